This is an optimization exercise on Yosys and OpenROAD, whose aim is small area, not a production implementation. Only simulation tests tie the RTL to the original design; equivalence was not proved. Order is by start time. A run may have started before the one above it ended, and the first run may already hold edits. Some runs may be left out. An edit can pass the tests and still lose a function that they never use. Power figures rest on the tool's default switching activity, not on a simulated workload.

--- config.mk ---
export PLATFORM = sky130hd
export DESIGN_NAME = can2
export DESIGN_NICKNAME = can2
export VERILOG_FILES = /design/flow/design.v
export SDC_FILE = /design/flow/constraint.sdc
export NUM_CORES = 4
export LEC_CHECK = 0
export CAP_MARGIN = 20
export CORE_MARGIN = 2
export CORE_UTILIZATION = 40
export SLEW_MARGIN = 20
--- constraint.sdc ---
create_clock -name core_clock -period 20.0 [get_ports {clock}]
set_input_delay 4.0000 -clock core_clock [delete_from_list [all_inputs] [get_ports {clock}]]
set_output_delay 4.0000 -clock core_clock [all_outputs]
set_load 0.01 [all_outputs]
--- design.v ---
module accmaskreg2(
  input wire clk,
  input wire rst,
  input wire cpu,             
  input wire [15:0] reginp,   
  output reg [15:0] regout    
);
always@(posedge clk)   
begin
  if (rst == 1'b0) begin   
    regout <= 16'd0;
  end
  else if (cpu == 1'b1) begin   
    regout <= reginp;
  end
end
endmodule
module biterrordetect2 (
  input  wire clock,        
  input  wire bitin,       
  input  wire bitout,      
  input  wire activ,       
  input  wire reset,       
  output reg  biterror     
  );
always@(posedge clock)     
begin
  if (reset ==1'b0)
    biterror <= 1'b0;
  else if (activ == 1'b1)
   begin
    if (bitin != bitout)
      biterror <= 1'b1;
    else
      biterror <= 1'b0;
   end
end
endmodule
module bittime2 (
 input wire clock,
 input wire Prescale_EN,                 
 input wire reset,                      
 input wire hardsync,                    
 input wire notnull,                     
 input wire gtsjwp1,                     
 input wire gttseg1p1,                   
 input wire cpsgetseg1ptseg2p2,          
 input wire cetseg1ptseg2p1,             
 input wire countesmpltime,              
 input wire puffer,                      
 input wire rx,                          
 output reg increment,                   
 output reg setctzero,                   
 output reg setctotwo,                   
 output reg sendpoint,                   
 output reg smplpoint,                   
 output reg [1:0] smpldbit_reg_ctrl,     
 output reg [1:0] tseg_reg_ctrl,         
 output reg [3:0] bitst	                 
 );	
 parameter [3:0] normal = 4'd0, hardset = 4'd1, stretchok = 4'd2, stretchnok = 4'd3,
                 slimok  = 4'd4, slimnok  = 4'd5, sndprescnt = 4'd6, samplepoint = 4'd7,				 
				         resetstate = 4'd8;
 reg [3:0] current_state, next_state;
 always @(posedge clock, negedge reset)   
 begin
  if (reset == 1'b0)
    current_state <= resetstate;
  else 
    if (Prescale_EN == 1'b1)
    current_state <= next_state;  
 end
 always @*   
 begin
  case (current_state)
    normal      : bitst <= 4'h0;
	  hardset     : bitst <= 4'h1;
	  stretchok   : bitst <= 4'h2;
	  stretchnok  : bitst <= 4'h3;
	  slimok      : bitst <= 4'h4;
	  slimnok     : bitst <= 4'h5;
	  sndprescnt  : bitst <= 4'h6;
	  samplepoint : bitst <= 4'h7;
	  resetstate  : bitst <= 4'h8;
    default     : bitst <= 4'ha;
  endcase
 end
 always @*                      
 begin
   case (current_state)
    resetstate : begin
   	  increment  <= 1'b0; setctzero <= 1'b0; setctotwo <= 1'b0; sendpoint <= 1'b0;
      smplpoint  <= 1'b0; smpldbit_reg_ctrl <= 2'b01; tseg_reg_ctrl <= 2'b01;
      next_state <= hardset;
	  end
  	 normal: begin
  	   increment <= 1'b1; setctzero <= 1'b0; setctotwo <= 1'b0; sendpoint <= 1'b0;
      smplpoint <= 1'b0; smpldbit_reg_ctrl <= 2'b00; tseg_reg_ctrl <= 2'b00;
	    if (rx == 1'b0 && puffer == 1'b1)
  	     if (hardsync == 1)
  		     next_state <= hardset;
  	 	   else
  		     if (notnull == 1'b1 && gtsjwp1 == 1'b0)
  		      next_state <= stretchok;
  	 	    else if (gtsjwp1 == 1'b1 && gttseg1p1 == 1'b0)
   		     next_state <= stretchnok;
 	       else if (gttseg1p1 == 1'b1 && cpsgetseg1ptseg2p2 == 1'b0)
  		      next_state <= slimnok;
  		     else if (cpsgetseg1ptseg2p2 == 1'b1)
  		      next_state <= slimok;
  		     else
  		      next_state <= normal;
  	   else 
  	     if (cetseg1ptseg2p1 == 1'b1)
  		     next_state <= sndprescnt;
  		    else if (countesmpltime == 1'b1)
  	      next_state <= samplepoint;
  		    else
  		     next_state <= normal;
   	end
  	 hardset : begin
  	    increment <= 1'b0; setctzero <= 1'b0; setctotwo <= 1'b1; sendpoint <= 1'b1;
       smplpoint <= 1'b0; smpldbit_reg_ctrl <= 2'b00; tseg_reg_ctrl <= 2'b01;
       next_state <= normal;
  	 end
  	 sndprescnt : begin
        increment <= 1'b0; setctzero <= 1'b1; setctotwo <= 1'b0; sendpoint <= 1'b1;
        smplpoint <= 1'b0; smpldbit_reg_ctrl <= 2'b00; tseg_reg_ctrl <= 2'b01;	
  	     if (rx == 1'b0 && puffer == 1'b1)
  	       if (hardsync == 1)
  		       next_state <= hardset;
  		      else
  	        next_state <= slimok;
  	     else
  	      next_state <= normal;
 	  end
  	 stretchok : begin
  	   increment  <= 1'b1; setctzero <= 1'b0; setctotwo <= 1'b0; sendpoint <= 1'b0;
      smplpoint  <= 1'b0; smpldbit_reg_ctrl <= 2'b00; tseg_reg_ctrl <= 2'b10;
      next_state <= normal;  
  	 end
  	 stretchnok : begin
  	   increment  <= 1'b1; setctzero <= 1'b0; setctotwo <= 1'b0; sendpoint <= 1'b0;
      smplpoint  <= 1'b0; smpldbit_reg_ctrl <= 2'b00; tseg_reg_ctrl <= 2'b11;
      next_state <= normal;
  	 end
  	 slimok : begin
  	   increment  <= 1'b0; setctzero <= 1'b0; setctotwo <= 1'b1; sendpoint <= 1'b1;
      smplpoint  <= 1'b0; smpldbit_reg_ctrl <= 2'b00; tseg_reg_ctrl <= 2'b01;
      next_state <= normal;
  	 end
  	 slimnok : begin
      increment <= 1'b1; setctzero <= 1'b0; setctotwo <= 1'b0; sendpoint <= 1'b0;
      smplpoint <= 1'b0; smpldbit_reg_ctrl <= 2'b00; tseg_reg_ctrl <= 2'b00;
  	   if (cpsgetseg1ptseg2p2 == 1'b1)
  	     next_state <= slimok;
  	   else
  	     next_state <= slimnok;  
  	 end	
  	 samplepoint : begin
      increment <= 1'b1; setctzero <= 1'b0; setctotwo <= 1'b0; sendpoint <= 1'b0;
      smplpoint <= 1'b1; smpldbit_reg_ctrl <= 2'b10; tseg_reg_ctrl <= 2'b00;
  	   if (rx == 1'b0 && puffer == 1'b1)
  	     if (hardsync == 1)
  		     next_state <= hardset;
  		    else
  		     if (cpsgetseg1ptseg2p2 == 1'b1)
  		      next_state <= slimok;
  		     else
  		      next_state <= slimnok;
  	   else
  	    next_state <= normal; 
  	 end
  	 default : begin 
     	 increment <= 1'b0; setctzero <= 1'b0; setctotwo <= 1'b0; sendpoint <= 1'b0;
      	smplpoint <= 1'b0; smpldbit_reg_ctrl <= 2'b00; tseg_reg_ctrl <= 2'b00;  	   
  	   next_state <= current_state; 
  	 end
   endcase
 end
endmodule
module bittiming2 (
 input wire clock,          
 input wire Prescale_EN,    
 input wire reset,
 input wire hardsync,       
 input wire rx,             
 input wire [2:0] tseg1,    
 input wire [2:0] tseg2,    
 input wire [2:0] sjw,      
 output wire sendpoint,      
 output wire smplpoint,      
 output wire smpledbit,      
 output wire [6:0] bitst    
 );	
 wire [4:0] tseg1pcount; 
 wire [4:0] tseg1p1psjw;        
 wire       notnull;            
 wire       gtsjwp1;            
 wire       gttseg1p1;          
 wire       cpsgetseg1ptseg2p2; 
 wire       cetseg1ptseg2p1;    
 wire       countesmpltime;     
 wire       puffer;             
 wire [4:0] tseg1mpl;           
 wire       increment;          
 wire       setctzero;          
 wire       setctotwo;          
 wire [3:0] count;              
 wire [1:0] smpldbit_reg_ctrl;  
 wire [1:0] tseg_reg_ctrl;  
 wire [2:0] deblatch; 
 reg        rxf;
 always @(posedge clock, negedge reset)     
 begin
  if (reset == 1'b0)                        
    rxf <= 1'b1;
  else 
    rxf <= rx;
 end
 assign deblatch [0]   = Prescale_EN;
 assign deblatch [2:1] = tseg_reg_ctrl;
 assign bitst    [6:4] = deblatch;
 bittime2 bittiming (
  .clock              ( clock              ),  
  .Prescale_EN        ( Prescale_EN        ),  
  .reset              ( reset              ),  
  .hardsync           ( hardsync           ),  
  .notnull            ( notnull            ),  
  .gtsjwp1            ( gtsjwp1            ),  
  .gttseg1p1          ( gttseg1p1          ),  
  .cpsgetseg1ptseg2p2 ( cpsgetseg1ptseg2p2 ),  
  .cetseg1ptseg2p1    ( cetseg1ptseg2p1    ),  
  .countesmpltime     ( countesmpltime     ),  
  .puffer             ( puffer             ),  
  .rx                 ( rxf                ),  
  .increment          ( increment          ),  
  .setctzero          ( setctzero          ),  
  .setctotwo          ( setctotwo          ),  
  .sendpoint          ( sendpoint          ),  
  .smplpoint          ( smplpoint          ),  
  .smpldbit_reg_ctrl  ( smpldbit_reg_ctrl  ),  
  .tseg_reg_ctrl      ( tseg_reg_ctrl      ),  
  .bitst              ( bitst[3:0]         )   
  );            
 sum2 aritmetic (
  .count              ( count              ),  
  .tseg1org           ( tseg1              ),  
  .tseg1mpl           ( tseg1mpl           ),  
  .tseg2              ( tseg2              ),  
  .sjw                ( sjw                ),  
  .notnull            ( notnull            ),  
  .gtsjwp1            ( gtsjwp1            ),  
  .gttseg1p1          ( gttseg1p1          ),  
  .cpsgetseg1ptseg2p2 ( cpsgetseg1ptseg2p2 ),  
  .cetseg1ptseg2p1    ( cetseg1ptseg2p1    ),  
  .countesmpltime     ( countesmpltime     ),  
  .tseg1p1psjw        ( tseg1p1psjw        ),  
  .tseg1pcount        ( tseg1pcount        )   
  );
 timecount2 counter (
  .clock       ( clock       ),  
  .Prescale_EN ( Prescale_EN ),  
  .reset       ( reset       ),  
  .increment   ( increment   ),  
  .setctzero   ( setctzero   ),  
  .setctotwo   ( setctotwo   ),  
  .counto      ( count       )   
  );
 edgepuffer2 flipflop (
  .clock       ( clock       ),  
  .Prescale_EN ( Prescale_EN ),  
  .reset       ( reset       ),  
  .rx          ( rxf         ),  
  .puffer      ( puffer      )   
  );
 smpldbit_reg2 smpldbit_reg_i (
  .clock    ( clock             ),  
  .reset    ( reset             ),  
  .ctrl     ( smpldbit_reg_ctrl ),  
  .smpldbit ( smpledbit         ),  
  .puffer   ( puffer            )   
  );
 tseg_reg2 tseg_reg_i (
  .clock       ( clock         ),  
  .reset       ( reset         ),  
  .ctrl        ( tseg_reg_ctrl ),  
  .tseg1       ( tseg1         ),  
  .tseg1pcount ( tseg1pcount   ),  
  .tseg1p1psjw ( tseg1p1psjw   ),  
  .tseg1mpl    ( tseg1mpl      )   
 );
endmodule
module counter2 (
  input  wire clock,
  input  wire Prescale_EN,
  input  wire inc,            
  input  wire reset,
  output reg  lt3,            
  output reg  gt3,
  output reg  eq3,
  output reg  lt11,           
  output reg  eq11,
  output wire [6:0]counto
);
reg       inc_rise_merker;   
reg [6:0] count;
assign counto = count;       
always@(posedge clock)       
begin
  if (Prescale_EN == 1'b1)   
   begin
    if (reset == 1'b0)
      begin
       count           <= 7'd0;
       inc_rise_merker <= 1'b0;       
      end
    else if (inc == 1'b1)
      begin
       if (inc_rise_merker == 1'b0)    
        begin                          
         inc_rise_merker <= 1'b1;
         if (count == 7'd127)          
           count <= 7'd0;
         else
           count <= count + 1;
        end
      end
    else
      inc_rise_merker <= 1'b0;         
   end 
end
always @*
begin
  if (count < 3) 
    begin
     lt3 = 1'b1; 
     gt3 = 1'b0; 
     eq3 = 1'b0;
    end
  else if (count == 3) 
    begin
     lt3 = 1'b0; 
     gt3 = 1'b0; 
     eq3 = 1'b1;
    end
  else 
    begin
     lt3 = 1'b0; 
     gt3 = 1'b1; 
     eq3 = 1'b0;
    end
end    
always @*
begin
  if (count < 11) 
    begin
     lt11 = 1'b1; 
     eq11 = 1'b0;
    end
  else if (count == 11) 
    begin
     lt11 = 1'b0; 
     eq11 = 1'b1;
    end
  else 
    begin
     lt11 = 1'b0; 
     eq11 = 1'b0;
    end     
end
endmodule
module decapsulation2 (
  input  wire [17:0] message_b,
  input  wire [10:0] message_c,
  input  wire        extended,
  output reg  [28:0] identifier
  );
always @*
begin
  if(extended == 1'b0)   
   begin
    identifier [28:18] = message_b[10:0];
    identifier [17: 0] = 18'd0;
   end
  else                 
   begin    
    identifier [28:18] = message_c;
    identifier [17: 0] = message_b;
   end
end
endmodule
module destuffing2(
  input  wire clock,
  input  wire bitin,     
  input  wire activ,     
  input  wire reset,     
  input  wire direct,    
  output reg  stfer,     
  output reg  stuff,     
  output reg  bitout     
  );
reg [2:0] count;
reg [3:0] state;
reg buff;          
reg edged;         
always@(posedge clock)     
begin
 if (reset == 1'b0)
  begin
    count = 3'b0;
    state = 4'b0000;
    stuff <= 1'b0;
    stfer <= 1'b0;
    edged = 1'b0;
  end  
 else
  begin
    if (activ == 1'b1)
      if (edged == 1'b0)
       begin
        edged <= 1'b1;
        bitout <= bitin;        
        if (bitin == buff)      
          state[3] = 1'b1; 
        else
          state[3] = 1'b0;
        if (count == 3'd0)      
          state[2] = 1'b1;
        else
          state[2] = 1'b0;
        if (count == 3'd5)      
          state[1] = 1'b1;
        else
          state[1] = 1'b0;
        if (direct == 1'b1)     
          state[0] = 1'b1;
        else
          state[0] = 1'b0;
        case (state)
         4'b0100, 4'b1100, 4'b0000  : begin
                                      buff  = bitin;     
                                      count = 3'b1;      
                                      stuff <= 1'b0;      
                                      stfer <= 1'b0;
                                      end
         4'b0010                    : begin
                                      count = 3'b1;      
                                      stuff <= 1'b1;
                                      buff  = bitin;
                                      end
         4'b1010                    : begin
                                      stfer <= 1'b1;      
                                      stuff <= 1'b0;
                                      count = 3'd0;
                                      end
         4'b1000                    : begin 
                                      count = count +4'd1;  
                                      stuff <= 1'b0;         
                                      end
         default                    : begin                
                                      buff   = buff;
                                      count  = count;
                                      stuff <= stuff;
                                      stfer <= stfer;
                                      end                  
        endcase
       end
      else
        edged <= 1'b1;
    else
      edged <= 1'b0;
  end
end
endmodule
module edgepuffer2 (
 input  wire  clock, 			
 input  wire  Prescale_EN, 	  
 input  wire  reset,     
 input  wire  rx,             
 output wire  puffer	         
 );	
 reg buff;	 
 assign puffer = buff;
 always @(posedge clock, negedge reset)
 begin
 if (reset == 1'b0)
  begin
	  buff   <= 1'b0;
	end
 else
	 if (Prescale_EN == 1'b1)    
	  begin                
	   buff   <= rx;             
	  end
 end
endmodule
module encapsulation2 (
  input  wire        clock,          
  input  wire [28:0] identifier,     
  input  wire        extended,       
  input  wire        remote,         
  input  wire        activ,          
  input  wire        reset,
  input  wire [ 3:0] datalen,        
  output wire [ 3:0] tmlen,          
  output reg  [38:0] message         
  );
reg [3:0] datalen_buf;
reg rem;
assign tmlen = datalen_buf;
always@(posedge clock)             
begin                              
  if(reset == 1'b0) begin               
    datalen_buf <= 4'b0000;
    rem <= 1'b0;
  end
  else begin           
    if(activ == 1'b1 ) begin
      if(rem == 1'b0) begin
        rem <= 1'b1;    
        if (remote == 1'b1)
          datalen_buf <= 4'b0000;      
        else
          datalen_buf <= datalen;      
      end    
    end
    else
     rem <= 1'b0;
  end 
end
always @*
begin
  message[38]  = 1'b0;                     
  message[6]   = remote;                   
  message[5:4] = 2'b00;                    
  message[3:0] = datalen;                  
  if (extended == 1'b1)                     
   begin
    message[37:27] = identifier [28:18];   
    message[26:25] = 2'b11;                
    message[24:7]  = identifier[17:0];     
   end
  else
   begin
    message[37:18] = 20'd0;                
    message[17:7]  = identifier[28:18];    
 end
end
endmodule
module equal_id2 (
  input wire        extended,      
  input wire [28:0] idregister,    
  input wire [28:0] idreceived,    
  input wire [28:0] accmask,       
  output reg        equal          
);
always @*
 begin
   if (  ((extended == 1'b1) & (( (idregister        ^ idreceived)        & accmask)        == 29'd0)) | 
         ((extended == 1'b0) & ((((idregister[28:18] ^ idreceived[28:18]) & accmask[28:18]) == 11'd0)))  )
    equal = 1'b1;
   else
    equal = 1'b0;
 end
endmodule
module erbcount2(
   input  wire clock,     
   input  wire reset,
   input  wire elevrecb,        
   output reg  erb_eq128        
  );
reg [7:0] counter;              
reg       edged;                
always @(posedge clock)         
begin
  if (reset == 1'b0)            
    begin
     counter <= 8'd0;
     edged   <= 1'b0;
    end
  else if (elevrecb == 1'b1)
    begin
    if (edged == 1'b0)          
      begin
       edged <= 1'b1;
       if (counter < 8'd128)
         counter <= counter+1;  
      end 
    end                      
  else
    edged <= 1'b0;              
end                             
always @*               
begin
  if (counter == 8'd128)
    erb_eq128 = 1'b1;
  else
    erb_eq128 = 1'b0;
end
endmodule
module fastshift2 (
  input  wire       reset,
  input  wire       clock,       
  input  wire       activate,    
  input  wire [3:0] rmlb,        
  output wire       setzero,     
  output wire       directshift  
  );
wire      reset_i;
reg       directshift_i;
reg       working;
reg [7:0] count;                     
reg [3:0] upper4count, lower4count;  
reg [3:0] rmlb_us;                   
reg [7:0] count_us;                  
assign reset_i     = reset;
assign setzero     = ~working;        
assign directshift = directshift_i;
always@(posedge clock)   
begin
  if (reset_i == 1'b0)   
    begin
      working <= 1'b0;
      count <= 8'd128;           
      directshift_i <= 1'b0;
    end
  else if (activate == 1'b1)   
    begin
      working <= 1'b1;
    end
  else if (working == 1'b1)    
    begin                      
      if (!((rmlb_us == upper4count) && (lower4count == 4'd0)))  
        begin
          directshift_i <= ~directshift_i;   
          count         <= count - 1;         
        end
      else
        working <= 1'b0;   
    end
end
always @*  
begin
  count_us    = count;
  upper4count = count_us[7:4];
  lower4count = count_us[3:0];
  rmlb_us     = rmlb;
end
endmodule
module faultfsm2(
   input  wire  clock,
   input  wire  reset,        
   input  wire  rec_lt96,     
   input  wire  rec_ge96,     
   input  wire  rec_ge128,    
   input  wire  tec_lt96,     
   input  wire  tec_ge96,     
   input  wire  tec_ge128,    
   input  wire  tec_ge256,    
   input  wire  erb_eq128,    
   output reg   resetcount,   
   output reg   erroractive,  
   output reg   errorpassive, 
   output reg   busoff,       
   output reg   warnsig,      
   output wire  irqsig      
);
localparam  [2:0] erroractiv  = 3'b000, 
                  errorpassiv = 3'b001, 
                  busof       = 3'b010, 
                  resetstate  = 3'b011, 
                  warning     = 3'b100;
reg [2:0] CURRENT_STATE, NEXT_STATE;
always @(posedge clock) 
begin
  if (reset == 1'b0)               
    CURRENT_STATE <= erroractiv;   
  else
    CURRENT_STATE <= NEXT_STATE;
end                 
assign irqsig = (CURRENT_STATE == NEXT_STATE) ? 1'b0 : 1'b1;
always @*
begin
  case (CURRENT_STATE)
    erroractiv: begin
      erroractive  = 1'b1; 
      errorpassive = 1'b0;
      busoff       = 1'b0;
      warnsig      = 1'b0;
      resetcount   = 1'b1;
      if (rec_ge96 == 1'b1 || tec_ge96 == 1'b1)
        NEXT_STATE = warning;
      else
        NEXT_STATE = erroractiv;
    end 
    warning: begin
      erroractive  = 1'b1;
      errorpassive = 1'b0;
      busoff       = 1'b0;
      warnsig      = 1'b1;
      resetcount   = 1'b1;
      if (rec_ge128 == 1'b1 || tec_ge128 == 1'b1)  
        NEXT_STATE = errorpassiv;
      else if (rec_lt96 == 1'b1 && tec_lt96 == 1'b1)  
        NEXT_STATE = erroractiv;
      else
        NEXT_STATE = warning;
    end
    errorpassiv: begin
      erroractive  = 1'b0;
      errorpassive = 1'b1;
      busoff       = 1'b0;
      warnsig      = 1'b0;
      resetcount   = 1'b1;
      if (tec_ge256 == 1'b1)  
        NEXT_STATE = busof;
      else if (tec_ge128 == 1'b0 && rec_ge128 == 1'b0)  
        NEXT_STATE = erroractiv;
      else
        NEXT_STATE = errorpassiv;  
    end
    busof: begin
      erroractive  = 1'b0;
      errorpassive = 1'b0;
      busoff       = 1'b1;
      warnsig      = 1'b0;
      resetcount   = 1'b1;
      if (erb_eq128 == 1'b1)  
        NEXT_STATE = resetstate;
      else
        NEXT_STATE = busof;
    end
    resetstate: begin
      erroractive  = 1'b1;
      errorpassive = 1'b0;
      busoff       = 1'b0;
      warnsig      = 1'b0;
      resetcount   = 1'b0;
      NEXT_STATE   = erroractiv;
    end
    default: begin
      erroractive  = 1'b0;
      errorpassive = 1'b0;
      busoff       = 1'b0;
      warnsig      = 1'b0;
      resetcount   = 1'b0;
      NEXT_STATE   = CURRENT_STATE;
    end
  endcase  
end
endmodule
module fce2(
   input  wire clock,
   input  wire reset,
   input  wire inconerec,          
   input  wire incegtrec,          
   input  wire incegttra,          
   input  wire decrec,             
   input  wire dectra,             
   input  wire elevrecb,           
   output wire erroractive,        
   output wire errorpassive,       
   output wire busoff,             
   output wire warnsig,            
   output wire irqsig,
   output wire [7:0] tecfce,   
   output wire [7:0] recfce
); 
  wire rec_ge96_i;
  wire rec_ge128_i;
  wire rec_lt96_i;       
  wire tec_lt96_i; 
  wire tec_ge96_i;
  wire tec_ge128_i;
  wire tec_ge256_i;
  wire erb_eq128_i;
  wire resetcount_i;    
  wire resetsig;
  assign resetsig = reset & resetcount_i;   
  faultfsm2 fsm (
      .clock        ( clock        ),
      .reset        ( reset        ),
      .rec_lt96     ( rec_lt96_i   ),    
      .rec_ge96     ( rec_ge96_i   ),    
      .rec_ge128    ( rec_ge128_i  ),    
      .tec_lt96     ( tec_lt96_i   ),    
      .tec_ge96     ( tec_ge96_i   ),    
      .tec_ge128    ( tec_ge128_i  ),    
      .tec_ge256    ( tec_ge256_i  ),    
      .erb_eq128    ( erb_eq128_i  ),    
      .resetcount   ( resetcount_i ),    
      .erroractive  ( erroractive  ),    
      .errorpassive ( errorpassive ),    
      .busoff       ( busoff       ),    
      .warnsig      ( warnsig      ),
      .irqsig       ( irqsig       )     
  );
  rec2 rec_count ( 
      .reset     ( resetsig     ),
      .clock     ( clock        ),
      .inconerec ( inconerec    ),
      .incegtrec ( incegtrec    ),
      .decrec    ( decrec       ),
      .rec_lt96  ( rec_lt96_i   ),
      .rec_ge96  ( rec_ge96_i   ),
      .rec_ge128 ( rec_ge128_i  ),
      .reccount  ( recfce       )
  );
  tec2 tec_count (
      .reset     ( resetsig     ),
      .clock     ( clock        ),
      .incegttra ( incegttra    ),
      .dectra    ( dectra       ),
      .tec_lt96  ( tec_lt96_i   ),
      .tec_ge96  ( tec_ge96_i   ),
      .tec_ge128 ( tec_ge128_i  ),
      .tec_ge256 ( tec_ge256_i  ),
      .teccount  ( tecfce       )
  );
  erbcount2 erb_count (
      .clock     ( clock        ),
      .reset     ( resetsig     ),
      .elevrecb  ( elevrecb     ),
      .erb_eq128 ( erb_eq128_i  )
  );
endmodule
module fsm_register2(
    input  wire       clock,
    input  wire       reset,
    input  wire [1:0] ackerror_set,      
    input  wire [1:0] onarbit_set,
    input  wire [1:0] transmitter_set,
    input  wire [1:0] receiver_set,
    input  wire [1:0] error_set,
    input  wire [1:0] first_set,
    input  wire [1:0] puffer_set,
    input  wire [1:0] rext_set,
    input  wire [1:0] rrtr_set,
    output reg        ackerror,          
    output reg        onarbit,
    output reg        transmitter,
    output reg        receiver,
    output reg        error,
    output reg        first,
    output reg        puffer,
    output reg        rext,
    output reg        rrtr
  );
always@(posedge clock)   
  begin   
      if (reset == 1'b0)                  
        ackerror <= 1'b0;
      else
        case (ackerror_set)
          2'b11   : ackerror <= 1'b1;     
          2'b10   : ackerror <= 1'b0;     
          default : ackerror <= ackerror;   
        endcase
end
always@(posedge clock)   
  begin   
      if (reset == 1'b0) 
        case (onarbit_set) 
          2'b11   : onarbit <= 1'b1;
          2'b10   : onarbit <= 1'b0;
          default : onarbit <= 1'b0;   
        endcase
end 
always@(posedge clock)   
  begin   
      if (reset == 1'b0) 
        transmitter <= 1'b0;
      else
        case (transmitter_set) 
          2'b11   : transmitter <= 1'b1;
          2'b10   : transmitter <= 1'b0;
          default : transmitter <= transmitter;   
        endcase
end
always@(posedge clock)   
  begin   
      if (reset == 1'b0) 
        receiver <= 1'b0;
      else
        case (receiver_set) 
          2'b11   : receiver <= 1'b1;
          2'b10   : receiver <= 1'b0;
          default : receiver <= receiver;   
        endcase
end
always@(posedge clock)   
  begin   
      if (reset == 1'b0) 
        error <= 1'b0;
      else
        case (error_set) 
          2'b11   : error <= 1'b1;
          2'b10   : error <= 1'b0;
          default : error <= error;   
        endcase
end
always@(posedge clock)   
  begin   
      if (reset == 1'b0) 
        first <= 1'b0;
      else
        case (first_set) 
          2'b11   : first <= 1'b1;
          2'b10   : first <= 1'b0;
          default : first <= first;   
        endcase
end
always@(posedge clock)   
  begin   
      if (reset == 1'b0) 
        puffer <= 1'b0;
      else
        case (puffer_set) 
          2'b11   : puffer <= 1'b1;
          2'b10   : puffer <= 1'b0;
         default  : puffer <= puffer;   
        endcase
end
always@(posedge clock)   
  begin   
      if (reset == 1'b0) 
        rext <= 1'b0;
      else
        case (rext_set) 
          2'b11   : rext <= 1'b1;
          2'b10   : rext <= 1'b0;
          default : rext <= rext;   
        endcase
end
always@(posedge clock)   
  begin   
      if (reset == 1'b0) 
        rrtr <= 1'b0;
      else
        case (rrtr_set) 
          2'b11   : rrtr <= 1'b1;
          2'b10   : rrtr <= 1'b0;
          default : rrtr <= rrtr;   
        endcase
end
endmodule
module generalregister2(
        input wire clk,
        input wire rst,
        input wire cpu,    
        input wire can,    
        input wire bof,    
        input wire era,    
        input wire erp,    
        input wire war,    
        input wire [2:0] sjw,
        input wire [2:0] tseg1,
        input wire [2:0] tseg2,
        input wire ssp,    
        input wire srp,    
        input wire ssc,    
        input wire src,    
        input wire rsp,    
        output reg [15:0] register   
);
always@(posedge clk)
begin
  if (rst == 1'b0) begin
    register <= 16'b0000000010101100;
    end
  else begin
    register[15]    <= bof;
    register[14]    <= era;
    register[13]    <= erp;
    register[12]    <= war;
    if (can == 1'b1) begin
      register[11]  <= ssc;
      register[10]  <= src;
      end
    else if (cpu == 1'b1) begin
      register[11]  <= ssp;
      register[10]  <= srp;
      register[ 9]  <= rsp;
      register[8:6] <= sjw;
      register[5:3] <= tseg1;
      register[2:0] <= tseg2;  
      end
    end
end   
endmodule
module interrupregister2(
    input wire clk,
    input wire rst,
    input wire cpu,             
    input wire can,             
    input wire onoffnin,
    input wire iestatusp,
    input wire iesuctrap,
    input wire iesucrecp,
    input wire irqstatusp,
    input wire irqsuctrap,
    input wire irqsucrecp,
    input wire irqstatusc,
    input wire irqsuctrac,
    input wire irqsucrecc,
    output reg [15:0] register   
);
always@(posedge clk)
begin
  if (rst == 1'b0) begin
    register <= 16'd0;
    end
  else if (can == 1'b1) begin
    if (irqstatusc == 1'b1)
      register[2] <= irqstatusc;    
    if (irqsuctrac == 1'b1)
      register[1] <= irqsuctrac;    
    if (irqsucrecc == 1'b1)
        register[0] <= irqsucrecc;    
    end
  else if (cpu == 1'b1) begin
    register[15] <= onoffnin;
    register[6]  <= iestatusp;
    register[5]  <= iesuctrap;
    register[4]  <= iesucrecp;
    if (irqstatusp == 1'b0)        
     register[2] <= irqstatusp;
    if (irqsuctrap == 1'b0)        
     register[1] <= irqsuctrap;
    if (irqsucrecp == 1'b0)        
     register[0] <= irqsucrecp;      
    end
end
endmodule
module interruptunit2 (
 input  wire       clock,
 input  wire       reset,
 input  wire [2:0] ienable,        
 input  wire [2:0] irqstd,         
 input  wire       irqsig,         
 input  wire       sucfrec,        
 input  wire       sucftra,        
 output reg        activintreg,    
 output reg        irqstatus,      
 output reg        irqsuctra,
 output reg        irqsucrec,
 output wire       irq             
 );
 reg       [1:0]  CURRENT_STATE, NEXT_STATE;
 parameter [1:0]  waitoact  = 2'b00, 
                  recind    = 2'b01, 
                  traind    = 2'b10, 
                  statind   = 2'b11;
 assign irq = (irqstd[0] | irqstd[1] | irqstd [2]);  
 always @(posedge clock)   
  begin
    if (reset == 1'b0) 
      CURRENT_STATE <= waitoact;
    else
      CURRENT_STATE <= NEXT_STATE;
  end
 always @*    
  begin
    case (CURRENT_STATE)
      waitoact : begin
        activintreg   = 1'b0;
        irqstatus     = 1'b0;
        irqsuctra     = 1'b0;
        irqsucrec     = 1'b0;
        if      (sucfrec == 1'b1 & irqstd[0] == 1'b0 & ienable[0] == 1'b1)   
          NEXT_STATE = recind;
        else if (sucftra == 1'b1 & irqstd[1] == 1'b0 & ienable[1] == 1'b1)   
          NEXT_STATE = traind;
        else if (irqsig == 1'b1 & irqstd[2] == 1'b0 & ienable[2] == 1'b1)   
          NEXT_STATE = statind;
        else
          NEXT_STATE = waitoact;                                              
      end
      recind : begin
        activintreg   = 1'b1;
        irqstatus     = 1'b0;
        irqsuctra     = 1'b0;
        irqsucrec     = 1'b1;
        if      (sucftra == 1'b1 & irqstd[1] == 1'b0 & ienable[1] == 1'b1)   
          NEXT_STATE = traind;        
        else if (irqsig ==  1'b1 & irqstd[2] == 1'b0 & ienable[2] == 1'b1)   
          NEXT_STATE = statind;
        else                                                                   
          NEXT_STATE = waitoact;        
      end
      traind : begin
        activintreg   = 1'b1;
        irqstatus     = 1'b0;
        irqsuctra     = 1'b1;
        irqsucrec     = 1'b0; 
        if      (sucfrec == 1'b1 & irqstd[0] == 1'b0 & ienable[0] == 1'b1)   
          NEXT_STATE = recind;       
        else if (irqsig ==  1'b1 & irqstd[2] == 1'b0 & ienable[2] == 1'b1)   
          NEXT_STATE = statind;                                              
        else  
          NEXT_STATE = waitoact;        
      end
      statind : begin
        activintreg   = 1'b1;
        irqstatus     = 1'b1;
        irqsuctra     = 1'b0;
        irqsucrec     = 1'b0;
        if      (sucfrec == 1'b1 & irqstd[0] == 1'b0 & ienable[0] == 1'b1)    
          NEXT_STATE = recind;       
        else if (sucftra ==  1'b1 & irqstd[1] == 1'b0 & ienable[1] == 1'b1)   
          NEXT_STATE = traind;                                              
        else  
          NEXT_STATE = waitoact;                                             
      end
  endcase        
 end
endmodule
module iocpu2( 
   input  wire clock,
   input  wire reset,
   input  wire [4:0]  address,      
   output wire [15:0] readdata,     
   input  wire [15:0] writedata,    
   input  wire read_n,              
   input  wire write_n,             
   input  wire cs,                  
   input  wire activgreg,           
   input  wire activtreg,           
   input  wire activrreg,           
   input  wire activintreg,         
   input  wire ldrecid,             
   input  wire sucftrani,           
   input  wire sucfrecvi,           
   input  wire overflowo,           
   input  wire erroractive,         
   input  wire errorpassive,        
   input  wire busoff,              
   input  wire warning,             
   input  wire irqstatus,           
   input  wire irqsuctra,           
   input  wire irqsucrec,           
   input  wire [28:0] rec_id,       
   input  wire rremote,             
   input  wire [3:0] rdlc,          
   input  wire [7:0] data1r,        
   input  wire [7:0] data2r,        
   input  wire [7:0] data3r,        
   input  wire [7:0] data4r,        
   input  wire [7:0] data5r,        
   input  wire [7:0] data6r,        
   input  wire [7:0] data7r,        
   input  wire [7:0] data8r,        
   input  wire [7:0] teccan,       
   input  wire [7:0] reccan,       
   output wire [2:0] sjw,           
   output wire [2:0] tseg1,          
   output wire [2:0] tseg2,         
   output wire sucfrecvo,           
   output wire sucftrano,           
   output wire initreqr,            
   output wire traregbit,           
   output wire [28:0] accmask,      
   output wire [28:0] ridentifier,  
   output wire rextended,           
   output wire [2:0] ienable,       
   output wire [2:0] irqstd,        
   output wire [28:0]tidentifier,   
   output wire [7:0] data1t,        
   output wire [7:0] data2t,        
   output wire [7:0] data3t,        
   output wire [7:0] data4t,        
   output wire [7:0] data5t,        
   output wire [7:0] data6t,        
   output wire [7:0] data7t,        
   output wire [7:0] data8t,        
   output wire textended,           
   output wire tremote,             
   output wire [3:0] tdlc,          
   output wire [7:0] prescale_out,  
   output wire onoffn
   );
parameter [15:0] system_id = 16'hCA05;  
wire [15:0] preregr;     
wire [15:0] genregr;     
wire [15:0] intregr;     
wire [15:0] traconr;     
wire [15:0] traar1r;     
wire [15:0] traar2r;     
wire [15:0] trad01r;     
wire [15:0] trad23r;     
wire [15:0] trad45r;     
wire [15:0] trad67r;     
wire [15:0] recconr;     
wire [15:0] recar1r;     
wire [15:0] recar2r;     
wire [15:0] accmask1r;   
wire [15:0] accmask2r;   
wire [15:0] recd01r;     
wire [15:0] recd23r;     
wire [15:0] recd45r;     
wire [15:0] recd67r;     
wire [15:0] fehlregout;   
wire [15:0] register_bus; 
wire presca;
wire genrega;   
wire intrega;   
wire tracona;   
wire traar1a;   
wire traar2a;   
wire trad01a;   
wire trad23a;   
wire trad45a;   
wire trad67a;   
wire reccona;   
wire recar1a;   
wire recar2a;   
wire [15:0] recidin1; 
wire [15:0] recidin2; 
wire accmask1a;   
wire accmask2a;   
assign prescale_out = preregr [7:0];
assign sjw       = genregr[8:6];
assign tseg1     = genregr[5:3];
assign tseg2     = genregr[2:0];
assign sucfrecvo = genregr[10];
assign sucftrano = genregr[11];
assign initreqr  = genregr[9];
assign traregbit = traconr[15];
assign textended = traconr[4];
assign tremote   = traconr[5];
assign tdlc      = traconr[3:0];    
assign tidentifier[28:13] = traar1r;   
assign tidentifier[12:0]  = traar2r[15 : 3];
assign data1t = trad01r[15:8];      
assign data2t = trad01r[ 7:0];
assign data3t = trad23r[15:8];      
assign data4t = trad23r[ 7:0];
assign data5t = trad45r[15:8];
assign data6t = trad45r[ 7:0];
assign data7t = trad67r[15:8];
assign data8t = trad67r[ 7:0];
assign rextended  = recconr[4];
assign recidin1         = rec_id[28:13];            
assign recidin2[15 : 0] = {rec_id[12: 0],3'b000};   
assign ridentifier[28:13] = recar1r;           
assign ridentifier[12: 0] = recar2r[15: 3];    
assign accmask[28:13] = accmask1r;             
assign accmask[12: 0] = accmask2r[15 : 3];     
assign onoffn       = intregr[15];
assign ienable      = intregr[6:4];
assign irqstd       = intregr[2:0];   
assign fehlregout     = {teccan, reccan}; 
multiplexer2 #(
       .system_id  ( system_id    ))     
      komplexe (
       .readdata   ( readdata     ), 
       .writedata  ( writedata    ), 
       .address    ( address      ), 
       .cs         ( cs           ), 
       .read_n     ( read_n       ), 
       .write_n    ( write_n      ), 
       .preregr    ( preregr      ),     
       .genregr    ( genregr      ),     
       .intregr    ( intregr      ),     
       .traconr    ( traconr      ),     
       .traar1r    ( traar1r      ),     
       .traar2r    ( traar2r      ),     
       .trad01r    ( trad01r      ),     
       .trad23r    ( trad23r      ),     
       .trad45r    ( trad45r      ),     
       .trad67r    ( trad67r      ),     
       .recconr    ( recconr      ),     
       .accmask1r  ( accmask1r    ),     
       .accmask2r  ( accmask2r    ),     
       .recar1r    ( recar1r      ),     
       .recar2r    ( recar2r      ),     
       .recd01r    ( recd01r      ),     
       .recd23r    ( recd23r      ),     
       .recd45r    ( recd45r      ),     
       .recd67r    ( recd67r      ),     
       .fehlregr   ( fehlregout   ), 
       .regbus     ( register_bus ), 
       .presca     ( presca       ), 
       .genrega    ( genrega      ),     
       .intrega    ( intrega      ), 
       .tracona    ( tracona      ),     
       .traar1a    ( traar1a      ),     
       .traar2a    ( traar2a      ),     
       .trad01a    ( trad01a      ),     
       .trad23a    ( trad23a      ),     
       .trad45a    ( trad45a      ),     
       .trad67a    ( trad67a      ),     
       .reccona    ( reccona      ),     
       .recar1a    ( recar1a      ),     
       .recar2a    ( recar2a      ),     
       .accmask1a  ( accmask1a    ), 
       .accmask2a  ( accmask2a    ) 
    );
  generalregister2 general(
         .clk       ( clock             ),
         .rst       ( reset             ),
         .cpu       ( genrega           ),       
         .can       ( activgreg         ),       
         .bof       ( busoff            ),       
         .era       ( erroractive       ),       
         .erp       ( errorpassive      ),       
         .war       ( warning           ),       
         .sjw       ( register_bus[8:6] ),
         .tseg1     ( register_bus[5:3] ),
         .tseg2     ( register_bus[2:0] ),
         .ssp       ( register_bus[11]  ),       
         .srp       ( register_bus[10]  ),       
         .ssc       ( sucftrani         ),       
         .src       ( sucfrecvi         ),       
         .rsp       ( register_bus[9]   ),       
         .register  ( genregr           )        
  );
  recmescontrolreg2 mcontrol(
     .clk   ( clock             ),
     .rst   ( reset             ),
     .cpu   ( reccona           ),                   
     .can   ( activrreg         ),                   
     .ofp   ( register_bus[15]  ),                   
     .ofc   ( overflowo         ),                   
     .rip   ( register_bus[14]  ),                   
     .ric   ( activrreg         ),                   
     .ien   ( register_bus[8]   ),                   
     .rtr   ( rremote           ),                   
     .ext   ( register_bus[4]   ),                   
     .dlc   ( rdlc              ),                   
     .regout( recconr           )
  );   
  recarbitreg2 rarbit1(
     .clk     ( clock         ),
     .rst     ( reset         ),
     .cpu     ( recar1a       ),                       
     .can     ( ldrecid       ),
     .reginp  ( register_bus  ),                       
     .recidin ( recidin1      ),
     .regout  ( recar1r       )
  );
   recarbitreg2 rarbit2(
     .clk     ( clock         ),
     .rst     ( reset         ),
     .cpu     ( recar2a       ),                       
     .can     ( ldrecid       ),                       
     .reginp  ( register_bus  ),                       
     .recidin ( recidin2      ),
     .regout  ( recar2r       )
  ); 
  accmaskreg2 accmask1(
     .clk     ( clock         ),
     .rst     ( reset         ),
     .cpu     ( accmask1a     ),                       
     .reginp  ( register_bus  ),                       
     .regout  ( accmask1r     )
  );
  accmaskreg2 accmask2(
     .clk     ( clock         ),
     .rst     ( reset         ),
     .cpu     ( accmask2a     ),                       
     .reginp  ( register_bus  ),                       
     .regout  ( accmask2r     )
  );
  interrupregister2 interruptreg(
      .clk        ( clock            ),
      .rst        ( reset            ),
      .cpu        ( intrega          ),                      
      .can        ( activintreg      ),                      
      .onoffnin   ( register_bus[15] ),                      
      .iestatusp  ( register_bus[6]  ),                      
      .iesuctrap  ( register_bus[5]  ),                      
      .iesucrecp  ( register_bus[4]  ),                      
      .irqstatusp ( register_bus[2]  ),                      
      .irqsuctrap ( register_bus[1]  ),                      
      .irqsucrecp ( register_bus[0]  ),                      
      .irqstatusc ( irqstatus        ),                      
      .irqsuctrac ( irqsuctra        ),                      
      .irqsucrecc ( irqsucrec        ),                      
      .register   ( intregr          )                       
  );
  prescalereg2 prescaleregister(
      .clk    ( clock         ),
      .rst    ( reset         ),
      .cpu    ( presca        ),
      .reginp ( register_bus  ),            
      .regout ( preregr       )             
      ); 
  recregister2 rdata12(
     .clk     ( clock     ),
     .rst     ( reset     ),
     .can     ( activrreg ),                
     .regin1  ( data1r    ),
     .regin2  ( data2r    ),
     .regout  ( recd01r   )
  );
  recregister2 rdata34(
     .clk     ( clock     ),
     .rst     ( reset     ),
     .can     ( activrreg ),                
     .regin1  ( data3r    ),
     .regin2  ( data4r    ),
     .regout  ( recd23r   )
  );
  recregister2 rdata56(
     .clk     ( clock     ),
     .rst     ( reset     ),
     .can     ( activrreg ),                
     .regin1  ( data5r    ),
     .regin2  ( data6r    ),
     .regout  ( recd45r   )
  );
  recregister2 rdata78(
     .clk     ( clock     ),
     .rst     ( reset     ),
     .can     ( activrreg ),                
     .regin1  ( data7r    ),
     .regin2  ( data8r    ),
     .regout  ( recd67r   )
  );
  transmesconreg2 tcontrol(
     .clk     ( clock         ),
     .rst     ( reset         ),
     .cpu     ( tracona       ),                       
     .can     ( activtreg     ),                       
     .tsucf   ( sucftrani     ),                       
     .reginp  ( register_bus  ),                       
     .regout  ( traconr       )
  );
  transmitreg2 tarbit1(
     .clk     ( clock         ),
     .rst     ( reset         ),
     .cpu     ( traar1a       ),                       
     .reginp  ( register_bus  ),                       
     .regout  ( traar1r       )
  );
  transmitreg2 tarbit2(
     .clk     ( clock         ),
     .rst     ( reset         ),
     .cpu     ( traar2a       ),                       
     .reginp  ( register_bus  ),                       
     .regout  ( traar2r       )
  );  
  transmitreg2 tdata12(
     .clk     ( clock         ),
     .rst     ( reset         ),
     .cpu     ( trad01a       ),                       
     .reginp  ( register_bus  ),                       
     .regout  ( trad01r       )
  );  
    transmitreg2 tdata34(
     .clk     ( clock         ),
     .rst     ( reset         ),
     .cpu     ( trad23a       ),                       
     .reginp  ( register_bus  ),                       
     .regout  ( trad23r       )
  ); 
    transmitreg2 tdata56(
     .clk     ( clock         ),
     .rst     ( reset         ),
     .cpu     ( trad45a       ),                       
     .reginp  ( register_bus  ),                       
     .regout  ( trad45r       )
  ); 
    transmitreg2 tdata78(
     .clk     ( clock         ),
     .rst     ( reset         ),
     .cpu     ( trad67a       ),                       
     .reginp  ( register_bus  ),                       
     .regout  ( trad67r       )
  ); 
endmodule
module llc2 (
  input  wire clock,              
  input  wire reset,                  
  input  wire initreqr,            
  input  wire traregbit,           
  input  wire sucfrecvc,           
  input  wire sucftranc,           
  input  wire sucfrecvr,           
  input  wire sucftranr,           
  input  wire extended,            
  input  wire [28:0] accmaskreg,   
  input  wire [28:0] idreg,        
  input  wire [28:0] idrec,        
  output wire  activtreg,           
  output wire  activrreg,           
  output wire  activgreg,           
  output wire  ldrecid,             
  output wire  sucftrano,           
  output wire  sucfrecvo,           
  output wire  overflowo,           
  output wire  trans,               
  output wire  load,                
  output wire  actvtsft,            
  output wire  actvtcap,            
  output wire  resettra,            
  output wire  resetall             
  );
llc_fsm2 llc_fsm_2 (
      .clock      ( clock     ),  
      .reset      ( reset     ),  
      .initreqr   ( initreqr  ),   
      .traregbit  ( traregbit ),   
      .sucfrecvc  ( sucfrecvc ),   
      .sucftranc  ( sucftranc ),   
      .sucfrecvr  ( sucfrecvr ),   
      .sucftranr  ( sucftranr ),   
      .equal      ( equal_i   ),   
      .activtreg  ( activtreg ),   
      .activrreg  ( activrreg ),   
      .activgreg  ( activgreg ),   
      .ldrecid    ( ldrecid   ),   
      .sucftrano  ( sucftrano ),   
      .sucfrecvo  ( sucfrecvo ),   
      .overflowo  ( overflowo ),   
      .trans      ( trans     ),   
      .load       ( load      ),   
      .actvtsft   ( actvtsft  ),   
      .actvtcap   ( actvtcap  ),   
      .resettra   ( resettra  ),   
      .resetall   ( resetall  )    
);
equal_id2 equal_id_2 (
      .extended   ( extended   ),   
      .idregister ( idreg      ),   
      .idreceived ( idrec      ),   
      .accmask    ( accmaskreg ),   
      .equal      ( equal_i    )    
);
endmodule
module llc_fsm2 (
  input wire  clock,
  input wire  reset, 
  input wire  initreqr,     
  input wire  traregbit,    
  input wire  sucfrecvc,    
  input wire  sucftranc,    
  input wire  sucfrecvr,    
  input wire  sucftranr,    
  input wire  equal,        
  output reg  activtreg,    
  output wire activrreg,    
  output reg  activgreg,    
  output wire ldrecid,      
  output reg  sucftrano,    
  output reg  sucfrecvo,    
  output reg  overflowo,    
  output reg  trans,        
  output reg  load,         
  output reg  actvtsft,     
  output reg  actvtcap,     
  output reg  resettra,     
  output reg  resetall      
);
localparam  waitoact    = 4'b0000, 
            tradrvdat   = 4'b0001, 
            traruncap   = 4'b0010, 
            tralodsft   = 4'b0011, 
            trawtosuc   = 4'b0100, 
            trasetvall  = 4'b0101, 
            trareset    = 4'b0110,   
            trasetvalh  = 4'b0111, 
            recwrtmesll = 4'b1000, 
            recwrtmeslh = 4'b1001, 
            recwrtmeshl = 4'b1010, 
            recwrtmeshh = 4'b1011, 
            resetste    = 4'b1100;
reg  [3:0] CURRENT_STATE, NEXT_STATE;
reg        activrreg_i; 
wire [1:0] sctrrcin;
assign sctrrcin   = {sucftranr, sucfrecvr};
assign ldrecid    = activrreg_i;
assign activrreg  = activrreg_i;
always @(posedge clock)
 begin
   if (reset == 1'b0)
    CURRENT_STATE <= waitoact;
   else
    CURRENT_STATE <= NEXT_STATE;
 end
always @*
 begin   
	activtreg   = 1'b0;
        activrreg_i = 1'b0;
        activgreg   = 1'b0;
        sucftrano   = 1'b0;
        sucfrecvo   = 1'b0;
        trans       = 1'b0;
        load        = 1'b0;
        actvtsft    = 1'b0;
        actvtcap    = 1'b0;
        overflowo   = 1'b0;
        resettra    = 1'b1;
        resetall    = 1'b1;
   case (CURRENT_STATE)
      waitoact: begin
        activtreg   = 1'b0;
        activrreg_i = 1'b0;
        activgreg   = 1'b0;
        sucftrano   = 1'b0;
        sucfrecvo   = 1'b0;
        trans       = 1'b0;
        load        = 1'b0;
        actvtsft    = 1'b0;
        actvtcap    = 1'b0;
        overflowo   = 1'b0;
        resettra    = 1'b1;
        resetall    = 1'b1; 
        if (initreqr == 1'b1) 
          NEXT_STATE = resetste;
        else if (initreqr == 1'b0 && traregbit == 1'b1 && sucfrecvc == 1'b0)
          NEXT_STATE = tradrvdat;
        else if (sctrrcin == 2'b00 && sucfrecvc == 1'b1 && initreqr == 1'b0 && equal == 1'b1)   
          NEXT_STATE = recwrtmesll;
        else if (sctrrcin == 2'b01 && sucfrecvc == 1'b1 && initreqr == 1'b0 && equal == 1'b1)  
          NEXT_STATE = recwrtmeslh;
        else if (sctrrcin == 2'b10 && sucfrecvc == 1'b1 && initreqr == 1'b0 && equal == 1'b1)  
          NEXT_STATE = recwrtmeshl;
        else if (sctrrcin == 2'b11 && sucfrecvc == 1'b1 && initreqr == 1'b0 && equal == 1'b1)  
          NEXT_STATE = recwrtmeshh;
        else
          NEXT_STATE = waitoact;
      end
      resetste: begin
        activtreg   = 1'b0;
        activrreg_i = 1'b0;
        activgreg   = 1'b1;
        sucftrano   = 1'b0;
        sucfrecvo   = 1'b0;
        trans       = 1'b0;
        load        = 1'b0;
        actvtsft    = 1'b0;
        actvtcap    = 1'b0;
        overflowo   = 1'b0;
        resettra    = 1'b1;
        resetall    = 1'b0;
        NEXT_STATE  = waitoact;
      end
      trareset: begin
        activtreg   = 1'b0;
        activrreg_i = 1'b0;
        activgreg   = 1'b0;
        sucftrano   = 1'b0;
        sucfrecvo   = 1'b0;
        trans       = 1'b0;
        load        = 1'b0;
        actvtsft    = 1'b0;
        actvtcap    = 1'b0;
        overflowo   = 1'b0;
        resettra    = 1'b0;
        resetall    = 1'b1;
        if (initreqr == 1'b1)
          NEXT_STATE = resetste;
        else
          NEXT_STATE = tradrvdat;
      end
      tradrvdat: begin
        activtreg   = 1'b0;
        activrreg_i = 1'b0;
        activgreg   = 1'b0;
        sucftrano   = 1'b0;
        sucfrecvo   = 1'b0;
        trans       = 1'b0;
        load        = 1'b0;
        actvtsft    = 1'b0;
        actvtcap    = 1'b0;
        overflowo   = 1'b0;
        resettra    = 1'b1;
        resetall    = 1'b1;
        if (initreqr == 1'b1)
          NEXT_STATE = resetste;
        else
          NEXT_STATE = traruncap;
      end
      traruncap: begin
        activtreg   = 1'b0;
        activrreg_i = 1'b0;
        activgreg   = 1'b0;
        sucftrano   = 1'b0;
        sucfrecvo   = 1'b0;
        trans       = 1'b0;
        load        = 1'b1;
        actvtsft    = 1'b0;
        actvtcap    = 1'b1;
        overflowo   = 1'b0;
        resettra    = 1'b1;
        resetall    = 1'b1;
        if (initreqr == 1'b1)
          NEXT_STATE = resetste;
        else
          NEXT_STATE = tralodsft; 
      end
      tralodsft: begin
        activtreg   = 1'b0;
        activrreg_i = 1'b0;
        activgreg   = 1'b0;
        sucftrano   = 1'b0;
        sucfrecvo   = 1'b0;
        trans       = 1'b0;
        load        = 1'b1;
        actvtsft    = 1'b1;
        actvtcap    = 1'b0;
        overflowo   = 1'b0;
        resettra    = 1'b1;
        resetall    = 1'b1;
        if (initreqr == 1'b1)
          NEXT_STATE = resetste;
        else
          NEXT_STATE = trawtosuc;
      end
      trawtosuc: begin
        activtreg   = 1'b0;
        activrreg_i = 1'b0;
        activgreg   = 1'b0;
        sucftrano   = 1'b0;
        sucfrecvo   = 1'b0;
        trans       = 1'b1;
        load        = 1'b0;
        actvtsft    = 1'b0;
        actvtcap    = 1'b0;
        overflowo   = 1'b0;
        resettra    = 1'b1;
        resetall    = 1'b1;
        if (initreqr == 1'b1)
          NEXT_STATE = resetste;
        else if (initreqr == 1'b0 && sucftranc == 1'b1 && sucfrecvc == 1'b0 && sucfrecvr == 1'b0)
          NEXT_STATE = trasetvall;
        else if (initreqr == 1'b0 && sucftranc == 1'b1 && sucfrecvc == 1'b0 && sucfrecvr == 1'b1)
          NEXT_STATE = trasetvalh;
        else if (sctrrcin == 2'b00 && sucfrecvc == 1'b1 && initreqr == 1'b0 && equal == 1'b1)       
          NEXT_STATE = recwrtmesll;
        else if (sctrrcin == 2'b01 && sucfrecvc == 1'b1 && initreqr == 1'b0 && equal == 1'b1)       
          NEXT_STATE = recwrtmeshl;
        else if (sctrrcin == 2'b10 && sucfrecvc == 1'b1 && initreqr == 1'b0 && equal == 1'b1)       
          NEXT_STATE = recwrtmeshl;
        else if (sctrrcin == 2'b11 && sucfrecvc == 1'b1 && initreqr == 1'b0 && equal == 1'b1)       
          NEXT_STATE = recwrtmeshh;
        else
          NEXT_STATE = trawtosuc;   
      end
      trasetvall: begin
        activtreg   = 1'b1;
        activrreg_i = 1'b0;
        activgreg   = 1'b1;
        sucftrano   = 1'b1;
        sucfrecvo   = 1'b0;
        trans       = 1'b0;
        load        = 1'b0;
        actvtsft    = 1'b0;
        actvtcap    = 1'b0;
        overflowo   = 1'b0;
        resettra    = 1'b1;
        resetall    = 1'b1;
        if (initreqr == 1'b1)
          NEXT_STATE = resetste;
        else
          NEXT_STATE = waitoact;
      end
      trasetvalh: begin
        activtreg   = 1'b1;
        activrreg_i = 1'b0;
        activgreg   = 1'b1;
        sucftrano   = 1'b1;
        sucfrecvo   = 1'b1;
        trans       = 1'b0;
        load        = 1'b0;
        actvtsft    = 1'b0;
        actvtcap    = 1'b0;
        overflowo   = 1'b0;
        resettra    = 1'b1;
        resetall    = 1'b1;
        if (initreqr == 1'b1)
          NEXT_STATE = resetste;
        else
          NEXT_STATE = waitoact;
      end
      recwrtmesll: begin
        activtreg   = 1'b0;
        activrreg_i = 1'b1;
        activgreg   = 1'b1;
        sucftrano   = 1'b0;
        sucfrecvo   = 1'b1;
        trans       = 1'b0;
        load        = 1'b0;
        actvtsft    = 1'b0;
        actvtcap    = 1'b0;
        resettra    = 1'b1;
        overflowo   = 1'b0;
        resetall    = 1'b1;
        if (initreqr == 1'b1)
          NEXT_STATE = resetste;
        else if (sucfrecvc == 1'b0)
          NEXT_STATE = waitoact;
        else
          NEXT_STATE = recwrtmesll;
      end
      recwrtmeslh: begin
        activtreg   = 1'b0;
        activrreg_i = 1'b1;
        activgreg   = 1'b1;
        sucftrano   = 1'b0;
        sucfrecvo   = 1'b1;
        trans       = 1'b0;
        load        = 1'b0;
        actvtsft    = 1'b0;
        actvtcap    = 1'b0;
        resettra    = 1'b1;
        overflowo   = 1'b1;
        resetall    = 1'b1;
        if (initreqr == 1'b1)
          NEXT_STATE = resetste;
        else if (sucfrecvc == 1'b0)
          NEXT_STATE = waitoact;
        else
          NEXT_STATE = recwrtmeslh;
      end
      recwrtmeshl: begin
        activtreg   = 1'b0;
        activrreg_i = 1'b1;
        activgreg   = 1'b1;
        sucftrano   = 1'b1;
        sucfrecvo   = 1'b1;
        trans       = 1'b0;
        load        = 1'b0;
        actvtsft    = 1'b0;
        actvtcap    = 1'b0;
        resettra    = 1'b1;
        overflowo   = 1'b0;
        resetall    = 1'b1;
        if (initreqr == 1'b1)
          NEXT_STATE = resetste;
        else if (sucfrecvc == 1'b0)
          NEXT_STATE = waitoact;
        else
          NEXT_STATE = recwrtmeshl;
      end
      recwrtmeshh: begin
        activtreg   = 1'b0;
        activrreg_i = 1'b1;
        activgreg   = 1'b1;
        sucftrano   = 1'b1;
        sucfrecvo   = 1'b1;
        trans       = 1'b0;
        load        = 1'b0;
        actvtsft    = 1'b0;
        actvtcap    = 1'b0;
        resettra    = 1'b1;
        overflowo   = 1'b1;
        resetall    = 1'b1;
        if (initreqr == 1'b1)
          NEXT_STATE = resetste;
        else if (sucfrecvc == 1'b0)
          NEXT_STATE = waitoact;
        else
          NEXT_STATE = recwrtmeshh;
       end
       default: begin       
        NEXT_STATE = CURRENT_STATE;
      end        
  endcase          
 end 
endmodule
module mac2(
   input  wire        clock,     
   input  wire        Prescale_EN,    
   input  wire        reset,          
   input  wire        sendpoint,      
   input  wire        smplpoint,      
   input  wire        inbit,          
   input  wire        trans,          
   input  wire        erroractiv,     
   input  wire        errorpassiv,    
   input  wire        busof,          
   input  wire        load,           
   input  wire        actvtsftllc,    
   input  wire        actvtcap,       
   input  wire        resettra,       
   input  wire [28:0] identifierr,    
   input  wire [ 7:0] data1r,         
   input  wire [ 7:0] data2r,         
   input  wire [ 7:0] data3r,         
   input  wire [ 7:0] data4r,         
   input  wire [ 7:0] data5r,         
   input  wire [ 7:0] data6r,         
   input  wire [ 7:0] data7r,         
   input  wire [ 7:0] data8r,         
   input  wire        extendedr,      
   input  wire        remoter,        
   input  wire [ 3:0] datalenr,       
   output wire [28:0] identifierw,    
   output wire [ 7:0] data1w,         
   output wire [ 7:0] data2w,         
   output wire [ 7:0] data3w,         
   output wire [ 7:0] data4w,         
   output wire [ 7:0] data5w,         
   output wire [ 7:0] data6w,         
   output wire [ 7:0] data7w,         
   output wire [ 7:0] data8w,         
   output wire        remotew,        
   output wire [ 3:0]  datalenw,      
   output wire        inconerec,      
   output wire        incegtrec,      
   output wire        incegttra,      
   output wire        decrec,         
   output wire        dectra,         
   output wire        elevrecb,       
   output wire        hardsync,       
   output wire        outbit,      
   output wire [ 7:0] statedeb    
);
wire        stufft;    
wire        stuffr;    
wire        biterror;  
wire        stferror;  
wire [ 6:0] count;     
wire [ 3:0] rmlb;          
wire [ 2:0] setrmleno; 
wire        actvrmln;  
wire        actvtcrc;  
wire        actvrcrc;  
wire        actvtstf;  
wire        actvrstf;  
wire        actvtsft;  
wire        actvrsft;  
wire        actvtdct;  
wire        actvrdct;  
wire        actvtbed;  
wire        setbdom;   
wire        setbrec;   
wire        lcrc;      
wire        lmsg;      
wire        tshift;    
wire        inccount;  
wire        resrmlen;  
wire        rescount;  
wire        resetdst;  
wire        resetstf;  
wire        bitout; 
wire [67:0] mesout_a;      
wire [17:0] mesout_b;      
wire [10:0] mesout_c;      
wire [102:0]mesin;    
wire        bittosend;   
wire        receivedbit; 
wire        actvtsftsig; 
wire        resetsig;    
wire        resetstfsig; 
wire        rescountsig; 
wire        resrmlensig; 
wire        resetdstsig; 
wire        loader; 
wire [14:0] crc_pre_load_sig_ext;    
wire [14:0] crc_pre_load_sig_rem;    
wire        crc_out_bit;             
wire        crc_ok;                  
wire [ 1:0] ackerror_set_i;    
wire [ 1:0] onarbit_set_i;     
wire [ 1:0] transmitter_set_i; 
wire [ 1:0] receiver_set_i;    
wire [ 1:0] error_set_i;       
wire [ 1:0] first_set_i;       
wire [ 1:0] puffer_set_i;      
wire [ 1:0] rext_set_i;       
wire [ 1:0] rrtr_set_i;        
wire        ackerror_i;    
wire        onarbit_i;     
wire        transmitter_i; 
wire        receiver_i;    
wire        error_i;       
wire        first_i;       
wire        puffer_i;      
wire        rext;          
wire        rrtr;          
wire        rmzero;        
wire        lt3_i, gt3_i, eq3_i;    
wire        lt11_i, eq11_i;         
wire        activatefast;           
wire        directshift;  
wire        setzero;      
wire        crc_shft_out; 
wire        crc_tosend;   
wire        stuff_inbit;  
wire [ 3:0] tmlen;         
wire        startrcrc_i;   
wire        starttcrc_i;   
wire        zerointcrc_i;  
wire        en_zerointcrc; 
wire        sync_reset_i; 
assign remotew  = rrtr;
assign datalenw = mesout_a[67:64];
assign data1w   = mesout_a[63:56];
assign data2w   = mesout_a[55:48];
assign data3w   = mesout_a[47:40];
assign data4w   = mesout_a[39:32];
assign data5w   = mesout_a[31:24];
assign data6w   = mesout_a[23:16];
assign data7w   = mesout_a[15 : 8];
assign remotew  = rrtr;
assign datalenw = mesout_a[67:64];
assign data1w   = mesout_a[63:56];
assign data2w   = mesout_a[55:48];
assign data3w   = mesout_a[47:40];
assign data4w   = mesout_a[39:32];
assign data5w   = mesout_a[31:24];
assign data6w   = mesout_a[23:16];
assign data7w   = mesout_a[15: 8];
assign data8w   = mesout_a[ 7: 0];
assign data8w   = mesout_a[ 7: 0];
assign stuff_inbit = (crc_shft_out  & crc_tosend) | ((~crc_shft_out) & bittosend);                                                                                                                                                                                                                      
assign mesin[63:0] = {data1r, data2r, data3r, data4r, data5r, data6r, data7r, data8r};
assign crc_pre_load_sig_ext = mesin[102:88];          
assign crc_pre_load_sig_rem = mesin[82:68];
assign actvtsftsig  =  actvtsft | actvtsftllc;               
assign resetsig     = sync_reset_i & resettra;               
assign resetstfsig  = sync_reset_i & resettra & resetstf;    
assign rescountsig  = sync_reset_i & rescount;               
assign resrmlensig  = sync_reset_i & resrmlen;               
assign resetdstsig  = sync_reset_i & resetdst;               
assign outbit       = bitout;                                
assign loader       = load | lmsg;                           
  reset_mac2 reset_mac_i ( 
      .reset      ( reset        ),
      .sync_reset ( sync_reset_i ),
      .clock      ( clock        ),
      .prescaler  ( Prescale_EN  )      
  );
  macfsm2 fsm (  
      .clock            ( clock             ),    
      .Prescale_EN      ( Prescale_EN       ),    
      .reset            ( sync_reset_i      ),
      .sendpoint        ( sendpoint         ),
      .smplpoint        ( smplpoint         ),
      .crc_ok           ( crc_ok            ),
      .inbit            ( receivedbit       ),
      .stufft           ( stufft            ),
      .stuffr           ( stuffr            ),
      .biterror         ( biterror          ),
      .stferror         ( stferror          ),
      .trans            ( trans             ),
      .text             ( extendedr         ),
      .erroractiv       ( erroractiv        ),
      .errorpassiv      ( errorpassiv       ),
      .busof            ( busof             ),
      .ackerror         ( ackerror_i        ),
      .onarbit          ( onarbit_i         ),
      .transmitter      ( transmitter_i     ),
      .receiver         ( receiver_i        ),
      .error            ( error_i           ),
      .first            ( first_i           ),
      .puffer           ( puffer_i          ),
      .rext             ( rext              ),
      .rrtr             ( rrtr              ),
      .startrcrc        ( startrcrc_i       ),
      .rmzero           ( rmzero            ),
      .starttcrc        ( starttcrc_i       ),
      .lt3              ( lt3_i             ),
      .gt3              ( gt3_i             ),
      .eq3              ( eq3_i             ),
      .lt11             ( lt11_i            ),
      .eq11             ( eq11_i            ),
      .ackerror_set     ( ackerror_set_i    ),
      .onarbit_set      ( onarbit_set_i     ),
      .transmitter_set  ( transmitter_set_i ),
      .receiver_set     ( receiver_set_i    ),
      .error_set        ( error_set_i       ),
      .first_set        ( first_set_i       ),
      .puffer_set       ( puffer_set_i      ),
      .rext_set         ( rext_set_i        ),
      .rrtr_set         ( rrtr_set_i        ),
      .count            ( count             ),
      .setrmleno        ( setrmleno         ),
      .actvrmln         ( actvrmln          ),
      .actvtcrc         ( actvtcrc          ),
      .actvrcrc         ( actvrcrc          ),
      .actvtstf         ( actvtstf          ),
      .actvrstf         ( actvrstf          ),
      .actvtsft         ( actvtsft          ),
      .actvrsft         ( actvrsft          ),
      .actvtdct         ( actvtdct          ),
      .actvrdct         ( actvrdct          ),
      .actvtbed         ( actvtbed          ),
      .setbdom          ( setbdom           ),
      .setbrec          ( setbrec           ),
      .lcrc             ( lcrc              ),
      .lmsg             ( lmsg              ),
      .tshift           ( tshift            ),
      .inconerec        ( inconerec         ),
      .incegtrec        ( incegtrec         ),
      .incegttra        ( incegttra         ),
      .decrec           ( decrec            ),
      .dectra           ( dectra            ),
      .elevrecb         ( elevrecb          ),
      .hardsync         ( hardsync          ),
      .inccount         ( inccount          ),
      .resrmlen         ( resrmlen          ),
      .rescount         ( rescount          ),
      .resetdst         ( resetdst          ),
      .resetstf         ( resetstf          ),
      .activatefast     ( activatefast      ),
      .crc_shft_out     ( crc_shft_out      ),
      .en_zerointcrc    ( en_zerointcrc     ),
      .statedeb         ( statedeb          )
  );
  biterrordetect2 errordetect (  
     .clock     ( clock        ),
     .bitin     ( inbit        ),
     .bitout    ( bitout       ),
     .activ     ( actvtbed     ),
     .reset     ( sync_reset_i ),
     .biterror  ( biterror     )
  );
  counter2 counting (    
      .clock       ( clock        ),     
      .Prescale_EN ( Prescale_EN  ),     
      .inc         ( inccount     ),
      .reset       ( rescountsig  ),
      .lt3         ( lt3_i        ),
      .gt3         ( gt3_i        ),
      .eq3         ( eq3_i        ),
      .lt11        ( lt11_i       ),
      .eq11        ( eq11_i       ),
      .counto      ( count        )
  );
  decapsulation2 decaps (   
      .message_b  ( mesout_b    ),
      .message_c  ( mesout_c    ),
      .extended   ( rext        ),
      .identifier ( identifierw )  
  );
  destuffing2 destuff (  
     .clock   ( clock       ),
     .bitin   ( inbit       ),
     .activ   ( actvrstf    ),
     .reset   ( resetdstsig ),
     .direct  ( actvrdct    ),
     .stfer   ( stferror    ),
     .stuff   ( stuffr      ),
     .bitout  ( receivedbit )
  );
  encapsulation2 encaps (  
     .clock      ( clock         ),
     .identifier ( identifierr   ),
     .extended   ( extendedr     ),
     .remote     (  remoter      ),
     .activ      (  actvtcap     ),
     .reset      (  resetsig     ),
     .datalen    (  datalenr     ),
     .tmlen      (  tmlen        ),
     .message    ( mesin[102:64] )       
  );             
  rcrc2 receivecrc (  
     .clock  ( clock        ),
     .bitin  ( receivedbit  ),
     .activ  ( actvrcrc     ),
     .reset  ( resrmlensig  ),
     .crc_ok ( crc_ok       )
  );
  recmeslen2 recmlen (  
     .clock    ( clock       ),
     .activ    ( actvrmln    ),
     .reset    ( resrmlensig ),
     .setrmlen ( setrmleno   ),
     .rmlb     (  rmlb       )
  );
  rshiftreg2 recshift (  
     .clock         (  clock        ),
     .bitin         ( receivedbit   ),
     .activ         (  actvrsft     ),
     .reset         ( sync_reset_i  ),
     .lcrc          ( lcrc          ),    
     .setzero       ( setzero       ),
     .directshift   ( directshift   ),
     .mesout_a      ( mesout_a      ),
     .mesout_b      ( mesout_b      ),
     .mesout_c      ( mesout_c      )
  );
  stuffing2 stuff (  
     .clock  ( clock        ),
     .bitin  (  stuff_inbit ),
     .activ  ( actvtstf     ),
     .reset  ( resetstfsig  ),
     .direct ( actvtdct     ),
     .setdom ( setbdom      ),
     .setrec ( setbrec      ),
     .bitout ( bitout       ),
     .stuff  (  stufft      )
  );
  tcrc2 transmitcrc (  
     .clock            ( clock                ),
     .bitin            ( crc_out_bit          ),
     .activ            ( actvtcrc             ),
     .reset            ( resetsig             ),
     .crc_pre_load_ext ( crc_pre_load_sig_ext ),
     .crc_pre_load_rem ( crc_pre_load_sig_rem ),
     .extended         ( extendedr            ),
     .load             ( loader               ),
     .load_activ       ( actvtsftsig          ),
     .crc_shft_out     ( crc_shft_out         ),
     .zerointcrc       ( zerointcrc_i         ),
     .crc_tosend       ( crc_tosend           )
  );
  tshiftreg2 transhift (  
     .clock       ( clock       ),
     .mesin       ( mesin       ),
     .activ       ( actvtsftsig ),
     .reset       ( resetsig    ),
     .load        ( loader      ),
     .shift       ( tshift      ),
     .extended    ( extendedr   ),
     .bitout      ( bittosend   ),
     .crc_out_bit ( crc_out_bit )
  );
  fsm_register2 fsm_regs (  
      .clock              ( clock           ),
      .reset              ( sync_reset_i    ),
      .ackerror_set     ( ackerror_set_i    ),
      .onarbit_set      ( onarbit_set_i     ),
      .transmitter_set  ( transmitter_set_i ),
      .receiver_set     ( receiver_set_i    ),
      .error_set        ( error_set_i       ),
      .first_set        ( first_set_i       ),
      .puffer_set       ( puffer_set_i      ),
      .rext_set         ( rext_set_i        ),
      .rrtr_set         ( rrtr_set_i        ),
      .ackerror         ( ackerror_i        ),
      .onarbit          ( onarbit_i         ),
      .transmitter      ( transmitter_i     ),
      .receiver         ( receiver_i        ),
      .error            ( error_i           ),
      .first            ( first_i           ),
      .puffer           ( puffer_i          ),
      .rext             ( rext            ),
      .rrtr             ( rrtr            )
  );
  fastshift2 frshift (     
      .reset       ( resrmlensig  ),
      .clock       ( clock        ),
      .activate    ( activatefast ),
      .rmlb        ( rmlb         ),
      .setzero     ( setzero      ),
      .directshift ( directshift  )
  );
  meslencompare2 comparator (     
      .count         ( count          ),
      .rmlen         ( rmlb           ),
      .tmlen         ( tmlen          ),
      .ext_r         ( rext           ),
      .ext_t         ( extendedr      ),
      .startrcrc     ( startrcrc_i    ),
      .rmzero        ( rmzero         ),
      .starttcrc     ( starttcrc_i    ),
      .zerointcrc    ( zerointcrc_i   ),
      .en_zerointcrc ( en_zerointcrc  )
  );
endmodule
module macfsm2(
	input  wire clock,      	 
	input  wire Prescale_EN,     
	input  wire reset,      	 
	input  wire sendpoint,       
	input  wire smplpoint,       
	input  wire crc_ok,      	 
	input  wire inbit,      	 
	input  wire stufft,      	 
	input  wire stuffr,      	 
	input  wire biterror,      	 
	input  wire stferror,      	 
	input  wire trans,      	 
	input  wire text,      		 
	input  wire erroractiv,      
	input  wire errorpassiv,     
	input  wire busof,      	 
	input  wire ackerror,      	 
	input  wire onarbit,      	 
	input  wire transmitter,     
	input  wire receiver,      	 
	input  wire error,      	 
	input  wire first,      	 
	input  wire puffer,      	 
	input  wire rext,      		 
	input  wire rrtr,      		 
	input  wire lt3, 			 
	input  wire gt3, 
	input  wire eq3,      
	input  wire lt11, 			 
	input  wire eq11,      
	input  wire startrcrc,       
	input  wire rmzero,      	 
	input  wire starttcrc,       
	output reg  [1:0] ackerror_set,  	 
	output reg  [1:0] onarbit_set,  	 
	output reg  [1:0] transmitter_set,   
	output reg  [1:0] receiver_set,  	 
	output reg  [1:0] error_set,  		 
	output reg  [1:0] first_set,  		 
	output reg  [1:0] puffer_set,  		 
	output reg  [1:0] rext_set,  		 
	output reg  [1:0] rrtr_set,  		 
	input  wire [6:0] count,  			 
	output reg  [2:0] setrmleno,  		 
	output reg  actvrmln,      	 
	output reg  actvtcrc,      	 
	output reg  actvrcrc,      	 
	output reg  actvtstf,      	 
	output reg  actvrstf,      	 
	output reg  actvtsft,      	 
	output reg  actvrsft,      	 
	output reg  actvtdct,      	 
	output reg  actvrdct,      	 
	output reg  actvtbed,     	 
	output reg  setbdom,      	 
	output reg  setbrec,      	 
	output reg  lcrc,     	 	 
	output reg  lmsg,      		 
	output reg  tshift,      	 
	output reg  inconerec,       
	output reg  incegtrec,       
	output reg  incegttra,       
	output reg  decrec,      	 
	output reg  dectra,      	 
	output reg  elevrecb,      	 
	output reg  hardsync,      	 
	output reg  inccount,      	 
	output reg  resrmlen,      	 
	output reg  rescount,      	 
	output reg  resetdst,      	 
	output reg  resetstf,      	 
	output reg  activatefast,    
	output reg  crc_shft_out,    
	output reg  en_zerointcrc,
	output wire [7:0] statedeb  
	);     						
parameter 	sync_start             = 8'h00, sync_sample           	= 8'h01,
        			sync_sum               = 8'h02, sync_end               = 8'h03,
        			inter_sample           = 8'h04, inter_check            = 8'h05,
        			inter_goregtran        = 8'h06, inter_react            = 8'h07,
        			bus_idle_chk           = 8'h08, bus_idle_sample        = 8'h09,
        			inter_transhift        = 8'h0a, inter_regtrancnt       = 8'h0b,
        			inter_preprec          = 8'h0c, inter_incsigres        = 8'h0d,
        			tra_arbit_tactrsftn    = 8'h0e, tra_arbit_tactrsftsr   = 8'h0f,
        			tra_arbit_tactrsfte    = 8'h10, tra_arbit_tactrsfter   = 8'h11,
        			tra_arbit_tnactrnsft   = 8'h12, tra_arbit_tsftrsmpl    = 8'h13,
        			tra_arbit_tnsftrsmpl   = 8'h14, tra_arbit_goreceive    = 8'h15,
        			tra_data_activatecrc   = 8'h16, tra_data_activatncrc   = 8'h17,
        			tra_data_shifting      = 8'h18, tra_data_noshift       = 8'h19,
        			tra_data_lastshift     = 8'h1a, tra_data_loadcrc       = 8'h1b,
        			tra_crc_activatedec    = 8'h1c, tra_crc_activatndec    = 8'h1d,
        			tra_crc_shifting       = 8'h1e, tra_crc_noshift        = 8'h1f,
        			tra_crc_delshft        = 8'h20, tra_ack_sendack        = 8'h21,
        			tra_ack_shifting       = 8'h22, tra_ack_stopack        = 8'h23,
        			tra_edof_sendrecb      = 8'h24, tra_edof_shifting      = 8'h25,
        			rec_flglen_sample      = 8'h26, rec_flglen_shiftstdrtr = 8'h27,
        			rec_flglen_shiftextnor = 8'h28, rec_flglen_shiftdlc64  = 8'h29,
        			rec_flglen_shiftdlc32  = 8'h2a, rec_flglen_shiftdlc16  = 8'h2b,
        			rec_flglen_shiftdlc8   = 8'h2c, rec_flglen_shiftextrtr = 8'h2d,
        			rec_flglen_shifting    = 8'h2e, rec_flglen_noshift     = 8'h2f,
        			rec_acptdat_sample     = 8'h30, rec_acptdat_shifting   = 8'h31,
        			rec_acptdat_noshift    = 8'h32, rec_crc_rescnt         = 8'h33,
        			rec_crc_sample         = 8'h34, rec_crc_shifting       = 8'h35,
        			rec_crc_noshift        = 8'h36, rec_ack_recdelim       = 8'h37,
        			rec_ack_prepgiveack    = 8'h38, rec_ack_prepnoack      = 8'h39,
        			rec_ack_noack          = 8'h3a, rec_ack_giveack        = 8'h3b,
        			rec_ack_checkack       = 8'h3c, rec_ack_stopack        = 8'h3d,
        			rec_edof_sample        = 8'h3e, rec_edof_check         = 8'h3f,
        			rec_edof_endrec        = 8'h40, rec_flglen_setdlc      = 8'h41,
        			rec_acptdat_lastshift  = 8'h42, over_firstdom          = 8'h43,
        			over_senddomb          = 8'h44, over_check1            = 8'h45,
        			over_preprecb          = 8'h46, over_wtonrecb          = 8'h47,
        			over_increccounter     = 8'h48, over_inctracounter     = 8'h49,
        			over_check2            = 8'h4a, over_sendrecb          = 8'h4b,
        			over_check3            = 8'h4c, over_waitoclk          = 8'h4d,
        			over_prepsend          = 8'h4e, erroractiv_firstdom    = 8'h4f,
        			erroractiv_inceinsrec  = 8'h50, erroractiv_incachtrec  = 8'h51,
        			erroractiv_incachttra  = 8'h52, erroractiv_senddomb    = 8'h53,
        			erroractiv_check1      = 8'h54, erroractiv_preprecb    = 8'h55,
        			erroractiv_wtonrecb    = 8'h56, erroractiv_dombitdct   = 8'h57,
        			erroractiv_egtdombt    = 8'h58, erroractiv_egtdombr    = 8'h59,
        			erroractiv_check2      = 8'h5a, erroractiv_sendrecb    = 8'h5b,
        			erroractiv_check3      = 8'h5c, erroractiv_waitoclk    = 8'h5d,
        			erroractiv_prepsend    = 8'h5e, errorpassiv_firstrec   = 8'h5f,
        			errorpassiv_inceinsrec = 8'h60, errorpassiv_incachtrec = 8'h61,
        			errorpassiv_fillpuffer = 8'h62, errorpassiv_incachttra = 8'h63,
        			errorpassiv_incsrecb   = 8'h64, errorpassiv_zersrecbi  = 8'h65,
        			errorpassiv_pufferrec  = 8'h66, errorpassiv_zersrecbz  = 8'h67,
        			errorpassiv_zersrecbo  = 8'h68, errorpassiv_check1     = 8'h69,
        			errorpassiv_pufferdom  = 8'h6a, errorpassiv_wtonrecb   = 8'h6b,
        			errorpassiv_dombitdct  = 8'h6c, errorpassiv_egtdombt   = 8'h6d,
        			errorpassiv_pufferdomi = 8'h6e, errorpassiv_egtdombr   = 8'h6f,
        			errorpassiv_check2     = 8'h70, errorpassiv_sendrecb   = 8'h71,
        			errorpassiv_check3     = 8'h72, errorpassiv_waitoclk   = 8'h73,
        			errorpassiv_prepsend   = 8'h74, errorpassiv_preprecb   = 8'h75,
        			errorpassiv_newcount   = 8'h76, errorpassiv_prepcount  = 8'h77,
        			busoff_first           = 8'h78, busoff_sample          = 8'h79,
        			busoff_setzer          = 8'h7a, busoff_increm          = 8'h7b,
        			busoff_deccnt          = 8'h7c, rec_edof_lastbit       = 8'h7d,
        			rec_edof_inter         = 8'h7e, tra_edof_dectra        = 8'h7f,
        			inter_preprec_shifting = 8'h80, inter_arbit_tsftrsmpl  = 8'h81; 
reg [7:0] 	current_state, next_state; 
assign statedeb = current_state;		 
always@(posedge clock, negedge reset)	
begin
  if (reset == 1'b0)              		 
      current_state <= sync_start;    	
  else
    if (Prescale_EN == 1'b1)      		 
      current_state <= next_state;
end
always@* 
begin
    rext_set        <= 2'b00; rrtr_set <= 2'b00;     actvtcrc <= 1'b0;
    actvrcrc        <= 1'b0;  actvtstf <= 1'b0;      actvrstf <= 1'b0;     actvtsft <= 1'b0;
    actvrsft        <= 1'b0;  actvtdct <= 1'b0;      actvrdct <= 1'b1;     actvtbed <= 1'b0;
    setbdom         <= 1'b0;  setbrec <= 1'b0;       lcrc <= 1'b0;         tshift <= 1'b0;
    inconerec       <= 1'b0;  incegtrec <= 1'b0;     incegttra <= 1'b0;    lmsg <= 1'b0;
    decrec          <= 1'b0;  dectra <= 1'b0;        elevrecb <= 1'b0;     resetdst <= 1'b1;
    resetstf        <= 1'b1;  hardsync <= 1'b1;      inccount <= 1'b0;     rescount <= 1'b0;
    setrmleno       <= 0;    actvrmln <= 1'b0;      resrmlen <= 1'b0;     ackerror_set <= 2'b10;
    transmitter_set <= 2'b10; receiver_set <= 2'b10; error_set <= 2'b10;   first_set <= 2'b10;
    activatefast    <= 1'b0;  puffer_set <= 2'b10;   onarbit_set <= 2'b10; en_zerointcrc <= 1'b1;
    crc_shft_out <= 1'b0;
    next_state      <= current_state;
    case(current_state)
       sync_start : begin
        rext_set        <= 2'b10; rrtr_set <= 2'b10;     actvtcrc <= 1'b0;
        actvrcrc        <= 1'b0;  actvtstf <= 1'b0;      actvrstf <= 1'b0;     actvtsft <= 1'b0;
        actvrsft        <= 1'b0;  actvtdct <= 1'b0;      actvrdct <= 1'b1;     actvtbed <= 1'b0;
        setbdom         <= 1'b0;  setbrec <= 1'b0;       lcrc <= 1'b0;           tshift <= 1'b0;
        inconerec       <= 1'b0;  incegtrec <= 1'b0;     incegttra <= 1'b0;    lmsg <= 1'b0;
        decrec          <= 1'b0;  dectra <= 1'b0;        elevrecb <= 1'b0;     resetdst <= 1'b1;
        resetstf        <= 1'b1;  hardsync <= 1'b1;      inccount <= 1'b0;     rescount <= 1'b0;
        setrmleno       <= 0;    actvrmln <= 1'b0;      resrmlen <= 1'b0;     ackerror_set <= 2'b10;
        transmitter_set <= 2'b10; receiver_set <= 2'b10; error_set <= 2'b10;   first_set <= 2'b10;
        activatefast    <= 1'b0;  puffer_set <= 2'b10;   onarbit_set <= 2'b10; en_zerointcrc <= 1'b1; 
        crc_shft_out <= 1'b0;
        if (smplpoint == 1'b1) 
          next_state <= sync_sample;
        else
          next_state <= sync_start;
        end
       sync_sample : begin
        rext_set        <= 2'b10; rrtr_set <= 2'b10;     actvtcrc <= 1'b0;
        actvrcrc        <= 1'b0;  actvtstf <= 1'b0;      actvrstf <= 1'b1;     actvtsft <= 1'b0;
        actvrsft        <= 1'b0;  actvtdct <= 1'b0;      actvrdct <= 1'b1;     actvtbed <= 1'b0;
        setbdom         <= 1'b0;  setbrec <= 1'b0;       lcrc <= 1'b0;           tshift <= 1'b0;
        inconerec       <= 1'b0;  incegtrec <= 1'b0;     incegttra <= 1'b0;    lmsg <= 1'b0;
        decrec          <= 1'b0;  dectra <= 1'b0;        elevrecb <= 1'b0;     resetdst <= 1'b1;
        resetstf        <= 1'b1;  hardsync <= 1'b1;      inccount <= 1'b0;     rescount <= 1'b1;
        setrmleno       <= 0;    actvrmln <= 1'b0;      resrmlen <= 1'b1;     ackerror_set <= 2'b10;
        transmitter_set <= 2'b10; receiver_set <= 2'b10; error_set <= 2'b10;   first_set <= 2'b10;
        activatefast    <= 1'b0;  puffer_set <= 2'b10;   onarbit_set <= 2'b10; en_zerointcrc <= 1'b1; 
        crc_shft_out <= 1'b0;
        if (inbit == 1'b1) 
          next_state <= sync_sum;
        else
          next_state <= sync_start;
        end
       sync_sum : begin
        rext_set        <= 2'b10; rrtr_set <= 2'b10;     actvtcrc <= 1'b0;
        actvrcrc        <= 1'b0;  actvtstf <= 1'b0;      actvrstf <= 1'b0;     actvtsft <= 1'b0;
        actvrsft        <= 1'b0;  actvtdct <= 1'b0;      actvrdct <= 1'b1;     actvtbed <= 1'b0;
        setbdom         <= 1'b0;  setbrec <= 1'b0;       lcrc <= 1'b0;           tshift <= 1'b0;
        inconerec       <= 1'b0;  incegtrec <= 1'b0;     incegttra <= 1'b0;    lmsg <= 1'b0;
        decrec          <= 1'b0;  dectra <= 1'b0;        elevrecb <= 1'b0;     resetdst <= 1'b1;
        resetstf        <= 1'b1;  hardsync <= 1'b1;      inccount <= 1'b1;     rescount <= 1'b1;
        setrmleno       <= 0;    actvrmln <= 1'b0;      resrmlen <= 1'b1;     ackerror_set <= 2'b10;
        transmitter_set <= 2'b10; receiver_set <= 2'b10; error_set <= 2'b10;   first_set <= 2'b10;
        activatefast    <= 1'b0;  puffer_set <= 2'b10;   onarbit_set <= 2'b10; en_zerointcrc <= 1'b1; 
        crc_shft_out <= 1'b0;
        if (smplpoint == 1'b1 && count != 8) 
          next_state <= sync_sample;
        else if (count == 8) 
          next_state <= sync_end;
        else
          next_state <= sync_sum;
        end
       sync_end : begin
        rext_set        <= 2'b10; rrtr_set <= 2'b10;     actvtcrc <= 1'b0;
        actvrcrc        <= 1'b0;  actvtstf <= 1'b0;      actvrstf <= 1'b0;     actvtsft <= 1'b0;
        actvrsft        <= 1'b0;  actvtdct <= 1'b0;      actvrdct <= 1'b0;     actvtbed <= 1'b0;
        setbdom         <= 1'b0;  setbrec <= 1'b0;       lcrc <= 1'b0;           tshift <= 1'b0;
        inconerec       <= 1'b0;  incegtrec <= 1'b0;     incegttra <= 1'b0;    lmsg <= 1'b0;
        decrec          <= 1'b0;  dectra <= 1'b0;        elevrecb <= 1'b0;     resetdst <= 1'b1;
        resetstf        <= 1'b1;  hardsync <= 1'b1;      inccount <= 1'b0;     rescount <= 1'b0;
        setrmleno       <= 0;    actvrmln <= 1'b0;      resrmlen <= 1'b1;     ackerror_set <= 2'b10;
        transmitter_set <= 2'b10; receiver_set <= 2'b10; error_set <= 2'b10;   first_set <= 2'b10;
        activatefast    <= 1'b0;  puffer_set <= 2'b10;   onarbit_set <= 2'b10; en_zerointcrc <= 1'b1; 
        crc_shft_out <= 1'b0;
        if (smplpoint == 1'b1) 
          next_state <= bus_idle_sample;   
        else
          next_state <= sync_end;
        end
       inter_sample : begin
        rext_set        <= 2'b10; rrtr_set <= 2'b10;     actvtcrc <= 1'b0;
        actvrcrc        <= 1'b0;  actvtstf <= 1'b0;      actvrstf <= 1'b1;     actvtsft <= 1'b0;
        actvrsft        <= 1'b0;  actvtdct <= 1'b0;      actvrdct <= 1'b0;     actvtbed <= 1'b0;
        setbdom         <= 1'b0;  setbrec <= 1'b0;       lcrc <= 1'b0;           tshift <= 1'b0;
        inconerec       <= 1'b0;  incegtrec <= 1'b0;     incegttra <= 1'b0;    lmsg <= 1'b0;
        decrec          <= 1'b0;  dectra <= 1'b0;        elevrecb <= 1'b0;     resetdst <= 1'b1;
        resetstf        <= 1'b1;  hardsync <= 1'b1;      inccount <= 1'b1;     rescount <= 1'b1;
        setrmleno       <= 0;    actvrmln <= 1'b0;      resrmlen <= 1'b1;     ackerror_set <= 2'b10;
        transmitter_set <= 2'b00; receiver_set <= 2'b00; error_set <= 2'b10;   first_set <= 2'b10;
        activatefast    <= 1'b0;  puffer_set <= 2'b10;   onarbit_set <= 2'b10; en_zerointcrc <= 1'b0; 
        crc_shft_out <= 1'b0;
        if (busof == 1'b1) 
          next_state <= busoff_first;
        else if ((((errorpassiv == 1'b0 || receiver == 1'b1) && lt3 == 1'b1)||((errorpassiv == 1'b1 && receiver == 1'b0) && lt11 == 1'b1)) && inbit == 1'b1) 
          next_state <= inter_check;
        else if (lt3 == 1'b1 && inbit == 1'b0) 
          next_state <= over_firstdom;
        else if (inbit == 1'b0 && (gt3 == 1'b1 || ((eq3 == 1'b1 || gt3 == 1'b1) &&((errorpassiv == 1'b1 && receiver == 1'b0) || trans == 1'b0)))) 
          next_state <= inter_preprec;
        else if (sendpoint == 1'b1 &&(((errorpassiv == 1'b0 || receiver == 1'b1)&& (eq3 == 1'b1 || gt3 == 1'b1))||((errorpassiv == 1'b1 && receiver == 1'b0)&& (eq11 == 1'b1 || lt11 == 1'b0))) && inbit == 1'b1 && trans == 1'b1)    
          next_state <= inter_goregtran;
        else if ((errorpassiv == 1'b0 || receiver == 1'b1) && (eq3 == 1'b1 || gt3 == 1'b1) && inbit == 1'b0 && trans == 1'b1)    
          next_state <= inter_react;
        else if (trans == 1'b0 &&(((eq3 == 1'b1 || gt3 == 1'b1) && (errorpassiv == 1'b0 || receiver == 1'b1))||( (eq11 == 1'b1 || lt11 == 1'b0) && (errorpassiv == 1'b1 && receiver == 1'b0))))    
          next_state <= bus_idle_chk;
        else
          next_state <= inter_sample;
        end
       inter_check : begin
        rext_set        <= 2'b10; rrtr_set <= 2'b10;     actvtcrc <= 1'b0;
        actvrcrc        <= 1'b0;  actvtstf <= 1'b0;      actvrstf <= 1'b0;     actvtsft <= 1'b0;
        actvrsft        <= 1'b0;  actvtdct <= 1'b0;      actvrdct <= 1'b0;     actvtbed <= 1'b0;
        setbdom         <= 1'b0;  setbrec <= 1'b0;       lcrc <= 1'b0;           tshift <= 1'b0;
        inconerec       <= 1'b0;  incegtrec <= 1'b0;     incegttra <= 1'b0;    lmsg <= 1'b0;
        decrec          <= 1'b0;  dectra <= 1'b0;        elevrecb <= 1'b0;     resetdst <= 1'b0;
        resetstf        <= 1'b1;  hardsync <= 1'b1;      inccount <= 1'b0;     rescount <= 1'b1;
        setrmleno       <= 0;    actvrmln <= 1'b0;      resrmlen <= 1'b1;     ackerror_set <= 2'b10;
        transmitter_set <= 2'b00; receiver_set <= 2'b00; error_set <= 2'b10;   first_set <= 2'b10;
        activatefast    <= 1'b0;  puffer_set <= 2'b10;   onarbit_set <= 2'b10; en_zerointcrc <= 1'b0; 
        crc_shft_out <= 1'b0;
        if (smplpoint == 1'b1) 
          next_state <= inter_sample;
        else
          next_state <= inter_check;
        end
       bus_idle_chk : begin
        rext_set        <= 2'b10; rrtr_set <= 2'b10;     actvtcrc <= 1'b0;
        actvrcrc        <= 1'b0;  actvtstf <= 1'b0;      actvrstf <= 1'b0;     actvtsft <= 1'b0;
        actvrsft        <= 1'b0;  actvtdct <= 1'b0;      actvrdct <= 1'b0;     actvtbed <= 1'b0;
        setbdom         <= 1'b0;  setbrec <= 1'b0;       lcrc <= 1'b0;           tshift <= 1'b0;
        inconerec       <= 1'b0;  incegtrec <= 1'b0;     incegttra <= 1'b0;    lmsg <= 1'b0;
        decrec          <= 1'b0;  dectra <= 1'b0;        elevrecb <= 1'b0;     resetdst <= 1'b0;
        resetstf        <= 1'b1;  hardsync <= 1'b1;      inccount <= 1'b0;     rescount <= 1'b1;
        setrmleno       <= 0;    actvrmln <= 1'b0;      resrmlen <= 1'b1;     ackerror_set <= 2'b10;
        transmitter_set <= 2'b00; receiver_set <= 2'b00; error_set <= 2'b10;   first_set <= 2'b10;
        activatefast    <= 1'b0;  puffer_set <= 2'b10;   onarbit_set <= 2'b10; en_zerointcrc <= 1'b0; 
        crc_shft_out <= 1'b0;
        if (smplpoint == 1'b1) 
          next_state <= bus_idle_sample;
        else
          next_state <= bus_idle_chk;
        end
       bus_idle_sample : begin
        rext_set        <= 2'b10; rrtr_set <= 2'b10;     actvtcrc <= 1'b0;
        actvrcrc        <= 1'b0;  actvtstf <= 1'b0;      actvrstf <= 1'b1;     actvtsft <= 1'b0;
        actvrsft        <= 1'b0;  actvtdct <= 1'b0;      actvrdct <= 1'b0;     actvtbed <= 1'b0;
        setbdom         <= 1'b0;  setbrec <= 1'b0;       lcrc <= 1'b0;           tshift <= 1'b0;
        inconerec       <= 1'b0;  incegtrec <= 1'b0;     incegttra <= 1'b0;    lmsg <= 1'b0;
        decrec          <= 1'b0;  dectra <= 1'b0;        elevrecb <= 1'b0;     resetdst <= 1'b1;
        resetstf        <= 1'b1;  hardsync <= 1'b1;      inccount <= 1'b0;     rescount <= 1'b1;
        setrmleno       <= 0;    actvrmln <= 1'b0;      resrmlen <= 1'b1;     ackerror_set <= 2'b10;
        transmitter_set <= 2'b00; receiver_set <= 2'b00; error_set <= 2'b10;   first_set <= 2'b10;
        activatefast    <= 1'b0;  puffer_set <= 2'b10;   onarbit_set <= 2'b10; en_zerointcrc <= 1'b0; 
        crc_shft_out <= 1'b0;
        if (trans == 1'b0 && inbit == 1'b1) 
          next_state <= bus_idle_chk;
        else if (inbit == 1'b0 && trans == 1'b0) 
          next_state <= inter_preprec;
        else if (inbit == 1'b0 && trans == 1'b1) 
          next_state <= inter_react;
        else if (sendpoint == 1'b1 && inbit == 1'b1 && trans == 1'b1) 
          next_state <= inter_goregtran;
        else
          next_state <= bus_idle_sample;
        end
       inter_react : begin
        rext_set        <= 2'b10; rrtr_set <= 2'b10;     actvtcrc <= 1'b1;
        actvrcrc        <= 1'b0;  actvtstf <= 1'b1;      actvrstf <= 1'b0;     actvtsft <= 1'b0;
        actvrsft        <= 1'b0;  actvtdct <= 1'b0;      actvrdct <= 1'b0;     actvtbed <= 1'b0;
        setbdom         <= 1'b0;  setbrec <= 1'b0;       lcrc <= 1'b0;           tshift <= 1'b1;
        inconerec       <= 1'b0;  incegtrec <= 1'b0;     incegttra <= 1'b0;    lmsg <= 1'b0;
        decrec          <= 1'b0;  dectra <= 1'b0;        elevrecb <= 1'b0;     resetdst <= 1'b1;
        resetstf        <= 1'b1;  hardsync <= 1'b0;      inccount <= 1'b0;     rescount <= 1'b0;
        setrmleno       <= 0;    actvrmln <= 1'b0;      resrmlen <= 1'b0;     ackerror_set <= 2'b10;
        transmitter_set <= 2'b10; receiver_set <= 2'b10; error_set <= 2'b10;   first_set <= 2'b10;
        activatefast    <= 1'b0;  puffer_set <= 2'b10;   onarbit_set <= 2'b10; en_zerointcrc <= 1'b0; 
        crc_shft_out <= 1'b0;
        next_state      <= inter_transhift;
        end
       inter_goregtran : begin
        rext_set        <= 2'b10; rrtr_set <= 2'b10;     actvtcrc <= 1'b1;
        actvrcrc        <= 1'b0;  actvtstf <= 1'b1;      actvrstf <= 1'b0;     actvtsft <= 1'b0;
        actvrsft        <= 1'b0;  actvtdct <= 1'b0;      actvrdct <= 1'b0;     actvtbed <= 1'b0;
        setbdom         <= 1'b0;  setbrec <= 1'b0;       lcrc <= 1'b0;           tshift <= 1'b1;
        inconerec       <= 1'b0;  incegtrec <= 1'b0;     incegttra <= 1'b0;    lmsg <= 1'b0;
        decrec          <= 1'b0;  dectra <= 1'b0;        elevrecb <= 1'b0;     resetdst <= 1'b0;
        resetstf        <= 1'b1;  hardsync <= 1'b0;      inccount <= 1'b0;     rescount <= 1'b0;
        setrmleno       <= 0;    actvrmln <= 1'b0;      resrmlen <= 1'b0;     ackerror_set <= 2'b10;
        transmitter_set <= 2'b10; receiver_set <= 2'b10; error_set <= 2'b10;   first_set <= 2'b10;
        activatefast    <= 1'b0;  puffer_set <= 2'b10;   onarbit_set <= 2'b10; en_zerointcrc <= 1'b0; 
        crc_shft_out <= 1'b0;
        next_state      <= inter_regtrancnt;
        end
       inter_regtrancnt : begin
        rext_set        <= 2'b10; rrtr_set <= 2'b10;     actvtcrc <= 1'b1;
        actvrcrc        <= 1'b0;  actvtstf <= 1'b1;      actvrstf <= 1'b0;     actvtsft <= 1'b0;
        actvrsft        <= 1'b0;  actvtdct <= 1'b0;      actvrdct <= 1'b0;     actvtbed <= 1'b0;
        setbdom         <= 1'b0;  setbrec <= 1'b0;       lcrc <= 1'b0;           tshift <= 1'b1;
        inconerec       <= 1'b0;  incegtrec <= 1'b0;     incegttra <= 1'b0;    lmsg <= 1'b0;
        decrec          <= 1'b0;  dectra <= 1'b0;        elevrecb <= 1'b0;     resetdst <= 1'b0;
        resetstf        <= 1'b1;  hardsync <= 1'b0;      inccount <= 1'b1;     rescount <= 1'b1;
        setrmleno       <= 0;    actvrmln <= 1'b0;      resrmlen <= 1'b1;     ackerror_set <= 2'b10;
        transmitter_set <= 2'b10; receiver_set <= 2'b10; error_set <= 2'b10;   first_set <= 2'b10;
        activatefast    <= 1'b0;  puffer_set <= 2'b10;   onarbit_set <= 2'b10; en_zerointcrc <= 1'b0; 
        crc_shft_out <= 1'b0;
        if (smplpoint == 1'b1) 
          next_state <= inter_arbit_tsftrsmpl;   
        else
          next_state <= inter_regtrancnt;
        end
       inter_arbit_tsftrsmpl : begin
        rext_set        <= 2'b00; rrtr_set <= 2'b00;     actvtcrc <= 1'b0;
        actvrcrc        <= 1'b0;  actvtstf <= 1'b0;      actvrstf <= 1'b1;     actvtsft <= 1'b1;
        actvrsft        <= 1'b0;  actvtdct <= 1'b0;      actvrdct <= 1'b0;     actvtbed <= 1'b1;
        setbdom         <= 1'b0;  setbrec <= 1'b0;       lcrc <= 1'b0;           tshift <= 1'b1;
        inconerec       <= 1'b0;  incegtrec <= 1'b0;     incegttra <= 1'b0;    lmsg <= 1'b0;
        decrec          <= 1'b0;  dectra <= 1'b0;        elevrecb <= 1'b0;     resetdst <= 1'b1;
        resetstf        <= 1'b1;  hardsync <= 1'b0;      inccount <= 1'b0;     rescount <= 1'b1;
        setrmleno       <= 0;    actvrmln <= 1'b0;      resrmlen <= 1'b1;     ackerror_set <= 2'b10;
        transmitter_set <= 2'b11; receiver_set <= 2'b10; error_set <= 2'b10;   first_set <= 2'b10;
        activatefast    <= 1'b0;  puffer_set <= 2'b10;   onarbit_set <= 2'b11; en_zerointcrc <= 1'b0; 
        crc_shft_out <= 1'b0;
        if (sendpoint == 1'b1) 
          next_state <= tra_arbit_tactrsftn;
        else
          next_state <= inter_arbit_tsftrsmpl;
        end
       inter_transhift : begin
        rext_set        <= 2'b10; rrtr_set <= 2'b10;     actvtcrc <= 1'b0;
        actvrcrc        <= 1'b0;  actvtstf <= 1'b0;      actvrstf <= 1'b0;     actvtsft <= 1'b1;
        actvrsft        <= 1'b0;  actvtdct <= 1'b0;      actvrdct <= 1'b0;     actvtbed <= 1'b0;
        setbdom         <= 1'b0;  setbrec <= 1'b0;       lcrc <= 1'b0;           tshift <= 1'b1;
        inconerec       <= 1'b0;  incegtrec <= 1'b0;     incegttra <= 1'b0;    lmsg <= 1'b0;
        decrec          <= 1'b0;  dectra <= 1'b0;        elevrecb <= 1'b0;     resetdst <= 1'b1;
        resetstf        <= 1'b1;  hardsync <= 1'b0;      inccount <= 1'b1;     rescount <= 1'b1;
        setrmleno       <= 0;    actvrmln <= 1'b0;      resrmlen <= 1'b1;     ackerror_set <= 2'b10;
        transmitter_set <= 2'b10; receiver_set <= 2'b10; error_set <= 2'b10;   first_set <= 2'b10;
        activatefast    <= 1'b0;  puffer_set <= 2'b10;   onarbit_set <= 2'b10; en_zerointcrc <= 1'b0; 
        crc_shft_out <= 1'b0;
        next_state      <= inter_incsigres;
		end
       inter_incsigres : begin
        rext_set        <= 2'b10; rrtr_set <= 2'b10;     actvtcrc <= 1'b0;
        actvrcrc        <= 1'b0;  actvtstf <= 1'b0;      actvrstf <= 1'b0;     actvtsft <= 1'b0;
        actvrsft        <= 1'b0;  actvtdct <= 1'b0;      actvrdct <= 1'b0;     actvtbed <= 1'b0;
        setbdom         <= 1'b0;  setbrec <= 1'b0;       lcrc <= 1'b0;           tshift <= 1'b1;
        inconerec       <= 1'b0;  incegtrec <= 1'b0;     incegttra <= 1'b0;    lmsg <= 1'b0;
        decrec          <= 1'b0;  dectra <= 1'b0;        elevrecb <= 1'b0;     resetdst <= 1'b1;
        resetstf        <= 1'b1;  hardsync <= 1'b0;      inccount <= 1'b0;     rescount <= 1'b1;
        setrmleno       <= 0;    actvrmln <= 1'b0;      resrmlen <= 1'b1;     ackerror_set <= 2'b10;
        transmitter_set <= 2'b10; receiver_set <= 2'b10; error_set <= 2'b10;   first_set <= 2'b10;
        activatefast    <= 1'b0;  puffer_set <= 2'b10;   onarbit_set <= 2'b10; en_zerointcrc <= 1'b0; 
        crc_shft_out <= 1'b0;
        next_state <= tra_arbit_tactrsftn;
		end
       inter_preprec : begin
        rext_set        <= 2'b10; rrtr_set <= 2'b10;     actvtcrc <= 1'b0;
        actvrcrc        <= 1'b0;  actvtstf <= 1'b0;      actvrstf <= 1'b0;     actvtsft <= 1'b0;
        actvrsft        <= 1'b0;  actvtdct <= 1'b0;      actvrdct <= 1'b0;     actvtbed <= 1'b0;
        setbdom         <= 1'b0;  setbrec <= 1'b0;       lcrc <= 1'b0;           tshift <= 1'b0;
        inconerec       <= 1'b0;  incegtrec <= 1'b0;     incegttra <= 1'b0;    lmsg <= 1'b0;
        decrec          <= 1'b0;  dectra <= 1'b0;        elevrecb <= 1'b0;     resetdst <= 1'b1;
        resetstf        <= 1'b1;  hardsync <= 1'b0;      inccount <= 1'b0;     rescount <= 1'b0;
        setrmleno       <= 0;    actvrmln <= 1'b0;      resrmlen <= 1'b0;     ackerror_set <= 2'b10;
        transmitter_set <= 2'b10; receiver_set <= 2'b10; error_set <= 2'b10;   first_set <= 2'b10;
        activatefast    <= 1'b0;  puffer_set <= 2'b10;   onarbit_set <= 2'b10; en_zerointcrc <= 1'b1; 
        crc_shft_out <= 1'b0;
        next_state      <= inter_preprec_shifting;
		end
       inter_preprec_shifting : begin
        rext_set        <= 2'b00; rrtr_set <= 2'b00;     actvtcrc <= 1'b0;
        actvrcrc        <= 1'b1;  actvtstf <= 1'b0;      actvrstf <= 1'b0;     actvtsft <= 1'b0;
        actvrsft        <= 1'b1;  actvtdct <= 1'b0;      actvrdct <= 1'b0;     actvtbed <= 1'b0;
        setbdom         <= 1'b0;  setbrec <= 1'b0;       lcrc <= 1'b0;           tshift <= 1'b0;
        inconerec       <= 1'b0;  incegtrec <= 1'b0;     incegttra <= 1'b0;    lmsg <= 1'b0;
        decrec          <= 1'b0;  dectra <= 1'b0;        elevrecb <= 1'b0;     hardsync <= 1'b0;
        resetdst        <= 1'b1;  resetstf <= 1'b1;      inccount <= 1'b1;     rescount <= 1'b1;
        setrmleno       <= 0;    actvrmln <= 1'b0;      resrmlen <= 1'b1;     ackerror_set <= 2'b10;
        transmitter_set <= 2'b10; receiver_set <= 2'b11; error_set <= 2'b10;   first_set <= 2'b10;
        activatefast    <= 1'b0;  puffer_set <= 2'b10;   onarbit_set <= 2'b10; en_zerointcrc <= 1'b1; 
        crc_shft_out <= 1'b0;
        if (smplpoint == 1'b1) 
          next_state <= rec_flglen_sample;
        else
          next_state <= inter_preprec_shifting;
        end
       tra_arbit_tnactrnsft : begin
        rext_set        <= 2'b00; rrtr_set <= 2'b00;     actvtcrc <= 1'b0;
        actvrcrc        <= 1'b0;  actvtstf <= 1'b1;      actvrstf <= 1'b0;     actvtsft <= 1'b0;
        actvrsft        <= 1'b0;  actvtdct <= 1'b0;      actvrdct <= 1'b0;     actvtbed <= 1'b0;
        setbdom         <= 1'b0;  setbrec <= 1'b0;       lcrc <= 1'b0;           tshift <= 1'b1;
        inconerec       <= 1'b0;  incegtrec <= 1'b0;     incegttra <= 1'b0;    lmsg <= 1'b0;
        decrec          <= 1'b0;  dectra <= 1'b0;        elevrecb <= 1'b0;     resetdst <= 1'b1;
        resetstf        <= 1'b1;  hardsync <= 1'b0;      inccount <= 1'b0;     rescount <= 1'b1;
        setrmleno       <= 0;    actvrmln <= 1'b0;      resrmlen <= 1'b1;     ackerror_set <= 2'b10;
        transmitter_set <= 2'b11; receiver_set <= 2'b10; error_set <= 2'b10;   first_set <= 2'b10;
        activatefast    <= 1'b0;  puffer_set <= 2'b10;   onarbit_set <= 2'b11; en_zerointcrc <= 1'b1; 
        crc_shft_out <= 1'b0;
        if (smplpoint == 1'b1) 
          next_state <= tra_arbit_tsftrsmpl;
        else
          next_state <= tra_arbit_tnactrnsft;
        end
       tra_arbit_tactrsftn : begin
        rext_set        <= 2'b00; rrtr_set <= 2'b00;     actvtcrc <= 1'b1;
        actvrcrc        <= 1'b1;  actvtstf <= 1'b1;      actvrstf <= 1'b0;     actvtsft <= 1'b0;
        actvrsft        <= 1'b1;  actvtdct <= 1'b0;      actvrdct <= 1'b0;     actvtbed <= 1'b0;
        setbdom         <= 1'b0;  setbrec <= 1'b0;       lcrc <= 1'b0;           tshift <= 1'b1;
        inconerec       <= 1'b0;  incegtrec <= 1'b0;     incegttra <= 1'b0;    lmsg <= 1'b0;
        decrec          <= 1'b0;  dectra <= 1'b0;        elevrecb <= 1'b0;     resetdst <= 1'b1;
        resetstf        <= 1'b1;  hardsync <= 1'b0;      inccount <= 1'b1;     rescount <= 1'b1;
        setrmleno       <= 0;    actvrmln <= 1'b0;      resrmlen <= 1'b1;     ackerror_set <= 2'b10;
        transmitter_set <= 2'b11; receiver_set <= 2'b10; error_set <= 2'b10;   first_set <= 2'b10;
        activatefast    <= 1'b0;  puffer_set <= 2'b10;   onarbit_set <= 2'b11; en_zerointcrc <= 1'b1; 
        crc_shft_out <= 1'b0;
        if (smplpoint == 1'b1 && stufft == 1'b0) 
          next_state <= tra_arbit_tsftrsmpl;
        else if (smplpoint == 1'b1 && stufft == 1'b1) 
          next_state <= tra_arbit_tnsftrsmpl;
        else
          next_state <= tra_arbit_tactrsftn;
        end
       tra_arbit_tactrsftsr : begin
        rext_set        <= 2'b00; rrtr_set <= 2'b11;     actvtcrc <= 1'b1;
        actvrcrc        <= 1'b1;  actvtstf <= 1'b1;      actvrstf <= 1'b0;     actvtsft <= 1'b0;
        actvrsft        <= 1'b1;  actvtdct <= 1'b0;      actvrdct <= 1'b0;     actvtbed <= 1'b0;
        setbdom         <= 1'b0;  setbrec <= 1'b0;       lcrc <= 1'b0;           tshift <= 1'b1;
        inconerec       <= 1'b0;  incegtrec <= 1'b0;     incegttra <= 1'b0;    lmsg <= 1'b0;
        decrec          <= 1'b0;  dectra <= 1'b0;        elevrecb <= 1'b0;     resetdst <= 1'b1;
        resetstf        <= 1'b1;  hardsync <= 1'b0;      inccount <= 1'b1;     rescount <= 1'b1;
        setrmleno       <= 0;    actvrmln <= 1'b0;      resrmlen <= 1'b1;     ackerror_set <= 2'b10;
        transmitter_set <= 2'b11; receiver_set <= 2'b10; error_set <= 2'b10;   first_set <= 2'b10;
        activatefast    <= 1'b0;  puffer_set <= 2'b10;   onarbit_set <= 2'b11; en_zerointcrc <= 1'b1; 
        crc_shft_out <= 1'b0;
        if (smplpoint == 1'b1 && stufft == 1'b0) 
          next_state <= tra_arbit_tsftrsmpl;
        else if (smplpoint == 1'b1 && stufft == 1'b1) 
          next_state <= tra_arbit_tnsftrsmpl;
        else
          next_state <= tra_arbit_tactrsftsr;
        end
       tra_arbit_tactrsfte : begin
        rext_set        <= 2'b11; rrtr_set <= 2'b10;     actvtcrc <= 1'b1;
        actvrcrc        <= 1'b1;  actvtstf <= 1'b1;      actvrstf <= 1'b0;     actvtsft <= 1'b0;
        actvrsft        <= 1'b1;  actvtdct <= 1'b0;      actvrdct <= 1'b0;     actvtbed <= 1'b0;
        setbdom         <= 1'b0;  setbrec <= 1'b0;       lcrc <= 1'b0;           tshift <= 1'b1;
        inconerec       <= 1'b0;  incegtrec <= 1'b0;     incegttra <= 1'b0;    lmsg <= 1'b0;
        decrec          <= 1'b0;  dectra <= 1'b0;        elevrecb <= 1'b0;     resetdst <= 1'b1;
        resetstf        <= 1'b1;  hardsync <= 1'b0;      inccount <= 1'b1;     rescount <= 1'b1;
        setrmleno       <= 0;    actvrmln <= 1'b0;      resrmlen <= 1'b1;     ackerror_set <= 2'b10;
        transmitter_set <= 2'b11; receiver_set <= 2'b10; error_set <= 2'b10;   first_set <= 2'b10;
        activatefast    <= 1'b0;  puffer_set <= 2'b10;   onarbit_set <= 2'b11; en_zerointcrc <= 1'b1; 
        crc_shft_out <= 1'b0;
        if (smplpoint == 1'b1 && stufft == 1'b0) 
          next_state <= tra_arbit_tsftrsmpl;
        else if (smplpoint == 1'b1 && stufft == 1'b1) 
          next_state <= tra_arbit_tnsftrsmpl;
        else
          next_state <= tra_arbit_tactrsfte;
        end
       tra_arbit_tactrsfter : begin
        rext_set        <= 2'b11; rrtr_set <= 2'b11;     actvtcrc <= 1'b1;
        actvrcrc        <= 1'b1;  actvtstf <= 1'b1;      actvrstf <= 1'b0;     actvtsft <= 1'b0;
        actvrsft        <= 1'b1;  actvtdct <= 1'b0;      actvrdct <= 1'b0;     actvtbed <= 1'b0;
        setbdom         <= 1'b0;  setbrec <= 1'b0;       lcrc <= 1'b0;           tshift <= 1'b1;
        inconerec       <= 1'b0;  incegtrec <= 1'b0;     incegttra <= 1'b0;    lmsg <= 1'b0;
        decrec          <= 1'b0;  dectra <= 1'b0;        elevrecb <= 1'b0;     resetdst <= 1'b1;
        resetstf        <= 1'b1;  hardsync <= 1'b0;      inccount <= 1'b1;     rescount <= 1'b1;
        setrmleno       <= 0;    actvrmln <= 1'b0;      resrmlen <= 1'b1;     ackerror_set <= 2'b10;
        transmitter_set <= 2'b11; receiver_set <= 2'b10; error_set <= 2'b10;   first_set <= 2'b10;
        activatefast    <= 1'b0;  puffer_set <= 2'b10;   onarbit_set <= 2'b11; en_zerointcrc <= 1'b1; 
        crc_shft_out <= 1'b0;
        if (smplpoint == 1'b1 && stufft == 1'b0) 
          next_state <= tra_arbit_tsftrsmpl;
        else if (smplpoint == 1'b1 && stufft == 1'b1) 
          next_state <= tra_arbit_tnsftrsmpl;
        else
          next_state <= tra_arbit_tactrsfter;
        end
       tra_arbit_tsftrsmpl : begin
        rext_set        <= 2'b00; rrtr_set <= 2'b00;     actvtcrc <= 1'b0;
        actvrcrc        <= 1'b0;  actvtstf <= 1'b0;      actvrstf <= 1'b1;     actvtsft <= 1'b1;
        actvrsft        <= 1'b0;  actvtdct <= 1'b0;      actvrdct <= 1'b0;     actvtbed <= 1'b1;
        setbdom         <= 1'b0;  setbrec <= 1'b0;       lcrc <= 1'b0;           tshift <= 1'b1;
        inconerec       <= 1'b0;  incegtrec <= 1'b0;     incegttra <= 1'b0;    lmsg <= 1'b0;
        decrec          <= 1'b0;  dectra <= 1'b0;        elevrecb <= 1'b0;     resetdst <= 1'b1;
        resetstf        <= 1'b1;  hardsync <= 1'b0;      inccount <= 1'b0;     rescount <= 1'b1;
        setrmleno       <= 0;    actvrmln <= 1'b0;      resrmlen <= 1'b1;     ackerror_set <= 2'b10;
        transmitter_set <= 2'b11; receiver_set <= 2'b10; error_set <= 2'b10;   first_set <= 2'b10;
        activatefast    <= 1'b0;  puffer_set <= 2'b10;   onarbit_set <= 2'b11; en_zerointcrc <= 1'b1; 
        crc_shft_out <= 1'b0;
        if (sendpoint == 1'b1 && biterror == 1'b0 && stferror == 1'b0 && count == 13 && inbit == 1'b1 && text == 1'b1)
          next_state <= tra_arbit_tactrsftsr;
        else if(sendpoint == 1'b1 && biterror == 1'b0 && stferror == 1'b0 && count == 14 && inbit == 1'b1)
          next_state <= tra_arbit_tactrsfte;   
        else if(sendpoint == 1'b1 && biterror == 1'b0 && stferror == 1'b0 && count == 33 && inbit == 1'b1)
          next_state <= tra_arbit_tactrsfter;
        else if(sendpoint == 1'b1 && biterror == 1'b0 && stferror == 1'b0 &&
              (inbit == 1'b0 ||(count != 13 && count != 14 && count != 33 )) &&
              (!((count == 13 && text == 1'b0) || (count == 34 && text == 1'b1 ))))  
          next_state <= tra_arbit_tactrsftn;
        else if(sendpoint == 1'b1 && biterror == 1'b0 && stferror == 1'b0 &&((count == 13 && text == 1'b0)
                                                                      || (count == 34 && text == 1'b1))) 
          next_state <= tra_data_activatecrc;
        else if (biterror == 1'b1 && stferror == 1'b0) 
          next_state <= tra_arbit_goreceive;
        else
          next_state <= tra_arbit_tsftrsmpl;
        end
       tra_arbit_goreceive : begin
        rext_set        <= 2'b00; rrtr_set <= 2'b00;     actvtcrc <= 1'b0;
        actvrcrc        <= 1'b1;  actvtstf <= 1'b0;      actvrstf <= 1'b0;     actvtsft <= 1'b0;
        actvrsft        <= 1'b1;  actvtdct <= 1'b0;      actvrdct <= 1'b0;     actvtbed <= 1'b0;
        setbdom         <= 1'b0;  setbrec <= 1'b0;       lcrc <= 1'b0;           tshift <= 1'b0;
        inconerec       <= 1'b0;  incegtrec <= 1'b0;     incegttra <= 1'b0;    lmsg <= 1'b0;
        decrec          <= 1'b0;  dectra <= 1'b0;        elevrecb <= 1'b0;     hardsync <= 1'b0;
        resetdst        <= 1'b1;  resetstf <= 1'b1;      inccount <= 1'b0;     rescount <= 1'b1;
        setrmleno       <= 0;    actvrmln <= 1'b0;      resrmlen <= 1'b1;     ackerror_set <= 2'b10;
        transmitter_set <= 2'b10; receiver_set <= 2'b11; error_set <= 2'b10;   first_set <= 2'b10;
        activatefast    <= 1'b0;  puffer_set <= 2'b10;   onarbit_set <= 2'b10; en_zerointcrc <= 1'b1; 
        crc_shft_out <= 1'b0;
        if (smplpoint == 1'b1) 
          next_state <= rec_flglen_sample;
        else
          next_state <= tra_arbit_goreceive;
        end
       tra_arbit_tnsftrsmpl : begin
        rext_set        <= 2'b00; rrtr_set <= 2'b00;     actvtcrc <= 1'b0;
        actvrcrc        <= 1'b0;  actvtstf <= 1'b0;      actvrstf <= 1'b1;     actvtsft <= 1'b0;
        actvrsft        <= 1'b0;  actvtdct <= 1'b0;      actvrdct <= 1'b0;     actvtbed <= 1'b1;
        setbdom         <= 1'b0;  setbrec <= 1'b0;       lcrc <= 1'b0;           tshift <= 1'b1;
        inconerec       <= 1'b0;  incegtrec <= 1'b0;     incegttra <= 1'b0;    lmsg <= 1'b0;
        decrec          <= 1'b0;  dectra <= 1'b0;        elevrecb <= 1'b0;     resetdst <= 1'b1;
        resetstf        <= 1'b1;  hardsync <= 1'b0;      inccount <= 1'b0;     rescount <= 1'b1;
        setrmleno       <= 0;    actvrmln <= 1'b0;      resrmlen <= 1'b1;     ackerror_set <= 2'b10;
        transmitter_set <= 2'b11; receiver_set <= 2'b10; error_set <= 2'b10;   first_set <= 2'b10;
        activatefast    <= 1'b0;  puffer_set <= 2'b10;   onarbit_set <= 2'b11; en_zerointcrc <= 1'b1; 
        crc_shft_out <= 1'b0;
        if (sendpoint == 1'b1 && biterror == 1'b0) 
          next_state <= tra_arbit_tnactrnsft;
        else if (stferror == 1'b1 && erroractiv == 1'b1) 
          next_state <= erroractiv_firstdom;
        else if (stferror == 1'b1 && errorpassiv == 1'b1) 
          next_state <= errorpassiv_firstrec;
        else
          next_state <= tra_arbit_tnsftrsmpl;
        end
       tra_data_activatecrc : begin
        rext_set        <= 2'b10; rrtr_set <= 2'b10;     actvtcrc <= 1'b1;
        actvrcrc        <= 1'b0;  actvtstf <= 1'b1;      actvrstf <= 1'b0;     actvtsft <= 1'b0;
        actvrsft        <= 1'b0;  actvtdct <= 1'b0;      actvrdct <= 1'b0;     actvtbed <= 1'b0;
        setbdom         <= 1'b0;  setbrec <= 1'b0;       lcrc <= 1'b0;           tshift <= 1'b1;
        inconerec       <= 1'b0;  incegtrec <= 1'b0;     incegttra <= 1'b0;    lmsg <= 1'b0;
        decrec          <= 1'b0;  dectra <= 1'b0;        elevrecb <= 1'b0;     hardsync <= 1'b0;
        resetdst        <= 1'b1;  resetstf <= 1'b1;      inccount <= 1'b1;     rescount <= 1'b1;
        setrmleno       <= 0;    actvrmln <= 1'b0;      resrmlen <= 1'b1;     ackerror_set <= 2'b10;
        transmitter_set <= 2'b11; receiver_set <= 2'b10; error_set <= 2'b10;   first_set <= 2'b10;
        activatefast    <= 1'b0;  puffer_set <= 2'b10;   onarbit_set <= 2'b10; en_zerointcrc <= 1'b1; 
        crc_shft_out <= 1'b0;
        if (smplpoint == 1'b1 && stufft == 1'b0 && starttcrc == 1'b0) 
          next_state <= tra_data_shifting;
        else if (smplpoint == 1'b1 && stufft == 1'b0 && starttcrc == 1'b1) 
          next_state <= tra_data_lastshift;
        else if (smplpoint == 1'b1 && stufft == 1'b1) 
          next_state <= tra_data_noshift;
        else
          next_state <= tra_data_activatecrc;
        end
       tra_data_activatncrc : begin
        rext_set        <= 2'b10; rrtr_set <= 2'b10;     actvtcrc <= 1'b0;
        actvrcrc        <= 1'b0;  actvtstf <= 1'b1;      actvrstf <= 1'b0;     actvtsft <= 1'b0;
        actvrsft        <= 1'b0;  actvtdct <= 1'b0;      actvrdct <= 1'b0;     actvtbed <= 1'b0;
        setbdom         <= 1'b0;  setbrec <= 1'b0;       lcrc <= 1'b0;           tshift <= 1'b1;
        inconerec       <= 1'b0;  incegtrec <= 1'b0;     incegttra <= 1'b0;    lmsg <= 1'b0;
        decrec          <= 1'b0;  dectra <= 1'b0;        elevrecb <= 1'b0;     hardsync <= 1'b0;
        resetdst        <= 1'b1;  resetstf <= 1'b1;      inccount <= 1'b0;     rescount <= 1'b1;
        setrmleno       <= 0;    actvrmln <= 1'b0;      resrmlen <= 1'b1;     ackerror_set <= 2'b10;
        transmitter_set <= 2'b11; receiver_set <= 2'b10; error_set <= 2'b10;   first_set <= 2'b10;
        activatefast    <= 1'b0;  puffer_set <= 2'b10;   onarbit_set <= 2'b10; en_zerointcrc <= 1'b1; 
        crc_shft_out <= 1'b0;
        if (smplpoint == 1'b1 && starttcrc == 1'b0) 
          next_state <= tra_data_shifting;
        else if (smplpoint == 1'b1 && starttcrc == 1'b1) 
          next_state <= tra_data_lastshift;
        else
          next_state <= tra_data_activatncrc;
        end
       tra_data_shifting : begin
        rext_set        <= 2'b10; rrtr_set <= 2'b10;     actvtcrc <= 1'b0;
        actvrcrc        <= 1'b0;  actvtstf <= 1'b0;      actvrstf <= 1'b0;     actvtsft <= 1'b1;
        actvrsft        <= 1'b0;  actvtdct <= 1'b0;      actvrdct <= 1'b0;     actvtbed <= 1'b1;
        setbdom         <= 1'b0;  setbrec <= 1'b0;       lcrc <= 1'b0;           tshift <= 1'b1;
        inconerec       <= 1'b0;  incegtrec <= 1'b0;     incegttra <= 1'b0;    lmsg <= 1'b0;
        decrec          <= 1'b0;  dectra <= 1'b0;        elevrecb <= 1'b0;     hardsync <= 1'b0;
        resetdst        <= 1'b1;  resetstf <= 1'b1;      inccount <= 1'b0;     rescount <= 1'b1;
        setrmleno       <= 0;    actvrmln <= 1'b0;      resrmlen <= 1'b1;     ackerror_set <= 2'b10;
        transmitter_set <= 2'b11; receiver_set <= 2'b10; error_set <= 2'b10;   first_set <= 2'b10;
        activatefast    <= 1'b0;  puffer_set <= 2'b10;   onarbit_set <= 2'b10; en_zerointcrc <= 1'b1; 
        crc_shft_out <= 1'b0;
        if (sendpoint == 1'b1 && biterror == 1'b0) 
          next_state <= tra_data_activatecrc;
        else if (biterror == 1'b1 && erroractiv == 1'b1) 
          next_state <= erroractiv_firstdom;
        else if (biterror == 1'b1 && errorpassiv == 1'b1) 
          next_state <= errorpassiv_firstrec;
        else
          next_state <= tra_data_shifting;
        end
       tra_data_lastshift : begin
        rext_set        <= 2'b10; rrtr_set <= 2'b10;     actvtcrc <= 1'b0;
        actvrcrc        <= 1'b0;  actvtstf <= 1'b0;      actvrstf <= 1'b0;     actvtsft <= 1'b0;
        actvrsft        <= 1'b0;  actvtdct <= 1'b0;      actvrdct <= 1'b0;     actvtbed <= 1'b1;
        setbdom         <= 1'b0;  setbrec <= 1'b0;       lcrc <= 1'b1;           tshift <= 1'b1;
        inconerec       <= 1'b0;  incegtrec <= 1'b0;     incegttra <= 1'b0;    lmsg <= 1'b0;
        decrec          <= 1'b0;  dectra <= 1'b0;        elevrecb <= 1'b0;     hardsync <= 1'b0;
        resetdst        <= 1'b1;  resetstf <= 1'b1;      inccount <= 1'b0;     rescount <= 1'b0;
        setrmleno       <= 0;    actvrmln <= 1'b0;      resrmlen <= 1'b1;     ackerror_set <= 2'b10;
        transmitter_set <= 2'b11; receiver_set <= 2'b10; error_set <= 2'b10;   first_set <= 2'b10;
        activatefast    <= 1'b0;  puffer_set <= 2'b10;   onarbit_set <= 2'b10; en_zerointcrc <= 1'b1; 
        crc_shft_out <= 1'b0;
        if (biterror == 1'b1 && erroractiv == 1'b1) 
          next_state <= erroractiv_firstdom;
        else if (biterror == 1'b1 && errorpassiv == 1'b1) 
          next_state <= errorpassiv_firstrec;
        else
          next_state <= tra_data_loadcrc;
        end
       tra_data_noshift : begin
        rext_set        <= 2'b10; rrtr_set <= 2'b10;     actvtcrc <= 1'b0;
        actvrcrc        <= 1'b0;  actvtstf <= 1'b0;      actvrstf <= 1'b0;     actvtsft <= 1'b0;
        actvrsft        <= 1'b0;  actvtdct <= 1'b0;      actvrdct <= 1'b0;     actvtbed <= 1'b1;
        setbdom         <= 1'b0;  setbrec <= 1'b0;       lcrc <= 1'b0;           tshift <= 1'b1;
        inconerec       <= 1'b0;  incegtrec <= 1'b0;     incegttra <= 1'b0;    lmsg <= 1'b0;
        decrec          <= 1'b0;  dectra <= 1'b0;        elevrecb <= 1'b0;     hardsync <= 1'b0;
        resetdst        <= 1'b1;  resetstf <= 1'b1;      inccount <= 1'b0;     rescount <= 1'b1;
        setrmleno       <= 0;    actvrmln <= 1'b0;      resrmlen <= 1'b1;     ackerror_set <= 2'b10;
        transmitter_set <= 2'b11; receiver_set <= 2'b10; error_set <= 2'b10;   first_set <= 2'b10;
        activatefast    <= 1'b0;  puffer_set <= 2'b10;   onarbit_set <= 2'b10; en_zerointcrc <= 1'b1; 
        crc_shft_out <= 1'b0;
        if (sendpoint == 1'b1 && biterror == 1'b0) 
          next_state <= tra_data_activatncrc;
        else if (biterror == 1'b1 && erroractiv == 1'b1) 
          next_state <= erroractiv_firstdom;
        else if (biterror == 1'b1 && errorpassiv == 1'b1) 
          next_state <= errorpassiv_firstrec;
        else
          next_state <= tra_data_noshift;
        end
       tra_data_loadcrc : begin
        rext_set        <= 2'b10; rrtr_set <= 2'b10;     actvtcrc <= 1'b0;
        actvrcrc        <= 1'b0;  actvtstf <= 1'b0;      actvrstf <= 1'b0;     actvtsft <= 1'b1;
        actvrsft        <= 1'b0;  actvtdct <= 1'b0;      actvrdct <= 1'b0;     actvtbed <= 1'b0;
        setbdom         <= 1'b0;  setbrec <= 1'b0;       lcrc <= 1'b1;           tshift <= 1'b1;
        inconerec       <= 1'b0;  incegtrec <= 1'b0;     incegttra <= 1'b0;    lmsg <= 1'b0;
        decrec          <= 1'b0;  dectra <= 1'b0;        elevrecb <= 1'b0;     hardsync <= 1'b0;
        resetdst        <= 1'b1;  resetstf <= 1'b1;      inccount <= 1'b0;     rescount <= 1'b1;
        setrmleno       <= 0;    actvrmln <= 1'b0;      resrmlen <= 1'b1;     ackerror_set <= 2'b10;
        transmitter_set <= 2'b11; receiver_set <= 2'b10; error_set <= 2'b10;   first_set <= 2'b10;
        activatefast    <= 1'b0;  puffer_set <= 2'b10;   onarbit_set <= 2'b10; en_zerointcrc <= 1'b1; 
        crc_shft_out <= 1'b0;
        if (sendpoint == 1'b1) 
          next_state <= tra_crc_activatedec;
        else
          next_state <= tra_data_loadcrc;
        end
       tra_crc_activatedec : begin
        rext_set        <= 2'b10; rrtr_set <= 2'b10;     actvtcrc <= 1'b0;
        actvrcrc        <= 1'b0;  actvtstf <= 1'b1;      actvrstf <= 1'b0;     actvtsft <= 1'b0;
        actvrsft        <= 1'b0;  actvtdct <= 1'b0;      actvrdct <= 1'b0;     actvtbed <= 1'b0;
        setbdom         <= 1'b0;  setbrec <= 1'b0;       lcrc <= 1'b0;           tshift <= 1'b1;
        inconerec       <= 1'b0;  incegtrec <= 1'b0;     incegttra <= 1'b0;    lmsg <= 1'b0;
        decrec          <= 1'b0;  dectra <= 1'b0;        elevrecb <= 1'b0;     hardsync <= 1'b0;
        resetdst        <= 1'b1;  resetstf <= 1'b1;      inccount <= 1'b1;     rescount <= 1'b1;
        setrmleno       <= 0;    actvrmln <= 1'b0;      resrmlen <= 1'b1;     ackerror_set <= 2'b10;
        transmitter_set <= 2'b11; receiver_set <= 2'b10; error_set <= 2'b10;   first_set <= 2'b10;
        activatefast    <= 1'b0;  puffer_set <= 2'b10;   onarbit_set <= 2'b10; en_zerointcrc <= 1'b1; 
        crc_shft_out <= 1'b1;
        if (smplpoint == 1'b1 && stufft == 1'b0 && count != 16) 
          next_state <= tra_crc_shifting;
        else if (smplpoint == 1'b1 && stufft == 1'b0 && count == 16) 
          next_state <= tra_crc_delshft;
        else if (smplpoint == 1'b1 && stufft == 1'b1) 
          next_state <= tra_crc_noshift;
        else
          next_state <= tra_crc_activatedec;
        end
       tra_crc_activatndec : begin
        rext_set        <= 2'b10; rrtr_set <= 2'b10;     actvtcrc <= 1'b0;
        actvrcrc        <= 1'b0;  actvtstf <= 1'b1;      actvrstf <= 1'b0;     actvtsft <= 1'b0;
        actvrsft        <= 1'b0;  actvtdct <= 1'b0;      actvrdct <= 1'b0;     actvtbed <= 1'b0;
        setbdom         <= 1'b0;  setbrec <= 1'b0;       lcrc <= 1'b0;           tshift <= 1'b1;
        inconerec       <= 1'b0;  incegtrec <= 1'b0;     incegttra <= 1'b0;    lmsg <= 1'b0;
        decrec          <= 1'b0;  dectra <= 1'b0;        elevrecb <= 1'b0;     hardsync <= 1'b0;
        resetdst        <= 1'b1;  resetstf <= 1'b1;      inccount <= 1'b0;     rescount <= 1'b1;
        setrmleno       <= 0;    actvrmln <= 1'b0;      resrmlen <= 1'b1;     ackerror_set <= 2'b10;
        transmitter_set <= 2'b11; receiver_set <= 2'b10; error_set <= 2'b10;   first_set <= 2'b10;
        activatefast    <= 1'b0;  puffer_set <= 2'b10;   onarbit_set <= 2'b10; en_zerointcrc <= 1'b1; 
        crc_shft_out <= 1'b1;
        if (smplpoint == 1'b1 && count != 16) 
          next_state <= tra_crc_shifting;
        else if (smplpoint == 1'b1 && count == 16) 
          next_state <= tra_crc_delshft;
        else
          next_state <= tra_crc_activatndec;
        end
       tra_crc_shifting : begin
        rext_set        <= 2'b10; rrtr_set <= 2'b10;     actvtcrc <= 1'b0;
        actvrcrc        <= 1'b0;  actvtstf <= 1'b0;      actvrstf <= 1'b0;     actvtsft <= 1'b1;
        actvrsft        <= 1'b0;  actvtdct <= 1'b0;      actvrdct <= 1'b0;     actvtbed <= 1'b1;
        setbdom         <= 1'b0;  setbrec <= 1'b0;       lcrc <= 1'b0;           tshift <= 1'b1;
        inconerec       <= 1'b0;  incegtrec <= 1'b0;     incegttra <= 1'b0;    lmsg <= 1'b0;
        decrec          <= 1'b0;  dectra <= 1'b0;        elevrecb <= 1'b0;     hardsync <= 1'b0;
        resetdst        <= 1'b1;  resetstf <= 1'b1;      inccount <= 1'b0;     rescount <= 1'b1;
        setrmleno       <= 0;    actvrmln <= 1'b0;      resrmlen <= 1'b1;     ackerror_set <= 2'b10;
        transmitter_set <= 2'b11; receiver_set <= 2'b10; error_set <= 2'b10;   first_set <= 2'b10;
        activatefast    <= 1'b0;  puffer_set <= 2'b10;   onarbit_set <= 2'b10; en_zerointcrc <= 1'b1; 
        crc_shft_out <= 1'b1;
        if (sendpoint == 1'b1 && biterror == 1'b0) 
          next_state <= tra_crc_activatedec;
        else if (biterror == 1'b1 && erroractiv == 1'b1) 
          next_state <= erroractiv_firstdom;
        else if (biterror == 1'b1 && errorpassiv == 1'b1) 
          next_state <= errorpassiv_firstrec;
        else
          next_state <= tra_crc_shifting;
        end
       tra_crc_noshift : begin
        rext_set        <= 2'b10; rrtr_set <= 2'b10;     actvtcrc <= 1'b0;
        actvrcrc        <= 1'b0;  actvtstf <= 1'b0;      actvrstf <= 1'b0;     actvtsft <= 1'b0;
        actvrsft        <= 1'b0;  actvtdct <= 1'b0;      actvrdct <= 1'b0;     actvtbed <= 1'b1;
        setbdom         <= 1'b0;  setbrec <= 1'b0;       lcrc <= 1'b0;           tshift <= 1'b1;
        inconerec       <= 1'b0;  incegtrec <= 1'b0;     incegttra <= 1'b0;    lmsg <= 1'b0;
        decrec          <= 1'b0;  dectra <= 1'b0;        elevrecb <= 1'b0;     hardsync <= 1'b0;
        resetdst        <= 1'b1;  resetstf <= 1'b1;      inccount <= 1'b0;     rescount <= 1'b1;
        setrmleno       <= 0;    actvrmln <= 1'b0;      resrmlen <= 1'b1;     ackerror_set <= 2'b10;
        transmitter_set <= 2'b11; receiver_set <= 2'b10; error_set <= 2'b10;   first_set <= 2'b10;
        activatefast    <= 1'b0;  puffer_set <= 2'b10;   onarbit_set <= 2'b10; en_zerointcrc <= 1'b1; 
        crc_shft_out <= 1'b1;
        if (sendpoint == 1'b1 && biterror == 1'b0) 
          next_state <= tra_crc_activatndec;
        else if (biterror == 1'b1 && erroractiv == 1'b1) 
          next_state <= erroractiv_firstdom;
        else if (biterror == 1'b1 && errorpassiv == 1'b1) 
          next_state <= errorpassiv_firstrec;
        else
          next_state <= tra_crc_noshift;
        end
       tra_crc_delshft : begin
        rext_set        <= 2'b10; rrtr_set <= 2'b10;     actvtcrc <= 1'b0;
        actvrcrc        <= 1'b0;  actvtstf <= 1'b0;      actvrstf <= 1'b0;     actvtsft <= 1'b1;
        actvrsft        <= 1'b0;  actvtdct <= 1'b0;      actvrdct <= 1'b0;     actvtbed <= 1'b1;
        setbdom         <= 1'b0;  setbrec <= 1'b1;       lcrc <= 1'b0;           tshift <= 1'b1;
        inconerec       <= 1'b0;  incegtrec <= 1'b0;     incegttra <= 1'b0;    lmsg <= 1'b0;
        decrec          <= 1'b0;  dectra <= 1'b0;        elevrecb <= 1'b0;     hardsync <= 1'b0;
        resetdst        <= 1'b1;  resetstf <= 1'b1;      inccount <= 1'b0;     rescount <= 1'b0;
        setrmleno       <= 0;    actvrmln <= 1'b0;      resrmlen <= 1'b1;     ackerror_set <= 2'b10;
        transmitter_set <= 2'b11; receiver_set <= 2'b10; error_set <= 2'b10;   first_set <= 2'b10;
        activatefast    <= 1'b0;  puffer_set <= 2'b10;   onarbit_set <= 2'b10; en_zerointcrc <= 1'b1; 
        crc_shft_out <= 1'b1;
        if (sendpoint == 1'b1 && biterror == 1'b0) 
          next_state <= tra_ack_sendack;
        else if (biterror == 1'b1 && erroractiv == 1'b1) 
          next_state <= erroractiv_firstdom;
        else if (biterror == 1'b1 && errorpassiv == 1'b1) 
          next_state <= errorpassiv_firstrec;
        else
          next_state <= tra_crc_delshft;
        end
       tra_ack_sendack : begin
        rext_set        <= 2'b10; rrtr_set <= 2'b10;     actvtcrc <= 1'b0;
        actvrcrc        <= 1'b0;  actvtstf <= 1'b1;      actvrstf <= 1'b0;     actvtsft <= 1'b0;
        actvrsft        <= 1'b0;  actvtdct <= 1'b0;      actvrdct <= 1'b0;     actvtbed <= 1'b0;
        setbdom         <= 1'b0;  setbrec <= 1'b1;       lcrc <= 1'b0;           tshift <= 1'b0;
        inconerec       <= 1'b0;  incegtrec <= 1'b0;     incegttra <= 1'b0;    lmsg <= 1'b0;
        decrec          <= 1'b0;  dectra <= 1'b0;        elevrecb <= 1'b0;     hardsync <= 1'b0;
        resetdst        <= 1'b1;  resetstf <= 1'b1;      inccount <= 1'b0;     rescount <= 1'b1;
        setrmleno       <= 0;    actvrmln <= 1'b0;      resrmlen <= 1'b1;     ackerror_set <= 2'b10;
        transmitter_set <= 2'b11; receiver_set <= 2'b10; error_set <= 2'b10;   first_set <= 2'b10;
        activatefast    <= 1'b0;  puffer_set <= 2'b10;   onarbit_set <= 2'b10; en_zerointcrc <= 1'b1; 
        crc_shft_out <= 1'b0;
        if (smplpoint == 1'b1) 
          next_state <= tra_ack_shifting;
        else
          next_state <= tra_ack_sendack;
        end
       tra_ack_shifting : begin
        rext_set        <= 2'b10; rrtr_set <= 2'b10;     actvtcrc <= 1'b0;
        actvrcrc        <= 1'b0;  actvtstf <= 1'b0;      actvrstf <= 1'b0;     actvtsft <= 1'b0;
        actvrsft        <= 1'b0;  actvtdct <= 1'b0;      actvrdct <= 1'b0;     actvtbed <= 1'b1;
        setbdom         <= 1'b0;  setbrec <= 1'b1;       lcrc <= 1'b0;           tshift <= 1'b0;
        inconerec       <= 1'b0;  incegtrec <= 1'b0;     incegttra <= 1'b0;    lmsg <= 1'b0;
        decrec          <= 1'b0;  dectra <= 1'b0;        elevrecb <= 1'b0;     hardsync <= 1'b0;
        resetdst        <= 1'b1;  resetstf <= 1'b1;      inccount <= 1'b0;     rescount <= 1'b1;
        setrmleno       <= 0;    actvrmln <= 1'b0;      resrmlen <= 1'b1;     ackerror_set <= 2'b10;
        transmitter_set <= 2'b11; receiver_set <= 2'b10; error_set <= 2'b10;   first_set <= 2'b10;
        activatefast    <= 1'b0;  puffer_set <= 2'b10;   onarbit_set <= 2'b10; en_zerointcrc <= 1'b1; 
        crc_shft_out <= 1'b0;
        if (biterror == 1'b0) 
          next_state <= tra_ack_stopack;
        else if (sendpoint == 1'b1 && biterror == 1'b1) 
          next_state <= tra_edof_sendrecb;   
        else
          next_state <= tra_ack_shifting;
        end
       tra_ack_stopack : begin
        rext_set        <= 2'b10; rrtr_set <= 2'b10;     actvtcrc <= 1'b0;
        actvrcrc        <= 1'b0;  actvtstf <= 1'b0;      actvrstf <= 1'b0;     actvtsft <= 1'b0;
        actvrsft        <= 1'b0;  actvtdct <= 1'b0;      actvrdct <= 1'b0;     actvtbed <= 1'b1;
        setbdom         <= 1'b0;  setbrec <= 1'b1;       lcrc <= 1'b0;           tshift <= 1'b0;
        inconerec       <= 1'b0;  incegtrec <= 1'b0;     incegttra <= 1'b0;    lmsg <= 1'b0;
        decrec          <= 1'b0;  dectra <= 1'b0;        elevrecb <= 1'b0;     hardsync <= 1'b0;
        resetdst        <= 1'b1;  resetstf <= 1'b1;      inccount <= 1'b0;     rescount <= 1'b1;
        setrmleno       <= 0;    actvrmln <= 1'b0;      resrmlen <= 1'b1;     ackerror_set <= 2'b11;
        transmitter_set <= 2'b11; receiver_set <= 2'b10; error_set <= 2'b10;   first_set <= 2'b10;
        activatefast    <= 1'b0;  puffer_set <= 2'b10;   onarbit_set <= 2'b10; en_zerointcrc <= 1'b1; 
        crc_shft_out <= 1'b0;
        if (erroractiv == 1'b1) 
          next_state <= erroractiv_firstdom;
        else
          next_state <= errorpassiv_firstrec;
        end
       tra_edof_sendrecb : begin
        rext_set        <= 2'b10; rrtr_set <= 2'b10;     actvtcrc <= 1'b0;
        actvrcrc        <= 1'b0;  actvtstf <= 1'b1;      actvrstf <= 1'b0;     actvtsft <= 1'b0;
        actvrsft        <= 1'b0;  actvtdct <= 1'b0;      actvrdct <= 1'b0;     actvtbed <= 1'b0;
        setbdom         <= 1'b0;  setbrec <= 1'b1;       lcrc <= 1'b0;           tshift <= 1'b0;
        inconerec       <= 1'b0;  incegtrec <= 1'b0;     incegttra <= 1'b0;    lmsg <= 1'b0;
        decrec          <= 1'b0;  dectra <= 1'b0;        elevrecb <= 1'b0;     hardsync <= 1'b0;
        resetdst        <= 1'b1;  resetstf <= 1'b1;      inccount <= 1'b1;     rescount <= 1'b1;
        setrmleno       <= 0;    actvrmln <= 1'b0;      resrmlen <= 1'b1;     ackerror_set <= 2'b10;
        transmitter_set <= 2'b11; receiver_set <= 2'b10; error_set <= 2'b10;   first_set <= 2'b10;
        activatefast    <= 1'b0;  puffer_set <= 2'b10;   onarbit_set <= 2'b10; en_zerointcrc <= 1'b1; 
        crc_shft_out <= 1'b0;
        if (smplpoint == 1'b1) 
          next_state <= tra_edof_shifting;
        else
          next_state <= tra_edof_sendrecb;
        end
       tra_edof_shifting : begin
        rext_set        <= 2'b10; rrtr_set <= 2'b10;     actvtcrc <= 1'b0;
        actvrcrc        <= 1'b0;  actvtstf <= 1'b0;      actvrstf <= 1'b0;     actvtsft <= 1'b0;
        actvrsft        <= 1'b0;  actvtdct <= 1'b0;      actvrdct <= 1'b0;     actvtbed <= 1'b1;
        setbdom         <= 1'b0;  setbrec <= 1'b1;       lcrc <= 1'b0;           tshift <= 1'b0;
        inconerec       <= 1'b0;  incegtrec <= 1'b0;     incegttra <= 1'b0;    lmsg <= 1'b0;
        decrec          <= 1'b0;  dectra <= 1'b0;        elevrecb <= 1'b0;     hardsync <= 1'b0;
        resetdst        <= 1'b1;  resetstf <= 1'b1;      inccount <= 1'b0;     rescount <= 1'b1;
        setrmleno       <= 0;    actvrmln <= 1'b0;      resrmlen <= 1'b1;     ackerror_set <= 2'b10;
        transmitter_set <= 2'b11; receiver_set <= 2'b10; error_set <= 2'b10;   first_set <= 2'b10;
        activatefast    <= 1'b0;  puffer_set <= 2'b10;   onarbit_set <= 2'b10; en_zerointcrc <= 1'b1; 
        crc_shft_out <= 1'b0;
        if (sendpoint == 1'b1 && biterror == 1'b0 && count != 8) 
          next_state <= tra_edof_sendrecb;
        else if (sendpoint == 1'b1 && biterror == 1'b0 && count == 8) 
          next_state <= tra_edof_dectra;
        else if (biterror == 1'b1 && count == 8) 
          next_state <= over_firstdom;
        else if (biterror == 1'b1 && erroractiv == 1'b1 && count != 8) 
          next_state <= erroractiv_firstdom;
        else if (biterror == 1'b1 && errorpassiv == 1'b1 && count != 8) 
          next_state <= errorpassiv_firstrec;
        else
          next_state <= tra_edof_shifting;
        end
       tra_edof_dectra : begin
        rext_set        <= 2'b10; rrtr_set <= 2'b10;     actvtcrc <= 1'b0;
        actvrcrc        <= 1'b0;  actvtstf <= 1'b0;      actvrstf <= 1'b0;     actvtsft <= 1'b0;
        actvrsft        <= 1'b0;  actvtdct <= 1'b0;      actvrdct <= 1'b0;     actvtbed <= 1'b1;
        setbdom         <= 1'b0;  setbrec <= 1'b0;       lcrc <= 1'b0;           tshift <= 1'b0;
        inconerec       <= 1'b0;  incegtrec <= 1'b0;     incegttra <= 1'b0;    lmsg <= 1'b0;
        decrec          <= 1'b0;  dectra <= 1'b1;        elevrecb <= 1'b0;     hardsync <= 1'b0;
        resetdst        <= 1'b1;  resetstf <= 1'b0;      inccount <= 1'b0;     rescount <= 1'b0;
        setrmleno       <= 0;    actvrmln <= 1'b0;      resrmlen <= 1'b1;     ackerror_set <= 2'b10;
        transmitter_set <= 2'b11; receiver_set <= 2'b10; error_set <= 2'b10;   first_set <= 2'b10;
        activatefast    <= 1'b0;  puffer_set <= 2'b10;   onarbit_set <= 2'b10; en_zerointcrc <= 1'b1; 
        crc_shft_out <= 1'b0;
        if (smplpoint == 1'b1) 
          next_state <= inter_sample;
        else
          next_state <= tra_edof_dectra;
        end
       rec_flglen_sample : begin
        rext_set        <= 2'b00; rrtr_set <= 2'b00;     actvtcrc <= 1'b0;
        actvrcrc        <= 1'b0;  actvtstf <= 1'b0;      actvrstf <= 1'b1;     actvtsft <= 1'b0;
        actvrsft        <= 1'b0;  actvtdct <= 1'b0;      actvrdct <= 1'b0;     actvtbed <= 1'b0;
        setbdom         <= 1'b0;  setbrec <= 1'b0;       lcrc <= 1'b0;           tshift <= 1'b0;
        inconerec       <= 1'b0;  incegtrec <= 1'b0;     incegttra <= 1'b0;    lmsg <= 1'b0;
        decrec          <= 1'b0;  dectra <= 1'b0;        elevrecb <= 1'b0;     hardsync <= 1'b0;
        resetdst        <= 1'b1;  resetstf <= 1'b1;      inccount <= 1'b0;     rescount <= 1'b1;
        setrmleno       <= 0;    actvrmln <= 1'b0;      resrmlen <= 1'b1;     ackerror_set <= 2'b10;
        transmitter_set <= 2'b10; receiver_set <= 2'b11; error_set <= 2'b10;   first_set <= 2'b10;
        activatefast    <= 1'b0;  puffer_set <= 2'b10;   onarbit_set <= 2'b10; en_zerointcrc <= 1'b1; 
        crc_shft_out <= 1'b0;
        if (stuffr == 1'b1 && stferror == 1'b0) 
          next_state <= rec_flglen_noshift;
        else if (stferror == 1'b1 && erroractiv == 1'b1) 
          next_state <= erroractiv_firstdom;
        else if (stferror == 1'b1 && errorpassiv == 1'b1) 
          next_state <= errorpassiv_firstrec;
        else if (stuffr == 1'b0 && stferror == 1'b0 && inbit == 1'b1 && count == 12) 
          next_state <= rec_flglen_shiftstdrtr;
        else if ((stuffr == 1'b0) && (stferror == 1'b0) && (inbit == 1'b1) && (count == 13)) 
          next_state <= rec_flglen_shiftextnor;
        else if (stuffr == 1'b0 && stferror == 1'b0 && inbit == 1'b1 && count == 15 && rrtr == 1'b0 && rext == 1'b0) 
          next_state <= rec_flglen_shiftdlc64;
        else if (stuffr == 1'b0 && stferror == 1'b0 && inbit == 1'b1 && count == 16 && rrtr == 1'b0 && rext == 1'b0) 
          next_state <= rec_flglen_shiftdlc32;
        else if (stuffr == 1'b0 && stferror == 1'b0 && inbit == 1'b1 && count == 17 && rrtr == 1'b0 && rext == 1'b0) 
          next_state <= rec_flglen_shiftdlc16;
        else if (stuffr == 1'b0 && stferror == 1'b0 && inbit == 1'b1 && count == 18 && rrtr == 1'b0 && rext == 1'b0) 
          next_state <= rec_flglen_shiftdlc8;
        else if (stuffr == 1'b0 && stferror == 1'b0 && inbit == 1'b1 && count == 32 && rext == 1'b1) 
          next_state <= rec_flglen_shiftextrtr;
        else if (stuffr == 1'b0 && stferror == 1'b0 && inbit == 1'b1 && count == 35 && rrtr == 1'b0 && rext == 1'b1) 
          next_state <= rec_flglen_shiftdlc64;
        else if (stuffr == 1'b0 && stferror == 1'b0 && inbit == 1'b1 && count == 36 && rrtr == 1'b0 && rext == 1'b1) 
          next_state <= rec_flglen_shiftdlc32;
        else if (stuffr == 1'b0 && stferror == 1'b0 && inbit == 1'b1 && count == 37 && rrtr == 1'b0 && rext == 1'b1) 
          next_state <= rec_flglen_shiftdlc16;
        else if (stuffr == 1'b0 && stferror == 1'b0 && inbit == 1'b1 && count == 38 && rrtr == 1'b0 && rext == 1'b1) 
          next_state <= rec_flglen_shiftdlc8;
        else if (stuffr == 1'b0 && stferror == 1'b0 &&
               (inbit == 1'b0 ||
                (
                  count != 12 &&
                  count != 13 &&        
                  (rext == 1'b1 || rrtr == 1'b1 ||(count != 15 && count != 16 && count != 17 && count != 18)) &&
                  (count != 32 || rext == 1'b0)&&
                  (rext == 1'b0 || rrtr == 1'b1 ||(count != 35 && count != 36 && count != 37 && count != 38))
                  )
                )
               ) 
          next_state <= rec_flglen_shifting;
        else
          next_state <= rec_flglen_sample;
        end
       rec_flglen_shifting : begin
        rext_set        <= 2'b00; rrtr_set <= 2'b00;     actvtcrc <= 1'b0;
        actvrcrc        <= 1'b1;  actvtstf <= 1'b0;      actvrstf <= 1'b0;     actvtsft <= 1'b0;
        actvrsft        <= 1'b1;  actvtdct <= 1'b0;      actvrdct <= 1'b0;     actvtbed <= 1'b0;
        setbdom         <= 1'b0;  setbrec <= 1'b0;       lcrc <= 1'b0;           tshift <= 1'b0;
        inconerec       <= 1'b0;  incegtrec <= 1'b0;     incegttra <= 1'b0;    lmsg <= 1'b0;
        decrec          <= 1'b0;  dectra <= 1'b0;        elevrecb <= 1'b0;     hardsync <= 1'b0;
        resetdst        <= 1'b1;  resetstf <= 1'b1;      inccount <= 1'b1;     rescount <= 1'b1;
        setrmleno       <= 0;    actvrmln <= 1'b0;      resrmlen <= 1'b1;     ackerror_set <= 2'b10;
        transmitter_set <= 2'b10; receiver_set <= 2'b11; error_set <= 2'b10;   first_set <= 2'b10;
        activatefast    <= 1'b0;  puffer_set <= 2'b10;   onarbit_set <= 2'b10; en_zerointcrc <= 1'b1; 
        crc_shft_out <= 1'b0;
        if (smplpoint == 1'b1 && (!((count == 19 && rext == 1'b0) || (count == 39 && rext == 1'b1))))  
          next_state <= rec_flglen_sample;
        else if(smplpoint == 1'b1 &&((count == 19 && rext == 1'b0)||(count == 39 && rext == 1'b1))&& rrtr == 1'b0 && rmzero == 1'b0) 
          next_state <= rec_acptdat_sample;
        else if(smplpoint == 1'b1 &&((count == 19 && rext == 1'b0)||(count == 39 && rext == 1'b1))&& (rrtr == 1'b1 || rmzero == 1'b1))
          next_state <= rec_crc_rescnt;
        else
          next_state <= rec_flglen_shifting;
        end
       rec_flglen_shiftstdrtr : begin
        rext_set        <= 2'b00; rrtr_set <= 2'b11;     actvtcrc <= 1'b0;
        actvrcrc        <= 1'b1;  actvtstf <= 1'b0;      actvrstf <= 1'b0;     actvtsft <= 1'b0;
        actvrsft        <= 1'b1;  actvtdct <= 1'b0;      actvrdct <= 1'b0;     actvtbed <= 1'b0;
        setbdom         <= 1'b0;  setbrec <= 1'b0;       lcrc <= 1'b0;           tshift <= 1'b0;
        inconerec       <= 1'b0;  incegtrec <= 1'b0;     incegttra <= 1'b0;    lmsg <= 1'b0;
        decrec          <= 1'b0;  dectra <= 1'b0;        elevrecb <= 1'b0;     hardsync <= 1'b0;
        resetdst        <= 1'b1;  resetstf <= 1'b1;      inccount <= 1'b1;     rescount <= 1'b1;
        setrmleno       <= 0;    actvrmln <= 1'b0;      resrmlen <= 1'b1;     ackerror_set <= 2'b10;
        transmitter_set <= 2'b10; receiver_set <= 2'b11; error_set <= 2'b10;   first_set <= 2'b10;
        activatefast    <= 1'b0;  puffer_set <= 2'b10;   onarbit_set <= 2'b10; en_zerointcrc <= 1'b1; 
        crc_shft_out <= 1'b0;
        if (smplpoint == 1'b1) 
          next_state <= rec_flglen_sample;
        else
          next_state <= rec_flglen_shiftstdrtr;
        end
       rec_flglen_shiftextnor : begin
        rext_set        <= 2'b11; rrtr_set <= 2'b10;     actvtcrc <= 1'b0;
        actvrcrc        <= 1'b1;  actvtstf <= 1'b0;      actvrstf <= 1'b0;     actvtsft <= 1'b0;
        actvrsft        <= 1'b1;  actvtdct <= 1'b0;      actvrdct <= 1'b0;     actvtbed <= 1'b0;
        setbdom         <= 1'b0;  setbrec <= 1'b0;       lcrc <= 1'b0;           tshift <= 1'b0;
        inconerec       <= 1'b0;  incegtrec <= 1'b0;     incegttra <= 1'b0;    lmsg <= 1'b0;
        decrec          <= 1'b0;  dectra <= 1'b0;        elevrecb <= 1'b0;     hardsync <= 1'b0;
        resetdst        <= 1'b1;  resetstf <= 1'b1;      inccount <= 1'b1;     rescount <= 1'b1;
        setrmleno       <= 0;    actvrmln <= 1'b0;      resrmlen <= 1'b1;     ackerror_set <= 2'b10;
        transmitter_set <= 2'b10; receiver_set <= 2'b11; error_set <= 2'b10;   first_set <= 2'b10;
        activatefast    <= 1'b0;  puffer_set <= 2'b10;   onarbit_set <= 2'b10; en_zerointcrc <= 1'b1; 
        crc_shft_out <= 1'b0;
        if (smplpoint == 1'b1) 
          next_state <= rec_flglen_sample;
        else
          next_state <= rec_flglen_shiftextnor;
        end
       rec_flglen_shiftdlc64 : begin
        rext_set        <= 2'b00; rrtr_set <= 2'b00;     actvtcrc <= 1'b0;
        actvrcrc        <= 1'b1;  actvtstf <= 1'b0;      actvrstf <= 1'b0;     actvtsft <= 1'b0;
        actvrsft        <= 1'b1;  actvtdct <= 1'b0;      actvrdct <= 1'b0;     actvtbed <= 1'b0;
        setbdom         <= 1'b0;  setbrec <= 1'b0;       lcrc <= 1'b0;           tshift <= 1'b0;
        inconerec       <= 1'b0;  incegtrec <= 1'b0;     incegttra <= 1'b0;    lmsg <= 1'b0;
        decrec          <= 1'b0;  dectra <= 1'b0;        elevrecb <= 1'b0;     hardsync <= 1'b0;
        resetdst        <= 1'b1;  resetstf <= 1'b1;      inccount <= 1'b1;     rescount <= 1'b1;
        setrmleno       <= 4;    actvrmln <= 1'b1;      resrmlen <= 1'b1;     ackerror_set <= 2'b10;
        transmitter_set <= 2'b10; receiver_set <= 2'b11; error_set <= 2'b10;   first_set <= 2'b10;
        activatefast    <= 1'b0;  puffer_set <= 2'b10;   onarbit_set <= 2'b10; en_zerointcrc <= 1'b1; 
        crc_shft_out <= 1'b0;
        next_state      <= rec_flglen_setdlc;
		end
       rec_flglen_shiftdlc32 : begin
        rext_set        <= 2'b00; rrtr_set <= 2'b00;     actvtcrc <= 1'b0;
        actvrcrc        <= 1'b1;  actvtstf <= 1'b0;      actvrstf <= 1'b0;     actvtsft <= 1'b0;
        actvrsft        <= 1'b1;  actvtdct <= 1'b0;      actvrdct <= 1'b0;     actvtbed <= 1'b0;
        setbdom         <= 1'b0;  setbrec <= 1'b0;       lcrc <= 1'b0;           tshift <= 1'b0;
        inconerec       <= 1'b0;  incegtrec <= 1'b0;     incegttra <= 1'b0;    lmsg <= 1'b0;
        decrec          <= 1'b0;  dectra <= 1'b0;        elevrecb <= 1'b0;     hardsync <= 1'b0;
        resetdst        <= 1'b1;  resetstf <= 1'b1;      inccount <= 1'b1;     rescount <= 1'b1;
        setrmleno       <= 3;    actvrmln <= 1'b1;      resrmlen <= 1'b1;     ackerror_set <= 2'b10;
        transmitter_set <= 2'b10; receiver_set <= 2'b11; error_set <= 2'b10;   first_set <= 2'b10;
        activatefast    <= 1'b0;  puffer_set <= 2'b10;   onarbit_set <= 2'b10; en_zerointcrc <= 1'b1; 
        crc_shft_out <= 1'b0;
        next_state      <= rec_flglen_setdlc;
		end
       rec_flglen_shiftdlc16 : begin
        rext_set        <= 2'b00; rrtr_set <= 2'b00;     actvtcrc <= 1'b0;
        actvrcrc        <= 1'b1;  actvtstf <= 1'b0;      actvrstf <= 1'b0;     actvtsft <= 1'b0;
        actvrsft        <= 1'b1;  actvtdct <= 1'b0;      actvrdct <= 1'b0;     actvtbed <= 1'b0;
        setbdom         <= 1'b0;  setbrec <= 1'b0;       lcrc <= 1'b0;           tshift <= 1'b0;
        inconerec       <= 1'b0;  incegtrec <= 1'b0;     incegttra <= 1'b0;    lmsg <= 1'b0;
        decrec          <= 1'b0;  dectra <= 1'b0;        elevrecb <= 1'b0;     hardsync <= 1'b0;
        resetdst        <= 1'b1;  resetstf <= 1'b1;      inccount <= 1'b1;     rescount <= 1'b1;
        setrmleno       <= 2;    actvrmln <= 1'b1;      resrmlen <= 1'b1;     ackerror_set <= 2'b10;
        transmitter_set <= 2'b10; receiver_set <= 2'b11; error_set <= 2'b10;   first_set <= 2'b10;
        activatefast    <= 1'b0;  puffer_set <= 2'b10;   onarbit_set <= 2'b10; en_zerointcrc <= 1'b1; 
        crc_shft_out <= 1'b0;
        next_state      <= rec_flglen_setdlc;
		end
       rec_flglen_shiftdlc8 : begin
        rext_set        <= 2'b00; rrtr_set <= 2'b00;     actvtcrc <= 1'b0;
        actvrcrc        <= 1'b1;  actvtstf <= 1'b0;      actvrstf <= 1'b0;     actvtsft <= 1'b0;
        actvrsft        <= 1'b1;  actvtdct <= 1'b0;      actvrdct <= 1'b0;     actvtbed <= 1'b0;
        setbdom         <= 1'b0;  setbrec <= 1'b0;       lcrc <= 1'b0;           tshift <= 1'b0;
        inconerec       <= 1'b0;  incegtrec <= 1'b0;     incegttra <= 1'b0;    lmsg <= 1'b0;
        decrec          <= 1'b0;  dectra <= 1'b0;        elevrecb <= 1'b0;     hardsync <= 1'b0;
        resetdst        <= 1'b1;  resetstf <= 1'b1;      inccount <= 1'b1;     rescount <= 1'b1;
        setrmleno       <= 1;    actvrmln <= 1'b1;      resrmlen <= 1'b1;     ackerror_set <= 2'b10;
        transmitter_set <= 2'b10; receiver_set <= 2'b11; error_set <= 2'b10;   first_set <= 2'b10;
        activatefast    <= 1'b0;  puffer_set <= 2'b10;   onarbit_set <= 2'b10; en_zerointcrc <= 1'b1; 
        crc_shft_out <= 1'b0;
        next_state      <= rec_flglen_setdlc;
		end
       rec_flglen_setdlc : begin
        rext_set        <= 2'b00; rrtr_set <= 2'b00;     actvtcrc <= 1'b0;
        actvrcrc        <= 1'b0;  actvtstf <= 1'b0;      actvrstf <= 1'b0;     actvtsft <= 1'b0;
        actvrsft        <= 1'b0;  actvtdct <= 1'b0;      actvrdct <= 1'b0;     actvtbed <= 1'b0;
        setbdom         <= 1'b0;  setbrec <= 1'b0;       lcrc <= 1'b0;           tshift <= 1'b0;
        inconerec       <= 1'b0;  incegtrec <= 1'b0;     incegttra <= 1'b0;    lmsg <= 1'b0;
        decrec          <= 1'b0;  dectra <= 1'b0;        elevrecb <= 1'b0;     hardsync <= 1'b0;
        resetdst        <= 1'b1;  resetstf <= 1'b1;      inccount <= 1'b0;     rescount <= 1'b1;
        setrmleno       <= 7;    actvrmln <= 1'b0;      resrmlen <= 1'b1;     ackerror_set <= 2'b10;
        transmitter_set <= 2'b10; receiver_set <= 2'b11; error_set <= 2'b10;   first_set <= 2'b10;
        activatefast    <= 1'b0;  puffer_set <= 2'b10;   onarbit_set <= 2'b10; en_zerointcrc <= 1'b1; 
        crc_shft_out <= 1'b0;
        if (smplpoint == 1'b1 && (!((count == 19 && rext == 1'b0) || (count == 39 && rext == 1'b1))))   
          next_state <= rec_flglen_sample;
        else if(smplpoint == 1'b1 &&((count == 19 && rext == 1'b0)||(count == 39 && rext == 1'b1))&& rrtr == 1'b0)
          next_state <= rec_acptdat_sample;
        else
          next_state <= rec_flglen_setdlc;
        end
       rec_flglen_shiftextrtr : begin
        rext_set        <= 2'b00; rrtr_set <= 2'b11;     actvtcrc <= 1'b0;
        actvrcrc        <= 1'b1;  actvtstf <= 1'b0;      actvrstf <= 1'b0;     actvtsft <= 1'b0;
        actvrsft        <= 1'b1;  actvtdct <= 1'b0;      actvrdct <= 1'b0;     actvtbed <= 1'b0;
        setbdom         <= 1'b0;  setbrec <= 1'b0;       lcrc <= 1'b0;           tshift <= 1'b0;
        inconerec       <= 1'b0;  incegtrec <= 1'b0;     incegttra <= 1'b0;    lmsg <= 1'b0;
        decrec          <= 1'b0;  dectra <= 1'b0;        elevrecb <= 1'b0;     hardsync <= 1'b0;
        resetdst        <= 1'b1;  resetstf <= 1'b1;      inccount <= 1'b1;     rescount <= 1'b1;
        setrmleno       <= 0;    actvrmln <= 1'b0;      resrmlen <= 1'b1;     ackerror_set <= 2'b10;
        transmitter_set <= 2'b10; receiver_set <= 2'b11; error_set <= 2'b10;   first_set <= 2'b10;
        activatefast    <= 1'b0;  puffer_set <= 2'b10;   onarbit_set <= 2'b10; en_zerointcrc <= 1'b1; 
        crc_shft_out <= 1'b0;
        if (smplpoint == 1'b1) 
          next_state <= rec_flglen_sample;
        else
          next_state <= rec_flglen_shiftextrtr;
        end
       rec_flglen_noshift : begin
        rext_set        <= 2'b00; rrtr_set <= 2'b00;     actvtcrc <= 1'b0;
        actvrcrc        <= 1'b0;  actvtstf <= 1'b0;      actvrstf <= 1'b0;     actvtsft <= 1'b0;
        actvrsft        <= 1'b0;  actvtdct <= 1'b0;      actvrdct <= 1'b0;     actvtbed <= 1'b0;
        setbdom         <= 1'b0;  setbrec <= 1'b0;       lcrc <= 1'b0;           tshift <= 1'b0;
        inconerec       <= 1'b0;  incegtrec <= 1'b0;     incegttra <= 1'b0;    lmsg <= 1'b0;
        decrec          <= 1'b0;  dectra <= 1'b0;        elevrecb <= 1'b0;     hardsync <= 1'b0;
        resetdst        <= 1'b1;  resetstf <= 1'b1;      inccount <= 1'b0;     rescount <= 1'b1;
        setrmleno       <= 0;    actvrmln <= 1'b0;      resrmlen <= 1'b1;     ackerror_set <= 2'b10;
        transmitter_set <= 2'b10; receiver_set <= 2'b11; error_set <= 2'b10;   first_set <= 2'b10;
        activatefast    <= 1'b0;  puffer_set <= 2'b10;   onarbit_set <= 2'b10; en_zerointcrc <= 1'b1; 
        crc_shft_out <= 1'b0;
        if (smplpoint == 1'b1) 
          next_state <= rec_flglen_sample;
        else
          next_state <= rec_flglen_noshift;
        end
       rec_acptdat_sample : begin
        rext_set        <= 2'b00; rrtr_set <= 2'b00;     actvtcrc <= 1'b0;
        actvrcrc        <= 1'b0;  actvtstf <= 1'b0;      actvrstf <= 1'b1;     actvtsft <= 1'b0;
        actvrsft        <= 1'b0;  actvtdct <= 1'b0;      actvrdct <= 1'b0;     actvtbed <= 1'b0;
        setbdom         <= 1'b0;  setbrec <= 1'b0;       lcrc <= 1'b0;           tshift <= 1'b0;
        inconerec       <= 1'b0;  incegtrec <= 1'b0;     incegttra <= 1'b0;    lmsg <= 1'b0;
        decrec          <= 1'b0;  dectra <= 1'b0;        elevrecb <= 1'b0;     hardsync <= 1'b0;
        resetdst        <= 1'b1;  resetstf <= 1'b1;      inccount <= 1'b0;     rescount <= 1'b1;
        setrmleno       <= 0;    actvrmln <= 1'b0;      resrmlen <= 1'b1;     ackerror_set <= 2'b10;
        transmitter_set <= 2'b10; receiver_set <= 2'b11; error_set <= 2'b10;   first_set <= 2'b10;
        activatefast    <= 1'b0;  puffer_set <= 2'b10;   onarbit_set <= 2'b10; en_zerointcrc <= 1'b1; 
        crc_shft_out <= 1'b0;
        if (stuffr == 1'b1 && stferror == 1'b0) 
          next_state <= rec_acptdat_noshift;
        else if (stferror == 1'b1 && erroractiv == 1'b1) 
          next_state <= erroractiv_firstdom;
        else if (stferror == 1'b1 && errorpassiv == 1'b1) 
          next_state <= errorpassiv_firstrec;
        else
          next_state <= rec_acptdat_shifting;
        end
       rec_acptdat_shifting : begin
        rext_set        <= 2'b00; rrtr_set <= 2'b00;     actvtcrc <= 1'b0;
        actvrcrc        <= 1'b1;  actvtstf <= 1'b0;      actvrstf <= 1'b0;     actvtsft <= 1'b0;
        actvrsft        <= 1'b1;  actvtdct <= 1'b0;      actvrdct <= 1'b0;     actvtbed <= 1'b0;
        setbdom         <= 1'b0;  setbrec <= 1'b0;       lcrc <= 1'b0;           tshift <= 1'b0;
        inconerec       <= 1'b0;  incegtrec <= 1'b0;     incegttra <= 1'b0;    lmsg <= 1'b0;
        decrec          <= 1'b0;  dectra <= 1'b0;        elevrecb <= 1'b0;     hardsync <= 1'b0;
        resetdst        <= 1'b1;  resetstf <= 1'b1;      inccount <= 1'b1;     rescount <= 1'b1;
        setrmleno       <= 0;    actvrmln <= 1'b0;      resrmlen <= 1'b1;     ackerror_set <= 2'b10;
        transmitter_set <= 2'b10; receiver_set <= 2'b11; error_set <= 2'b10;   first_set <= 2'b10;
        activatefast    <= 1'b0;  puffer_set <= 2'b10;   onarbit_set <= 2'b10; en_zerointcrc <= 1'b1; 
        crc_shft_out <= 1'b0;
        if (smplpoint == 1'b1 && startrcrc == 1'b0) 
          next_state <= rec_acptdat_sample;
        else if (startrcrc == 1'b1) 
          next_state <= rec_acptdat_lastshift;
        else
          next_state <= rec_acptdat_shifting;
        end
       rec_acptdat_noshift : begin
        rext_set        <= 2'b00; rrtr_set <= 2'b00;     actvtcrc <= 1'b0;
        actvrcrc        <= 1'b0;  actvtstf <= 1'b0;      actvrstf <= 1'b0;     actvtsft <= 1'b0;
        actvrsft        <= 1'b0;  actvtdct <= 1'b0;      actvrdct <= 1'b0;     actvtbed <= 1'b0;
        setbdom         <= 1'b0;  setbrec <= 1'b0;       lcrc <= 1'b0;           tshift <= 1'b0;
        inconerec       <= 1'b0;  incegtrec <= 1'b0;     incegttra <= 1'b0;    lmsg <= 1'b0;
        decrec          <= 1'b0;  dectra <= 1'b0;        elevrecb <= 1'b0;     hardsync <= 1'b0;
        resetdst        <= 1'b1;  resetstf <= 1'b1;      inccount <= 1'b0;     rescount <= 1'b1;
        setrmleno       <= 0;    actvrmln <= 1'b0;      resrmlen <= 1'b1;     ackerror_set <= 2'b10;
        transmitter_set <= 2'b10; receiver_set <= 2'b11; error_set <= 2'b10;   first_set <= 2'b10;
        activatefast    <= 1'b0;  puffer_set <= 2'b10;   onarbit_set <= 2'b10; en_zerointcrc <= 1'b1; 
        crc_shft_out <= 1'b0;
        if (smplpoint == 1'b1) 
          next_state <= rec_acptdat_sample;
        else
          next_state <= rec_acptdat_noshift;
        end
       rec_acptdat_lastshift : begin
        rext_set        <= 2'b00; rrtr_set <= 2'b00;     actvtcrc <= 1'b0;
        actvrcrc        <= 1'b1;  actvtstf <= 1'b0;      actvrstf <= 1'b0;     actvtsft <= 1'b0;
        actvrsft        <= 1'b1;  actvtdct <= 1'b0;      actvrdct <= 1'b0;     actvtbed <= 1'b0;
        setbdom         <= 1'b0;  setbrec <= 1'b0;       lcrc <= 1'b0;           tshift <= 1'b0;
        inconerec       <= 1'b0;  incegtrec <= 1'b0;     incegttra <= 1'b0;    lmsg <= 1'b0;
        decrec          <= 1'b0;  dectra <= 1'b0;        elevrecb <= 1'b0;     hardsync <= 1'b0;
        resetdst        <= 1'b1;  resetstf <= 1'b1;      inccount <= 1'b0;     rescount <= 1'b0;
        setrmleno       <= 0;    actvrmln <= 1'b0;      resrmlen <= 1'b1;     ackerror_set <= 2'b10;
        transmitter_set <= 2'b10; receiver_set <= 2'b11; error_set <= 2'b10;   first_set <= 2'b10;
        activatefast    <= 1'b0;  puffer_set <= 2'b10;   onarbit_set <= 2'b10; en_zerointcrc <= 1'b1; 
        crc_shft_out <= 1'b0;
        if(smplpoint == 1'b1) 
          next_state <= rec_crc_rescnt;   
        else
          next_state <= rec_acptdat_lastshift;
        end
       rec_crc_rescnt : begin
        rext_set        <= 2'b00; rrtr_set <= 2'b00;     actvtcrc <= 1'b0;
        actvrcrc        <= 1'b0;  actvtstf <= 1'b0;      actvrstf <= 1'b1;     actvtsft <= 1'b0;
        actvrsft        <= 1'b0;  actvtdct <= 1'b0;      actvrdct <= 1'b0;     actvtbed <= 1'b0;
        setbdom         <= 1'b0;  setbrec <= 1'b0;       lcrc <= 1'b1;           tshift <= 1'b0;
        inconerec       <= 1'b0;  incegtrec <= 1'b0;     incegttra <= 1'b0;    lmsg <= 1'b0;
        decrec          <= 1'b0;  dectra <= 1'b0;        elevrecb <= 1'b0;     hardsync <= 1'b0;
        resetdst        <= 1'b1;  resetstf <= 1'b1;      inccount <= 1'b0;     rescount <= 1'b0;
        setrmleno       <= 0;    actvrmln <= 1'b0;      resrmlen <= 1'b1;     ackerror_set <= 2'b10;
        transmitter_set <= 2'b10; receiver_set <= 2'b11; error_set <= 2'b10;   first_set <= 2'b10;
        activatefast    <= 1'b1;  puffer_set <= 2'b10;   onarbit_set <= 2'b10; en_zerointcrc <= 1'b1; 
        crc_shft_out <= 1'b0;
        next_state <= rec_crc_sample;
		end
       rec_crc_sample : begin
        rext_set        <= 2'b00; rrtr_set <= 2'b00;     actvtcrc <= 1'b0;
        actvrcrc        <= 1'b0;  actvtstf <= 1'b0;      actvrstf <= 1'b1;     actvtsft <= 1'b0;
        actvrsft        <= 1'b0;  actvtdct <= 1'b0;      actvrdct <= 1'b0;     actvtbed <= 1'b0;
        setbdom         <= 1'b0;  setbrec <= 1'b0;       lcrc <= 1'b1;           tshift <= 1'b0;
        inconerec       <= 1'b0;  incegtrec <= 1'b0;     incegttra <= 1'b0;    lmsg <= 1'b0;
        decrec          <= 1'b0;  dectra <= 1'b0;        elevrecb <= 1'b0;     hardsync <= 1'b0;
        resetdst        <= 1'b1;  resetstf <= 1'b1;      inccount <= 1'b0;     rescount <= 1'b1;
        setrmleno       <= 0;    actvrmln <= 1'b0;      resrmlen <= 1'b1;     ackerror_set <= 2'b10;
        transmitter_set <= 2'b10; receiver_set <= 2'b11; error_set <= 2'b10;   first_set <= 2'b10;
        activatefast    <= 1'b0;  puffer_set <= 2'b10;   onarbit_set <= 2'b10; en_zerointcrc <= 1'b1; 
        crc_shft_out <= 1'b0;
        if (stuffr == 1'b1 && stferror == 1'b0) 
          next_state <= rec_crc_noshift;
        else if (stferror == 1'b1 && erroractiv == 1'b1) 
          next_state <= erroractiv_firstdom;
        else if (stferror == 1'b1 && errorpassiv == 1'b1) 
          next_state <= errorpassiv_firstrec;
        else if (count == 15) 
          next_state <= rec_ack_recdelim;
        else
          next_state <= rec_crc_shifting;
        end
       rec_crc_shifting : begin
        rext_set        <= 2'b00; rrtr_set <= 2'b00;     actvtcrc <= 1'b0;
        actvrcrc        <= 1'b1;  actvtstf <= 1'b0;      actvrstf <= 1'b0;     actvtsft <= 1'b0;
        actvrsft        <= 1'b1;  actvtdct <= 1'b0;      actvrdct <= 1'b0;     actvtbed <= 1'b0;
        setbdom         <= 1'b0;  setbrec <= 1'b0;       lcrc <= 1'b1;           tshift <= 1'b0;
        inconerec       <= 1'b0;  incegtrec <= 1'b0;     incegttra <= 1'b0;    lmsg <= 1'b0;
        decrec          <= 1'b0;  dectra <= 1'b0;        elevrecb <= 1'b0;     hardsync <= 1'b0;
        resetdst        <= 1'b1;  resetstf <= 1'b1;      inccount <= 1'b1;     rescount <= 1'b1;
        setrmleno       <= 0;    actvrmln <= 1'b0;      resrmlen <= 1'b1;     ackerror_set <= 2'b10;
        transmitter_set <= 2'b10; receiver_set <= 2'b11; error_set <= 2'b10;   first_set <= 2'b10;
        activatefast    <= 1'b0;  puffer_set <= 2'b10;   onarbit_set <= 2'b10; en_zerointcrc <= 1'b1; 
        crc_shft_out <= 1'b0;
        if (smplpoint == 1'b1) 
          next_state <= rec_crc_sample;
        else
          next_state <= rec_crc_shifting;
        end
       rec_crc_noshift : begin
        rext_set        <= 2'b00; rrtr_set <= 2'b00;     actvtcrc <= 1'b0;
        actvrcrc        <= 1'b0;  actvtstf <= 1'b0;      actvrstf <= 1'b0;     actvtsft <= 1'b0;
        actvrsft        <= 1'b0;  actvtdct <= 1'b0;      actvrdct <= 1'b0;     actvtbed <= 1'b0;
        setbdom         <= 1'b0;  setbrec <= 1'b0;       lcrc <= 1'b1;           tshift <= 1'b0;
        inconerec       <= 1'b0;  incegtrec <= 1'b0;     incegttra <= 1'b0;    lmsg <= 1'b0;
        decrec          <= 1'b0;  dectra <= 1'b0;        elevrecb <= 1'b0;     hardsync <= 1'b0;
        resetdst        <= 1'b1;  resetstf <= 1'b1;      inccount <= 1'b0;     rescount <= 1'b1;
        setrmleno       <= 0;    actvrmln <= 1'b0;      resrmlen <= 1'b1;     ackerror_set <= 2'b10;
        transmitter_set <= 2'b10; receiver_set <= 2'b11; error_set <= 2'b10;   first_set <= 2'b10;
        activatefast    <= 1'b0;  puffer_set <= 2'b10;   onarbit_set <= 2'b10; en_zerointcrc <= 1'b1; 
        crc_shft_out <= 1'b0;
        if (smplpoint == 1'b1) 
          next_state <= rec_crc_sample;
        else
          next_state <= rec_crc_noshift;
        end
       rec_ack_recdelim : begin
        rext_set        <= 2'b00; rrtr_set <= 2'b00;     actvtcrc <= 1'b0;
        actvrcrc        <= 1'b0;  actvtstf <= 1'b0;      actvrstf <= 1'b1;     actvtsft <= 1'b0;
        actvrsft        <= 1'b0;  actvtdct <= 1'b0;      actvrdct <= 1'b1;     actvtbed <= 1'b0;
        setbdom         <= 1'b0;  setbrec <= 1'b0;       lcrc <= 1'b0;           tshift <= 1'b0;
        inconerec       <= 1'b0;  incegtrec <= 1'b0;     incegttra <= 1'b0;    lmsg <= 1'b0;
        decrec          <= 1'b0;  dectra <= 1'b0;        elevrecb <= 1'b0;     hardsync <= 1'b0;
        resetdst        <= 1'b1;  resetstf <= 1'b1;      inccount <= 1'b0;     rescount <= 1'b0;
        setrmleno       <= 0;    actvrmln <= 1'b0;      resrmlen <= 1'b1;     ackerror_set <= 2'b10;
        transmitter_set <= 2'b10; receiver_set <= 2'b11; error_set <= 2'b10;   first_set <= 2'b10;
        activatefast    <= 1'b0;  puffer_set <= 2'b10;   onarbit_set <= 2'b10; en_zerointcrc <= 1'b1; 
        crc_shft_out <= 1'b0;
        if (inbit == 1'b1 && crc_ok == 1'b0) 
          next_state <= rec_ack_prepnoack;
        else if (inbit == 1'b0 && erroractiv == 1'b1) 
          next_state <= erroractiv_firstdom;
        else if (inbit == 1'b0 && errorpassiv == 1'b1) 
          next_state <= errorpassiv_firstrec;
        else if (inbit == 1'b0 && busof == 1'b1) 
          next_state <= busoff_first;
        else
          next_state <= rec_ack_prepgiveack;
        end
       rec_ack_prepgiveack : begin
        rext_set        <= 2'b00; rrtr_set <= 2'b00;     actvtcrc <= 1'b0;
        actvrcrc        <= 1'b0;  actvtstf <= 1'b0;      actvrstf <= 1'b0;     actvtsft <= 1'b0;
        actvrsft        <= 1'b0;  actvtdct <= 1'b1;      actvrdct <= 1'b1;     actvtbed <= 1'b0;
        setbdom         <= 1'b1;  setbrec <= 1'b0;       lcrc <= 1'b0;           tshift <= 1'b0;
        inconerec       <= 1'b0;  incegtrec <= 1'b0;     incegttra <= 1'b0;    lmsg <= 1'b0;
        decrec          <= 1'b0;  dectra <= 1'b0;        elevrecb <= 1'b0;     hardsync <= 1'b0;
        resetdst        <= 1'b1;  resetstf <= 1'b1;      inccount <= 1'b0;     rescount <= 1'b1;
        setrmleno       <= 0;    actvrmln <= 1'b0;      resrmlen <= 1'b1;     ackerror_set <= 2'b10;
        transmitter_set <= 2'b10; receiver_set <= 2'b11; error_set <= 2'b10;   first_set <= 2'b10;
        activatefast    <= 1'b0;  puffer_set <= 2'b10;   onarbit_set <= 2'b10; en_zerointcrc <= 1'b1; 
        crc_shft_out <= 1'b0;
        if (sendpoint == 1'b1) 
          next_state <= rec_ack_giveack;
        else
          next_state <= rec_ack_prepgiveack;
        end
       rec_ack_giveack : begin
        rext_set        <= 2'b00; rrtr_set <= 2'b00;     actvtcrc <= 1'b0;
        actvrcrc        <= 1'b0;  actvtstf <= 1'b1;      actvrstf <= 1'b0;     actvtsft <= 1'b1;
        actvrsft        <= 1'b0;  actvtdct <= 1'b0;      actvrdct <= 1'b1;     actvtbed <= 1'b0;
        setbdom         <= 1'b1;  setbrec <= 1'b0;       lcrc <= 1'b0;           tshift <= 1'b0;
        inconerec       <= 1'b0;  incegtrec <= 1'b0;     incegttra <= 1'b0;    lmsg <= 1'b0;
        decrec          <= 1'b0;  dectra <= 1'b0;        elevrecb <= 1'b0;     hardsync <= 1'b0;
        resetdst        <= 1'b1;  resetstf <= 1'b1;      inccount <= 1'b0;     rescount <= 1'b1;
        setrmleno       <= 0;    actvrmln <= 1'b0;      resrmlen <= 1'b1;     ackerror_set <= 2'b10;
        transmitter_set <= 2'b10; receiver_set <= 2'b11; error_set <= 2'b10;   first_set <= 2'b10;
        activatefast    <= 1'b0;  puffer_set <= 2'b10;   onarbit_set <= 2'b10; en_zerointcrc <= 1'b1; 
        crc_shft_out <= 1'b0;
        if (smplpoint == 1'b1) 
          next_state <= rec_ack_checkack;
        else
          next_state <= rec_ack_giveack;
        end
       rec_ack_checkack : begin
        rext_set        <= 2'b00; rrtr_set <= 2'b00;     actvtcrc <= 1'b0;
        actvrcrc        <= 1'b0;  actvtstf <= 1'b0;      actvrstf <= 1'b0;     actvtsft <= 1'b0;
        actvrsft        <= 1'b0;  actvtdct <= 1'b0;      actvrdct <= 1'b1;     actvtbed <= 1'b1;
        setbdom         <= 1'b0;  setbrec <= 1'b1;       lcrc <= 1'b0;           tshift <= 1'b0;
        inconerec       <= 1'b0;  incegtrec <= 1'b0;     incegttra <= 1'b0;    lmsg <= 1'b0;
        decrec          <= 1'b0;  dectra <= 1'b0;        elevrecb <= 1'b0;     hardsync <= 1'b0;
        resetdst        <= 1'b1;  resetstf <= 1'b1;      inccount <= 1'b0;     rescount <= 1'b1;
        setrmleno       <= 0;    actvrmln <= 1'b0;      resrmlen <= 1'b1;     ackerror_set <= 2'b10;
        transmitter_set <= 2'b10; receiver_set <= 2'b11; error_set <= 2'b10;   first_set <= 2'b10;
        activatefast    <= 1'b0;  puffer_set <= 2'b10;   onarbit_set <= 2'b10; en_zerointcrc <= 1'b1; 
        crc_shft_out <= 1'b0;
        if (biterror == 1'b1 && erroractiv == 1'b1) 
          next_state <= erroractiv_firstdom;
        else if (biterror == 1'b1 && errorpassiv == 1'b1) 
          next_state <= errorpassiv_firstrec;
        else if (sendpoint == 1'b1) 
          next_state <= rec_ack_stopack;
        else
          next_state <= rec_ack_checkack;
        end
       rec_ack_prepnoack : begin
        rext_set        <= 2'b10; rrtr_set <= 2'b10;     actvtcrc <= 1'b0;
        actvrcrc        <= 1'b0;  actvtstf <= 1'b0;      actvrstf <= 1'b0;     actvtsft <= 1'b0;
        actvrsft        <= 1'b0;  actvtdct <= 1'b0;      actvrdct <= 1'b0;     actvtbed <= 1'b0;
        setbdom         <= 1'b0;  setbrec <= 1'b1;       lcrc <= 1'b0;           tshift <= 1'b0;
        inconerec       <= 1'b0;  incegtrec <= 1'b0;     incegttra <= 1'b0;    lmsg <= 1'b0;
        decrec          <= 1'b0;  dectra <= 1'b0;        elevrecb <= 1'b0;     hardsync <= 1'b0;
        resetdst        <= 1'b1;  resetstf <= 1'b1;      inccount <= 1'b0;     rescount <= 1'b1;
        setrmleno       <= 0;    actvrmln <= 1'b0;      resrmlen <= 1'b1;     ackerror_set <= 2'b10;
        transmitter_set <= 2'b10; receiver_set <= 2'b11; error_set <= 2'b10;   first_set <= 2'b10;
        activatefast    <= 1'b0;  puffer_set <= 2'b10;   onarbit_set <= 2'b10; en_zerointcrc <= 1'b1; 
        crc_shft_out <= 1'b0;
        if (sendpoint == 1'b1) 
          next_state <= rec_ack_noack;
        else
          next_state <= rec_ack_prepnoack;
        end
       rec_ack_noack : begin
        rext_set        <= 2'b10; rrtr_set <= 2'b10;     actvtcrc <= 1'b0;
        actvrcrc        <= 1'b0;  actvtstf <= 1'b1;      actvrstf <= 1'b0;     actvtsft <= 1'b0;
        actvrsft        <= 1'b0;  actvtdct <= 1'b0;      actvrdct <= 1'b0;     actvtbed <= 1'b0;
        setbdom         <= 1'b0;  setbrec <= 1'b1;       lcrc <= 1'b0;           tshift <= 1'b0;
        inconerec       <= 1'b0;  incegtrec <= 1'b0;     incegttra <= 1'b0;    lmsg <= 1'b0;
        decrec          <= 1'b0;  dectra <= 1'b0;        elevrecb <= 1'b0;     hardsync <= 1'b0;
        resetdst        <= 1'b1;  resetstf <= 1'b1;      inccount <= 1'b0;     rescount <= 1'b1;
        setrmleno       <= 0;    actvrmln <= 1'b0;      resrmlen <= 1'b1;     ackerror_set <= 2'b10;
        transmitter_set <= 2'b10; receiver_set <= 2'b11; error_set <= 2'b10;   first_set <= 2'b10;
        activatefast    <= 1'b0;  puffer_set <= 2'b10;   onarbit_set <= 2'b10; en_zerointcrc <= 1'b1; 
        crc_shft_out <= 1'b0;
        if (smplpoint == 1'b1 && erroractiv == 1'b1) 
          next_state <= erroractiv_firstdom;
        else if (smplpoint == 1'b1 && errorpassiv == 1'b1) 
          next_state <= errorpassiv_firstrec;
        else if (smplpoint == 1'b1 && busof == 1'b1) 
          next_state <= busoff_first;
        else
          next_state <= rec_ack_noack;
        end
       rec_ack_stopack : begin
        rext_set        <= 2'b00; rrtr_set <= 2'b00;     actvtcrc <= 1'b0;
        actvrcrc        <= 1'b0;  actvtstf <= 1'b1;      actvrstf <= 1'b0;     actvtsft <= 1'b0;
        actvrsft        <= 1'b0;  actvtdct <= 1'b0;      actvrdct <= 1'b1;     actvtbed <= 1'b0;
        setbdom         <= 1'b0;  setbrec <= 1'b1;       lcrc <= 1'b0;           tshift <= 1'b0;
        inconerec       <= 1'b0;  incegtrec <= 1'b0;     incegttra <= 1'b0;    lmsg <= 1'b0;
        decrec          <= 1'b0;  dectra <= 1'b0;        elevrecb <= 1'b0;     hardsync <= 1'b0;
        resetdst        <= 1'b1;  resetstf <= 1'b1;      inccount <= 1'b0;     rescount <= 1'b1;
        setrmleno       <= 0;    actvrmln <= 1'b0;      resrmlen <= 1'b1;     ackerror_set <= 2'b10;
        transmitter_set <= 2'b10; receiver_set <= 2'b11; error_set <= 2'b10;   first_set <= 2'b10;
        activatefast    <= 1'b0;  puffer_set <= 2'b10;   onarbit_set <= 2'b10; en_zerointcrc <= 1'b1; 
        crc_shft_out <= 1'b0;
        if (smplpoint == 1'b1) 
          next_state <= rec_edof_sample;
        else
          next_state <= rec_ack_stopack;
        end
       rec_edof_sample : begin
        rext_set        <= 2'b00; rrtr_set <= 2'b00;     actvtcrc <= 1'b0;
        actvrcrc        <= 1'b0;  actvtstf <= 1'b0;      actvrstf <= 1'b1;     actvtsft <= 1'b0;
        actvrsft        <= 1'b0;  actvtdct <= 1'b0;      actvrdct <= 1'b1;     actvtbed <= 1'b0;
        setbdom         <= 1'b0;  setbrec <= 1'b0;       lcrc <= 1'b0;           tshift <= 1'b0;
        inconerec       <= 1'b0;  incegtrec <= 1'b0;     incegttra <= 1'b0;    lmsg <= 1'b0;
        decrec          <= 1'b0;  dectra <= 1'b0;        elevrecb <= 1'b0;     hardsync <= 1'b0;
        resetdst        <= 1'b1;  resetstf <= 1'b1;      inccount <= 1'b1;     rescount <= 1'b1;
        setrmleno       <= 0;    actvrmln <= 1'b0;      resrmlen <= 1'b1;     ackerror_set <= 2'b10;
        transmitter_set <= 2'b10; receiver_set <= 2'b11; error_set <= 2'b10;   first_set <= 2'b10;
        activatefast    <= 1'b0;  puffer_set <= 2'b10;   onarbit_set <= 2'b10; en_zerointcrc <= 1'b1; 
        crc_shft_out <= 1'b0;
        if (inbit == 1'b0 && erroractiv == 1'b1) 
          next_state <= erroractiv_firstdom;
        else if (inbit == 1'b0 && errorpassiv == 1'b1) 
          next_state <= errorpassiv_firstrec;
        else
          next_state <= rec_edof_check;
        end
       rec_edof_check : begin
        rext_set        <= 2'b00; rrtr_set <= 2'b00;     actvtcrc <= 1'b0;
        actvrcrc        <= 1'b0;  actvtstf <= 1'b0;      actvrstf <= 1'b0;     actvtsft <= 1'b0;
        actvrsft        <= 1'b0;  actvtdct <= 1'b0;      actvrdct <= 1'b1;     actvtbed <= 1'b0;
        setbdom         <= 1'b0;  setbrec <= 1'b0;       lcrc <= 1'b0;           tshift <= 1'b0;
        inconerec       <= 1'b0;  incegtrec <= 1'b0;     incegttra <= 1'b0;    lmsg <= 1'b0;
        decrec          <= 1'b0;  dectra <= 1'b0;        elevrecb <= 1'b0;     hardsync <= 1'b0;
        resetdst        <= 1'b1;  resetstf <= 1'b1;      inccount <= 1'b0;     rescount <= 1'b1;
        setrmleno       <= 0;    actvrmln <= 1'b0;      resrmlen <= 1'b1;     ackerror_set <= 2'b10;
        transmitter_set <= 2'b10; receiver_set <= 2'b11; error_set <= 2'b10;   first_set <= 2'b10;
        activatefast    <= 1'b0;  puffer_set <= 2'b10;   onarbit_set <= 2'b10; en_zerointcrc <= 1'b1; 
        crc_shft_out <= 1'b0;
        if (count != 7 && smplpoint == 1'b1) 
          next_state <= rec_edof_sample;
        else if (count == 7 && inbit == 1'b1) 
          next_state <= rec_edof_endrec;
        else
          next_state <= rec_edof_check;
        end
       rec_edof_endrec : begin
        rext_set        <= 2'b00; rrtr_set <= 2'b00;     actvtcrc <= 1'b0;
        actvrcrc        <= 1'b0;  actvtstf <= 1'b0;      actvrstf <= 1'b0;     actvtsft <= 1'b0;
        actvrsft        <= 1'b0;  actvtdct <= 1'b0;      actvrdct <= 1'b1;     actvtbed <= 1'b0;
        setbdom         <= 1'b0;  setbrec <= 1'b0;       lcrc <= 1'b0;           tshift <= 1'b0;
        inconerec       <= 1'b0;  incegtrec <= 1'b0;     incegttra <= 1'b0;    lmsg <= 1'b0;
        decrec          <= 1'b1;  dectra <= 1'b0;        elevrecb <= 1'b0;     hardsync <= 1'b0;
        resetdst        <= 1'b1;  resetstf <= 1'b1;      inccount <= 1'b0;     rescount <= 1'b0;
        setrmleno       <= 0;    actvrmln <= 1'b0;      resrmlen <= 1'b1;     ackerror_set <= 2'b10;
        transmitter_set <= 2'b10; receiver_set <= 2'b11; error_set <= 2'b10;   first_set <= 2'b10;
        activatefast    <= 1'b0;  puffer_set <= 2'b10;   onarbit_set <= 2'b10; en_zerointcrc <= 1'b1; 
        crc_shft_out <= 1'b0;
        if (smplpoint == 1'b1) 
          next_state <= rec_edof_lastbit;
        else
          next_state <= rec_edof_endrec;
        end
       rec_edof_lastbit : begin
        rext_set        <= 2'b00; rrtr_set <= 2'b00;     actvtcrc <= 1'b0;
        actvrcrc        <= 1'b0;  actvtstf <= 1'b0;      actvrstf <= 1'b1;     actvtsft <= 1'b0;
        actvrsft        <= 1'b0;  actvtdct <= 1'b0;      actvrdct <= 1'b1;     actvtbed <= 1'b0;
        setbdom         <= 1'b0;  setbrec <= 1'b0;       lcrc <= 1'b0;           tshift <= 1'b0;
        inconerec       <= 1'b0;  incegtrec <= 1'b0;     incegttra <= 1'b0;    lmsg <= 1'b0;
        decrec          <= 1'b0;  dectra <= 1'b0;        elevrecb <= 1'b0;     hardsync <= 1'b0;
        resetdst        <= 1'b1;  resetstf <= 1'b0;      inccount <= 1'b0;     rescount <= 1'b1;
        setrmleno       <= 0;    actvrmln <= 1'b0;      resrmlen <= 1'b1;     ackerror_set <= 2'b10;
        transmitter_set <= 2'b10; receiver_set <= 2'b11; error_set <= 2'b10;   first_set <= 2'b10;
        activatefast    <= 1'b0;  puffer_set <= 2'b10;   onarbit_set <= 2'b10; en_zerointcrc <= 1'b1; 
        crc_shft_out <= 1'b0;
        if (inbit == 1'b1) 
          next_state <= rec_edof_inter;   
        else if (inbit == 1'b0) 
          next_state <= over_firstdom;
        else
          next_state <= rec_edof_lastbit;
        end
       rec_edof_inter : begin
        rext_set        <= 2'b00; rrtr_set <= 2'b00;     actvtcrc <= 1'b0;
        actvrcrc        <= 1'b0;  actvtstf <= 1'b0;      actvrstf <= 1'b0;     actvtsft <= 1'b0;
        actvrsft        <= 1'b0;  actvtdct <= 1'b0;      actvrdct <= 1'b1;     actvtbed <= 1'b0;
        setbdom         <= 1'b0;  setbrec <= 1'b0;       lcrc <= 1'b0;           tshift <= 1'b0;
        inconerec       <= 1'b0;  incegtrec <= 1'b0;     incegttra <= 1'b0;    lmsg <= 1'b0;
        decrec          <= 1'b0;  dectra <= 1'b0;        elevrecb <= 1'b0;     hardsync <= 1'b0;
        resetdst        <= 1'b1;  resetstf <= 1'b0;      inccount <= 1'b0;     rescount <= 1'b1;
        setrmleno       <= 0;    actvrmln <= 1'b0;      resrmlen <= 1'b1;     ackerror_set <= 2'b10;
        transmitter_set <= 2'b10; receiver_set <= 2'b11; error_set <= 2'b10;   first_set <= 2'b10;
        activatefast    <= 1'b0;  puffer_set <= 2'b10;   onarbit_set <= 2'b10; en_zerointcrc <= 1'b1; 
        crc_shft_out <= 1'b0;
        if (smplpoint == 1'b1) 
          next_state <= inter_sample;
        else
          next_state <= rec_edof_inter;
        end
       over_firstdom : begin
        rext_set        <= 2'b10; rrtr_set <= 2'b10;     actvtcrc <= 1'b0;
        actvrcrc        <= 1'b0;  actvtstf <= 1'b0;      actvrstf <= 1'b0;     actvtsft <= 1'b0;
        actvrsft        <= 1'b0;  actvtdct <= 1'b0;      actvrdct <= 1'b0;     actvtbed <= 1'b0;
        setbdom         <= 1'b1;  setbrec <= 1'b0;       lcrc <= 1'b0;           tshift <= 1'b0;
        inconerec       <= 1'b0;  incegtrec <= 1'b0;     incegttra <= 1'b0;    lmsg <= 1'b0;
        decrec          <= 1'b0;  dectra <= 1'b0;        elevrecb <= 1'b0;     hardsync <= 1'b0;
        resetdst        <= 1'b1;  resetstf <= 1'b1;      inccount <= 1'b0;     rescount <= 1'b0;
        setrmleno       <= 0;    actvrmln <= 1'b0;      resrmlen <= 1'b1;     ackerror_set <= 2'b10;
        transmitter_set <= 2'b00; receiver_set <= 2'b00; error_set <= 2'b11;   first_set <= 2'b10;
        activatefast    <= 1'b0;  puffer_set <= 2'b10;   onarbit_set <= 2'b10; en_zerointcrc <= 1'b1; 
        crc_shft_out <= 1'b0;
        if (sendpoint == 1'b1) 
          next_state <= over_senddomb;
        else
          next_state <= over_firstdom;
        end
       over_senddomb : begin
        rext_set        <= 2'b10; rrtr_set <= 2'b10;     actvtcrc <= 1'b0;
        actvrcrc        <= 1'b0;  actvtstf <= 1'b1;      actvrstf <= 1'b0;     actvtsft <= 1'b0;
        actvrsft        <= 1'b0;  actvtdct <= 1'b0;      actvrdct <= 1'b0;     actvtbed <= 1'b0;
        setbdom         <= 1'b1;  setbrec <= 1'b0;       lcrc <= 1'b0;           tshift <= 1'b0;
        inconerec       <= 1'b0;  incegtrec <= 1'b0;     incegttra <= 1'b0;    lmsg <= 1'b0;
        decrec          <= 1'b0;  dectra <= 1'b0;        elevrecb <= 1'b0;     hardsync <= 1'b0;
        resetdst        <= 1'b1;  resetstf <= 1'b1;      inccount <= 1'b0;     rescount <= 1'b1;
        setrmleno       <= 0;    actvrmln <= 1'b0;      resrmlen <= 1'b1;     ackerror_set <= 2'b10;
        transmitter_set <= 2'b00; receiver_set <= 2'b00; error_set <= 2'b11;   first_set <= 2'b10;
        activatefast    <= 1'b0;  puffer_set <= 2'b10;   onarbit_set <= 2'b10; en_zerointcrc <= 1'b1; 
        crc_shft_out <= 1'b0;
        if (smplpoint == 1'b1) 
          next_state <= over_check1;
        else
          next_state <= over_senddomb;
        end
       over_check1 : begin
        rext_set        <= 2'b10; rrtr_set <= 2'b10;     actvtcrc <= 1'b0;
        actvrcrc        <= 1'b0;  actvtstf <= 1'b0;      actvrstf <= 1'b0;     actvtsft <= 1'b0;
        actvrsft        <= 1'b0;  actvtdct <= 1'b0;      actvrdct <= 1'b0;     actvtbed <= 1'b1;
        setbdom         <= 1'b1;  setbrec <= 1'b0;       lcrc <= 1'b0;           tshift <= 1'b0;
        inconerec       <= 1'b0;  incegtrec <= 1'b0;     incegttra <= 1'b0;    lmsg <= 1'b0;
        decrec          <= 1'b0;  dectra <= 1'b0;        elevrecb <= 1'b0;     hardsync <= 1'b0;
        resetdst        <= 1'b1;  resetstf <= 1'b1;      inccount <= 1'b1;     rescount <= 1'b1;
        setrmleno       <= 0;    actvrmln <= 1'b0;      resrmlen <= 1'b1;     ackerror_set <= 2'b10;
        transmitter_set <= 2'b00; receiver_set <= 2'b00; error_set <= 2'b11;   first_set <= 2'b10;
        activatefast    <= 1'b0;  puffer_set <= 2'b10;   onarbit_set <= 2'b10; en_zerointcrc <= 1'b1; 
        crc_shft_out <= 1'b0;
        if (sendpoint == 1'b1 && biterror == 1'b0 && count != 6) 
          next_state <= over_senddomb;
        else if (biterror == 1'b0 && count == 6) 
          next_state <= over_preprecb;
        else if (biterror == 1'b1 && erroractiv == 1'b1) 
          next_state <= erroractiv_firstdom;
        else if (biterror == 1'b1 && errorpassiv == 1'b1) 
          next_state <= errorpassiv_firstrec;
        else if (biterror == 1'b1 && busof == 1'b1) 
          next_state <= busoff_first;
        else
          next_state <= over_check1;
        end
       over_preprecb : begin
        rext_set        <= 2'b10; rrtr_set <= 2'b10;     actvtcrc <= 1'b0;
        actvrcrc        <= 1'b0;  actvtstf <= 1'b0;      actvrstf <= 1'b0;     actvtsft <= 1'b0;
        actvrsft        <= 1'b0;  actvtdct <= 1'b0;      actvrdct <= 1'b0;     actvtbed <= 1'b0;
        setbdom         <= 1'b0;  setbrec <= 1'b1;       lcrc <= 1'b0;           tshift <= 1'b0;
        inconerec       <= 1'b0;  incegtrec <= 1'b0;     incegttra <= 1'b0;    lmsg <= 1'b0;
        decrec          <= 1'b0;  dectra <= 1'b0;        elevrecb <= 1'b0;     hardsync <= 1'b0;
        resetdst        <= 1'b1;  resetstf <= 1'b1;      inccount <= 1'b0;     rescount <= 1'b0;
        setrmleno       <= 0;    actvrmln <= 1'b0;      resrmlen <= 1'b1;     ackerror_set <= 2'b10;
        transmitter_set <= 2'b00; receiver_set <= 2'b00; error_set <= 2'b11;   first_set <= 2'b10;
        activatefast    <= 1'b0;  puffer_set <= 2'b10;   onarbit_set <= 2'b10; en_zerointcrc <= 1'b1; 
        crc_shft_out <= 1'b0;
        if (sendpoint == 1'b1) 
          next_state <= over_wtonrecb;
        else
          next_state <= over_preprecb;
        end
       over_wtonrecb : begin
        rext_set        <= 2'b10; rrtr_set <= 2'b10;     actvtcrc <= 1'b0;
        actvrcrc        <= 1'b0;  actvtstf <= 1'b1;      actvrstf <= 1'b0;     actvtsft <= 1'b0;
        actvrsft        <= 1'b0;  actvtdct <= 1'b0;      actvrdct <= 1'b0;     actvtbed <= 1'b0;
        setbdom         <= 1'b0;  setbrec <= 1'b1;       lcrc <= 1'b0;           tshift <= 1'b0;
        inconerec       <= 1'b0;  incegtrec <= 1'b0;     incegttra <= 1'b0;    lmsg <= 1'b0;
        decrec          <= 1'b0;  dectra <= 1'b0;        elevrecb <= 1'b0;     hardsync <= 1'b0;
        resetdst        <= 1'b1;  resetstf <= 1'b1;      inccount <= 1'b1;     rescount <= 1'b1;
        setrmleno       <= 0;    actvrmln <= 1'b0;      resrmlen <= 1'b1;     ackerror_set <= 2'b10;
        transmitter_set <= 2'b00; receiver_set <= 2'b00; error_set <= 2'b11;   first_set <= 2'b10;
        activatefast    <= 1'b0;  puffer_set <= 2'b10;   onarbit_set <= 2'b10; en_zerointcrc <= 1'b1; 
        crc_shft_out <= 1'b0;
        if (smplpoint == 1'b1) 
          next_state <= over_check2;
        else
          next_state <= over_wtonrecb;
        end
       over_inctracounter : begin
        rext_set        <= 2'b10; rrtr_set <= 2'b10;     actvtcrc <= 1'b0;
        actvrcrc        <= 1'b0;  actvtstf <= 1'b1;      actvrstf <= 1'b0;     actvtsft <= 1'b0;
        actvrsft        <= 1'b0;  actvtdct <= 1'b0;      actvrdct <= 1'b0;     actvtbed <= 1'b0;
        setbdom         <= 1'b0;  setbrec <= 1'b1;       lcrc <= 1'b0;           tshift <= 1'b0;
        inconerec       <= 1'b0;  incegtrec <= 1'b0;     incegttra <= 1'b1;    lmsg <= 1'b0;
        decrec          <= 1'b0;  dectra <= 1'b0;        elevrecb <= 1'b0;     hardsync <= 1'b0;
        resetdst        <= 1'b1;  resetstf <= 1'b1;      inccount <= 1'b0;     rescount <= 1'b0;
        setrmleno       <= 0;    actvrmln <= 1'b0;      resrmlen <= 1'b1;     ackerror_set <= 2'b10;
        transmitter_set <= 2'b00; receiver_set <= 2'b00; error_set <= 2'b11;   first_set <= 2'b10;
        activatefast    <= 1'b0;  puffer_set <= 2'b10;   onarbit_set <= 2'b10; en_zerointcrc <= 1'b1; 
        crc_shft_out <= 1'b0;
        if (smplpoint == 1'b1) 
          next_state <= over_check2;
        else
          next_state <= over_inctracounter;
        end
       over_increccounter : begin
        rext_set        <= 2'b10; rrtr_set <= 2'b10;     actvtcrc <= 1'b0;
        actvrcrc        <= 1'b0;  actvtstf <= 1'b1;      actvrstf <= 1'b0;     actvtsft <= 1'b0;
        actvrsft        <= 1'b0;  actvtdct <= 1'b0;      actvrdct <= 1'b0;     actvtbed <= 1'b0;
        setbdom         <= 1'b0;  setbrec <= 1'b1;       lcrc <= 1'b0;           tshift <= 1'b0;
        inconerec       <= 1'b0;  incegtrec <= 1'b1;     incegttra <= 1'b0;    lmsg <= 1'b0;
        decrec          <= 1'b0;  dectra <= 1'b0;        elevrecb <= 1'b0;     hardsync <= 1'b0;
        resetdst        <= 1'b1;  resetstf <= 1'b1;      inccount <= 1'b0;     rescount <= 1'b0;
        setrmleno       <= 0;    actvrmln <= 1'b0;      resrmlen <= 1'b1;     ackerror_set <= 2'b10;
        transmitter_set <= 2'b00; receiver_set <= 2'b00; error_set <= 2'b11;   first_set <= 2'b10;
        activatefast    <= 1'b0;  puffer_set <= 2'b10;   onarbit_set <= 2'b10; en_zerointcrc <= 1'b1; 
        crc_shft_out <= 1'b0;
        if (smplpoint == 1'b1) 
          next_state <= over_check2;
        else
          next_state <= over_increccounter;
        end
       over_check2 : begin
        rext_set        <= 2'b10; rrtr_set <= 2'b10;     actvtcrc <= 1'b0;
        actvrcrc        <= 1'b0;  actvtstf <= 1'b0;      actvrstf <= 1'b0;     actvtsft <= 1'b0;
        actvrsft        <= 1'b0;  actvtdct <= 1'b0;      actvrdct <= 1'b0;     actvtbed <= 1'b1;
        setbdom         <= 1'b0;  setbrec <= 1'b1;       lcrc <= 1'b0;           tshift <= 1'b0;
        inconerec       <= 1'b0;  incegtrec <= 1'b0;     incegttra <= 1'b0;    lmsg <= 1'b0;
        decrec          <= 1'b0;  dectra <= 1'b0;        elevrecb <= 1'b0;     hardsync <= 1'b0;
        resetdst        <= 1'b1;  resetstf <= 1'b1;      inccount <= 1'b0;     rescount <= 1'b1;
        setrmleno       <= 0;    actvrmln <= 1'b0;      resrmlen <= 1'b1;     ackerror_set <= 2'b10;
        transmitter_set <= 2'b00; receiver_set <= 2'b00; error_set <= 2'b11;   first_set <= 2'b10;
        activatefast    <= 1'b0;  puffer_set <= 2'b10;   onarbit_set <= 2'b10; en_zerointcrc <= 1'b1; 
        crc_shft_out <= 1'b0;
        if (sendpoint == 1'b1 && biterror == 1'b1 && count != 7) 
          next_state <= over_wtonrecb;
        else if (sendpoint == 1'b1 && biterror == 1'b1 && count == 7 && receiver == 1'b1) 
          next_state <= over_increccounter;
        else if (sendpoint == 1'b1 && biterror == 1'b1 && count == 7 && transmitter == 1'b1) 
          next_state <= over_inctracounter;
        else if (biterror == 1'b0) 
          next_state <= over_prepsend;
        else
          next_state <= over_check2;
        end
       over_prepsend : begin
        rext_set        <= 2'b10; rrtr_set <= 2'b10;     actvtcrc <= 1'b0;
        actvrcrc        <= 1'b0;  actvtstf <= 1'b0;      actvrstf <= 1'b0;     actvtsft <= 1'b0;
        actvrsft        <= 1'b0;  actvtdct <= 1'b0;      actvrdct <= 1'b0;     actvtbed <= 1'b0;
        setbdom         <= 1'b0;  setbrec <= 1'b1;       lcrc <= 1'b0;           tshift <= 1'b0;
        inconerec       <= 1'b0;  incegtrec <= 1'b0;     incegttra <= 1'b0;    lmsg <= 1'b0;
        decrec          <= 1'b0;  dectra <= 1'b0;        elevrecb <= 1'b0;     hardsync <= 1'b0;
        resetdst        <= 1'b1;  resetstf <= 1'b1;      inccount <= 1'b0;     rescount <= 1'b0;
        setrmleno       <= 0;    actvrmln <= 1'b0;      resrmlen <= 1'b1;     ackerror_set <= 2'b10;
        transmitter_set <= 2'b00; receiver_set <= 2'b00; error_set <= 2'b11;   first_set <= 2'b10;
        activatefast    <= 1'b0;  puffer_set <= 2'b10;   onarbit_set <= 2'b10; en_zerointcrc <= 1'b1; 
        crc_shft_out <= 1'b0;
        if (sendpoint == 1'b1) 
          next_state <= over_sendrecb;
        else
          next_state <= over_prepsend;
        end
       over_sendrecb : begin
        rext_set        <= 2'b10; rrtr_set <= 2'b10;     actvtcrc <= 1'b0;
        actvrcrc        <= 1'b0;  actvtstf <= 1'b1;      actvrstf <= 1'b0;     actvtsft <= 1'b0;
        actvrsft        <= 1'b0;  actvtdct <= 1'b0;      actvrdct <= 1'b0;     actvtbed <= 1'b0;
        setbdom         <= 1'b0;  setbrec <= 1'b1;       lcrc <= 1'b0;           tshift <= 1'b0;
        inconerec       <= 1'b0;  incegtrec <= 1'b0;     incegttra <= 1'b0;    lmsg <= 1'b0;
        decrec          <= 1'b0;  dectra <= 1'b0;        elevrecb <= 1'b0;     hardsync <= 1'b0;
        resetdst        <= 1'b1;  resetstf <= 1'b1;      inccount <= 1'b0;     rescount <= 1'b1;
        setrmleno       <= 0;    actvrmln <= 1'b0;      resrmlen <= 1'b1;     ackerror_set <= 2'b10;
        transmitter_set <= 2'b00; receiver_set <= 2'b00; error_set <= 2'b11;   first_set <= 2'b10;
        activatefast    <= 1'b0;  puffer_set <= 2'b10;   onarbit_set <= 2'b10; en_zerointcrc <= 1'b1; 
        crc_shft_out <= 1'b0;
        if (smplpoint == 1'b1) 
          next_state <= over_check3;
        else
          next_state <= over_sendrecb;
        end
       over_check3 : begin
        rext_set        <= 2'b10; rrtr_set <= 2'b10;     actvtcrc <= 1'b0;
        actvrcrc        <= 1'b0;  actvtstf <= 1'b0;      actvrstf <= 1'b0;     actvtsft <= 1'b0;
        actvrsft        <= 1'b0;  actvtdct <= 1'b0;      actvrdct <= 1'b0;     actvtbed <= 1'b1;
        setbdom         <= 1'b0;  setbrec <= 1'b1;       lcrc <= 1'b0;           tshift <= 1'b0;
        inconerec       <= 1'b0;  incegtrec <= 1'b0;     incegttra <= 1'b0;    lmsg <= 1'b0;
        decrec          <= 1'b0;  dectra <= 1'b0;        elevrecb <= 1'b0;     hardsync <= 1'b0;
        resetdst        <= 1'b1;  resetstf <= 1'b1;      inccount <= 1'b1;     rescount <= 1'b1;
        setrmleno       <= 0;    actvrmln <= 1'b0;      resrmlen <= 1'b1;     ackerror_set <= 2'b10;
        transmitter_set <= 2'b00; receiver_set <= 2'b00; error_set <= 2'b11;   first_set <= 2'b10;
        activatefast    <= 1'b0;  puffer_set <= 2'b10;   onarbit_set <= 2'b10; en_zerointcrc <= 1'b1; 
        crc_shft_out <= 1'b0;
        if (sendpoint == 1'b1 && biterror == 1'b0 && count != 7) 
          next_state <= over_sendrecb;
        else if (biterror == 1'b0 && count == 7) 
          next_state <= over_waitoclk;
        else if (biterror == 1'b1 && count == 7) 
          next_state <= over_firstdom;
        else if (biterror == 1'b1 && erroractiv == 1'b1 && count != 7) 
          next_state <= erroractiv_firstdom;
        else if (biterror == 1'b1 && errorpassiv == 1'b1 && count != 7) 
          next_state <= errorpassiv_firstrec;
        else if (biterror == 1'b1 && busof == 1'b1 && count != 7) 
          next_state <= busoff_first;
        else
          next_state <= over_check3;
        end
       over_waitoclk : begin
        rext_set        <= 2'b10; rrtr_set <= 2'b10;     actvtcrc <= 1'b0;
        actvrcrc        <= 1'b0;  actvtstf <= 1'b0;      actvrstf <= 1'b0;     actvtsft <= 1'b0;
        actvrsft        <= 1'b0;  actvtdct <= 1'b0;      actvrdct <= 1'b0;     actvtbed <= 1'b0;
        setbdom         <= 1'b0;  setbrec <= 1'b0;       lcrc <= 1'b0;           tshift <= 1'b0;
        inconerec       <= 1'b0;  incegtrec <= 1'b0;     incegttra <= 1'b0;    lmsg <= 1'b0;
        decrec          <= 1'b0;  dectra <= 1'b0;        elevrecb <= 1'b0;     hardsync <= 1'b0;
        resetdst        <= 1'b1;  resetstf <= 1'b0;      inccount <= 1'b0;     rescount <= 1'b0;
        setrmleno       <= 0;    actvrmln <= 1'b0;      resrmlen <= 1'b1;     ackerror_set <= 2'b10;
        transmitter_set <= 2'b00; receiver_set <= 2'b00; error_set <= 2'b10;   first_set <= 2'b10;
        activatefast    <= 1'b0;  puffer_set <= 2'b10;   onarbit_set <= 2'b10; en_zerointcrc <= 1'b1; 
        crc_shft_out <= 1'b0;
        if (smplpoint == 1'b1) 
          next_state <= inter_sample;
        else
          next_state <= over_waitoclk;
        end
       erroractiv_firstdom : begin
        rext_set        <= 2'b10; rrtr_set <= 2'b10;     actvtcrc <= 1'b0;
        actvrcrc        <= 1'b0;  actvtstf <= 1'b0;      actvrstf <= 1'b0;     actvtsft <= 1'b0;
        actvrsft        <= 1'b0;  actvtdct <= 1'b0;      actvrdct <= 1'b0;     actvtbed <= 1'b0;
        setbdom         <= 1'b1;  setbrec <= 1'b0;       lcrc <= 1'b0;           tshift <= 1'b0;
        inconerec       <= 1'b0;  incegtrec <= 1'b0;     incegttra <= 1'b0;    lmsg <= 1'b0;
        decrec          <= 1'b0;  dectra <= 1'b0;        elevrecb <= 1'b0;     hardsync <= 1'b0;
        resetdst        <= 1'b1;  resetstf <= 1'b1;      inccount <= 1'b0;     rescount <= 1'b0;
        setrmleno       <= 0;    actvrmln <= 1'b0;      resrmlen <= 1'b1;     ackerror_set <= 2'b10;
        transmitter_set <= 2'b00; receiver_set <= 2'b00; error_set <= 2'b00;   first_set <= 2'b11;
        activatefast    <= 1'b0;  puffer_set <= 2'b10;   onarbit_set <= 2'b00; en_zerointcrc <= 1'b1; 
        crc_shft_out <= 1'b0;
        if (sendpoint == 1'b1 && onarbit == 1'b1) 
          next_state <= erroractiv_senddomb;
        else if (onarbit == 1'b0 && transmitter == 1'b0 && receiver == 1'b1 && error == 1'b0) 
          next_state <= erroractiv_inceinsrec;
        else if (onarbit == 1'b0 && transmitter == 1'b0 && receiver == 1'b1 && error == 1'b1) 
          next_state <= erroractiv_incachtrec;
        else if (onarbit == 1'b0 && transmitter == 1'b1) 
          next_state <= erroractiv_incachttra;
        else
          next_state <= erroractiv_firstdom;
        end
       erroractiv_inceinsrec : begin
        rext_set        <= 2'b10; rrtr_set <= 2'b10;     actvtcrc <= 1'b0;
        actvrcrc        <= 1'b0;  actvtstf <= 1'b0;      actvrstf <= 1'b0;     actvtsft <= 1'b0;
        actvrsft        <= 1'b0;  actvtdct <= 1'b0;      actvrdct <= 1'b0;     actvtbed <= 1'b0;
        setbdom         <= 1'b1;  setbrec <= 1'b0;       lcrc <= 1'b0;           tshift <= 1'b0;
        inconerec       <= 1'b1;  incegtrec <= 1'b0;     incegttra <= 1'b0;    lmsg <= 1'b0;
        decrec          <= 1'b0;  dectra <= 1'b0;        elevrecb <= 1'b0;     hardsync <= 1'b0;
        resetdst        <= 1'b1;  resetstf <= 1'b1;      inccount <= 1'b0;     rescount <= 1'b1;
        setrmleno       <= 0;    actvrmln <= 1'b0;      resrmlen <= 1'b1;     ackerror_set <= 2'b10;
        transmitter_set <= 2'b00; receiver_set <= 2'b00; error_set <= 2'b11;   first_set <= 2'b11;
        activatefast    <= 1'b0;  puffer_set <= 2'b10;   onarbit_set <= 2'b10; en_zerointcrc <= 1'b1; 
        crc_shft_out <= 1'b0;
        if (sendpoint == 1'b1) 
          next_state <= erroractiv_senddomb;
        else
          next_state <= erroractiv_inceinsrec;
        end
       erroractiv_incachtrec : begin
        rext_set        <= 2'b10; rrtr_set <= 2'b10;     actvtcrc <= 1'b0;
        actvrcrc        <= 1'b0;  actvtstf <= 1'b0;      actvrstf <= 1'b0;     actvtsft <= 1'b0;
        actvrsft        <= 1'b0;  actvtdct <= 1'b0;      actvrdct <= 1'b0;     actvtbed <= 1'b0;
        setbdom         <= 1'b1;  setbrec <= 1'b0;       lcrc <= 1'b0;           tshift <= 1'b0;
        inconerec       <= 1'b0;  incegtrec <= 1'b1;     incegttra <= 1'b0;    lmsg <= 1'b0;
        decrec          <= 1'b0;  dectra <= 1'b0;        elevrecb <= 1'b0;     hardsync <= 1'b0;
        resetdst        <= 1'b1;  resetstf <= 1'b1;      inccount <= 1'b0;     rescount <= 1'b1;
        setrmleno       <= 0;    actvrmln <= 1'b0;      resrmlen <= 1'b1;     ackerror_set <= 2'b10;
        transmitter_set <= 2'b00; receiver_set <= 2'b00; error_set <= 2'b11;   first_set <= 2'b11;
        activatefast    <= 1'b0;  puffer_set <= 2'b10;   onarbit_set <= 2'b10; en_zerointcrc <= 1'b1; 
        crc_shft_out <= 1'b0;
        if (sendpoint == 1'b1) 
          next_state <= erroractiv_senddomb;
        else
          next_state <= erroractiv_incachtrec;
        end
       erroractiv_incachttra : begin
        rext_set        <= 2'b10; rrtr_set <= 2'b10;     actvtcrc <= 1'b0;
        actvrcrc        <= 1'b0;  actvtstf <= 1'b0;      actvrstf <= 1'b0;     actvtsft <= 1'b0;
        actvrsft        <= 1'b0;  actvtdct <= 1'b0;      actvrdct <= 1'b0;     actvtbed <= 1'b0;
        setbdom         <= 1'b1;  setbrec <= 1'b0;       lcrc <= 1'b0;           tshift <= 1'b0;
        inconerec       <= 1'b0;  incegtrec <= 1'b0;     incegttra <= 1'b1;    lmsg <= 1'b0;
        decrec          <= 1'b0;  dectra <= 1'b0;        elevrecb <= 1'b0;     hardsync <= 1'b0;
        resetdst        <= 1'b1;  resetstf <= 1'b1;      inccount <= 1'b0;     rescount <= 1'b1;
        setrmleno       <= 0;    actvrmln <= 1'b0;      resrmlen <= 1'b1;     ackerror_set <= 2'b10;
        transmitter_set <= 2'b00; receiver_set <= 2'b00; error_set <= 2'b11;   first_set <= 2'b11;
        activatefast    <= 1'b0;  puffer_set <= 2'b10;   onarbit_set <= 2'b10; en_zerointcrc <= 1'b1; 
        crc_shft_out <= 1'b0;
        if (sendpoint == 1'b1) 
          next_state <= erroractiv_senddomb;
        else
          next_state <= erroractiv_incachttra;
        end
       erroractiv_senddomb : begin
        rext_set        <= 2'b10; rrtr_set <= 2'b10;     actvtcrc <= 1'b0;
        actvrcrc        <= 1'b0;  actvtstf <= 1'b1;      actvrstf <= 1'b0;     actvtsft <= 1'b0;
        actvrsft        <= 1'b0;  actvtdct <= 1'b0;      actvrdct <= 1'b0;     actvtbed <= 1'b0;
        setbdom         <= 1'b1;  setbrec <= 1'b0;       lcrc <= 1'b0;           tshift <= 1'b0;
        inconerec       <= 1'b0;  incegtrec <= 1'b0;     incegttra <= 1'b0;    lmsg <= 1'b0;
        decrec          <= 1'b0;  dectra <= 1'b0;        elevrecb <= 1'b0;     hardsync <= 1'b0;
        resetdst        <= 1'b1;  resetstf <= 1'b1;      inccount <= 1'b0;     rescount <= 1'b1;
        setrmleno       <= 0;    actvrmln <= 1'b0;      resrmlen <= 1'b1;     ackerror_set <= 2'b10;
        transmitter_set <= 2'b00; receiver_set <= 2'b00; error_set <= 2'b11;   first_set <= 2'b11;
        activatefast    <= 1'b0;  puffer_set <= 2'b10;   onarbit_set <= 2'b10; en_zerointcrc <= 1'b1; 
        crc_shft_out <= 1'b0;
        if (smplpoint == 1'b1) 
          next_state <= erroractiv_check1;
        else
          next_state <= erroractiv_senddomb;
        end
       erroractiv_check1 : begin
        rext_set        <= 2'b10; rrtr_set <= 2'b10;     actvtcrc <= 1'b0;
        actvrcrc        <= 1'b0;  actvtstf <= 1'b0;      actvrstf <= 1'b0;     actvtsft <= 1'b0;
        actvrsft        <= 1'b0;  actvtdct <= 1'b0;      actvrdct <= 1'b0;     actvtbed <= 1'b1;
        setbdom         <= 1'b1;  setbrec <= 1'b0;       lcrc <= 1'b0;           tshift <= 1'b0;
        inconerec       <= 1'b0;  incegtrec <= 1'b0;     incegttra <= 1'b0;    lmsg <= 1'b0;
        decrec          <= 1'b0;  dectra <= 1'b0;        elevrecb <= 1'b0;     hardsync <= 1'b0;
        resetdst        <= 1'b1;  resetstf <= 1'b1;      inccount <= 1'b1;     rescount <= 1'b1;
        setrmleno       <= 0;    actvrmln <= 1'b0;      resrmlen <= 1'b1;     ackerror_set <= 2'b10;
        transmitter_set <= 2'b00; receiver_set <= 2'b00; error_set <= 2'b11;   first_set <= 2'b11;
        activatefast    <= 1'b0;  puffer_set <= 2'b10;   onarbit_set <= 2'b10; en_zerointcrc <= 1'b1; 
        crc_shft_out <= 1'b0;
        if (sendpoint == 1'b1 && biterror == 1'b0 && count != 6) 
          next_state <= erroractiv_senddomb;
        else if (biterror == 1'b0 && count == 6) 
          next_state <= erroractiv_preprecb;
        else if (biterror == 1'b1 && erroractiv == 1'b1) 
          next_state <= erroractiv_firstdom;
        else if (biterror == 1'b1 && errorpassiv == 1'b1) 
          next_state <= errorpassiv_firstrec;
        else if (biterror == 1'b1 && busof == 1'b1) 
          next_state <= busoff_first;
        else
          next_state <= erroractiv_check1;
        end
       erroractiv_preprecb : begin
        rext_set        <= 2'b10; rrtr_set <= 2'b10;     actvtcrc <= 1'b0;
        actvrcrc        <= 1'b0;  actvtstf <= 1'b0;      actvrstf <= 1'b0;     actvtsft <= 1'b0;
        actvrsft        <= 1'b0;  actvtdct <= 1'b0;      actvrdct <= 1'b0;     actvtbed <= 1'b0;
        setbdom         <= 1'b0;  setbrec <= 1'b1;       lcrc <= 1'b0;           tshift <= 1'b0;
        inconerec       <= 1'b0;  incegtrec <= 1'b0;     incegttra <= 1'b0;    lmsg <= 1'b0;
        decrec          <= 1'b0;  dectra <= 1'b0;        elevrecb <= 1'b0;     hardsync <= 1'b0;
        resetdst        <= 1'b1;  resetstf <= 1'b1;      inccount <= 1'b0;     rescount <= 1'b0;
        setrmleno       <= 0;    actvrmln <= 1'b0;      resrmlen <= 1'b1;     ackerror_set <= 2'b10;
        transmitter_set <= 2'b00; receiver_set <= 2'b00; error_set <= 2'b11;   first_set <= 2'b11;
        activatefast    <= 1'b0;  puffer_set <= 2'b10;   onarbit_set <= 2'b10; en_zerointcrc <= 1'b1; 
        crc_shft_out <= 1'b0;
        if (sendpoint == 1'b1) 
          next_state <= erroractiv_wtonrecb;
        else
          next_state <= erroractiv_preprecb;
        end
       erroractiv_wtonrecb : begin
        rext_set        <= 2'b10; rrtr_set <= 2'b10;     actvtcrc <= 1'b0;
        actvrcrc        <= 1'b0;  actvtstf <= 1'b1;      actvrstf <= 1'b0;     actvtsft <= 1'b0;
        actvrsft        <= 1'b0;  actvtdct <= 1'b0;      actvrdct <= 1'b0;     actvtbed <= 1'b0;
        setbdom         <= 1'b0;  setbrec <= 1'b1;       lcrc <= 1'b0;           tshift <= 1'b0;
        inconerec       <= 1'b0;  incegtrec <= 1'b0;     incegttra <= 1'b0;    lmsg <= 1'b0;
        decrec          <= 1'b0;  dectra <= 1'b0;        elevrecb <= 1'b0;     hardsync <= 1'b0;
        resetdst        <= 1'b1;  resetstf <= 1'b1;      inccount <= 1'b1;     rescount <= 1'b1;
        setrmleno       <= 0;    actvrmln <= 1'b0;      resrmlen <= 1'b1;     ackerror_set <= 2'b10;
        transmitter_set <= 2'b00; receiver_set <= 2'b00; error_set <= 2'b11;   first_set <= 2'b00;
        activatefast    <= 1'b0;  puffer_set <= 2'b10;   onarbit_set <= 2'b10; en_zerointcrc <= 1'b1; 
        crc_shft_out <= 1'b0;
        if (smplpoint == 1'b1) 
          next_state <= erroractiv_check2;
        else
          next_state <= erroractiv_wtonrecb;
        end
       erroractiv_dombitdct : begin
        rext_set        <= 2'b10; rrtr_set <= 2'b10;     actvtcrc <= 1'b0;
        actvrcrc        <= 1'b0;  actvtstf <= 1'b1;      actvrstf <= 1'b0;     actvtsft <= 1'b0;
        actvrsft        <= 1'b0;  actvtdct <= 1'b0;      actvrdct <= 1'b0;     actvtbed <= 1'b0;
        setbdom         <= 1'b0;  setbrec <= 1'b1;       lcrc <= 1'b0;           tshift <= 1'b0;
        inconerec       <= 1'b0;  incegtrec <= 1'b1;     incegttra <= 1'b0;    lmsg <= 1'b0;
        decrec          <= 1'b0;  dectra <= 1'b0;        elevrecb <= 1'b0;     hardsync <= 1'b0;
        resetdst        <= 1'b1;  resetstf <= 1'b1;      inccount <= 1'b1;     rescount <= 1'b1;
        setrmleno       <= 0;    actvrmln <= 1'b0;      resrmlen <= 1'b1;     ackerror_set <= 2'b10;
        transmitter_set <= 2'b00; receiver_set <= 2'b00; error_set <= 2'b11;   first_set <= 2'b10;
        activatefast    <= 1'b0;  puffer_set <= 2'b10;   onarbit_set <= 2'b10; en_zerointcrc <= 1'b1; 
        crc_shft_out <= 1'b0;
        if (smplpoint == 1'b1) 
          next_state <= erroractiv_check2;
        else
          next_state <= erroractiv_dombitdct;
        end
       erroractiv_egtdombr : begin
        rext_set        <= 2'b10; rrtr_set <= 2'b10;     actvtcrc <= 1'b0;
        actvrcrc        <= 1'b0;  actvtstf <= 1'b1;      actvrstf <= 1'b0;     actvtsft <= 1'b0;
        actvrsft        <= 1'b0;  actvtdct <= 1'b0;      actvrdct <= 1'b0;     actvtbed <= 1'b0;
        setbdom         <= 1'b0;  setbrec <= 1'b1;       lcrc <= 1'b0;           tshift <= 1'b0;
        inconerec       <= 1'b0;  incegtrec <= 1'b1;     incegttra <= 1'b0;    lmsg <= 1'b0;
        decrec          <= 1'b0;  dectra <= 1'b0;        elevrecb <= 1'b0;     hardsync <= 1'b0;
        resetdst        <= 1'b1;  resetstf <= 1'b1;      inccount <= 1'b0;     rescount <= 1'b0;
        setrmleno       <= 0;    actvrmln <= 1'b0;      resrmlen <= 1'b1;     ackerror_set <= 2'b10;
        transmitter_set <= 2'b00; receiver_set <= 2'b00; error_set <= 2'b11;   first_set <= 2'b10;
        activatefast    <= 1'b0;  puffer_set <= 2'b10;   onarbit_set <= 2'b10; en_zerointcrc <= 1'b1; 
        crc_shft_out <= 1'b0;
        if (smplpoint == 1'b1) 
          next_state <= erroractiv_check2;
        else
          next_state <= erroractiv_egtdombr;
        end
       erroractiv_egtdombt : begin
        rext_set        <= 2'b10; rrtr_set <= 2'b10;     actvtcrc <= 1'b0;
        actvrcrc        <= 1'b0;  actvtstf <= 1'b1;      actvrstf <= 1'b0;     actvtsft <= 1'b0;
        actvrsft        <= 1'b0;  actvtdct <= 1'b0;      actvrdct <= 1'b0;     actvtbed <= 1'b0;
        setbdom         <= 1'b0;  setbrec <= 1'b1;       lcrc <= 1'b0;           tshift <= 1'b0;
        inconerec       <= 1'b0;  incegtrec <= 1'b0;     incegttra <= 1'b1;    lmsg <= 1'b0;
        decrec          <= 1'b0;  dectra <= 1'b0;        elevrecb <= 1'b0;     hardsync <= 1'b0;
        resetdst        <= 1'b1;  resetstf <= 1'b1;      inccount <= 1'b0;     rescount <= 1'b0;
        setrmleno       <= 0;    actvrmln <= 1'b0;      resrmlen <= 1'b1;     ackerror_set <= 2'b10;
        transmitter_set <= 2'b00; receiver_set <= 2'b00; error_set <= 2'b11;   first_set <= 2'b10;
        activatefast    <= 1'b0;  puffer_set <= 2'b10;   onarbit_set <= 2'b10; en_zerointcrc <= 1'b1; 
        crc_shft_out <= 1'b0;
        if (smplpoint == 1'b1) 
          next_state <= erroractiv_check2;
        else
          next_state <= erroractiv_egtdombt;
        end
       erroractiv_check2 : begin
        rext_set        <= 2'b10; rrtr_set <= 2'b10;     actvtcrc <= 1'b0;
        actvrcrc        <= 1'b0;  actvtstf <= 1'b0;      actvrstf <= 1'b0;     actvtsft <= 1'b0;
        actvrsft        <= 1'b0;  actvtdct <= 1'b0;      actvrdct <= 1'b0;     actvtbed <= 1'b1;
        setbdom         <= 1'b0;  setbrec <= 1'b1;       lcrc <= 1'b0;           tshift <= 1'b0;
        inconerec       <= 1'b0;  incegtrec <= 1'b0;     incegttra <= 1'b0;    lmsg <= 1'b0;
        decrec          <= 1'b0;  dectra <= 1'b0;        elevrecb <= 1'b0;     hardsync <= 1'b0;
        resetdst        <= 1'b1;  resetstf <= 1'b1;      inccount <= 1'b0;     rescount <= 1'b1;
        setrmleno       <= 0;    actvrmln <= 1'b0;      resrmlen <= 1'b1;     ackerror_set <= 2'b10;
        transmitter_set <= 2'b00; receiver_set <= 2'b00; error_set <= 2'b11;   first_set <= 2'b00;
        activatefast    <= 1'b0;  puffer_set <= 2'b10;   onarbit_set <= 2'b10; en_zerointcrc <= 1'b1; 
        crc_shft_out <= 1'b0;
        if(sendpoint == 1'b1 && biterror == 1'b1 && count != 7 &&(count != 1 || receiver == 1'b0 || first == 1'b0))
          next_state <= erroractiv_wtonrecb;
        else if(sendpoint == 1'b1 && biterror == 1'b1 && count == 1 && receiver == 1'b1 && first == 1'b1) 
          next_state <= erroractiv_dombitdct;
        else if(sendpoint == 1'b1 && biterror == 1'b1 && count == 7 && transmitter == 1'b1 && receiver == 1'b0) 
          next_state <= erroractiv_egtdombt;
        else if(sendpoint == 1'b1 && biterror == 1'b1 && count == 7 && transmitter == 1'b0 && receiver == 1'b1) 
          next_state <= erroractiv_egtdombr;
        else if (biterror == 1'b0) 
          next_state <= erroractiv_prepsend;
        else
          next_state <= erroractiv_check2;
        end
       erroractiv_prepsend : begin
        rext_set        <= 2'b10; rrtr_set <= 2'b10;     actvtcrc <= 1'b0;
        actvrcrc        <= 1'b0;  actvtstf <= 1'b0;      actvrstf <= 1'b0;     actvtsft <= 1'b0;
        actvrsft        <= 1'b0;  actvtdct <= 1'b0;      actvrdct <= 1'b0;     actvtbed <= 1'b0;
        setbdom         <= 1'b0;  setbrec <= 1'b1;       lcrc <= 1'b0;           tshift <= 1'b0;
        inconerec       <= 1'b0;  incegtrec <= 1'b0;     incegttra <= 1'b0;    lmsg <= 1'b0;
        decrec          <= 1'b0;  dectra <= 1'b0;        elevrecb <= 1'b0;     hardsync <= 1'b0;
        resetdst        <= 1'b1;  resetstf <= 1'b1;      inccount <= 1'b0;     rescount <= 1'b0;
        setrmleno       <= 0;    actvrmln <= 1'b0;      resrmlen <= 1'b1;     ackerror_set <= 2'b10;
        transmitter_set <= 2'b00; receiver_set <= 2'b00; error_set <= 2'b11;   first_set <= 2'b10;
        activatefast    <= 1'b0;  puffer_set <= 2'b10;   onarbit_set <= 2'b10; en_zerointcrc <= 1'b1; 
        crc_shft_out <= 1'b0;
        if (sendpoint == 1'b1) 
          next_state <= erroractiv_sendrecb;
        else
          next_state <= erroractiv_prepsend;
        end
       erroractiv_sendrecb : begin
        rext_set        <= 2'b10; rrtr_set <= 2'b10;     actvtcrc <= 1'b0;
        actvrcrc        <= 1'b0;  actvtstf <= 1'b1;      actvrstf <= 1'b0;     actvtsft <= 1'b0;
        actvrsft        <= 1'b0;  actvtdct <= 1'b0;      actvrdct <= 1'b0;     actvtbed <= 1'b0;
        setbdom         <= 1'b0;  setbrec <= 1'b1;       lcrc <= 1'b0;           tshift <= 1'b0;
        inconerec       <= 1'b0;  incegtrec <= 1'b0;     incegttra <= 1'b0;    lmsg <= 1'b1;
        decrec          <= 1'b0;  dectra <= 1'b0;        elevrecb <= 1'b0;     hardsync <= 1'b0;
        resetdst        <= 1'b1;  resetstf <= 1'b1;      inccount <= 1'b0;     rescount <= 1'b1;
        setrmleno       <= 0;    actvrmln <= 1'b0;      resrmlen <= 1'b1;     ackerror_set <= 2'b10;
        transmitter_set <= 2'b00; receiver_set <= 2'b00; error_set <= 2'b11;   first_set <= 2'b10;
        activatefast    <= 1'b0;  puffer_set <= 2'b10;   onarbit_set <= 2'b10; en_zerointcrc <= 1'b1; 
        crc_shft_out <= 1'b0;
        if (smplpoint == 1'b1) 
          next_state <= erroractiv_check3;
        else
          next_state <= erroractiv_sendrecb;
        end
       erroractiv_check3 : begin
        rext_set        <= 2'b10; rrtr_set <= 2'b10;     actvtcrc <= 1'b0;
        actvrcrc        <= 1'b0;  actvtstf <= 1'b0;      actvrstf <= 1'b0;     actvtsft <= 1'b0;
        actvrsft        <= 1'b0;  actvtdct <= 1'b0;      actvrdct <= 1'b0;     actvtbed <= 1'b1;
        setbdom         <= 1'b0;  setbrec <= 1'b0;       lcrc <= 1'b0;           tshift <= 1'b0;
        inconerec       <= 1'b0;  incegtrec <= 1'b0;     incegttra <= 1'b0;    lmsg <= 1'b1;
        decrec          <= 1'b0;  dectra <= 1'b0;        elevrecb <= 1'b0;     hardsync <= 1'b0;
        resetdst        <= 1'b1;  resetstf <= 1'b1;      inccount <= 1'b1;     rescount <= 1'b1;
        setrmleno       <= 0;    actvrmln <= 1'b0;      resrmlen <= 1'b1;     ackerror_set <= 2'b10;
        transmitter_set <= 2'b00; receiver_set <= 2'b00; error_set <= 2'b11;   first_set <= 2'b10;
        activatefast    <= 1'b0;  puffer_set <= 2'b10;   onarbit_set <= 2'b10; en_zerointcrc <= 1'b1; 
        crc_shft_out <= 1'b0;
        if (sendpoint == 1'b1 && biterror == 1'b0 && count != 7) 
          next_state <= erroractiv_sendrecb;
        else if (sendpoint == 1'b1 && biterror == 1'b0 && count == 7) 
          next_state <= erroractiv_waitoclk;
        else if (biterror == 1'b1 && erroractiv == 1'b1) 
          next_state <= erroractiv_firstdom;
        else if (biterror == 1'b1 && errorpassiv == 1'b1) 
          next_state <= errorpassiv_firstrec;
        else if (biterror == 1'b1 && busof == 1'b1) 
          next_state <= busoff_first;
        else
          next_state <= erroractiv_check3;
        end
       erroractiv_waitoclk : begin
        rext_set        <= 2'b10; rrtr_set <= 2'b10;     actvtcrc <= 1'b0;
        actvrcrc        <= 1'b0;  actvtstf <= 1'b0;      actvrstf <= 1'b0;     actvtsft <= 1'b1;
        actvrsft        <= 1'b0;  actvtdct <= 1'b0;      actvrdct <= 1'b0;     actvtbed <= 1'b0;
        setbdom         <= 1'b0;  setbrec <= 1'b0;       lcrc <= 1'b0;           tshift <= 1'b0;
        inconerec       <= 1'b0;  incegtrec <= 1'b0;     incegttra <= 1'b0;    lmsg <= 1'b1;
        decrec          <= 1'b0;  dectra <= 1'b0;        elevrecb <= 1'b0;     hardsync <= 1'b0;
        resetdst        <= 1'b1;  resetstf <= 1'b0;      inccount <= 1'b0;     rescount <= 1'b0;
        setrmleno       <= 0;    actvrmln <= 1'b0;      resrmlen <= 1'b1;     ackerror_set <= 2'b10;
        transmitter_set <= 2'b00; receiver_set <= 2'b00; error_set <= 2'b11;   first_set <= 2'b10;
        activatefast    <= 1'b0;  puffer_set <= 2'b10;   onarbit_set <= 2'b10; en_zerointcrc <= 1'b1; 
        crc_shft_out <= 1'b0;
        if (smplpoint == 1'b1) 
          next_state <= inter_sample;
        else
          next_state <= erroractiv_waitoclk;
        end
       errorpassiv_firstrec : begin
        rext_set        <= 2'b10; rrtr_set <= 2'b10;     actvtcrc <= 1'b0;
        actvrcrc        <= 1'b0;  actvtstf <= 1'b0;      actvrstf <= 1'b0;     actvtsft <= 1'b0;
        actvrsft        <= 1'b0;  actvtdct <= 1'b0;      actvrdct <= 1'b0;     actvtbed <= 1'b0;
        setbdom         <= 1'b0;  setbrec <= 1'b1;       lcrc <= 1'b0;           tshift <= 1'b0;
        inconerec       <= 1'b0;  incegtrec <= 1'b0;     incegttra <= 1'b0;    lmsg <= 1'b0;
        decrec          <= 1'b0;  dectra <= 1'b0;        elevrecb <= 1'b0;     hardsync <= 1'b0;
        resetdst        <= 1'b1;  resetstf <= 1'b1;      inccount <= 1'b0;     rescount <= 1'b0;
        setrmleno       <= 0;    actvrmln <= 1'b0;      resrmlen <= 1'b1;     ackerror_set <= 2'b00;
        transmitter_set <= 2'b00; receiver_set <= 2'b00; error_set <= 2'b00;   first_set <= 2'b11;
        activatefast    <= 1'b0;  puffer_set <= 2'b10;   onarbit_set <= 2'b00; en_zerointcrc <= 1'b1; 
        crc_shft_out <= 1'b0;
        if (sendpoint == 1'b1 && transmitter == 1'b1 && (onarbit == 1'b1 || ackerror == 1'b1)) 
          next_state <= errorpassiv_incsrecb;
        else if (onarbit == 1'b0 && transmitter == 1'b0 && receiver == 1'b1 && error == 1'b0) 
          next_state <= errorpassiv_inceinsrec;
        else if (onarbit == 1'b0 && transmitter == 1'b0 && receiver == 1'b1 && error == 1'b1) 
          next_state <= errorpassiv_incachtrec;
        else if (onarbit == 1'b0 && transmitter == 1'b1 && ackerror == 1'b0) 
          next_state <= errorpassiv_incachttra;
        else
          next_state <= errorpassiv_firstrec;
        end
       errorpassiv_inceinsrec : begin
        rext_set        <= 2'b10; rrtr_set <= 2'b10;     actvtcrc <= 1'b0;
        actvrcrc        <= 1'b0;  actvtstf <= 1'b0;      actvrstf <= 1'b0;     actvtsft <= 1'b0;
        actvrsft        <= 1'b0;  actvtdct <= 1'b0;      actvrdct <= 1'b0;     actvtbed <= 1'b0;
        setbdom         <= 1'b0;  setbrec <= 1'b1;       lcrc <= 1'b0;           tshift <= 1'b0;
        inconerec       <= 1'b1;  incegtrec <= 1'b0;     incegttra <= 1'b0;    lmsg <= 1'b0;
        decrec          <= 1'b0;  dectra <= 1'b0;        elevrecb <= 1'b0;     hardsync <= 1'b0;
        resetdst        <= 1'b1;  resetstf <= 1'b1;      inccount <= 1'b0;     rescount <= 1'b1;
        setrmleno       <= 0;    actvrmln <= 1'b0;      resrmlen <= 1'b1;     ackerror_set <= 2'b00;
        transmitter_set <= 2'b00; receiver_set <= 2'b00; error_set <= 2'b11;   first_set <= 2'b11;
        activatefast    <= 1'b0;  puffer_set <= 2'b10;   onarbit_set <= 2'b10; en_zerointcrc <= 1'b1; 
        crc_shft_out <= 1'b0;
        if (sendpoint == 1'b1) 
          next_state <= errorpassiv_incsrecb;
        else
          next_state <= errorpassiv_inceinsrec;
        end
       errorpassiv_incachtrec : begin
        rext_set        <= 2'b10; rrtr_set <= 2'b10;     actvtcrc <= 1'b0;
        actvrcrc        <= 1'b0;  actvtstf <= 1'b0;      actvrstf <= 1'b0;     actvtsft <= 1'b0;
        actvrsft        <= 1'b0;  actvtdct <= 1'b0;      actvrdct <= 1'b0;     actvtbed <= 1'b0;
        setbdom         <= 1'b0;  setbrec <= 1'b1;       lcrc <= 1'b0;           tshift <= 1'b0;
        inconerec       <= 1'b0;  incegtrec <= 1'b1;     incegttra <= 1'b0;    lmsg <= 1'b0;
        decrec          <= 1'b0;  dectra <= 1'b0;        elevrecb <= 1'b0;     hardsync <= 1'b0;
        resetdst        <= 1'b1;  resetstf <= 1'b1;      inccount <= 1'b0;     rescount <= 1'b1;
        setrmleno       <= 0;    actvrmln <= 1'b0;      resrmlen <= 1'b1;     ackerror_set <= 2'b00;
        transmitter_set <= 2'b00; receiver_set <= 2'b00; error_set <= 2'b11;   first_set <= 2'b11;
        activatefast    <= 1'b0;  puffer_set <= 2'b10;   onarbit_set <= 2'b10; en_zerointcrc <= 1'b1; 
        crc_shft_out <= 1'b0;
        if (sendpoint == 1'b1) 
          next_state <= errorpassiv_incsrecb;
        else
          next_state <= errorpassiv_incachtrec;
        end
       errorpassiv_incachttra : begin
        rext_set        <= 2'b10; rrtr_set <= 2'b10;     actvtcrc <= 1'b0;
        actvrcrc        <= 1'b0;  actvtstf <= 1'b0;      actvrstf <= 1'b0;     actvtsft <= 1'b0;
        actvrsft        <= 1'b0;  actvtdct <= 1'b0;      actvrdct <= 1'b0;     actvtbed <= 1'b0;
        setbdom         <= 1'b0;  setbrec <= 1'b1;       lcrc <= 1'b0;           tshift <= 1'b0;
        inconerec       <= 1'b0;  incegtrec <= 1'b0;     incegttra <= 1'b1;    lmsg <= 1'b0;
        decrec          <= 1'b0;  dectra <= 1'b0;        elevrecb <= 1'b0;     hardsync <= 1'b0;
        resetdst        <= 1'b1;  resetstf <= 1'b1;      inccount <= 1'b0;     rescount <= 1'b1;
        setrmleno       <= 0;    actvrmln <= 1'b0;      resrmlen <= 1'b1;     ackerror_set <= 2'b00;
        transmitter_set <= 2'b00; receiver_set <= 2'b00; error_set <= 2'b11;   first_set <= 2'b11;
        activatefast    <= 1'b0;  puffer_set <= 2'b10;   onarbit_set <= 2'b10; en_zerointcrc <= 1'b1; 
        crc_shft_out <= 1'b0;
        if (sendpoint == 1'b1) 
          next_state <= errorpassiv_incsrecb;
        else
          next_state <= errorpassiv_incachttra;
        end
       errorpassiv_incsrecb : begin
        rext_set        <= 2'b10; rrtr_set <= 2'b10;     actvtcrc <= 1'b0;
        actvrcrc        <= 1'b0;  actvtstf <= 1'b1;      actvrstf <= 1'b0;     actvtsft <= 1'b0;
        actvrsft        <= 1'b0;  actvtdct <= 1'b0;      actvrdct <= 1'b0;     actvtbed <= 1'b0;
        setbdom         <= 1'b0;  setbrec <= 1'b1;       lcrc <= 1'b0;           tshift <= 1'b0;
        inconerec       <= 1'b0;  incegtrec <= 1'b0;     incegttra <= 1'b0;    lmsg <= 1'b0;
        decrec          <= 1'b0;  dectra <= 1'b0;        elevrecb <= 1'b0;     hardsync <= 1'b0;
        resetdst        <= 1'b1;  resetstf <= 1'b1;      inccount <= 1'b0;     rescount <= 1'b1;
        setrmleno       <= 0;    actvrmln <= 1'b0;      resrmlen <= 1'b1;     ackerror_set <= 2'b00;
        transmitter_set <= 2'b00; receiver_set <= 2'b00; error_set <= 2'b11;   first_set <= 2'b11;
        activatefast    <= 1'b0;  puffer_set <= 2'b00;   onarbit_set <= 2'b10; en_zerointcrc <= 1'b1; 
        crc_shft_out <= 1'b0;
        if (smplpoint == 1'b1 && count != 0) 
          next_state <= errorpassiv_check1;
        else if (smplpoint == 1'b1 && count == 0) 
          next_state <= errorpassiv_fillpuffer;
        else
          next_state <= errorpassiv_incsrecb;
        end
       errorpassiv_fillpuffer : begin
        rext_set        <= 2'b10; rrtr_set <= 2'b10;     actvtcrc <= 1'b0;
        actvrcrc        <= 1'b0;  actvtstf <= 1'b0;      actvrstf <= 1'b1;     actvtsft <= 1'b0;
        actvrsft        <= 1'b0;  actvtdct <= 1'b0;      actvrdct <= 1'b1;     actvtbed <= 1'b0;
        setbdom         <= 1'b0;  setbrec <= 1'b1;       lcrc <= 1'b0;           tshift <= 1'b0;
        inconerec       <= 1'b0;  incegtrec <= 1'b0;     incegttra <= 1'b0;    lmsg <= 1'b0;
        decrec          <= 1'b0;  dectra <= 1'b0;        elevrecb <= 1'b0;     hardsync <= 1'b0;
        resetdst        <= 1'b1;  resetstf <= 1'b1;      inccount <= 1'b1;     rescount <= 1'b1;
        setrmleno       <= 0;    actvrmln <= 1'b0;      resrmlen <= 1'b1;     ackerror_set <= 2'b00;
        transmitter_set <= 2'b00; receiver_set <= 2'b00; error_set <= 2'b11;   first_set <= 2'b11;
        activatefast    <= 1'b0;  puffer_set <= 2'b10;   onarbit_set <= 2'b10; en_zerointcrc <= 1'b1; 
        crc_shft_out <= 1'b0;
        if(inbit == 1'b0 && transmitter == 1'b1 && ackerror == 1'b1) 
          next_state <= errorpassiv_pufferdomi;
        else if(inbit == 1'b0 && (transmitter == 1'b0 || ackerror == 1'b0)) 
          next_state <= errorpassiv_pufferdom;
        else
          next_state <= errorpassiv_pufferrec;
        end
       errorpassiv_pufferrec : begin
        rext_set        <= 2'b10; rrtr_set <= 2'b10;     actvtcrc <= 1'b0;
        actvrcrc        <= 1'b0;  actvtstf <= 1'b0;      actvrstf <= 1'b0;     actvtsft <= 1'b0;
        actvrsft        <= 1'b0;  actvtdct <= 1'b0;      actvrdct <= 1'b0;     actvtbed <= 1'b0;
        setbdom         <= 1'b0;  setbrec <= 1'b1;       lcrc <= 1'b0;           tshift <= 1'b0;
        inconerec       <= 1'b0;  incegtrec <= 1'b0;     incegttra <= 1'b0;    lmsg <= 1'b0;
        decrec          <= 1'b0;  dectra <= 1'b0;        elevrecb <= 1'b0;     hardsync <= 1'b0;
        resetdst        <= 1'b1;  resetstf <= 1'b1;      inccount <= 1'b0;     rescount <= 1'b1;
        setrmleno       <= 0;    actvrmln <= 1'b0;      resrmlen <= 1'b1;     ackerror_set <= 2'b00;
        transmitter_set <= 2'b00; receiver_set <= 2'b00; error_set <= 2'b11;   first_set <= 2'b11;
        activatefast    <= 1'b0;  puffer_set <= 2'b11;   onarbit_set <= 2'b10; en_zerointcrc <= 1'b1; 
        crc_shft_out <= 1'b0;
        if(sendpoint == 1'b1) 
          next_state <= errorpassiv_incsrecb;
        else
          next_state <= errorpassiv_pufferrec;
        end
       errorpassiv_pufferdom : begin
        rext_set        <= 2'b10; rrtr_set <= 2'b10;     actvtcrc <= 1'b0;
        actvrcrc        <= 1'b0;  actvtstf <= 1'b0;      actvrstf <= 1'b0;     actvtsft <= 1'b0;
        actvrsft        <= 1'b0;  actvtdct <= 1'b0;      actvrdct <= 1'b0;     actvtbed <= 1'b0;
        setbdom         <= 1'b0;  setbrec <= 1'b1;       lcrc <= 1'b0;           tshift <= 1'b0;
        inconerec       <= 1'b0;  incegtrec <= 1'b0;     incegttra <= 1'b0;    lmsg <= 1'b0;
        decrec          <= 1'b0;  dectra <= 1'b0;        elevrecb <= 1'b0;     hardsync <= 1'b0;
        resetdst        <= 1'b1;  resetstf <= 1'b1;      inccount <= 1'b0;     rescount <= 1'b1;
        setrmleno       <= 0;    actvrmln <= 1'b0;      resrmlen <= 1'b1;     ackerror_set <= 2'b00;
        transmitter_set <= 2'b00; receiver_set <= 2'b00; error_set <= 2'b11;   first_set <= 2'b11;
        activatefast    <= 1'b0;  puffer_set <= 2'b10;   onarbit_set <= 2'b10; en_zerointcrc <= 1'b1; 
        crc_shft_out <= 1'b0;
        if(sendpoint == 1'b1) 
          next_state <= errorpassiv_incsrecb;
        else
          next_state <= errorpassiv_pufferdom;
        end
       errorpassiv_pufferdomi : begin
        rext_set        <= 2'b10; rrtr_set <= 2'b10;     actvtcrc <= 1'b0;
        actvrcrc        <= 1'b0;  actvtstf <= 1'b0;      actvrstf <= 1'b0;     actvtsft <= 1'b0;
        actvrsft        <= 1'b0;  actvtdct <= 1'b0;      actvrdct <= 1'b0;     actvtbed <= 1'b0;
        setbdom         <= 1'b0;  setbrec <= 1'b1;       lcrc <= 1'b0;           tshift <= 1'b0;
        inconerec       <= 1'b0;  incegtrec <= 1'b0;     incegttra <= 1'b1;    lmsg <= 1'b0;
        decrec          <= 1'b0;  dectra <= 1'b0;        elevrecb <= 1'b0;     hardsync <= 1'b0;
        resetdst        <= 1'b1;  resetstf <= 1'b1;      inccount <= 1'b0;     rescount <= 1'b1;
        setrmleno       <= 0;    actvrmln <= 1'b0;      resrmlen <= 1'b1;     ackerror_set <= 2'b00;
        transmitter_set <= 2'b00; receiver_set <= 2'b00; error_set <= 2'b11;   first_set <= 2'b11;
        activatefast    <= 1'b0;  puffer_set <= 2'b10;   onarbit_set <= 2'b10; en_zerointcrc <= 1'b1; 
        crc_shft_out <= 1'b0;
        if(sendpoint == 1'b1) 
          next_state <= errorpassiv_incsrecb;
        else
          next_state <= errorpassiv_pufferdomi;
        end
       errorpassiv_zersrecbo : begin
        rext_set        <= 2'b10; rrtr_set <= 2'b10;     actvtcrc <= 1'b0;
        actvrcrc        <= 1'b0;  actvtstf <= 1'b1;      actvrstf <= 1'b0;     actvtsft <= 1'b0;
        actvrsft        <= 1'b0;  actvtdct <= 1'b0;      actvrdct <= 1'b0;     actvtbed <= 1'b0;
        setbdom         <= 1'b0;  setbrec <= 1'b1;       lcrc <= 1'b0;           tshift <= 1'b0;
        inconerec       <= 1'b0;  incegtrec <= 1'b0;     incegttra <= 1'b0;    lmsg <= 1'b0;
        decrec          <= 1'b0;  dectra <= 1'b0;        elevrecb <= 1'b0;     hardsync <= 1'b0;
        resetdst        <= 1'b1;  resetstf <= 1'b1;      inccount <= 1'b0;     rescount <= 1'b0;
        setrmleno       <= 0;    actvrmln <= 1'b0;      resrmlen <= 1'b1;     ackerror_set <= 2'b00;
        transmitter_set <= 2'b00; receiver_set <= 2'b00; error_set <= 2'b11;   first_set <= 2'b11;
        activatefast    <= 1'b0;  puffer_set <= 2'b11;   onarbit_set <= 2'b10; en_zerointcrc <= 1'b1; 
        crc_shft_out <= 1'b0;
        next_state      <= errorpassiv_newcount;
		end
       errorpassiv_zersrecbz : begin
        rext_set        <= 2'b10; rrtr_set <= 2'b10;     actvtcrc <= 1'b0;
        actvrcrc        <= 1'b0;  actvtstf <= 1'b1;      actvrstf <= 1'b0;     actvtsft <= 1'b0;
        actvrsft        <= 1'b0;  actvtdct <= 1'b0;      actvrdct <= 1'b0;     actvtbed <= 1'b0;
        setbdom         <= 1'b0;  setbrec <= 1'b1;       lcrc <= 1'b0;           tshift <= 1'b0;
        inconerec       <= 1'b0;  incegtrec <= 1'b0;     incegttra <= 1'b0;    lmsg <= 1'b0;
        decrec          <= 1'b0;  dectra <= 1'b0;        elevrecb <= 1'b0;     hardsync <= 1'b0;
        resetdst        <= 1'b1;  resetstf <= 1'b1;      inccount <= 1'b0;     rescount <= 1'b0;
        setrmleno       <= 0;    actvrmln <= 1'b0;      resrmlen <= 1'b1;     ackerror_set <= 2'b00;
        transmitter_set <= 2'b00; receiver_set <= 2'b00; error_set <= 2'b11;   first_set <= 2'b11;
        activatefast    <= 1'b0;  puffer_set <= 2'b10;   onarbit_set <= 2'b10; en_zerointcrc <= 1'b1; 
        crc_shft_out <= 1'b0;
        next_state      <= errorpassiv_newcount;
		end
       errorpassiv_zersrecbi : begin
        rext_set        <= 2'b10; rrtr_set <= 2'b10;     actvtcrc <= 1'b0;
        actvrcrc        <= 1'b0;  actvtstf <= 1'b1;      actvrstf <= 1'b0;     actvtsft <= 1'b0;
        actvrsft        <= 1'b0;  actvtdct <= 1'b0;      actvrdct <= 1'b0;     actvtbed <= 1'b0;
        setbdom         <= 1'b0;  setbrec <= 1'b1;       lcrc <= 1'b0;           tshift <= 1'b0;
        inconerec       <= 1'b0;  incegtrec <= 1'b0;     incegttra <= 1'b1;    lmsg <= 1'b0;
        decrec          <= 1'b0;  dectra <= 1'b0;        elevrecb <= 1'b0;     hardsync <= 1'b0;
        resetdst        <= 1'b1;  resetstf <= 1'b1;      inccount <= 1'b0;     rescount <= 1'b0;
        setrmleno       <= 0;    actvrmln <= 1'b0;      resrmlen <= 1'b1;     ackerror_set <= 2'b10;
        transmitter_set <= 2'b00; receiver_set <= 2'b00; error_set <= 2'b11;   first_set <= 2'b11;
        activatefast    <= 1'b0;  puffer_set <= 2'b10;   onarbit_set <= 2'b10; en_zerointcrc <= 1'b1; 
        crc_shft_out <= 1'b0;
        next_state      <= errorpassiv_newcount;
		end
       errorpassiv_newcount : begin
        rext_set        <= 2'b10; rrtr_set <= 2'b10;     actvtcrc <= 1'b0;
        actvrcrc        <= 1'b0;  actvtstf <= 1'b1;      actvrstf <= 1'b0;     actvtsft <= 1'b0;
        actvrsft        <= 1'b0;  actvtdct <= 1'b0;      actvrdct <= 1'b0;     actvtbed <= 1'b0;
        setbdom         <= 1'b0;  setbrec <= 1'b1;       lcrc <= 1'b0;           tshift <= 1'b0;
        inconerec       <= 1'b0;  incegtrec <= 1'b0;     incegttra <= 1'b0;    lmsg <= 1'b0;
        decrec          <= 1'b0;  dectra <= 1'b0;        elevrecb <= 1'b0;     hardsync <= 1'b0;
        resetdst        <= 1'b1;  resetstf <= 1'b1;      inccount <= 1'b1;     rescount <= 1'b1;
        setrmleno       <= 0;    actvrmln <= 1'b0;      resrmlen <= 1'b1;     ackerror_set <= 2'b10;
        transmitter_set <= 2'b00; receiver_set <= 2'b00; error_set <= 2'b11;   first_set <= 2'b11;
        activatefast    <= 1'b0;  puffer_set <= 2'b00;   onarbit_set <= 2'b10; en_zerointcrc <= 1'b1; 
        crc_shft_out <= 1'b0;
        next_state      <= errorpassiv_prepcount;
		end
       errorpassiv_prepcount : begin
        rext_set        <= 2'b10; rrtr_set <= 2'b10;     actvtcrc <= 1'b0;
        actvrcrc        <= 1'b0;  actvtstf <= 1'b1;      actvrstf <= 1'b0;     actvtsft <= 1'b0;
        actvrsft        <= 1'b0;  actvtdct <= 1'b0;      actvrdct <= 1'b0;     actvtbed <= 1'b0;
        setbdom         <= 1'b0;  setbrec <= 1'b1;       lcrc <= 1'b0;           tshift <= 1'b0;
        inconerec       <= 1'b0;  incegtrec <= 1'b0;     incegttra <= 1'b0;    lmsg <= 1'b0;
        decrec          <= 1'b0;  dectra <= 1'b0;        elevrecb <= 1'b0;     hardsync <= 1'b0;
        resetdst        <= 1'b1;  resetstf <= 1'b1;      inccount <= 1'b0;     rescount <= 1'b1;
        setrmleno       <= 0;    actvrmln <= 1'b0;      resrmlen <= 1'b1;     ackerror_set <= 2'b10;
        transmitter_set <= 2'b00; receiver_set <= 2'b00; error_set <= 2'b11;   first_set <= 2'b11;
        activatefast    <= 1'b0;  puffer_set <= 2'b00;   onarbit_set <= 2'b10; en_zerointcrc <= 1'b1; 
        crc_shft_out <= 1'b0;
        if (smplpoint == 1'b1) 
          next_state <= errorpassiv_check1;
        else
          next_state <= errorpassiv_prepcount;
        end
       errorpassiv_check1 : begin
        rext_set        <= 2'b10; rrtr_set <= 2'b10;     actvtcrc <= 1'b0;
        actvrcrc        <= 1'b0;  actvtstf <= 1'b0;      actvrstf <= 1'b0;     actvtsft <= 1'b0;
        actvrsft        <= 1'b0;  actvtdct <= 1'b0;      actvrdct <= 1'b0;     actvtbed <= 1'b1;
        setbdom         <= 1'b0;  setbrec <= 1'b1;       lcrc <= 1'b0;           tshift <= 1'b0;
        inconerec       <= 1'b0;  incegtrec <= 1'b0;     incegttra <= 1'b0;    lmsg <= 1'b0;
        decrec          <= 1'b0;  dectra <= 1'b0;        elevrecb <= 1'b0;     hardsync <= 1'b0;
        resetdst        <= 1'b1;  resetstf <= 1'b1;      inccount <= 1'b1;     rescount <= 1'b1;
        setrmleno       <= 0;    actvrmln <= 1'b0;      resrmlen <= 1'b1;     ackerror_set <= 2'b00;
        transmitter_set <= 2'b00; receiver_set <= 2'b00; error_set <= 2'b11;   first_set <= 2'b11;
        activatefast    <= 1'b0;  puffer_set <= 2'b00;   onarbit_set <= 2'b10; en_zerointcrc <= 1'b1; 
        crc_shft_out <= 1'b0;
        if(sendpoint == 1'b1 && biterror == puffer && biterror == 1'b1 && transmitter == 1'b1 && ackerror == 1'b1)
          next_state <= errorpassiv_zersrecbi;
        else if(sendpoint == 1'b1 && biterror == puffer && biterror == 1'b1 &&(ackerror == 1'b0 || transmitter == 1'b0))
          next_state <= errorpassiv_zersrecbz;
        else if(sendpoint == 1'b1 && biterror == puffer && biterror == 1'b0) 
          next_state <= errorpassiv_zersrecbo;
        else if (sendpoint == 1'b1 && biterror != puffer && count != 6) 
          next_state <= errorpassiv_incsrecb;
        else if (biterror != puffer && count == 6) 
          next_state <= errorpassiv_preprecb;
        else
          next_state <= errorpassiv_check1;
        end
       errorpassiv_preprecb : begin
        rext_set        <= 2'b10; rrtr_set <= 2'b10;     actvtcrc <= 1'b0;
        actvrcrc        <= 1'b0;  actvtstf <= 1'b0;      actvrstf <= 1'b0;     actvtsft <= 1'b0;
        actvrsft        <= 1'b0;  actvtdct <= 1'b0;      actvrdct <= 1'b0;     actvtbed <= 1'b0;
        setbdom         <= 1'b0;  setbrec <= 1'b1;       lcrc <= 1'b0;           tshift <= 1'b0;
        inconerec       <= 1'b0;  incegtrec <= 1'b0;     incegttra <= 1'b0;    lmsg <= 1'b0;
        decrec          <= 1'b0;  dectra <= 1'b0;        elevrecb <= 1'b0;     hardsync <= 1'b0;
        resetdst        <= 1'b1;  resetstf <= 1'b1;      inccount <= 1'b0;     rescount <= 1'b0;
        setrmleno       <= 0;    actvrmln <= 1'b0;      resrmlen <= 1'b1;     ackerror_set <= 2'b10;
        transmitter_set <= 2'b00; receiver_set <= 2'b00; error_set <= 2'b11;   first_set <= 2'b11;
        activatefast    <= 1'b0;  puffer_set <= 2'b10;   onarbit_set <= 2'b10; en_zerointcrc <= 1'b1; 
        crc_shft_out <= 1'b0;
        if (sendpoint == 1'b1) 
          next_state <= errorpassiv_wtonrecb;
        else
          next_state <= errorpassiv_preprecb;
        end
       errorpassiv_wtonrecb : begin
        rext_set        <= 2'b10; rrtr_set <= 2'b10;     actvtcrc <= 1'b0;
        actvrcrc        <= 1'b0;  actvtstf <= 1'b1;      actvrstf <= 1'b0;     actvtsft <= 1'b0;
        actvrsft        <= 1'b0;  actvtdct <= 1'b0;      actvrdct <= 1'b0;     actvtbed <= 1'b0;
        setbdom         <= 1'b0;  setbrec <= 1'b1;       lcrc <= 1'b0;           tshift <= 1'b0;
        inconerec       <= 1'b0;  incegtrec <= 1'b0;     incegttra <= 1'b0;    lmsg <= 1'b0;
        decrec          <= 1'b0;  dectra <= 1'b0;        elevrecb <= 1'b0;     hardsync <= 1'b0;
        resetdst        <= 1'b1;  resetstf <= 1'b1;      inccount <= 1'b1;     rescount <= 1'b1;
        setrmleno       <= 0;    actvrmln <= 1'b0;      resrmlen <= 1'b1;     ackerror_set <= 2'b10;
        transmitter_set <= 2'b00; receiver_set <= 2'b00; error_set <= 2'b11;   first_set <= 2'b00;
        activatefast    <= 1'b0;  puffer_set <= 2'b10;   onarbit_set <= 2'b10; en_zerointcrc <= 1'b1; 
        crc_shft_out <= 1'b0;
        if (smplpoint == 1'b1) 
          next_state <= errorpassiv_check2;
        else
          next_state <= errorpassiv_wtonrecb;
        end
       errorpassiv_dombitdct : begin
        rext_set        <= 2'b10; rrtr_set <= 2'b10;     actvtcrc <= 1'b0;
        actvrcrc        <= 1'b0;  actvtstf <= 1'b1;      actvrstf <= 1'b0;     actvtsft <= 1'b0;
        actvrsft        <= 1'b0;  actvtdct <= 1'b0;      actvrdct <= 1'b0;     actvtbed <= 1'b0;
        setbdom         <= 1'b0;  setbrec <= 1'b1;       lcrc <= 1'b0;           tshift <= 1'b0;
        inconerec       <= 1'b0;  incegtrec <= 1'b1;     incegttra <= 1'b0;    lmsg <= 1'b0;
        decrec          <= 1'b0;  dectra <= 1'b0;        elevrecb <= 1'b0;     hardsync <= 1'b0;
        resetdst        <= 1'b1;  resetstf <= 1'b1;      inccount <= 1'b1;     rescount <= 1'b1;
        setrmleno       <= 0;    actvrmln <= 1'b0;      resrmlen <= 1'b1;     ackerror_set <= 2'b10;
        transmitter_set <= 2'b00; receiver_set <= 2'b00; error_set <= 2'b11;   first_set <= 2'b10;
        activatefast    <= 1'b0;  puffer_set <= 2'b10;   onarbit_set <= 2'b10; en_zerointcrc <= 1'b1; 
        crc_shft_out <= 1'b0;
        if (smplpoint == 1'b1) 
          next_state <= errorpassiv_check2;
        else
          next_state <= errorpassiv_dombitdct;
        end
       errorpassiv_egtdombr : begin
        rext_set        <= 2'b10; rrtr_set <= 2'b10;     actvtcrc <= 1'b0;
        actvrcrc        <= 1'b0;  actvtstf <= 1'b1;      actvrstf <= 1'b0;     actvtsft <= 1'b0;
        actvrsft        <= 1'b0;  actvtdct <= 1'b0;      actvrdct <= 1'b0;     actvtbed <= 1'b0;
        setbdom         <= 1'b0;  setbrec <= 1'b1;       lcrc <= 1'b0;           tshift <= 1'b0;
        inconerec       <= 1'b0;  incegtrec <= 1'b1;     incegttra <= 1'b0;    lmsg <= 1'b0;
        decrec          <= 1'b0;  dectra <= 1'b0;        elevrecb <= 1'b0;     hardsync <= 1'b0;
        resetdst        <= 1'b1;  resetstf <= 1'b1;      inccount <= 1'b0;     rescount <= 1'b0;
        setrmleno       <= 0;    actvrmln <= 1'b0;      resrmlen <= 1'b1;     ackerror_set <= 2'b10;
        transmitter_set <= 2'b00; receiver_set <= 2'b00; error_set <= 2'b11;   first_set <= 2'b10;
        activatefast    <= 1'b0;  puffer_set <= 2'b10;   onarbit_set <= 2'b10; en_zerointcrc <= 1'b1; 
        crc_shft_out <= 1'b0;
        if (smplpoint == 1'b1) 
          next_state <= errorpassiv_check2;
        else
          next_state <= errorpassiv_egtdombr;
        end
       errorpassiv_egtdombt : begin
        rext_set        <= 2'b10; rrtr_set <= 2'b10;     actvtcrc <= 1'b0;
        actvrcrc        <= 1'b0;  actvtstf <= 1'b1;      actvrstf <= 1'b0;     actvtsft <= 1'b0;
        actvrsft        <= 1'b0;  actvtdct <= 1'b0;      actvrdct <= 1'b0;     actvtbed <= 1'b0;
        setbdom         <= 1'b0;  setbrec <= 1'b1;       lcrc <= 1'b0;           tshift <= 1'b0;
        inconerec       <= 1'b0;  incegtrec <= 1'b0;     incegttra <= 1'b1;    lmsg <= 1'b0;
        decrec          <= 1'b0;  dectra <= 1'b0;        elevrecb <= 1'b0;     hardsync <= 1'b0;
        resetdst        <= 1'b1;  resetstf <= 1'b1;      inccount <= 1'b0;     rescount <= 1'b0;
        setrmleno       <= 0;    actvrmln <= 1'b0;      resrmlen <= 1'b1;     ackerror_set <= 2'b10;
        transmitter_set <= 2'b00; receiver_set <= 2'b00; error_set <= 2'b11;   first_set <= 2'b10;
        activatefast    <= 1'b0;  puffer_set <= 2'b10;   onarbit_set <= 2'b10; en_zerointcrc <= 1'b1; 
        crc_shft_out <= 1'b0;
        if (smplpoint == 1'b1) 
          next_state <= errorpassiv_check2;
        else
          next_state <= errorpassiv_egtdombt;
        end
       errorpassiv_check2 : begin
        rext_set        <= 2'b10; rrtr_set <= 2'b10;     actvtcrc <= 1'b0;
        actvrcrc        <= 1'b0;  actvtstf <= 1'b0;      actvrstf <= 1'b0;     actvtsft <= 1'b0;
        actvrsft        <= 1'b0;  actvtdct <= 1'b0;      actvrdct <= 1'b0;     actvtbed <= 1'b1;
        setbdom         <= 1'b0;  setbrec <= 1'b1;       lcrc <= 1'b0;           tshift <= 1'b0;
        inconerec       <= 1'b0;  incegtrec <= 1'b0;     incegttra <= 1'b0;    lmsg <= 1'b0;
        decrec          <= 1'b0;  dectra <= 1'b0;        elevrecb <= 1'b0;     hardsync <= 1'b0;
        resetdst        <= 1'b1;  resetstf <= 1'b1;      inccount <= 1'b0;     rescount <= 1'b1;
        setrmleno       <= 0;    actvrmln <= 1'b0;      resrmlen <= 1'b1;     ackerror_set <= 2'b10;
        transmitter_set <= 2'b00; receiver_set <= 2'b00; error_set <= 2'b11;   first_set <= 2'b00;
        activatefast    <= 1'b0;  puffer_set <= 2'b10;   onarbit_set <= 2'b10; en_zerointcrc <= 1'b1; 
        crc_shft_out <= 1'b0;
        if(sendpoint == 1'b1 && biterror == 1'b1 && count != 7 &&(count != 1 || receiver == 1'b0 || first == 1'b0))
          next_state <= errorpassiv_wtonrecb;
        else if(sendpoint == 1'b1 && biterror == 1'b1 && count == 1 && receiver == 1'b1 && first == 1'b1) 
          next_state <= errorpassiv_dombitdct;
        else if(sendpoint == 1'b1 && biterror == 1'b1 && count == 7 && transmitter == 1'b1 && receiver == 1'b0) 
          next_state <= errorpassiv_egtdombt;
        else if(sendpoint == 1'b1 && biterror == 1'b1 && count == 7 && transmitter == 1'b0 && receiver == 1'b1) 
          next_state <= errorpassiv_egtdombr;
        else if (biterror == 1'b0) 
          next_state <= errorpassiv_prepsend;
        else
          next_state <= errorpassiv_check2;
        end
       errorpassiv_prepsend : begin
        rext_set        <= 2'b10; rrtr_set <= 2'b10;     actvtcrc <= 1'b0;
        actvrcrc        <= 1'b0;  actvtstf <= 1'b0;      actvrstf <= 1'b0;     actvtsft <= 1'b0;
        actvrsft        <= 1'b0;  actvtdct <= 1'b0;      actvrdct <= 1'b0;     actvtbed <= 1'b0;
        setbdom         <= 1'b0;  setbrec <= 1'b1;       lcrc <= 1'b0;           tshift <= 1'b0;
        inconerec       <= 1'b0;  incegtrec <= 1'b0;     incegttra <= 1'b0;    lmsg <= 1'b0;
        decrec          <= 1'b0;  dectra <= 1'b0;        elevrecb <= 1'b0;     hardsync <= 1'b0;
        resetdst        <= 1'b1;  resetstf <= 1'b1;      inccount <= 1'b0;     rescount <= 1'b0;
        setrmleno       <= 0;    actvrmln <= 1'b0;      resrmlen <= 1'b1;     ackerror_set <= 2'b10;
        transmitter_set <= 2'b00; receiver_set <= 2'b00; error_set <= 2'b11;   first_set <= 2'b10;
        activatefast    <= 1'b0;  puffer_set <= 2'b10;   onarbit_set <= 2'b10; en_zerointcrc <= 1'b1; 
        crc_shft_out <= 1'b0;
        if (sendpoint == 1'b1) 
          next_state <= errorpassiv_sendrecb;
        else
          next_state <= errorpassiv_prepsend;
        end
       errorpassiv_sendrecb : begin
        rext_set        <= 2'b10; rrtr_set <= 2'b10;     actvtcrc <= 1'b0;
        actvrcrc        <= 1'b0;  actvtstf <= 1'b1;      actvrstf <= 1'b0;     actvtsft <= 1'b0;
        actvrsft        <= 1'b0;  actvtdct <= 1'b0;      actvrdct <= 1'b0;     actvtbed <= 1'b0;
        setbdom         <= 1'b0;  setbrec <= 1'b1;       lcrc <= 1'b0;           tshift <= 1'b0;
        inconerec       <= 1'b0;  incegtrec <= 1'b0;     incegttra <= 1'b0;    lmsg <= 1'b1;
        decrec          <= 1'b0;  dectra <= 1'b0;        elevrecb <= 1'b0;     hardsync <= 1'b0;
        resetdst        <= 1'b1;  resetstf <= 1'b1;      inccount <= 1'b0;     rescount <= 1'b1;
        setrmleno       <= 0;    actvrmln <= 1'b0;      resrmlen <= 1'b1;     ackerror_set <= 2'b10;
        transmitter_set <= 2'b00; receiver_set <= 2'b00; error_set <= 2'b11;   first_set <= 2'b10;
        activatefast    <= 1'b0;  puffer_set <= 2'b10;   onarbit_set <= 2'b10; en_zerointcrc <= 1'b1; 
        crc_shft_out <= 1'b0;
        if (smplpoint == 1'b1) 
          next_state <= errorpassiv_check3;
        else
          next_state <= errorpassiv_sendrecb;
        end
       errorpassiv_check3 : begin
        rext_set        <= 2'b10; rrtr_set <= 2'b10;     actvtcrc <= 1'b0;
        actvrcrc        <= 1'b0;  actvtstf <= 1'b0;      actvrstf <= 1'b0;     actvtsft <= 1'b0;
        actvrsft        <= 1'b0;  actvtdct <= 1'b0;      actvrdct <= 1'b0;     actvtbed <= 1'b1;
        setbdom         <= 1'b0;  setbrec <= 1'b0;       lcrc <= 1'b0;           tshift <= 1'b0;
        inconerec       <= 1'b0;  incegtrec <= 1'b0;     incegttra <= 1'b0;    lmsg <= 1'b1;
        decrec          <= 1'b0;  dectra <= 1'b0;        elevrecb <= 1'b0;     hardsync <= 1'b0;
        resetdst        <= 1'b1;  resetstf <= 1'b1;      inccount <= 1'b1;     rescount <= 1'b1;
        setrmleno       <= 0;    actvrmln <= 1'b0;      resrmlen <= 1'b1;     ackerror_set <= 2'b10;
        transmitter_set <= 2'b00; receiver_set <= 2'b00; error_set <= 2'b11;   first_set <= 2'b10;
        activatefast    <= 1'b0;  puffer_set <= 2'b10;   onarbit_set <= 2'b10; en_zerointcrc <= 1'b1; 
        crc_shft_out <= 1'b0;
        if (sendpoint == 1'b1 && biterror == 1'b0 && count != 7) 
          next_state <= errorpassiv_sendrecb;
        else if (sendpoint == 1'b1 && biterror == 1'b0 && count == 7) 
          next_state <= errorpassiv_waitoclk;
        else if (biterror == 1'b1 && errorpassiv == 1'b1) 
          next_state <= errorpassiv_firstrec;
        else if (biterror == 1'b1 && busof == 1'b1) 
          next_state <= busoff_first;
        else
          next_state <= errorpassiv_check3;
        end
       errorpassiv_waitoclk : begin
        rext_set        <= 2'b10; rrtr_set <= 2'b10;     actvtcrc <= 1'b0;
        actvrcrc        <= 1'b0;  actvtstf <= 1'b0;      actvrstf <= 1'b0;     actvtsft <= 1'b1;
        actvrsft        <= 1'b0;  actvtdct <= 1'b0;      actvrdct <= 1'b0;     actvtbed <= 1'b0;
        setbdom         <= 1'b0;  setbrec <= 1'b0;       lcrc <= 1'b0;           tshift <= 1'b0;
        inconerec       <= 1'b0;  incegtrec <= 1'b0;     incegttra <= 1'b0;    lmsg <= 1'b1;
        decrec          <= 1'b0;  dectra <= 1'b0;        elevrecb <= 1'b0;     hardsync <= 1'b0;
        resetdst        <= 1'b1;  resetstf <= 1'b0;      inccount <= 1'b0;     rescount <= 1'b0;
        setrmleno       <= 0;    actvrmln <= 1'b0;      resrmlen <= 1'b1;     ackerror_set <= 2'b10;
        transmitter_set <= 2'b00; receiver_set <= 2'b00; error_set <= 2'b11;   first_set <= 2'b10;
        activatefast    <= 1'b0;  puffer_set <= 2'b10;   onarbit_set <= 2'b10; en_zerointcrc <= 1'b1; 
        crc_shft_out <= 1'b0;
        if (smplpoint == 1'b1) 
          next_state <= inter_sample;
        else
          next_state <= errorpassiv_waitoclk;
        end
       busoff_first : begin
        rext_set        <= 2'b10; rrtr_set <= 2'b10;     actvtcrc <= 1'b0;
        actvrcrc        <= 1'b0;  actvtstf <= 1'b0;      actvrstf <= 1'b0;     actvtsft <= 1'b0;
        actvrsft        <= 1'b0;  actvtdct <= 1'b0;      actvrdct <= 1'b1;     actvtbed <= 1'b0;
        setbdom         <= 1'b0;  setbrec <= 1'b0;       lcrc <= 1'b0;           tshift <= 1'b0;
        inconerec       <= 1'b0;  incegtrec <= 1'b0;     incegttra <= 1'b0;    lmsg <= 1'b0;
        decrec          <= 1'b0;  dectra <= 1'b0;        elevrecb <= 1'b0;     hardsync <= 1'b0;
        resetdst        <= 1'b1;  resetstf <= 1'b1;      inccount <= 1'b0;     rescount <= 1'b0;
        setrmleno       <= 0;    actvrmln <= 1'b0;      resrmlen <= 1'b1;     ackerror_set <= 2'b10;
        transmitter_set <= 2'b10; receiver_set <= 2'b10; error_set <= 2'b10;   first_set <= 2'b10;
        activatefast    <= 1'b0;  puffer_set <= 2'b10;   onarbit_set <= 2'b10; en_zerointcrc <= 1'b1; 
        crc_shft_out <= 1'b0;
        if (smplpoint == 1'b1) 
          next_state <= busoff_sample;
        else
          next_state <= busoff_first;
        end
       busoff_sample : begin
        rext_set        <= 2'b10; rrtr_set <= 2'b10;     actvtcrc <= 1'b0;
        actvrcrc        <= 1'b0;  actvtstf <= 1'b0;      actvrstf <= 1'b1;     actvtsft <= 1'b0;
        actvrsft        <= 1'b0;  actvtdct <= 1'b0;      actvrdct <= 1'b1;     actvtbed <= 1'b0;
        setbdom         <= 1'b0;  setbrec <= 1'b0;       lcrc <= 1'b0;           tshift <= 1'b0;
        inconerec       <= 1'b0;  incegtrec <= 1'b0;     incegttra <= 1'b0;    lmsg <= 1'b0;
        decrec          <= 1'b0;  dectra <= 1'b0;        elevrecb <= 1'b0;     hardsync <= 1'b0;
        resetdst        <= 1'b1;  resetstf <= 1'b1;      inccount <= 1'b0;     rescount <= 1'b1;
        setrmleno       <= 0;    actvrmln <= 1'b0;      resrmlen <= 1'b1;     ackerror_set <= 2'b10;
        transmitter_set <= 2'b10; receiver_set <= 2'b10; error_set <= 2'b10;   first_set <= 2'b10;
        activatefast    <= 1'b0;  puffer_set <= 2'b10;   onarbit_set <= 2'b10; en_zerointcrc <= 1'b1; 
        crc_shft_out <= 1'b0;
        if (inbit == 1'b1 && count != 10) 
          next_state <= busoff_increm;
        else if (inbit == 1'b1 && count == 10) 
          next_state <= busoff_deccnt;
        else
          next_state <= busoff_setzer;
        end
       busoff_increm : begin
        rext_set        <= 2'b10; rrtr_set <= 2'b10;     actvtcrc <= 1'b0;
        actvrcrc        <= 1'b0;  actvtstf <= 1'b0;      actvrstf <= 1'b0;     actvtsft <= 1'b0;
        actvrsft        <= 1'b0;  actvtdct <= 1'b0;      actvrdct <= 1'b1;     actvtbed <= 1'b0;
        setbdom         <= 1'b0;  setbrec <= 1'b0;       lcrc <= 1'b0;           tshift <= 1'b0;
        inconerec       <= 1'b0;  incegtrec <= 1'b0;     incegttra <= 1'b0;    lmsg <= 1'b0;
        decrec          <= 1'b0;  dectra <= 1'b0;        elevrecb <= 1'b0;     hardsync <= 1'b0;
        resetdst        <= 1'b1;  resetstf <= 1'b1;      inccount <= 1'b1;     rescount <= 1'b1;
        setrmleno       <= 0;    actvrmln <= 1'b0;      resrmlen <= 1'b1;     ackerror_set <= 2'b10;
        transmitter_set <= 2'b10; receiver_set <= 2'b10; error_set <= 2'b10;   first_set <= 2'b10;
        activatefast    <= 1'b0;  puffer_set <= 2'b10;   onarbit_set <= 2'b10; en_zerointcrc <= 1'b1; 
        crc_shft_out <= 1'b0;
        if (smplpoint == 1'b1) 
          next_state <= busoff_sample;
        else
          next_state <= busoff_increm;
        end
       busoff_setzer : begin
        rext_set        <= 2'b10; rrtr_set <= 2'b10;     actvtcrc <= 1'b0;
        actvrcrc        <= 1'b0;  actvtstf <= 1'b0;      actvrstf <= 1'b0;     actvtsft <= 1'b0;
        actvrsft        <= 1'b0;  actvtdct <= 1'b0;      actvrdct <= 1'b1;     actvtbed <= 1'b0;
        setbdom         <= 1'b0;  setbrec <= 1'b0;       lcrc <= 1'b0;           tshift <= 1'b0;
        inconerec       <= 1'b0;  incegtrec <= 1'b0;     incegttra <= 1'b0;    lmsg <= 1'b0;
        decrec          <= 1'b0;  dectra <= 1'b0;        elevrecb <= 1'b0;     hardsync <= 1'b0;
        resetdst        <= 1'b1;  resetstf <= 1'b1;      inccount <= 1'b0;     rescount <= 1'b0;
        setrmleno       <= 0;    actvrmln <= 1'b0;      resrmlen <= 1'b1;     ackerror_set <= 2'b10;
        transmitter_set <= 2'b10; receiver_set <= 2'b10; error_set <= 2'b10;   first_set <= 2'b10;
        activatefast    <= 1'b0;  puffer_set <= 2'b10;   onarbit_set <= 2'b10; en_zerointcrc <= 1'b1; 
        crc_shft_out <= 1'b0;
        if (smplpoint == 1'b1) 
          next_state <= busoff_sample;
        else
          next_state <= busoff_setzer;
        end
       busoff_deccnt : begin
        rext_set        <= 2'b10; rrtr_set <= 2'b10;     actvtcrc <= 1'b0;
        actvrcrc        <= 1'b0;  actvtstf <= 1'b0;      actvrstf <= 1'b0;     actvtsft <= 1'b0;
        actvrsft        <= 1'b0;  actvtdct <= 1'b0;      actvrdct <= 1'b1;     actvtbed <= 1'b0;
        setbdom         <= 1'b0;  setbrec <= 1'b0;       lcrc <= 1'b0;           tshift <= 1'b0;
        inconerec       <= 1'b0;  incegtrec <= 1'b0;     incegttra <= 1'b0;    lmsg <= 1'b0;
        decrec          <= 1'b0;  dectra <= 1'b0;        elevrecb <= 1'b1;     hardsync <= 1'b0;
        resetdst        <= 1'b1;  resetstf <= 1'b0;      inccount <= 1'b0;     rescount <= 1'b0;
        setrmleno       <= 0;    actvrmln <= 1'b0;      resrmlen <= 1'b1;     ackerror_set <= 2'b10;
        transmitter_set <= 2'b10; receiver_set <= 2'b10; error_set <= 2'b10;   first_set <= 2'b10;
        activatefast    <= 1'b0;  puffer_set <= 2'b10;   onarbit_set <= 2'b10; en_zerointcrc <= 1'b1; 
        crc_shft_out <= 1'b0;
        if (smplpoint == 1'b1 && busof == 1'b1) 
          next_state <= busoff_sample;
        else if (smplpoint == 1'b1 && busof == 1'b0) 
          next_state <= inter_sample;
        else
          next_state <= busoff_deccnt;
        end
       default : begin
	     end	
	   endcase
end
endmodule
module meslencompare2 (
    input  wire [6:0] count,          
    input  wire [3:0] rmlen,          
    input  wire [3:0] tmlen,          
    input  wire       ext_r,          
    input  wire       ext_t,          
    input  wire       en_zerointcrc,  
    output reg        startrcrc,      
    output reg        rmzero,         
    output reg        starttcrc,      
    output wire       zerointcrc      
    );
wire [6:0] count_s;        
wire [3:0] count_top_us;   
wire [2:0] count_bot_us;   
wire [3:0] tmlb19_us;      
wire [3:0] tmlb39_us;      
wire [3:0] rmlb19_us;      
wire [3:0] rmlb39_us;      
wire [6:0] tmlen_bit_us4;  
wire [6:0] tmlen_bit_us24; 
reg        zerointcrc_i;
assign count_s      = count;
assign count_top_us = count_s [6:3];
assign count_bot_us = count_s [2:0];
assign tmlb19_us    = tmlen +4'd2;  
assign tmlb39_us    = tmlen +4'd4;
assign rmlb19_us    = rmlen +4'd2;
assign rmlb39_us    = rmlen +4'd4;
assign tmlen_bit_us4  [6:3] = tmlen;
assign tmlen_bit_us4  [2:0] = 3'b011;    
assign tmlen_bit_us24 [6:3] = tmlen +4'd2;
assign tmlen_bit_us24 [2:0] = 3'b111;
assign zerointcrc = (zerointcrc_i | (~en_zerointcrc));
always @*
begin  
  if (((count_top_us == tmlb19_us) && (count_bot_us == 3'd3) && (ext_t == 1'b0)) || 
     ( (count_top_us == tmlb39_us) && (count_bot_us == 3'd7) && (ext_t == 1'b1)))
    starttcrc = 1'b1;
  else
    starttcrc = 1'b0;  
end
always @*
begin  
  if (((count_top_us == rmlb19_us) && (count_bot_us == 3'd3) && (ext_r == 1'b0)) ||
     ( (count_top_us == rmlb39_us) && (count_bot_us == 3'd7) && (ext_r == 1'b1))) 
    startrcrc = 1'b1;
  else
    startrcrc = 1'b0;
end 
always @*
begin  
  if (((count_s >  tmlen_bit_us4) && (ext_t == 1'b0))  || 
     ( (count_s > tmlen_bit_us24) && (ext_t == 1'b1)))
    zerointcrc_i = 1'b0;   
  else
    zerointcrc_i = 1'b1;   
end
always @*
begin  
  if (rmlen == 4'b0000)
    rmzero = 1'b1;
  else
    rmzero = 1'b0;
end
endmodule
module multiplexer2( 
        output wire [15:0] readdata,
        input  wire [15:0] writedata,  
        input  wire [4:0]  address,    
        input  wire        cs,         
        input  wire        read_n,     
        input  wire        write_n,    
        input  wire [15:0] preregr,    
        input  wire [15:0] genregr,    
        input  wire [15:0] intregr,    
        input  wire [15:0] traconr,    
        input  wire [15:0] traar1r,    
        input  wire [15:0] traar2r,    
        input  wire [15:0] trad01r,    
        input  wire [15:0] trad23r,    
        input  wire [15:0] trad45r,    
        input  wire [15:0] trad67r,    
        input  wire [15:0] recconr,    
        input  wire [15:0] accmask1r,  
        input  wire [15:0] accmask2r,  
        input  wire [15:0] recar1r,    
        input  wire [15:0] recar2r,    
        input  wire [15:0] recd01r,    
        input  wire [15:0] recd23r,    
        input  wire [15:0] recd45r,    
        input  wire [15:0] recd67r,    
        input  wire [15:0] fehlregr,
        output wire [15:0]  regbus,   
        output wire presca,
        output wire genrega,     
        output wire intrega,     
        output wire tracona,     
        output wire traar1a,     
        output wire traar2a,     
        output wire trad01a,     
        output wire trad23a,     
        output wire trad45a,     
        output wire trad67a,     
        output wire reccona,     
        output wire recar1a,     
        output wire recar2a,     
        output wire accmask1a,   
        output wire accmask2a    
);
parameter [15:0] system_id = 16'hCA05;  
  wire [15:0] data_regout_i;   
  wire [15:0] writedata_i;
  reg  [15:0] data_tri_out;
  reg         activ_i;
  wire        write_sig, read_sig;
 read_mux2 #(
      .system_id (system_id))     
      read_multiplexer (
      .address   ( address   ),
      .preregr   ( preregr   ),
      .genregr   ( genregr   ),
      .intregr   ( intregr   ),
      .traconr   ( traconr   ),
      .traar1r   ( traar1r   ),
      .traar2r   ( traar2r   ),
      .trad01r   ( trad01r   ),
      .trad23r   ( trad23r   ),
      .trad45r   ( trad45r   ),
      .trad67r   ( trad67r   ),
      .recconr   ( recconr   ),
      .accmask1r ( accmask1r ),
      .accmask2r ( accmask2r ),
      .recar1r   ( recar1r   ),
      .recar2r   ( recar2r   ),
      .recd01r   ( recd01r   ),
      .recd23r   ( recd23r   ),
      .recd45r   ( recd45r   ),
      .recd67r   ( recd67r   ),
      .fehlregr  ( fehlregr  ),
      .data_out  ( data_regout_i)
      );
  write_demux2 write_demultiplexer(
      .address    ( address ),
      .activ_in   ( activ_i ),
      .activ_out  ({intrega,       
                    accmask1a,     
                    accmask2a,     
                    presca,        
                    genrega,       
                    tracona,       
                    traar1a,       
                    traar2a,       
                    trad01a,       
                    trad23a,       
                    trad45a,       
                    trad67a,       
                    reccona,       
                    recar1a,       
                    recar2a})      
      );
assign regbus   = writedata_i;     
assign readdata = data_tri_out;
assign read_sig  = cs & (~ read_n);     
assign write_sig = cs & (~ write_n);    
assign writedata_i = writedata;      
always @* 
begin
  if (read_sig == 1'b1)
    data_tri_out = data_regout_i;
  else 
    data_tri_out = 16'd0;
  end
always @*   
begin
  if (write_sig == 1'b1)
    activ_i = 1'b1;
  else
    activ_i = 1'b0;
  end    
endmodule
module prescale2 ( 
 input  wire       clock,
 input  wire       reset,
 input  wire [3:0] high,         
 input  wire [3:0] low,          
 output reg        Prescale_EN  
 );
 reg [3:0] lo_count;
 reg [3:0] hi_count;
 reg       hilo;
 always @(posedge clock, negedge reset)
 begin
   if (reset == 1'b0)
    begin
      lo_count    <= 4'b0000;
      hi_count    <= 4'b0000;
      hilo        <= 1'b1;
      Prescale_EN <= 1'b0;
    end
   else
    begin
      if (hilo == 1'b1)
        begin
          Prescale_EN <= 1'b0;
          if (hi_count == high)
            begin
              hi_count <= 4'b0000;
              hilo     <= 1'b0; 
            end
          else
            hi_count <= hi_count + 1;   
        end
      else
        begin
          if (lo_count == low)
            begin
              Prescale_EN <= 1'b1;
              lo_count    <= 4'b0000;
              hilo        <= 1'b1;
            end
          else
            begin
              Prescale_EN <= 1'b0;
              lo_count    <= lo_count + 1;
            end
          end
        end
    end
endmodule
module prescalereg2 (
  input wire clk,
  input wire rst,            
  input wire cpu,            
  input wire [15:0] reginp,  
  output reg [15:0] regout   
);
always @(posedge clk)
begin
  if (rst == 1'b0) begin          
    regout <= 16'd0;
    end
  else if (cpu == 1'b1) begin
    regout <= {8'd0,reginp[7:0]};
  end
end 
endmodule
module rcrc_cell2(
    input  wire enable,
    input  wire clock,
    input  wire reset,
    input  wire Input,    
    output reg  q
    );
reg edge_var;
always@(posedge clock)
begin
  if (reset == 1'b0) begin     
        q <= 1'b0;
        edge_var = 1'b0;
        end
  else
    if ((enable == 1'b1) && (edge_var == 1'b0)) begin
        q <= Input;
        edge_var = 1'b1;
        end
    else if ((enable == 1'b0) && (edge_var == 1'b1)) begin
        edge_var = 1'b0;
        end
end 
endmodule
module rcrc2 (
    input  wire clock,
    input  wire bitin,     
    input  wire activ,     
    input  wire reset,
    output reg  crc_ok     
    );
reg         enable_i;      
wire        reset_i;       
wire [14:0] q_out;         
wire [14:0] inp;           
reg edged;                 
assign reset_i = reset;    
genvar i;
generate for (i = 0; i < 15; i = i + 1) begin
    rcrc_cell2 reg_i(
        .enable ( enable_i ),
        .clock  ( clock    ),
        .reset  ( reset_i  ),
        .Input  ( inp[i]   ),
        .q      ( q_out[i] )
    );
end endgenerate
always@(negedge clock)     
begin
  if(reset == 1'b0)        
    enable_i <= 1'b1;
  else
    if (activ == 1'b1)     
      if (edged == 1'b0) 
        begin
        edged    = 1'b1;
        enable_i <= 1'b1;   
        end
      else
        edged = 1'b1;      
    else 
      begin
      edged    = 1'b0;     
      enable_i <= 1'b0;     
      end     
end
always @*
begin
  if (q_out == 15'd0)      
    crc_ok = 1'b1;
  else
    crc_ok = 1'b0;
end
assign inp[ 0] = bitin     ^ q_out[14];
assign inp[ 1] = q_out[ 0];
assign inp[ 2] = q_out[ 1];
assign inp[ 3] = q_out[ 2] ^ q_out[14];
assign inp[ 4] = q_out[ 3] ^ q_out[14];
assign inp[ 5] = q_out[ 4];
assign inp[ 6] = q_out[ 5];
assign inp[ 7] = q_out[ 6] ^ q_out[14];
assign inp[ 8] = q_out[ 7] ^ q_out[14];
assign inp[ 9] = q_out[ 8];
assign inp[10] = q_out[ 9] ^ q_out[14];
assign inp[11] = q_out[10];
assign inp[12] = q_out[11];
assign inp[13] = q_out[12];
assign inp[14] = q_out[13] ^ q_out[14];
endmodule
module read_mux2(
  input wire [4:0]  address,   
  input wire [15:0] preregr,   
  input wire [15:0] genregr,    
  input wire [15:0] intregr,    
  input wire [15:0] traconr,    
  input wire [15:0] traar1r,    
  input wire [15:0] traar2r,    
  input wire [15:0] trad01r,    
  input wire [15:0] trad23r,    
  input wire [15:0] trad45r,    
  input wire [15:0] trad67r,    
  input wire [15:0] recconr,    
  input wire [15:0] accmask1r,  
  input wire [15:0] accmask2r,  
  input wire [15:0] recar1r,    
  input wire [15:0] recar2r,    
  input wire [15:0] recd01r,    
  input wire [15:0] recd23r,    
  input wire [15:0] recd45r,    
  input wire [15:0] recd67r,    
  input wire [15:0] fehlregr,   
  output reg [15:0] data_out    
);
parameter [15:0] system_id = 16'hCA05;  
always@*
begin
  case (address)    
    5'b10100 : data_out = system_id;
    5'b10011 : data_out = fehlregr;
    5'b10010 : data_out = intregr;
    5'b10001 : data_out = accmask1r;
    5'b10000 : data_out = accmask2r;
    5'b01111 : data_out = preregr;
    5'b01110 : data_out = genregr;
    5'b01101 : data_out = traconr;
    5'b01100 : data_out = traar1r;
    5'b01011 : data_out = traar2r;
    5'b01010 : data_out = trad01r;
    5'b01001 : data_out = trad23r;
    5'b01000 : data_out = trad45r;
    5'b00111 : data_out = trad67r;
    5'b00110 : data_out = recconr;
    5'b00101 : data_out = recar1r;
    5'b00100 : data_out = recar2r;
    5'b00011 : data_out = recd01r;
    5'b00010 : data_out = recd23r;
    5'b00001 : data_out = recd45r;
    5'b00000 : data_out = recd67r;
    default  : data_out = 16'd0;
  endcase
end
endmodule
module rec2 (
    input wire reset,           
    input wire clock,
    input wire inconerec,       
    input wire incegtrec,       
    input wire decrec,          
    output reg rec_lt96,        
    output reg rec_ge96,        
    output reg rec_ge128,       
    output wire [7:0] reccount
);
reg  [8:0] counter;     
reg        edged;       
wire       action;
assign action   = inconerec | incegtrec | decrec;  
assign reccount = counter[7:0];
always @(posedge clock)    
begin
  if (reset == 1'b0)       
    begin
    counter <= 9'd0;
    edged   <= 1'b0;
    end
  else if (action == 1'b1)
    begin
    if (edged == 1'b0)     
      begin
      edged <= 1'b1;       
      if (counter != 9'd0 && decrec == 1'b1)
        counter <= counter-1;        
      else if (counter <= 255)
        begin
        if (inconerec == 1'b1)
          counter <= counter+1;      
        else if (incegtrec == 1'b1)
          counter <= counter+8;      
        end
      end    
    end
  else               
    edged <= 1'b0;   
end
always @*
begin
  if (counter > 9'd127)
    begin
    rec_lt96  <= 1'b0;
    rec_ge96  <= 1'b1;
    rec_ge128 <= 1'b1;
    end
  else if (counter <= 9'd127 && counter >= 9'd96) 
    begin
    rec_lt96  <= 1'b0;
    rec_ge96  <= 1'b1;
    rec_ge128 <= 1'b0;
    end
  else
    begin
    rec_lt96  <= 1'b1;
    rec_ge96  <= 1'b0;
    rec_ge128 <= 1'b0; 
    end
end
endmodule
module recarbitreg2 (
  input wire clk,
  input wire rst,
  input wire cpu,              
  input wire can,              
  input wire [15:0] reginp,
  input wire [15:0] recidin,
  output reg [15:0] regout
);
always @(posedge clk)
begin
  if (rst == 1'b0)         
    regout <= 16'd0;
  else if (cpu == 1'b1)    
    regout <= reginp;
  else if (can == 1'b1)    
    regout <= recidin;
end
endmodule
module recmescontrolreg2 (
  input wire clk,
  input wire rst,
  input wire cpu,            
  input wire can,            
  input wire ofp,            
  input wire ofc,            
  input wire rip,            
  input wire ric,            
  input wire ien,            
  input wire rtr,            
  input wire ext,            
  input wire [3:0]  dlc,     
  output reg [15:0] regout   
);
always @(posedge clk)
begin
  if (rst == 1'b0) begin         
   regout <= 16'd0;
  end
  else if (cpu == 1'b1) begin         
    regout[15]  <= ofp;
    regout[14]  <= rip;
    regout[8]   <= ien;
    regout[4]   <= ext;
    end
  else if (can == 1'b1) begin    
    regout[15]  <= ofc;          
    regout[14]  <= ric;          
    regout[5]   <= rtr;          
    regout[3:0] <= dlc;          
    end
end
endmodule
module recmeslen2(
       input  wire       clock,      
       input  wire       activ,      
       input  wire       reset,      
       input  wire [2:0] setrmlen,   
       output wire [3:0] rmlb        
       );
reg        edged;       
reg  [3:0] rmlb_reg;   
wire [2:0] setrmlen_reg; 
assign rmlb         = rmlb_reg;      
assign setrmlen_reg = setrmlen;
always@(posedge clock)
begin
  if (reset == 1'b0) begin               
    rmlb_reg <= 4'b0000;
    edged     = 1'b0;
    end
  else
    if (activ == 1'b1) begin
	if (edged == 1'b0) begin
		edged = 1'b1;                    
		if (setrmlen_reg == 3'd1)        
		  rmlb_reg[0] <= 1'b1;
		else if (setrmlen_reg == 3'd2)   
		  rmlb_reg[1] <= 1'b1;
		else if (setrmlen_reg == 3'd3)   
		  rmlb_reg[2] <= 1'b1;
		else if (setrmlen_reg == 3'd4)   
		  rmlb_reg[3] <= 1'b1;
		end
	else begin
	  edged = 1'b1;                  
	  end
	end
    else
      edged = 1'b0;                   
end
endmodule
module recregister2 (
  input wire clk,
  input wire rst,            
  input wire can,            
  input wire [7:0]  regin1,  
  input wire [7:0]  regin2,  
  output reg [15:0] regout   
);
always @(posedge clk)
begin
  if (rst == 1'b0) begin         
    regout <= 16'd0;
    end
  else if (can == 1'b1) begin    
    regout[15:8] <= regin1[7:0];
    regout[7:0]  <= regin2[7:0];  
    end
end
endmodule
module reset_mac2(
    input  wire reset,           
    input  wire clock,           
    input  wire prescaler,       
    output wire sync_reset      
);
reg [1:0] count;
reg       active;                 
assign sync_reset = reset & (~active);
always@(posedge clock, negedge reset)
begin
  if (reset == 1'b0) begin         
      active <= 1'b1;              
      count  <= 2'd0;              
      end
  else begin
   if (prescaler == 1'b1)
     if (active == 1'b1)
       if (count == 2'd3)           
         active <= 1'b0;            
       else
         count  <= count +2'd1;     
  end
end
endmodule
module resetgen2 (
 input  wire clock,       
 input  wire reset,       
 output wire sync_reset   
 );
 reg active;
 reg [1:0] count;
 always @(posedge clock, negedge reset)
 begin
  if (reset == 1'b0) 
    begin
     active <= 1'b1;
     count <= 2'b00;
    end
  else
    begin
    if (active == 1'b1)
      if (count == 2'b11)
        active <= 1'b0;
      else
        count <= count+1;
    end
 end
 assign sync_reset = reset & ~active;
endmodule
module rshift_cell2(
	  input  wire enable,
    input  wire clock,
    input  wire reset,
    input  wire Input,
    output reg q
);
always@(posedge clock)     
begin   
  if (reset == 1'b0)       
        q <= 1'b0;
  else
	  if (enable == 1'b1) 
	    begin
      q <= Input;
      end
end
endmodule
module rshiftreg2(
    input  wire        clock,
    input  wire        bitin,
    input  wire        activ,           
    input  wire        reset,           
    input  wire        lcrc,            
    input  wire        setzero,         
    input  wire        directshift,     
    output wire [67:0] mesout_a,        
    output wire [17:0] mesout_b,        
    output wire [10:0] mesout_c         
    );
reg          edged;
wire         activ_i;
wire         bitin_i;
reg          enable_i;
wire         reset_i;
wire [102:0] q_i;
assign mesout_a = q_i[ 67: 0];                       
assign mesout_b = q_i[ 88:71];                       
assign mesout_c = q_i[101:91];                       
assign activ_i  = (activ & (~lcrc)) | directshift;   
assign bitin_i  = bitin & setzero;                   
assign reset_i  = reset;                             
rshift_cell2 bottom (
	  .enable ( enable_i  ),
    .clock  ( clock   ),
    .reset  ( reset_i ),
    .Input  ( bitin_i ),
    .q      ( q_i[0]  )
  );
genvar i;
generate for (i = 1; i < 103; i = i + 1) begin
    rshift_cell2 reg_i(
     	  .enable ( enable_i   ),
        .clock  ( clock    ),
        .reset  ( reset_i  ),
        .Input  ( q_i[i-1] ),
        .q      ( q_i[i]   )
    );
end endgenerate 
always@(posedge clock)   
begin
  if (reset == 1'b0) begin        
    enable_i <= 1'b0;               
    edged   = 1'b0;
    end                
  else
    if (activ_i == 1'b1)
      if (edged == 1'b0) begin    
        edged   = 1'b1;           
        enable_i <= 1'b1;           
        end
      else
        enable_i <= 1'b0;            
    else
      begin
      edged   = 1'b0;             
      enable_i <= 1'b0;             
      end
end
endmodule
module smpldbit_reg2 (
 input  wire       clock, 			
 input  wire       reset, 			
 input  wire [1:0] ctrl,       
 output reg        smpldbit,   
 input  wire       puffer	     
 );	
always @(posedge clock, negedge reset)
begin
 if (reset == 1'b0)
  smpldbit <= 1'b1;
 else
  begin
   case (ctrl) 
	 2'b01 : smpldbit <= 1'b1;         
	 2'b10 : smpldbit <= puffer;       
	 default : smpldbit <= smpldbit;  
	 endcase
  end  
end
endmodule
module stuffing2(
  input  wire clock,
  input  wire bitin,          
  input  wire activ,          
  input  wire reset,          
  input  wire direct,         
  input  wire setdom,         
  input  wire setrec,         
  output reg  bitout,         
  output reg  stuff           
);
reg [2:0] count;   
reg       Buf;     
reg       edged;   
always@(posedge clock)   
begin
  if (reset == 1'b0) begin               
    count   = 3'd0;
    Buf     = 1'b0;
    bitout <= 1'b1;
    stuff  <= 1'b0;
    edged   = 1'b0;
    end
  else  
    if (activ == 1'b1) begin
      if (edged == 1'b0) begin                   
        edged = 1'b1;                             
        if (direct == 1'b1) begin                
          bitout <= bitin;
          stuff  <= 1'b0;                        
          end              
        else if (setdom == 1'b1) begin           
            bitout <= 1'b0;
            stuff  <= 1'b0;                      
            end          
        else if (setrec == 1'b1) begin           
            bitout <= 1'b1;
            stuff  <= 1'b0;                      
            end
        else if ((count == 3'd0) || ((bitin != Buf) && (count != 5))) begin
          Buf     = bitin;                       
          count   = 3'd1;                        
          bitout <= bitin;                       
          stuff  <= 1'b0;                        
          end
        else if (bitin == Buf && count != 5) begin
          count  = count +3'd1;                  
          bitout <= bitin;                       
          stuff  <= 1'b0;                        
          end
        else if (count == 3'd5) begin            
          count  = 3'd1;                         
          Buf    = ~Buf;                         
          bitout <= Buf;                         
          stuff  <= 1'b1;                        
          end
        end      
      else
        edged = 1'b1;                            
      end
     else
       edged = 1'b0;                             
end 
endmodule
module sum2 (
 input wire [3:0] count,            
 input wire [2:0] tseg1org,         
 input wire [4:0] tseg1mpl,         
 input wire [2:0] tseg2,            
 input wire [2:0] sjw,              
 output reg notnull,                
 output reg gtsjwp1,                
 output reg gttseg1p1,              
 output reg cpsgetseg1ptseg2p2,     
 output reg cetseg1ptseg2p1,        
 output reg countesmpltime,         
 output reg [4:0] tseg1p1psjw,      
 output reg [4:0] tseg1pcount	      
 );	
 reg [2:0] tseg1m1;
 reg [4:0] tseg1p1mpl;
 reg [3:0] tseg1p1org;
 reg [3:0] sjwp1;
 reg [4:0] countpsjw;
 reg [4:0] tseg1ptseg2p1;
 reg [4:0] tseg1ptseg2p2;
 always @* 
 begin
   tseg1p1mpl <= tseg1mpl + 1;
 end
 always @* 
 begin
  tseg1p1org <= tseg1org+1;
 end
 always @* 
 begin
  if (tseg1org > 0)
    tseg1m1 <= tseg1org-1;
  else
    tseg1m1 <= 0;   
 end
 always @* 
 begin
  sjwp1 <= sjw + 1;
 end
 always @* 
 begin
  countpsjw <= count+sjw;
 end
 always @* 
 begin
  tseg1ptseg2p1 <= tseg1p1mpl+{2'b00,tseg2};
 end
 always @* 
 begin
  tseg1ptseg2p2 <= tseg1ptseg2p1+1;
 end
 always @* 
 begin
  tseg1pcount <= tseg1m1+count;
 end
 always @* 
 begin
  tseg1p1psjw <= tseg1p1org+sjw;
 end
 always @* 
 begin
  if (count != 0)		 
    notnull <= 1'b1;
  else
    notnull <= 1'b0;
 end
 always @* 
 begin
  if (count > sjwp1)
    gtsjwp1 <= 1'b1;
  else
    gtsjwp1 <= 1'b0;
 end
 always @* 
 begin
  if ({1'b0,count} > tseg1p1mpl)
    gttseg1p1 <= 1'b1;
  else
    gttseg1p1 <= 1'b0;
 end
 always @* 
 begin
   if (countpsjw >= tseg1ptseg2p2)
     cpsgetseg1ptseg2p2 <= 1'b1;
   else
     cpsgetseg1ptseg2p2 <= 1'b0;
 end
 always @* 
 begin
  if ({1'b0,count} == tseg1ptseg2p1)
    cetseg1ptseg2p1 <= 1'b1;
  else
    cetseg1ptseg2p1 <= 1'b0;
 end
 always @* 
 begin
  if ({1'b0,count} == tseg1p1mpl)
    countesmpltime <= 1'b1;
  else
    countesmpltime <= 1'b0;
 end
endmodule
module tcrc_cell2(
    input  wire enable,
    input  wire preload,
    input  wire clock,
    input  wire reset,
    input  wire load,
    input  wire Input,
    output reg  q
  );
always@(posedge clock)   
begin
  if (reset == 1'b0)     
    q <= 1'b0;
  else 
    if (enable == 1'b1) begin                                       
      q <= (preload & load) | (Input & (~load));   
    end
end
endmodule
module tcrc2 (
    input  wire        clock,
    input  wire        bitin,
    input  wire        activ,
    input  wire        reset,
    input  wire [14:0] crc_pre_load_ext,
    input  wire [14:0] crc_pre_load_rem,
    input  wire        extended,
    input  wire        load,
    input  wire        load_activ,
    input  wire        crc_shft_out,
    input  wire        zerointcrc,
    output wire        crc_tosend 
  );
reg	    edged;
reg         enable_i;            
wire        activ_i;
wire        reset_i;
wire        load_i;
wire        bitin_i;
wire        feedback;
wire [14:0] q_out;            
wire [14:0] inp;              
reg  [14:0] crc_pre_load_i;   
assign reset_i = reset;
assign activ_i  = (activ & (~crc_shft_out)) | (load_activ & crc_shft_out);
assign feedback = ( ~crc_shft_out) & q_out[14];   
assign load_i   = load & load_activ;
assign bitin_i  = (bitin | crc_shft_out) & zerointcrc; 
assign inp[ 0] = bitin_i ^ feedback;
assign inp[ 1] = q_out[ 0];
assign inp[ 2] = q_out[ 1];
assign inp[ 3] = q_out[ 2] ^ feedback;
assign inp[ 4] = q_out[ 3] ^ feedback;
assign inp[ 5] = q_out[ 4];
assign inp[ 6] = q_out[ 5];
assign inp[ 7] = q_out[ 6] ^ feedback;
assign inp[ 8] = q_out[ 7] ^ feedback;
assign inp[ 9] = q_out[ 8];
assign inp[10] = q_out[ 9] ^ feedback;
assign inp[11] = q_out[10];
assign inp[12] = q_out[11];
assign inp[13] = q_out[12];
assign inp[14] = q_out[13] ^ feedback;
assign crc_tosend = q_out[14];
genvar i;
generate for (i = 0; i < 15; i = i + 1) begin
    tcrc_cell2 reg_i( 
	.enable  ( enable_i	     ),
        .preload ( crc_pre_load_i[i] ),
        .clock   ( clock             ),
        .reset   ( reset_i           ),
        .load    ( load_i            ),
        .Input   ( inp[i]            ),
        .q       ( q_out[i]          )
       );
end endgenerate
always @*
begin
  if (extended == 1'b1)
    crc_pre_load_i = crc_pre_load_ext;   
  else
    crc_pre_load_i = crc_pre_load_rem;   
end 
always@(negedge clock)   
begin  
  if (reset == 1'b0)           
    begin
     enable_i <= 1'b1;
     edged = 1'b0;
    end
  else
    if (activ_i == 1'b1)
      if (edged == 1'b0)       
        begin 
         edged = 1'b1;         
         enable_i <= 1'b1;      
        end
      else 
        begin
         edged = 1'b1;         
         enable_i <= 1'b0;      
        end
    else 
      begin
       edged = 1'b0;           
       if (load == 1'b1 && load_activ == 1'b1)
         enable_i <= 1'b1;      
       else
         enable_i <= 1'b0;
      end
end
endmodule
module tec2 (
  input wire  reset,            
  input wire  clock,     
  input wire  incegttra,        
  input wire  dectra,           
  output reg  tec_lt96,         
  output reg  tec_ge96,         
  output reg  tec_ge128,        
  output reg  tec_ge256,        
  output wire [7:0] teccount
);
reg [8:0] counter;
reg       edged;
wire      action; 
assign action   = incegttra | dectra;    
assign teccount = counter [7:0];
always @(posedge clock)
begin
  if (reset == 1'b0)
    begin
    counter <= 9'd0;
    edged   <= 1'b0;
    end
  else if (action == 1'b1)
    begin
    if (edged == 1'b0)
      begin
      edged <= 1'b1;
      if (counter <= 9'd255 && incegttra == 1'b1)
        counter <= counter+8;
      else if (counter != 9'd0 && dectra == 1'b1)
        counter <= counter-1;
      end
    end
  else
    edged <= 1'b0;
end
always @*
  begin   
    if (counter >= 9'd256)          
      begin
      tec_lt96    <= 1'b0;               
      tec_ge96    <= 1'b1;        
      tec_ge128   <= 1'b1;        
      tec_ge256   <= 1'b1;        
      end
    else if (counter >= 9'd128 && counter < 9'd256)   
      begin
      tec_lt96    <= 1'b0;
      tec_ge96    <= 1'b1;        
      tec_ge128   <= 1'b1;        
      tec_ge256   <= 1'b0;
      end
    else if (counter <= 9'd127 && counter >= 9'd96)   
      begin
      tec_lt96    <= 1'b0;
      tec_ge96    <= 1'b1;        
      tec_ge128   <= 1'b0;
      tec_ge256   <= 1'b0;
      end
    else                         
      begin
      tec_lt96    <= 1'b1;        
      tec_ge96    <= 1'b0;
      tec_ge128   <= 1'b0;
      tec_ge256   <= 1'b0;
      end
  end
endmodule
module timecount2 (
 input  wire  clock, 			     
 input  wire  Prescale_EN, 	 
 input  wire  reset,         
 input  wire  increment,     
 input  wire  setctzero,     
 input  wire  setctotwo,     
 output reg [3:0] counto 	   
 );	
 always @(posedge clock, negedge reset)  
 begin
  if (reset == 1'b0) 
   counto <= 4'b0000;
  else
	 if (Prescale_EN == 1'b1)           
	  begin 
    if (setctzero == 1'b1)	           
	    counto <= 4'b0000;        
    else if (increment == 1'b1)       
	    counto <= counto+1;
	  else if (setctotwo == 1'b1)       
	    counto <= 4'd2;
	  else 
	    counto <= counto;                 
    end
 end 
endmodule
module transmesconreg2 (
  input wire clk,
  input wire rst,
  input wire cpu,            
  input wire can,            
  input wire tsucf,          
  input wire [15:0] reginp,  
  output reg [15:0] regout   
);
always @(posedge clk)
begin
  if (rst == 1'b0) begin
    regout <= 16'd0;           
    end
  else if (cpu == 1'b1) begin       
    regout <= reginp;
    end
  else if (can == 1'b1) begin  
    regout[15] <= 1'b0;        
    regout[14] <= tsucf;       
    end
end
endmodule
module transmitreg2 (
  input wire clk,
  input wire rst,
  input wire cpu,            
  input wire [15:0] reginp,  
  output reg [15:0] regout   
);
always@(posedge clk)
begin
  if (rst == 1'b0) begin     
    regout <= 16'd0;    
  end
  else if (cpu == 1'b1) begin     
    regout <= reginp;
  end
end
endmodule
module tseg_reg2 (
 input  wire       clock, 		     
 input  wire       reset, 		     
 input  wire [1:0] ctrl,		
 input  wire [2:0] tseg1,		      
 input  wire [4:0] tseg1pcount,  
 input  wire [4:0] tseg1p1psjw,  
 output reg  [4:0] tseg1mpl	     
 );
 always @(posedge clock, negedge reset)
 begin
  if (reset == 1'b0)
   tseg1mpl <= 5'b00000;
  else
   begin
  	 case (ctrl)  
	  2'b01 : tseg1mpl <= {2'b00,tseg1};
	  2'b10 : tseg1mpl <= tseg1pcount;
	  2'b11 : tseg1mpl <= tseg1p1psjw;
	  default : tseg1mpl <= tseg1mpl;    
	 endcase  
   end
 end
endmodule
module tshift_cell2(
    input  wire enable,
    input  wire preload,
    input  wire clock,
    input  wire reset,
    input  wire load,
    input  wire Input,
    output reg  q
    );
always@(posedge clock)     
begin  
  if (reset == 1'b0)       
    q <= 1'b0;
  else
    if (enable == 1'b1) begin    
      q <= (preload & load) | (Input & (~load));
    end
end
endmodule
module tshiftreg2(
    input  wire         clock,
    input  wire [102:0] mesin,
    input  wire         activ,            
    input  wire         reset,            
    input  wire         load,             
    input  wire         shift,            
    input  wire         extended,         
    output wire         bitout,           
    output wire         crc_out_bit       
);
wire         reset_i;
wire         load_reg;
wire [102:0] q_i;  
wire         zero;
wire         bitout_i;
reg          enable_i;
reg          edged;
assign reset_i   = reset;
assign load_reg  = load;        
assign zero      = 1'b0;        
assign bitout    = (bitout_i & extended) | (q_i[82] & (~extended));   
assign crc_out_bit = (q_i[87] & extended) | (q_i[67] & (~extended));  
  tshift_cell2 topreg(                   
      .enable  ( enable_i   ),
      .preload ( mesin[102] ),
      .clock   ( clock      ),
      .reset   ( reset_i    ),
      .load    ( load_reg   ),
      .Input   ( q_i[101]   ),
      .q       ( bitout_i   )
      );
genvar i;
generate for (i = 1; i < 102; i = i + 1) begin
  tshift_cell2 reg_i(
      .enable  ( enable_i ),
      .preload ( mesin[i] ),
      .clock   ( clock    ),
      .reset   ( reset_i  ),
      .load    ( load_reg ),
      .Input   ( q_i[i-1] ),
      .q       ( q_i[i]   )
      );
end endgenerate
  tshift_cell2 bottom_reg(                
      .enable  ( enable_i ),
      .preload ( mesin[0] ),
      .clock   ( clock    ),
      .reset   ( reset_i  ),
      .load    ( load_reg ),
      .Input   ( zero     ),
      .q       ( q_i[0]   )
      );
always@(negedge clock)
begin
  if (reset == 1'b0) begin                    
    edged   = 1'b0;                           
    enable_i <= 1'b0; 
    end
  else
    if (activ == 1'b1) begin
      if (edged == 1'b0) begin               
        edged = 1'b1;                        
        if (shift == 1'b1 || load == 1'b1) 
          enable_i <= 1'b1;                  
        else                                 
          enable_i <= 1'b0;
        end
      else begin
        enable_i <= 1'b0;
        edged = 1'b1;                        
        end
      end
    else begin
      enable_i <= 1'b0;
      edged   = 1'b0;                        
      end
end
endmodule
module write_demux2 (
  input  wire [4:0] address,       
  input  wire activ_in,            
  output reg  [14:0] activ_out     
);
always @*
begin
  case(address)
      5'b10010  : begin 
                  activ_out[14] = activ_in;   
                  activ_out[13:0]  = 14'd0; 
                  end
      5'b10001  : begin 
                  activ_out[13] = activ_in;   
                  activ_out[14 : 14] = 1'd0;
                  activ_out[12 : 0]  = 13'd0; 
                  end
      5'b10000  : begin 
                  activ_out[12] = activ_in;   
                  activ_out[14 : 13] = 2'd0;
                  activ_out[11 : 0]  = 12'd0;
                  end
      5'b01111  : begin
                  activ_out[11] = activ_in;   
                  activ_out[14 : 12] = 3'd0;
                  activ_out[10 : 0]  = 11'd0;
                  end                  
      5'b01110  : begin 
                  activ_out[10] = activ_in;   
                  activ_out[14 : 11] = 4'd0;
                  activ_out[ 9 : 0]  = 10'd0;
                  end                  
      5'b01101  : begin 
                  activ_out[ 9] = activ_in;   
                  activ_out[14 : 10] = 5'd0;
                  activ_out[ 8 : 0]  = 9'd0;
                  end                  
      5'b01100  : begin 
                  activ_out[ 8] = activ_in;   
                  activ_out[14 : 9]  = 6'd0;
                  activ_out[ 7 : 0]  = 8'd0;
                  end                  
      5'b01011  : begin 
                  activ_out[ 7] = activ_in;   
                  activ_out[14 : 8]  = 7'd0;
                  activ_out[ 6 : 0]  = 7'd0;
                  end                  
      5'b01010  : begin 
                  activ_out[ 6] = activ_in;   
                  activ_out[14 : 7]  = 8'd0;
                  activ_out[ 5 : 0]  = 6'd0;
                  end                  
      5'b01001  : begin 
                  activ_out[ 5] = activ_in;   
                  activ_out[14 : 6]  = 9'd0;
                  activ_out[ 4 : 0]  = 5'd0;
                  end                  
      5'b01000  : begin 
                  activ_out[ 4] = activ_in;   
                  activ_out[14 : 5]  = 10'd0;
                  activ_out[ 3 : 0]  = 4'd0;
                  end                  
      5'b00111  : begin 
                  activ_out[ 3] = activ_in;   
                  activ_out[14 : 4]  = 11'd0;
                  activ_out[ 2 : 0]  = 3'd0;
                  end                  
      5'b00110  : begin 
                  activ_out[ 2] = activ_in;   
                  activ_out[14 : 3]  = 12'd0;
                  activ_out[ 1 : 0]  = 2'd0;
                  end                  
      5'b00101  : begin 
                  activ_out[ 1] = activ_in;   
                  activ_out[14 : 2]  = 13'd0;
                  activ_out[ 0 : 0]  = 1'd0;
                  end                  
      5'b00100  : begin 
                  activ_out[ 0] = activ_in;   
                  activ_out[14 : 1]  = 14'd0;
                  end                  
      default   : activ_out = 15'd0;   
  endcase
end
endmodule
module can2 (
  input  wire        clock,
  input  wire        reset,
  input  wire [ 4:0] address,
  output wire [15:0] readdata,            
  input  wire [15:0] writedata,
  input  wire        cs,                  
  input  wire        read_n,              
  input  wire        write_n,             
  output wire        irq,
  output wire        irqstatus,
  output wire        irqsuctra,
  output wire        irqsucrec,
  input  wire        rx,                  
  output wire        tx,                  
  output wire [ 7:0] statedeb,
  output wire        Prescale_EN_debug,   
  output wire [ 6:0] bitst
  );
parameter [15:0] system_id = 16'hCA05;  
wire        sendpoint;        
wire        smplpoint;
wire        trans;
wire        erroractiv;
wire        errorpassiv;
wire        busof;
wire        load;
wire        actvtsftllc;
wire        actvtcap;
wire        resettra;
wire [28:0] accmaskreg_i;
wire [28:0] identifierr;
wire [ 7:0] data1r;
wire [ 7:0] data2r;
wire [ 7:0] data3r;
wire [ 7:0] data4r;
wire [ 7:0] data5r;
wire [ 7:0] data6r;
wire [ 7:0] data7r;
wire [ 7:0] data8r;
wire        extendedr;
wire        remoter;
wire [ 3:0] datalenr;
wire [28:0] identifierw;
wire [ 7:0] data1w;
wire [ 7:0] data2w;
wire [ 7:0] data3w;
wire [ 7:0] data4w;
wire [ 7:0] data5w;
wire [ 7:0] data6w;
wire [ 7:0] data7w;
wire [ 7:0] data8w;
wire        remotew;
wire [ 3:0] datalenw;
wire        inconerec;
wire        incegtrec;
wire        incegttra;
wire        decrec;
wire        dectra;
wire        elevrecb;
wire        hardsync;
wire        initreqr;            
wire        traregbit;
wire        sucfrecvr;
wire        sucftranr;
wire        activtreg;
wire        activrreg;
wire        activgreg;
wire        sucftrano;
wire        sucfrecvo;
wire        overflowo;
wire        resetall;
wire        ldrecid;
wire [ 2:0] tseg1;                
wire [ 2:0] tseg2;  
wire [ 2:0] sjw;
wire        smpledbit;
wire        warnsig;           
wire        irqsig;
wire [28:0] ridentifier;
wire        rextended;     
wire        resetsig;   
wire [ 3:0] high_i;     
wire [ 3:0] low_i;
wire [ 7:0] prescale_out;
wire        sync_reset_i;
wire        Prescale_EN;   
wire        activintreg;  
wire [ 2:0] ienable;
wire [ 2:0] irqstd;
wire [ 7:0] tec_i;
wire [ 7:0] rec_i;
wire        switched_rx;
wire        tx_i;
wire        onoffn_i;
wire        irqstatus_internal;
wire        irqsucrec_internal;
wire        irqsuctra_internal;
assign switched_rx        = rx    | (~ onoffn_i);
assign tx                 = tx_i  | (~ onoffn_i);  
assign resetsig           = reset & resetall;
assign high_i             = prescale_out [7:4];
assign low_i              = prescale_out [3:0];
assign Prescale_EN_debug  = Prescale_EN;
assign irqstatus          = irqstatus_internal;
assign irqsucrec          = irqsucrec_internal;
assign irqsuctra          = irqsuctra_internal;
resetgen2 reset_generator(
    .reset      ( resetsig      ),
    .sync_reset ( sync_reset_i  ),
    .clock      ( clock         )
    );
mac2 MediumAccessControl(
   .clock       ( clock        ),
   .Prescale_EN ( Prescale_EN  ),    
   .reset       ( sync_reset_i ),
   .sendpoint   ( sendpoint    ),
   .smplpoint   ( smplpoint    ),
   .inbit       ( smpledbit    ),
   .trans       ( trans        ),
   .erroractiv  ( erroractiv   ),
   .errorpassiv ( errorpassiv  ),
   .busof       ( busof        ),
   .load        ( load         ),
   .actvtsftllc ( actvtsftllc  ),
   .actvtcap    ( actvtcap     ),
   .resettra    ( resettra     ),
   .identifierr ( identifierr  ),
   .data1r      ( data1r       ),
   .data2r      ( data2r       ),
   .data3r      ( data3r       ),
   .data4r      ( data4r       ),
   .data5r      ( data5r       ),
   .data6r      ( data6r       ),
   .data7r      ( data7r       ),
   .data8r      ( data8r       ),
   .extendedr   ( extendedr    ),
   .remoter     ( remoter      ),
   .datalenr    ( datalenr     ),
   .identifierw ( identifierw  ),
   .data1w      ( data1w       ),
   .data2w      ( data2w       ),
   .data3w      ( data3w       ),
   .data4w      ( data4w       ),
   .data5w      ( data5w       ),
   .data6w      ( data6w       ),
   .data7w      ( data7w       ),
   .data8w      ( data8w       ),
   .remotew     ( remotew      ),
   .datalenw    ( datalenw     ),
   .inconerec   ( inconerec    ),
   .incegtrec   ( incegtrec    ),
   .incegttra   ( incegttra    ),
   .decrec      ( decrec       ),
   .dectra      ( dectra       ),
   .elevrecb    ( elevrecb     ),
   .hardsync    ( hardsync     ),
   .outbit      ( tx_i         ),
   .statedeb    ( statedeb     )
   );
llc2 LogicalLinkControl( 
   .clock      ( clock         ),
   .reset      ( sync_reset_i  ),
   .initreqr   ( initreqr      ),
   .traregbit  ( traregbit     ),
   .sucfrecvc  ( decrec        ),
   .sucftranc  ( dectra        ),
   .sucfrecvr  ( sucfrecvr     ),
   .sucftranr  ( sucftranr     ),
   .extended   ( rextended     ),
   .accmaskreg ( accmaskreg_i  ),
   .idreg      ( ridentifier   ),
   .idrec      ( identifierw   ),
   .activtreg  ( activtreg     ),
   .activrreg  ( activrreg     ),
   .activgreg  ( activgreg     ),
   .ldrecid    ( ldrecid       ),
   .sucftrano  ( sucftrano     ),
   .sucfrecvo  ( sucfrecvo     ),
   .overflowo  ( overflowo     ),
   .trans      ( trans         ),
   .load       ( load          ),
   .actvtsft   ( actvtsftllc   ),
   .actvtcap   ( actvtcap      ),
   .resettra   ( resettra      ),
   .resetall   ( resetall      )
		 );
bittiming2 TimeControl( 
  .clock       ( clock       ),
  .Prescale_EN ( Prescale_EN ),       
  .reset       ( resetsig    ),
  .hardsync    ( hardsync    ),
  .rx          ( switched_rx ),
  .tseg1       ( tseg1       ),
  .tseg2       ( tseg2       ),
  .sjw         ( sjw         ),
  .sendpoint   ( sendpoint   ),
  .smplpoint   ( smplpoint   ),
  .smpledbit   ( smpledbit   ),
  .bitst       ( bitst       )
	);
fce2 FaultConfinement( 
   .clock        ( clock         ),
   .reset        ( sync_reset_i  ),
   .inconerec    ( inconerec     ),
   .incegtrec    ( incegtrec     ),
   .incegttra    ( incegttra     ),
   .decrec       ( decrec        ),
   .dectra       ( dectra        ),
   .elevrecb     ( elevrecb      ),
   .erroractive  ( erroractiv    ),
   .errorpassive ( errorpassiv   ),
   .busoff       ( busof         ),
   .warnsig      ( warnsig       ),
   .irqsig       ( irqsig        ),
   .tecfce       ( tec_i         ),        
   .recfce       ( rec_i         )
 );
interruptunit2 irqunit(  
   .clock       ( clock               ),
   .reset       ( sync_reset_i        ),
   .ienable     ( ienable             ),
   .irqstd      ( irqstd              ),
   .irqsig      ( irqsig              ),
   .sucfrec     ( sucfrecvo           ),
   .sucftra     ( sucftrano           ),
   .activintreg ( activintreg         ),
   .irqstatus   ( irqstatus_internal  ),
   .irqsuctra   ( irqsuctra_internal  ),
   .irqsucrec   ( irqsucrec_internal  ),
   .irq         ( irq                 )
    );
iocpu2 #(  
   .system_id    ( system_id          ))
  IOControl (
   .clock        ( clock              ),
   .reset        ( sync_reset_i       ),
   .address      ( address            ),
   .readdata     ( readdata           ),
   .writedata    ( writedata          ),
   .read_n       ( read_n             ),
   .write_n      ( write_n            ),
   .cs           ( cs                 ),
   .activgreg    ( activgreg          ),
   .activtreg    ( activtreg          ),
   .activrreg    ( activrreg          ),
   .activintreg  ( activintreg        ),
   .ldrecid      ( ldrecid            ),
   .sucftrani    ( sucftrano          ),
   .sucfrecvi    ( sucfrecvo          ),
   .overflowo    ( overflowo          ),
   .erroractive  ( erroractiv         ),
   .errorpassive ( errorpassiv        ),
   .busoff       ( busof              ),
   .warning      ( warnsig            ),
   .irqstatus    ( irqstatus_internal ),
   .irqsuctra    ( irqsuctra_internal ),
   .irqsucrec    ( irqsucrec_internal ),
   .rec_id       ( identifierw        ),
   .rremote      ( remotew            ),
   .rdlc         ( datalenw           ),
   .data1r       ( data1w             ),
   .data2r       ( data2w             ),
   .data3r       ( data3w             ),
   .data4r       ( data4w             ),
   .data5r       ( data5w             ),
   .data6r       ( data6w             ),
   .data7r       ( data7w             ),
   .data8r       ( data8w             ),
   .teccan       ( tec_i              ),
   .reccan       ( rec_i              ),
   .sjw          ( sjw                ),
   .tseg1        ( tseg1              ),
   .tseg2        ( tseg2              ),
   .sucfrecvo    ( sucfrecvr          ),
   .sucftrano    ( sucftranr          ),
   .initreqr     ( initreqr           ),
   .traregbit    ( traregbit          ),
   .accmask      ( accmaskreg_i       ),
   .ridentifier  ( ridentifier        ),
   .rextended    ( rextended          ),
   .ienable      ( ienable            ),
   .irqstd       ( irqstd             ),
   .tidentifier  ( identifierr        ),
   .data1t       ( data1r             ),
   .data2t       ( data2r             ),
   .data3t       ( data3r             ),
   .data4t       ( data4r             ),
   .data5t       ( data5r             ),
   .data6t       ( data6r             ),
   .data7t       ( data7r             ),
   .data8t       ( data8r             ),
   .textended    ( extendedr          ),
   .tremote      ( remoter            ),
   .tdlc         ( datalenr           ),
   .prescale_out ( prescale_out       ),
   .onoffn       ( onoffn_i           )
    );
prescale2 prescaler(
   .clock       ( clock       ),
   .reset       ( reset       ),
   .high        ( high_i      ),
   .low         ( low_i       ),
   .Prescale_EN ( Prescale_EN )      
   );
endmodule
--- run.sh ---
#!/bin/bash
# synth_recipe.tcl (not shown) runs the flow's synth.tcl, then flattens the netlist and writes it again
# the make line also repeats each setting of config.mk as NAME=value (left out here)
make -C /OpenROAD-flow-scripts/flow DESIGN_CONFIG=/design/flow/config.mk WORK_HOME=/design/flow/orfs CLKGATE_MAP_FILE= SYNTH_SCRIPT=/design/flow/synth_recipe.tcl finish
==> impl_metrics.toml, run 1 <==
[outcome]
status = "finished clean"

[layout]
antennaDiodeCount = 0
multiInputGateArea_um2 = 22600
layout-drive-gt1-share_pct = 8.03
fillers = 9725
final_cell_count_no_fill = 6120
fin_area_um2 = 42500
fin_nets = 4908
flow.area_growth_from_synthesis_pct = 10.9
top_regs = "MediumAccessControl.recshift.genblk1.reg_i.q x101, MediumAccessControl.transhift.genblk1.reg_i.q x101"
seqCellArea_um2 = 13700

[worst_setup_path]
cp.buffers_inverters = 4
rr_endpoint = "MediumAccessControl.receivecrc.edged"
cp.arrival_ps = 6760
endpoint_kind = "flip-flop"
r2r_start = "MediumAccessControl.fsm.current_state[0]"
setup.worst_path.start_class = "input pin"
crit_slowest_cell = "a41o_1"
worstRegToRegCells = 9
crit_family = "buffers and inverters"
cp_max_fo = 25
slowest_delay_ps = 740
required_ps = 10390
crit_type = "in -> reg"
ff2ff_setup_slack_ps = 5360
crit_chain = "clkdlybuf4s50_1 > buf_4 > nor2b_1 > o21ai_4 > clkinv_1 > nand2b_4 > a41o_1 > inv_1"

[floorplan]
coreArea_um2 = 95000
fp-row-count = 113
start_util_pct = 40.4
fp.dieW_um = 314
die-area_um2 = 98400
die_h_um = 314
io_pins = 64

[yosys]
postSynth.asyncResetShare_pct = 5.98
avgSynthCellArea_um2 = 7.79
synth-seq-cells = 669
yosys.area.top_type = "dfxtp_1"
syn-num-nets = 5040
synth_top_flop_cell = "dfxtp_1"
synth_cell_type_count = 118
yosysSeqAreaShare_pct = 35.8
syn_inst = 4923
yosysWarningCount = 49
synthTopCellsByArea = "dfxtp_1, nand2_1, a21oi_1"
synth_top_cell_area_share_pct = 32.2
synth_edf_count = 12
netlist_area_um2 = 38400

[min_path]
min_to = "MediumAccessControl.recshift.enable_i"
hold_depth = 1
hp-class = "reg -> reg"
hold_start = "MediumAccessControl.recshift.edged"

[clock_network]
clk_path_buf_depth = 3
worstSkewPairLatency_ps = 670
post_cts_resized = 0
cts_tree = "yes"
clk_pin_slew_ps = 60
numCtsBuffers = 77
postCtsSetupBuffers = 0
cts.sinks = 669
cts_hold_buf = 0
cts-root-buf = "clkbuf_16"
cts-htree-levels = 3

[pwr]
power.total_mw = 5.03
peakVddDrop_v = 0.0000781
power.leakage_nw = 14.2
power_density_nw_per_um2 = 118

[global_routing]
grt_usage_pct = 36.8
grt_pass1_vias = 35999
grtUsageMet3_pct = 8.37
grt_pass1_wl_um = 265000
met1_usage_pct = 45.3
grt_max_degree = 176
antenna_found_initial = 4
grt_overflow = 0
busiest_layer = "met2"
grtUsageMet2_pct = 56.4

[sta]
worstMarginPinSlew_ps = 1290
rsz0062_at_grt = "no"
setup_viol = 0
setup_slack_ps = 3630
finalHoldViolCount = 0
drv_slew = 0
tns_ps = 0
timing.slew.headroom_pct = 13.6
fin_skew_ps = 31.0

[routing]
drcViolationCount = 0
drtAntennaViolNets = 0
dr_total_vias = 39030
drt_wl_total_um = 187000
post_drt_wl_per_cell_um = 30.5
dr.pass1.iters = 9
drt_iter0_markers = 5271
vias_per_cell = 6.38

[place]
hpwl_um = 131000
portBuffers = 63
place_area_um2 = 39900
gp_congestion = 1.10
dp.cells = 5970
post-place-ws_ps = 2950

[flow_run]
drv_cap = 0
==> layout make-up <==
| class | count | area share, % |
|---|---|---|
| repair buffers | 197 | 3.93 |
| clock buffers | 111 | 5.23 |
| clock inverters | 38 | 0.927 |
| inverters | 100 | 0.882 |
| flip-flops and latches | 669 | 32.3 |
| multi-input cells | 3740 | 53.0 |
| well taps | 1265 | 3.72 |
==> metrics by stage <==
stage,util (%),hold WS (ps)
2_1_floorplan,-,321
6_report,44.8,392
3_5_place_dp,42.0,375
4_1_cts,44.7,391
3_3_place_gp,42.0,366
5_1_grt,44.8,405
==> how the worst max path moves through the flow <==
stage,startpoint,to,slack (ps),cells after the start
3_3_place_gp,reset,MediumAccessControl.receivecrc.edged,2940,8
2_1_floorplan,reset,MediumAccessControl.transmitcrc.edged,4000,10
3_5_place_dp,reset,MediumAccessControl.receivecrc.edged,2950,8
6_report,reset,MediumAccessControl.receivecrc.edged,3630,8
4_1_cts,reset,MediumAccessControl.receivecrc.edged,3620,8
5_1_grt,reset,MediumAccessControl.receivecrc.edged,3480,8
==> placed cells by master (no fill, tap or decap), drive strengths merged, types with 34 or more instances in the layout <==
| master | Yosys | layout |
|---|---|---|
| a22oi | 98 | 98 |
| a31oi | 40 | 40 |
| dfrtp | 34 | 34 |
| o21ai | 189 | 189 |
| nor2b | 37 | 37 |
| clkdlybuf4s50 | 0 | 63 |
| nor2 | 552 | 552 |
| buf | 166 | 134 |
| nand4 | 70 | 70 |
| mux2i | 192 | 192 |
| a211oi | 74 | 74 |
| ha | 86 | 86 |
| nor3 | 95 | 95 |
| a311oi | 86 | 86 |
| nor4 | 40 | 40 |
| a221oi | 49 | 49 |
| nand2b | 58 | 58 |
| nand2 | 837 | 837 |
| dfxtp | 617 | 617 |
| a21oi | 439 | 439 |
| o22ai | 46 | 46 |
| clkbuf | 247 | 111 |
| nand3 | 137 | 137 |
| xor2 | 45 | 45 |
| a22o | 39 | 39 |
| xnor2 | 77 | 77 |
| inv | 99 | 113 |
==> worst reg2reg max path, cell delays in order, from the launching register on <==
cell and delay [ps]:
dfrtp_2 830, buf_4 470, buf_4 530, or4b_2 430, o221ai_2 170, a21o_1 280
nor4_1 530, and2_1 260, a41o_1 770, inv_1 120
==> cells in the mapped netlist (37+ instances only) <==
master,count
a211oi_1,72
a21oi_1,438
a221oi_1,49
a22o_1,39
a22oi_1,98
a311oi_1,84
a31oi_1,39
buf_1,42
buf_2,72
clkbuf_1,245
dfxtp_1,617
ha_1,86
inv_1,98
mux2i_1,192
nand2_1,836
nand2b_1,58
nand3_1,137
nand4_1,70
nor2_1,549
nor2b_1,37
nor3_1,91
nor4_1,39
o21ai_0,179
o22ai_1,45
xnor2_1,77
xor2_1,45
==> kinds of logic after synthesis <==
group,share of synthesized area [%]
buffers and inverters,6.04
xor gates and xnor gates,2.78
adders and majority gates,3.04
and+or+nand+nor,24.4
muxes,5.36
DFF,35.8
AOI/OAI and AO/OA,22.6
==> report_power, final <==
part / switching [mW] / internal, mW / total [mW]
Sequential: 0.182 / 1.44 / 1.62
Combinational: 1.35 / 0.605 / 1.96
Clock: 0.627 / 0.827 / 1.45
Total: 2.16 / 2.87 / 5.03
==> metal layers <==
metal / up-vias / part of all wire (%)
met3: 680 / 9.8
li1: 17426 / -
met5: - / 0.017
met1: 18573 / 38
met4: 6 / 8.9
met2: 2345 / 43
==> run 2: changes to the inputs <==
--- a/config.mk
+++ b/config.mk
@@ -5,6 +5,7 @@
 export SDC_FILE = /design/flow/constraint.sdc
 export NUM_CORES = 4
 export LEC_CHECK = 0
+export ABC_AREA = 1
 export CAP_MARGIN = 20
 export CORE_MARGIN = 2
 export CORE_UTILIZATION = 40
==> run 2 against run 1 <==
Compared with the run above: combinational power shrank 22%; non-clock buffer count shrank 59; setup slack got worse by 1400 ps; routed wire length increased by 4.6%; critical endpoint is now MediumAccessControl.transmitcrc.enable_i; largest power group is now sequential cells; highest routed layer unchanged.
==> impl_metrics.toml, run 2 <==
[outcome]
status = "finished clean"

[routing]
drcViolationCount = 0
drt_wl_total_um = 195000
drt_iter0_markers = 4973
drtAntennaViolNets = 0
dr_total_vias = 41468
post_drt_wl_per_cell_um = 27.7
vias_per_cell = 5.88
dr.pass1.iters = 6

[yosys]
netlist_area_um2 = 38000
synth_edf_count = 12
synth-seq-cells = 669
yosysWarningCount = 49
yosys.area.top_type = "dfxtp_1"
synth_top_flop_cell = "dfxtp_1"
postSynth.asyncResetShare_pct = 5.98
ys_top_cells_by_count = "nand2_1, a21oi_1, dfxtp_1"
avgSynthCellArea_um2 = 6.60
synth_top_cell_area_share_pct = 32.5
syn_inst = 5761
syn-num-nets = 5878
synth_cell_type_count = 67
synth.most_common_cell = "nand2_1"
synthTopCellsByArea = "dfxtp_1, nand2_1, a21oi_1"
yosysSeqAreaShare_pct = 36.1

[worst_setup_path]
cp_max_fo = 44
r2r_start = "LogicalLinkControl.llc_fsm_2.CURRENT_STATE[0]"
endpoint_kind = "flip-flop"
critPathLaunch = "reset"
rr_endpoint = "MediumAccessControl.transmitcrc.enable_i"
cp.arrival_ps = 8380
crit_chain = "clkdlybuf4s50_1 > inv_1 > nor2_2 > buf_4 > nand2_4 > nor2_4 > inv_4 > nor2_2 > buf_4 > clkinv_2 > a21oi_1 > o21ai_0"
required_ps = 10560
ff2ff_setup_slack_ps = 5620
worstRegToRegCells = 13
crit_type = "in -> reg"
setup.worst_path.start_class = "input pin"
crit_slowest_cell = "clkdlybuf4s50_1"
slowest_delay_ps = 790

[sta]
fin_skew_ps = 55.5
tns_ps = 0
finalHoldViolCount = 0
drv_slew = 0
setup_viol = 0
rsz0062_at_grt = "no"
worstMarginPinSlew_ps = 1370
timing.slew.headroom_pct = 8.07

[layout]
flow.area_growth_from_synthesis_pct = 11.7
fin_area_um2 = 42500
seqCellArea_um2 = 13700
fillers = 9939
final_common_cell = "nand2_1"
final_cell_mix = "nand2_1, a21oi_1, dfxtp_1"
fin_nets = 5846
top_regs = "MediumAccessControl.recshift.genblk1.reg_i.q x101, MediumAccessControl.transhift.genblk1.reg_i.q x101"
multiInputGateArea_um2 = 21000
layout-drive-gt1-share_pct = 6.51

[pwr]
power_frac_comb_pct = 33.7
p_int_mw = 2.69
power_density_nw_per_um2 = 106
power.leakage_nw = 17.6
peakVddDrop_v = 0.0000743
seqPwrFrac_pct = 33.8
clockPowerShare_pct = 32.5
swShare_pct = 40.5
power.switching_mw = 1.83

[clock_network]
post_cts_resized = 0
postCtsSetupBuffers = 0
cts_tree = "yes"
cts-root-buf = "clkbuf_16"
clk_path_buf_depth = 3
numCtsBuffers = 76
cts.sinks = 669
cts-htree-levels = 3
cts_hold_buf = 0
worstSkewPairLatency_ps = 690
clk_pin_slew_ps = 40

[place]
portBuffers = 63
place_area_um2 = 39800
gp_congestion = 1.12
hpwl_um = 149000

[min_path]
min_to = "MediumAccessControl.transhift.enable_i"
hold_start = "MediumAccessControl.transhift.edged"
hp-class = "reg -> reg"
hold_depth = 1

[global_routing]
grt_pass1_wl_um = 276000
grt_usage_pct = 39.0
grt_overflow = 0
antenna_found_initial = 13
grt_max_degree = 111
grt_pass1_vias = 38228

[floorplan]
die-area_um2 = 97600
fp-row-count = 113
start_util_pct = 40.2
coreArea_um2 = 94600
die_h_um = 312
fp.dieW_um = 312
io_pins = 64

[flow_run]
drv_cap = 0
run 2: worst max-delay path, delay by kind of cell:
family                 cells  cell delay (ps)
and+or+nand+nor            4             1380
buffers and inverters      6             2500
AOI/OAI and AO/OA          2              410
run 2: cell families (layout without fill, tap and decap cells):
logic type      Yosys count  count (layout)  share of synthesized area, %
mux                       4               4                         0.112
compound gates         1447            1447                          21.3
xor+xnor                 62              62                          1.43
other cells               0               4                             0
flops                   669             669                          36.1
simple gates           2608            2608                          29.1
fa+ha+maj                90              90                          3.04
buf+inv                 881             908                          9.01
run 2: layout make-up:
| cell class | instances | area share (%) |
|---|---|---|
| antenna | 4 | 0.0235 |
| inverter | 627 | 5.57 |
| clock inverter | 29 | 0.762 |
| tap | 1265 | 3.72 |
| sequential | 669 | 32.3 |
| clock buffer | 114 | 5.45 |
| multi-input combinational | 4211 | 49.4 |
| timing repair buffer | 138 | 2.81 |
run 2: per-layer routing:
metal | wire, um | share of wire (%) | track usage, % | vias to the layer above
li1 | - | - | - | 19205
met1 | 78200 | 40 | 49.3 | 19536
met2 | 83400 | 43 | 59.5 | 2141
met3 | 17100 | 8.8 | 7.37 | 580
met4 | 16600 | 8.5 | 28.0 | 6
met5 | 36 | 0.018 | 0 | -
run 2: stage by stage:
| step | setup WS [ps] | hold slack, ps | utilization, % | power [mW] | std cells |
|---|---|---|---|---|---|
| after floorplan | 3360 | 266 | - | 2.49 | 5761 |
| after global placement | 1500 | 376 | 42.1 | 3.03 | 6910 |
| after detailed placement | 1490 | 378 | 42.1 | 3.04 | 6910 |
| after CTS | 2210 | 391 | 44.9 | 4.50 | 7052 |
| after global routing | 1690 | 427 | 44.9 | 4.72 | 7053 |
| final | 2190 | 384 | 44.9 | 4.52 | 7057 |
run 2: worst max-delay path by stage:
stage | cells after the start | endpoint | slack [ps]
finish | 12 | MediumAccessControl.transmitcrc.enable_i | 2190
global route | 12 | MediumAccessControl.transmitcrc.enable_i | 1690
CTS | 12 | MediumAccessControl.transmitcrc.enable_i | 2210
detailed placement | 12 | MediumAccessControl.transmitcrc.enable_i | 1490
global placement | 12 | MediumAccessControl.transmitcrc.enable_i | 1500
floorplan | 10 | MediumAccessControl.transmitcrc.enable_i | 3360
run 2: power groups by stage:
stage	combinational [mW]	sequential [mW]	clock [mW]
2_1_floorplan	0.983	1.51	0.00216
3_3_place_gp	1.48	1.55	0.00216
3_5_place_dp	1.48	1.56	0.00216
4_1_cts	1.49	1.53	1.49
5_1_grt	1.64	1.54	1.54
6_report	1.53	1.53	1.47
--- run 3: outline of the changes from run 2 ---
design.v: 6496 -> 4194 lines; modules unchanged: 44
  accmaskreg2: edited, 17 -> 9 lines
  iocpu2: edited, 355 -> 348 lines
  macfsm2: edited, 2595 -> 352 lines, shown in part
  prescale2: edited, 49 -> 31 lines
  prescalereg2: edited, 17 -> 9 lines
  rcrc2: edited, 65 -> 71 lines
  recarbitreg2: edited, 19 -> 11 lines
  transmesconreg2: edited, 23 -> 15 lines
  transmitreg2: edited, 17 -> 9 lines
==> module accmaskreg2 as of run 3 <==
module accmaskreg2 (
  input wire clk,
  input wire ld,             
  input wire [15:0] reginp,  
  output reg [15:0] regout
);
always @(posedge clk)
  if (ld) regout <= reginp;
endmodule
==> module iocpu2 as of run 3 <==
module iocpu2( 
   input  wire clock,
   input  wire reset,
   input  wire [4:0]  address,      
   output wire [15:0] readdata,     
   input  wire [15:0] writedata,    
   input  wire read_n,              
   input  wire write_n,             
   input  wire cs,                  
   input  wire activgreg,           
   input  wire activtreg,           
   input  wire activrreg,           
   input  wire activintreg,         
   input  wire ldrecid,             
   input  wire sucftrani,           
   input  wire sucfrecvi,           
   input  wire overflowo,           
   input  wire erroractive,         
   input  wire errorpassive,        
   input  wire busoff,              
   input  wire warning,             
   input  wire irqstatus,           
   input  wire irqsuctra,           
   input  wire irqsucrec,           
   input  wire [28:0] rec_id,       
   input  wire rremote,             
   input  wire [3:0] rdlc,          
   input  wire [7:0] data1r,        
   input  wire [7:0] data2r,        
   input  wire [7:0] data3r,        
   input  wire [7:0] data4r,        
   input  wire [7:0] data5r,        
   input  wire [7:0] data6r,        
   input  wire [7:0] data7r,        
   input  wire [7:0] data8r,        
   input  wire [7:0] teccan,       
   input  wire [7:0] reccan,       
   output wire [2:0] sjw,           
   output wire [2:0] tseg1,          
   output wire [2:0] tseg2,         
   output wire sucfrecvo,           
   output wire sucftrano,           
   output wire initreqr,            
   output wire traregbit,           
   output wire [28:0] accmask,      
   output wire [28:0] ridentifier,  
   output wire rextended,           
   output wire [2:0] ienable,       
   output wire [2:0] irqstd,        
   output wire [28:0]tidentifier,   
   output wire [7:0] data1t,        
   output wire [7:0] data2t,        
   output wire [7:0] data3t,        
   output wire [7:0] data4t,        
   output wire [7:0] data5t,        
   output wire [7:0] data6t,        
   output wire [7:0] data7t,        
   output wire [7:0] data8t,        
   output wire textended,           
   output wire tremote,             
   output wire [3:0] tdlc,          
   output wire [7:0] prescale_out,  
   output wire onoffn
   );
parameter [15:0] system_id = 16'hCA05;  
wire [15:0] preregr;     
wire [15:0] genregr;     
wire [15:0] intregr;     
wire [15:0] traconr;     
wire [15:0] traar1r;     
wire [15:0] traar2r;     
wire [15:0] trad01r;     
wire [15:0] trad23r;     
wire [15:0] trad45r;     
wire [15:0] trad67r;     
wire [15:0] recconr;     
wire [15:0] recar1r;     
wire [15:0] recar2r;     
wire [15:0] accmask1r;   
wire [15:0] accmask2r;   
wire [15:0] recd01r;     
wire [15:0] recd23r;     
wire [15:0] recd45r;     
wire [15:0] recd67r;     
wire [15:0] fehlregout;   
wire [15:0] register_bus; 
wire presca;
wire genrega;   
wire intrega;   
wire tracona;   
wire traar1a;   
wire traar2a;   
wire trad01a;   
wire trad23a;   
wire trad45a;   
wire trad67a;   
wire reccona;   
wire recar1a;   
wire recar2a;   
wire [15:0] recidin1; 
wire [15:0] recidin2; 
wire accmask1a;   
wire accmask2a;   
assign prescale_out = preregr [7:0];
assign sjw       = genregr[8:6];
assign tseg1     = genregr[5:3];
assign tseg2     = genregr[2:0];
assign sucfrecvo = genregr[10];
assign sucftrano = genregr[11];
assign initreqr  = genregr[9];
assign traregbit = traconr[15];
assign textended = traconr[4];
assign tremote   = traconr[5];
assign tdlc      = traconr[3:0];    
assign tidentifier[28:13] = traar1r;   
assign tidentifier[12:0]  = traar2r[15 : 3];
assign data1t = trad01r[15:8];      
assign data2t = trad01r[ 7:0];
assign data3t = trad23r[15:8];      
assign data4t = trad23r[ 7:0];
assign data5t = trad45r[15:8];
assign data6t = trad45r[ 7:0];
assign data7t = trad67r[15:8];
assign data8t = trad67r[ 7:0];
assign rextended  = recconr[4];
assign recidin1         = rec_id[28:13];            
assign recidin2[15 : 0] = {rec_id[12: 0],3'b000};   
assign ridentifier[28:13] = recar1r;           
assign ridentifier[12: 0] = recar2r[15: 3];    
assign accmask[28:13] = accmask1r;             
assign accmask[12: 0] = accmask2r[15 : 3];     
assign onoffn       = intregr[15];
assign ienable      = intregr[6:4];
assign irqstd       = intregr[2:0];   
assign fehlregout     = {teccan, reccan}; 
wire [15:0] wdm = writedata & {16{reset}};    
wire        nrst = ~reset;
multiplexer2 #(
       .system_id  ( system_id    ))     
      komplexe (
       .readdata   ( readdata     ), 
       .writedata  ( writedata    ), 
       .address    ( address      ), 
       .cs         ( cs           ), 
       .read_n     ( read_n       ), 
       .write_n    ( write_n      ), 
       .preregr    ( preregr      ),
       .genregr    ( genregr      ),
       .intregr    ( intregr      ),
       .traconr    ( traconr      ),
       .traar1r    ( traar1r      ),
       .traar2r    ( traar2r      ),
       .trad01r    ( trad01r      ),
       .trad23r    ( trad23r      ),
       .trad45r    ( trad45r      ),
       .trad67r    ( trad67r      ),
       .recconr    ( recconr      ),
       .accmask1r  ( accmask1r    ),
       .accmask2r  ( accmask2r    ),
       .recar1r    ( recar1r      ),
       .recar2r    ( recar2r      ),
       .recd01r    ( recd01r      ),
       .recd23r    ( recd23r      ),
       .recd45r    ( recd45r      ),
       .recd67r    ( recd67r      ),
       .fehlregr   ( fehlregout   ), 
       .regbus     ( register_bus ), 
       .presca     ( presca       ), 
       .genrega    ( genrega      ),
       .intrega    ( intrega      ), 
       .tracona    ( tracona      ),
       .traar1a    ( traar1a      ),
       .traar2a    ( traar2a      ),
       .trad01a    ( trad01a      ),
       .trad23a    ( trad23a      ),
       .trad45a    ( trad45a      ),
       .trad67a    ( trad67a      ),
       .reccona    ( reccona      ),
       .recar1a    ( recar1a      ),
       .recar2a    ( recar2a      ),
       .accmask1a  ( accmask1a    ), 
       .accmask2a  ( accmask2a    ) 
    );
  generalregister2 general(
         .clk       ( clock             ),
         .rst       ( reset             ),
         .cpu       ( genrega           ),
         .can       ( activgreg         ),
         .bof       ( busoff            ),
         .era       ( erroractive       ),
         .erp       ( errorpassive      ),
         .war       ( warning           ),
         .sjw       ( register_bus[8:6] ),
         .tseg1     ( register_bus[5:3] ),
         .tseg2     ( register_bus[2:0] ),
         .ssp       ( register_bus[11]  ),
         .srp       ( register_bus[10]  ),
         .ssc       ( sucftrani         ),
         .src       ( sucfrecvi         ),
         .rsp       ( register_bus[9]   ),
         .register  ( genregr           )
  );
  recmescontrolreg2 mcontrol(
     .clk   ( clock             ),
     .rst   ( reset             ),
     .cpu   ( reccona           ),
     .can   ( activrreg         ),
     .ofp   ( register_bus[15]  ),
     .ofc   ( overflowo         ),
     .rip   ( register_bus[14]  ),
     .ric   ( activrreg         ),
     .ien   ( register_bus[8]   ),
     .rtr   ( rremote           ),
     .ext   ( register_bus[4]   ),
     .dlc   ( rdlc              ),
     .regout( recconr           )
  );   
  recarbitreg2 rarbit1(
     .clk     ( clock         ),
     .sel     ( recar1a | nrst ),
     .can     ( ldrecid       ),
     .reginp  ( wdm           ),
     .recidin ( recidin1      ),
     .regout  ( recar1r       )
  );
  recarbitreg2 rarbit2(
     .clk     ( clock         ),
     .sel     ( recar2a | nrst ),
     .can     ( ldrecid       ),
     .reginp  ( wdm           ),
     .recidin ( recidin2      ),
     .regout  ( recar2r       )
  ); 
  accmaskreg2 accmask1(
     .clk     ( clock         ),
     .ld      ( accmask1a | nrst ),
     .reginp  ( wdm           ),
     .regout  ( accmask1r     )
  );
  accmaskreg2 accmask2(
     .clk     ( clock         ),
     .ld      ( accmask2a | nrst ),
     .reginp  ( wdm           ),
     .regout  ( accmask2r     )
  );
  interrupregister2 interruptreg(
      .clk        ( clock            ),
      .rst        ( reset            ),
      .cpu        ( intrega          ),
      .can        ( activintreg      ),
      .onoffnin   ( register_bus[15] ),
      .iestatusp  ( register_bus[6]  ),
      .iesuctrap  ( register_bus[5]  ),
      .iesucrecp  ( register_bus[4]  ),
      .irqstatusp ( register_bus[2]  ),
      .irqsuctrap ( register_bus[1]  ),
      .irqsucrecp ( register_bus[0]  ),
      .irqstatusc ( irqstatus        ),
      .irqsuctrac ( irqsuctra        ),
      .irqsucrecc ( irqsucrec        ),
      .register   ( intregr          )
  );
  wire [7:0] prescale_q;
  prescalereg2 prescaleregister(
      .clk    ( clock         ),
      .ld     ( presca | nrst ),
      .reginp ( wdm[7:0]      ),
      .regout ( prescale_q    )
      ); 
  assign preregr = {8'd0, prescale_q};
  recregister2 rdata12(
     .clk     ( clock     ),
     .rst     ( reset     ),
     .can     ( activrreg ),
     .regin1  ( data1r    ),
     .regin2  ( data2r    ),
     .regout  ( recd01r   )
  );
  recregister2 rdata34(
     .clk     ( clock     ),
     .rst     ( reset     ),
     .can     ( activrreg ),
     .regin1  ( data3r    ),
     .regin2  ( data4r    ),
     .regout  ( recd23r   )
  );
  recregister2 rdata56(
     .clk     ( clock     ),
     .rst     ( reset     ),
     .can     ( activrreg ),
     .regin1  ( data5r    ),
     .regin2  ( data6r    ),
     .regout  ( recd45r   )
  );
  recregister2 rdata78(
     .clk     ( clock     ),
     .rst     ( reset     ),
     .can     ( activrreg ),
     .regin1  ( data7r    ),
     .regin2  ( data8r    ),
     .regout  ( recd67r   )
  );
  transmesconreg2 tcontrol(
     .clk     ( clock         ),
     .rst     ( reset         ),
     .ld      ( tracona | nrst ),
     .can     ( activtreg     ),
     .tsucf   ( sucftrani     ),
     .reginp  ( wdm           ),
     .regout  ( traconr       )
  );
  transmitreg2 tarbit1(
     .clk     ( clock         ),
     .ld      ( traar1a | nrst ),
     .reginp  ( wdm           ),
     .regout  ( traar1r       )
  );
  transmitreg2 tarbit2(
     .clk     ( clock         ),
     .ld      ( traar2a | nrst ),
     .reginp  ( wdm           ),
     .regout  ( traar2r       )
  );  
  transmitreg2 tdata12(
     .clk     ( clock         ),
     .ld      ( trad01a | nrst ),
     .reginp  ( wdm           ),
     .regout  ( trad01r       )
  );  
  transmitreg2 tdata34(
     .clk     ( clock         ),
     .ld      ( trad23a | nrst ),
     .reginp  ( wdm           ),
     .regout  ( trad23r       )
  ); 
  transmitreg2 tdata56(
     .clk     ( clock         ),
     .ld      ( trad45a | nrst ),
     .reginp  ( wdm           ),
     .regout  ( trad45r       )
  ); 
  transmitreg2 tdata78(
     .clk     ( clock         ),
     .ld      ( trad67a | nrst ),
     .reginp  ( wdm           ),
     .regout  ( trad67r       )
  ); 
endmodule
==> module macfsm2, changes in run 3, first 62 of 2940 lines <==
@@ -1,2595 +1,352 @@
 module macfsm2(
-	input  wire clock,      	 
-	input  wire Prescale_EN,     
-	input  wire reset,      	 
-	input  wire sendpoint,       
-	input  wire smplpoint,       
-	input  wire crc_ok,      	 
-	input  wire inbit,      	 
-	input  wire stufft,      	 
-	input  wire stuffr,      	 
-	input  wire biterror,      	 
-	input  wire stferror,      	 
-	input  wire trans,      	 
-	input  wire text,      		 
-	input  wire erroractiv,      
-	input  wire errorpassiv,     
-	input  wire busof,      	 
-	input  wire ackerror,      	 
-	input  wire onarbit,      	 
-	input  wire transmitter,     
-	input  wire receiver,      	 
-	input  wire error,      	 
-	input  wire first,      	 
-	input  wire puffer,      	 
-	input  wire rext,      		 
-	input  wire rrtr,      		 
-	input  wire lt3, 			 
+	input  wire clock,      	
+	input  wire Prescale_EN,    
+	input  wire reset,      	
+	input  wire sendpoint,      
+	input  wire smplpoint,      
+	input  wire crc_ok,      	
+	input  wire inbit,      	
+	input  wire stufft,      	
+	input  wire stuffr,      	
+	input  wire biterror,      	
+	input  wire stferror,      	
+	input  wire trans,      	
+	input  wire text,      		
+	input  wire erroractiv,     
+	input  wire errorpassiv,    
+	input  wire busof,      	
+	input  wire ackerror,      	
+	input  wire onarbit,      	
+	input  wire transmitter,    
+	input  wire receiver,      	
+	input  wire error,      	
+	input  wire first,      	
+	input  wire puffer,      	
+	input  wire rext,      		
+	input  wire rrtr,      		
+	input  wire lt3, 			
 	input  wire gt3, 
 	input  wire eq3,      
-	input  wire lt11, 			 
+	input  wire lt11, 			
 	input  wire eq11,      
-	input  wire startrcrc,       
-	input  wire rmzero,      	 
-	input  wire starttcrc,       
==> module prescale2 as of run 3 <==
module prescale2 ( 
 input  wire       clock,
 input  wire       reset,
 input  wire [3:0] high,         
 input  wire [3:0] low,          
 output reg        Prescale_EN   
 );
 reg [3:0] count;
 reg       hilo;
 wire      last = (count == (hilo ? high : low));
 always @(posedge clock, negedge reset)
 begin
   if (reset == 1'b0)
    begin
      count       <= 4'b0000;
      hilo        <= 1'b1;
      Prescale_EN <= 1'b0;
    end
   else
    begin
      Prescale_EN <= ~hilo & last;
      if (last)
        begin
          count <= 4'b0000;
          hilo  <= ~hilo;
        end
      else
        count <= count + 1;
    end
 end
endmodule
==> module prescalereg2 as of run 3 <==
module prescalereg2 (
  input wire clk,
  input wire ld,             
  input wire [7:0] reginp,   
  output reg [7:0] regout
);
always @(posedge clk)
  if (ld) regout <= reginp;
endmodule
==> module rcrc2, changes in run 3 <==
@@ -11,16 +11,22 @@
 wire [14:0] inp;           
 reg edged;                 
 assign reset_i = reset;    
-genvar i;
-generate for (i = 0; i < 15; i = i + 1) begin
-    rcrc_cell2 reg_i(
-        .enable ( enable_i ),
-        .clock  ( clock    ),
-        .reset  ( reset_i  ),
-        .Input  ( inp[i]   ),
-        .q      ( q_out[i] )
-    );
-end endgenerate
+reg [14:0] q_r;
+reg        edge_var;       
+assign q_out = q_r;
+always @(posedge clock)
+begin
+  if (reset_i == 1'b0) begin
+    q_r      <= 15'd0;
+    edge_var <= 1'b0;
+  end
+  else if ((enable_i == 1'b1) && (edge_var == 1'b0)) begin
+    q_r      <= inp;
+    edge_var <= 1'b1;
+  end
+  else if ((enable_i == 1'b0) && (edge_var == 1'b1))
+    edge_var <= 1'b0;
+end
 always@(negedge clock)     
 begin
   if(reset == 1'b0)        
==> module recarbitreg2 as of run 3 <==
module recarbitreg2 (
  input wire clk,
  input wire sel,              
  input wire can,
  input wire [15:0] reginp,    
  input wire [15:0] recidin,
  output reg [15:0] regout
);
always @(posedge clk)
  if (sel | can) regout <= sel ? reginp : recidin;
endmodule
==> module transmesconreg2 as of run 3 <==
module transmesconreg2 (
  input wire clk,
  input wire rst,
  input wire ld,             
  input wire can,            
  input wire tsucf,          
  input wire [15:0] reginp,  
  output reg [15:0] regout
);
always @(posedge clk)
  if (ld) regout[13:0] <= reginp[13:0];
always @(posedge clk)
  if (ld) regout[15:14] <= reginp[15:14];
  else if (can) regout[15:14] <= {1'b0, tsucf};
endmodule
==> module transmitreg2 as of run 3 <==
module transmitreg2 (
  input wire clk,
  input wire ld,             
  input wire [15:0] reginp,  
  output reg [15:0] regout
);
always @(posedge clk)
  if (ld) regout <= reginp;
endmodule
removed: run.sh
==> flow/run.sh (new file) <==
#!/bin/bash
# Own layout flow: the standard synthesis, then the combinational logic
# of the synthesised netlist is mapped again with a stronger ABC script (the
# registers, their names and cell types are left exactly as synthesis made
# them), then the standard flow from floorplan to the final layout, with
# a leaner clock tree (no dummy loads) and small port buffers.
# Every tool writes its full output to a log file of its own here.
set -euo pipefail
R=orfs/results/${FLOW_PLATFORM}/can2/base
bash standard.sh synth > log_1_standard_synth.txt 2>&1
cp "$R/1_2_yosys.v" "$R/1_2_yosys_standard.v"
yosys -c flow/remap.tcl > log_2_remap.txt 2>&1
bash standard.sh \
  "CTS_ARGS=-sink_clustering_enable -repair_clock_nets -dont_use_dummy_load -buf_list sky130_fd_sc_hd__clkbuf_8 -sink_clustering_size 14 -sink_clustering_max_diameter 60" \
  "BUFFER_PORTS_ARGS=-buffer_cell sky130_fd_sc_hd__buf_1" \
  finish > log_3_standard_finish.txt 2>&1
==> flow/remap.abc (new file) <==
strash
&get -n
&fraig -x
&deepsyn -T 300
&put
&get -n
&dch -f
&nf -R 1000
&put
==> flow/remap.tcl (new file) <==
# Re-map the combinational logic of the standard synthesis netlist.
# Sequential cells are kept as black boxes, so every register keeps its
# instance name and cell type; all other cells are replaced by their
# Liberty functions, optimised with ABC (&deepsyn) and mapped again.
yosys -import
set R orfs/results/$::env(FLOW_PLATFORM)/can2/base
set lib $::env(FLOW_HOME)/platforms/$::env(FLOW_PLATFORM)/lib/sky130_fd_sc_hd__tt_025C_1v80.lib
set dont_use {}
foreach c {probe_p_8 probec_p_8 lpflow_bleeder_1 lpflow_clkbufkapwr_1 lpflow_clkbufkapwr_16
  lpflow_clkbufkapwr_2 lpflow_clkbufkapwr_4 lpflow_clkbufkapwr_8 lpflow_clkinvkapwr_1
  lpflow_clkinvkapwr_16 lpflow_clkinvkapwr_2 lpflow_clkinvkapwr_4 lpflow_clkinvkapwr_8
  lpflow_decapkapwr_12 lpflow_decapkapwr_3 lpflow_decapkapwr_4 lpflow_decapkapwr_6
  lpflow_decapkapwr_8 lpflow_inputiso0n_1 lpflow_inputiso0p_1 lpflow_inputiso1n_1
  lpflow_inputiso1p_1 lpflow_inputisolatch_1 lpflow_isobufsrc_1 lpflow_isobufsrc_16
  lpflow_isobufsrc_2 lpflow_isobufsrc_4 lpflow_isobufsrc_8 lpflow_isobufsrckapwr_16
  lpflow_lsbuf_lh_hl_isowell_tap_1 lpflow_lsbuf_lh_hl_isowell_tap_2
  lpflow_lsbuf_lh_hl_isowell_tap_4 lpflow_lsbuf_lh_isowell_4 lpflow_lsbuf_lh_isowell_tap_1
  lpflow_lsbuf_lh_isowell_tap_2 lpflow_lsbuf_lh_isowell_tap_4} {
  lappend dont_use -dont_use sky130_fd_sc_hd__$c
}
read_liberty -ignore_miss_func $lib
blackbox sky130_fd_sc_hd__df* sky130_fd_sc_hd__edf* sky130_fd_sc_hd__sdf* sky130_fd_sc_hd__sedf* sky130_fd_sc_hd__dl* sky130_fd_sc_hd__dfbb*
read_verilog $R/1_2_yosys_standard.v
hierarchy -check -top $::env(FLOW_TOP)
tee -o $R/remap_stat_before.txt stat -liberty $lib
flatten
opt -fast
set script [file normalize flow/remap.abc]
abc -script $script -liberty $lib {*}$dont_use
# flatten dropped the cell library modules: read them back as black boxes
read_liberty -lib -ignore_miss_func $lib
setundef -zero
splitnets
opt_clean -purge
hilomap -singleton -hicell sky130_fd_sc_hd__conb_1 HI -locell sky130_fd_sc_hd__conb_1 LO
insbuf -buf sky130_fd_sc_hd__buf_4 A X
opt_clean -purge
tee -o $R/remap_stat_after.txt stat -liberty $lib
check -assert -mapped
write_verilog -noattr -nohex -nodec $R/1_2_yosys.v
==> standard.sh (new file) <==
#!/bin/bash
# synth_recipe.tcl (not shown) runs the flow's synth.tcl, then flattens the netlist and writes it again
# the make line also repeats each setting of config.mk as NAME=value (left out here)
make -C /OpenROAD-flow-scripts/flow DESIGN_CONFIG=/design/flow/config.mk WORK_HOME=/design/flow/orfs CLKGATE_MAP_FILE= SYNTH_SCRIPT=/design/flow/synth_recipe.tcl "${@:-finish}"
--- a/config.mk
+++ b/config.mk
@@ -5,8 +5,7 @@
 export SDC_FILE = /design/flow/constraint.sdc
 export NUM_CORES = 4
 export LEC_CHECK = 0
-export ABC_AREA = 1
 export CAP_MARGIN = 20
 export CORE_MARGIN = 2
-export CORE_UTILIZATION = 40
+export CORE_UTILIZATION = 50
 export SLEW_MARGIN = 20
==> run 3 against run 2 <==
Compared with the run above: sequential share of layout area is 16 points higher; die area is 39% lower; final cell count is 45% lower; via count is 32% lower; clock power is 53% lower; non-clock buffer count is 3 higher; critical path type unchanged.
==> impl_metrics.toml, run 3 <==
[outcome]
status = "finished clean"

[routing]
dr.pass1.iters = 15
vias_per_cell = 7.29
dr_total_vias = 28151
drt_iter0_markers = 4598
drtAntennaViolNets = 0
drcViolationCount = 0
drt_wl_total_um = 131000
post_drt_wl_per_cell_um = 33.9

[sta]
setup_viol = 0
finalHoldViolCount = 0
tns_ps = 0
fin_skew_ps = 147
worst_hold_slack_ps = 389
worstMarginPinSlew_ps = 1250
timing.slew.headroom_pct = 16.8
drv_slew = 0
rsz0062_at_grt = "no"

[worst_setup_path]
endpoint_kind = "flip-flop"
ff2ff_setup_slack_ps = 5800
cp_max_fo = 24
required_ps = 10540
crit_type = "in -> reg"
cp.arrival_ps = 6600
r2r_start = "MediumAccessControl.fsm.current_state[6]"
rr_endpoint = "MediumAccessControl.transmitcrc.enable_i"
worstRegToRegCells = 12
setup.worst_path.start_class = "input pin"

[layout]
layout-drive-gt1-share_pct = 5.37
final_common_cell = "dfxtp_1"
fin_nets = 3119
fillers = 5156
top_regs = "MediumAccessControl.recshift.genblk1.reg_i.q x101, MediumAccessControl.transhift.genblk1.reg_i.q x101"
flow.area_growth_from_synthesis_pct = 8.62
final_cell_mix = "dfxtp_1, nand2_1, nor2_1"
final_cell_count_no_fill = 3859

[yosys]
avgSynthCellArea_um2 = 9.94
netlist_area_um2 = 29000
yosysWarningCount = 48
syn_inst = 2917
syn-num-nets = 2944

[pwr]
clockPowerShare_pct = 28.1
swShare_pct = 28.2
power.total_mw = 2.45
power_frac_comb_pct = 11.1
power_density_nw_per_um2 = 77.8
power.switching_mw = 0.692
seqPwrFrac_pct = 60.8
p_int_mw = 1.76
power.leakage_nw = 11.0
peakVddDrop_v = 0.0000733

[min_path]
min_to = "MediumAccessControl.recshift.enable_i"
hold_depth = 1
hp-class = "reg -> reg"
hold_start = "MediumAccessControl.recshift.edged"

[floorplan]
die-area_um2 = 60000
coreArea_um2 = 57500
die_h_um = 245
fp-row-count = 88
start_util_pct = 50.5
fp.dieW_um = 245
io_pins = 64

[clock_network]
cts_tree = "yes"
cts.sinks = 651
post_cts_resized = 0
cts-root-buf = "clkbuf_8"
clk_path_buf_depth = 3
numCtsBuffers = 58
cts_hold_buf = 0
postCtsSetupBuffers = 0
cts-htree-levels = 2
worstSkewPairLatency_ps = 740
clk_pin_slew_ps = 100

[place]
hpwl_um = 95800
dp.cells = 3791
portBuffers = 63
gp_congestion = 1.06

[global_routing]
antenna_found_initial = 7
grt_max_degree = 104
grt_pass1_vias = 26636
grt_pass1_wl_um = 187000
grt_overflow = 0
grt_usage_pct = 42.8

[flow_run]
drv_cap = 0
-- run 3: worst max-delay path by stage --
stage	slack, ps	depth (start not counted)	from	to
6_report	3940	10	reset	MediumAccessControl.transmitcrc.enable_i
5_1_grt	3660	10	reset	MediumAccessControl.transmitcrc.enable_i
2_1_floorplan	3550	5	reset	MediumAccessControl.receivecrc.edged
3_3_place_gp	3440	10	reset	MediumAccessControl.transmitcrc.enable_i
3_5_place_dp	3290	10	reset	MediumAccessControl.transmitcrc.enable_i
4_1_cts	3930	10	reset	MediumAccessControl.transmitcrc.enable_i
-- run 3: layer usage --
metal | wire length [um] | vias to the layer above | part of all wire (%) | GRT usage (%)
li1 | - | 11745 | - | -
met1 | 46200 | 13615 | 35 | 51.4
met2 | 57300 | 2210 | 44 | 66.1
met3 | 15000 | 575 | 12 | 10.8
met4 | 12300 | 6 | 9.4 | 32.4
met5 | 34 | - | 0.026 | 0
-- run 3: power by group through the flow --
stage                     Combinational [mW]  Sequential (mW)  Clock, mW
after floorplan                        0.181             1.48    0.00221
after global placement                 0.256             1.51    0.00221
after detailed placement               0.263             1.52    0.00221
after CTS                              0.264             1.49      0.688
after global routing                   0.289             1.49      0.733
final                                  0.273             1.49      0.689
-- run 3: critical path, cell delays in order --
cell and delay [ps]:
buf_1 300, nor2b_1 270, nand2_1 80, buf_4 240
nor2_1 140, buf_4 320, clkinv_1 380, a21oi_1 450
o21ai_0 190, a31o_1 210
-- run 3: final cells by class --
| cell class | count | area (um^2) | area share [%] |
|---|---|---|---|
| Sequential cell | 651 | 15200 | 48.2 |
| Timing Repair Buffer | 141 | 823 | 2.61 |
| Clock inverter | 6 | 22.5 | 0.0715 |
| Tap cell | 765 | 957 | 3.04 |
| Inverter | 136 | 510 | 1.62 |
| Clock buffer | 58 | 798 | 2.53 |
| Antenna cell | 4 | 10.0 | 0.0318 |
| Multi-Input combinational cell | 2098 | 13200 | 41.9 |
-- run 3: stage by stage --
step / worst slack, ps / util [%] / area, um^2
2_1_floorplan: 3550 / - / 29000
3_3_place_gp: 3440 / 53.3 / 30600
3_5_place_dp: 3290 / 53.3 / 30600
4_1_cts: 3930 / 54.7 / 31500
5_1_grt: 3660 / 54.8 / 31500
6_report: 3940 / 54.8 / 31500
==> run 4: changes to the inputs <==
--- a/flow/run.sh
+++ b/flow/run.sh
@@ -11,6 +11,6 @@
 cp "$R/1_2_yosys.v" "$R/1_2_yosys_standard.v"
 yosys -c flow/remap.tcl > log_2_remap.txt 2>&1
 bash standard.sh \
-  "CTS_ARGS=-sink_clustering_enable -repair_clock_nets -dont_use_dummy_load -buf_list sky130_fd_sc_hd__clkbuf_8 -sink_clustering_size 14 -sink_clustering_max_diameter 60" \
+  "CTS_ARGS=-sink_clustering_enable -repair_clock_nets -dont_use_dummy_load -buf_list sky130_fd_sc_hd__clkbuf_8 -sink_clustering_size 16 -sink_clustering_max_diameter 64" \
   "BUFFER_PORTS_ARGS=-buffer_cell sky130_fd_sc_hd__buf_1" \
   finish > log_3_standard_finish.txt 2>&1
==> run 4 against run 3 <==
Compared with the run above: setup slack worse by 240 ps; synthesized cell count up 0.24%; global-route usage up 4.2 points; area after synthesis down 0.45%; cell area down 0.17%; final cell count up 0.39%; routed wire length up 8.8%; power up 16%; clock power down 2%; core utilization about the same; critical path type unchanged; critical endpoint is now MediumAccessControl.receivecrc.edged; highest routed layer unchanged.
==> impl_metrics.toml, run 4 <==
[layout]
final_cell_mix = "dfxtp_1, nand2_1, nor2_1"
post-route-util_pct = 54.8
layout-drive-gt1-share_pct = 5.64
fillers = 4956
final_common_cell = "dfxtp_1"
fin_nets = 3133
top_regs = "MediumAccessControl.recshift.genblk1.reg_i.q x101, MediumAccessControl.transhift.genblk1.reg_i.q x101"
flow.area_growth_from_synthesis_pct = 8.93

[pwr]
power_density_nw_per_um2 = 90.1
peakVddDrop_v = 0.0000803
power.leakage_nw = 11.1

[clock_network]
worstSkewPairLatency_ps = 720
clk_path_buf_depth = 3
cts_tree = "yes"
post_cts_resized = 0
numCtsBuffers = 53
cts-htree-levels = 2
clk_pin_slew_ps = 110
cts_hold_buf = 0
cts-root-buf = "clkbuf_8"
postCtsSetupBuffers = 0
cts.sinks = 651

[worst_setup_path]
required_ps = 10390
cp_max_fo = 21
cp.arrival_ps = 6690
endpoint_kind = "flip-flop"
crit_type = "in -> reg"
crit_slowest_cell = "a21boi_4"
crit_chain = "buf_1 > a21boi_4 > nand2b_1 > buf_4 > nor2_1 > nand2b_1 > clkinv_1"
cpMostUsedCell = "nand2b_1"
setup.worst_path.start_class = "input pin"
slowest_delay_ps = 650

[routing]
dr_total_vias = 28798
dr.pass1.iters = 14
drt_wl_total_um = 142000
vias_per_cell = 7.43
drtAntennaViolNets = 0
drcViolationCount = 0
drt_iter0_markers = 5493
post_drt_wl_per_cell_um = 36.7

[flow_run]
drv_cap = 0

[place]
hpwl_um = 103000
portBuffers = 63
post-place-ws_ps = 2600
gp_congestion = 1.07

[global_routing]
grt_pass1_wl_um = 201000
antenna_found_initial = 6
grt_pass1_vias = 27320
grt_max_degree = 104
grt_usage_pct = 46.9
grt_overflow = 0

[sta]
tns_ps = 0
setup_viol = 0
setup_slack_ps = 3700
drv_slew = 0
rsz0062_at_grt = "no"
timing.slew.headroom_pct = 14.6
fin_skew_ps = 116
worst_hold_slack_ps = 357
finalHoldViolCount = 0
worstMarginPinSlew_ps = 1270

[yosys]
netlist_area_um2 = 28900
syn-num-nets = 2951
syn_inst = 2924
yosysWarningCount = 48
avgSynthCellArea_um2 = 9.88

[min_path]
hp-class = "reg -> reg"

[floorplan]
fp.dieW_um = 244
start_util_pct = 50.3
fp-row-count = 88
coreArea_um2 = 57400
die-area_um2 = 59700
io_pins = 64
die_h_um = 244

[outcome]
status = "finished clean"
run 4: changes by cell type in the layout (fill, tap and decap cells not counted), sizes merged, moves of 8 or more:
cell / delta
or2: -8
and2: -12
nand2: +30
a22oi: -16
buf: +12
nand2b: -9
nand3: +25
a21oi: +13
o22ai: -13
nor2b: -20
clkinv: -11
nor2: +25
run 4: final timing paths:
path / startpoint / end / slack (ps) / cells after the start
hold / removal: MediumAccessControl.recshift.edged / MediumAccessControl.recshift.enable_i / 360 / 1
setup / recovery: reset / MediumAccessControl.receivecrc.edged / 3700 / 7
hold reg to reg: MediumAccessControl.recshift.edged / MediumAccessControl.recshift.enable_i / 360 / 1
max in group asynchronous: reset / MediumAccessControl.fsm.current_state[7] / 14430 / 6
min in group asynchronous: MediumAccessControl.reset_mac_i.active / MediumAccessControl.fsm.current_state[6] / 420 / 1
setup reg to reg: MediumAccessControl.fsm.current_state[6] / MediumAccessControl.transmitcrc.enable_i / 6370 / 14
run 4: cell type report:
type	instances	area, um^2	area share (%)
multi-input cells	2116	13200	41.8
clock inverters	6	22.5	0.0716
repair buffers	153	928	2.95
clock buffers	53	729	2.32
flip-flops and latches	651	15200	48.3
well taps	765	957	3.04
inverters	125	469	1.49
diodes	5	12.5	0.0398
run 4: critical path: cells and delay by family:
kind	cells	cell delay (ps)
and+or+nand+nor	3	1250
AOI/OAI and AO/OA	1	650
buffers and inverters	3	790
run 4: layer usage:
metal | wire length (um) | track usage [%]
met4 | 16600 | 42.8
met5 | 32 | 0
met2 | 63100 | 73.6
met3 | 16000 | 10.3
met1 | 46600 | 53.7
run 4: per-stage QoR:
stage / cell area (um^2) / std cells / power [mW]
after floorplan: 28900 / 2924 / 1.87
after global placement: 30600 / 3806 / 2.14
after detailed placement: 30600 / 3806 / 2.15
after CTS: 31400 / 3864 / 2.78
after global routing: 31400 / 3870 / 2.89
final: 31500 / 3874 / 2.83
run 4: report_power, final:
group | switching, mW | leakage [nW] | internal (mW)
registers | 0.0969 | 5.72 | 1.43
clock network | 0.436 | 0.390 | 0.238
logic | 0.459 | 4.97 | 0.173
total | 0.992 | 11.1 | 1.84
